Background: an optimization exercise with open tools, aiming at a short achievable clock period and few clock cycles. Do not read the settings as production practice.
At most, simulation tests tie the RTL to the original design; equivalence was not proved.
Runs are listed by start time; runs that overlapped did not see each other's results, and the first one shown may already differ from the original design.
Not every run is shown, and edits may drop behaviour that the tests do not exercise.
The RTL of runs 4 to 7, 12 to 15, 18 to 22, 24 to 28, 31, 34 and 37 was laid out without a check of its function.

## flow/run.sh

```bash
#!/bin/bash
# synth_recipe.tcl (not shown) runs the flow's synth.tcl, then flattens the netlist and writes it again
# the make line also repeats each setting of config.mk as NAME=value (left out here)
make -C /OpenROAD-flow-scripts/flow DESIGN_CONFIG=/design/flow/config.mk WORK_HOME=/design/flow/orfs CLKGATE_MAP_FILE= SYNTH_SCRIPT=/design/flow/synth_recipe.tcl finish
```

## flow/config.mk

```make
export PLATFORM = sky130hd
export DESIGN_NAME = cpu
export DESIGN_NICKNAME = cpu
export VERILOG_FILES = /design/flow/design.v
export SDC_FILE = /design/flow/constraint.sdc
export NUM_CORES = 4
export LEC_CHECK = 0
export CAP_MARGIN = 20
export CORE_MARGIN = 2
export CORE_UTILIZATION = 40
export SLEW_MARGIN = 20
```

## flow/constraint.sdc

```tcl
create_clock -name core_clock -period 4.0 [get_ports {CLOCK}]
set_input_delay 0.8000 -clock core_clock [delete_from_list [all_inputs] [get_ports {CLOCK}]]
set_output_delay 0.8000 -clock core_clock [all_outputs]
set_load 0.01 [all_outputs]
```

## flow/design.v

```verilog
typedef logic [8-1:0] DEFAULT_TYPE;
typedef logic [9-1:0] EXTEND_DEFAULT_TYPE;
typedef struct packed{
  DEFAULT_TYPE a;
  DEFAULT_TYPE sp;
  DEFAULT_TYPE flag;
} REGISTER_PACK_TYPE;
typedef enum logic [2:0] {
  RESET_STAGE
  , FETCH_OPERATION
  , DECODE
  , FETCH_IMMEDIATE
  , EXECUTE
  , WRITE_REGISTER
  , WRITE_MEMORY
} STAGE_TYPE;
typedef enum logic [1:0] {
  IDL_FETCH_OPERATION
  , BGN_FETCH_OPERATION
  , END_FETCH_OPERATION
} STAGE_FETCH_OPERATION_TYPE;
typedef enum logic [3:0] {
  IDL_FETCH_IMMEDIATE
  , BGN_FETCH_IMMEDIATE
  , END_FETCH_IMMEDIATE
  , WAIT_IMMEDIATE
  , LOAD_IMMEDIATE
  , WAIT_SRC_ADDR
  , LOAD_SRC_ADDR
  , WAIT_SRC
  , LOAD_SRC
  , WAIT_DST_ADDR
  , LOAD_DST_ADDR
  , WAIT_DST
  , LOAD_DST
} STAGE_FETCH_IMMEDIATE_TYPE;
typedef enum logic [4:0] {ADD, CMP, MOV, HLT, JMP, NOP, PUSH, POP, JO, JNO, JC, JNC, JZ, JNZ, JBE, JA, JS, JNS, JP, JNP, JL, JGE, JLE, JG} OPECODE_TYPE;
typedef enum logic [3:0] {
  REG_A
  , REG_SP
  , ADDRESS_REG_A
  , ADDRESS_REG_SP_PUSH
  , ADDRESS_REG_SP_POP
  , ADDRESS_REG_SP
  , ADDRESS_IMM
  , IMM
  , UNUSED
} OPERAND_TYPE;
typedef enum logic [3:0] {MEMORY_STAY, MEMORY_READ, MEMORY_WRITE} MEMORY_FLAG_TYPE;
typedef enum logic [1:0] {
  IDL_WRITE_MEMORY
  , BGN_WRITE_MEMORY
  , END_WRITE_MEMORY
} STAGE_WRITE_MEMORY_TYPE;
typedef struct packed{
  OPECODE_TYPE ope;
  OPERAND_TYPE src;
  OPERAND_TYPE dst;
} INSTRUCTION_PACK_TYPE;
module cpu( 
  input logic CLOCK
  , input logic RESET
  , input  logic [8-1:0] read_bus
  , output logic [3:0]          ctrl_bus
  , output logic [8-1:0] addr_bus
  , output logic [8-1:0] write_bus
  , output logic [8-1:0] OUT
);
  STAGE_TYPE stage;
  STAGE_FETCH_OPERATION_TYPE stage_fetch_operation;
  STAGE_FETCH_IMMEDIATE_TYPE stage_fetch_immediate;
  STAGE_WRITE_MEMORY_TYPE    stage_write_memory;
  DEFAULT_TYPE ip;
  DEFAULT_TYPE ope;
  INSTRUCTION_PACK_TYPE instruction;
  decoder decoder0(.*);
  REGISTER_PACK_TYPE register;
  DEFAULT_TYPE imm;
  DEFAULT_TYPE mem_src, imm_src_addr;
  DEFAULT_TYPE mem_dst, imm_dst_addr;
  DEFAULT_TYPE addr_immediate;
  DEFAULT_TYPE next_ip_immediate;
  DEFAULT_TYPE src;
  decoder_src decoder_src0(.*);
  DEFAULT_TYPE original_dst;
  update_original_dst update_original_dst0(.*);
  DEFAULT_TYPE dst, dst_register_flag;;
  alu alu0(.*);
  update_register_value update_register_value0(.*);
  DEFAULT_TYPE jmp;
  jmp_addr_bus jmp_addr_bus0(.*);
  DEFAULT_TYPE addr_write;
  MEMORY_FLAG_TYPE ctrl_bus_write;
  update_memory_write update_memory_write0(.*,
    .addr(addr_write),
    .ctrl_bus(ctrl_bus_write)
  );
  update_memory_addr_bus update_memory_addr_bus0(.*);
  update_memory_flag update_memory_flag0(.*);
  update_stage update_stage0(.*);
  DEFAULT_TYPE next_ip_operation;
  update_stage_fetch_operation update_stage_fetch_operation0(.*, .next_ip(next_ip_operation));
  update_ip  update_ip0(.*);
  update_stage_fetch_immediate update_stage_fetch_immediate0(.*,
    .next_ip(next_ip_immediate),
    .addr(addr_immediate)
  );
  assign OUT = register.a;
  logic flag_carry, flag_zero, flag_sign, flag_overflow, flag_underflow;
  assign flag_carry     = register.flag[0];
  assign flag_zero      = register.flag[1];
  assign flag_sign      = register.flag[2];
  assign flag_overflow  = register.flag[3];
  assign flag_underflow = register.flag[4];
endmodule 
module decoder( 
  input    logic        CLOCK
  , input  logic        RESET
  , input  STAGE_TYPE   stage
  , input  DEFAULT_TYPE ope
  , output INSTRUCTION_PACK_TYPE instruction
);
  INSTRUCTION_PACK_TYPE next_instruction;
  always_comb begin
    case (stage)
      DECODE: casez (ope)
        8'b00_???_???: next_instruction.ope = MOV;
        8'b01_???_???: next_instruction.ope = ADD;
        8'b10_???_???: next_instruction.ope = CMP;
        8'b11_000_???: next_instruction.ope = PUSH;
        8'b11_001_???: next_instruction.ope = POP;
        8'b11_010_000: next_instruction.ope = JMP;
        8'b11_100_000: next_instruction.ope = JO;
        8'b11_100_001: next_instruction.ope = JNO;
        8'b11_100_010: next_instruction.ope = JC;
        8'b11_100_011: next_instruction.ope = JNC;
        8'b11_100_100: next_instruction.ope = JZ;
        8'b11_100_101: next_instruction.ope = JNZ;
        8'b11_100_110: next_instruction.ope = JBE;
        8'b11_100_111: next_instruction.ope = JA;
        8'b11_101_000: next_instruction.ope = JS;
        8'b11_101_001: next_instruction.ope = JNS;
        8'b11_101_010: next_instruction.ope = JP;
        8'b11_101_011: next_instruction.ope = JNP;
        8'b11_101_100: next_instruction.ope = JL;
        8'b11_101_101: next_instruction.ope = JGE;
        8'b11_101_110: next_instruction.ope = JLE;
        8'b11_101_111: next_instruction.ope = JG;
        8'b11_111_110: next_instruction.ope = NOP;
        8'b11_111_111: next_instruction.ope = HLT;
        default:              next_instruction.ope = HLT;
      endcase
      default:                next_instruction.ope = instruction.ope;
    endcase
  end
  always_comb begin
    case (stage)
      DECODE: casez (ope)
        8'b0?_000_???: next_instruction.dst = REG_A;
        8'b0?_001_???: next_instruction.dst = ADDRESS_REG_A;
        8'b0?_010_???: next_instruction.dst = ADDRESS_IMM;
        8'b0?_011_???: next_instruction.dst = IMM;
        8'b0?_100_???: next_instruction.dst = REG_SP;
        8'b0?_101_???: next_instruction.dst = ADDRESS_REG_SP;
        8'b0?_110_???: next_instruction.dst = ADDRESS_IMM;
        8'b0?_111_???: next_instruction.dst = IMM;
        8'b10_000_???: next_instruction.dst = REG_A;
        8'b10_001_???: next_instruction.dst = ADDRESS_REG_A;
        8'b10_010_???: next_instruction.dst = ADDRESS_IMM;
        8'b10_011_???: next_instruction.dst = IMM;
        8'b10_100_???: next_instruction.dst = REG_SP;
        8'b10_101_???: next_instruction.dst = ADDRESS_REG_SP;
        8'b10_110_???: next_instruction.dst = ADDRESS_IMM;
        8'b10_111_???: next_instruction.dst = IMM;
        8'b11_000_???: next_instruction.dst = ADDRESS_REG_SP;
        8'b11_001_000: next_instruction.dst = REG_A;
        8'b11_001_001: next_instruction.dst = ADDRESS_REG_A;
        8'b11_001_010: next_instruction.dst = ADDRESS_IMM;
        8'b11_001_011: next_instruction.dst = IMM;
        8'b11_001_100: next_instruction.dst = REG_SP;
        8'b11_001_101: next_instruction.dst = ADDRESS_REG_SP;
        8'b11_001_110: next_instruction.dst = ADDRESS_IMM;
        8'b11_001_111: next_instruction.dst = IMM;
        default:              next_instruction.dst = UNUSED;
        endcase
      default:                next_instruction.dst = instruction.dst;
    endcase
  end
  always_comb begin
    case (stage)
      DECODE: casez (ope)
        8'b0?_???_000: next_instruction.src = REG_A;
        8'b0?_???_001: next_instruction.src = ADDRESS_REG_A;
        8'b0?_???_010: next_instruction.src = ADDRESS_IMM;
        8'b0?_???_011: next_instruction.src = IMM;  
        8'b0?_???_100: next_instruction.src = REG_SP;
        8'b0?_???_101: next_instruction.src = ADDRESS_REG_SP;
        8'b0?_???_110: next_instruction.src = ADDRESS_IMM;
        8'b0?_???_111: next_instruction.src = IMM;
        8'b10_???_000: next_instruction.src = REG_A;
        8'b10_???_001: next_instruction.src = ADDRESS_REG_A;
        8'b10_???_010: next_instruction.src = ADDRESS_IMM;
        8'b10_???_011: next_instruction.src = IMM;  
        8'b10_???_100: next_instruction.src = REG_SP;
        8'b10_???_101: next_instruction.src = ADDRESS_REG_SP;
        8'b10_???_110: next_instruction.src = ADDRESS_IMM;
        8'b10_???_111: next_instruction.src = IMM;
        8'b11_000_000: next_instruction.src = REG_A;
        8'b11_000_001: next_instruction.src = ADDRESS_REG_A;
        8'b11_000_010: next_instruction.src = ADDRESS_IMM;
        8'b11_000_011: next_instruction.src = IMM;
        8'b11_000_100: next_instruction.src = REG_SP;
        8'b11_000_101: next_instruction.src = ADDRESS_REG_SP;
        8'b11_000_110: next_instruction.src = ADDRESS_IMM;
        8'b11_000_111: next_instruction.src = IMM;
        8'b11_001_???: next_instruction.src = ADDRESS_REG_SP;
        8'b11_01?_???: next_instruction.src = IMM;
        8'b11_10?_???: next_instruction.src = IMM;
        default:              next_instruction.src = UNUSED;
        endcase
      default:                next_instruction.src = instruction.src;
    endcase
  end
  always_ff @(posedge CLOCK) begin
    if (RESET) begin
      instruction.ope <= NOP;
      instruction.src <= UNUSED;
      instruction.dst <= UNUSED;
    end else begin
      instruction.ope <= next_instruction.ope;
      instruction.src <= next_instruction.src;
      instruction.dst <= next_instruction.dst;
    end
  end
endmodule 
module decoder_src( 
  input INSTRUCTION_PACK_TYPE instruction
  , input REGISTER_PACK_TYPE register
  , input DEFAULT_TYPE imm
  , input DEFAULT_TYPE mem_src
  , output DEFAULT_TYPE src
);
  always_comb begin
    case (instruction.src)
      REG_A:               src = register.a;
      REG_SP:              src = register.sp;
      ADDRESS_REG_A:       src = mem_src;
      ADDRESS_REG_SP:      src = mem_src;
      ADDRESS_IMM:         src = mem_src;
      IMM:                 src = imm;
      default:             src = 8'd0;
    endcase
  end
endmodule 
module update_original_dst( 
  input    logic        CLOCK
  , input  logic        RESET
  , input INSTRUCTION_PACK_TYPE instruction
  , input  REGISTER_PACK_TYPE register
  , input  DEFAULT_TYPE imm
  , input  DEFAULT_TYPE mem_dst
  , output DEFAULT_TYPE original_dst
);
  DEFAULT_TYPE next_original_dst;
  always_comb begin
    case (instruction.dst)
      REG_A:               next_original_dst = register.a;
      REG_SP:              next_original_dst = register.sp;
      ADDRESS_REG_A:       next_original_dst = mem_dst;
      ADDRESS_REG_SP:      next_original_dst = mem_dst;
      ADDRESS_IMM:         next_original_dst = mem_dst;
      default:             next_original_dst = 8'd0;
    endcase
  end
  always_ff @(posedge CLOCK) begin
    if (RESET) original_dst <= 8'b0;
    else original_dst <= next_original_dst;
  end
endmodule 
module alu( 
  input    logic        CLOCK
  , input  logic        RESET
  , input  STAGE_TYPE   stage
  , input  INSTRUCTION_PACK_TYPE instruction
  , input  DEFAULT_TYPE src
  , input  DEFAULT_TYPE original_dst
  , output DEFAULT_TYPE dst
  , output DEFAULT_TYPE dst_register_flag
);
  EXTEND_DEFAULT_TYPE u_ex_src1, u_ex_src2, u_ex_inv2;
  EXTEND_DEFAULT_TYPE s_ex_src1, s_ex_src2, s_ex_inv2;
  assign u_ex_src1 = {1'b0, original_dst};
  assign u_ex_src2 = {1'b0, src};
  assign u_ex_inv2 = {1'b0, 8'(~(src) + 8'b1)};
  assign s_ex_src1 = {original_dst[8-1], original_dst};
  assign s_ex_src2 = {src[8-1], src};
  assign s_ex_inv2 = ~(s_ex_src2) + 9'b1;
  EXTEND_DEFAULT_TYPE u_ex_dst;
  always_comb begin
    case (instruction.ope)
      ADD:     u_ex_dst = u_ex_src1 + u_ex_src2;
      CMP:     u_ex_dst = u_ex_src1 + u_ex_inv2;
      MOV:     u_ex_dst = u_ex_src2;
      PUSH:    u_ex_dst = u_ex_src2;
      POP:     u_ex_dst = u_ex_src2;
      HLT:     u_ex_dst = u_ex_src1;
      default: u_ex_dst = u_ex_src1;
    endcase
  end
  EXTEND_DEFAULT_TYPE s_ex_dst;
  always_comb begin
    case (instruction.ope)
      ADD:     s_ex_dst = s_ex_src1 + s_ex_src2;
      CMP:     s_ex_dst = s_ex_src1 + s_ex_inv2;
      MOV:     s_ex_dst = s_ex_src2;
      PUSH:    s_ex_dst = s_ex_src2;
      POP:     s_ex_dst = s_ex_src2;
      HLT:     s_ex_dst = s_ex_src1;
      default: s_ex_dst = s_ex_src1;
    endcase
  end
  logic carry, zero, sign, overflow, underflow;
  assign carry     = u_ex_dst[9-1];
  assign zero      = ~(|(u_ex_dst[8-1:0]));
  assign sign      = u_ex_dst[8-1];
  assign overflow  = ((s_ex_dst[9-1] == 1'b0) & (s_ex_dst[8-1] == 1'b1)) ? 1'b1 : 1'b0;
  assign underflow = ((s_ex_dst[9-1] == 1'b1) & (s_ex_dst[8-1] == 1'b0)) ? 1'b1 : 1'b0;
  DEFAULT_TYPE flag;
  assign flag = {1'b0, 1'b0, 1'b0, underflow, overflow, sign, zero, carry};
  DEFAULT_TYPE next_dst;
  always_comb begin
    case (stage)
      EXECUTE: case (instruction.ope)
        CMP:     next_dst = dst;
        default: next_dst = u_ex_dst[8-1:0];
      endcase
      default:   next_dst = dst;
    endcase
  end
  DEFAULT_TYPE next_flag;
  always_comb begin
    case (stage)
      EXECUTE: case (instruction.ope)
        ADD:     next_flag = flag;
        CMP:     next_flag = flag;
        default: next_flag = dst_register_flag;
      endcase
      default:   next_flag = dst_register_flag;
    endcase
  end
  always_ff @(posedge CLOCK) begin
    if (RESET) dst <= 8'd0;
    else dst <= next_dst;
    if (RESET) dst_register_flag <= 8'd0;
    else dst_register_flag <= next_flag;
  end
endmodule 
module jmp_addr_bus( 
  input INSTRUCTION_PACK_TYPE instruction
  , input DEFAULT_TYPE imm
  , input REGISTER_PACK_TYPE register
  , output DEFAULT_TYPE jmp
);
  logic cf, zf, sf, of;
  assign cf = register.flag[0];
  assign zf = register.flag[1];
  assign sf = register.flag[2];
  assign of = register.flag[3];
  always_comb begin
    case (instruction.ope)
      JMP:     jmp = imm;
      JO:      jmp = (of == 1'b1)                   ? imm : 8'd0;
      JNO:     jmp = (of == 1'b0)                   ? imm : 8'd0;
      JC:      jmp = (cf == 1'b1)                   ? imm : 8'd0;
      JNC:     jmp = (cf == 1'b0)                   ? imm : 8'd0;
      JZ:      jmp = (zf == 1'b1)                   ? imm : 8'd0;
      JNZ:     jmp = (zf == 1'b0)                   ? imm : 8'd0;
      JBE:     jmp = ((cf == 1'b1) | (zf == 1'b1))  ? imm : 8'd0;
      JA:      jmp = ((cf == 1'b0) & (zf == 1'b0))  ? imm : 8'd0;
      JS:      jmp = (sf == 1'b1)                   ? imm : 8'd0;
      JNS:     jmp = (sf == 1'b0)                   ? imm : 8'd0;
      JP:      jmp = imm;  
      JNP:     jmp = imm;  
      JL:      jmp = (sf != of)                     ? imm : 8'd0;
      JGE:     jmp = (sf == of)                     ? imm : 8'd0;
      JLE:     jmp = ((zf == 1'b1) | (sf != of))    ? imm : 8'd0;
      JG:      jmp = ((zf != 1'b1) & (sf == of))    ? imm : 8'd0;
      default: jmp = 8'd0;
    endcase
  end
endmodule 
module update_stage( 
  input    logic CLOCK
  , input  logic RESET
  , input STAGE_FETCH_OPERATION_TYPE stage_fetch_operation
  , input STAGE_FETCH_IMMEDIATE_TYPE stage_fetch_immediate
  , input STAGE_WRITE_MEMORY_TYPE    stage_write_memory
  , input INSTRUCTION_PACK_TYPE instruction
  , output STAGE_TYPE stage
);
  STAGE_TYPE next_stage;
  always_comb begin
    case (stage)
      RESET_STAGE: next_stage = FETCH_OPERATION;
      FETCH_OPERATION: case (stage_fetch_operation)
        END_FETCH_OPERATION: next_stage = DECODE;
        default:             next_stage = FETCH_OPERATION;
      endcase
      DECODE: next_stage = FETCH_IMMEDIATE;
      FETCH_IMMEDIATE: case (stage_fetch_immediate)
        END_FETCH_IMMEDIATE: next_stage = EXECUTE;
        default:             next_stage = FETCH_IMMEDIATE;
      endcase
      EXECUTE: next_stage = WRITE_REGISTER;
      WRITE_REGISTER: case (instruction.dst)
        ADDRESS_IMM:         next_stage = WRITE_MEMORY;
        ADDRESS_REG_SP:      next_stage = WRITE_MEMORY;
        default:             next_stage = FETCH_OPERATION;
      endcase
      WRITE_MEMORY: case (stage_write_memory)
        END_WRITE_MEMORY:    next_stage = FETCH_OPERATION;
        default:             next_stage = WRITE_MEMORY;
      endcase
      default: next_stage = FETCH_OPERATION;
    endcase
  end
  always_ff @(posedge CLOCK) begin
    if (RESET) stage <= RESET_STAGE;
    else stage <= next_stage;
  end
endmodule 
module update_register_value( 
  input    logic        CLOCK
  , input  logic        RESET
  , input  STAGE_TYPE   stage
  , input  INSTRUCTION_PACK_TYPE instruction
  , input  DEFAULT_TYPE dst
  , output REGISTER_PACK_TYPE register
  , input  DEFAULT_TYPE dst_register_flag
);
  REGISTER_PACK_TYPE next_register;
  always_comb begin
    if ((stage == WRITE_REGISTER) & (instruction.dst == REG_A )) next_register.a  = dst;
    else next_register.a = register.a;
  end
  always_comb begin
    if (stage == WRITE_REGISTER) begin
      if (instruction.dst == REG_SP)    next_register.sp = dst;
      else if (instruction.ope == PUSH) next_register.sp = register.sp-8'd1;
      else if (instruction.ope == POP)  next_register.sp = register.sp+8'd1;
      else next_register.sp = register.sp;
    end else next_register.sp = register.sp;
  end
  always_comb begin
    if (stage == WRITE_REGISTER) next_register.flag = dst_register_flag;
    else next_register.flag = register.flag;
  end
  always_ff @(posedge CLOCK) begin
    if (RESET) register.a <= 8'd0;
    else              register.a <= next_register.a;
    if (RESET) register.sp <= 8'd128;
    else              register.sp <= next_register.sp;
    if (RESET) register.flag <= 8'd128;
    else              register.flag <= next_register.flag;
  end
endmodule 
module update_ip( 
  input    logic        CLOCK
  , input  logic        RESET
  , input  STAGE_TYPE   stage
  , input INSTRUCTION_PACK_TYPE instruction
  , input  DEFAULT_TYPE next_ip_operation
  , input  DEFAULT_TYPE next_ip_immediate
  , input  DEFAULT_TYPE jmp
  , output DEFAULT_TYPE ip
);
  DEFAULT_TYPE next_ip;
  always_comb begin
    if (instruction.ope == HLT) next_ip = ip;
    else case (stage)
      FETCH_OPERATION: next_ip = next_ip_operation;
      FETCH_IMMEDIATE: next_ip = next_ip_immediate;
      EXECUTE:         next_ip = ip + jmp;
      default:         next_ip = ip;
    endcase
  end
  always_ff @(posedge CLOCK) begin
    if (RESET) ip <= 8'b0;
    else ip <= next_ip;
  end
endmodule 
module update_memory_addr_bus( 
  input    STAGE_TYPE   stage
  , input  DEFAULT_TYPE ip
  , input  DEFAULT_TYPE addr_immediate
  , input  DEFAULT_TYPE addr_write
  , output DEFAULT_TYPE addr_bus
);
  always_comb begin
    case (stage)
      FETCH_OPERATION: addr_bus = ip;
      FETCH_IMMEDIATE: addr_bus = addr_immediate;
      WRITE_MEMORY:    addr_bus = addr_write;
      default:         addr_bus = 8'd0;
    endcase
  end
endmodule 
module update_memory_write( 
  input    logic        CLOCK
  , input  logic        RESET
  , input  REGISTER_PACK_TYPE register
  , input  DEFAULT_TYPE imm_dst_addr
  , output DEFAULT_TYPE addr
  , input  STAGE_TYPE   stage
  , input INSTRUCTION_PACK_TYPE instruction
  , input  DEFAULT_TYPE dst
  , output DEFAULT_TYPE write_bus
  , output STAGE_WRITE_MEMORY_TYPE stage_write_memory
  , output MEMORY_FLAG_TYPE ctrl_bus
);
  STAGE_WRITE_MEMORY_TYPE next_stage_write_memory;
  always_comb begin
    case (stage)
      WRITE_MEMORY: begin
        case (stage_write_memory)
          BGN_WRITE_MEMORY: next_stage_write_memory = END_WRITE_MEMORY;
          END_WRITE_MEMORY: next_stage_write_memory = IDL_WRITE_MEMORY;
          IDL_WRITE_MEMORY: next_stage_write_memory = BGN_WRITE_MEMORY;
          default:          next_stage_write_memory = IDL_WRITE_MEMORY;
        endcase
      end
      default: next_stage_write_memory = IDL_WRITE_MEMORY;
    endcase
  end
  always_comb begin
    case (stage)
      WRITE_MEMORY: case(stage_write_memory)
        BGN_WRITE_MEMORY: ctrl_bus = MEMORY_WRITE;
        END_WRITE_MEMORY: ctrl_bus = MEMORY_WRITE;
        IDL_WRITE_MEMORY: ctrl_bus = MEMORY_STAY;
        default:          ctrl_bus = MEMORY_STAY;
      endcase
      default:            ctrl_bus = MEMORY_STAY;
    endcase
  end
  always_comb begin
    case (stage)
      WRITE_MEMORY: case (instruction.dst)
        ADDRESS_REG_A:  addr = register.a;
        ADDRESS_REG_SP: addr = register.sp;
        ADDRESS_IMM:    addr = imm_dst_addr;
        default:        addr = 8'd0;
      endcase
      default:          addr = 8'd0;
    endcase
  end
  DEFAULT_TYPE next_write_bus;
  always_comb begin
    case (stage)
      WRITE_MEMORY: case (instruction.dst)
        REG_A:          next_write_bus = write_bus;
        REG_SP:         next_write_bus = write_bus;
        ADDRESS_REG_A:  next_write_bus = dst;
        ADDRESS_REG_SP: next_write_bus = dst;
        ADDRESS_IMM:    next_write_bus = dst;
        default:        next_write_bus = write_bus;
      endcase
      default:         next_write_bus = write_bus;
    endcase
  end
  always_ff @(posedge CLOCK) begin
    if (RESET) begin
      stage_write_memory <= IDL_WRITE_MEMORY;
      write_bus <= 8'b0;
    end else begin
      stage_write_memory <= next_stage_write_memory;
      write_bus <= next_write_bus;
    end
  end
endmodule 
module update_memory_flag( 
  input    STAGE_TYPE       stage
  , input  MEMORY_FLAG_TYPE ctrl_bus_write
  , output MEMORY_FLAG_TYPE ctrl_bus
);
  always_comb begin
    case (stage)
      FETCH_OPERATION: ctrl_bus = MEMORY_READ;
      FETCH_IMMEDIATE: ctrl_bus = MEMORY_READ;
      WRITE_MEMORY:    ctrl_bus = ctrl_bus_write;
      default:         ctrl_bus = MEMORY_STAY;
    endcase
  end
endmodule 
module update_stage_fetch_operation( 
  input logic CLOCK
  , input logic RESET
  , input STAGE_TYPE stage
  , input  DEFAULT_TYPE read_bus
  , input  DEFAULT_TYPE ip
  , output STAGE_FETCH_OPERATION_TYPE stage_fetch_operation
  , output DEFAULT_TYPE next_ip
  , output DEFAULT_TYPE ope
);
  STAGE_FETCH_OPERATION_TYPE next_stage_fetch_operation;
  always_comb begin
    case (stage)
      FETCH_OPERATION: begin
        case (stage_fetch_operation)
          BGN_FETCH_OPERATION: next_stage_fetch_operation = END_FETCH_OPERATION;
          END_FETCH_OPERATION: next_stage_fetch_operation = IDL_FETCH_OPERATION;
          IDL_FETCH_OPERATION: next_stage_fetch_operation = BGN_FETCH_OPERATION;
          default:             next_stage_fetch_operation = IDL_FETCH_OPERATION;
        endcase
      end
      default: next_stage_fetch_operation = IDL_FETCH_OPERATION;
    endcase
  end
  DEFAULT_TYPE next_ope;
  always_comb begin
    case (stage)
      FETCH_OPERATION: begin
        case (stage_fetch_operation)
          BGN_FETCH_OPERATION: begin
            next_ope = read_bus;
            next_ip  = ip;
          end
          END_FETCH_OPERATION: begin
            next_ope = ope;
            next_ip  = ip + 8'd1;
          end
          default: begin
            next_ope = ope;
            next_ip  = ip;
          end
        endcase
      end
      default: begin
        next_ope = ope;
        next_ip  = ip;
      end
    endcase
  end
  always_ff @(posedge CLOCK) begin
    if (RESET) begin
      stage_fetch_operation <= IDL_FETCH_OPERATION;
      ope <= 8'b11111110;
    end else begin
      stage_fetch_operation <= next_stage_fetch_operation;
      ope <= next_ope;
    end
  end
endmodule 
module update_stage_fetch_immediate( 
  input logic CLOCK
  , input logic RESET
  , input STAGE_TYPE stage
  , input  DEFAULT_TYPE read_bus
  , input  DEFAULT_TYPE ip
  , input  REGISTER_PACK_TYPE register
  , input  INSTRUCTION_PACK_TYPE instruction
  , output STAGE_FETCH_IMMEDIATE_TYPE stage_fetch_immediate
  , output DEFAULT_TYPE next_ip
  , output DEFAULT_TYPE imm
  , output DEFAULT_TYPE mem_src
  , output DEFAULT_TYPE imm_src_addr
  , output DEFAULT_TYPE mem_dst
  , output DEFAULT_TYPE imm_dst_addr
  , output DEFAULT_TYPE addr
);
  STAGE_FETCH_IMMEDIATE_TYPE next_stage_fetch_immediate;
  always_comb begin
    case (stage)
      FETCH_IMMEDIATE: case (stage_fetch_immediate)
        BGN_FETCH_IMMEDIATE: begin
          if (instruction.src == IMM)            next_stage_fetch_immediate = WAIT_IMMEDIATE;
          else if     (instruction.src == ADDRESS_IMM)    next_stage_fetch_immediate = WAIT_SRC_ADDR;
          else if     (instruction.src == ADDRESS_REG_A)  next_stage_fetch_immediate = WAIT_SRC;
          else if     (instruction.src == ADDRESS_REG_SP) next_stage_fetch_immediate = WAIT_SRC;
          else if     (instruction.dst == ADDRESS_IMM)    next_stage_fetch_immediate = WAIT_DST_ADDR;
          else if     (instruction.dst == ADDRESS_REG_A)  next_stage_fetch_immediate = WAIT_DST;
          else if     (instruction.dst == ADDRESS_REG_SP) next_stage_fetch_immediate = WAIT_DST;
          else                                            next_stage_fetch_immediate = END_FETCH_IMMEDIATE;
        end
        LOAD_IMMEDIATE: begin
          if (instruction.dst == ADDRESS_IMM)    next_stage_fetch_immediate = WAIT_DST_ADDR;
          else if     (instruction.dst == ADDRESS_REG_A)  next_stage_fetch_immediate = WAIT_DST;
          else if     (instruction.dst == ADDRESS_REG_SP) next_stage_fetch_immediate = WAIT_DST;
          else                                            next_stage_fetch_immediate = END_FETCH_IMMEDIATE;
        end
        LOAD_SRC_ADDR: next_stage_fetch_immediate = WAIT_SRC;
        LOAD_SRC: begin
          if (instruction.dst == ADDRESS_IMM)    next_stage_fetch_immediate = WAIT_DST_ADDR;
          else if     (instruction.dst == ADDRESS_REG_A)  next_stage_fetch_immediate = WAIT_DST;
          else if     (instruction.dst == ADDRESS_REG_SP) next_stage_fetch_immediate = WAIT_DST;
          else                                            next_stage_fetch_immediate = END_FETCH_IMMEDIATE;
        end
        LOAD_DST_ADDR: next_stage_fetch_immediate = WAIT_DST;
        LOAD_DST: next_stage_fetch_immediate = END_FETCH_IMMEDIATE;
        WAIT_IMMEDIATE: next_stage_fetch_immediate = LOAD_IMMEDIATE;
        WAIT_SRC_ADDR:  next_stage_fetch_immediate = LOAD_SRC_ADDR;
        WAIT_SRC:       next_stage_fetch_immediate = LOAD_SRC;
        WAIT_DST_ADDR:  next_stage_fetch_immediate = LOAD_DST_ADDR;
        WAIT_DST:       next_stage_fetch_immediate = LOAD_DST;
        END_FETCH_IMMEDIATE: next_stage_fetch_immediate = IDL_FETCH_IMMEDIATE;
        IDL_FETCH_IMMEDIATE: next_stage_fetch_immediate = BGN_FETCH_IMMEDIATE;
        default:             next_stage_fetch_immediate = IDL_FETCH_IMMEDIATE;
      endcase
      default: next_stage_fetch_immediate = IDL_FETCH_IMMEDIATE;
    endcase
  end
  DEFAULT_TYPE next_imm;
  DEFAULT_TYPE next_mem_src;
  DEFAULT_TYPE next_mem_dst;
  DEFAULT_TYPE next_imm_src_addr;
  DEFAULT_TYPE next_imm_dst_addr;
  always_comb begin
    case (stage)
      FETCH_IMMEDIATE: case (stage_fetch_immediate)
        LOAD_IMMEDIATE: begin
          next_ip           = ip + 8'd1;
          next_imm          = read_bus;
          next_imm_src_addr = imm_src_addr;
          next_mem_src      = mem_src;
          next_imm_dst_addr = imm_dst_addr;
          next_mem_dst      = mem_dst;
        end
        LOAD_SRC_ADDR: begin
          next_ip           = ip + 8'd1;
          next_imm          = imm;
          next_imm_src_addr = read_bus;
          next_mem_src      = mem_src;
          next_imm_dst_addr = imm_dst_addr;
          next_mem_dst      = mem_dst;
        end
        LOAD_SRC: begin
          next_ip           = ip;
          next_imm          = imm;
          next_imm_src_addr = imm_src_addr;
          next_mem_src      = read_bus;
          next_imm_dst_addr = imm_dst_addr;
          next_mem_dst      = mem_dst;
        end
        LOAD_DST_ADDR: begin
          next_ip           = ip + 8'd1;
          next_imm          = imm;
          next_imm_src_addr = imm_src_addr;
          next_mem_src      = mem_src;
          next_imm_dst_addr = read_bus;
          next_mem_dst      = mem_dst;
        end
        LOAD_DST: begin
          next_ip           = ip;
          next_imm          = imm;
          next_imm_src_addr = imm_src_addr;
          next_mem_src      = mem_src;
          next_imm_dst_addr = imm_dst_addr;
          next_mem_dst      = read_bus;
        end
        default: begin
          next_ip           = ip;
          next_imm          = imm;
          next_imm_src_addr = imm_src_addr;
          next_mem_src      = mem_src;
          next_imm_dst_addr = imm_dst_addr;
          next_mem_dst      = mem_dst;
        end
      endcase
      default: begin
        next_ip           = ip;
        next_imm          = imm;
        next_imm_src_addr = imm_src_addr;
        next_mem_src      = mem_src;
        next_imm_dst_addr = imm_dst_addr;
        next_mem_dst      = mem_dst;
      end
    endcase
  end
  always_comb begin
    case (stage)
      FETCH_IMMEDIATE: begin
        case (stage_fetch_immediate)
          WAIT_IMMEDIATE, LOAD_IMMEDIATE:  addr = ip;
          WAIT_SRC_ADDR,  LOAD_SRC_ADDR:   addr = ip;
          WAIT_DST_ADDR,  LOAD_DST_ADDR:   addr = ip;
          WAIT_SRC, LOAD_SRC: case (instruction.src)
            ADDRESS_REG_A:       addr = register.a;
            ADDRESS_REG_SP:      addr = register.sp;
            ADDRESS_IMM:         addr = imm_src_addr;
            default:             addr = 8'd0;
          endcase
          WAIT_DST, LOAD_DST: case (instruction.dst)
            ADDRESS_REG_A:  addr = register.a;
            ADDRESS_REG_SP: addr = register.sp;
            ADDRESS_IMM:    addr = imm_dst_addr;
            default:        addr = 8'd0;
          endcase
          default:          addr = 8'd0;
        endcase
      end
      default:              addr = 8'd0;
    endcase
  end
  always_ff @(posedge CLOCK) begin
    if (RESET) begin
      stage_fetch_immediate <= IDL_FETCH_IMMEDIATE;
      imm          <= 8'd0;
      imm_src_addr <= 8'd0;
      mem_src      <= 8'd0;
      imm_dst_addr <= 8'd0;
      mem_dst      <= 8'd0;
    end else begin
      stage_fetch_immediate <= next_stage_fetch_immediate;
      imm          <= next_imm;
      imm_src_addr <= next_imm_src_addr;
      mem_src      <= next_mem_src;
      imm_dst_addr <= next_imm_dst_addr;
      mem_dst      <= next_mem_dst;
    end
  end
endmodule 
```

==> results of run 1 <==
-- flip-flops by register name, indices dropped and copies added, names as in the netlist, 3 cells and up --
name and flops:
update_ip0.ip 8, update_memory_write0.write_bus 8, update_original_dst0.original_dst 8, alu0.dst 8, update_stage_fetch_immediate0.mem_src 8, update_stage_fetch_immediate0.imm_dst_addr 8
update_stage0.stage 3, alu0.dst_register_flag 4, update_stage_fetch_immediate0.mem_dst 8, update_register_value0.register 20, update_stage_fetch_immediate0.stage_fetch_immediate 4, update_stage_fetch_immediate0.imm_src_addr 8
update_stage_fetch_operation0.ope 8, update_stage_fetch_immediate0.imm 8, decoder0.instruction 13
-- cells by family (layout without fill, tap and decap cells) --
| group | count (synthesis) | count (layout) | synth area share |
|---|---|---|---|
| AND/OR/NAND/NOR | 369 | 369 | 0.217 |
| AO/OA/AOI/OAI | 254 | 254 | 0.205 |
| flip-flops | 128 | 128 | 0.320 |
| buffers and inverters | 113 | 135 | 0.0603 |
| multiplexers | 81 | 81 | 0.103 |
| adder cells (fa/ha/maj) | 44 | 44 | 0.0716 |
| XOR/XNOR | 20 | 20 | 0.0219 |
| other | 1 | 2 | 0.000468 |
-- timing repair --
action	CTS	global route
buffers inserted	0	0
resized for setup	0	10
setup endpoints to repair	0	12
-- placed cells by master, fill, tap and decap left out, types with 26 or more instances in the layout --
master and n:
buf_4 30, clkdlybuf4s50_1 34, nand2_1 82, dfxtp_1 124, ha_1 41, nand3_1 26, nor2_1 146, inv_1 42
mux2i_1 69, a21oi_1 70, o21ai_0 48
-- synthesized netlist by cell type (all sizes together) (11+ instances only) --
| cell type | number |
|---|---|
| dfxtp | 128 |
| xnor2 | 15 |
| inv | 43 |
| a31oi | 12 |
| nand2 | 82 |
| mux2i | 69 |
| a22oi | 24 |
| buf | 22 |
| nor2b | 16 |
| o21ai | 51 |
| mux2 | 12 |
| a21oi | 71 |
| a211oi | 16 |
| o22ai | 11 |
| nand3 | 26 |
| nor3 | 19 |
| clkbuf | 48 |
| nand2b | 16 |
| nor2 | 148 |
| ha | 41 |
-- layout make-up --
type / instances / area [sq um]
clock buffer: 21 / 470
clock inverter: 7 / 87.6
fill: 1977 / 10400
inverter: 43 / 161
multi-input combinational: 770 / 4990
sequential: 128 / 2570
tap: 265 / 332
timing repair buffer: 64 / 566
-- stage by stage --
step / area, sq um / instances / utilization / hold slack, ns
floorplan: 8010 / 1011 / - / 0.427
global placement: 8590 / 1270 / 0.440 / 0.452
detailed placement: 8590 / 1270 / 0.440 / 0.463
CTS: 9150 / 1298 / 0.468 / 0.464
global route: 9170 / 1298 / 0.470 / 0.477
finish: 9170 / 1298 / 0.470 / 0.463
-- worst reg2reg max path, cell delays in order, from the launching register on --
cell	delay [ns]
dfxtp_1	0.50
buf_4	0.22
nand3b_1	0.11
a21oi_1	0.21
a221o_1	0.32
inv_1	0.13
ha_1	0.23
nor2_1	0.14
xor2_1	0.23
ha_1	0.29
nand2_1	0.12
a31oi_1	0.11
or4_1	0.40
o21ai_0	0.10
xnor2_1	0.14
a21oi_1	0.12
a31o_2	0.25
-- final timing paths --
check / start / end / slack, ns / cells past startpoint
worst max register to register: decoder0.instruction[4]$_SDFFE_PP0P_ / alu0.dst_register_flag[1]$_SDFFE_PP0P_ / 0.27 / 16
worst min register to register: alu0.dst_register_flag[2]$_SDFFE_PP0P_ / update_register_value0.register[2]$_SDFFE_PP0P_ / 0.46 / 2
worst max-delay path: decoder0.instruction[4]$_SDFFE_PP0P_ / addr_bus[7] / 0.22 / 8
worst min-delay path: alu0.dst_register_flag[2]$_SDFFE_PP0P_ / update_register_value0.register[2]$_SDFFE_PP0P_ / 0.46 / 2
-- metal layers --
layer / vias to the layer above / share of wire / global-route usage
met3: 43 / 0.051 / 0.0445
met1: 3411 / 0.49 / 0.327
met5: - / 0 / 0
li1: 3620 / - / -
met4: 0 / 0.021 / 0.0706
met2: 211 / 0.44 / 0.357
==> key figures, run 1 <==
Drt
  – Via count: ~7.3k
  – WL per Instance: 18.7 um
  – 1st-iter DRT viols: between 500 and 600
  – Drt pass-1 iters: 5
  – Routed wire length: roughly 24000 um
  – DRC: 0
  – Post-route ant nets: 0
  – Vias per inst: between 5 and 6

Die
  – Die span in x: 146 um
  – Die area: between 0.02 and 0.025 sq mm
  – Initial Util: 0.410
  – I/O pin count: 38
  – Row count: 51
  – Core area: between 0.015 and 0.02 sq mm
  – Chip height: roughly 150 um

Critical path
  – Worst EP arrival: around 3.0 ns
  – CP max stage delay: about 0.57 ns
  – Crit-path cells: buf_4, nand3b_1, a21oi_1, buf_4, and3_1, a22oi_1, o22ai_1, clkdlybuf4s50_1
  – Critical Path Slowest Stage Cell: clkdlybuf4s50_1
  – CP Max Fanout: 10
  – Worst Path Required: ~3.2 ns
  – WS Path Type: reg -> out
  – Delay-heaviest family, CP: buffers and inverters
  – Worst path buffer plus inverter count: 3
  – Critical path endpoint category: output pin
  – CP dominant cell by count: buf_4
  – Critical Path Source Type: flop

Clock network
  – CTS tree: yes
  – Number of H-tree levels: 4
  – Root Buffer: clkbuf_16
  – CTS Buf Count: 17
  – Clock transition at path regs: around 0.06 ns
  – Hold bufs inserted after CTS: 0
  – Latest clock arrival within the worst-skew pair: 0.43 ns
  – Clock buffer depth: 2
  – Clk sinks: around 130

Final layout
  – Diodes inserted: 0
  – Area growth syn-to-layout: 14.5%
  – Nets: about 1.1k
  – Share of cells above drive strength 1: 0.0862

Placement
  – DP HPWL: between 15000 and 20000 um
  – DP Worst Slack: 0.122 ns
  – IO buf count: 35
  – RD Place Congestion: between 0.8 and 0.9

Logic synthesis
  – Synth Register Bits: roughly 130
  – Post-synth ARST share: 0
  – Mapped Avg Cell Area: about 8 sq um
  – Area share of the largest cell type after synthesis: 0.320
  – Fraction of the yosys area taken by sequential cells: 0.320
  – Top area cells in the synthesized netlist: dfxtp_1, mux2i_1, nor2_1
  – Synth warn: 13
  – Count of cell types in the netlist: 66
  – Cells after Synth: roughly 1.0k
  – Prevailing post-synth register cell: dfxtp_1
  – Cell area after synthesis: 0.00801 sq mm
  – Largest area contributor in the netlist: dfxtp_1
  – Post-synth EDFFs: 0

Timing
  – Tcrit/Tclk final: 0.946
  – Worst Setup Slack, final: 0.216 ns
  – Max Freq: approximately 260 MHz
  – Max Slew Vio Count: 0
  – Final hold vios: 0
  – # setup viols final: 0
  – Relative slew slack: 0.349
  – RSZ-0062 raised after global routing: no
  – Max Clock Skew: a little over 0.008 ns
  – TNS Setup: 0 ns
  – Least-Margin Pin Slew: between 0.9 and 1 ns
  – Minimum clock period: between 3 and 4 ns

Outcome
  – Outcome: timing/DRC/antenna clean

Global route
  – Largest net degree at the start of global routing: slightly below 90
  – Total grt overflow: 0
  – Initial antenna violation count: 0
  – Gr usage total: 0.231
  – Vias in the first global route: just under 7k
  – First-pass GRT wire length: roughly 38000 um

Worst hold path
  – Worst Hold Class: reg -> reg

Run
  – Max-Cap Viols: 0
Testbench counts, summed over its fixed seeds: cycles 108,034.
Power of run 1 is not shown: the default activity estimate is doubtful for this run.
==> run 2: changes to the inputs <==
==> flow/design.v (replaced) <==
module cpu (
    input  logic       CLOCK
  , input  logic       RESET
  , input  logic [7:0] read_bus
  , output logic [3:0] ctrl_bus
  , output logic [7:0] addr_bus
  , output logic [7:0] write_bus
  , output logic [7:0] OUT
);
  logic [7:0] a, sp, last;
  logic       fc, fz, fs, fo, fu;
  logic [7:0] addr_q, wd_q;
  logic       wr_q;
  logic [7:0] fp;             
  logic [7:0] hd;             
  logic [7:0] q [0:3];        
  logic [2:0] qn;             
  logic       pv;             
  logic       rv;             
  logic       ph;             
  localparam logic [1:0] S_DEC = 2'd0, S_A1 = 2'd1, S_A2 = 2'd2, S_A3 = 2'd3;
  logic [1:0] st;
  logic       i_add, i_cmp, i_push, i_pop, i_dsta, i_dstsp, i_r1, i_r2, i_w, i_wimm;
  logic [7:0] i_x, i_y, i_r2addr, i_db;
  assign addr_bus  = addr_q;
  assign write_bus = wd_q;
  assign ctrl_bus  = {2'b00, wr_q, 1'b0};
  assign OUT       = a;
  logic [7:0] o;
  assign o = q[0];
  logic d_mac, d_mov, d_add, d_cmp, d_push, d_pop, d_jmp, d_jcc, d_nop, d_hlt;
  always_comb begin
    d_mac  = ~(o[7] & o[6]);
    d_mov  = o[7:6] == 2'b00;
    d_add  = o[7:6] == 2'b01;
    d_cmp  = o[7:6] == 2'b10;
    d_push = o[7:3] == 5'b11000;
    d_pop  = o[7:3] == 5'b11001;
    d_jmp  = o == 8'b11010000;
    d_jcc  = o[7:4] == 4'b1110;
    d_nop  = o == 8'b11111110;
    d_hlt  = o[7:6] == 2'b11 & ~(d_push | d_pop | d_jmp | d_jcc | d_nop);
  end
  logic [2:0] sm, dm;
  assign sm = o[2:0];
  assign dm = d_pop ? o[2:0] : o[5:3];
  logic has_sb, has_db, d_r1, d_r2, d_w, d_wimm, d_dsta, d_dstsp;
  always_comb begin
    has_sb  = (d_mac | d_push) & sm[1];
    has_db  = (d_mac | d_pop) & (dm[1:0] == 2'b10);
    d_r1    = ((d_mac | d_push) & (sm[1:0] == 2'b01 | sm[1:0] == 2'b10)) | d_pop;
    d_r2    = (d_add | d_cmp) & (dm[1:0] == 2'b01 | dm[1:0] == 2'b10);
    d_wimm  = (d_mac | d_pop) & (dm[1:0] == 2'b10);
    d_w     = d_wimm | ((d_mac | d_pop) & dm == 3'b101) | d_push;
    d_dsta  = (d_mac | d_pop) & dm == 3'b000;
    d_dstsp = (d_mac | d_pop) & dm == 3'b100;
  end
  logic [1:0] nb;
  logic [2:0] need;
  logic [1:0] cons_n;
  always_comb begin
    if (d_jmp | d_jcc) nb = 2'd1;
    else if (d_hlt | d_nop) nb = 2'd0;
    else nb = {1'b0, has_sb} + {1'b0, has_db};
    need   = {2'b00, ~ph} + {1'b0, nb};
    if (need == 3'd0) need = 3'd1;
    cons_n = d_hlt ? {1'b0, ~ph} : ({1'b0, ~ph} + nb);
  end
  logic [7:0] sb, db;
  always_comb begin
    sb = ph ? q[0] : q[1];
    case ({~ph, has_sb})
      2'b00:   db = q[0];
      2'b01,
      2'b10:   db = q[1];
      default: db = q[2];
    endcase
  end
  logic [7:0] dx, dy;
  always_comb begin
    if (dm[1:0] == 2'b00) dx = dm[2] ? sp : a;
    else dx = 8'd0;
    if (d_pop) dy = 8'd0;
    else if (sm[1:0] == 2'b00) dy = sm[2] ? sp : a;
    else dy = sb;
  end
  logic taken;
  always_comb begin
    logic base;
    case (o[3:1])
      3'd0: base = fo;
      3'd1: base = fc;
      3'd2: base = fz;
      3'd3: base = fc | fz;
      3'd4: base = fs;
      3'd5: base = 1'b0;
      3'd6: base = fs ^ fo;
      default: base = fz | (fs ^ fo);
    endcase
    taken = d_jmp | (d_jcc & ((o[3:1] == 3'd5) | (base ^ o[0])));
  end
  logic avail, go;
  assign avail = qn >= need;
  assign go    = (st == S_DEC) & avail;
  logic [7:0] hd_next_ip;    
  assign hd_next_ip = hd + {6'd0, cons_n};
  logic ex_dec, ex_a3, ex;
  assign ex_dec = go & (d_mac | d_push | d_pop) & ~d_r1 & ~d_r2;
  assign ex_a3  = st == S_A3;
  assign ex     = ex_dec | ex_a3;
  logic e_add, e_cmp, e_push, e_pop, e_dsta, e_dstsp, e_w, e_wimm;
  logic [7:0] e_x, e_y, e_db;
  always_comb begin
    if (ex_a3) begin
      e_add = i_add; e_cmp = i_cmp; e_push = i_push; e_pop = i_pop;
      e_dsta = i_dsta; e_dstsp = i_dstsp; e_w = i_w; e_wimm = i_wimm;
      e_x = i_r2 ? read_bus : i_x;
      e_y = (i_r1 & ~i_r2) ? read_bus : i_y;
      e_db = i_db;
    end else begin
      e_add = d_add; e_cmp = d_cmp; e_push = d_push; e_pop = d_pop;
      e_dsta = d_dsta; e_dstsp = d_dstsp; e_w = d_w; e_wimm = d_wimm;
      e_x = dx;
      e_y = dy;
      e_db = db;
    end
  end
  logic [7:0] yy, sum, res;
  logic       c8, s8;
  logic       n_c, n_z, n_s, n_o, n_u;
  always_comb begin
    yy = e_cmp ? ~e_y : e_y;
    {c8, sum} = {1'b0, e_x} + {1'b0, yy} + {8'd0, e_cmp};
    s8 = e_x[7] ^ yy[7] ^ c8;
    n_c = e_cmp ? (c8 & (e_y != 8'd0)) : c8;
    n_z = sum == 8'd0;
    n_s = sum[7];
    n_o = ~s8 & sum[7];
    n_u = s8 & ~sum[7];
    res = e_add ? sum : e_cmp ? last : e_y;
  end
  logic [7:0] sp_inc, sp_dec, sp_wr;
  assign sp_inc = sp + 8'd1;
  assign sp_dec = sp - 8'd1;
  assign sp_wr  = e_push ? sp_dec : e_pop ? sp_inc : sp;
  logic [7:0] e_waddr;
  assign e_waddr = e_wimm ? e_db : sp_wr;
  logic       rq, rq_w;
  logic [7:0] rq_addr;
  always_comb begin
    rq = 1'b0; rq_w = 1'b0; rq_addr = 8'd0;
    if (go & d_r1) begin
      rq = 1'b1;
      if (d_pop) rq_addr = sp;
      else if (sm[1:0] == 2'b10) rq_addr = sb;
      else rq_addr = sm[2] ? sp : a;
    end else if (go & d_r2) begin
      rq = 1'b1;
      if (dm[1:0] == 2'b10) rq_addr = db;
      else rq_addr = dm[2] ? sp : a;
    end else if (st == S_A1 & i_r1 & i_r2) begin
      rq = 1'b1;
      rq_addr = i_r2addr;
    end else if (ex & e_w) begin
      rq = 1'b1; rq_w = 1'b1;
      rq_addr = e_waddr;
    end
  end
  logic [2:0] consumed;
  assign consumed = go ? {1'b0, cons_n} : 3'd0;
  logic [7:0] hd_after;
  assign hd_after = hd + {5'd0, consumed};
  logic jflush, wdiff_hit, wflush, flush;
  logic [7:0] wdiff;
  assign jflush   = go & taken;
  assign wdiff    = e_waddr - hd_after;
  assign wdiff_hit = wdiff[7:3] == 5'd0;
  assign wflush   = ex & e_w & (e_waddr[7] | (e_waddr[6] & e_waddr[5])) & wdiff_hit;
  assign flush    = jflush | wflush;
  logic [7:0] new_fp;
  assign new_fp = jflush ? (hd_next_ip + sb) : hd_after;
  logic [2:0] qn_after;
  assign qn_after = flush ? 3'd0 : (qn - consumed + {2'b00, rv});
  logic pv_keep;
  assign pv_keep = pv & ~flush;
  logic fetch;
  assign fetch = ~rq & ({1'b0, qn_after} + {3'b000, pv_keep} < 4'd4);
  logic [7:0] fp_cur;
  assign fp_cur = flush ? new_fp : fp;
  logic [7:0] qs [0:3];
  always_comb begin
    for (int i = 0; i < 4; i++) begin
      logic [2:0] k;
      k = 3'(i) + consumed;
      if (k < qn) qs[i] = q[k[1:0]];
      else qs[i] = read_bus;
    end
  end
  always_ff @(posedge CLOCK) begin
    if (RESET) begin
      a <= 8'd0; sp <= 8'h80; last <= 8'd0;
      fc <= 1'b0; fz <= 1'b0; fs <= 1'b0; fo <= 1'b0; fu <= 1'b0;
      addr_q <= 8'd0; wd_q <= 8'd0; wr_q <= 1'b0;
      fp <= 8'd1; hd <= 8'd0; qn <= 3'd0; pv <= 1'b1; rv <= 1'b0; ph <= 1'b0;
      st <= S_DEC;
      for (int i = 0; i < 4; i++) q[i] <= 8'd0;
      i_add <= 1'b0; i_cmp <= 1'b0; i_push <= 1'b0; i_pop <= 1'b0;
      i_dsta <= 1'b0; i_dstsp <= 1'b0; i_r1 <= 1'b0; i_r2 <= 1'b0; i_w <= 1'b0; i_wimm <= 1'b0;
      i_x <= 8'd0; i_y <= 8'd0; i_r2addr <= 8'd0; i_db <= 8'd0;
    end else begin
      for (int i = 0; i < 4; i++) q[i] <= qs[i];
      qn <= qn_after;
      hd <= jflush ? new_fp : hd_after;
      rv <= pv_keep;
      if (rq) begin
        addr_q <= rq_addr;
        wr_q   <= rq_w;
        if (rq_w) wd_q <= res;
        pv     <= 1'b0;
        fp     <= fp_cur;
      end else if (fetch) begin
        addr_q <= fp_cur;
        wr_q   <= 1'b0;
        pv     <= 1'b1;
        fp     <= fp_cur + 8'd1;
      end else begin
        wr_q   <= 1'b0;
        pv     <= 1'b0;
        fp     <= fp_cur;
      end
      if (go) ph <= d_hlt;
      if (go & (d_jmp | d_jcc | d_nop | d_hlt)) last <= 8'd0;
      if (ex) begin
        last <= res;
        if (e_dsta) a <= res;
        if (e_dstsp) sp <= res;
        else sp <= sp_wr;
        if (e_add | e_cmp) begin
          fc <= n_c; fz <= n_z; fs <= n_s; fo <= n_o; fu <= n_u;
        end
      end
      case (st)
        S_DEC: if (go & (d_r1 | d_r2)) begin
          st <= S_A1;
          i_add <= d_add; i_cmp <= d_cmp; i_push <= d_push; i_pop <= d_pop;
          i_dsta <= d_dsta; i_dstsp <= d_dstsp; i_w <= d_w; i_wimm <= d_wimm;
          i_r1 <= d_r1; i_r2 <= d_r2;
          i_x <= dx; i_y <= dy; i_db <= db;
          i_r2addr <= (dm[1:0] == 2'b10) ? db : (dm[2] ? sp : a);
        end
        S_A1: st <= (i_r1 & i_r2) ? S_A2 : S_A3;
        S_A2: begin
          i_y <= read_bus;
          st <= S_A3;
        end
        default: st <= S_DEC;
      endcase
    end
  end
endmodule
--- a/flow/config.mk
+++ b/flow/config.mk
@@ -6,6 +6,8 @@
 export NUM_CORES = 4
 export LEC_CHECK = 0
+export ABC_CLOCK_PERIOD_IN_PS = 1500
 export CAP_MARGIN = 20
 export CORE_MARGIN = 2
 export CORE_UTILIZATION = 40
+export SETUP_SLACK_MARGIN = 2.0
 export SLEW_MARGIN = 20
==> run 2 against run 1 <==
Net effect:
- the layout now fails its checks (negative setup slack)
- fmax is 43% lower
- count of clock-buffer cells in the layout decreased by 2
- via count grew 74%
- sequential share of layout area down 11 points
- non-clock buffer count increased by 312
- critical path type is now reg -> reg
- critical endpoint is now fp[4]$_SDFF_PP0_
- highest routed layer unchanged
==> key figures, run 2 <==
Timing
  – Final hold vios: 0 (unchanged)
  – # setup viols final: 142 (+142)
  – Worst Setup Slack, final: -2.66 ns (-2.88 ns)
  – Max Clock Skew: 0.0195 ns (+0.0113 ns)
  – Tcrit/Tclk final: 1.67 (+0.720)
  – Max Slew Vio Count: 0 (unchanged)
  – Relative slew slack: 0.341 (-0.00783)
  – Minimum clock period: 6.66 ns (+2.88 ns)
  – Least-Margin Pin Slew: 0.989 ns (+0.0118 ns)
  – RSZ-0062 raised after global routing: yes
  – Max Freq: 150 MHz (-43%)

Die
  – Die span in x: 172 um (+18%)
  – Core area: 0.0279 sq mm (+43%)
  – Initial Util: 0.407 (-0.00347)
  – Row count: 61 (+20%)
  – Chip height: 172 um (+18%)
  – Die area: 0.0297 sq mm (+40%)
  – I/O pin count: 38 (unchanged)

Logic synthesis
  – Synth Register Bits: 143 (+12%)
  – Largest area contributor in the netlist: dfxtp_1
  – Fraction of the yosys area taken by sequential cells: 0.253 (-0.0673)
  – Commonest cells post-synth: nor2_1, a21oi_1, dfxtp_1, nand2_1, clkbuf_1
  – Post-synth EDFFs: 0 (unchanged)
  – Synth warn: 3 (-10)
  – Prevailing post-synth register cell: dfxtp_1
  – Area share of the largest cell type after synthesis: 0.253 (-0.0673)
  – Cells after Synth: 1474 (+46%)
  – Mapped Avg Cell Area: 7.69 sq um (-3.1%)
  – Count of cell types in the netlist: 96 (+45%)
  – Top area cells in the synthesized netlist: dfxtp_1, ha_1, nor2_1
  – Post-synth ARST share: 0 (unchanged)
  – Most common cell in the netlist: nor2_1
  – Cell area after synthesis: 0.0113 sq mm (+41%)

Worst hold path
  – Worst Hold Class: reg -> reg

Drt
  – Post-route ant nets: 0 (unchanged)
  – Vias per inst: 5.90 (+5.1%)
  – Drt pass-1 iters: 8 (+3)
  – Via count: 12.7k (+74%)
  – WL per Instance: 20.6 um (+10%)
  – Routed wire length: 44400 um (+83%)
  – 1st-iter DRT viols: 1072 (+89%)
  – DRC: 0 (unchanged)

Critical path
  – Critical Path Slowest Stage Cell: fa_2
  – CP Max Fanout: 5 (-5)
  – WS Path Type: reg -> reg
  – CP dominant cell by count: ha_4
  – CP max stage delay: 0.59 ns (+0.02 ns)
  – Worst Path Required: 4.37 ns (+1.17 ns)
  – Critical Path Source Type: flop
  – Worst EP arrival: 7.03 ns (+4.05 ns)
  – Critical path endpoint category: flop

Clock network
  – Hold bufs inserted after CTS: 0 (unchanged)
  – Clock buffer depth: 2 (unchanged)
  – Number of H-tree levels: 4 (unchanged)
  – Clock transition at path regs: 0.07 ns (about the same)
  – CTS tree: yes
  – Clk sinks: 143 (+12%)
  – CTS Buf Count: 17 (unchanged)
  – Root Buffer: clkbuf_16
  – Latest clock arrival within the worst-skew pair: 0.44 ns (about the same)

Placement
  – DP Worst Slack: -2.85 ns (-2.97 ns)
  – RD Place Congestion: 0.930 (+4.6%)
  – DP HPWL: 31600 um (+78%)
  – IO buf count: 34 (-2.9%)
  – Placed Cells: 2079 (+64%)
  – Dpl cell area: 0.0146 sq mm (+70%)

Final layout
  – Finished Layout Cells: 2155 (+66%)
  – Fin util: 0.595 (+0.125)
  – Most common cell after layout, fill and taps aside: buf_4
  – Area growth syn-to-layout: 46.2%
  – Cell area after layout: 0.0166 sq mm (+81%)
  – Diodes inserted: 0 (unchanged)
  – Most frequent cells in the layout: buf_4, nor2_1, dfxtp_1, a21oi_1, nand2_1
  – Top reg by flops: q
  – Nets: 1845 (+71%)
  – Max reg flops: 32 (+60%)
  – Fillers: 2387 (+21%)
  – Share of cells above drive strength 1: 0.354 (+0.268)

Global route
  – Total grt overflow: 0 (unchanged)
  – Vias in the first global route: 12.3k (+81%)
  – Gr usage total: 0.296 (+0.0651)
  – First-pass GRT wire length: 67900 um (+77%)
  – Initial antenna violation count: 0 (unchanged)
  – Largest net degree at the start of global routing: 79 (-11%)

Outcome
  – Outcome: complete, but fails checks
  – Violated Checks: negative setup slack

Run
  – Max-Cap Viols: 0 (unchanged)
-- run 2: changes by cell type in the layout (fill, tap and decap cells not counted), sizes merged, moves of 33 or more --
| cell | previous run | this run |
|---|---|---|
| a211oi | 16 | 66 |
| a21oi | 71 | 154 |
| a221oi | 3 | 36 |
| buf | 30 | 341 |
| nand2 | 82 | 121 |
| nor2 | 148 | 209 |
-- run 2: critical path, delay by kind of cell (launching register included) --
family / cells / cell delay, ns
AO/OA/AOI/OAI: 15 / 2.55
adder cells (fa/ha/maj): 8 / 2.18
buffers and inverters: 6 / 0.53
flip-flops: 1 / 0.34
multiplexers: 1 / 0.34
AND/OR/NAND/NOR: 6 / 0.68
-- run 2: logic make-up (layout without fill, tap and decap cells) --
group,Yosys count,in the layout,synth area share
other,1,3,0.000331
adders and majority gates,72,72,0.0834
and+or+nand+nor,500,501,0.205
AOI/OAI and AO/OA,447,448,0.271
buffers and inverters,172,471,0.0627
DFF,143,143,0.253
xor gates and xnor gates,38,38,0.0317
muxes,101,101,0.0930
-- run 2: area by class of cell --
type | instances | area [sq um] | share of cell area
multi-input cells | 1163 | 9030 | 0.545
repair buffers | 376 | 3350 | 0.202
flip-flops and latches | 143 | 2870 | 0.173
well taps | 378 | 473 | 0.0285
clock buffers | 19 | 453 | 0.0273
inverters | 63 | 244 | 0.0147
clock inverters | 13 | 149 | 0.00899
-- run 2: worst paths after layout --
path                              from                    to  slack (ns)  cells after the start
hold / removal    i_db[2]$_SDFFE_PP0P_  i_db[2]$_SDFFE_PP0P_        0.45                      2
setup reg to reg  q[0][4]$_SDFFE_PP0P_      fp[4]$_SDFF_PP0_       -2.66                     36
setup / recovery  q[0][4]$_SDFFE_PP0P_      fp[4]$_SDFF_PP0_       -2.66                     36
hold reg to reg   i_db[2]$_SDFFE_PP0P_  i_db[2]$_SDFFE_PP0P_        0.45                      2
-- run 2: metrics by stage --
stage | hold slack, ns | setup TNS [ns]
6_report | 0.453 | -137.48
5_1_grt | 0.483 | -164.34
4_1_cts | 0.454 | -117.73
2_1_floorplan | 0.428 | -129.65
3_5_place_dp | 0.445 | -149.89
3_3_place_gp | 0.435 | -138.32
-- run 2: timing repair --
| action | 4_1_cts | 5_1_grt |
|---|---|---|
| buffers inserted | 20 | 18 |
| setup endpoints to repair | 168 | 168 |
| cloned | 3 | 3 |
| pin swaps | 54 | 44 |
| resized for setup | 118 | 98 |
| hold endpoints to repair | 0 | 0 |
-- run 2: layer usage --
layer	up-vias	global-route usage	routed length, um
li1	5932	-	-
met1	6068	0.382	18700
met2	549	0.502	20900
met3	157	0.0350	2890
met4	0	0.123	1970
met5	-	0	0
Testbench counts for the RTL of run 2, summed over its fixed seeds: cycles 22,933.
Power of run 2 is not shown: the default activity estimate is doubtful for this run.
==> run 3: changes to the inputs <==
--- a/flow/config.mk
+++ b/flow/config.mk
@@ -6,8 +6,6 @@
 export NUM_CORES = 4
 export LEC_CHECK = 0
-export ABC_CLOCK_PERIOD_IN_PS = 1500
 export CAP_MARGIN = 20
 export CORE_MARGIN = 2
 export CORE_UTILIZATION = 40
-export SETUP_SLACK_MARGIN = 2.0
 export SLEW_MARGIN = 20
==> run 3 against run 2 <==
Net effect:
- the layout still fails its checks (negative setup slack)
- global-route usage up 0.18 points
- first-iteration DRC count up 27%
- area after synthesis unchanged
- fmax down 0.63%
- synthesized cell count unchanged
- core utilization up 1.3 points
- clock skew down 0.0050 ns
- sequential cell count unchanged
- die area unchanged
- via count up 1.5%
- routed wire length up 2.7%
- critical path type unchanged
- highest routed layer unchanged
==> key figures, run 3 <==
Logic synthesis
  – Simple-gate area share of the yosys netlist: 0.205 (unchanged)
  – Mapped Avg Cell Area: 7.69 sq um (unchanged)
  – Compound-Gate Fraction of Synth Area: 0.271 (unchanged)
  – Largest area contributor in the netlist: dfxtp_1
  – Count of cell types in the netlist: 96 (unchanged)
  – Largest family of logic cells by synthesized area: compound AO/OA/AOI/OAI gates
  – Area share of the largest cell type after synthesis: 0.253 (unchanged)
  – Multiplexer area fraction after synthesis: 0.0930 (unchanged)
  – Cells after Synth: 1474 (unchanged)
  – Synth warn: 3 (unchanged)
  – Adder-cell share of the synthesized area: 0.0834 (unchanged)
  – Fraction of the yosys area taken by sequential cells: 0.253 (unchanged)
  – Cell area after synthesis: 0.0113 sq mm (unchanged)
  – Post-synth ARST share: 0 (unchanged)
  – Commonest cells post-synth: nor2_1, a21oi_1, dfxtp_1, nand2_1, clkbuf_1
  – Post-synth EDFFs: 0 (unchanged)
  – Post-Synth XOR/XNOR Area: 0.0317 (unchanged)
  – Prevailing post-synth register cell: dfxtp_1
  – Synth Register Bits: 143 (unchanged)
  – Top area cells in the synthesized netlist: dfxtp_1, ha_1, nor2_1
  – Most common cell in the netlist: nor2_1

Placement
  – DP Worst Slack: -2.92 ns (-0.0690 ns)
  – RD Place Congestion: 0.921 (-1.0%)
  – Dpl cell area: 0.0146 sq mm (about the same)
  – DP HPWL: 32200 um (+2.0%)
  – IO buf count: 34 (unchanged)

Timing
  – Max Clock Skew: 0.0145 ns (-0.00498 ns)
  – Tcrit/Tclk final: 1.68 (+0.0105)
  – Least-Margin Pin Slew: 0.811 ns (-0.178 ns)
  – Final hold vios: 0 (unchanged)
  – TNS Setup: -143.22 ns (-5.74 ns)
  – Max Freq: 149 MHz (-0.63%)
  – Relative slew slack: 0.454 (+0.113)
  – Max Slew Vio Count: 0 (unchanged)
  – Minimum clock period: 6.71 ns (+0.0420 ns)
  – # setup viols final: 137 (-3.5%)
  – Worst Setup Slack, final: -2.71 ns (-0.0420 ns)
  – RSZ-0062 raised after global routing: yes

Drt
  – DRC: 0 (unchanged)
  – Vias per inst: 5.96 (+1.1%)
  – WL per Instance: 21.1 um (+2.3%)
  – 1st-iter DRT viols: 1361 (+27%)
  – Post-route ant nets: 0 (unchanged)
  – Routed wire length: 45600 um (+2.7%)
  – Via count: 12.9k (+1.5%)
  – Drt pass-1 iters: 5 (-3)

Critical path
  – Critical Path Slowest Stage Cell: fa_2
  – CP Max Fanout: 4 (-1)
  – CP max stage delay: 0.58 ns (about the same)
  – Worst path buffer plus inverter count: 6 (unchanged)
  – CP dominant cell by count: ha_4
  – Critical Path Source Type: flop
  – Worst EP arrival: 7.08 ns (+0.05 ns)
  – Worst Path Required: 4.37 ns (about the same)
  – Critical path endpoint category: flop
  – Delay-heaviest family, CP: compound AO/OA/AOI/OAI gates
  – WS Path Type: reg -> reg

Final layout
  – Nets: 1853 (+0.43%)
  – Share of cells above drive strength 1: 0.370 (+0.0158)
  – Cell area after layout: 0.0169 sq mm (+2.2%)
  – Fillers: 2352 (-1.5%)
  – Most common cell after layout, fill and taps aside: buf_4
  – Most frequent cells in the layout: buf_4, nor2_1, dfxtp_1, a21oi_1, nand2_1
  – Area growth syn-to-layout: 49.4%
  – Max reg flops: 32 (unchanged)
  – Multi-input logic area: 0.00917 sq mm (+1.5%)
  – Reg area: 0.00287 sq mm (about the same)
  – Top reg by flops: q
  – Diodes inserted: 0 (unchanged)

Clock network
  – Root Buffer: clkbuf_16
  – Hold bufs inserted after CTS: 0 (unchanged)
  – Clk sinks: 143 (unchanged)
  – Number of H-tree levels: 4 (unchanged)
  – CTS tree: yes
  – Latest clock arrival within the worst-skew pair: 0.44 ns (about the same)
  – Clock transition at path regs: 0.06 ns (about the same)
  – CTS Buf Count: 17 (unchanged)
  – Clock buffer depth: 2 (unchanged)

Die
  – Core area: 0.0279 sq mm (unchanged)
  – Initial Util: 0.407 (unchanged)
  – Chip height: 172 um (unchanged)
  – Die area: 0.0297 sq mm (unchanged)
  – Die span in x: 172 um (unchanged)
  – Row count: 61 (unchanged)
  – I/O pin count: 38 (unchanged)

Global route
  – First-pass GRT wire length: 67900 um (about the same)
  – Initial antenna violation count: 0 (unchanged)
  – Total grt overflow: 0 (unchanged)
  – Largest net degree at the start of global routing: 64 (-19%)
  – Gr usage total: 0.298 (+0.00175)
  – Vias in the first global route: 12.0k (-1.9%)

Run
  – Max-Cap Viols: 0 (unchanged)

Worst hold path
  – Worst Hold Class: reg -> reg

Outcome
  – Outcome: complete, but fails checks
  – Violated Checks: negative setup slack
[run 3: cell counts after synthesis]
No cell type changed its count.
[run 3: logic make-up after synthesis]
kind of cell | after synthesis
adders and majority gates | 72
AOI/OAI and AO/OA | 447
and+or+nand+nor | 500
DFF | 143
other | 1
muxes | 101
xor gates and xnor gates | 38
buffers and inverters | 172
[run 3: path summary, 6_finish.rpt]
check                            start                  end  slack (ns)  cells after the start
setup reg to reg  q[0][5]$_SDFFE_PP0P_     fp[4]$_SDFF_PP0_       -2.71                     36
hold reg to reg    i_x[1]$_SDFFE_PP0P_  i_x[1]$_SDFFE_PP0P_        0.46                      2
setup / recovery  q[0][5]$_SDFFE_PP0P_     fp[4]$_SDFF_PP0_       -2.71                     36
hold / removal     i_x[1]$_SDFFE_PP0P_  i_x[1]$_SDFFE_PP0P_        0.46                      2
[run 3: what timing repair did]
| action | 4_1_cts | 5_1_grt |
|---|---|---|
| gates resized for setup | 118 | 152 |
| setup endpoints to repair | 142 | 142 |
| gates cloned | 1 | 7 |
| pin swaps | 50 | 58 |
| setup buffers | 22 | 28 |
[run 3: cell type report]
class	count	share of cell area
clock buffers	20	0.0270
clock inverters	12	0.0107
inverters	63	0.0152
multi-input cells	1163	0.541
flip-flops and latches	143	0.169
well taps	378	0.0279
repair buffers	384	0.208
[run 3: per-layer routing]
metal / vias to the layer above / share of wire / track usage
met5: - / 0 / 0
met2: 640 / 0.47 / 0.507
li1: 5941 / - / -
met1: 6180 / 0.42 / 0.388
met4: 0 / 0.041 / 0.106
met3: 133 / 0.070 / 0.0366
[run 3: tightest hold or removal path: cells and delay by family, from the launching register on]
kind | cells | cell delay, ns
AO/OA/AOI/OAI | 1 | 0.04
flip-flops | 1 | 0.31
AND/OR/NAND/NOR | 1 | 0.06
[run 3: through the flow]
step | instances | hold WS, ns | utilization
after global routing | 2163 | 0.470 | 0.608
after global placement | 2078 | 0.437 | 0.523
final | 2163 | 0.458 | 0.608
after CTS | 2131 | 0.452 | 0.572
after detailed placement | 2078 | 0.443 | 0.523
after floorplan | 1476 | 0.428 | -
Power of run 3 is not shown: the default activity estimate is doubtful for this run.
==> run 4: changes to the inputs <==
--- a/flow/design.v
+++ b/flow/design.v
@@ -14,4 +14,6 @@
   logic [7:0] fp;             
   logic [7:0] hd;             
+  logic [7:0] hd1, hd2;       
+  logic [4:0] hdw1;           
   logic [7:0] q [0:3];        
   logic [2:0] qn;             
@@ -19,4 +21,5 @@
   logic       rv;             
   logic       ph;             
+  logic       whit;           
   localparam logic [1:0] S_DEC = 2'd0, S_A1 = 2'd1, S_A2 = 2'd2, S_A3 = 2'd3;
   logic [1:0] st;
@@ -27,10 +30,18 @@
   assign ctrl_bus  = {2'b00, wr_q, 1'b0};
   assign OUT       = a;
+  logic [7:0] vq [0:4];
+  always_comb begin
+    for (int i = 0; i < 5; i++) begin
+      if (i < 4 && 3'(i) < qn) vq[i] = q[i[1:0]];
+      else vq[i] = read_bus;
+    end
+  end
+  logic [2:0] avail;
+  assign avail = qn + {2'b00, rv};
   logic [7:0] o;
-  assign o = q[0];
-  logic d_mac, d_mov, d_add, d_cmp, d_push, d_pop, d_jmp, d_jcc, d_nop, d_hlt;
+  assign o = vq[0];
+  logic d_mac, d_add, d_cmp, d_push, d_pop, d_jmp, d_jcc, d_nop, d_hlt;
   always_comb begin
     d_mac  = ~(o[7] & o[6]);
-    d_mov  = o[7:6] == 2'b00;
     d_add  = o[7:6] == 2'b01;
     d_cmp  = o[7:6] == 2'b10;
@@ -51,5 +62,5 @@
     d_r1    = ((d_mac | d_push) & (sm[1:0] == 2'b01 | sm[1:0] == 2'b10)) | d_pop;
     d_r2    = (d_add | d_cmp) & (dm[1:0] == 2'b01 | dm[1:0] == 2'b10);
-    d_wimm  = (d_mac | d_pop) & (dm[1:0] == 2'b10);
+    d_wimm  = has_db;
     d_w     = d_wimm | ((d_mac | d_pop) & dm == 3'b101) | d_push;
     d_dsta  = (d_mac | d_pop) & dm == 3'b000;
@@ -69,10 +80,10 @@
   logic [7:0] sb, db;
   always_comb begin
-    sb = ph ? q[0] : q[1];
+    sb = ph ? vq[0] : vq[1];
     case ({~ph, has_sb})
-      2'b00:   db = q[0];
+      2'b00:   db = vq[0];
       2'b01,
-      2'b10:   db = q[1];
-      default: db = q[2];
+      2'b10:   db = vq[1];
+      default: db = vq[2];
     endcase
   end
@@ -81,28 +92,23 @@
     if (dm[1:0] == 2'b00) dx = dm[2] ? sp : a;
     else dx = 8'd0;
-    if (d_pop) dy = 8'd0;
-    else if (sm[1:0] == 2'b00) dy = sm[2] ? sp : a;
+    if (sm[1:0] == 2'b00) dy = sm[2] ? sp : a;
     else dy = sb;
   end
-  logic taken;
-  always_comb begin
-    logic base;
+  logic taken, cbase;
+  always_comb begin
     case (o[3:1])
-      3'd0: base = fo;
-      3'd1: base = fc;
-      3'd2: base = fz;
-      3'd3: base = fc | fz;
-      3'd4: base = fs;
-      3'd5: base = 1'b0;
-      3'd6: base = fs ^ fo;
-      default: base = fz | (fs ^ fo);
+      3'd0: cbase = fo;
+      3'd1: cbase = fc;
+      3'd2: cbase = fz;
+      3'd3: cbase = fc | fz;
+      3'd4: cbase = fs;
+      3'd5: cbase = 1'b0;
+      3'd6: cbase = fs ^ fo;
+      default: cbase = fz | (fs ^ fo);
     endcase
-    taken = d_jmp | (d_jcc & ((o[3:1] == 3'd5) | (base ^ o[0])));
-  end
-  logic avail, go;
-  assign avail = qn >= need;
-  assign go    = (st == S_DEC) & avail;
-  logic [7:0] hd_next_ip;    
-  assign hd_next_ip = hd + {6'd0, cons_n};
+    taken = d_jmp | (d_jcc & ((o[3:1] == 3'd5) | (cbase ^ o[0])));
+  end
+  logic go;
+  assign go = (st == S_DEC) & ~whit & (avail >= need);
   logic ex_dec, ex_a3, ex;
   assign ex_dec = go & (d_mac | d_push | d_pop) & ~d_r1 & ~d_r2;
@@ -110,12 +116,11 @@
   assign ex     = ex_dec | ex_a3;
   logic e_add, e_cmp, e_push, e_pop, e_dsta, e_dstsp, e_w, e_wimm;
-  logic [7:0] e_x, e_y, e_db;
-  always_comb begin
-    if (ex_a3) begin
+  logic [7:0] e_x, e_y;
+  always_comb begin
+    if (st == S_A3) begin
       e_add = i_add; e_cmp = i_cmp; e_push = i_push; e_pop = i_pop;
       e_dsta = i_dsta; e_dstsp = i_dstsp; e_w = i_w; e_wimm = i_wimm;
       e_x = i_r2 ? read_bus : i_x;
       e_y = (i_r1 & ~i_r2) ? read_bus : i_y;
-      e_db = i_db;
     end else begin
       e_add = d_add; e_cmp = d_cmp; e_push = d_push; e_pop = d_pop;
@@ -123,5 +128,4 @@
       e_x = dx;
       e_y = dy;
-      e_db = db;
     end
   end
@@ -140,10 +144,32 @@
     res = e_add ? sum : e_cmp ? last : e_y;
   end
-  logic [7:0] sp_inc, sp_dec, sp_wr;
+  logic [7:0] sp_inc, sp_dec;
   assign sp_inc = sp + 8'd1;
   assign sp_dec = sp - 8'd1;
-  assign sp_wr  = e_push ? sp_dec : e_pop ? sp_inc : sp;
+  function automatic logic near_hd(input logic [7:0] x, input logic [7:0] h, input logic [4:0] h1);
+    logic ram, nr;
+    ram = x[7] | (x[6] & x[5]);
+    nr = (x[7:3] == h[7:3]) | (x[7:3] == h1);
+    near_hd = ram & nr;
+  endfunction
   logic [7:0] e_waddr;
-  assign e_waddr = e_wimm ? e_db : sp_wr;
+  logic       e_whit;
+  always_comb begin
+    logic [7:0] wdb;
+    wdb = (st == S_A3) ? i_db : db;
+    if (e_wimm) begin
+      e_waddr = wdb;
+      e_whit  = near_hd(wdb, hd, hdw1);
+    end else if (e_push) begin
+      e_waddr = sp_dec;
+      e_whit  = near_hd(sp_dec, hd, hdw1);
+    end else if (e_pop) begin
+      e_waddr = sp_inc;
+      e_whit  = near_hd(sp_inc, hd, hdw1);
+    end else begin
+      e_waddr = sp;
+      e_whit  = near_hd(sp, hd, hdw1);
+    end
+  end
   logic       rq, rq_w;
   logic [7:0] rq_addr;
@@ -167,32 +193,33 @@
     end
   end
-  logic [2:0] consumed;
-  assign consumed = go ? {1'b0, cons_n} : 3'd0;
+  logic [1:0] consumed;
+  assign consumed = go ? cons_n : 2'd0;
+  logic jflush;
+  assign jflush = go & taken;
+  logic [7:0] target;
+  assign target = (ph ? hd1 : hd2) + sb;
   logic [7:0] hd_after;
-  assign hd_after = hd + {5'd0, consumed};
-  logic jflush, wdiff_hit, wflush, flush;
-  logic [7:0] wdiff;
-  assign jflush   = go & taken;
-  assign wdiff    = e_waddr - hd_after;
-  assign wdiff_hit = wdiff[7:3] == 5'd0;
-  assign wflush   = ex & e_w & (e_waddr[7] | (e_waddr[6] & e_waddr[5])) & wdiff_hit;
-  assign flush    = jflush | wflush;
-  logic [7:0] new_fp;
-  assign new_fp = jflush ? (hd_next_ip + sb) : hd_after;
-  logic [2:0] qn_after;
-  assign qn_after = flush ? 3'd0 : (qn - consumed + {2'b00, rv});
-  logic pv_keep;
-  assign pv_keep = pv & ~flush;
-  logic fetch;
-  assign fetch = ~rq & ({1'b0, qn_after} + {3'b000, pv_keep} < 4'd4);
-  logic [7:0] fp_cur;
-  assign fp_cur = flush ? new_fp : fp;
+  always_comb begin
+    case (consumed)
+      2'd0: hd_after = hd;
+      2'd1: hd_after = hd1;
+      2'd2: hd_after = hd2;
+      default: hd_after = hd + 8'd3;
+    endcase
+    if (jflush) hd_after = target;
+  end
+  logic flush;
+  assign flush = jflush | whit;
+  logic fetch_room;
+  assign fetch_room = ({1'b0, qn} + {3'b000, rv} + {3'b000, pv} < 4'd4) | (go & ~ph);
   logic [7:0] qs [0:3];
   always_comb begin
     for (int i = 0; i < 4; i++) begin
-      logic [2:0] k;
-      k = 3'(i) + consumed;
-      if (k < qn) qs[i] = q[k[1:0]];
-      else qs[i] = read_bus;
+      case (consumed)
+        2'd0: qs[i] = vq[i];
+        2'd1: qs[i] = vq[i + 1];
+        2'd2: qs[i] = vq[i + 2];
+        default: qs[i] = (i < 2) ? vq[i + 3] : read_bus;
+      endcase
     end
   end
@@ -202,5 +229,6 @@
       fc <= 1'b0; fz <= 1'b0; fs <= 1'b0; fo <= 1'b0; fu <= 1'b0;
       addr_q <= 8'd0; wd_q <= 8'd0; wr_q <= 1'b0;
-      fp <= 8'd1; hd <= 8'd0; qn <= 3'd0; pv <= 1'b1; rv <= 1'b0; ph <= 1'b0;
+      fp <= 8'd1; hd <= 8'd0; hd1 <= 8'd1; hd2 <= 8'd2; hdw1 <= 5'd1;
+      qn <= 3'd0; pv <= 1'b1; rv <= 1'b0; ph <= 1'b0; whit <= 1'b0;
       st <= S_DEC;
       for (int i = 0; i < 4; i++) q[i] <= 8'd0;
@@ -210,7 +238,11 @@
     end else begin
       for (int i = 0; i < 4; i++) q[i] <= qs[i];
-      qn <= qn_after;
-      hd <= jflush ? new_fp : hd_after;
-      rv <= pv_keep;
+      qn <= flush ? 3'd0 : (avail - {1'b0, consumed});
+      rv <= pv & ~flush;
+      hd <= hd_after;
+      hd1 <= hd_after + 8'd1;
+      hd2 <= hd_after + 8'd2;
+      hdw1 <= hd_after[7:3] + 5'd1;
+      whit <= rq_w & e_whit;
       if (rq) begin
         addr_q <= rq_addr;
@@ -218,14 +250,24 @@
         if (rq_w) wd_q <= res;
         pv     <= 1'b0;
-        fp     <= fp_cur;
-      end else if (fetch) begin
-        addr_q <= fp_cur;
+        if (whit) fp <= hd;
+        else if (jflush) fp <= target;
+      end else if (whit) begin
+        addr_q <= hd;
         wr_q   <= 1'b0;
         pv     <= 1'b1;
-        fp     <= fp_cur + 8'd1;
+        fp     <= hd1;
+      end else if (jflush) begin
+        addr_q <= target;
+        wr_q   <= 1'b0;
+        pv     <= 1'b1;
+        fp     <= target + 8'd1;
+      end else if (fetch_room) begin
+        addr_q <= fp;
+        wr_q   <= 1'b0;
+        pv     <= 1'b1;
+        fp     <= fp + 8'd1;
       end else begin
         wr_q   <= 1'b0;
         pv     <= 1'b0;
-        fp     <= fp_cur;
       end
       if (go) ph <= d_hlt;
@@ -235,5 +277,6 @@
         if (e_dsta) a <= res;
         if (e_dstsp) sp <= res;
-        else sp <= sp_wr;
+        else if (e_push) sp <= sp_dec;
+        else if (e_pop) sp <= sp_inc;
         if (e_add | e_cmp) begin
           fc <= n_c; fz <= n_z; fs <= n_s; fo <= n_o; fu <= n_u;
==> run 4 against run 3 <==
Net effect:
- still fails the layout checks on negative setup slack
- non-clock buffer count increased by 79
- clock skew increased by 0.0013 ns
- fmax up 24%
- worst setup slack improved by 1.3 ns
- first-iteration DRC count grew 8.2%
- count of clock-buffer cells in the layout is 3 lower
- global-route usage down 0.25 points
- routed wire length grew 14%
- highest routed layer is now met5
==> key figures, run 4 <==
Die
  – Die span in x: 180 um (+4.7%)
  – Chip height: 180 um (+4.7%)
  – Row count: 64 (+4.9%)
  – Die area: 0.0325 sq mm (+9.6%)
  – Initial Util: 0.407 (about the same)
  – Core area: 0.0306 sq mm (+9.8%)
  – I/O pin count: 38 (unchanged)

Drt
  – Via count: 14.1k (+9.7%)
  – Vias per inst: 5.95 (-0.15%)
  – 1st-iter DRT viols: 1473 (+8.2%)
  – WL per Instance: 21.8 um (+3.3%)
  – Post-route ant nets: 0 (unchanged)
  – DRC: 0 (unchanged)
  – Drt pass-1 iters: 8 (+3)
  – Routed wire length: 51800 um (+14%)

Global route
  – Vias in the first global route: 13.3k (+10%)
  – GR Util met1: 0.386 (-0.00166)
  – Largest net degree at the start of global routing: 58 (-9.4%)
  – Gr usage total: 0.296 (-0.00246)
  – First-pass GRT wire length: 76100 um (+12%)
  – Gr busiest metal: met2
  – Total grt overflow: 0 (unchanged)
  – Met3 Use GR: 0.0511 (+0.0145)
  – Initial antenna violation count: 1 (+1)
  – Met2 global-route usage: 0.500 (-0.00727)

Critical path
  – Setup crit start: qn[1]$_SDFF_PP0_
  – CP Depth: 27 (-25%)
  – Worst path buffer plus inverter count: 8 (+2)
  – Critical path endpoint category: flop
  – Worst Setup EP: fp[7]$_SDFFE_PP0P_
  – Delay-heaviest family, CP: compound AO/OA/AOI/OAI gates
  – R2R Path End: fp[7]$_SDFFE_PP0P_
  – Worst Path Required: 4.34 ns (-0.03 ns)
  – Critical Path Slowest Stage Cell: or3_1
  – Worst EP arrival: 5.75 ns (-1.33 ns)
  – Critical Path Source Type: flop
  – CP max stage delay: 0.38 ns (-0.20 ns)
  – WS Path Type: reg -> reg
  – RR Startpoint: qn[1]$_SDFF_PP0_
  – Worst-case reg-to-reg path depth: 27 (-25%)
  – CP Max Fanout: 6 (+2)
  – Worst R2R Setup Slack: -1.41 ns (+1.30 ns)

Clock network
  – Clk sinks: 164 (+15%)
  – Clock buffer depth: 2 (unchanged)
  – Hold bufs inserted after CTS: 0 (unchanged)
  – Root Buffer: clkbuf_16
  – Number of H-tree levels: 4 (unchanged)
  – CTS Buf Count: 17 (unchanged)
  – CTS tree: yes
  – Latest clock arrival within the worst-skew pair: 0.46 ns (+0.02 ns)
  – Clock transition at path regs: 0.07 ns (about the same)

Logic synthesis
  – Cell area after synthesis: 0.0124 sq mm (+9.8%)
  – Largest area contributor in the netlist: dfxtp_1
  – Most common cell in the netlist: nand2_1
  – Synth warn: 4 (+1)
  – Count of cell types in the netlist: 103 (+7.3%)
  – Post-synth ARST share: 0 (unchanged)
  – Synth Register Bits: 164 (+15%)
  – Prevailing post-synth register cell: dfxtp_1
  – Fraction of the yosys area taken by sequential cells: 0.264 (+0.0113)
  – Post-synth EDFFs: 0 (unchanged)
  – Commonest cells post-synth: nand2_1, nor2_1, dfxtp_1, a21oi_1, clkbuf_1
  – Area share of the largest cell type after synthesis: 0.264 (+0.0113)
  – Cells after Synth: 1603 (+8.8%)
  – Mapped Avg Cell Area: 7.76 sq um (+0.96%)
  – Top area cells in the synthesized netlist: dfxtp_1, nand2_1, mux2i_1

Final layout
  – Area growth syn-to-layout: 49.5% (about the same)
  – Nets: 2024 (+9.2%)
  – Most frequent cells in the layout: buf_4, dfxtp_1, nand2_1, nor2_1, a21oi_1
  – Most common cell after layout, fill and taps aside: buf_4
  – Max reg flops: 32 (unchanged)
  – Share of cells above drive strength 1: 0.396 (+0.0265)
  – Fillers: 2663 (+13%)
  – Top reg by flops: q
  – Reg area: 0.00329 sq mm (+15%)
  – Diodes inserted: 0 (unchanged)
  – Multi-input logic area: 0.00995 sq mm (+8.5%)

Placement
  – DP HPWL: 37100 um (+15%)
  – IO buf count: 34 (unchanged)
  – RD Place Congestion: 0.962 (+4.5%)
  – DP Worst Slack: -1.95 ns (+0.975 ns)

Timing
  – # setup viols final: 164 (+20%)
  – Relative slew slack: 0.390 (-0.0640)
  – Final hold vios: 0 (unchanged)
  – RSZ-0062 raised after global routing: yes
  – Tcrit/Tclk final: 1.35 (-0.324)
  – Max Freq: 185 MHz (+24%)
  – Minimum clock period: 5.41 ns (-1.30 ns)
  – Max Clock Skew: 0.0158 ns (+0.00133 ns)
  – Least-Margin Pin Slew: 0.915 ns (+0.105 ns)
  – Worst Setup Slack, final: -1.41 ns (+1.30 ns)
  – Max Slew Vio Count: 0 (unchanged)

Worst hold path
  – Worst Hold Class: reg -> reg

Outcome
  – Violated Checks: negative setup slack
  – Outcome: complete, but fails checks

Run
  – Max-Cap Viols: 0 (unchanged)
-- run 4: changes by cell type in the layout (fill, tap and decap cells not counted), moves of 18 or more --
| cell | delta |
|---|---|
| xor2_1 | +18 |
| dfxtp_1 | +24 |
| a211oi_1 | -22 |
| nor2_1 | -46 |
| nand2_1 | +53 |
| xnor2_1 | +32 |
| a21oi_1 | -24 |
| buf_4 | +80 |
-- run 4: cells by family (layout without fill, tap and decap cells) --
kind of cell    count (synthesis)  count (layout)  synth area share
flops                         164             164             0.264
xor+xnor                       83              83            0.0590
simple gates                  537             538             0.199
compound gates                472             473             0.259
mux                           127             127             0.113
fa+ha+maj                      46              46            0.0481
other cells                     1               3          0.000301
buf+inv                       173             547            0.0576
-- run 4: repair_timing --
action	in CTS	in global routing
resized for setup	92	217
endpoints found under the setup margin	164	164
pin swaps	21	72
setup buffers	21	46
cloned	4	7
-- run 4: worst min path at each step --
| stage | startpoint | end | depth (start not counted) |
|---|---|---|---|
| final | i_db[6]$_SDFFE_PP0P_ | i_db[6]$_SDFFE_PP0P_ | 2 |
| after detailed placement | i_x[5]$_SDFFE_PP0P_ | i_x[5]$_SDFFE_PP0P_ | 2 |
| after global routing | i_db[6]$_SDFFE_PP0P_ | i_db[6]$_SDFFE_PP0P_ | 2 |
| after CTS | i_x[5]$_SDFFE_PP0P_ | i_x[5]$_SDFFE_PP0P_ | 2 |
| after global placement | i_x[6]$_SDFFE_PP0P_ | i_x[6]$_SDFFE_PP0P_ | 2 |
| after floorplan | i_w$_SDFFE_PP0P_ | i_w$_SDFFE_PP0P_ | 2 |
-- run 4: final cells by class --
type | instances | share of cell area
clock buffers | 17 | 0.0229
clock inverters | 15 | 0.00855
inverters | 52 | 0.0109
multi-input cells | 1270 | 0.535
flip-flops and latches | 164 | 0.177
well taps | 396 | 0.0267
repair buffers | 463 | 0.219
-- run 4: tightest hold or removal path: stages (launching register included) --
cell	delay [ns]
dfxtp_1	0.31
nand2_1	0.05
a21oi_1	0.05
-- run 4: routing by layer --
layer	share of wire	vias up
met5	0.00025	-
met4	0.036	2
met3	0.070	145
met2	0.47	621
met1	0.42	6832
li1	-	6548
-- run 4: per-stage QoR --
step / util / setup TNS, ns / std cells / hold WS (ns) / instance area [sq um]
3_3_place_gp: 0.528 / -227.85 / 2277 / 0.441 / 16100
5_1_grt: 0.608 / -175.03 / 2377 / 0.469 / 18600
3_5_place_dp: 0.528 / -241.75 / 2277 / 0.447 / 16100
6_report: 0.608 / -154.54 / 2377 / 0.451 / 18600
2_1_floorplan: - / -118.94 / 1605 / 0.431 / 13300
4_1_cts: 0.566 / -117.75 / 2334 / 0.456 / 17300
Power of run 4 is left out: the tool's default activity adds up to more than one toggle a clock period on the data nets, which glitch-free logic cannot reach.
==> run 5: changes to the inputs <==
--- a/flow/config.mk
+++ b/flow/config.mk
@@ -6,6 +6,8 @@
 export NUM_CORES = 4
 export LEC_CHECK = 0
+export ABC_CLOCK_PERIOD_IN_PS = 2000
 export CAP_MARGIN = 20
 export CORE_MARGIN = 2
 export CORE_UTILIZATION = 40
+export SETUP_SLACK_MARGIN = 2.0
 export SLEW_MARGIN = 20
==> run 5 against run 4 <==
Net effect:
- still fails the layout checks on negative setup slack
- worst setup slack better by 0.090 ns
- via count is 2.2% lower
- first-iteration DRC count is 15% lower
- clock skew is 0.0011 ns lower
- synthesized cell count stayed put
- global-route usage hardly changed
- fmax is 1.7% higher
- sequential cell count stayed put
- final cell count is 1.1% lower
- sequential share of layout area is 0.90 points higher
- critical endpoint is now hd1[6]$_SDFF_PP0_
- highest routed layer unchanged
==> key figures, run 5 <==
Logic synthesis
  – Top area cells in the synthesized netlist: dfxtp_1, nand2_1, mux2i_1
  – Fraction of the yosys area taken by sequential cells: 0.264 (unchanged)
  – Area share of the largest cell type after synthesis: 0.264 (unchanged)
  – Post-synth EDFFs: 0 (unchanged)
  – Commonest cells post-synth: nand2_1, nor2_1, dfxtp_1, a21oi_1, clkbuf_1
  – Post-synth ARST share: 0 (unchanged)
  – Most common cell in the netlist: nand2_1
  – Prevailing post-synth register cell: dfxtp_1
  – Synth warn: 4 (unchanged)
  – Mapped Avg Cell Area: 7.76 sq um (unchanged)
  – Cell area after synthesis: 0.0124 sq mm (unchanged)
  – Largest area contributor in the netlist: dfxtp_1
  – Cells after Synth: 1603 (unchanged)
  – Synth Register Bits: 164 (unchanged)
  – Count of cell types in the netlist: 103 (unchanged)

Die
  – Die area: 0.0325 sq mm (unchanged)
  – I/O pin count: 38 (unchanged)
  – Die span in x: 180 um (unchanged)
  – Initial Util: 0.407 (unchanged)
  – Chip height: 180 um (unchanged)
  – Core area: 0.0306 sq mm (unchanged)
  – Row count: 64 (unchanged)

Critical path
  – CP Max Fanout: 6 (unchanged)
  – Critical path endpoint category: flop
  – RR Startpoint: qn[1]$_SDFF_PP0_
  – Worst-case reg-to-reg path depth: 25 (-7.4%)
  – Worst R2R Setup Slack: -1.32 ns (+0.09 ns)
  – Critical Path Source Type: flop
  – Worst Path Required: 4.34 ns (about the same)
  – Worst EP arrival: 5.66 ns (-0.09 ns)
  – R2R Path End: hd1[6]$_SDFF_PP0_
  – WS Path Type: reg -> reg

Clock network
  – Number of H-tree levels: 4 (unchanged)
  – Clock transition at path regs: 0.08 ns (about the same)
  – Clock buffer depth: 2 (unchanged)
  – Clk sinks: 164 (unchanged)
  – CTS tree: yes
  – CTS Buf Count: 17 (unchanged)
  – Root Buffer: clkbuf_16
  – Latest clock arrival within the worst-skew pair: 0.46 ns (about the same)
  – Hold bufs inserted after CTS: 0 (unchanged)

Final layout
  – Fin util: 0.578 (-0.0297)
  – Max reg flops: 32 (unchanged)
  – Fillers: 2771 (+4.1%)
  – Most frequent cells in the layout: buf_4, nand2_1, dfxtp_1, nor2_1, a21oi_1
  – Finished Layout Cells: 2350 (-1.1%)
  – Reg area: 0.00329 sq mm (about the same)
  – Top reg by flops: q
  – Multi-input logic area: 0.00945 sq mm (-5.0%)
  – Area growth syn-to-layout: 42.1%
  – Share of cells above drive strength 1: 0.350 (-0.0467)
  – Most common cell after layout, fill and taps aside: buf_4
  – Diodes inserted: 0 (unchanged)
  – Nets: 1997 (-1.3%)

Timing
  – RSZ-0062 raised after global routing: yes
  – Max Slew Vio Count: 0 (unchanged)
  – Relative slew slack: 0.409 (+0.0197)
  – Max Freq: 188 MHz (+1.7%)
  – # setup viols final: 164 (unchanged)
  – Worst Setup Slack, final: -1.32 ns (+0.0899 ns)
  – Least-Margin Pin Slew: 0.886 ns (-0.0296 ns)
  – Max Clock Skew: 0.0147 ns (-0.00113 ns)
  – TNS Setup: -130.52 ns (+24.02 ns)
  – Minimum clock period: 5.32 ns (-0.0899 ns)
  – Final hold vios: 0 (unchanged)
  – Hold_ws: 0.456 ns (+0.00426 ns)
  – Tcrit/Tclk final: 1.33 (-0.0225)

Global route
  – First-pass GRT wire length: 76100 um (about the same)
  – Vias in the first global route: 13.3k (-0.030%)
  – Gr usage total: 0.296 (about the same)
  – Total grt overflow: 0 (unchanged)
  – Initial antenna violation count: 1 (unchanged)
  – Largest net degree at the start of global routing: 58 (unchanged)

Drt
  – Routed wire length: 49700 um (-4.1%)
  – Via count: 13.8k (-2.2%)
  – 1st-iter DRT viols: 1249 (-15%)
  – Post-route ant nets: 0 (unchanged)
  – Vias per inst: 5.89 (-1.1%)
  – WL per Instance: 21.1 um (-3.0%)
  – Drt pass-1 iters: 6 (-2)
  – DRC: 0 (unchanged)

Placement
  – RD Place Congestion: 0.962 (unchanged)
  – Placed Cells: 2277 (unchanged)
  – DP HPWL: 37100 um (unchanged)
  – IO buf count: 34 (unchanged)

Outcome
  – Outcome: complete, but fails checks
  – Violated Checks: negative setup slack

Worst hold path
  – Worst Hold Class: reg -> reg
  – Beginning of the worst hold path: i_x[5]$_SDFFE_PP0P_
  – Endpoint with the worst hold slack: i_x[5]$_SDFFE_PP0P_
  – Hold Path Stages: 2 (unchanged)

Run
  – Max-Cap Viols: 0 (unchanged)
==> run 5: changes by cell type in the layout (fill, tap and decap cells not counted), sizes merged <==
cell	before	now
dlygate4sd2	6	15
o21ai	85	84
buf	426	404
nand2	192	191
clkdlybuf4s50	27	7
clkdlybuf4s15	0	2
dlymetal6s2s	0	8
clkbuf	21	19
==> run 5: cells by family (layout without fill, tap and decap cells) <==
kind of cell / Yosys count / count (layout) / share of synthesized area
compound gates: 472 / 472 / 0.259
other cells: 1 / 3 / 0.000301
xor+xnor: 83 / 83 / 0.0590
buf+inv: 173 / 522 / 0.0576
flops: 164 / 164 / 0.264
mux: 127 / 127 / 0.113
simple gates: 537 / 537 / 0.199
fa+ha+maj: 46 / 46 / 0.0481
==> run 5: layer usage <==
metal,part of all wire,track usage,up-vias
met3,0.074,0.0511,105
met2,0.47,0.500,595
li1,-,-,6493
met4,0.029,0.0832,2
met5,0.00028,0,-
met1,0.42,0.387,6645
==> run 5: worst max-delay path by stage <==
| stage | slack [ns] | start | cells past startpoint | endpoint |
|---|---|---|---|---|
| after floorplan | -1.52 | qn[1]$_SDFF_PP0_ | 27 | hd1[6]$_SDFF_PP0_ |
| after global placement | -1.82 | read_bus[5] | 25 | hd1[6]$_SDFF_PP0_ |
| after detailed placement | -1.95 | read_bus[5] | 26 | hd2[7]$_SDFF_PP0_ |
| after CTS | -1.29 | qn[1]$_SDFF_PP0_ | 25 | hd1[6]$_SDFF_PP0_ |
| after global routing | -1.52 | read_bus[5] | 28 | hd1[6]$_SDFF_PP0_ |
| final | -1.32 | qn[1]$_SDFF_PP0_ | 25 | hd1[6]$_SDFF_PP0_ |
==> run 5: final cells by class <==
class | count | area share
repair buffers | 438 | 0.207
well taps | 396 | 0.0280
clock inverters | 15 | 0.00899
multi-input cells | 1268 | 0.534
inverters | 52 | 0.0115
clock buffers | 17 | 0.0241
flip-flops and latches | 164 | 0.186
==> run 5: through the flow <==
step | worst slack, ns | cell area [sq um]
6_report | -1.32 | 17700
5_1_grt | -1.52 | 17700
3_3_place_gp | -1.82 | 16100
2_1_floorplan | -1.52 | 13300
4_1_cts | -1.29 | 17300
3_5_place_dp | -1.95 | 16100
==> run 5: timing repair <==
action                     4_1_cts  5_1_grt
gates resized for setup        107       61
gates cloned                     4        1
buffers inserted                21       15
pin swaps                       21       13
setup endpoints to repair      189      180
==> run 5: worst max-delay path: stages, from the launching register on <==
cell and delay, ns:
dfxtp_2 0.35, or3_1 0.38, buf_6 0.16, mux2_4 0.32, ha_4 0.20, nand4b_1 0.13, nor3_1 0.07, a221o_1 0.33
a21o_1 0.20, ha_4 0.17, ha_4 0.27, o21ai_2 0.05, ha_1 0.26, nand2b_4 0.15, a211oi_4 0.30, buf_6 0.16
nor4_2 0.04, mux2i_2 0.26, inv_2 0.09, a222oi_1 0.31, a21oi_1 0.09, mux2i_2 0.21, inv_1 0.12, ha_4 0.19
nand3_2 0.08, mux2_4 0.30
Power of run 5 is not shown: the default activity estimate is doubtful for this run.
--- run 6: outline of the changes from run 5 ---
flow/design.v: 303 -> 339 lines; modules unchanged: 0
  cpu: edited, 303 -> 339 lines, shown in part
==> module cpu, changes in run 6, first 15 of 495 lines <==
@@ -12,31 +12,53 @@
   logic [7:0] addr_q, wd_q;
   logic       wr_q;
-  logic [7:0] fp;             
-  logic [7:0] hd;             
-  logic [7:0] hd1, hd2;       
-  logic [4:0] hdw1;           
-  logic [7:0] q [0:3];        
-  logic [2:0] qn;             
-  logic       pv;             
-  logic       rv;             
-  logic       ph;             
-  logic       whit;           
-  localparam logic [1:0] S_DEC = 2'd0, S_A1 = 2'd1, S_A2 = 2'd2, S_A3 = 2'd3;
-  logic [1:0] st;
--- a/flow/config.mk
+++ b/flow/config.mk
@@ -6,8 +6,6 @@
 export NUM_CORES = 4
 export LEC_CHECK = 0
-export ABC_CLOCK_PERIOD_IN_PS = 2000
 export CAP_MARGIN = 20
 export CORE_MARGIN = 2
 export CORE_UTILIZATION = 40
-export SETUP_SLACK_MARGIN = 2.0
 export SLEW_MARGIN = 20
==> run 6 against run 5 <==
Net effect:
- worst setup slack improved by 0.96 ns
- final cell count fell by 2.0%
- core utilization fell by 6.6 points
- synthesized cell count rose by 4.6%
- highest routed layer is now met4
- largest cell class unchanged
- critical path type unchanged
- the layout still fails its checks (negative setup slack)
- sequential cell count rose by 25
- count of clock-buffer cells in the layout rose by 4
- first-iteration DRC count fell by 7.4%
- non-clock buffer count fell by 153
==> key figures, run 6 <==
Drt
  – Vias per inst: 5.76 (-2.2%)
  – Drt pass-1 iters: 5 (-1)
  – Routed wire length: 45900 um (-7.6%)
  – Top Layer Used: met4
  – DR WL met3: 2210 um (-40%)
  – 1st-iter DRT viols: 1157 (-7.4%)
  – DRC: 0 (unchanged)
  – Via count: 13.3k (-4.2%)
  – Post-route ant nets: 0 (unchanged)
  – WL per Instance: 19.9 um (-5.7%)
  – Routed met2 length: 22000 um (-6.0%)
  – M1 WL: 20400 um (-3.2%)

Critical path
  – Worst EP arrival: 4.74 ns (-0.92 ns)
  – Delay-heaviest family, CP: simple AND/OR/NAND/NOR gates
  – CP Depth: 19 (-24%)
  – Worst path buffer plus inverter count: 2 (-2)
  – Critical Path Source Type: flop
  – CP max stage delay: 0.55 ns (+0.17 ns)
  – Critical Path Slowest Stage Cell: mux4_2
  – CP dominant cell by count: a21oi_4
  – Worst Path Required: 4.38 ns (+0.04 ns)
  – WS Path Type: reg -> reg
  – Critical path endpoint category: flop
  – Worst-case reg-to-reg path depth: 19 (-24%)
  – Crit-path cells: mux4_2, mux2i_4, nand3_4, nor3_2, nand2b_4, ha_4, a21boi_4, ha_4, a21oi_4, a21oi_4, buf_4, buf_4, a21oi_4, nor2_4, and3_4, a222oi_1, o22ai_1, or4_1, a21oi_1
  – CP Max Fanout: 6 (unchanged)

Logic synthesis
  – Cell area after synthesis: 0.0135 sq mm (+8.3%)
  – Mapped Avg Cell Area: 8.03 sq um (+3.5%)
  – Prevailing post-synth register cell: dfxtp_1
  – Area share of the largest cell type after synthesis: 0.233 (-0.0305)
  – Largest area contributor in the netlist: dfxtp_1
  – Count of cell types in the netlist: 90 (-13%)
  – Post-synth ARST share: 0 (unchanged)
  – Commonest cells post-synth: nand2_1, nor2_1, a21oi_1, dfxtp_1, clkbuf_1
  – Synth warn: 2 (-2)
  – Cells after Synth: 1677 (+4.6%)
  – Top area cells in the synthesized netlist: dfxtp_1, edfxtp_1, mux2i_1
  – Synth Register Bits: 189 (+15%)
  – Fraction of the yosys area taken by sequential cells: 0.305 (+0.0408)
  – Post-synth EDFFs: 32 (+32)
  – Most common cell in the netlist: nand2_1

Timing
  – Least-Margin Pin Slew: 0.827 ns (-0.0585 ns)
  – Max Slew Vio Count: 0 (unchanged)
  – Max Freq: 230 MHz (+22%)
  – Minimum clock period: 4.36 ns (-0.962 ns)
  – Max Clock Skew: 0.0149 ns (+0.000202 ns)
  – TNS Setup: -5.32 ns (+125.20 ns)
  – Final hold vios: 0 (unchanged)
  – Relative slew slack: 0.447 (+0.0377)
  – RSZ-0062 raised after global routing: yes
  – Tcrit/Tclk final: 1.09 (-0.241)
  – Worst Setup Slack, final: -0.356 ns (+0.962 ns)
  – # setup viols final: 37 (-77%)

Die
  – I/O pin count: 38 (unchanged)
  – Row count: 67 (+4.7%)
  – Chip height: 187 um (+4.0%)
  – Die area: 0.0352 sq mm (+8.1%)
  – Initial Util: 0.404 (-0.00304)
  – Core area: 0.0334 sq mm (+9.1%)
  – Die span in x: 187 um (+4.0%)

Placement
  – DP HPWL: 33300 um (-10%)
  – Dpl cell area: 0.0156 sq mm (-3.3%)
  – IO buf count: 34 (unchanged)
  – RD Place Congestion: 0.894 (-7.1%)

Clock network
  – CTS Buf Count: 17 (unchanged)
  – Clock transition at path regs: 0.08 ns (about the same)
  – Latest clock arrival within the worst-skew pair: 0.46 ns (about the same)
  – Number of H-tree levels: 4 (unchanged)
  – Hold bufs inserted after CTS: 0 (unchanged)
  – CTS tree: yes
  – Clk sinks: 189 (+15%)
  – Root Buffer: clkbuf_16
  – Clock buffer depth: 2 (unchanged)

Worst hold path
  – Worst Hold Class: reg -> reg
  – Hold Path Stages: 2 (unchanged)

Global route
  – Initial antenna violation count: 0 (-1)
  – Total grt overflow: 0 (unchanged)
  – First-pass GRT wire length: 70400 um (-7.5%)
  – Gr usage total: 0.254 (-0.0416)
  – Vias in the first global route: 12.5k (-5.7%)
  – Largest net degree at the start of global routing: 104 (+79%)

Final layout
  – Max reg flops: 32 (unchanged)
  – Share of cells above drive strength 1: 0.251 (-0.0982)
  – Diodes inserted: 0 (unchanged)
  – Area growth syn-to-layout: 27.0%
  – Fin util: 0.513 (-0.0655)
  – Top reg by flops: buf_q
  – Reg area: 0.00411 sq mm (+25%)
  – Multi-input logic area: 0.00928 sq mm (-1.8%)
  – Nets: 1896 (-5.1%)
  – Most common cell after layout, fill and taps aside: buf_4
  – Cell area after layout: 0.0171 sq mm (-3.3%)
  – Most frequent cells in the layout: buf_4, nand2_1, nor2_1, dfxtp_1, a21oi_1
  – Fillers: 3211 (+16%)

Outcome
  – Outcome: complete, but fails checks
  – Violated Checks: negative setup slack

Run
  – Max-Cap Viols: 0 (unchanged)
run 6: changes by cell type after synthesis, sizes merged, moves of 11 or more:
| cell | delta |
|---|---|
| a221oi | -15 |
| clkbuf | +27 |
| a21oi | +31 |
| o22ai | -20 |
| and2 | +22 |
| edfxtp | +32 |
| xor2 | +11 |
| and3 | +14 |
| mux4 | +22 |
| a22oi | -13 |
| mux2 | -23 |
run 6: worst register-to-register path: stages, from the launching register on:
cell	delay, ns
dfxtp_4	0.40
mux4_2	0.55
mux2i_4	0.21
nand3_4	0.13
nor3_2	0.17
nand2b_4	0.18
ha_4	0.13
a21boi_4	0.20
ha_4	0.24
a21oi_4	0.13
a21oi_4	0.09
buf_4	0.14
buf_4	0.13
a21oi_4	0.17
nor2_4	0.05
and3_4	0.21
a222oi_1	0.34
o22ai_1	0.16
or4_1	0.54
a21oi_1	0.13
run 6: layer usage:
layer  global-route usage  vias up
met2                0.419      387
met3               0.0439       79
met5                    0        -
met4               0.0848        0
met1                0.337     6473
li1                     -     6315
run 6: repair_timing:
action	CTS	global route
pin swaps	22	46
resized for setup	48	108
gates cloned	2	1
setup buffers	13	23
setup endpoints to repair	58	66
run 6: layout make-up:
class                           count  share of cell area
Clock buffer                       21              0.0282
Clock inverter                     11             0.00461
Inverter                           51              0.0115
Multi-Input combinational cell   1297               0.543
Sequential cell                   189               0.240
Tap cell                          448              0.0328
Timing Repair Buffer              285               0.140
run 6: logic make-up after synthesis:
kind of cell,count (synthesis),synth area share
adder cells (fa/ha/maj),45,0.0429
AND/OR/NAND/NOR,571,0.195
buffers and inverters,194,0.0569
AO/OA/AOI/OAI,440,0.207
other,1,0.000278
XOR/XNOR,103,0.0670
flip-flops,189,0.305
multiplexers,134,0.126
run 6: final timing paths:
kind | from | end | slack, ns
max | flop | hdw1[4]$_SDFF_PP0_ | -0.36
min | last[7]$_SDFFE_PP0P_ | last[7]$_SDFFE_PP0P_ | 0.46
max reg2reg | flop | hdw1[4]$_SDFF_PP0_ | -0.36
min reg2reg | last[7]$_SDFFE_PP0P_ | last[7]$_SDFFE_PP0P_ | 0.46
run 6: per-stage QoR:
step | hold slack, ns | cells | setup slack (ns)
finish | 0.456 | 2302 | -0.356
global route | 0.476 | 2302 | -0.535
CTS | 0.455 | 2284 | -0.305
detailed placement | 0.444 | 2238 | -0.705
global placement | 0.438 | 2238 | -0.619
floorplan | 0.427 | 1679 | -0.365
Power of run 6 is not shown: the default activity estimate is doubtful for this run.
==> run 7: changes to the inputs <==
--- a/flow/config.mk
+++ b/flow/config.mk
@@ -6,6 +6,8 @@
 export NUM_CORES = 4
 export LEC_CHECK = 0
+export ABC_CLOCK_PERIOD_IN_PS = 2500
 export CAP_MARGIN = 20
 export CORE_MARGIN = 2
 export CORE_UTILIZATION = 40
+export SETUP_SLACK_MARGIN = 1.5
 export SLEW_MARGIN = 20
==> run 7 against run 6 <==
Net effect:
- still fails the layout checks on negative setup slack
- clock skew is 0.0034 ns lower
- fmax is 0.82% lower
- register-to-register slack worse by 0.04 ns
- area after synthesis stayed put
- routed wire length is 3.1% higher
- die area stayed put
- largest cell class unchanged
==> key figures, run 7 <==
Outcome
  – Outcome: complete, but fails checks
  – Violated Checks: negative setup slack

Logic synthesis
  – Most common cell in the netlist: nand2_1
  – Post-synth EDFFs: 32 (unchanged)
  – Commonest cells post-synth: nand2_1, nor2_1, a21oi_1, dfxtp_1, clkbuf_1
  – Cells after Synth: 1677 (unchanged)
  – Top area cells in the synthesized netlist: dfxtp_1, edfxtp_1, mux2i_1
  – Synth Register Bits: 189 (unchanged)
  – Synth warn: 2 (unchanged)
  – Mapped Avg Cell Area: 8.03 sq um (unchanged)
  – Area share of the largest cell type after synthesis: 0.233 (unchanged)
  – Cell area after synthesis: 0.0135 sq mm (unchanged)
  – Count of cell types in the netlist: 90 (unchanged)
  – Largest area contributor in the netlist: dfxtp_1
  – Post-synth ARST share: 0 (unchanged)
  – Fraction of the yosys area taken by sequential cells: 0.305 (unchanged)
  – Prevailing post-synth register cell: dfxtp_1

Global route
  – GR Util met1: 0.363 (+0.0254)
  – Met3 Use GR: 0.0328 (-0.0111)
  – Vias in the first global route: 12.9k (+3.2%)
  – Initial antenna violation count: 0 (unchanged)
  – Total grt overflow: 0 (unchanged)
  – Gr busiest metal: met2
  – First-pass GRT wire length: 73000 um (+3.7%)
  – Largest net degree at the start of global routing: 67 (-36%)
  – Met2 global-route usage: 0.432 (+0.0130)
  – Gr usage total: 0.262 (+0.00746)

Timing
  – Max Clock Skew: 0.0115 ns (-0.00344 ns)
  – TNS Setup: -11.15 ns (-5.83 ns)
  – Tcrit/Tclk final: 1.10 (+0.00895)
  – RSZ-0062 raised after global routing: yes
  – # setup viols final: 58 (+57%)
  – Relative slew slack: 0.384 (-0.0628)
  – Final hold vios: 0 (unchanged)
  – Least-Margin Pin Slew: 0.914 ns (+0.0865 ns)
  – Worst Setup Slack, final: -0.392 ns (-0.0358 ns)
  – Max Freq: 228 MHz (-0.82%)
  – Minimum clock period: 4.39 ns (+0.0358 ns)
  – Max Slew Vio Count: 0 (unchanged)

Die
  – Chip height: 187 um (unchanged)
  – Die area: 0.0352 sq mm (unchanged)
  – Die span in x: 187 um (unchanged)
  – I/O pin count: 38 (unchanged)
  – Core area: 0.0334 sq mm (unchanged)
  – Initial Util: 0.404 (unchanged)
  – Row count: 67 (unchanged)

Critical path
  – Critical Path Source Type: flop
  – Worst Path Required: 4.38 ns (about the same)
  – CP Max Fanout: 5 (-1)
  – WS Path Type: reg -> reg
  – Worst EP arrival: 4.77 ns (+0.03 ns)
  – Critical path endpoint category: flop

Final layout
  – Area growth syn-to-layout: 38.3%
  – Max reg flops: 32 (unchanged)
  – Nets: 1949 (+2.8%)
  – Most frequent cells in the layout: buf_4, nand2_1, nor2_1, dfxtp_1, a21oi_1
  – Top reg by flops: buf_q
  – Share of cells above drive strength 1: 0.335 (+0.0839)
  – Most common cell after layout, fill and taps aside: buf_4
  – Diodes inserted: 0 (unchanged)

Clock network
  – Clock buffer depth: 2 (unchanged)
  – CTS tree: yes
  – Clock transition at path regs: 0.08 ns (about the same)
  – Root Buffer: clkbuf_16
  – Number of H-tree levels: 4 (unchanged)
  – Clk sinks: 189 (unchanged)
  – CTS Buf Count: 17 (unchanged)
  – Latest clock arrival within the worst-skew pair: 0.46 ns (about the same)

Run
  – Max-Cap Viols: 0 (unchanged)

Drt
  – Routed wire length: 47300 um (+3.1%)
  – Post-route ant nets: 0 (unchanged)
  – DRC: 0 (unchanged)
  – WL per Instance: 20.1 um (+0.78%)
  – Vias per inst: 5.79 (+0.57%)
  – Via count: 13.6k (+2.8%)
  – Drt pass-1 iters: 6 (+1)
  – 1st-iter DRT viols: 1175 (+1.6%)

Placement
  – IO buf count: 34 (unchanged)
  – DP Worst Slack: -0.779 ns (-0.0739 ns)
  – DP HPWL: 33000 um (-0.98%)
  – RD Place Congestion: 0.875 (-2.1%)

Worst hold path
  – Worst Hold Class: reg -> reg
run 7: kinds of logic after synthesis:
| family | after synthesis | share of synthesized area |
|---|---|---|
| adders and majority gates | 45 | 0.0429 |
| DFF | 189 | 0.305 |
| AOI/OAI and AO/OA | 440 | 0.207 |
| other | 1 | 0.000278 |
| xor gates and xnor gates | 103 | 0.0670 |
| buffers and inverters | 194 | 0.0569 |
| muxes | 134 | 0.126 |
| and+or+nand+nor | 571 | 0.195 |
run 7: worst paths after layout:
path	from	endpoint	slack, ns	cells past startpoint
hold / removal	p_tgt[0]$_SDFFE_PP0P_	p_tgt[0]$_SDFFE_PP0P_	0.46	2
setup / recovery	flop	hdw1[4]$_SDFF_PP0_	-0.39	18
hold reg to reg	p_tgt[0]$_SDFFE_PP0P_	p_tgt[0]$_SDFFE_PP0P_	0.46	2
setup reg to reg	flop	hdw1[4]$_SDFF_PP0_	-0.39	18
run 7: through the flow:
stage                     cell area (sq um)   util  instances  hold WS, ns
after floorplan                       14000      -       1679        0.427
after global placement                15800  0.474       2228        0.437
after detailed placement              15800  0.474       2228        0.445
after CTS                             17800  0.535       2323        0.456
after global routing                  18600  0.558       2354        0.475
final                                 18600  0.558       2354        0.456
run 7: per-layer routing:
layer	part of all wire	vias to the layer above	routed length [um]
met3	0.055	68	2590
met1	0.44	6686	21000
met5	0	-	0
met2	0.48	470	22700
li1	-	6407	-
met4	0.020	0	946
run 7: repair_timing:
| item | CTS | global route |
|---|---|---|
| pin swaps | 59 | 51 |
| hold buffers | 0 | 0 |
| endpoints found under the setup margin | 116 | 119 |
| gates resized for setup | 223 | 118 |
| buffers inserted | 64 | 31 |
run 7: area by class of cell:
type,instances,area [sq um]
timing repair buffer,339,3040
clock buffer,17,425
fill,3034,14700
multi-input combinational,1296,10100
clock inverter,14,196
tap,448,561
sequential,189,4140
inverter,51,191
run 7: worst max-delay path, cell delays in order, from the launching register on:
cell and delay (ns):
dfxtp_2 0.36, buf_6 0.12, mux4_2 0.54, mux2_4 0.30, nor2_4 0.14, nand2_2 0.06, nand2_2 0.09, ha_4 0.13
a21boi_4 0.22, ha_4 0.24, a21oi_4 0.15, a21oi_4 0.10, mux2i_1 0.12, a211o_1 0.31, and3_4 0.22, a222oi_1 0.40
o22ai_2 0.14, or4_1 0.53, a21oi_1 0.13
Power of run 7 is not shown: the default activity estimate is doubtful for this run.
==> run 8: changes to the inputs <==
--- a/flow/design.v
+++ b/flow/design.v
@@ -14,8 +14,11 @@
   logic [7:0] fp;                   
   logic       fpx;
-  logic [7:0] hd, hd1, hd2;         
-  logic       hfix;                 
-  logic [4:0] hdw1;                 
-  logic [7:0] buf_q [0:3];          
+  logic [7:0] ra;                   
+  logic [4:0] hb, hbm1, hbp1, hbp2;  
+  logic [7:0] b_d [0:3];
+  logic [7:0] b_a [0:3];
+  logic [7:0] b_t [0:3];            
+  logic [2:0] b_n [0:3];            
+  logic [1:0] b_j [0:3];            
   logic [1:0] rp, wp;
   logic [3:0] qt;                   
@@ -37,7 +40,37 @@
   assign ctrl_bus  = {2'b00, wr_q, 1'b0};
   assign OUT       = a;
-  logic [7:0] vq [0:2];
-  always_comb begin
-    for (int i = 0; i < 3; i++) vq[i] = qt[i] ? buf_q[rp + 2'(i)] : read_bus;
+  function automatic logic [2:0] opnb(input logic [7:0] o);
+    logic mac, push, pop, jmp, jcc, hs, hd, n1, n2;
+    logic [2:0] dm;
+    mac  = ~(o[7] & o[6]);
+    push = o[7:3] == 5'b11000;
+    pop  = o[7:3] == 5'b11001;
+    jmp  = o == 8'b11010000;
+    jcc  = o[7:4] == 4'b1110;
+    dm   = pop ? o[2:0] : o[5:3];
+    hs   = (mac | push) & o[1];
+    hd   = (mac | pop) & (dm[1:0] == 2'b10);
+    n2   = hs & hd;
+    n1   = jmp | jcc | (hs ^ hd);
+    opnb = {n2, n1, ~n1 & ~n2};
+  endfunction
+  logic [2:0] rb_n;
+  logic [1:0] rb_j;
+  logic [7:0] rb_t;
+  assign rb_n = opnb(read_bus);
+  assign rb_j = {read_bus == 8'b11010000, read_bus[7:4] == 4'b1110};
+  assign rb_t = ra + read_bus + 8'd1;
+  logic [7:0] vq0, vq1, vq2, vt0, vt1, va0;
+  logic [2:0] vn0;
+  logic [1:0] vj0;
+  always_comb begin
+    vq0 = qt[0] ? b_d[rp] : read_bus;
+    vt0 = qt[0] ? b_t[rp] : rb_t;
+    vn0 = qt[0] ? b_n[rp] : rb_n;
+    vj0 = qt[0] ? b_j[rp] : rb_j;
+    va0 = qt[0] ? b_a[rp] : ra;
+    vq1 = qt[1] ? b_d[rp + 2'd1] : read_bus;
+    vt1 = qt[1] ? b_t[rp + 2'd1] : rb_t;
+    vq2 = qt[2] ? b_d[rp + 2'd2] : read_bus;
   end
   logic av1, av2, av3, av4;         
@@ -46,4 +79,7 @@
   assign av3 = qt[2] | (qt[1] & rv);
   assign av4 = qt[3] | (qt[2] & rv);
+  logic [7:0] fa, hd;
+  assign fa = fpx ? fp : fp + 8'd1;
+  assign hd = qt[0] ? b_a[rp] : rv ? ra : pv ? addr_q : fa;
   function automatic logic cond(input logic [3:0] cc, input logic c, input logic z,
                                 input logic s, input logic v);
@@ -62,5 +98,5 @@
   endfunction
   logic [7:0] o;
-  assign o = vq[0];
+  assign o = vq0;
   logic d_mac, d_add, d_cmp, d_push, d_pop, d_jmp, d_jcc, d_nop, d_hlt;
   always_comb begin
@@ -70,6 +106,6 @@
     d_push = o[7:3] == 5'b11000;
     d_pop  = o[7:3] == 5'b11001;
-    d_jmp  = o == 8'b11010000;
-    d_jcc  = o[7:4] == 4'b1110;
+    d_jmp  = vj0[1];
+    d_jcc  = vj0[0];
     d_nop  = o == 8'b11111110;
     d_hlt  = o[7:6] == 2'b11 & ~(d_push | d_pop | d_jmp | d_jcc | d_nop);
@@ -88,27 +124,23 @@
     d_dstsp = (d_mac | d_pop) & dm == 3'b100;
   end
-  logic nb0, nb1, nb2;
-  assign nb2 = has_sb & has_db;
-  assign nb1 = (d_jmp | d_jcc) | (has_sb ^ has_db);
-  assign nb0 = ~nb1 & ~nb2;
   logic bytes_ok;
   always_comb begin
-    if (ph) bytes_ok = nb2 ? av2 : av1;
-    else    bytes_ok = nb2 ? av3 : nb1 ? av2 : av1;
+    if (ph) bytes_ok = vn0[2] ? av2 : av1;
+    else    bytes_ok = vn0[2] ? av3 : vn0[1] ? av2 : av1;
   end
   logic [3:0] cons_h;
-  assign cons_h = ph ? {1'b0, nb2, nb1, nb0} : {nb2, nb1, nb0, 1'b0};
+  assign cons_h = ph ? {1'b0, vn0} : {vn0, 1'b0};
   logic [7:0] sb, db;
   always_comb begin
-    sb = ph ? vq[0] : vq[1];
+    sb = ph ? vq0 : vq1;
     case ({~ph, has_sb})
-      2'b00:   db = vq[0];
+      2'b00:   db = vq0;
       2'b01,
-      2'b10:   db = vq[1];
-      default: db = vq[2];
+      2'b10:   db = vq1;
+      default: db = vq2;
     endcase
   end
   logic [7:0] d_tgt;
-  assign d_tgt = (ph ? hd1 : hd2) + sb;
+  assign d_tgt = ph ? vt0 : vt1;
   logic d_stable;
   assign d_stable = ~(xv & (p_add | p_cmp));
@@ -145,5 +177,5 @@
     s8 = e_x[7] ^ yy[7] ^ c8;
     n_c = p_cmp ? (c8 & (e_y != 8'd0)) : c8;
-    n_z = sum == 8'd0;
+    n_z = ((e_x ^ yy) == {(e_x[6:0] | yy[6:0]), p_cmp});
     n_s = sum[7];
     n_o = ~s8 & sum[7];
@@ -154,26 +186,18 @@
   assign sp_inc = sp + 8'd1;
   assign sp_dec = sp - 8'd1;
-  function automatic logic near_hd(input logic [7:0] x, input logic [7:0] h, input logic [4:0] h1);
-    logic ram, nr;
-    ram = x[7] | (x[6] & x[5]);
-    nr = (x[7:3] == h[7:3]) | (x[7:3] == h1);
-    near_hd = ram & nr;
-  endfunction
+  logic x_whit;
+  always_comb begin
+    logic hit_db, hit_sp;
+    hit_db = (p_db[7] | (p_db[6] & p_db[5])) & ((p_db[7:3] == hb) | (p_db[7:3] == hbp1));
+    hit_sp = (sp[7] | (sp[6] & (sp[5] | sp[4:0] == 5'h1f)))
+           & ((sp[7:3] == hbm1) | (sp[7:3] == hb) | (sp[7:3] == hbp1) | (sp[7:3] == hbp2));
+    x_whit = p_wimm ? hit_db : hit_sp;
+  end
   logic [7:0] x_waddr;
-  logic       x_whit;
   always_comb begin
-    if (p_wimm) begin
-      x_waddr = p_db;
-      x_whit  = near_hd(p_db, hd, hdw1);
-    end else if (p_push) begin
-      x_waddr = sp_dec;
-      x_whit  = near_hd(sp_dec, hd, hdw1);
-    end else if (p_pop) begin
-      x_waddr = sp_inc;
-      x_whit  = near_hd(sp_inc, hd, hdw1);
-    end else begin
-      x_waddr = sp;
-      x_whit  = near_hd(sp, hd, hdw1);
-    end
+    if (p_wimm) x_waddr = p_db;
+    else if (p_push) x_waddr = sp_dec;
+    else if (p_pop) x_waddr = sp_inc;
+    else x_waddr = sp;
   end
   logic       x_rq, x_rqw;
@@ -211,7 +235,4 @@
     else rd_a = d_tgt;
   end
-  logic [7:0] hd3, hd4;
-  assign hd3 = hd + 8'd3;
-  assign hd4 = hd + 8'd4;
   logic room;
   always_comb begin
@@ -230,6 +251,4 @@
     if (redir) qt_n = 4'd0;
   end
-  logic [7:0] fa;                   
-  assign fa = fpx ? fp : fp + 8'd1;
   always_ff @(posedge CLOCK) begin
     if (RESET) begin
@@ -237,9 +256,11 @@
       fc <= 1'b0; fz <= 1'b0; fs <= 1'b0; fo <= 1'b0; fu <= 1'b0;
       addr_q <= 8'd0; wd_q <= 8'd0; wr_q <= 1'b0;
-      fp <= 8'd0; fpx <= 1'b0;
-      hd <= 8'd0; hd1 <= 8'd1; hd2 <= 8'd2; hdw1 <= 5'd1; hfix <= 1'b0;
+      fp <= 8'd0; fpx <= 1'b0; ra <= 8'd0;
+      hb <= 5'd0; hbm1 <= 5'h1f; hbp1 <= 5'd1; hbp2 <= 5'd2;
       rp <= 2'd0; wp <= 2'd0;
       qt <= 4'd0; pv <= 1'b1; rv <= 1'b0; ph <= 1'b0;
-      for (int i = 0; i < 4; i++) buf_q[i] <= 8'd0;
+      for (int i = 0; i < 4; i++) begin
+        b_d[i] <= 8'd0; b_a[i] <= 8'd0; b_t[i] <= 8'd0; b_n[i] <= 3'd0; b_j[i] <= 2'd0;
+      end
       xv <= 1'b0; xs <= X_EX;
       p_add <= 1'b0; p_cmp <= 1'b0; p_push <= 1'b0; p_pop <= 1'b0; p_alu <= 1'b0;
@@ -251,7 +272,10 @@
       i_y <= 8'd0;
     end else begin
-      if (rv) buf_q[wp] <= read_bus;
+      if (rv) begin
+        b_d[wp] <= read_bus; b_a[wp] <= ra; b_t[wp] <= rb_t; b_n[wp] <= rb_n; b_j[wp] <= rb_j;
+      end
       qt <= qt_n;
       rv <= pv & ~redir;
+      ra <= addr_q;
       if (redir) begin
         rp <= 2'd0; wp <= 2'd0;
@@ -265,15 +289,8 @@
         endcase
       end
-      case (1'b1)
-        ch[1]:   begin hd <= hd1; hd1 <= hd2; hd2 <= hd3; hdw1 <= hd1[7:3] + 5'd1; end
-        ch[2]:   begin hd <= hd2; hd1 <= hd3; hd2 <= hd4; hdw1 <= hd2[7:3] + 5'd1; end
-        ch[3]:   begin hd <= hd3; hd1 <= hd4; hd2 <= hd + 8'd5; hdw1 <= hd3[7:3] + 5'd1; end
-        default: begin hdw1 <= hd[7:3] + 5'd1; end
-      endcase
-      if (hfix) begin
-        hd1 <= hd + 8'd1; hd2 <= hd + 8'd2;
-      end
-      if (redir) hd <= rd_a;
-      hfix <= redir;
+      hb <= hd[7:3];
+      hbm1 <= hd[7:3] - 5'd1;
+      hbp1 <= hd[7:3] + 5'd1;
+      hbp2 <= hd[7:3] + 5'd2;
       if (x_rq) begin
         addr_q <= x_addr;
@@ -332,6 +349,4 @@
         p_r2s <= (dm[1:0] == 2'b10) ? 2'd2 : {1'b0, dm[2]};
         p_sb <= sb; p_db <= db; p_tgt <= d_tgt; p_cc <= o[3:0];
-      end else if (xjt) begin
-        xv <= 1'b0;
       end
     end
--- a/flow/config.mk
+++ b/flow/config.mk
@@ -6,8 +6,8 @@
 export NUM_CORES = 4
 export LEC_CHECK = 0
-export ABC_CLOCK_PERIOD_IN_PS = 2500
+export ABC_CLOCK_PERIOD_IN_PS = 1500
 export CAP_MARGIN = 20
 export CORE_MARGIN = 2
 export CORE_UTILIZATION = 40
-export SETUP_SLACK_MARGIN = 1.5
+export GPL_TIMING_DRIVEN = 1
 export SLEW_MARGIN = 20
==> run 8 against run 7 <==
Net effect:
- now clean on timing, DRC and antenna
- final cell count increased by 1.9%
- sequential share of layout area increased by 12 points
- largest cell class unchanged
- first-iteration DRC count increased by 12%
- non-clock buffer count decreased by 154
- critical path depth decreased by 6
- highest routed layer unchanged
- critical endpoint is now addr_q[6]$_SDFFE_PP0P_
==> key figures, run 8 <==
Logic synthesis
  – Largest area contributor in the netlist: edfxtp_1
  – Fraction of the yosys area taken by sequential cells: 0.397 (+0.0923)
  – Commonest cells post-synth: nor2_1, nand2_1, dfxtp_1, a21oi_1, edfxtp_1
  – Top area cells in the synthesized netlist: edfxtp_1, dfxtp_1, mux4_2
  – Prevailing post-synth register cell: dfxtp_1
  – Cell area after synthesis: 0.0165 sq mm (+22%)
  – Area share of the largest cell type after synthesis: 0.211 (-0.0221)
  – Post-synth EDFFs: 116 (+260%)
  – Post-synth ARST share: 0 (unchanged)
  – Synth warn: 1 (-1)
  – Most common cell in the netlist: nor2_1
  – Mapped Avg Cell Area: 9.36 sq um (+17%)
  – Synth Register Bits: 269 (+42%)
  – Count of cell types in the netlist: 91 (+1.1%)
  – Cells after Synth: 1762 (+5.1%)

Clock network
  – CTS Buf Count: 29 (+12)
  – Post-CTS setup buffer count: 0 (-100%)
  – Number of H-tree levels: 1 (-3)
  – Root Buffer: clkbuf_16
  – Clock buffer depth: 3 (+1)
  – Latest clock arrival within the worst-skew pair: 0.58 ns (+0.12 ns)
  – Clk sinks: 269 (+42%)
  – Clock transition at path regs: 0.06 ns (-0.02 ns)
  – CTS tree: yes

Timing
  – # setup viols final: 0 (-100%)
  – Max Slew Vio Count: 0 (unchanged)
  – Tcrit/Tclk final: 0.920 (-0.178)
  – Max Clock Skew: 0.0118 ns (+0.000341 ns)
  – TNS Setup: 0 ns (+11.15 ns)
  – Minimum clock period: 3.68 ns (-0.714 ns)
  – RSZ-0062 raised after global routing: no
  – Relative slew slack: 0.439 (+0.0543)
  – Max Freq: 272 MHz (+19%)
  – Least-Margin Pin Slew: 0.840 ns (-0.0738 ns)
  – Final hold vios: 0 (unchanged)
  – Worst Setup Slack, final: 0.322 ns (+0.714 ns)

Global route
  – Total grt overflow: 0 (unchanged)
  – Gr usage total: 0.234 (-0.0273)
  – Initial antenna violation count: 0 (unchanged)
  – Vias in the first global route: 13.1k (+1.5%)
  – First-pass GRT wire length: 79100 um (+8.4%)
  – Largest net degree at the start of global routing: 69 (+3.0%)

Final layout
  – Area growth syn-to-layout: 16.2%
  – Biggest registers after layout: b_a (32), b_d (32), b_t (32)
  – Share of cells above drive strength 1: 0.163 (-0.172)
  – Nets: 1904 (-2.3%)
  – Fillers: 3836 (+26%)
  – Most common cell after layout, fill and taps aside: nor2_1
  – Fin util: 0.470 (-0.0880)
  – Diodes inserted: 0 (unchanged)
  – Most frequent cells in the layout: nor2_1, nand2_1, dfxtp_1, buf_4, a21oi_1

Die
  – Row count: 74 (+10%)
  – I/O pin count: 38 (unchanged)
  – Chip height: 207 um (+10%)
  – Die span in x: 207 um (+10%)
  – Initial Util: 0.405 (+0.00105)
  – Die area: 0.0429 sq mm (+22%)
  – Core area: 0.0407 sq mm (+22%)

Drt
  – 1st-iter DRT viols: 1318 (+12%)
  – Drt pass-1 iters: 5 (-1)
  – WL per Instance: 21.5 um (+7.0%)
  – Post-route ant nets: 0 (unchanged)
  – DRC: 0 (unchanged)
  – Routed wire length: 51500 um (+9.0%)
  – Via count: 13.8k (+1.2%)
  – Vias per inst: 5.75 (-0.64%)

Critical path
  – Critical path endpoint category: flop
  – Worst Path Required: 4.47 ns (+0.09 ns)
  – Worst-case reg-to-reg path depth: 13 (-5)
  – Worst EP arrival: 4.14 ns (-0.63 ns)
  – Critical Path Source Type: input port
  – WS Path Type: in -> reg
  – CP Max Fanout: 12 (+7)

Placement
  – IO buf count: 34 (unchanged)
  – DP Worst Slack: -0.234 ns (+0.546 ns)
  – RD Place Congestion: 0.890 (+1.7%)
  – DP HPWL: 36900 um (+12%)

Worst hold path
  – Worst Hold Class: reg -> reg
  – Hold Path Stages: 2 (unchanged)

Outcome
  – Outcome: timing/DRC/antenna clean

Run
  – Max-Cap Viols: 0 (unchanged)
## run 8: cell types whose count changed after synthesis, sizes merged, moves of 14 or more
cell	before	now
a21oi	164	132
and2	36	58
edfxtp	32	116
mux4	24	52
nand2	193	169
nor2	177	204
nor2b	11	25
xnor2	66	28
xor2	37	57
## run 8: repair_timing
action | 4_1_cts | 5_1_grt
setup endpoints to repair | 0 | 7
hold buffers | 0 | 0
gates resized for setup | 0 | 1
## run 8: final cells by class
cell class | count | area [sq um] | area share
clock buffers | 38 | 810 | 0.0422
clock inverters | 15 | 259 | 0.0135
flip-flops and latches | 269 | 6550 | 0.342
multi-input cells | 1302 | 9170 | 0.478
inverters | 57 | 214 | 0.0112
well taps | 532 | 666 | 0.0347
repair buffers | 185 | 1500 | 0.0781
## run 8: cells by family (layout without fill, tap and decap cells)
family	after synthesis	after routing	synth area share
fa+ha+maj	50	50	0.0389
buf+inv	193	295	0.0474
simple gates	620	620	0.178
xor+xnor	85	85	0.0452
other cells	1	3	0.000227
flops	269	269	0.397
compound gates	390	390	0.157
mux	154	154	0.137
## run 8: per-stage QoR
stage               hold WS (ns)  cell area [sq um]  std cells
global placement           0.438              18100       2345
floorplan                  0.429              16500       1764
global route               0.487              19200       2398
detailed placement         0.449              18100       2345
CTS                        0.458              19200       2398
finish                     0.460              19200       2398
## run 8: critical path: stages
cell	delay (ns)
clkdlybuf4s50_1	0.55
buf_4	0.26
or4b_4	0.58
nor4_1	0.34
a211oi_1	0.14
a2111oi_4	0.38
o311ai_4	0.24
o211ai_4	0.34
buf_4	0.21
nor3_1	0.05
o21ai_0	0.17
nand2_1	0.07
## run 8: worst paths after layout
path	from	slack [ns]	endpoint
setup reg to reg	flop	0.35	p_db[7]$_SDFFE_PP0N_
hold reg to reg	p_tgt[2]$_SDFFE_PP0N_	0.46	p_tgt[2]$_SDFFE_PP0N_
hold / removal	p_tgt[2]$_SDFFE_PP0N_	0.46	p_tgt[2]$_SDFFE_PP0N_
setup / recovery	read_bus[2]	0.32	addr_q[6]$_SDFFE_PP0P_
## run 8: per-layer routing
metal  share of wire  wire [um]  track usage  up-vias
li1                -          -            -     6508
met1            0.46      23600        0.335     6745
met2            0.45      23200        0.370      465
met3           0.063       3230       0.0311       79
met4           0.028       1430       0.0702        0
met5               0          0            0        -
Testbench counts for the RTL of run 8, summed over its fixed seeds: cycles 22,212.
Power of run 8 is not shown: the default activity estimate is doubtful for this run.
==> run 9: changes to the inputs <==
--- a/flow/config.mk
+++ b/flow/config.mk
@@ -6,8 +6,6 @@
 export NUM_CORES = 4
 export LEC_CHECK = 0
-export ABC_CLOCK_PERIOD_IN_PS = 1500
 export CAP_MARGIN = 20
 export CORE_MARGIN = 2
 export CORE_UTILIZATION = 40
-export GPL_TIMING_DRIVEN = 1
 export SLEW_MARGIN = 20
==> run 9 against run 8 <==
Net effect:
- still clean
- first-iteration DRC count is the same
- worst setup slack is the same
- sequential share of layout area is the same
- hold slack is the same
- critical path depth is the same
- fmax is the same
- design area is the same
- core utilization is the same
- routed wire length is the same
- die area is the same
- sequential cell count is the same
- highest routed layer unchanged
==> key figures, run 9 <==
Outcome
  – Outcome: timing/DRC/antenna clean

Timing
  – Tcrit/Tclk final: 0.920 (unchanged)
  – # setup viols final: 0 (unchanged)
  – TNS Setup: 0 ns (unchanged)
  – Least-Margin Pin Slew: 0.840 ns (unchanged)
  – Max Slew Vio Count: 0 (unchanged)
  – RSZ-0062 raised after global routing: no
  – Max Freq: 272 MHz (unchanged)
  – Max Clock Skew: 0.0118 ns (unchanged)
  – Minimum clock period: 3.68 ns (unchanged)
  – Final hold vios: 0 (unchanged)
  – Hold_ws: 0.460 ns (unchanged)
  – Relative slew slack: 0.439 (unchanged)

Logic synthesis
  – Area share of the largest cell type after synthesis: 0.211 (unchanged)
  – Cell area after synthesis: 0.0165 sq mm (unchanged)
  – Post-Synth XOR/XNOR Area: 0.0452 (unchanged)
  – Largest family of logic cells by synthesized area: simple AND/OR/NAND/NOR gates
  – Post-synth EDFFs: 116 (unchanged)
  – Adder-cell share of the synthesized area: 0.0389 (unchanged)
  – Top area cells in the synthesized netlist: edfxtp_1, dfxtp_1, mux4_2
  – Synth Register Bits: 269 (unchanged)
  – Commonest cells post-synth: nor2_1, nand2_1, dfxtp_1, a21oi_1, edfxtp_1
  – Simple-gate area share of the yosys netlist: 0.178 (unchanged)
  – Cells after Synth: 1762 (unchanged)
  – Largest area contributor in the netlist: edfxtp_1
  – Multiplexer area fraction after synthesis: 0.137 (unchanged)
  – Most common cell in the netlist: nor2_1
  – Fraction of the yosys area taken by sequential cells: 0.397 (unchanged)
  – Count of cell types in the netlist: 91 (unchanged)
  – Post-synth ARST share: 0 (unchanged)
  – Mapped Avg Cell Area: 9.36 sq um (unchanged)
  – Synth warn: 1 (unchanged)
  – Prevailing post-synth register cell: dfxtp_1
  – Compound-Gate Fraction of Synth Area: 0.157 (unchanged)

Clock network
  – Number of H-tree levels: 1 (unchanged)
  – Clock transition at path regs: 0.06 ns (about the same)
  – Latest clock arrival within the worst-skew pair: 0.58 ns (about the same)
  – Root Buffer: clkbuf_16
  – Clock buffer depth: 3 (unchanged)
  – Clk sinks: 269 (unchanged)
  – CTS Buf Count: 29 (unchanged)
  – Hold bufs inserted after CTS: 0 (unchanged)
  – CTS tree: yes

Run
  – Max-Cap Viols: 0 (unchanged)

Die
  – Chip height: 207 um (unchanged)
  – Die area: 0.0429 sq mm (unchanged)
  – I/O pin count: 38 (unchanged)
  – Core area: 0.0407 sq mm (unchanged)
  – Die span in x: 207 um (unchanged)
  – Initial Util: 0.405 (unchanged)
  – Row count: 74 (unchanged)

Drt
  – Via count: 13.8k (unchanged)
  – DRC: 0 (unchanged)
  – 1st-iter DRT viols: 1318 (unchanged)
  – Vias per inst: 5.75 (unchanged)
  – WL per Instance: 21.5 um (unchanged)
  – Drt pass-1 iters: 5 (unchanged)
  – Post-route ant nets: 0 (unchanged)
  – Routed wire length: 51500 um (unchanged)

Critical path
  – Worst R2R Setup Slack: 0.35 ns (about the same)
  – Crit-path cells: clkdlybuf4s50_1, buf_4, or4b_4, nor4_1, a211oi_1, a2111oi_4, o311ai_4, o211ai_4, buf_4, nor3_1, o21ai_0, nand2_1
  – Worst Path Required: 4.47 ns (about the same)
  – Critical Path Slowest Stage Cell: or4b_4
  – Critical Path Source Type: input port
  – Worst path buffer plus inverter count: 3 (unchanged)
  – CP max stage delay: 0.58 ns (about the same)
  – Worst EP arrival: 4.14 ns (about the same)
  – WS Path Type: in -> reg
  – CP dominant cell by count: buf_4
  – Delay-heaviest family, CP: compound AO/OA/AOI/OAI gates
  – CP Max Fanout: 12 (unchanged)
  – Critical path endpoint category: flop

Worst hold path
  – Worst Hold Class: reg -> reg

Final layout
  – Fin util: 0.470 (unchanged)
  – Area growth syn-to-layout: 16.2% (unchanged)
  – Most common cell after layout, fill and taps aside: nor2_1
  – Share of cells above drive strength 1: 0.163 (unchanged)
  – Most frequent cells in the layout: nor2_1, nand2_1, dfxtp_1, buf_4, a21oi_1
  – Nets: 1904 (unchanged)
  – Biggest registers after layout: b_a (32), b_d (32), b_t (32)
  – Diodes inserted: 0 (unchanged)
  – Cell area after layout: 0.0192 sq mm (unchanged)

Global route
  – Largest net degree at the start of global routing: 69 (unchanged)
  – Total grt overflow: 0 (unchanged)
  – Initial antenna violation count: 0 (unchanged)
  – Vias in the first global route: 13.1k (unchanged)
  – First-pass GRT wire length: 79100 um (unchanged)
  – Gr usage total: 0.234 (unchanged)

Placement
  – DP HPWL: 36900 um (unchanged)
  – Dpl cell area: 0.0181 sq mm (unchanged)
  – IO buf count: 34 (unchanged)
  – RD Place Congestion: 0.890 (unchanged)
[run 9: cell counts after synthesis]
Identical to the previous run, type by type.
[run 9: cell type report]
cell class | instances | area (sq um)
clock buffers | 38 | 810
clock inverters | 15 | 259
fillers | 3836 | 21600
inverters | 57 | 214
multi-input cells | 1302 | 9170
flip-flops and latches | 269 | 6550
well taps | 532 | 666
repair buffers | 185 | 1500
[run 9: what timing repair did]
item                                    CTS  global route
buffers inserted                          0             0
endpoints found under the hold margin     0             0
resized for setup                         0             1
endpoints found under the setup margin    0             7
[run 9: metrics by stage]
| stage | cells | setup WS, ns |
|---|---|---|
| after floorplan | 1764 | 0.146 |
| after global placement | 2345 | -0.253 |
| after detailed placement | 2345 | -0.234 |
| after CTS | 2398 | 0.365 |
| after global routing | 2398 | 0.0202 |
| final | 2398 | 0.322 |
[run 9: worst paths after layout]
kind,start,end,cells past startpoint
max,read_bus[2],addr_q[6]$_SDFFE_PP0P_,12
min,p_tgt[2]$_SDFFE_PP0N_,p_tgt[2]$_SDFFE_PP0N_,2
max reg2reg,flop,p_db[7]$_SDFFE_PP0N_,13
min reg2reg,p_tgt[2]$_SDFFE_PP0N_,p_tgt[2]$_SDFFE_PP0N_,2
[run 9: logic make-up (layout without fill, tap and decap cells)]
| kind of cell | count (synthesis) | count (layout) |
|---|---|---|
| compound gates | 390 | 390 |
| xor+xnor | 85 | 85 |
| fa+ha+maj | 50 | 50 |
| buf+inv | 193 | 295 |
| flops | 269 | 269 |
| mux | 154 | 154 |
| other cells | 1 | 3 |
| simple gates | 620 | 620 |
[run 9: worst reg2reg max path, delay by kind of cell, from the launching register on]
kind	cells	cell delay (ns)
adders and majority gates	1	0.39
buffers and inverters	2	0.26
DFF	1	0.75
muxes	2	0.91
AOI/OAI and AO/OA	3	0.61
and+or+nand+nor	5	0.66
[run 9: layer usage]
layer	track usage	share of wire
met5	0	0
met2	0.370	0.45
met4	0.0702	0.028
met1	0.335	0.46
met3	0.0311	0.063
Power of run 9 is not shown: the default activity estimate is doubtful for this run.
==> run 10: changes to the inputs <==
--- a/flow/config.mk
+++ b/flow/config.mk
@@ -9,3 +9,4 @@
 export CORE_MARGIN = 2
 export CORE_UTILIZATION = 40
+export SETUP_SLACK_MARGIN = 1.5
 export SLEW_MARGIN = 20
==> run 10 against run 9 <==
Net effect:
- still clean on timing, DRC and antenna
- sequential cell count stayed put
- area after synthesis stayed put
- final cell count is 4.4% higher
- routed wire length is 6.7% higher
- register-to-register slack better by 0.56 ns
- sequential share of layout area is 3.7 points lower
- fmax is 19% higher
- via count is 5.3% higher
- core utilization is 6.1 points higher
- critical path type is now reg -> reg
==> key figures, run 10 <==
Logic synthesis
  – Prevailing post-synth register cell: dfxtp_1
  – Synth Register Bits: 269 (unchanged)
  – Post-synth EDFFs: 116 (unchanged)
  – Area share of the largest cell type after synthesis: 0.211 (unchanged)
  – Commonest cells post-synth: nor2_1, nand2_1, dfxtp_1, a21oi_1, edfxtp_1
  – Mapped Avg Cell Area: 9.36 sq um (unchanged)
  – Largest area contributor in the netlist: edfxtp_1
  – Top area cells in the synthesized netlist: edfxtp_1, dfxtp_1, mux4_2
  – Synth warn: 1 (unchanged)
  – Cells after Synth: 1762 (unchanged)
  – Count of cell types in the netlist: 91 (unchanged)
  – Post-synth ARST share: 0 (unchanged)
  – Fraction of the yosys area taken by sequential cells: 0.397 (unchanged)
  – Most common cell in the netlist: nor2_1
  – Cell area after synthesis: 0.0165 sq mm (unchanged)

Critical path
  – Critical path endpoint category: flop
  – CP Max Fanout: 5 (-7)
  – Worst Path Required: 4.44 ns (-0.03 ns)
  – R2R Path End: sp[7]$_SDFFE_PP1P_
  – Critical Path Source Type: flop
  – Worst R2R Setup Slack: 0.91 ns (+0.56 ns)
  – Worst path buffer plus inverter count: 2 (-1)
  – Delay-heaviest family, CP: compound AO/OA/AOI/OAI gates
  – Crit-path cells: mux2i_1, o21ai_1, nand2_1, o21ai_2, xor2_1, inv_1, ha_4, buf_4, a21oi_4, nand2b_4, nand4_1, a31oi_4, xor2_2, a21oi_2, a2111oi_2, a31oi_1
  – CP max stage delay: 0.39 ns (-0.19 ns)
  – WS Path Type: reg -> reg
  – Worst-case reg-to-reg path depth: 16 (+3)
  – RR Startpoint: p_ysp$_SDFFE_PP0N_
  – Critical Path Slowest Stage Cell: dfxtp_4
  – Worst EP arrival: 3.53 ns (-0.61 ns)

Drt
  – Post-route ant nets: 0 (unchanged)
  – Via count: 14.5k (+5.3%)
  – Vias per inst: 5.80 (+0.83%)
  – 1st-iter DRT viols: 1269 (-3.7%)
  – Routed wire length: 55000 um (+6.7%)
  – WL per Instance: 22.0 um (+2.2%)
  – Drt pass-1 iters: 5 (unchanged)
  – DRC: 0 (unchanged)

Timing
  – RSZ-0062 raised after global routing: yes
  – Minimum clock period: 3.09 ns (-0.592 ns)
  – Max Clock Skew: 0.0154 ns (+0.00361 ns)
  – Hold_ws: 0.455 ns (-0.00512 ns)
  – Tcrit/Tclk final: 0.772 (-0.148)
  – Worst Setup Slack, final: 0.913 ns (+0.592 ns)
  – Max Slew Vio Count: 0 (unchanged)
  – Least-Margin Pin Slew: 0.766 ns (-0.0734 ns)
  – Max Freq: 324 MHz (+19%)
  – Final hold vios: 0 (unchanged)
  – Relative slew slack: 0.484 (+0.0449)
  – # setup viols final: 0 (unchanged)

Worst hold path
  – Beginning of the worst hold path: p_tgt[0]$_SDFFE_PP0N_
  – Hold Path Stages: 2 (unchanged)
  – Endpoint with the worst hold slack: p_tgt[0]$_SDFFE_PP0N_
  – Worst Hold Class: reg -> reg

Global route
  – Initial antenna violation count: 0 (unchanged)
  – Total grt overflow: 0 (unchanged)
  – Gr usage total: 0.244 (+0.00966)
  – Largest net degree at the start of global routing: 64 (-7.2%)
  – First-pass GRT wire length: 82800 um (+4.6%)
  – Vias in the first global route: 13.6k (+4.2%)

Run
  – Max-Cap Viols: 0 (unchanged)

Die
  – Die span in x: 207 um (unchanged)
  – Die area: 0.0429 sq mm (unchanged)
  – I/O pin count: 38 (unchanged)
  – Initial Util: 0.405 (unchanged)
  – Chip height: 207 um (unchanged)
  – Core area: 0.0407 sq mm (unchanged)
  – Row count: 74 (unchanged)

Placement
  – RD Place Congestion: 0.893 (+0.35%)
  – IO buf count: 34 (unchanged)
  – DP Worst Slack: -0.0722 ns (+0.161 ns)
  – DP HPWL: 37400 um (+1.5%)

Clock network
  – Clock buffer depth: 3 (unchanged)
  – Number of H-tree levels: 1 (unchanged)
  – Clock transition at path regs: 0.06 ns (about the same)
  – Latest clock arrival within the worst-skew pair: 0.59 ns (about the same)
  – CTS Buf Count: 31 (+6.9%)
  – Root Buffer: clkbuf_16
  – CTS tree: yes
  – Clk sinks: 269 (unchanged)

Final layout
  – Biggest registers after layout: b_a (32), b_d (32), b_t (32)
  – Most common cell after layout, fill and taps aside: buf_4
  – Diodes inserted: 0 (unchanged)
  – Nets: 2009 (+5.5%)
  – Area growth syn-to-layout: 31.2%
  – Most frequent cells in the layout: buf_4, nor2_1, nand2_1, dfxtp_1, edfxtp_1
  – Share of cells above drive strength 1: 0.319 (+0.157)

Outcome
  – Outcome: timing/DRC/antenna clean
-- run 10: changes by cell type in the layout (fill, tap and decap cells not counted), moves of 12 or more --
cell | before | now
buf_6 | 0 | 41
a21oi_2 | 0 | 19
o21ai_2 | 1 | 14
nor2_1 | 202 | 189
a211oi_1 | 37 | 24
dfxtp_1 | 150 | 133
a21oi_1 | 132 | 107
o21ai_1 | 9 | 21
o21ai_0 | 73 | 45
nand2_1 | 167 | 147
ha_1 | 48 | 29
ha_4 | 0 | 17
buf_4 | 150 | 198
-- run 10: worst reg2reg max path, stage by stage, from the launching register on --
cell	delay, ns
dfxtp_4	0.39
mux2i_1	0.23
o21ai_1	0.10
nand2_1	0.09
o21ai_2	0.06
xor2_1	0.18
inv_1	0.10
ha_4	0.26
buf_4	0.14
a21oi_4	0.12
nand2b_4	0.14
nand4_1	0.14
a31oi_4	0.27
xor2_2	0.19
a21oi_2	0.09
a2111oi_2	0.37
a31oi_1	0.07
-- run 10: how the worst max path moves through the flow --
stage,start,to,slack [ns],cells past startpoint
after floorplan,read_bus[1],fp[5]$_SDFFE_PP0P_,0.61,14
after global placement,read_bus[1],sp[7]$_SDFFE_PP1P_,0.003,16
after detailed placement,read_bus[1],sp[7]$_SDFFE_PP1P_,-0.07,16
after CTS,p_ysp$_SDFFE_PP0N_,sp[6]$_SDFFE_PP0P_,0.86,15
after global routing,p_ysp$_SDFFE_PP0N_,sp[7]$_SDFFE_PP1P_,0.78,16
final,p_ysp$_SDFFE_PP0N_,sp[7]$_SDFFE_PP1P_,0.91,16
-- run 10: kinds of logic (layout without fill, tap and decap cells) --
kind of cell / after synthesis / count (layout) / share of synthesized area
XOR/XNOR: 85 / 85 / 0.0452
other: 1 / 3 / 0.000227
flip-flops: 269 / 269 / 0.397
AND/OR/NAND/NOR: 620 / 620 / 0.178
AO/OA/AOI/OAI: 390 / 390 / 0.157
adder cells (fa/ha/maj): 50 / 50 / 0.0389
multiplexers: 154 / 154 / 0.137
buffers and inverters: 193 / 401 / 0.0474
-- run 10: area by class of cell --
type                            count  area, sq um
Fill cell                        3591        19100
Multi-Input combinational cell   1302        10600
Sequential cell                   269         6590
Timing Repair Buffer              288         2560
Clock buffer                       42          837
Tap cell                          532          666
Inverter                           57          231
Clock inverter                     14          180
-- run 10: per-layer routing --
| metal | part of all wire | routed length, um | track usage |
|---|---|---|---|
| met2 | 0.47 | 26100 | 0.398 |
| met4 | 0.029 | 1620 | 0.0680 |
| met5 | 0 | 0 | 0 |
| met1 | 0.44 | 24000 | 0.342 |
| met3 | 0.060 | 3310 | 0.0293 |
-- run 10: stage by stage --
stage | TNS (ns) | utilization | instance area, sq um | cells
2_1_floorplan | 0 | - | 16900 | 1764
3_3_place_gp | 0 | 0.449 | 18300 | 2331
3_5_place_dp | -0.0983 | 0.450 | 18300 | 2331
4_1_cts | 0 | 0.502 | 20400 | 2453
5_1_grt | 0 | 0.531 | 21600 | 2504
6_report | 0 | 0.531 | 21600 | 2504
-- run 10: timing repair --
item                       in CTS  in global routing
pin swaps                      57                 71
cloned                          2                  3
gates resized for setup       176                162
setup buffers                  64                 48
hold buffers                    0                  0
setup endpoints to repair     224                112
Power of run 10 is not shown: the default activity estimate is doubtful for this run.
==> run 11: changes to the inputs <==
--- a/flow/config.mk
+++ b/flow/config.mk
@@ -9,4 +9,5 @@
 export CORE_MARGIN = 2
 export CORE_UTILIZATION = 40
-export SETUP_SLACK_MARGIN = 1.5
+export SETUP_SLACK_MARGIN = 2.5
 export SLEW_MARGIN = 20
+export TNS_END_PERCENT = 100
==> run 11 against run 10 <==
Net effect:
- core utilization rose by 6.1 points
- fmax fell by 0.97%
- global-route usage rose by 1.4 points
- highest routed layer unchanged
- die area did not move
- sequential cell count did not move
- still clean on timing, DRC and antenna
- final cell count rose by 3.8%
- first-iteration DRC count rose by 23%
- via count rose by 6.8%
- critical path type unchanged
- critical path depth rose by 1
- clock skew fell by 0.0063 ns
==> key figures, run 11 <==
Outcome
  – Outcome: timing/DRC/antenna clean

Timing
  – RSZ-0062 raised after global routing: yes
  – Minimum clock period: 3.12 ns (+0.0304 ns)
  – Worst Setup Slack, final: 0.883 ns (-0.0304 ns)
  – Least-Margin Pin Slew: 0.757 ns (-0.00908 ns)
  – Max Freq: 321 MHz (-0.97%)
  – Final hold vios: 0 (unchanged)
  – Relative slew slack: 0.495 (+0.0115)
  – Max Clock Skew: 0.00919 ns (-0.00625 ns)
  – Tcrit/Tclk final: 0.779 (+0.00759)
  – # setup viols final: 0 (unchanged)
  – Max Slew Vio Count: 0 (unchanged)

Clock network
  – Root Buffer: clkbuf_16
  – Clock transition at path regs: 0.07 ns (about the same)
  – Clk sinks: 269 (unchanged)
  – Clock buffer depth: 3 (unchanged)
  – CTS Buf Count: 30 (-3.2%)
  – Latest clock arrival within the worst-skew pair: 0.58 ns (about the same)
  – Hold bufs inserted after CTS: 0 (unchanged)
  – Number of H-tree levels: 1 (unchanged)
  – CTS tree: yes

Final layout
  – Fin util: 0.592 (+0.0612)
  – Share of cells above drive strength 1: 0.437 (+0.117)
  – Diodes inserted: 0 (unchanged)
  – Nets: 2103 (+4.7%)
  – Finished Layout Cells: 2598 (+3.8%)
  – Fillers: 3228 (-10%)
  – Biggest registers after layout: b_a (32), b_d (32), b_t (32)
  – Most frequent cells in the layout: buf_4, nor2_1, buf_6, nand2_1, edfxtp_1
  – Most common cell after layout, fill and taps aside: buf_4
  – Area growth syn-to-layout: 46.4%
  – Cell area after layout: 0.0241 sq mm (+12%)

Logic synthesis
  – Largest area contributor in the netlist: edfxtp_1
  – Post-synth ARST share: 0 (unchanged)
  – Count of cell types in the netlist: 91 (unchanged)
  – Area share of the largest cell type after synthesis: 0.211 (unchanged)
  – Prevailing post-synth register cell: dfxtp_1
  – Top area cells in the synthesized netlist: edfxtp_1, dfxtp_1, mux4_2
  – Mapped Avg Cell Area: 9.36 sq um (unchanged)
  – Synth Register Bits: 269 (unchanged)
  – Fraction of the yosys area taken by sequential cells: 0.397 (unchanged)
  – Post-synth EDFFs: 116 (unchanged)
  – Most common cell in the netlist: nor2_1
  – Cells after Synth: 1762 (unchanged)
  – Commonest cells post-synth: nor2_1, nand2_1, dfxtp_1, a21oi_1, edfxtp_1
  – Cell area after synthesis: 0.0165 sq mm (unchanged)
  – Synth warn: 1 (unchanged)

Global route
  – Gr usage total: 0.258 (+0.0139)
  – Vias in the first global route: 14.4k (+5.4%)
  – Total grt overflow: 0 (unchanged)
  – Initial antenna violation count: 0 (unchanged)
  – Largest net degree at the start of global routing: 59 (-7.8%)
  – First-pass GRT wire length: 87000 um (+5.1%)

Critical path
  – Worst Setup EP: fc$_SDFFE_PP0P_
  – R2R Path End: fc$_SDFFE_PP0P_
  – RR Startpoint: p_ysp$_SDFFE_PP0N_
  – Setup crit start: p_ysp$_SDFFE_PP0N_
  – Worst-case reg-to-reg path depth: 17 (+1)
  – Worst Path Required: 4.51 ns (+0.07 ns)
  – Worst R2R Setup Slack: 0.88 ns (-0.03 ns)
  – Delay-heaviest family, CP: compound AO/OA/AOI/OAI gates
  – CP max stage delay: 0.38 ns (about the same)
  – Critical Path Source Type: flop
  – Worst path buffer plus inverter count: 3 (+1)
  – Critical Path Slowest Stage Cell: dfxtp_4
  – CP Depth: 17 (+1)
  – CP Max Fanout: 6 (+1)
  – Critical path endpoint category: flop
  – Crit-path cells: buf_6, mux2i_2, o21ai_2, nand2_2, o21ai_4, xor2_2, inv_2, fa_2, nor2b_1, o21ai_1, a21boi_1, o21ai_2, buf_4, a21boi_4, o21ai_1, a211o_1, a21oi_1
  – Worst EP arrival: 3.62 ns (+0.09 ns)
  – WS Path Type: reg -> reg

Drt
  – Drt pass-1 iters: 6 (+1)
  – 1st-iter DRT viols: 1565 (+23%)
  – DRC: 0 (unchanged)
  – WL per Instance: 23.9 um (+8.8%)
  – Vias per inst: 5.97 (+2.9%)
  – Routed wire length: 62100 um (+13%)
  – Post-route ant nets: 0 (unchanged)
  – Via count: 15.5k (+6.8%)

Die
  – Core area: 0.0407 sq mm (unchanged)
  – Die span in x: 207 um (unchanged)
  – Die area: 0.0429 sq mm (unchanged)
  – Initial Util: 0.405 (unchanged)
  – Row count: 74 (unchanged)
  – I/O pin count: 38 (unchanged)
  – Chip height: 207 um (unchanged)

Run
  – Max-Cap Viols: 0 (unchanged)

Worst hold path
  – Worst Hold Class: reg -> reg
  – Hold Path Stages: 2 (unchanged)

Placement
  – IO buf count: 34 (unchanged)
  – Placed Cells: 2293 (-1.6%)
  – RD Place Congestion: 0.917 (+2.7%)
  – Dpl cell area: 0.0185 sq mm (+0.94%)
  – DP Worst Slack: -0.165 ns (-0.0928 ns)
  – DP HPWL: 37100 um (-0.97%)
==> run 11: worst min path at each step <==
stage	slack, ns	endpoint	from
after global routing	0.47	p_tgt[7]$_SDFFE_PP0N_	p_tgt[7]$_SDFFE_PP0N_
after global placement	0.44	p_tgt[6]$_SDFFE_PP0N_	p_tgt[6]$_SDFFE_PP0N_
after floorplan	0.43	p_tgt[6]$_SDFFE_PP0N_	p_tgt[6]$_SDFFE_PP0N_
final	0.46	p_tgt[7]$_SDFFE_PP0N_	p_tgt[7]$_SDFFE_PP0N_
after detailed placement	0.45	p_tgt[7]$_SDFFE_PP0N_	p_tgt[7]$_SDFFE_PP0N_
after CTS	0.46	p_tgt[7]$_SDFFE_PP0N_	p_tgt[7]$_SDFFE_PP0N_
==> run 11: layout make-up <==
| cell class | instances | area, sq um | area share |
|---|---|---|---|
| multi-input combinational | 1320 | 11700 | 0.486 |
| clock inverter | 16 | 200 | 0.00830 |
| tap | 532 | 666 | 0.0276 |
| clock buffer | 39 | 826 | 0.0342 |
| timing repair buffer | 365 | 3760 | 0.156 |
| inverter | 57 | 285 | 0.0118 |
| sequential | 269 | 6670 | 0.276 |
==> run 11: kinds of logic (layout without fill, tap and decap cells) <==
| kind of cell | count (synthesis) | count (layout) | synth area share |
|---|---|---|---|
| other cells | 1 | 3 | 0.000227 |
| flops | 269 | 269 | 0.397 |
| compound gates | 390 | 390 | 0.157 |
| fa+ha+maj | 50 | 50 | 0.0389 |
| buf+inv | 193 | 477 | 0.0474 |
| xor+xnor | 85 | 85 | 0.0452 |
| mux | 154 | 154 | 0.137 |
| simple gates | 620 | 638 | 0.178 |
==> run 11: routing by layer <==
layer	up-vias	wire length, um	track usage
met2	706	29800	0.432
li1	6962	-	-
met4	0	2920	0.0855
met5	-	0	0
met3	182	4480	0.0323
met1	7659	24900	0.345
==> run 11: repair_timing <==
action,CTS,global route
pin swaps,82,135
setup buffers,131,93
gates resized for setup,444,299
endpoints found under the setup margin,391,386
gates cloned,12,14
==> run 11: worst min-delay path, cell delays in order, from the launching register on <==
cell and delay [ns]:
dfxtp_1 0.31, nand2_1 0.05, a21oi_1 0.05
==> run 11: per-stage QoR <==
| step | hold slack (ns) | setup TNS [ns] |
|---|---|---|
| 6_report | 0.462 | 0 |
| 3_3_place_gp | 0.442 | -0.416 |
| 4_1_cts | 0.456 | 0 |
| 3_5_place_dp | 0.450 | -1.44 |
| 5_1_grt | 0.468 | 0 |
| 2_1_floorplan | 0.432 | 0 |
Power of run 11 is not shown: the default activity estimate is doubtful for this run.
==> run 12: changes to the inputs <==
--- a/flow/design.v
+++ b/flow/design.v
@@ -18,5 +18,4 @@
   logic [7:0] b_d [0:3];
   logic [7:0] b_a [0:3];
-  logic [7:0] b_t [0:3];            
   logic [2:0] b_n [0:3];            
   logic [1:0] b_j [0:3];            
@@ -33,6 +32,7 @@
   logic       p_ya, p_ysp, p_xa, p_xsp;
   logic [1:0] p_r1s, p_r2s;         
-  logic [7:0] p_sb, p_db, p_tgt;
+  logic [7:0] p_sb, p_db, p_oa;     
   logic [3:0] p_cc;
+  logic       p_off;               
   logic [7:0] i_y;
   assign addr_bus  = addr_q;
@@ -40,4 +40,49 @@
   assign ctrl_bus  = {2'b00, wr_q, 1'b0};
   assign OUT       = a;
+  function automatic logic [7:0] inc8(input logic [7:0] x);
+    logic [7:0] c;
+    c[0] = 1'b1;
+    c[1] = x[0];
+    c[2] = &x[1:0];
+    c[3] = &x[2:0];
+    c[4] = &x[3:0];
+    c[5] = &x[4:0];
+    c[6] = &x[5:0];
+    c[7] = &x[6:0];
+    inc8 = x ^ c;
+  endfunction
+  function automatic logic [7:0] dec8(input logic [7:0] x);
+    logic [7:0] b;
+    b[0] = 1'b1;
+    b[1] = ~x[0];
+    b[2] = ~|x[1:0];
+    b[3] = ~|x[2:0];
+    b[4] = ~|x[3:0];
+    b[5] = ~|x[4:0];
+    b[6] = ~|x[5:0];
+    b[7] = ~|x[6:0];
+    dec8 = x ^ b;
+  endfunction
+  function automatic logic [8:0] add8(input logic [7:0] x, input logic [7:0] y, input logic ci);
+    logic [7:0] g, p, t;
+    logic [8:0] c;
+    g = x & y; p = x | y; t = x ^ y;
+    c[0] = ci;
+    c[1] = g[0] | p[0] & ci;
+    c[2] = g[1] | p[1] & g[0] | p[1] & p[0] & ci;
+    c[3] = g[2] | p[2] & g[1] | p[2] & p[1] & g[0] | p[2] & p[1] & p[0] & ci;
+    c[4] = g[3] | p[3] & g[2] | p[3] & p[2] & g[1] | p[3] & p[2] & p[1] & g[0]
+         | p[3] & p[2] & p[1] & p[0] & ci;
+    for (int i = 5; i <= 8; i++) begin
+      logic gg, pp;
+      gg = g[i-1]; pp = p[i-1];
+      for (int j = i - 2; j >= 4; j--) begin
+        gg = gg | pp & g[j];
+        pp = pp & p[j];
+      end
+      c[i] = gg | pp & c[4];
+    end
+    add8 = {c[8], t ^ c[7:0]};
+  endfunction
   function automatic logic [2:0] opnb(input logic [7:0] o);
     logic mac, push, pop, jmp, jcc, hs, hd, n1, n2;
@@ -57,19 +102,16 @@
   logic [2:0] rb_n;
   logic [1:0] rb_j;
-  logic [7:0] rb_t;
   assign rb_n = opnb(read_bus);
   assign rb_j = {read_bus == 8'b11010000, read_bus[7:4] == 4'b1110};
-  assign rb_t = ra + read_bus + 8'd1;
-  logic [7:0] vq0, vq1, vq2, vt0, vt1, va0;
+  logic [7:0] vq0, vq1, vq2, va0, va1;
   logic [2:0] vn0;
   logic [1:0] vj0;
   always_comb begin
     vq0 = qt[0] ? b_d[rp] : read_bus;
-    vt0 = qt[0] ? b_t[rp] : rb_t;
     vn0 = qt[0] ? b_n[rp] : rb_n;
     vj0 = qt[0] ? b_j[rp] : rb_j;
     va0 = qt[0] ? b_a[rp] : ra;
     vq1 = qt[1] ? b_d[rp + 2'd1] : read_bus;
-    vt1 = qt[1] ? b_t[rp + 2'd1] : rb_t;
+    va1 = qt[1] ? b_a[rp + 2'd1] : ra;
     vq2 = qt[2] ? b_d[rp + 2'd2] : read_bus;
   end
@@ -80,5 +122,5 @@
   assign av4 = qt[3] | (qt[2] & rv);
   logic [7:0] fa, hd;
-  assign fa = fpx ? fp : fp + 8'd1;
+  assign fa = fpx ? fp : inc8(fp);
   assign hd = qt[0] ? b_a[rp] : rv ? ra : pv ? addr_q : fa;
   function automatic logic cond(input logic [3:0] cc, input logic c, input logic z,
@@ -141,11 +183,4 @@
     endcase
   end
-  logic [7:0] d_tgt;
-  assign d_tgt = ph ? vt0 : vt1;
-  logic d_stable;
-  assign d_stable = ~(xv & (p_add | p_cmp));
-  logic d_jres, d_jtaken;
-  assign d_jres   = d_jmp | (d_jcc & d_stable);
-  assign d_jtaken = d_jmp | (d_jcc & d_stable & cond(o[3:0], fc, fz, fs, fo));
   logic x_done;
   always_comb begin
@@ -174,5 +209,5 @@
   always_comb begin
     yy = p_cmp ? ~e_y : e_y;
-    {c8, sum} = {1'b0, e_x} + {1'b0, yy} + {8'd0, p_cmp};
+    {c8, sum} = add8(e_x, yy, p_cmp);
     s8 = e_x[7] ^ yy[7] ^ c8;
     n_c = p_cmp ? (c8 & (e_y != 8'd0)) : c8;
@@ -184,6 +219,6 @@
   end
   logic [7:0] sp_inc, sp_dec;
-  assign sp_inc = sp + 8'd1;
-  assign sp_dec = sp - 8'd1;
+  assign sp_inc = inc8(sp);
+  assign sp_dec = dec8(sp);
   logic x_whit;
   always_comb begin
@@ -218,20 +253,20 @@
     end
   end
+  logic [7:0] x_tgt;
+  assign x_tgt = add8(p_oa, p_sb, 1'b1);
   logic xjt, xwh, xfl;
-  assign xjt = xv & xs == X_EX & p_jcc & cond(p_cc, fc, fz, fs, fo);
+  assign xjt = xv & xs == X_EX & p_jcc & p_off & cond(p_cc, fc, fz, fs, fo);
   assign xwh = x_done & p_w & x_whit;
   assign xfl = xjt | xwh;
-  logic x_free, dload, dredir, redir;
+  logic x_free, dload, redir;
   assign x_free = ~xv | x_done;
   assign dload  = bytes_ok & x_free & ~xfl;
-  assign dredir = dload & d_jtaken;
-  assign redir  = xfl | dredir;
+  assign redir  = xfl;
   logic [3:0] ch;                   
   assign ch = dload ? cons_h : 4'b0001;
   logic [7:0] rd_a;
   always_comb begin
-    if (xjt) rd_a = p_tgt;
-    else if (xwh) rd_a = hd;
-    else rd_a = d_tgt;
+    if (xjt) rd_a = x_tgt;
+    else rd_a = hd;
   end
   logic room;
@@ -261,5 +296,5 @@
       qt <= 4'd0; pv <= 1'b1; rv <= 1'b0; ph <= 1'b0;
       for (int i = 0; i < 4; i++) begin
-        b_d[i] <= 8'd0; b_a[i] <= 8'd0; b_t[i] <= 8'd0; b_n[i] <= 3'd0; b_j[i] <= 2'd0;
+        b_d[i] <= 8'd0; b_a[i] <= 8'd0; b_n[i] <= 3'd0; b_j[i] <= 2'd0;
       end
       xv <= 1'b0; xs <= X_EX;
@@ -269,9 +304,9 @@
       p_ya <= 1'b0; p_ysp <= 1'b0; p_xa <= 1'b0; p_xsp <= 1'b0;
       p_r1s <= 2'd0; p_r2s <= 2'd0;
-      p_sb <= 8'd0; p_db <= 8'd0; p_tgt <= 8'd0; p_cc <= 4'd0;
+      p_sb <= 8'd0; p_db <= 8'd0; p_oa <= 8'd0; p_cc <= 4'd0; p_off <= 1'b0;
       i_y <= 8'd0;
     end else begin
       if (rv) begin
-        b_d[wp] <= read_bus; b_a[wp] <= ra; b_t[wp] <= rb_t; b_n[wp] <= rb_n; b_j[wp] <= rb_j;
+        b_d[wp] <= read_bus; b_a[wp] <= ra; b_n[wp] <= rb_n; b_j[wp] <= rb_j;
       end
       qt <= qt_n;
@@ -341,5 +376,6 @@
         p_alu <= d_mac | d_push | d_pop;
         p_z <= d_jmp | d_jcc | d_nop | d_hlt;
-        p_jcc <= d_jcc & ~d_jres;
+        p_jcc <= d_jcc | d_jmp;
+        p_oa <= ph ? va0 : va1;
         p_r1 <= d_r1; p_r2 <= d_r2; p_w <= d_w; p_wimm <= has_db;
         p_dsta <= d_dsta; p_dstsp <= d_dstsp;
@@ -348,5 +384,6 @@
         p_r1s <= d_pop ? 2'd1 : (sm[1:0] == 2'b10) ? 2'd2 : {1'b0, sm[2]};
         p_r2s <= (dm[1:0] == 2'b10) ? 2'd2 : {1'b0, dm[2]};
-        p_sb <= sb; p_db <= db; p_tgt <= d_tgt; p_cc <= o[3:0];
+        p_sb <= sb; p_db <= db; p_cc <= d_jmp ? 4'b1010 : o[3:0];
+        p_off <= sb != 8'd0;
       end
     end
--- a/flow/config.mk
+++ b/flow/config.mk
@@ -9,5 +9,4 @@
 export CORE_MARGIN = 2
 export CORE_UTILIZATION = 40
-export SETUP_SLACK_MARGIN = 2.5
+export SETUP_SLACK_MARGIN = 2.0
 export SLEW_MARGIN = 20
-export TNS_END_PERCENT = 100
==> run 12 against run 11 <==
Net effect:
- routed wire length down 18%
- sequential cell count shrank 31
- register-to-register slack better by 0.12 ns
- core utilization is 2.1 points lower
- hold slack got worse by 0.013 ns
- synthesized cell count is 7.1% lower
- fmax is 3.9% higher
==> key figures, run 12 <==
Critical path
  – Worst-case reg-to-reg path depth: 11 (-6)
  – CP max stage delay: 0.54 ns (+0.16 ns)
  – Crit-path cells: mux4_2, mux2_4, or4_4, nor2_4, a21o_1, inv_2, ha_4, a21oi_2, o21ai_1, a211oi_1, nor3_1
  – Critical Path Slowest Stage Cell: mux4_2
  – Critical Path Source Type: flop
  – Worst path buffer plus inverter count: 1 (-2)
  – Delay-heaviest family, CP: multiplexers
  – CP Max Fanout: 5 (-1)
  – WS Path Type: reg -> reg
  – R2R Path End: p_w$_SDFFE_PP0N_
  – Worst EP arrival: 3.40 ns (-0.22 ns)
  – Worst R2R Setup Slack: 1.00 ns (+0.12 ns)
  – CP Depth: 11 (-6)
  – Critical path endpoint category: flop
  – Worst Path Required: 4.40 ns (-0.11 ns)

Global route
  – Vias in the first global route: 13.3k (-7.2%)
  – First-pass GRT wire length: 77900 um (-10%)
  – Initial antenna violation count: 1 (+1)
  – Largest net degree at the start of global routing: 93 (+58%)
  – Gr usage total: 0.255 (-0.00310)
  – Total grt overflow: 0 (unchanged)

Drt
  – Post-route ant nets: 0 (unchanged)
  – Vias per inst: 5.88 (-1.5%)
  – Drt pass-1 iters: 5 (-1)
  – DRC: 0 (unchanged)
  – 1st-iter DRT viols: 1231 (-21%)
  – Via count: 13.6k (-12%)
  – WL per Instance: 21.9 um (-8.2%)
  – Routed wire length: 50900 um (-18%)

Die
  – Die span in x: 198 um (-4.4%)
  – Initial Util: 0.408 (+0.00377)
  – Die area: 0.0391 sq mm (-8.7%)
  – Chip height: 198 um (-4.4%)
  – Core area: 0.0368 sq mm (-9.7%)
  – Row count: 70 (-5.4%)
  – I/O pin count: 38 (unchanged)

Clock network
  – Clock buffer depth: 3 (unchanged)
  – CTS tree: yes
  – CTS Buf Count: 28 (-6.7%)
  – Hold bufs inserted after CTS: 0 (unchanged)
  – Clk sinks: 238 (-12%)
  – Clock transition at path regs: 0.06 ns (about the same)
  – Number of H-tree levels: 1 (unchanged)
  – Root Buffer: clkbuf_16
  – Latest clock arrival within the worst-skew pair: 0.56 ns (-0.02 ns)

Timing
  – Relative slew slack: 0.310 (-0.185)
  – RSZ-0062 raised after global routing: yes
  – Tcrit/Tclk final: 0.750 (-0.0295)
  – Hold_ws: 0.449 ns (-0.0127 ns)
  – Max Freq: 333 MHz (+3.9%)
  – Max Clock Skew: 0.0139 ns (+0.00468 ns)
  – TNS Setup: 0 ns (unchanged)
  – Minimum clock period: 3.00 ns (-0.118 ns)
  – Max Slew Vio Count: 0 (unchanged)
  – # setup viols final: 0 (unchanged)
  – Worst Setup Slack, final: 1.00 ns (+0.118 ns)
  – Least-Margin Pin Slew: 1.04 ns (+0.278 ns)
  – Final hold vios: 0 (unchanged)

Logic synthesis
  – Post-synth EDFFs: 84 (-28%)
  – Fraction of the yosys area taken by sequential cells: 0.373 (-0.0240)
  – Cell area after synthesis: 0.0150 sq mm (-8.9%)
  – Synth Register Bits: 238 (-12%)
  – Mapped Avg Cell Area: 9.18 sq um (-1.9%)
  – Commonest cells post-synth: nand2_1, dfxtp_1, nor2_1, a21oi_1, clkbuf_1
  – Largest area contributor in the netlist: dfxtp_1
  – Count of cell types in the netlist: 83 (-8.8%)
  – Prevailing post-synth register cell: dfxtp_1
  – Synth warn: 1 (unchanged)
  – Top area cells in the synthesized netlist: dfxtp_1, edfxtp_1, mux4_2
  – Most common cell in the netlist: nand2_1
  – Area share of the largest cell type after synthesis: 0.205 (-0.00610)
  – Post-synth ARST share: 0 (unchanged)
  – Cells after Synth: 1637 (-7.1%)

Outcome
  – Outcome: timing/DRC/antenna clean

Final layout
  – Nets: 1908 (-9.3%)
  – Share of cells above drive strength 1: 0.395 (-0.0416)
  – Area growth syn-to-layout: 39.9%
  – Most frequent cells in the layout: buf_4, nand2_1, nor2_1, dfxtp_1, a21oi_1
  – Biggest registers after layout: b_a (32), b_d (32), b_n (12)
  – Most common cell after layout, fill and taps aside: buf_4
  – Diodes inserted: 0 (unchanged)

Placement
  – IO buf count: 34 (unchanged)
  – DP HPWL: 33300 um (-10%)
  – DP Worst Slack: 0.130 ns (+0.295 ns)
  – RD Place Congestion: 0.887 (-3.3%)

Worst hold path
  – Worst Hold Class: reg -> reg
  – Endpoint with the worst hold slack: wd_q[3]$_SDFFE_PP0P_
  – Hold Path Stages: 2 (unchanged)
  – Beginning of the worst hold path: wd_q[3]$_SDFFE_PP0P_

Run
  – Max-Cap Viols: 0 (unchanged)
## run 12: cell count changes in the layout (fill, tap and decap cells not counted), moves of 12 or more
cell	delta
ha_1	+12
xnor2_1	+27
nor2_1	-43
buf_4	-30
mux2i_1	-15
o21ai_1	-12
edfxtp_1	-32
inv_1	+21
xor2_1	-30
buf_6	-62
nor2_2	-22
a21oi_1	+12
## run 12: worst register-to-register path, stage by stage (launching register included)
cell	delay [ns]
dfxtp_4	0.42
mux4_2	0.54
mux2_4	0.31
or4_4	0.54
nor2_4	0.13
a21o_1	0.16
inv_2	0.06
ha_4	0.16
a21oi_2	0.12
o21ai_1	0.09
a211oi_1	0.24
nor3_1	0.07
## run 12: kinds of logic after synthesis
family | count (synthesis) | synth area share
AOI/OAI and AO/OA | 380 | 0.168
xor gates and xnor gates | 75 | 0.0437
adders and majority gates | 65 | 0.0551
buffers and inverters | 202 | 0.0527
DFF | 238 | 0.373
muxes | 133 | 0.130
other | 1 | 0.000250
and+or+nand+nor | 543 | 0.177
## run 12: cell type report
type / count / area (sq um)
fillers: 3068 / 15800
multi-input cells: 1202 / 10800
flip-flops and latches: 238 / 5720
repair buffers: 284 / 2770
clock buffers: 36 / 761
well taps: 468 / 586
inverters: 79 / 318
clock inverters: 14 / 106
## run 12: routing by layer
metal	global-route usage	routed length, um	part of all wire	up-vias
li1	-	-	-	6309
met1	0.336	21800	0.43	6755
met2	0.427	24300	0.48	448
met3	0.0329	2730	0.054	134
met4	0.0944	2100	0.041	2
met5	0	12	0.00024	-
## run 12: worst max-delay path by stage
stage,start,endpoint,slack (ns)
global placement,read_bus[0],sp[5]$_SDFFE_PP0P_,0.22
finish,flop,p_w$_SDFFE_PP0N_,1.00
global route,xs[1]$_SDFFE_PP0P_,a[6]$_SDFFE_PP0P_,0.90
detailed placement,read_bus[0],sp[5]$_SDFFE_PP0P_,0.13
CTS,xs[1]$_SDFFE_PP0P_,sp[5]$_SDFFE_PP0P_,1.06
floorplan,read_bus[1],sp[5]$_SDFFE_PP0P_,0.94
## run 12: stage by stage
stage | utilization | instances | area [sq um]
final | 0.571 | 2321 | 21000
after global routing | 0.571 | 2321 | 21000
after CTS | 0.545 | 2278 | 20000
after detailed placement | 0.449 | 2079 | 16500
after global placement | 0.449 | 2079 | 16500
after floorplan | - | 1639 | 15800
## run 12: what timing repair did
item	4_1_cts	5_1_grt
gates resized for setup	435	146
endpoints found under the setup margin	307	218
pin swaps	111	81
cloned	4	2
buffers inserted	145	41
Power of run 12 is not shown: the default activity estimate is doubtful for this run.
==> run 13: changes to the inputs <==
--- a/flow/design.v
+++ b/flow/design.v
@@ -30,5 +30,7 @@
   logic       p_add, p_cmp, p_push, p_pop, p_alu, p_z, p_jcc;
   logic       p_r1, p_r2, p_w, p_wimm, p_dsta, p_dstsp;
-  logic       p_ya, p_ysp, p_xa, p_xsp;
+  logic       p_ya, p_ysp, p_yimm, p_xa, p_xsp;
+  logic       sx_a, sx_sp, sx_rb;   
+  logic [4:0] syp, syn;             
   logic [1:0] p_r1s, p_r2s;         
   logic [7:0] p_sb, p_db, p_oa;     
@@ -193,28 +195,24 @@
   logic x_alu;
   assign x_alu = x_done & p_alu;
-  logic [7:0] e_x, e_y;
+  logic [7:0] e_x, yy;
   always_comb begin
-    if (xs == X_A3 & p_r2) e_x = read_bus;
-    else if (p_xa) e_x = a;
-    else if (p_xsp) e_x = sp;
-    else e_x = 8'd0;
-    if (xs == X_A3 & p_r1) e_y = p_r2 ? i_y : read_bus;
-    else if (p_ya) e_y = a;
-    else if (p_ysp) e_y = sp;
-    else e_y = p_sb;
+    e_x = ({8{sx_a}} & a) | ({8{sx_sp}} & sp) | ({8{sx_rb}} & read_bus);
+    yy  = ({8{syp[0]}} & a) | ({8{syp[1]}} & sp) | ({8{syp[2]}} & p_sb)
+        | ({8{syp[3]}} & read_bus) | ({8{syp[4]}} & i_y)
+        | ({8{syn[0]}} & ~a) | ({8{syn[1]}} & ~sp) | ({8{syn[2]}} & ~p_sb)
+        | ({8{syn[3]}} & ~read_bus) | ({8{syn[4]}} & ~i_y);
   end
-  logic [7:0] yy, sum, res;
+  logic [7:0] sum, res;
   logic       c8, s8;
   logic       n_c, n_z, n_s, n_o, n_u;
   always_comb begin
-    yy = p_cmp ? ~e_y : e_y;
     {c8, sum} = add8(e_x, yy, p_cmp);
     s8 = e_x[7] ^ yy[7] ^ c8;
-    n_c = p_cmp ? (c8 & (e_y != 8'd0)) : c8;
+    n_c = p_cmp ? (c8 & (yy != 8'hff)) : c8;
     n_z = ((e_x ^ yy) == {(e_x[6:0] | yy[6:0]), p_cmp});
     n_s = sum[7];
     n_o = ~s8 & sum[7];
     n_u = s8 & ~sum[7];
-    res = p_add ? sum : p_cmp ? last : e_y;
+    res = p_add ? sum : p_cmp ? last : yy;
   end
   logic [7:0] sp_inc, sp_dec;
@@ -287,4 +285,5 @@
   end
   always_ff @(posedge CLOCK) begin
+    logic [4:0] ysel;
     if (RESET) begin
       a <= 8'd0; sp <= 8'h80; last <= 8'd0;
@@ -302,5 +301,7 @@
       p_z <= 1'b0; p_jcc <= 1'b0;
       p_r1 <= 1'b0; p_r2 <= 1'b0; p_w <= 1'b0; p_wimm <= 1'b0; p_dsta <= 1'b0; p_dstsp <= 1'b0;
-      p_ya <= 1'b0; p_ysp <= 1'b0; p_xa <= 1'b0; p_xsp <= 1'b0;
+      p_ya <= 1'b0; p_ysp <= 1'b0; p_yimm <= 1'b0; p_xa <= 1'b0; p_xsp <= 1'b0;
+      sx_a <= 1'b0; sx_sp <= 1'b0; sx_rb <= 1'b0;
+      syp <= 5'd0; syn <= 5'd0;
       p_r1s <= 2'd0; p_r2s <= 2'd0;
       p_sb <= 8'd0; p_db <= 8'd0; p_oa <= 8'd0; p_cc <= 4'd0; p_off <= 1'b0;
@@ -370,4 +371,10 @@
         default: xs <= X_EX;
       endcase
+      if ((xs == X_A1 & ~(p_r1 & p_r2)) | xs == X_A2) begin
+        sx_rb <= p_r2; sx_a <= ~p_r2 & p_xa; sx_sp <= ~p_r2 & p_xsp;
+        ysel = {p_r1 & p_r2, p_r1 & ~p_r2, ~p_r1 & p_yimm, ~p_r1 & p_ysp, ~p_r1 & p_ya};
+        syp <= ysel & {5{~p_cmp}};
+        syn <= ysel & {5{p_cmp}};
+      end
       if (dload) ph <= d_hlt;
       if (x_free) begin
@@ -380,6 +387,10 @@
         p_r1 <= d_r1; p_r2 <= d_r2; p_w <= d_w; p_wimm <= has_db;
         p_dsta <= d_dsta; p_dstsp <= d_dstsp;
-        p_ya <= sm == 3'b000; p_ysp <= sm == 3'b100;
+        p_ya <= sm == 3'b000; p_ysp <= sm == 3'b100; p_yimm <= sm[1:0] == 2'b11;
         p_xa <= dm == 3'b000; p_xsp <= dm == 3'b100;
+        sx_a <= dm == 3'b000; sx_sp <= dm == 3'b100; sx_rb <= 1'b0;
+        ysel = {2'b00, sm[1:0] == 2'b11, sm == 3'b100, sm == 3'b000};
+        syp <= ysel & {5{~d_cmp}};
+        syn <= ysel & {5{d_cmp}};
         p_r1s <= d_pop ? 2'd1 : (sm[1:0] == 2'b10) ? 2'd2 : {1'b0, sm[2]};
         p_r2s <= (dm[1:0] == 2'b10) ? 2'd2 : {1'b0, dm[2]};
==> run 13 against run 12 <==
Net effect:
- still clean
- design area rose by 4.2%
- critical path depth rose by 3
- final cell count rose by 4.8%
- area after synthesis rose by 5.5%
- non-clock buffer count rose by 6
- global-route usage fell by 0.078 points
- hold slack improved by 0.021 ns
- register-to-register slack improved by 0.08 ns
- worst setup slack improved by 0.065 ns
- sequential cell count rose by 14
- routed wire length rose by 6.2%
- synthesized cell count rose by 4.4%
- largest cell class unchanged
- highest routed layer is now met4
==> key figures, run 13 <==
Final layout
  – Diodes inserted: 0 (unchanged)
  – Area growth syn-to-layout: 38.1%
  – Most frequent cells in the layout: buf_4, nor2_1, dfxtp_1, nand2_1, edfxtp_1
  – Share of cells above drive strength 1: 0.404 (+0.00914)
  – Nets: 1970 (+3.2%)
  – Biggest registers after layout: b_a (32), b_d (32), b_n (12)
  – Cell area after layout: 0.0219 sq mm (+4.2%)
  – Fin util: 0.563 (-0.00870)
  – Most common cell after layout, fill and taps aside: buf_4

Worst hold path
  – Worst Hold Class: reg -> reg
  – Endpoint with the worst hold slack: p_dsta$_SDFFE_PP0N_
  – Hold Path Stages: 2 (unchanged)
  – Beginning of the worst hold path: p_dsta$_SDFFE_PP0N_

Clock network
  – CTS Buf Count: 29 (+3.6%)
  – Latest clock arrival within the worst-skew pair: 0.56 ns (about the same)
  – Clk sinks: 252 (+5.9%)
  – Root Buffer: clkbuf_16
  – Clock buffer depth: 3 (unchanged)
  – Clock transition at path regs: 0.06 ns (about the same)
  – Number of H-tree levels: 1 (unchanged)
  – CTS tree: yes

Placement
  – DP HPWL: 34700 um (+4.1%)
  – Dpl cell area: 0.0174 sq mm (+5.4%)
  – RD Place Congestion: 0.898 (+1.3%)
  – IO buf count: 34 (unchanged)

Timing
  – # setup viols final: 0 (unchanged)
  – Final hold vios: 0 (unchanged)
  – Max Clock Skew: 0.0151 ns (+0.00125 ns)
  – Tcrit/Tclk final: 0.734 (-0.0161)
  – RSZ-0062 raised after global routing: yes
  – Minimum clock period: 2.93 ns (-0.0645 ns)
  – Max Freq: 341 MHz (+2.2%)
  – Least-Margin Pin Slew: 0.764 ns (-0.271 ns)
  – Relative slew slack: 0.490 (+0.180)
  – Max Slew Vio Count: 0 (unchanged)
  – TNS Setup: 0 ns (unchanged)
  – Hold_ws: 0.470 ns (+0.0211 ns)

Critical path
  – R2R Path End: sp[4]$_SDFFE_PP0P_
  – Critical Path Slowest Stage Cell: fa_2
  – Worst R2R Setup Slack: 1.08 ns (+0.08 ns)
  – Crit-path cells: buf_4, mux2_2, a211oi_2, nand3_2, inv_2, ha_4, o31a_1, nand2_1, nor2_2, fa_2, nand2_2, o21ai_4, mux2_4, a21oi_2
  – Worst EP arrival: 3.42 ns (+0.02 ns)
  – RR Startpoint: i_y[3]$_SDFFE_PP0P_
  – Worst-case reg-to-reg path depth: 14 (+3)
  – CP Max Fanout: 4 (-1)
  – Critical Path Source Type: input port
  – Critical path endpoint category: flop
  – CP max stage delay: 0.45 ns (-0.09 ns)
  – Worst Path Required: 4.49 ns (+0.09 ns)
  – WS Path Type: in -> reg

Drt
  – DR WL met3: 3360 um (+23%)
  – WL per Instance: 22.2 um (+1.3%)
  – Vias per inst: 5.86 (-0.34%)
  – 1st-iter DRT viols: 1154 (-6.3%)
  – Post-route ant nets: 0 (unchanged)
  – Via count: 14.3k (+4.5%)
  – DRC: 0 (unchanged)
  – Routed met2 length: 25900 um (+6.7%)
  – M1 WL: 23000 um (+5.4%)
  – Top Layer Used: met4
  – Drt pass-1 iters: 6 (+1)
  – Routed wire length: 54100 um (+6.2%)

Global route
  – Initial antenna violation count: 0 (-1)
  – Largest net degree at the start of global routing: 52 (-44%)
  – First-pass GRT wire length: 81700 um (+4.9%)
  – Total grt overflow: 0 (unchanged)
  – Vias in the first global route: 13.7k (+2.7%)
  – Gr usage total: 0.254 (-0.000783)

Logic synthesis
  – Post-synth ARST share: 0 (unchanged)
  – Mapped Avg Cell Area: 9.28 sq um (+1.1%)
  – Area share of the largest cell type after synthesis: 0.212 (+0.00694)
  – Post-synth EDFFs: 84 (unchanged)
  – Most common cell in the netlist: dfxtp_1
  – Cells after Synth: 1709 (+4.4%)
  – Fraction of the yosys area taken by sequential cells: 0.371 (-0.00184)
  – Prevailing post-synth register cell: dfxtp_1
  – Commonest cells post-synth: dfxtp_1, nor2_1, nand2_1, a21oi_1, clkbuf_1
  – Largest area contributor in the netlist: dfxtp_1
  – Top area cells in the synthesized netlist: dfxtp_1, edfxtp_1, mux4_2
  – Count of cell types in the netlist: 97 (+17%)
  – Synth warn: 1 (unchanged)
  – Synth Register Bits: 252 (+5.9%)
  – Cell area after synthesis: 0.0159 sq mm (+5.5%)

Die
  – Row count: 72 (+2.9%)
  – Chip height: 203 um (+2.7%)
  – Core area: 0.0389 sq mm (+5.8%)
  – I/O pin count: 38 (unchanged)
  – Die area: 0.0412 sq mm (+5.4%)
  – Die span in x: 203 um (+2.7%)
  – Initial Util: 0.407 (-0.00106)

Outcome
  – Outcome: timing/DRC/antenna clean

Run
  – Max-Cap Viols: 0 (unchanged)
==> run 13: repair_timing <==
item,in CTS,in global routing
hold buffers,0,0
endpoints found under the setup margin,329,228
gates cloned,5,0
endpoints found under the hold margin,0,0
setup buffers,135,55
gates resized for setup,394,143
pin swaps,119,69
==> run 13: per-layer routing <==
metal | vias up | global-route usage
li1 | 6570 | -
met1 | 7058 | 0.339
met2 | 521 | 0.423
met3 | 109 | 0.0324
met4 | 0 | 0.0902
met5 | - | 0
==> run 13: worst max path at each step <==
stage / startpoint / endpoint / slack (ns) / cells after the start
floorplan: read_bus[0] / sp[4]$_SDFFE_PP0P_ / 0.83 / 14
global placement: read_bus[0] / sp[4]$_SDFFE_PP0P_ / 0.04 / 13
detailed placement: read_bus[0] / sp[4]$_SDFFE_PP0P_ / 0.02 / 13
CTS: i_y[3]$_SDFFE_PP0P_ / sp[4]$_SDFFE_PP0P_ / 1.18 / 14
global route: flop / p_db[6]$_SDFFE_PP0N_ / 0.98 / 13
finish: read_bus[2] / sp[4]$_SDFFE_PP0P_ / 1.07 / 14
==> run 13: worst max-delay path: cells and delay by family <==
kind                       cells  cell delay [ns]
AOI/OAI and AO/OA              4             0.61
buffers and inverters          2             0.25
adders and majority gates      2             0.61
muxes                          2             0.63
and+or+nand+nor                4             0.51
==> run 13: cell type report <==
type | instances | area [sq um]
fill | 3293 | 17000
tap | 518 | 648
multi-input combinational | 1237 | 11100
clock inverter | 9 | 174
timing repair buffer | 290 | 2770
sequential | 252 | 6000
clock buffer | 44 | 893
inverter | 83 | 343
==> run 13: stage by stage <==
stage	std cells	setup slack, ns
after CTS	2378	1.18
after global routing	2433	0.976
after global placement	2185	0.0394
final	2433	1.07
after floorplan	1711	0.832
after detailed placement	2185	0.0176
==> run 13: cells by family (layout without fill, tap and decap cells) <==
logic type                 Yosys count  in the layout  synth area share
adders and majority gates           67             67            0.0543
other                                1              3          0.000237
xor gates and xnor gates            66             66            0.0365
muxes                              159            159             0.140
AOI/OAI and AO/OA                  372            374             0.160
buffers and inverters              225            426            0.0575
and+or+nand+nor                    567            568             0.180
DFF                                252            252             0.371
Power of run 13 is not shown: the default activity estimate is doubtful for this run.
## Run 14: large edit since run 13, in outline
flow/design.v: 402 -> 432 lines; modules unchanged: 0
  cpu: edited, 402 -> 432 lines, not shown
==> run 14 against run 13 <==
Net effect:
- still clean on timing, DRC and antenna
- design area increased by 14%
- fmax increased by 0.92%
- global-route usage increased by 1.7 points
- routed wire length increased by 30%
- via count increased by 31%
- area after synthesis increased by 19%
==> key figures, run 14 <==
Clock network
  – Clock buffer depth: 3 (unchanged)
  – Number of H-tree levels: 2 (+1)
  – Latest clock arrival within the worst-skew pair: 0.59 ns (+0.03 ns)
  – CTS Buf Count: 41 (+41%)
  – CTS tree: yes
  – Clock transition at path regs: 0.06 ns (about the same)
  – Clk sinks: 357 (+42%)
  – Root Buffer: clkbuf_16

Placement
  – IO buf count: 34 (unchanged)
  – Dpl cell area: 0.0206 sq mm (+18%)
  – RD Place Congestion: 0.896 (-0.29%)
  – DP HPWL: 44000 um (+27%)

Logic synthesis
  – Cell area after synthesis: 0.0189 sq mm (+19%)
  – Synth Register Bits: 357 (+42%)
  – Commonest cells post-synth: nand2_1, dfxtp_1, a21oi_1, nor2_1, clkbuf_1
  – Adder-cell share of the synthesized area: 0.0442 (-0.0101)
  – Synth warn: 4 (+3)
  – Mapped Avg Cell Area: 7.96 sq um (-14%)
  – Area share of the largest cell type after synthesis: 0.378 (+0.166)
  – Cells after Synth: 2375 (+39%)
  – Most common cell in the netlist: nand2_1
  – Multiplexer area fraction after synthesis: 0.0478 (-0.0923)
  – Post-synth ARST share: 0 (unchanged)
  – Simple-gate area share of the yosys netlist: 0.195 (+0.0150)
  – Largest area contributor in the netlist: dfxtp_1
  – Largest family of logic cells by synthesized area: compound AO/OA/AOI/OAI gates
  – Fraction of the yosys area taken by sequential cells: 0.378 (+0.00666)
  – Top area cells in the synthesized netlist: dfxtp_1, nand2_1, a21oi_1
  – Prevailing post-synth register cell: dfxtp_1
  – Post-synth EDFFs: 0 (-100%)
  – Compound-Gate Fraction of Synth Area: 0.242 (+0.0816)
  – Count of cell types in the netlist: 97 (unchanged)
  – Post-Synth XOR/XNOR Area: 0.0324 (-0.00404)

Final layout
  – Most frequent cells in the layout: nand2_1, dfxtp_1, a21oi_1, nor2_1, buf_4
  – Share of cells above drive strength 1: 0.274 (-0.130)
  – Max reg flops: 108
  – Nets: 2565 (+30%)
  – Area growth syn-to-layout: 31.9%
  – Fillers: 4220 (+28%)
  – Top reg by flops: b_u
  – Cell area after layout: 0.0249 sq mm (+14%)
  – Most common cell after layout, fill and taps aside: nand2_1
  – Biggest registers after layout: b_u (108), b_a (32), b_d (32)
  – Diodes inserted: 0 (unchanged)

Timing
  – Max Freq: 344 MHz (+0.92%)
  – Final hold vios: 0 (unchanged)
  – Relative slew slack: 0.457 (-0.0323)
  – # setup viols final: 0 (unchanged)
  – Max Clock Skew: 0.0275 ns (+0.0123 ns)
  – Minimum clock period: 2.91 ns (-0.0267 ns)
  – Tcrit/Tclk final: 0.727 (-0.00668)
  – RSZ-0062 raised after global routing: yes
  – Least-Margin Pin Slew: 0.814 ns (+0.0501 ns)
  – Max Slew Vio Count: 0 (unchanged)

Drt
  – 1st-iter DRT viols: 1921 (+66%)
  – Via count: 18.7k (+31%)
  – DRC: 0 (unchanged)
  – Vias per inst: 5.97 (+1.9%)
  – Post-route ant nets: 0 (unchanged)
  – WL per Instance: 22.5 um (+1.4%)
  – Drt pass-1 iters: 19 (+13)
  – Routed wire length: 70500 um (+30%)

Critical path
  – Critical path endpoint category: flop
  – WS Path Type: reg -> reg
  – CP dominant cell by count: ha_4
  – Worst-case reg-to-reg path depth: 14 (unchanged)
  – Crit-path cells: ha_4, and3_4, ha_4, inv_2, ha_4, nand2b_4, a21o_4, nor3_4, a221oi_4, and3_4, nand2b_4, a222oi_1, buf_4, nor3b_1
  – Critical Path Source Type: flop
  – Worst Path Required: 4.46 ns (-0.03 ns)
  – Delay-heaviest family, CP: compound AO/OA/AOI/OAI gates
  – Worst R2R Setup Slack: 1.09 ns (about the same)
  – CP Max Fanout: 5 (+1)
  – CP max stage delay: 0.47 ns (+0.02 ns)
  – RR Startpoint: sp[0]$_SDFFE_PP0P_
  – Worst EP arrival: 3.37 ns (-0.05 ns)
  – Critical Path Slowest Stage Cell: a221oi_4
  – Worst path buffer plus inverter count: 2 (unchanged)
  – R2R Path End: s0[0]$_SDFF_PP0_

Die
  – Row count: 79 (+9.7%)
  – Initial Util: 0.405 (-0.00202)
  – Chip height: 221 um (+9.0%)
  – I/O pin count: 38 (unchanged)
  – Die span in x: 221 um (+9.0%)
  – Die area: 0.0490 sq mm (+19%)
  – Core area: 0.0467 sq mm (+20%)

Global route
  – First-pass GRT wire length: 105000 um (+28%)
  – Total grt overflow: 0 (unchanged)
  – Gr usage total: 0.271 (+0.0169)
  – Initial antenna violation count: 0 (unchanged)
  – Vias in the first global route: 17.7k (+29%)
  – Largest net degree at the start of global routing: 163 (+210%)

Worst hold path
  – Beginning of the worst hold path: b_u[3][13]$_SDFFE_PP0P_
  – Endpoint with the worst hold slack: b_u[3][13]$_SDFFE_PP0P_
  – Worst Hold Class: reg -> reg
  – Hold Path Stages: 2 (unchanged)

Outcome
  – Outcome: timing/DRC/antenna clean

Run
  – Max-Cap Viols: 0 (unchanged)
-- run 14: cell types whose count changed after synthesis, sizes merged, moves of 26 or more --
cell    before  now
and2        58   16
nor3        43   17
a222oi       8   46
a21oi      109  246
nand2      129  405
clkbuf     107  168
edfxtp      84    0
dfxtp      168  357
a22oi        4   86
nor2       148  233
mux4        45    0
-- run 14: metrics by stage --
stage	TNS (ns)	setup WS [ns]	utilization	hold WS [ns]	cells
floorplan	0	0.474	-	0.420	2377
global placement	0	0.00829	0.441	0.434	2903
detailed placement	-0.0601	-0.0135	0.441	0.444	2903
CTS	0	1.07	0.511	0.455	3078
global route	0	0.971	0.535	0.470	3127
finish	0	1.09	0.535	0.452	3127
-- run 14: cell families (layout without fill, tap and decap cells) --
kind of cell | count (synthesis) | after routing
AO/OA/AOI/OAI | 670 | 670
XOR/XNOR | 70 | 70
adder cells (fa/ha/maj) | 65 | 65
buffers and inverters | 286 | 427
flip-flops | 357 | 357
multiplexers | 88 | 88
other | 1 | 3
AND/OR/NAND/NOR | 838 | 840
-- run 14: how the worst max path moves through the flow --
| stage | startpoint | to | slack (ns) | cells after the start |
|---|---|---|---|---|
| after floorplan | read_bus[1] | s0[0]$_SDFF_PP0_ | 0.47 | 14 |
| after global placement | read_bus[6] | s1[0]$_SDFF_PP0_ | 0.008 | 13 |
| after detailed placement | read_bus[6] | s1[0]$_SDFF_PP0_ | -0.01 | 13 |
| after CTS | sp[0]$_SDFFE_PP0P_ | sp[4]$_SDFFE_PP0P_ | 1.07 | 16 |
| after global routing | sp[0]$_SDFFE_PP0P_ | sp[4]$_SDFFE_PP0P_ | 0.97 | 16 |
| final | sp[0]$_SDFFE_PP0P_ | s0[0]$_SDFF_PP0_ | 1.09 | 14 |
-- run 14: final cells by class --
| class | count | area (sq um) | area share |
|---|---|---|---|
| multi-input combinational | 1736 | 12500 | 0.503 |
| clock buffer | 62 | 1220 | 0.0491 |
| inverter | 80 | 320 | 0.0128 |
| tap | 607 | 759 | 0.0305 |
| sequential | 357 | 7280 | 0.292 |
| timing repair buffer | 274 | 2680 | 0.107 |
| clock inverter | 11 | 140 | 0.00562 |
-- run 14: worst reg2reg max path: stages, from the launching register on --
cell and delay [ns]:
dfxtp_4 0.38, ha_4 0.16, and3_4 0.15, ha_4 0.15, inv_2 0.05, ha_4 0.11, nand2b_4 0.11, a21o_4 0.15
nor3_4 0.06, a221oi_4 0.47, and3_4 0.35, nand2b_4 0.09, a222oi_1 0.33, buf_4 0.20, nor3b_1 0.05
-- run 14: repair_timing --
| action | in CTS | in global routing |
|---|---|---|
| resized for setup | 361 | 170 |
| hold endpoints to repair | 0 | 0 |
| cloned | 2 | 3 |
| setup buffers | 100 | 46 |
| pin swaps | 99 | 96 |
| endpoints found under the setup margin | 253 | 176 |
| hold buffers | 0 | 0 |
-- run 14: layer usage --
metal / part of all wire / vias up / wire length [um] / track usage
met5: 0 / - / 0 / 0
met4: 0.034 / 0 / 2430 / 0.0998
met2: 0.47 / 801 / 33100 / 0.449
met1: 0.42 / 9051 / 29500 / 0.355
li1: - / 8655 / - / -
met3: 0.077 / 171 / 5440 / 0.0436
Power of run 14 is not shown: the default activity estimate is doubtful for this run.
==> run 15: changes to the inputs <==
--- a/flow/design.v
+++ b/flow/design.v
@@ -90,6 +90,7 @@
   logic [3:0] p_cc;
   logic       p_off;                
-  logic       sx_a, sx_sp, sx_rb;   
-  logic [4:0] syp, syn;             
+  logic       sx_a, sx_sp, sx_rb, inv_rb;
+  logic [3:0] syp, syn;             
+  logic [3:0] rsel;                 
   logic [7:0] i_y;
   assign addr_bus  = addr_q;
@@ -223,9 +224,7 @@
   logic [7:0] e_x, yy;
   always_comb begin
-    e_x = ({8{sx_a}} & a) | ({8{sx_sp}} & sp) | ({8{sx_rb}} & read_bus);
-    yy  = ({8{syp[0]}} & a) | ({8{syp[1]}} & sp) | ({8{syp[2]}} & p_sb)
-        | ({8{syp[3]}} & read_bus) | ({8{syp[4]}} & i_y)
-        | ({8{syn[0]}} & ~a) | ({8{syn[1]}} & ~sp) | ({8{syn[2]}} & ~p_sb)
-        | ({8{syn[3]}} & ~read_bus) | ({8{syn[4]}} & ~i_y);
+    e_x = ({8{sx_a}} & a) | ({8{sx_sp}} & sp) | ({8{sx_rb}} & (read_bus ^ {8{inv_rb}}));
+    yy  = ({8{syp[0]}} & a) | ({8{syp[1]}} & sp) | ({8{syp[2]}} & p_sb) | ({8{syp[3]}} & i_y)
+        | ({8{syn[0]}} & ~a) | ({8{syn[1]}} & ~sp) | ({8{syn[2]}} & ~p_sb) | ({8{syn[3]}} & ~i_y);
   end
   logic [7:0] sum, res;
@@ -233,12 +232,15 @@
   logic       n_c, n_z, n_s, n_o, n_u;
   always_comb begin
+    logic sub_nz;
     {c8, sum} = add8(e_x, yy, p_cmp);
     s8 = e_x[7] ^ yy[7] ^ c8;
-    n_c = p_cmp ? (c8 & (yy != 8'hff)) : c8;
+    sub_nz = inv_rb ? (read_bus != 8'd0) : (yy != 8'hff);
+    n_c = p_cmp ? (c8 & sub_nz) : c8;
     n_z = ((e_x ^ yy) == {(e_x[6:0] | yy[6:0]), p_cmp});
     n_s = sum[7];
     n_o = ~s8 & sum[7];
     n_u = s8 & ~sum[7];
-    res = p_add ? sum : p_cmp ? last : yy;
+    res = ({8{rsel[0]}} & sum) | ({8{rsel[1]}} & last) | ({8{rsel[2]}} & yy)
+        | ({8{rsel[3]}} & read_bus);
   end
   logic [7:0] sp_inc, sp_dec;
@@ -313,5 +315,5 @@
   end
   always_ff @(posedge CLOCK) begin
-    logic [4:0] ysel;
+    logic [3:0] ysel;
     if (RESET) begin
       a <= 8'd0; sp <= 8'h80; last <= 8'd0;
@@ -331,6 +333,6 @@
       p_r1 <= 1'b0; p_r2 <= 1'b0; p_w <= 1'b0; p_wimm <= 1'b0; p_dsta <= 1'b0; p_dstsp <= 1'b0;
       p_ya <= 1'b0; p_ysp <= 1'b0; p_yimm <= 1'b0; p_xa <= 1'b0; p_xsp <= 1'b0;
-      sx_a <= 1'b0; sx_sp <= 1'b0; sx_rb <= 1'b0;
-      syp <= 5'd0; syn <= 5'd0;
+      sx_a <= 1'b0; sx_sp <= 1'b0; sx_rb <= 1'b0; inv_rb <= 1'b0;
+      syp <= 4'd0; syn <= 4'd0; rsel <= 4'd0;
       p_r1s <= 2'd0; p_r2s <= 2'd0;
       p_sb <= 8'd0; p_db <= 8'd0; p_oa <= 8'd0; p_cc <= 4'd0; p_off <= 1'b0;
@@ -401,8 +403,15 @@
       endcase
       if ((xs == X_A1 & ~(p_r1 & p_r2)) | xs == X_A2) begin
-        sx_rb <= p_r2; sx_a <= ~p_r2 & p_xa; sx_sp <= ~p_r2 & p_xsp;
-        ysel = {p_r1 & p_r2, p_r1 & ~p_r2, ~p_r1 & p_yimm, ~p_r1 & p_ysp, ~p_r1 & p_ya};
-        syp <= ysel & {5{~p_cmp}};
-        syn <= ysel & {5{p_cmp}};
+        sx_rb <= 1'b1; sx_a <= 1'b0; sx_sp <= 1'b0;
+        inv_rb <= p_cmp & ~p_r2;
+        if (p_r2) begin
+          ysel = {p_r1, ~p_r1 & p_yimm, ~p_r1 & p_ysp, ~p_r1 & p_ya};
+          syp <= ysel & {4{~p_cmp}};
+          syn <= ysel & {4{p_cmp}};
+        end else begin
+          syp <= {2'b00, p_xsp, p_xa};
+          syn <= 4'd0;
+        end
+        rsel <= {~p_add & ~p_cmp, 1'b0, p_cmp, p_add};
       end
       if (dload) ph <= vu0[U_HLT];
@@ -418,8 +427,9 @@
         p_ya <= vu0[U_YA]; p_ysp <= vu0[U_YSP]; p_yimm <= vu0[U_YIMM];
         p_xa <= vu0[U_XA]; p_xsp <= vu0[U_XSP];
-        sx_a <= vu0[U_XA]; sx_sp <= vu0[U_XSP]; sx_rb <= 1'b0;
-        ysel = {2'b00, vu0[U_YIMM], vu0[U_YSP], vu0[U_YA]};
-        syp <= ysel & {5{~vu0[U_CMP]}};
-        syn <= ysel & {5{vu0[U_CMP]}};
+        sx_a <= vu0[U_XA]; sx_sp <= vu0[U_XSP]; sx_rb <= 1'b0; inv_rb <= 1'b0;
+        ysel = {1'b0, vu0[U_YIMM], vu0[U_YSP], vu0[U_YA]};
+        syp <= ysel & {4{~vu0[U_CMP]}};
+        syn <= ysel & {4{vu0[U_CMP]}};
+        rsel <= {1'b0, ~vu0[U_ADD] & ~vu0[U_CMP], vu0[U_CMP], vu0[U_ADD]};
         p_r1s <= {vu0[U_R1S1], vu0[U_R1S0]};
         p_r2s <= {vu0[U_R2S1], vu0[U_R2S0]};
==> run 15 against run 14 <==
Net effect:
- register-to-register slack worse by 0.18 ns
- die area fell by 0.14%
- first-iteration DRC count grew 24%
- hold slack better by 0.00056 ns
- global-route usage is 1.5 points higher
- critical path depth is 1 higher
- area after synthesis fell by 0.15%
- design area is 3.6% higher
- worst setup slack worse by 0.18 ns
==> key figures, run 15 <==
Outcome
  – Outcome: timing/DRC/antenna clean

Logic synthesis
  – Commonest cells post-synth: nand2_1, dfxtp_1, a21oi_1, nor2_1, clkbuf_1
  – Area share of the largest cell type after synthesis: 0.382 (+0.00373)
  – Largest area contributor in the netlist: dfxtp_1
  – Synth warn: 4 (unchanged)
  – Post-synth EDFFs: 0 (unchanged)
  – Count of cell types in the netlist: 83 (-14%)
  – Cells after Synth: 2392 (+0.72%)
  – Cell area after synthesis: 0.0189 sq mm (-0.15%)
  – Prevailing post-synth register cell: dfxtp_1
  – Most common cell in the netlist: nand2_1
  – Synth Register Bits: 360 (+0.84%)
  – Post-synth ARST share: 0 (unchanged)
  – Fraction of the yosys area taken by sequential cells: 0.382 (+0.00373)
  – Top area cells in the synthesized netlist: dfxtp_1, nand2_1, a21oi_1
  – Mapped Avg Cell Area: 7.89 sq um (-0.86%)

Timing
  – Worst Setup Slack, final: 0.913 ns (-0.179 ns)
  – Max Freq: 324 MHz (-5.8%)
  – Relative slew slack: 0.286 (-0.171)
  – # setup viols final: 0 (unchanged)
  – Least-Margin Pin Slew: 1.07 ns (+0.253 ns)
  – TNS Setup: 0 ns (unchanged)
  – RSZ-0062 raised after global routing: yes
  – Minimum clock period: 3.09 ns (+0.179 ns)
  – Max Clock Skew: 0.0137 ns (-0.0137 ns)
  – Tcrit/Tclk final: 0.772 (+0.0448)
  – Max Slew Vio Count: 0 (unchanged)
  – Final hold vios: 0 (unchanged)

Drt
  – Top Layer Used: met4
  – WL per Instance: 23.4 um (+3.6%)
  – Post-route ant nets: 0 (unchanged)
  – 1st-iter DRT viols: 2381 (+24%)
  – Routed wire length: 74800 um (+6.2%)
  – Vias per inst: 6.08 (+1.8%)
  – Routed met2 length: 34000 um (+2.8%)
  – Drt pass-1 iters: 9 (-10)
  – DR WL met3: 7420 um (+36%)
  – DRC: 0 (unchanged)
  – M1 WL: 30300 um (+2.9%)
  – Via count: 19.5k (+4.3%)

Worst hold path
  – Worst Hold Class: reg -> reg
  – Endpoint with the worst hold slack: b_u[2][27]$_SDFFE_PP0P_
  – Beginning of the worst hold path: b_u[2][27]$_SDFFE_PP0P_
  – Hold Path Stages: 2 (unchanged)

Die
  – Initial Util: 0.406 (about the same)
  – Core area: 0.0466 sq mm (-0.21%)
  – Chip height: 221 um (about the same)
  – Die area: 0.0490 sq mm (-0.14%)
  – I/O pin count: 38 (unchanged)
  – Die span in x: 221 um (about the same)
  – Row count: 79 (unchanged)

Global route
  – Initial antenna violation count: 2 (+2)
  – Gr usage total: 0.286 (+0.0149)
  – First-pass GRT wire length: 110000 um (+4.6%)
  – Total grt overflow: 0 (unchanged)
  – Largest net degree at the start of global routing: 159 (-2.5%)
  – Vias in the first global route: 18.1k (+2.3%)

Clock network
  – CTS Buf Count: 41 (unchanged)
  – Clk sinks: 360 (+0.84%)
  – Root Buffer: clkbuf_16
  – Clock transition at path regs: 0.07 ns (about the same)
  – Hold bufs inserted after CTS: 0 (unchanged)
  – CTS tree: yes
  – Clock buffer depth: 3 (unchanged)
  – Number of H-tree levels: 2 (unchanged)
  – Latest clock arrival within the worst-skew pair: 0.58 ns (about the same)

Final layout
  – Finished Layout Cells: 3203 (+2.4%)
  – Most frequent cells in the layout: nand2_1, dfxtp_1, a21oi_1, nor2_1, buf_4
  – Top reg by flops: b_u
  – Max reg flops: 108 (unchanged)
  – Fillers: 4088 (-3.1%)
  – Area growth syn-to-layout: 36.8%
  – Nets: 2640 (+2.9%)
  – Share of cells above drive strength 1: 0.310 (+0.0364)
  – Biggest registers after layout: b_u (108), b_a (32), b_d (32)
  – Most common cell after layout, fill and taps aside: nand2_1
  – Fin util: 0.555 (+0.0205)

Placement
  – RD Place Congestion: 0.934 (+4.3%)
  – DP Worst Slack: -0.251 ns (-0.238 ns)
  – Placed Cells: 2934 (+1.1%)
  – IO buf count: 34 (unchanged)
  – DP HPWL: 45100 um (+2.6%)

Critical path
  – Critical path endpoint category: flop
  – RR Startpoint: sp[0]$_SDFFE_PP0P_
  – CP Max Fanout: 3 (-2)
  – Worst EP arrival: 3.53 ns (+0.16 ns)
  – Worst-case reg-to-reg path depth: 15 (+1)
  – Worst R2R Setup Slack: 0.91 ns (-0.18 ns)
  – R2R Path End: sp[4]$_SDFFE_PP0P_
  – WS Path Type: reg -> reg
  – Worst Path Required: 4.44 ns (-0.02 ns)
  – Critical Path Source Type: flop

Run
  – Max-Cap Viols: 0 (unchanged)
run 15: timing repair:
item                       in CTS  in global routing
setup endpoints to repair     270                210
pin swaps                     111                110
buffers inserted              105                 85
gates cloned                    5                  0
resized for setup             431                228
run 15: kinds of logic after synthesis:
kind of cell | synth area share
AND/OR/NAND/NOR | 0.200
AO/OA/AOI/OAI | 0.238
flip-flops | 0.382
buffers and inverters | 0.0629
XOR/XNOR | 0.0348
multiplexers | 0.0376
adder cells (fa/ha/maj) | 0.0443
other | 0.000199
run 15: stage by stage:
step	hold WS [ns]	instance area, sq um
finish	0.452	25800
global placement	0.441	20500
CTS	0.455	24200
floorplan	0.425	19600
detailed placement	0.447	20500
global route	0.471	25800
run 15: worst max-delay path by stage:
stage | startpoint | endpoint | slack [ns] | cells past startpoint
finish | sp[0]$_SDFFE_PP0P_ | sp[4]$_SDFFE_PP0P_ | 0.91 | 15
global route | i_y[0]$_SDFFE_PP0P_ | sp[5]$_SDFFE_PP0P_ | 0.75 | 16
CTS | inv_rb$_SDFFE_PP0P_ | sp[4]$_SDFFE_PP0P_ | 0.96 | 13
detailed placement | read_bus[0] | sp[4]$_SDFFE_PP0P_ | -0.25 | 16
global placement | read_bus[0] | sp[4]$_SDFFE_PP0P_ | -0.25 | 17
floorplan | read_bus[0] | sp[4]$_SDFFE_PP0P_ | 0.27 | 15
run 15: critical path: stages, from the launching register on:
cell	delay [ns]
dfxtp_4	0.38
mux2i_1	0.18
nand4_1	0.27
inv_2	0.19
ha_4	0.14
nand2b_4	0.12
a21oi_4	0.07
o21bai_4	0.18
a21oi_2	0.09
or2_4	0.24
fa_2	0.40
a222oi_1	0.21
a21boi_2	0.22
nor2_1	0.05
a21oi_1	0.13
a211oi_1	0.08
run 15: metal layers:
metal / vias up / GRT usage
li1: 8848 / -
met1: 9396 / 0.375
met2: 1018 / 0.452
met3: 217 / 0.0613
met4: 0 / 0.123
met5: - / 0
run 15: layout make-up:
class	count	area, sq um	area share
multi-input combinational	1739	12800	0.494
sequential	360	7340	0.284
timing repair buffer	332	3210	0.124
clock buffer	57	1220	0.0472
tap	607	759	0.0294
inverter	91	365	0.0141
clock inverter	16	180	0.00697
antenna	1	2.50	0.0000968
Power of run 15 is not shown: the default activity estimate is doubtful for this run.
==> run 16: changes to the inputs <==
--- a/flow/design.v
+++ b/flow/design.v
@@ -69,5 +69,5 @@
   logic       fpx;
   logic [7:0] ra;                   
-  logic [4:0] hb, hbm1, hbp1, hbp2;  
+  logic       sir;                  
   logic [7:0]      b_d [0:3];
   logic [7:0]      b_a [0:3];
@@ -90,7 +90,6 @@
   logic [3:0] p_cc;
   logic       p_off;                
-  logic       sx_a, sx_sp, sx_rb, inv_rb;
-  logic [3:0] syp, syn;             
-  logic [3:0] rsel;                 
+  logic       sx_a, sx_sp, sx_rb;   
+  logic [4:0] syp, syn;             
   logic [7:0] i_y;
   assign addr_bus  = addr_q;
@@ -224,7 +223,9 @@
   logic [7:0] e_x, yy;
   always_comb begin
-    e_x = ({8{sx_a}} & a) | ({8{sx_sp}} & sp) | ({8{sx_rb}} & (read_bus ^ {8{inv_rb}}));
-    yy  = ({8{syp[0]}} & a) | ({8{syp[1]}} & sp) | ({8{syp[2]}} & p_sb) | ({8{syp[3]}} & i_y)
-        | ({8{syn[0]}} & ~a) | ({8{syn[1]}} & ~sp) | ({8{syn[2]}} & ~p_sb) | ({8{syn[3]}} & ~i_y);
+    e_x = ({8{sx_a}} & a) | ({8{sx_sp}} & sp) | ({8{sx_rb}} & read_bus);
+    yy  = ({8{syp[0]}} & a) | ({8{syp[1]}} & sp) | ({8{syp[2]}} & p_sb)
+        | ({8{syp[3]}} & read_bus) | ({8{syp[4]}} & i_y)
+        | ({8{syn[0]}} & ~a) | ({8{syn[1]}} & ~sp) | ({8{syn[2]}} & ~p_sb)
+        | ({8{syn[3]}} & ~read_bus) | ({8{syn[4]}} & ~i_y);
   end
   logic [7:0] sum, res;
@@ -232,15 +233,12 @@
   logic       n_c, n_z, n_s, n_o, n_u;
   always_comb begin
-    logic sub_nz;
     {c8, sum} = add8(e_x, yy, p_cmp);
     s8 = e_x[7] ^ yy[7] ^ c8;
-    sub_nz = inv_rb ? (read_bus != 8'd0) : (yy != 8'hff);
-    n_c = p_cmp ? (c8 & sub_nz) : c8;
+    n_c = p_cmp ? (c8 & (yy != 8'hff)) : c8;
     n_z = ((e_x ^ yy) == {(e_x[6:0] | yy[6:0]), p_cmp});
     n_s = sum[7];
     n_o = ~s8 & sum[7];
     n_u = s8 & ~sum[7];
-    res = ({8{rsel[0]}} & sum) | ({8{rsel[1]}} & last) | ({8{rsel[2]}} & yy)
-        | ({8{rsel[3]}} & read_bus);
+    res = p_add ? sum : p_cmp ? last : yy;
   end
   logic [7:0] sp_inc, sp_dec;
@@ -248,11 +246,5 @@
   assign sp_dec = dec8(sp);
   logic x_whit;
-  always_comb begin
-    logic hit_db, hit_sp;
-    hit_db = (p_db[7] | (p_db[6] & p_db[5])) & ((p_db[7:3] == hb) | (p_db[7:3] == hbp1));
-    hit_sp = (sp[7] | (sp[6] & (sp[5] | sp[4:0] == 5'h1f)))
-           & ((sp[7:3] == hbm1) | (sp[7:3] == hb) | (sp[7:3] == hbp1) | (sp[7:3] == hbp2));
-    x_whit = p_wimm ? hit_db : hit_sp;
-  end
+  assign x_whit = sir;
   logic [7:0] x_waddr;
   always_comb begin
@@ -315,5 +307,5 @@
   end
   always_ff @(posedge CLOCK) begin
-    logic [3:0] ysel;
+    logic [4:0] ysel;
     if (RESET) begin
       a <= 8'd0; sp <= 8'h80; last <= 8'd0;
@@ -321,5 +313,5 @@
       addr_q <= 8'd0; wd_q <= 8'd0; wr_q <= 1'b0;
       fp <= 8'd0; fpx <= 1'b0; ra <= 8'd0;
-      hb <= 5'd0; hbm1 <= 5'h1f; hbp1 <= 5'd1; hbp2 <= 5'd2;
+      sir <= 1'b0;
       rp <= 4'b0001; wp <= 4'b0001;
       s0 <= 4'd0; s1 <= 4'd0; s2 <= 4'd0; s0r <= 1'b1; s1r <= 1'b1; s2r <= 1'b1;
@@ -333,6 +325,6 @@
       p_r1 <= 1'b0; p_r2 <= 1'b0; p_w <= 1'b0; p_wimm <= 1'b0; p_dsta <= 1'b0; p_dstsp <= 1'b0;
       p_ya <= 1'b0; p_ysp <= 1'b0; p_yimm <= 1'b0; p_xa <= 1'b0; p_xsp <= 1'b0;
-      sx_a <= 1'b0; sx_sp <= 1'b0; sx_rb <= 1'b0; inv_rb <= 1'b0;
-      syp <= 4'd0; syn <= 4'd0; rsel <= 4'd0;
+      sx_a <= 1'b0; sx_sp <= 1'b0; sx_rb <= 1'b0;
+      syp <= 5'd0; syn <= 5'd0;
       p_r1s <= 2'd0; p_r2s <= 2'd0;
       p_sb <= 8'd0; p_db <= 8'd0; p_oa <= 8'd0; p_cc <= 4'd0; p_off <= 1'b0;
@@ -356,8 +348,5 @@
       if (redir) wp <= 4'b0001;
       else if (rv) wp <= rot(wp, 1);
-      hb <= hd[7:3];
-      hbm1 <= hd[7:3] - 5'd1;
-      hbp1 <= hd[7:3] + 5'd1;
-      hbp2 <= hd[7:3] + 5'd2;
+      sir <= hd >= 8'h59;
       if (x_rq) begin
         addr_q <= x_addr;
@@ -403,15 +392,8 @@
       endcase
       if ((xs == X_A1 & ~(p_r1 & p_r2)) | xs == X_A2) begin
-        sx_rb <= 1'b1; sx_a <= 1'b0; sx_sp <= 1'b0;
-        inv_rb <= p_cmp & ~p_r2;
-        if (p_r2) begin
-          ysel = {p_r1, ~p_r1 & p_yimm, ~p_r1 & p_ysp, ~p_r1 & p_ya};
-          syp <= ysel & {4{~p_cmp}};
-          syn <= ysel & {4{p_cmp}};
-        end else begin
-          syp <= {2'b00, p_xsp, p_xa};
-          syn <= 4'd0;
-        end
-        rsel <= {~p_add & ~p_cmp, 1'b0, p_cmp, p_add};
+        sx_rb <= p_r2; sx_a <= ~p_r2 & p_xa; sx_sp <= ~p_r2 & p_xsp;
+        ysel = {p_r1 & p_r2, p_r1 & ~p_r2, ~p_r1 & p_yimm, ~p_r1 & p_ysp, ~p_r1 & p_ya};
+        syp <= ysel & {5{~p_cmp}};
+        syn <= ysel & {5{p_cmp}};
       end
       if (dload) ph <= vu0[U_HLT];
@@ -427,9 +409,8 @@
         p_ya <= vu0[U_YA]; p_ysp <= vu0[U_YSP]; p_yimm <= vu0[U_YIMM];
         p_xa <= vu0[U_XA]; p_xsp <= vu0[U_XSP];
-        sx_a <= vu0[U_XA]; sx_sp <= vu0[U_XSP]; sx_rb <= 1'b0; inv_rb <= 1'b0;
-        ysel = {1'b0, vu0[U_YIMM], vu0[U_YSP], vu0[U_YA]};
-        syp <= ysel & {4{~vu0[U_CMP]}};
-        syn <= ysel & {4{vu0[U_CMP]}};
-        rsel <= {1'b0, ~vu0[U_ADD] & ~vu0[U_CMP], vu0[U_CMP], vu0[U_ADD]};
+        sx_a <= vu0[U_XA]; sx_sp <= vu0[U_XSP]; sx_rb <= 1'b0;
+        ysel = {2'b00, vu0[U_YIMM], vu0[U_YSP], vu0[U_YA]};
+        syp <= ysel & {5{~vu0[U_CMP]}};
+        syn <= ysel & {5{vu0[U_CMP]}};
         p_r1s <= {vu0[U_R1S1], vu0[U_R1S0]};
         p_r2s <= {vu0[U_R2S1], vu0[U_R2S0]};
==> run 16 against run 15 <==
Net effect:
- sequential share of layout area is 0.76 points lower
- non-clock buffer count is 10 higher
- clock skew is 0.0010 ns higher
- first-iteration DRC count is 17% higher
- critical endpoint is now fc$_SDFFE_PP0P_
- largest cell class unchanged
==> key figures, run 16 <==
Global route
  – Largest net degree at the start of global routing: 190 (+19%)
  – Met2 global-route usage: 0.450 (-0.00223)
  – Vias in the first global route: 17.4k (-4.1%)
  – Initial antenna violation count: 0 (-2)
  – GR Util met1: 0.381 (+0.00536)
  – Gr busiest metal: met2
  – Total grt overflow: 0 (unchanged)
  – Gr usage total: 0.282 (-0.00406)
  – First-pass GRT wire length: 104000 um (-5.5%)
  – Met3 Use GR: 0.0515 (-0.00984)

Logic synthesis
  – Most common cell in the netlist: nand2_1
  – Largest family of logic cells by synthesized area: compound AO/OA/AOI/OAI gates
  – Prevailing post-synth register cell: dfxtp_1
  – Compound-Gate Fraction of Synth Area: 0.249 (+0.0111)
  – Synth warn: 4 (unchanged)
  – Count of cell types in the netlist: 93 (+12%)
  – Largest area contributor in the netlist: dfxtp_1
  – Post-synth ARST share: 0 (unchanged)
  – Top area cells in the synthesized netlist: dfxtp_1, nand2_1, a21oi_1
  – Area share of the largest cell type after synthesis: 0.378 (-0.00404)
  – Cells after Synth: 2293 (-4.1%)
  – Commonest cells post-synth: nand2_1, dfxtp_1, a21oi_1, nor2_1, clkbuf_1
  – Adder-cell share of the synthesized area: 0.0429 (-0.00136)
  – Fraction of the yosys area taken by sequential cells: 0.378 (-0.00404)
  – Multiplexer area fraction after synthesis: 0.0517 (+0.0141)
  – Cell area after synthesis: 0.0180 sq mm (-4.5%)
  – Mapped Avg Cell Area: 7.86 sq um (-0.42%)
  – Post-Synth XOR/XNOR Area: 0.0160 (-0.0188)
  – Post-synth EDFFs: 0 (unchanged)
  – Simple-gate area share of the yosys netlist: 0.201 (+0.000930)
  – Synth Register Bits: 340 (-5.6%)

Timing
  – Least-Margin Pin Slew: 1.08 ns (+0.0158 ns)
  – Max Freq: 346 MHz (+6.8%)
  – Tcrit/Tclk final: 0.723 (-0.0491)
  – Final hold vios: 0 (unchanged)
  – Hold_ws: 0.450 ns (-0.00171 ns)
  – RSZ-0062 raised after global routing: yes
  – Max Clock Skew: 0.0147 ns (+0.00102 ns)
  – Minimum clock period: 2.89 ns (-0.196 ns)
  – # setup viols final: 0 (unchanged)
  – TNS Setup: 0 ns (unchanged)
  – Max Slew Vio Count: 0 (unchanged)
  – Relative slew slack: 0.278 (-0.00794)

Drt
  – Post-route ant nets: 0 (unchanged)
  – DRC: 0 (unchanged)
  – Drt pass-1 iters: 8 (-1)
  – 1st-iter DRT viols: 2791 (+17%)
  – Routed wire length: 69800 um (-6.7%)
  – WL per Instance: 22.5 um (-3.5%)
  – Vias per inst: 6.06 (-0.30%)
  – Via count: 18.8k (-3.6%)

Final layout
  – Area growth syn-to-layout: 39.7%
  – Max reg flops: 108 (unchanged)
  – Nets: 2544 (-3.6%)
  – Top reg by flops: b_u
  – Most common cell after layout, fill and taps aside: nand2_1
  – Fillers: 3839 (-6.1%)
  – Biggest registers after layout: b_u (108), b_a (32), b_d (32)
  – Diodes inserted: 0 (-1)
  – Most frequent cells in the layout: nand2_1, dfxtp_1, nor2_1, a21oi_1, buf_4
  – Share of cells above drive strength 1: 0.341 (+0.0303)

Critical path
  – Worst R2R Setup Slack: 1.12 ns (+0.21 ns)
  – Worst Path Required: 4.42 ns (-0.02 ns)
  – Worst EP arrival: 3.31 ns (-0.22 ns)
  – RR Startpoint: syn[0]$_SDFFE_PP0P_
  – Critical Path Source Type: input port
  – R2R Path End: fc$_SDFFE_PP0P_
  – WS Path Type: in -> reg
  – Critical path endpoint category: flop
  – Worst-case reg-to-reg path depth: 19 (+4)
  – CP Max Fanout: 2 (-1)

Run
  – Max-Cap Viols: 0 (unchanged)

Clock network
  – Root Buffer: clkbuf_16
  – Number of H-tree levels: 2 (unchanged)
  – CTS tree: yes
  – Clk sinks: 340 (-5.6%)
  – Clock buffer depth: 3 (unchanged)
  – Clock transition at path regs: 0.06 ns (about the same)
  – Latest clock arrival within the worst-skew pair: 0.58 ns (about the same)
  – CTS Buf Count: 40 (-2.4%)

Worst hold path
  – Beginning of the worst hold path: b_u[1][22]$_SDFFE_PP0P_
  – Endpoint with the worst hold slack: b_u[1][22]$_SDFFE_PP0P_
  – Hold Path Stages: 2 (unchanged)
  – Worst Hold Class: reg -> reg

Die
  – Die span in x: 216 um (-2.3%)
  – Chip height: 216 um (-2.3%)
  – Initial Util: 0.407 (+0.00112)
  – Row count: 77 (-2.5%)
  – Core area: 0.0443 sq mm (-4.8%)
  – I/O pin count: 38 (unchanged)
  – Die area: 0.0468 sq mm (-4.5%)

Placement
  – IO buf count: 34 (unchanged)
  – DP HPWL: 41800 um (-7.4%)
  – RD Place Congestion: 0.901 (-3.6%)

Outcome
  – Outcome: timing/DRC/antenna clean
run 16: changes by cell type after synthesis, sizes merged, moves of 13 or more:
cell	previous run	this run
nor2	220	246
a31oi	21	5
inv	90	74
mux2i	63	77
clkbuf	165	179
nand3	57	38
xor2	41	19
nor4	20	2
dfxtp	360	340
nand2	412	381
xnor2	34	14
buf	42	29
run 16: timing repair:
item,in CTS,in global routing
buffers inserted,134,78
hold buffers,0,0
resized for setup,515,245
pin swaps,126,130
setup endpoints to repair,270,234
cloned,7,6
run 16: cells by family after synthesis:
family | Yosys count
AOI/OAI and AO/OA | 658
xor gates and xnor gates | 33
adders and majority gates | 60
buffers and inverters | 282
DFF | 340
muxes | 91
other | 1
and+or+nand+nor | 828
run 16: critical path, stage by stage:
cell      delay (ns)
buf_12          0.11
mux2_4          0.19
a211oi_2        0.03
nand4_1         0.13
inv_2           0.07
buf_4           0.13
buf_4           0.12
buf_4           0.12
buf_4           0.12
buf_4           0.12
buf_4           0.12
buf_4           0.12
buf_4           0.12
buf_4           0.12
buf_4           0.12
buf_4           0.12
buf_4           0.14
nor4_4          0.14
a41oi_2         0.17
o31ai_1         0.11
a21oi_1         0.09
run 16: metal layers:
layer / up-vias / wire length (um)
li1: 8522 / -
met1: 9096 / 29000
met4: 0 / 2770
met2: 948 / 31700
met3: 212 / 6300
met5: - / 0
run 16: cell type report:
class	count	area [sq um]	share of cell area
clock inverter	15	138	0.00546
timing repair buffer	342	3380	0.134
tap	592	741	0.0294
multi-input combinational	1676	12500	0.496
sequential	340	6970	0.277
clock buffer	58	1180	0.0468
inverter	74	294	0.0117
run 16: worst max-delay path by stage:
stage,cells after the start,end,startpoint
2_1_floorplan,13,s1r$_SDFF_PP1_,read_bus[5]
3_3_place_gp,17,sp[4]$_SDFFE_PP0P_,read_bus[0]
3_5_place_dp,17,sp[4]$_SDFFE_PP0P_,read_bus[0]
4_1_cts,13,s1[0]$_SDFF_PP0_,read_bus[5]
5_1_grt,19,fc$_SDFFE_PP0P_,syn[0]$_SDFFE_PP0P_
6_report,21,fc$_SDFFE_PP0P_,read_bus[0]
run 16: metrics by stage:
step	util	cell area (sq um)	setup slack [ns]	instances
6_report	0.568	25200	1.11	3097
3_5_place_dp	0.438	19400	-0.112	2799
2_1_floorplan	-	18600	0.725	2295
3_3_place_gp	0.438	19400	-0.117	2799
4_1_cts	0.529	23400	1.18	3013
5_1_grt	0.568	25200	1.01	3097
Testbench counts for the RTL of run 16, summed over its fixed seeds: cycles 22,767.
Power of run 16 is not shown: the default activity estimate is doubtful for this run.
==> run 17: changes to the inputs <==
--- a/flow/config.mk
+++ b/flow/config.mk
@@ -8,5 +8,6 @@
 export CAP_MARGIN = 20
 export CORE_MARGIN = 2
-export CORE_UTILIZATION = 40
+export CORE_UTILIZATION = 25
+export PLACE_DENSITY = 0.5
 export SETUP_SLACK_MARGIN = 2.0
 export SLEW_MARGIN = 20
==> run 17 against run 16 <==
Net effect:
- worst setup slack got worse by 0.063 ns
- count of clock-buffer cells in the layout rose by 1
- hold slack improved by 0.0028 ns
- routed wire length increased by 5.3%
- still clean on timing, DRC and antenna
- global-route usage is 9.4 points lower
- first-iteration DRC count down 26%
==> key figures, run 17 <==
Outcome
  – Outcome: timing/DRC/antenna clean

Final layout
  – Fin util: 0.351 (-0.217)
  – Share of cells above drive strength 1: 0.316 (-0.0249)
  – Top reg by flops: b_u
  – Biggest registers after layout: b_u (108), b_a (32), b_d (32)
  – Max reg flops: 108 (unchanged)
  – Most common cell after layout, fill and taps aside: nand2_1
  – Area growth syn-to-layout: 39.4%
  – Most frequent cells in the layout: nand2_1, dfxtp_1, nor2_1, a21oi_1, buf_4
  – Cell area after layout: 0.0251 sq mm (-0.25%)
  – Diodes inserted: 0 (unchanged)
  – Nets: 2497 (-1.8%)
  – Fillers: 7261 (+89%)

Global route
  – Vias in the first global route: 17.4k (-0.13%)
  – Initial antenna violation count: 1 (+1)
  – Largest net degree at the start of global routing: 121 (-36%)
  – Total grt overflow: 0 (unchanged)
  – Gr usage total: 0.187 (-0.0944)
  – First-pass GRT wire length: 108000 um (+4.2%)

Logic synthesis
  – Most common cell in the netlist: nand2_1
  – Post-synth EDFFs: 0 (unchanged)
  – Commonest cells post-synth: nand2_1, dfxtp_1, a21oi_1, nor2_1, clkbuf_1
  – Mapped Avg Cell Area: 7.86 sq um (unchanged)
  – Synth Register Bits: 340 (unchanged)
  – Cells after Synth: 2293 (unchanged)
  – Top area cells in the synthesized netlist: dfxtp_1, nand2_1, a21oi_1
  – Cell area after synthesis: 0.0180 sq mm (unchanged)
  – Count of cell types in the netlist: 93 (unchanged)
  – Area share of the largest cell type after synthesis: 0.378 (unchanged)
  – Largest area contributor in the netlist: dfxtp_1
  – Synth warn: 4 (unchanged)
  – Prevailing post-synth register cell: dfxtp_1
  – Fraction of the yosys area taken by sequential cells: 0.378 (unchanged)
  – Post-synth ARST share: 0 (unchanged)

Timing
  – Minimum clock period: 2.95 ns (+0.0626 ns)
  – Tcrit/Tclk final: 0.738 (+0.0157)
  – Least-Margin Pin Slew: 0.947 ns (-0.135 ns)
  – Final hold vios: 0 (unchanged)
  – Max Clock Skew: 0.0369 ns (+0.0221 ns)
  – # setup viols final: 0 (unchanged)
  – TNS Setup: 0 ns (unchanged)
  – Max Freq: 339 MHz (-2.1%)
  – Hold_ws: 0.453 ns (+0.00279 ns)
  – RSZ-0062 raised after global routing: yes
  – Max Slew Vio Count: 0 (unchanged)
  – Relative slew slack: 0.368 (+0.0893)

Die
  – Chip height: 273 um (+26%)
  – Die span in x: 273 um (+26%)
  – Initial Util: 0.252 (-0.155)
  – I/O pin count: 38 (unchanged)
  – Core area: 0.0715 sq mm (+61%)
  – Row count: 98 (+27%)
  – Die area: 0.0743 sq mm (+59%)

Drt
  – DRC: 0 (unchanged)
  – Routed wire length: 73500 um (+5.3%)
  – Post-route ant nets: 0 (unchanged)
  – Via count: 18.3k (-2.8%)
  – Drt pass-1 iters: 8 (unchanged)
  – WL per Instance: 21.6 um (-4.1%)
  – 1st-iter DRT viols: 2058 (-26%)
  – Vias per inst: 5.37 (-11%)

Clock network
  – Latest clock arrival within the worst-skew pair: 0.60 ns (+0.02 ns)
  – CTS tree: yes
  – CTS Buf Count: 40 (unchanged)
  – Number of H-tree levels: 2 (unchanged)
  – Clock buffer depth: 3 (unchanged)
  – Root Buffer: clkbuf_16
  – Clock transition at path regs: 0.06 ns (about the same)
  – Hold bufs inserted after CTS: 0 (unchanged)
  – Clk sinks: 340 (unchanged)

Worst hold path
  – Hold Path Stages: 2 (unchanged)
  – Worst Hold Class: reg -> reg
  – Beginning of the worst hold path: b_u[3][26]$_SDFFE_PP0P_
  – Endpoint with the worst hold slack: b_u[3][26]$_SDFFE_PP0P_

Placement
  – Dpl cell area: 0.0199 sq mm (+2.8%)
  – RD Place Congestion: 0.860 (-4.5%)
  – IO buf count: 34 (unchanged)
  – DP HPWL: 45900 um (+9.9%)

Critical path
  – R2R Path End: sp[6]$_SDFFE_PP0P_
  – Critical Path Source Type: input port
  – CP Max Fanout: 3 (+1)
  – RR Startpoint: syp[3]$_SDFFE_PP0P_
  – Worst Path Required: 4.48 ns (+0.06 ns)
  – Worst-case reg-to-reg path depth: 16 (-3)
  – Worst EP arrival: 3.43 ns (+0.12 ns)
  – WS Path Type: in -> reg
  – Critical path endpoint category: flop
  – Worst R2R Setup Slack: 1.11 ns (about the same)

Run
  – Max-Cap Viols: 0 (unchanged)
## run 17: what timing repair did
action	CTS	global route
resized for setup	438	242
endpoints found under the hold margin	0	0
gates cloned	4	5
setup buffers	107	55
pin swaps	106	112
setup endpoints to repair	306	201
## run 17: how the worst max path moves through the flow
stage | from | endpoint | slack (ns) | cells past startpoint
floorplan | read_bus[5] | s1r$_SDFF_PP1_ | 0.72 | 13
global placement | read_bus[0] | sp[4]$_SDFFE_PP0P_ | -0.12 | 18
detailed placement | read_bus[0] | last[4]$_SDFFE_PP0P_ | -0.12 | 17
CTS | read_bus[0] | sp[4]$_SDFFE_PP0P_ | 1.10 | 18
global route | read_bus[0] | sp[4]$_SDFFE_PP0P_ | 0.94 | 18
finish | read_bus[0] | wd_q[4]$_SDFFE_PP0P_ | 1.05 | 17
## run 17: worst max-delay path, stage by stage
cell and delay [ns]:
buf_6 0.09, buf_8 0.13, mux2_4 0.29, a211oi_2 0.20, nand4_1 0.16, buf_4 0.19, ha_4 0.16, inv_4 0.05
a21oi_4 0.06, o21bai_4 0.14, a21oi_2 0.09, nor2_2 0.10, fa_2 0.45, nand2_2 0.08, o21ai_2 0.07, buf_6 0.15
a211oi_2 0.20
## run 17: area by class of cell
| cell class | count | area (sq um) | area share |
|---|---|---|---|
| clock buffer | 59 | 1170 | 0.0467 |
| clock inverter | 8 | 116 | 0.00463 |
| inverter | 74 | 285 | 0.0114 |
| multi-input combinational | 1677 | 12400 | 0.494 |
| sequential | 340 | 6930 | 0.276 |
| tap | 950 | 1190 | 0.0473 |
| timing repair buffer | 294 | 3020 | 0.120 |
## run 17: cell families after synthesis
logic type / share of synthesized area
simple gates: 0.201
compound gates: 0.249
flops: 0.378
buf+inv: 0.0609
mux: 0.0517
fa+ha+maj: 0.0429
xor+xnor: 0.0160
other cells: 0.000208
## run 17: layer usage
layer / share of wire / track usage / wire length (um)
met5: 0 / 0 / 0
met4: 0.028 / 0.0596 / 2080
met2: 0.46 / 0.302 / 33600
met1: 0.45 / 0.257 / 32900
met3: 0.066 / 0.0266 / 4860
## run 17: per-stage QoR
step / setup WS [ns] / std cells
after global routing: 0.936 / 3402
after global placement: -0.119 / 3164
after floorplan: 0.725 / 2295
final: 1.05 / 3402
after detailed placement: -0.115 / 3164
after CTS: 1.10 / 3342
Power of run 17 is not shown: the default activity estimate is doubtful for this run.
==> run 18: changes to the inputs <==
--- a/flow/design.v
+++ b/flow/design.v
@@ -152,10 +152,10 @@
   logic [U_W_-1:0] vu0;
   always_comb begin
-    vq0 = {8{s0r}} & read_bus;
+    vq0 = 8'd0;
     vq1 = {8{s1r}} & read_bus;
     vq2 = {8{s2r}} & read_bus;
-    va0 = {8{s0r}} & ra;
+    va0 = 8'd0;
     va1 = {8{s1r}} & ra;
-    vu0 = {U_W_{s0r}} & rb_u;
+    vu0 = '0;
     for (int k = 0; k < 4; k++) begin
       vq0 = vq0 | ({8{s0[k]}} & b_d[k]);
@@ -192,6 +192,6 @@
   logic bytes_ok;
   always_comb begin
-    if (ph) bytes_ok = vu0[U_NB2] ? av2 : av1;
-    else    bytes_ok = vu0[U_NB2] ? av3 : vu0[U_NB1] ? av2 : av1;
+    if (ph) bytes_ok = qt[0] & (vu0[U_NB2] ? av2 : av1);
+    else    bytes_ok = qt[0] & (vu0[U_NB2] ? av3 : vu0[U_NB1] ? av2 : av1);
   end
   logic [3:0] cons_h;
@@ -280,7 +280,17 @@
   assign x_free = ~xv | x_done;
   assign dload  = bytes_ok & x_free & ~xfl;
-  assign redir  = xfl;
+  assign redir  = (xjt & ~jskip) | xwh;
+  logic out2, out3, out4, jskip;
+  assign out2 = qt[1] | (qt[0] & (rv | pv)) | (rv & pv);
+  assign out3 = qt[2] | (qt[1] & (rv | pv)) | (qt[0] & rv & pv);
+  assign out4 = qt[3] | (qt[2] & (rv | pv)) | (qt[1] & rv & pv);
+  assign jskip = (p_sb[7:2] == 6'd0)
+               & ((p_sb[1:0] == 2'd1 & out2) | (p_sb[1:0] == 2'd2 & out3) | (p_sb[1:0] == 2'd3 & out4));
   logic [3:0] ch;                   
-  assign ch = dload ? cons_h : 4'b0001;
+  always_comb begin
+    if (dload) ch = cons_h;
+    else if (xjt & jskip) ch = {p_sb[1:0] == 2'd3, p_sb[1:0] == 2'd2, p_sb[1:0] == 2'd1, 1'b0};
+    else ch = 4'b0001;
+  end
   logic [7:0] rd_a;
   assign rd_a = xjt ? x_tgt : hd;
--- a/flow/config.mk
+++ b/flow/config.mk
@@ -8,6 +8,5 @@
 export CAP_MARGIN = 20
 export CORE_MARGIN = 2
-export CORE_UTILIZATION = 25
-export PLACE_DENSITY = 0.5
+export CORE_UTILIZATION = 40
 export SETUP_SLACK_MARGIN = 2.0
 export SLEW_MARGIN = 20
==> run 18 against run 17 <==
Net effect:
- first-iteration DRC count is 13% lower
- core utilization is 21 points higher
- critical path depth is 2 lower
- die area is 39% lower
- critical endpoint is now sp[4]$_SDFFE_PP0P_
- highest routed layer unchanged
==> key figures, run 18 <==
Outcome
  – Outcome: timing/DRC/antenna clean

Timing
  – Max Slew Vio Count: 0 (unchanged)
  – Least-Margin Pin Slew: 0.938 ns (-0.00916 ns)
  – TNS Setup: 0 ns (unchanged)
  – Relative slew slack: 0.374 (+0.00611)
  – Max Freq: 344 MHz (+1.7%)
  – Minimum clock period: 2.90 ns (-0.0485 ns)
  – RSZ-0062 raised after global routing: yes
  – Max Clock Skew: 0.0175 ns (-0.0194 ns)
  – # setup viols final: 0 (unchanged)
  – Tcrit/Tclk final: 0.726 (-0.0121)
  – Final hold vios: 0 (unchanged)

Logic synthesis
  – Multiplexer area fraction after synthesis: 0.0524 (+0.000647)
  – Synth Register Bits: 339 (-0.29%)
  – Mapped Avg Cell Area: 7.86 sq um (about the same)
  – Synth warn: 4 (unchanged)
  – Top area cells in the synthesized netlist: dfxtp_1, nand2_1, a21oi_1
  – Largest family of logic cells by synthesized area: compound AO/OA/AOI/OAI gates
  – Prevailing post-synth register cell: dfxtp_1
  – Post-synth ARST share: 0 (unchanged)
  – Compound-Gate Fraction of Synth Area: 0.242 (-0.00783)
  – Count of cell types in the netlist: 84 (-9.7%)
  – Commonest cells post-synth: nand2_1, dfxtp_1, nor2_1, a21oi_1, clkbuf_1
  – Most common cell in the netlist: nand2_1
  – Cells after Synth: 2235 (-2.5%)
  – Cell area after synthesis: 0.0176 sq mm (-2.6%)
  – Simple-gate area share of the yosys netlist: 0.201 (-0.000481)
  – Area share of the largest cell type after synthesis: 0.386 (+0.00879)
  – Fraction of the yosys area taken by sequential cells: 0.386 (+0.00879)
  – Post-Synth XOR/XNOR Area: 0.0180 (+0.00192)
  – Largest area contributor in the netlist: dfxtp_1
  – Post-synth EDFFs: 0 (unchanged)
  – Adder-cell share of the synthesized area: 0.0426 (-0.000297)

Clock network
  – Latest clock arrival within the worst-skew pair: 0.55 ns (-0.05 ns)
  – Clk sinks: 339 (-0.29%)
  – CTS tree: yes
  – Clock transition at path regs: 0.06 ns (about the same)
  – CTS Buf Count: 38 (-5.0%)
  – Root Buffer: clkbuf_16
  – Number of H-tree levels: 2 (unchanged)
  – Clock buffer depth: 3 (unchanged)

Worst hold path
  – Beginning of the worst hold path: b_u[3][18]$_SDFFE_PP0P_
  – Worst Hold Class: reg -> reg

Die
  – Core area: 0.0432 sq mm (-40%)
  – Row count: 76 (-22%)
  – Initial Util: 0.407 (+0.155)
  – Die span in x: 214 um (-22%)
  – Die area: 0.0456 sq mm (-39%)
  – I/O pin count: 38 (unchanged)
  – Chip height: 214 um (-22%)

Placement
  – RD Place Congestion: 0.903 (+5.0%)
  – DP HPWL: 39300 um (-14%)
  – IO buf count: 34 (unchanged)

Global route
  – Gr usage total: 0.288 (+0.101)
  – Total grt overflow: 0 (unchanged)
  – Vias in the first global route: 17.4k (+0.017%)
  – First-pass GRT wire length: 102000 um (-6.0%)
  – Initial antenna violation count: 0 (-1)
  – Largest net degree at the start of global routing: 127 (+5.0%)

Drt
  – Routed wire length: 67300 um (-8.4%)
  – WL per Instance: 22.4 um (+3.7%)
  – 1st-iter DRT viols: 1783 (-13%)
  – Drt pass-1 iters: 8 (unchanged)
  – Post-route ant nets: 0 (unchanged)
  – DRC: 0 (unchanged)
  – Vias per inst: 5.99 (+12%)
  – Via count: 18.0k (-1.5%)

Final layout
  – Most common cell after layout, fill and taps aside: nand2_1
  – Diodes inserted: 0 (unchanged)
  – Area growth syn-to-layout: 37.9%
  – Most frequent cells in the layout: nand2_1, dfxtp_1, nor2_1, a21oi_1, buf_4
  – Max reg flops: 108 (unchanged)
  – Fillers: 3744 (-48%)
  – Share of cells above drive strength 1: 0.308 (-0.00727)
  – Top reg by flops: b_u
  – Nets: 2457 (-1.6%)
  – Biggest registers after layout: b_u (108), b_a (32), b_d (32)

Critical path
  – Worst Path Required: 4.46 ns (-0.02 ns)
  – WS Path Type: reg -> reg
  – Critical Path Source Type: flop
  – Critical path endpoint category: flop
  – RR Startpoint: p_sb[0]$_SDFFE_PP0N_
  – Worst EP arrival: 3.36 ns (-0.07 ns)
  – CP Max Fanout: 3 (unchanged)
  – Setup crit start: p_sb[0]$_SDFFE_PP0N_

Run
  – Max-Cap Viols: 0 (unchanged)
[run 18: changes by cell type after synthesis, sizes merged, moves of 7 or more]
cell,change
o221ai,-7
nand2,-17
a22oi,+19
a22o,+10
and3,-9
nand3,+10
a222oi,-19
o21ai,-25
clkbuf,-12
a221oi,+11
o2111ai,-7
a311oi,+11
[run 18: final timing paths]
check	endpoint	slack (ns)	cells after the start
worst max register to register	sp[4]$_SDFFE_PP0P_	1.10	15
worst max-delay path	sp[4]$_SDFFE_PP0P_	1.10	15
worst min register to register	b_u[3][18]$_SDFFE_PP0P_	0.45	2
worst min-delay path	b_u[3][18]$_SDFFE_PP0P_	0.45	2
[run 18: through the flow]
stage                     hold slack (ns)  utilization  cell area (sq um)  std cells  setup slack [ns]
after floorplan                     0.432            -              18500       2237             0.910
after global placement              0.441        0.437              18800       2712             0.164
after detailed placement            0.447        0.437              18800       2712             0.136
after CTS                           0.455        0.539              23300       2959              1.21
after global routing                0.471        0.561              24200       3004             0.902
final                               0.454        0.561              24200       3004              1.10
[run 18: cell type report]
| class | instances | area (sq um) | share of cell area |
|---|---|---|---|
| Multi-Input combinational cell | 1637 | 11800 | 0.486 |
| Sequential cell | 339 | 6950 | 0.287 |
| Timing Repair Buffer | 302 | 3130 | 0.129 |
| Clock buffer | 53 | 1120 | 0.0462 |
| Tap cell | 585 | 732 | 0.0302 |
| Inverter | 71 | 305 | 0.0126 |
| Clock inverter | 17 | 203 | 0.00837 |
[run 18: cell families after synthesis]
family	Yosys count
AOI/OAI and AO/OA	631
adders and majority gates	58
buffers and inverters	263
other	1
muxes	90
and+or+nand+nor	817
xor gates and xnor gates	36
DFF	339
[run 18: layer usage]
metal,vias up,global-route usage,wire length (um)
li1,8260,-,-
met1,8687,0.366,27300
met2,824,0.465,30600
met3,209,0.0542,5810
met4,0,0.153,3520
met5,-,0,0
[run 18: worst max-delay path: stages, from the launching register on]
cell and delay, ns:
dfxtp_4 0.39, mux2i_1 0.21, nand2_1 0.07, or3_4 0.40, ha_4 0.17, nor2_1 0.08, o21ai_1 0.09, o211ai_1 0.16
a21oi_1 0.11, nor2_1 0.15, fa_1 0.44, nand2_2 0.10, o21ai_4 0.07, nor2_1 0.09, a21oi_1 0.05, a211oi_1 0.22
[run 18: timing repair]
action,CTS,global route
buffers inserted,163,45
pin swaps,154,81
hold buffers,0,0
endpoints found under the setup margin,255,191
gates cloned,14,0
resized for setup,488,152
Power of run 18 is not shown: the default activity estimate is doubtful for this run.
==> run 19: changes to the inputs <==
--- a/flow/design.v
+++ b/flow/design.v
@@ -80,7 +80,6 @@
   logic            rv;              
   logic            ph;              
-  localparam logic [1:0] X_EX = 2'd0, X_A1 = 2'd1, X_A2 = 2'd2, X_A3 = 2'd3;
   logic       xv;
-  logic [1:0] xs;
+  logic       x_ex, x_a1, x_a2, x_a3, x_done, x_free;
   logic       p_add, p_cmp, p_push, p_pop, p_alu, p_z, p_jcc;
   logic       p_r1, p_r2, p_w, p_wimm, p_dsta, p_dstsp;
@@ -90,7 +89,10 @@
   logic [3:0] p_cc;
   logic       p_off;                
-  logic       sx_a, sx_sp, sx_rb;   
-  logic [4:0] syp, syn;             
-  logic [7:0] i_y;
+  logic       sx_a, sx_sp;          
+  logic [2:0] syp, syn;             
+  logic [7:0] opy;                  
+  logic       inv_rb;
+  logic [4:0] a_sel, sp_sel, l_sel, w_sel;
+  logic       a_hold, sp_hold, sp_dsel, sp_isel, l_hold, w_hold, f_e, f_m;
   assign addr_bus  = addr_q;
   assign write_bus = wd_q;
@@ -211,35 +213,35 @@
     endcase
   end
-  logic x_done;
+  logic [7:0] ex_x, ey, sum_e;
+  logic       c8_e, s8_e, ec, ez, es, eo, eu;
   always_comb begin
-    case (xs)
-      X_EX:    x_done = xv & ~p_r1 & ~p_r2;
-      X_A3:    x_done = 1'b1;
-      default: x_done = 1'b0;
-    endcase
-  end
-  logic x_alu;
-  assign x_alu = x_done & p_alu;
-  logic [7:0] e_x, yy;
-  always_comb begin
-    e_x = ({8{sx_a}} & a) | ({8{sx_sp}} & sp) | ({8{sx_rb}} & read_bus);
-    yy  = ({8{syp[0]}} & a) | ({8{syp[1]}} & sp) | ({8{syp[2]}} & p_sb)
-        | ({8{syp[3]}} & read_bus) | ({8{syp[4]}} & i_y)
-        | ({8{syn[0]}} & ~a) | ({8{syn[1]}} & ~sp) | ({8{syn[2]}} & ~p_sb)
-        | ({8{syn[3]}} & ~read_bus) | ({8{syn[4]}} & ~i_y);
-  end
-  logic [7:0] sum, res;
-  logic       c8, s8;
-  logic       n_c, n_z, n_s, n_o, n_u;
-  always_comb begin
-    {c8, sum} = add8(e_x, yy, p_cmp);
-    s8 = e_x[7] ^ yy[7] ^ c8;
-    n_c = p_cmp ? (c8 & (yy != 8'hff)) : c8;
-    n_z = ((e_x ^ yy) == {(e_x[6:0] | yy[6:0]), p_cmp});
-    n_s = sum[7];
-    n_o = ~s8 & sum[7];
-    n_u = s8 & ~sum[7];
-    res = p_add ? sum : p_cmp ? last : yy;
-  end
+    ex_x = ({8{sx_a}} & a) | ({8{sx_sp}} & sp);
+    ey   = ({8{syp[0]}} & a) | ({8{syp[1]}} & sp) | ({8{syp[2]}} & p_sb)
+         | ({8{syn[0]}} & ~a) | ({8{syn[1]}} & ~sp) | ({8{syn[2]}} & ~p_sb);
+    {c8_e, sum_e} = add8(ex_x, ey, p_cmp);
+    s8_e = ex_x[7] ^ ey[7] ^ c8_e;
+    ec = p_cmp ? (c8_e & (ey != 8'hff)) : c8_e;
+    ez = ((ex_x ^ ey) == {(ex_x[6:0] | ey[6:0]), p_cmp});
+    es = sum_e[7];
+    eo = ~s8_e & sum_e[7];
+    eu = s8_e & ~sum_e[7];
+  end
+  logic [7:0] mx, sum_m;
+  logic       c8_m, s8_m, mc, mz, ms, mo, mu;
+  always_comb begin
+    mx = read_bus ^ {8{inv_rb}};
+    {c8_m, sum_m} = add8(mx, opy, p_cmp);
+    s8_m = mx[7] ^ opy[7] ^ c8_m;
+    mc = p_cmp ? (c8_m & (inv_rb ? (read_bus != 8'd0) : (opy != 8'hff))) : c8_m;
+    mz = ((mx ^ opy) == {(mx[6:0] | opy[6:0]), p_cmp});
+    ms = sum_m[7];
+    mo = ~s8_m & sum_m[7];
+    mu = s8_m & ~sum_m[7];
+  end
+  function automatic logic [7:0] pick(input logic [4:0] sel, input logic [7:0] se,
+      input logic [7:0] sm, input logic [7:0] sl, input logic [7:0] sy, input logic [7:0] sr);
+    pick = ({8{sel[0]}} & se) | ({8{sel[1]}} & sm) | ({8{sel[2]}} & sl)
+         | ({8{sel[3]}} & sy) | ({8{sel[4]}} & sr);
+  endfunction
   logic [7:0] sp_inc, sp_dec;
   assign sp_inc = inc8(sp);
@@ -258,11 +260,11 @@
   always_comb begin
     x_rq = 1'b0; x_rqw = 1'b0; x_addr = x_waddr;
-    if (xv & xs == X_EX & p_r1) begin
+    if (x_ex & p_r1) begin
       x_rq = 1'b1;
       x_addr = p_r1s == 2'd0 ? a : p_r1s == 2'd1 ? sp : p_sb;
-    end else if (xv & xs == X_EX & p_r2) begin
+    end else if (x_ex & p_r2) begin
       x_rq = 1'b1;
       x_addr = p_r2s == 2'd0 ? a : p_r2s == 2'd1 ? sp : p_db;
-    end else if (xs == X_A1 & p_r1 & p_r2) begin
+    end else if (x_a1 & p_r1 & p_r2) begin
       x_rq = 1'b1;
       x_addr = p_r2s == 2'd0 ? a : p_r2s == 2'd1 ? sp : p_db;
@@ -274,9 +276,8 @@
   assign x_tgt = add8(p_oa, p_sb, 1'b1);
   logic xjt, xwh, xfl;
-  assign xjt = xv & xs == X_EX & p_jcc & p_off & cond(p_cc, fc, fz, fs, fo);
+  assign xjt = x_ex & p_jcc & p_off & cond(p_cc, fc, fz, fs, fo);
   assign xwh = x_done & p_w & x_whit;
   assign xfl = xjt | xwh;
-  logic x_free, dload, redir;
-  assign x_free = ~xv | x_done;
+  logic dload, redir;
   assign dload  = bytes_ok & x_free & ~xfl;
   assign redir  = (xjt & ~jskip) | xwh;
@@ -317,5 +318,4 @@
   end
   always_ff @(posedge CLOCK) begin
-    logic [4:0] ysel;
     if (RESET) begin
       a <= 8'd0; sp <= 8'h80; last <= 8'd0;
@@ -330,14 +330,16 @@
         b_d[i] <= 8'd0; b_a[i] <= 8'd0; b_u[i] <= '0;
       end
-      xv <= 1'b0; xs <= X_EX;
+      xv <= 1'b0; x_ex <= 1'b0; x_a1 <= 1'b0; x_a2 <= 1'b0; x_a3 <= 1'b0;
+      x_done <= 1'b0; x_free <= 1'b1;
       p_add <= 1'b0; p_cmp <= 1'b0; p_push <= 1'b0; p_pop <= 1'b0; p_alu <= 1'b0;
       p_z <= 1'b0; p_jcc <= 1'b0;
       p_r1 <= 1'b0; p_r2 <= 1'b0; p_w <= 1'b0; p_wimm <= 1'b0; p_dsta <= 1'b0; p_dstsp <= 1'b0;
       p_ya <= 1'b0; p_ysp <= 1'b0; p_yimm <= 1'b0; p_xa <= 1'b0; p_xsp <= 1'b0;
-      sx_a <= 1'b0; sx_sp <= 1'b0; sx_rb <= 1'b0;
-      syp <= 5'd0; syn <= 5'd0;
+      sx_a <= 1'b0; sx_sp <= 1'b0; syp <= 3'd0; syn <= 3'd0; opy <= 8'd0; inv_rb <= 1'b0;
+      a_sel <= 5'd0; sp_sel <= 5'd0; l_sel <= 5'd0; w_sel <= 5'd0;
+      a_hold <= 1'b1; sp_hold <= 1'b1; sp_dsel <= 1'b0; sp_isel <= 1'b0; l_hold <= 1'b1; w_hold <= 1'b1;
+      f_e <= 1'b0; f_m <= 1'b0;
       p_r1s <= 2'd0; p_r2s <= 2'd0;
       p_sb <= 8'd0; p_db <= 8'd0; p_oa <= 8'd0; p_cc <= 4'd0; p_off <= 1'b0;
-      i_y <= 8'd0;
     end else begin
       for (int k = 0; k < 4; k++) begin
@@ -362,5 +364,4 @@
         addr_q <= x_addr;
         wr_q   <= x_rqw;
-        if (x_rqw) wd_q <= res;
         pv     <= 1'b0;
         if (redir) begin fp <= rd_a; fpx <= 1'b1; end
@@ -381,29 +382,58 @@
         pv     <= 1'b0;
       end
-      if (x_alu) begin
-        last <= res;
-        if (p_dsta) a <= res;
-        if (p_dstsp) sp <= res;
-        else if (p_push) sp <= sp_dec;
-        else if (p_pop) sp <= sp_inc;
-        if (p_add | p_cmp) begin
-          fc <= n_c; fz <= n_z; fs <= n_s; fo <= n_o; fu <= n_u;
-        end
+      a    <= pick(a_sel, sum_e, sum_m, last, ey, read_bus) | ({8{a_hold}} & a);
+      sp   <= pick(sp_sel, sum_e, sum_m, last, ey, read_bus) | ({8{sp_hold}} & sp)
+            | ({8{sp_dsel}} & sp_dec) | ({8{sp_isel}} & sp_inc);
+      last <= pick(l_sel, sum_e, sum_m, last, ey, read_bus) | ({8{l_hold}} & last);
+      wd_q <= pick(w_sel, sum_e, sum_m, last, ey, read_bus) | ({8{w_hold}} & wd_q);
+      if (f_e) begin fc <= ec; fz <= ez; fs <= es; fo <= eo; fu <= eu; end
+      if (f_m) begin fc <= mc; fz <= mz; fs <= ms; fo <= mo; fu <= mu; end
+      if (x_free) begin
+        x_ex <= dload;
+        x_a1 <= 1'b0; x_a2 <= 1'b0; x_a3 <= 1'b0;
+        x_done <= dload & ~vu0[U_R1] & ~vu0[U_R2];
+        x_free <= ~dload | (~vu0[U_R1] & ~vu0[U_R2]);
+      end else begin
+        x_ex <= 1'b0;
+        x_a1 <= x_ex;
+        x_a2 <= x_a1 & p_r1 & p_r2;
+        x_a3 <= (x_a1 & ~(p_r1 & p_r2)) | x_a2;
+        x_done <= (x_a1 & ~(p_r1 & p_r2)) | x_a2;
+        x_free <= (x_a1 & ~(p_r1 & p_r2)) | x_a2;
       end
-      if (xv & xs == X_EX & p_z) last <= 8'd0;
-      case (xs)
-        X_EX: if (xv & (p_r1 | p_r2)) xs <= X_A1;
-        X_A1: xs <= (p_r1 & p_r2) ? X_A2 : X_A3;
-        X_A2: begin
-          i_y <= read_bus;
-          xs <= X_A3;
-        end
-        default: xs <= X_EX;
-      endcase
-      if ((xs == X_A1 & ~(p_r1 & p_r2)) | xs == X_A2) begin
-        sx_rb <= p_r2; sx_a <= ~p_r2 & p_xa; sx_sp <= ~p_r2 & p_xsp;
-        ysel = {p_r1 & p_r2, p_r1 & ~p_r2, ~p_r1 & p_yimm, ~p_r1 & p_ysp, ~p_r1 & p_ya};
-        syp <= ysel & {5{~p_cmp}};
-        syn <= ysel & {5{p_cmp}};
+      if (x_a2) begin
+        opy <= read_bus ^ {8{p_cmp}}; inv_rb <= 1'b0;
+      end else if (x_a1 & ~p_r2) begin
+        opy <= ({8{p_xa}} & a) | ({8{p_xsp}} & sp); inv_rb <= p_cmp;
+      end else if (x_a1 & ~p_r1) begin
+        opy <= (({8{p_ya}} & a) | ({8{p_ysp}} & sp) | ({8{p_yimm}} & p_sb)) ^ {8{p_cmp}};
+        inv_rb <= 1'b0;
+      end
+      begin
+        logic nx_ex, nx_a3, nx_z, cm, c_add, c_cmp, c_dsta, c_dstsp, c_push, c_pop, c_w;
+        logic [4:0] roh;
+        nx_ex = x_free & dload & vu0[U_ALU] & ~vu0[U_R1] & ~vu0[U_R2];
+        nx_z  = x_free & dload & vu0[U_Z];
+        nx_a3 = (x_a1 & ~(p_r1 & p_r2)) | x_a2;
+        c_add   = nx_ex ? vu0[U_ADD]   : p_add;
+        c_cmp   = nx_ex ? vu0[U_CMP]   : p_cmp;
+        c_dsta  = nx_ex ? vu0[U_DSTA]  : p_dsta;
+        c_dstsp = nx_ex ? vu0[U_DSTSP] : p_dstsp;
+        c_push  = nx_ex ? vu0[U_PUSH]  : p_push;
+        c_pop   = nx_ex ? vu0[U_POP]   : p_pop;
+        c_w     = nx_ex ? vu0[U_W]     : p_w;
+        cm = nx_ex | nx_a3;
+        if (nx_ex) roh = {1'b0, ~c_add & ~c_cmp, c_cmp, 1'b0, c_add};
+        else       roh = {~c_add & ~c_cmp, 1'b0, c_cmp, c_add, 1'b0};
+        roh = roh & {5{cm}};
+        a_sel <= roh & {5{c_dsta}};       a_hold <= ~(cm & c_dsta);
+        sp_sel <= roh & {5{c_dstsp}};
+        sp_dsel <= cm & c_push;
+        sp_isel <= cm & c_pop & ~c_dstsp;
+        sp_hold <= ~(cm & (c_dstsp | c_push | c_pop));
+        l_sel <= roh;                     l_hold <= ~cm & ~nx_z;
+        w_sel <= roh & {5{c_w}};          w_hold <= ~(cm & c_w);
+        f_e <= nx_ex & (c_add | c_cmp);
+        f_m <= nx_a3 & (c_add | c_cmp);
       end
       if (dload) ph <= vu0[U_HLT];
@@ -419,8 +449,7 @@
         p_ya <= vu0[U_YA]; p_ysp <= vu0[U_YSP]; p_yimm <= vu0[U_YIMM];
         p_xa <= vu0[U_XA]; p_xsp <= vu0[U_XSP];
-        sx_a <= vu0[U_XA]; sx_sp <= vu0[U_XSP]; sx_rb <= 1'b0;
-        ysel = {2'b00, vu0[U_YIMM], vu0[U_YSP], vu0[U_YA]};
-        syp <= ysel & {5{~vu0[U_CMP]}};
-        syn <= ysel & {5{vu0[U_CMP]}};
+        sx_a <= vu0[U_XA]; sx_sp <= vu0[U_XSP];
+        syp <= {vu0[U_YIMM], vu0[U_YSP], vu0[U_YA]} & {3{~vu0[U_CMP]}};
+        syn <= {vu0[U_YIMM], vu0[U_YSP], vu0[U_YA]} & {3{vu0[U_CMP]}};
         p_r1s <= {vu0[U_R1S1], vu0[U_R1S0]};
         p_r2s <= {vu0[U_R2S1], vu0[U_R2S0]};
==> run 19 against run 18 <==
Net effect:
- hold slack got worse by 0.00071 ns
- register-to-register slack improved by 0.06 ns
- die area is 9.0% higher
- sequential cell count is 22 higher
- area after synthesis up 9.2%
- synthesized cell count rose by 8.1%
==> key figures, run 19 <==
Outcome
  – Outcome: timing/DRC/antenna clean

Logic synthesis
  – Cell area after synthesis: 0.0192 sq mm (+9.2%)
  – Mapped Avg Cell Area: 7.94 sq um (+1.0%)
  – Synth warn: 4 (unchanged)
  – Synth Register Bits: 361 (+6.5%)
  – Post-synth EDFFs: 0 (unchanged)
  – Post-synth ARST share: 0 (unchanged)
  – Cells after Synth: 2416 (+8.1%)
  – Area share of the largest cell type after synthesis: 0.377 (-0.00955)
  – Fraction of the yosys area taken by sequential cells: 0.377 (-0.00955)
  – Most common cell in the netlist: nand2_1
  – Top area cells in the synthesized netlist: dfxtp_1, nand2_1, a21oi_1
  – Largest area contributor in the netlist: dfxtp_1
  – Prevailing post-synth register cell: dfxtp_1
  – Commonest cells post-synth: nand2_1, dfxtp_1, a21oi_1, nor2_1, clkbuf_1
  – Count of cell types in the netlist: 78 (-7.1%)

Drt
  – Drt pass-1 iters: 10 (+2)
  – WL per Instance: 23.4 um (+4.4%)
  – 1st-iter DRT viols: 2537 (+42%)
  – Routed wire length: 73600 um (+9.4%)
  – DRC: 0 (unchanged)
  – Vias per inst: 6.15 (+2.7%)
  – Post-route ant nets: 0 (unchanged)
  – Via count: 19.3k (+7.6%)

Die
  – I/O pin count: 38 (unchanged)
  – Die area: 0.0497 sq mm (+9.0%)
  – Chip height: 223 um (+4.4%)
  – Row count: 80 (+5.3%)
  – Die span in x: 223 um (+4.4%)
  – Initial Util: 0.403 (-0.00348)
  – Core area: 0.0475 sq mm (+10%)

Final layout
  – Diodes inserted: 0 (unchanged)
  – Most frequent cells in the layout: nand2_1, dfxtp_1, a21oi_1, nor2_1, buf_4
  – Biggest registers after layout: b_u (108), b_a (32), b_d (32)
  – Max reg flops: 108 (unchanged)
  – Fin util: 0.526 (-0.0354)
  – Nets: 2586 (+5.3%)
  – Finished Layout Cells: 3148 (+4.8%)
  – Area growth syn-to-layout: 30.3%
  – Share of cells above drive strength 1: 0.265 (-0.0435)
  – Fillers: 4295 (+15%)
  – Most common cell after layout, fill and taps aside: nand2_1
  – Top reg by flops: b_u

Timing
  – Max Clock Skew: 0.0347 ns (+0.0172 ns)
  – Final hold vios: 0 (unchanged)
  – Max Freq: 351 MHz (+2.0%)
  – Tcrit/Tclk final: 0.712 (-0.0142)
  – Max Slew Vio Count: 0 (unchanged)
  – Relative slew slack: 0.354 (-0.0201)
  – Least-Margin Pin Slew: 0.969 ns (+0.0314 ns)
  – # setup viols final: 0 (unchanged)
  – RSZ-0062 raised after global routing: yes
  – TNS Setup: 0 ns (unchanged)
  – Minimum clock period: 2.85 ns (-0.0569 ns)

Critical path
  – Crit-path cells: and3b_1, or4_4, or3_4, nand3_4, nand2b_4, or3_4, buf_4, mux2i_4, or2_1
  – Critical Path Slowest Stage Cell: or4_4
  – Critical path endpoint category: flop
  – Delay-heaviest family, CP: simple AND/OR/NAND/NOR gates
  – Worst path buffer plus inverter count: 1 (+1)
  – CP Max Fanout: 7 (+4)
  – Worst Path Required: 4.45 ns (about the same)
  – WS Path Type: reg -> reg
  – Critical Path Source Type: flop
  – CP max stage delay: 0.47 ns (+0.03 ns)
  – Worst EP arrival: 3.29 ns (-0.07 ns)
  – CP dominant cell by count: or3_4

Clock network
  – Clock transition at path regs: 0.06 ns (about the same)
  – Root Buffer: clkbuf_16
  – CTS tree: yes
  – Number of H-tree levels: 2 (unchanged)
  – CTS Buf Count: 42 (+11%)
  – Clk sinks: 361 (+6.5%)
  – Latest clock arrival within the worst-skew pair: 0.59 ns (+0.04 ns)
  – Clock buffer depth: 3 (unchanged)
  – Hold bufs inserted after CTS: 0 (unchanged)

Global route
  – First-pass GRT wire length: 111000 um (+9.0%)
  – Vias in the first global route: 18.3k (+5.2%)
  – Largest net degree at the start of global routing: 126 (-0.79%)
  – Total grt overflow: 0 (unchanged)
  – Gr usage total: 0.286 (-0.00198)
  – Initial antenna violation count: 0 (unchanged)

Placement
  – Placed Cells: 2910 (+7.3%)
  – DP HPWL: 47300 um (+20%)
  – IO buf count: 34 (unchanged)
  – RD Place Congestion: 0.930 (+3.0%)

Worst hold path
  – Worst Hold Class: reg -> reg

Run
  – Max-Cap Viols: 0 (unchanged)
run 19: cell count changes in the layout (fill, tap and decap cells not counted), moves of 16 or more:
cell	delta
mux2i_1	-20
a31oi_1	+16
nor2_1	-29
a21oi_2	-20
nand2_1	+47
a222oi_1	+30
xnor2_1	+23
inv_1	+22
dfxtp_1	+36
run 19: final timing paths:
check	start	end	slack, ns	cells after the start
hold reg to reg	b_u[3][27]$_SDFFE_PP0P_	b_u[3][27]$_SDFFE_PP0P_	0.45	2
setup reg to reg	p_cc[2]$_SDFFE_PP0P_	w_hold$_SDFF_PP1_	1.15	9
setup / recovery	p_cc[2]$_SDFFE_PP0P_	w_hold$_SDFF_PP1_	1.15	9
hold / removal	b_u[3][27]$_SDFFE_PP0P_	b_u[3][27]$_SDFFE_PP0P_	0.45	2
run 19: cell families (layout without fill, tap and decap cells):
| kind of cell | count (synthesis) | count (layout) | synth area share |
|---|---|---|---|
| buffers and inverters | 301 | 415 | 0.0613 |
| AO/OA/AOI/OAI | 696 | 697 | 0.249 |
| other | 1 | 3 | 0.000196 |
| multiplexers | 72 | 72 | 0.0382 |
| AND/OR/NAND/NOR | 837 | 837 | 0.191 |
| adder cells (fa/ha/maj) | 74 | 74 | 0.0502 |
| flip-flops | 361 | 361 | 0.377 |
| XOR/XNOR | 74 | 74 | 0.0338 |
run 19: tightest hold or removal path, stage by stage (launching register included):
cell and delay [ns]:
dfxtp_1 0.31, nand2_1 0.05, a21oi_1 0.05
run 19: timing repair:
item | 4_1_cts | 5_1_grt
pin swaps | 117 | 97
resized for setup | 414 | 145
cloned | 1 | 1
setup buffers | 105 | 56
endpoints found under the setup margin | 244 | 248
hold endpoints to repair | 0 | 0
run 19: layout make-up:
| class | instances | area, sq um | share of cell area |
|---|---|---|---|
| multi-input cells | 1757 | 12800 | 0.511 |
| flip-flops and latches | 361 | 7370 | 0.295 |
| repair buffers | 251 | 2320 | 0.0928 |
| clock buffers | 63 | 1270 | 0.0509 |
| well taps | 615 | 769 | 0.0308 |
| inverters | 89 | 353 | 0.0141 |
| clock inverters | 12 | 148 | 0.00591 |
run 19: metal layers:
metal | track usage | wire (um) | vias to the layer above
li1 | - | - | 8789
met1 | 0.398 | 31200 | 9322
met2 | 0.446 | 32900 | 1036
met3 | 0.0519 | 6960 | 201
met4 | 0.0985 | 2580 | 0
met5 | 0 | 0 | -
run 19: through the flow:
stage / hold WS, ns / instance area [sq um] / worst slack, ns
finish: 0.453 / 25000 / 1.15
floorplan: 0.426 / 20100 / 1.01
CTS: 0.455 / 24000 / 1.24
detailed placement: 0.447 / 20500 / 0.253
global route: 0.470 / 25000 / 1.10
global placement: 0.441 / 20500 / 0.253
Power of run 19 is not shown: the default activity estimate is doubtful for this run.
==> run 20: changes to the inputs <==
--- a/flow/design.v
+++ b/flow/design.v
@@ -92,5 +92,6 @@
   logic [2:0] syp, syn;             
   logic [7:0] opy;                  
-  logic       inv_rb;
+  logic       inv_rb;               
+  logic       m_cin;
   logic [4:0] a_sel, sp_sel, l_sel, w_sel;
   logic       a_hold, sp_hold, sp_dsel, sp_isel, l_hold, w_hold, f_e, f_m;
@@ -230,12 +231,20 @@
   logic       c8_m, s8_m, mc, mz, ms, mo, mu;
   always_comb begin
-    mx = read_bus ^ {8{inv_rb}};
-    {c8_m, sum_m} = add8(mx, opy, p_cmp);
+    mx = read_bus;
+    {c8_m, sum_m} = add8(mx, opy, m_cin);
     s8_m = mx[7] ^ opy[7] ^ c8_m;
-    mc = p_cmp ? (c8_m & (inv_rb ? (read_bus != 8'd0) : (opy != 8'hff))) : c8_m;
-    mz = ((mx ^ opy) == {(mx[6:0] | opy[6:0]), p_cmp});
-    ms = sum_m[7];
-    mo = ~s8_m & sum_m[7];
-    mu = s8_m & ~sum_m[7];
+    if (inv_rb) begin
+      mc = ~c8_m & (read_bus != 8'd0);
+      mz = ~(mx ^ opy) == {(mx[6:0] & opy[6:0]), 1'b0};
+      ms = ~sum_m[7];
+      mo = s8_m & ~sum_m[7];
+      mu = ~s8_m & sum_m[7];
+    end else begin
+      mc = p_cmp ? (c8_m & (opy != 8'hff)) : c8_m;
+      mz = ((mx ^ opy) == {(mx[6:0] | opy[6:0]), m_cin});
+      ms = sum_m[7];
+      mo = ~s8_m & sum_m[7];
+      mu = s8_m & ~sum_m[7];
+    end
   end
   function automatic logic [7:0] pick(input logic [4:0] sel, input logic [7:0] se,
@@ -336,5 +345,5 @@
       p_r1 <= 1'b0; p_r2 <= 1'b0; p_w <= 1'b0; p_wimm <= 1'b0; p_dsta <= 1'b0; p_dstsp <= 1'b0;
       p_ya <= 1'b0; p_ysp <= 1'b0; p_yimm <= 1'b0; p_xa <= 1'b0; p_xsp <= 1'b0;
-      sx_a <= 1'b0; sx_sp <= 1'b0; syp <= 3'd0; syn <= 3'd0; opy <= 8'd0; inv_rb <= 1'b0;
+      sx_a <= 1'b0; sx_sp <= 1'b0; syp <= 3'd0; syn <= 3'd0; opy <= 8'd0; inv_rb <= 1'b0; m_cin <= 1'b0;
       a_sel <= 5'd0; sp_sel <= 5'd0; l_sel <= 5'd0; w_sel <= 5'd0;
       a_hold <= 1'b1; sp_hold <= 1'b1; sp_dsel <= 1'b0; sp_isel <= 1'b0; l_hold <= 1'b1; w_hold <= 1'b1;
@@ -403,10 +412,10 @@
       end
       if (x_a2) begin
-        opy <= read_bus ^ {8{p_cmp}}; inv_rb <= 1'b0;
+        opy <= read_bus ^ {8{p_cmp}}; inv_rb <= 1'b0; m_cin <= p_cmp;
       end else if (x_a1 & ~p_r2) begin
-        opy <= ({8{p_xa}} & a) | ({8{p_xsp}} & sp); inv_rb <= p_cmp;
+        opy <= (({8{p_xa}} & a) | ({8{p_xsp}} & sp)) ^ {8{p_cmp}}; inv_rb <= p_cmp; m_cin <= 1'b0;
       end else if (x_a1 & ~p_r1) begin
         opy <= (({8{p_ya}} & a) | ({8{p_ysp}} & sp) | ({8{p_yimm}} & p_sb)) ^ {8{p_cmp}};
-        inv_rb <= 1'b0;
+        inv_rb <= 1'b0; m_cin <= p_cmp;
       end
       begin
==> run 20 against run 19 <==
Net effect:
- still clean
- core utilization down 0.62 points
- fmax fell by 2.1%
- critical path depth up 6
- via count fell by 0.54%
- design area is 1.2% lower
- critical path type unchanged
- highest routed layer unchanged
==> key figures, run 20 <==
Critical path
  – R2R Path End: last[4]$_SDFF_PP0_
  – Worst-case reg-to-reg path depth: 15 (+6)
  – Worst path buffer plus inverter count: 3 (+2)
  – CP Max Fanout: 4 (-3)
  – Critical path endpoint category: flop
  – Worst R2R Setup Slack: 1.09 ns (-0.06 ns)
  – CP max stage delay: 0.52 ns (+0.05 ns)
  – Critical Path Source Type: flop
  – RR Startpoint: p_sb[0]$_SDFFE_PP0P_
  – Critical Path Slowest Stage Cell: fa_2
  – Delay-heaviest family, CP: compound AO/OA/AOI/OAI gates
  – Worst Path Required: 4.43 ns (-0.02 ns)
  – Worst EP arrival: 3.34 ns (+0.05 ns)
  – WS Path Type: reg -> reg
  – Crit-path cells: buf_6, mux2i_2, nand3_2, inv_2, ha_4, nand2b_4, a21oi_4, nor2_4, o21ba_4, nor2_4, nor2_2, fa_2, inv_2, a222oi_1, a31oi_1

Clock network
  – Clock transition at path regs: 0.06 ns (about the same)
  – Hold bufs inserted after CTS: 0 (unchanged)
  – Latest clock arrival within the worst-skew pair: 0.58 ns (about the same)
  – CTS tree: yes
  – Clk sinks: 362 (+0.28%)
  – Number of H-tree levels: 2 (unchanged)
  – CTS Buf Count: 40 (-4.8%)
  – Root Buffer: clkbuf_16
  – Clock buffer depth: 3 (unchanged)

Logic synthesis
  – Synth Register Bits: 362 (+0.28%)
  – Post-synth EDFFs: 0 (unchanged)
  – Largest area contributor in the netlist: dfxtp_1
  – Count of cell types in the netlist: 79 (+1.3%)
  – Commonest cells post-synth: nand2_1, dfxtp_1, a21oi_1, nor2_1, clkbuf_1
  – Cells after Synth: 2411 (-0.21%)
  – Fraction of the yosys area taken by sequential cells: 0.377 (about the same)
  – Area share of the largest cell type after synthesis: 0.377 (about the same)
  – Cell area after synthesis: 0.0192 sq mm (+0.22%)
  – Most common cell in the netlist: nand2_1
  – Post-synth ARST share: 0 (unchanged)
  – Prevailing post-synth register cell: dfxtp_1
  – Top area cells in the synthesized netlist: dfxtp_1, nand2_1, a21oi_1
  – Mapped Avg Cell Area: 7.97 sq um (+0.42%)
  – Synth warn: 4 (unchanged)

Worst hold path
  – Hold Path Stages: 2 (unchanged)
  – Beginning of the worst hold path: b_u[3][17]$_SDFFE_PP0P_
  – Endpoint with the worst hold slack: b_u[3][17]$_SDFFE_PP0P_
  – Worst Hold Class: reg -> reg

Final layout
  – Share of cells above drive strength 1: 0.257 (-0.00814)
  – Biggest registers after layout: b_u (108), b_a (32), b_d (32)
  – Top reg by flops: b_u
  – Most common cell after layout, fill and taps aside: nand2_1
  – Nets: 2572 (-0.54%)
  – Multi-input logic area: 0.0125 sq mm (-1.7%)
  – Most frequent cells in the layout: nand2_1, dfxtp_1, a21oi_1, nor2_1, buf_4
  – Area growth syn-to-layout: 28.5%
  – Reg area: 0.00739 sq mm (+0.31%)
  – Max reg flops: 108 (unchanged)
  – Fillers: 4338 (+1.0%)
  – Cell area after layout: 0.0247 sq mm (-1.2%)
  – Diodes inserted: 0 (unchanged)

Drt
  – Drt pass-1 iters: 8 (-2)
  – Post-route ant nets: 0 (unchanged)
  – Routed wire length: 73500 um (-0.16%)
  – Vias per inst: 6.15 (+0.13%)
  – Via count: 19.2k (-0.54%)
  – DRC: 0 (unchanged)
  – 1st-iter DRT viols: 2762 (+8.9%)
  – WL per Instance: 23.5 um (+0.51%)

Placement
  – IO buf count: 34 (unchanged)
  – RD Place Congestion: 0.966 (+3.9%)
  – DP HPWL: 47700 um (+0.86%)
  – DP Worst Slack: 0.568 ns (+0.315 ns)
  – Dpl cell area: 0.0206 sq mm (+0.41%)

Timing
  – # setup viols final: 0 (unchanged)
  – Final hold vios: 0 (unchanged)
  – RSZ-0062 raised after global routing: yes
  – TNS Setup: 0 ns (unchanged)
  – Tcrit/Tclk final: 0.728 (+0.0156)
  – Hold_ws: 0.451 ns (-0.00270 ns)
  – Max Slew Vio Count: 0 (unchanged)
  – Relative slew slack: 0.249 (-0.104)
  – Worst Setup Slack, final: 1.09 ns (-0.0623 ns)
  – Least-Margin Pin Slew: 1.12 ns (+0.155 ns)
  – Max Freq: 344 MHz (-2.1%)
  – Max Clock Skew: 0.0264 ns (-0.00827 ns)
  – Minimum clock period: 2.91 ns (+0.0624 ns)

Die
  – Chip height: 223 um (+0.11%)
  – Initial Util: 0.404 (+0.000868)
  – I/O pin count: 38 (unchanged)
  – Die span in x: 223 um (+0.11%)
  – Row count: 80 (unchanged)
  – Core area: 0.0475 sq mm (unchanged)
  – Die area: 0.0498 sq mm (+0.21%)

Global route
  – First-pass GRT wire length: 110000 um (-0.49%)
  – Gr usage total: 0.284 (-0.00252)
  – Total grt overflow: 0 (unchanged)
  – Vias in the first global route: 18.5k (+1.2%)
  – Largest net degree at the start of global routing: 72 (-43%)
  – Initial antenna violation count: 0 (unchanged)

Outcome
  – Outcome: timing/DRC/antenna clean

Run
  – Max-Cap Viols: 0 (unchanged)
## run 20: cells by family (layout without fill, tap and decap cells)
logic type / count (synthesis) / after routing / synth area share
xor+xnor: 60 / 60 / 0.0273
other cells: 1 / 3 / 0.000195
compound gates: 717 / 717 / 0.258
buf+inv: 310 / 409 / 0.0625
simple gates: 807 / 807 / 0.180
fa+ha+maj: 79 / 79 / 0.0557
mux: 75 / 75 / 0.0398
flops: 362 / 362 / 0.377
## run 20: per-stage QoR
stage,util,cells
after floorplan,-,2413
after global placement,0.433,2912
after CTS,0.498,3078
after global routing,0.519,3127
final,0.519,3127
after detailed placement,0.433,2913
## run 20: cell type report
cell class	instances	area share
Clock buffer	56	0.0454
Clock inverter	15	0.00851
Inverter	100	0.0160
Tap cell	615	0.0312
Timing Repair Buffer	238	0.0919
Sequential cell	362	0.299
Multi-Input combinational cell	1741	0.508
## run 20: worst register-to-register path: stages, from the launching register on
cell	delay (ns)
dfxtp_2	0.32
buf_6	0.11
mux2i_2	0.15
nand3_2	0.12
inv_2	0.08
ha_4	0.17
nand2b_4	0.14
a21oi_4	0.17
nor2_4	0.05
o21ba_4	0.21
nor2_4	0.13
nor2_2	0.06
fa_2	0.52
inv_2	0.06
a222oi_1	0.34
a31oi_1	0.12
## run 20: worst max path at each step
| stage | start | end | cells past startpoint |
|---|---|---|---|
| detailed placement | read_bus[5] | b_u[0][2]$_SDFFE_PP0P_ | 11 |
| global placement | read_bus[5] | b_u[1][2]$_SDFFE_PP0P_ | 11 |
| floorplan | p_sb[0]$_SDFFE_PP0P_ | last[4]$_SDFF_PP0_ | 15 |
| CTS | p_sb[0]$_SDFFE_PP0P_ | a[4]$_SDFF_PP0_ | 15 |
| global route | p_sb[0]$_SDFFE_PP0P_ | a[4]$_SDFF_PP0_ | 15 |
| finish | p_sb[0]$_SDFFE_PP0P_ | last[4]$_SDFF_PP0_ | 15 |
## run 20: layer usage
layer / wire length (um) / GRT usage / up-vias
met1: 30600 / 0.375 / 9231
met3: 6470 / 0.0456 / 229
met2: 33000 / 0.456 / 1039
met4: 3480 / 0.130 / 0
met5: 0 / 0 / -
li1: - / - / 8744
## run 20: what timing repair did
item	4_1_cts	5_1_grt
pin swaps	79	87
setup buffers	93	48
endpoints found under the setup margin	249	241
resized for setup	349	176
cloned	1	1
Power of run 20 is not shown: the default activity estimate is doubtful for this run.
==> run 21: changes to the inputs <==
--- a/flow/design.v
+++ b/flow/design.v
@@ -125,21 +125,18 @@
   endfunction
   function automatic logic [8:0] add8(input logic [7:0] x, input logic [7:0] y, input logic ci);
-    logic [7:0] g, p, t;
+    logic [8:0] g, p;
+    logic [7:0] t;
     logic [8:0] c;
-    g = x & y; p = x | y; t = x ^ y;
-    c[0] = ci;
-    c[1] = g[0] | p[0] & ci;
-    c[2] = g[1] | p[1] & g[0] | p[1] & p[0] & ci;
-    c[3] = g[2] | p[2] & g[1] | p[2] & p[1] & g[0] | p[2] & p[1] & p[0] & ci;
-    c[4] = g[3] | p[3] & g[2] | p[3] & p[2] & g[1] | p[3] & p[2] & p[1] & g[0]
-         | p[3] & p[2] & p[1] & p[0] & ci;
-    for (int i = 5; i <= 8; i++) begin
-      logic gg, pp;
-      gg = g[i-1]; pp = p[i-1];
-      for (int j = i - 2; j >= 4; j--) begin
-        gg = gg | pp & g[j];
-        pp = pp & p[j];
+    g = {x & y, ci}; p = {x | y, 1'b0}; t = x ^ y;
+    for (int i = 0; i <= 8; i++) begin
+      logic acc;
+      acc = 1'b0;
+      for (int j = 0; j <= i; j++) begin
+        logic term;
+        term = g[j];
+        for (int k = j + 1; k <= i; k++) term = term & p[k];
+        acc = acc | term;
       end
-      c[i] = gg | pp & c[4];
+      c[i] = acc;
     end
     add8 = {c[8], t ^ c[7:0]};
--- a/flow/config.mk
+++ b/flow/config.mk
@@ -9,4 +9,4 @@
 export CORE_MARGIN = 2
 export CORE_UTILIZATION = 40
-export SETUP_SLACK_MARGIN = 2.0
+export SETUP_SLACK_MARGIN = 2.5
 export SLEW_MARGIN = 20
==> run 21 against run 20 <==
Net effect:
- routed wire length up 16%
- die area up 0.75%
- synthesized cell count up 2.0%
- via count up 7.7%
- register-to-register slack better by 0.16 ns
- sequential cell count unchanged
- design area up 10%
- largest cell class unchanged
==> key figures, run 21 <==
Final layout
  – Area growth syn-to-layout: 40.8%
  – Nets: 2735 (+6.3%)
  – Most common cell after layout, fill and taps aside: nand2_1
  – Most frequent cells in the layout: nand2_1, dfxtp_1, a21oi_1, buf_4, nor2_1
  – Top reg by flops: b_u
  – Share of cells above drive strength 1: 0.340 (+0.0830)
  – Max reg flops: 108 (unchanged)
  – Biggest registers after layout: b_u (108), b_a (32), b_d (32)

Die
  – Chip height: 224 um (+0.38%)
  – I/O pin count: 38 (unchanged)
  – Core area: 0.0477 sq mm (+0.42%)
  – Die span in x: 224 um (+0.38%)
  – Die area: 0.0502 sq mm (+0.75%)
  – Initial Util: 0.406 (+0.00140)
  – Row count: 80 (unchanged)

Timing
  – Max Slew Vio Count: 0 (unchanged)
  – Least-Margin Pin Slew: 0.841 ns (-0.283 ns)
  – Minimum clock period: 2.75 ns (-0.159 ns)
  – Relative slew slack: 0.438 (+0.189)
  – RSZ-0062 raised after global routing: yes
  – Max Clock Skew: 0.0179 ns (-0.00849 ns)
  – Tcrit/Tclk final: 0.688 (-0.0398)
  – Hold_ws: 0.456 ns (+0.00527 ns)
  – TNS Setup: 0 ns (unchanged)
  – # setup viols final: 0 (unchanged)
  – Final hold vios: 0 (unchanged)
  – Max Freq: 364 MHz (+5.8%)

Clock network
  – Latest clock arrival within the worst-skew pair: 0.58 ns (about the same)
  – Number of H-tree levels: 2 (unchanged)
  – CTS Buf Count: 40 (unchanged)
  – CTS tree: yes
  – Root Buffer: clkbuf_16
  – Clk sinks: 362 (unchanged)
  – Clock buffer depth: 3 (unchanged)
  – Clock transition at path regs: 0.06 ns (about the same)

Logic synthesis
  – Prevailing post-synth register cell: dfxtp_1
  – Post-synth ARST share: 0 (unchanged)
  – Commonest cells post-synth: nand2_1, dfxtp_1, a21oi_1, nor2_1, clkbuf_1
  – Most common cell in the netlist: nand2_1
  – Cell area after synthesis: 0.0194 sq mm (+0.77%)
  – Fraction of the yosys area taken by sequential cells: 0.374 (-0.00287)
  – Cells after Synth: 2459 (+2.0%)
  – Synth Register Bits: 362 (unchanged)
  – Area share of the largest cell type after synthesis: 0.374 (-0.00287)
  – Synth warn: 4 (unchanged)
  – Count of cell types in the netlist: 80 (+1.3%)
  – Largest area contributor in the netlist: dfxtp_1
  – Top area cells in the synthesized netlist: dfxtp_1, nand2_1, a21oi_1
  – Post-synth EDFFs: 0 (unchanged)
  – Mapped Avg Cell Area: 7.88 sq um (-1.2%)

Global route
  – First-pass GRT wire length: 119000 um (+7.5%)
  – Total grt overflow: 0 (unchanged)
  – Largest net degree at the start of global routing: 111 (+54%)
  – Initial antenna violation count: 2 (+2)
  – Gr usage total: 0.308 (+0.0241)
  – Vias in the first global route: 19.3k (+4.6%)

Drt
  – 1st-iter DRT viols: 2944 (+6.6%)
  – Post-route ant nets: 0 (unchanged)
  – Routed met2 length: 37800 um (+15%)
  – WL per Instance: 25.9 um (+10%)
  – Via count: 20.7k (+7.7%)
  – Top Layer Used: met5
  – DRC: 0 (unchanged)
  – Vias per inst: 6.30 (+2.3%)
  – Routed wire length: 85300 um (+16%)
  – Drt pass-1 iters: 9 (+1)
  – DR WL met3: 9190 um (+42%)
  – M1 WL: 32800 um (+7.4%)

Placement
  – DP HPWL: 49000 um (+2.8%)
  – RD Place Congestion: 0.969 (+0.25%)
  – IO buf count: 34 (unchanged)

Critical path
  – Worst EP arrival: 3.26 ns (-0.08 ns)
  – Worst-case reg-to-reg path depth: 12 (-3)
  – Worst Path Required: 4.51 ns (+0.08 ns)
  – WS Path Type: reg -> reg
  – Critical path endpoint category: flop
  – Critical Path Source Type: flop
  – CP Max Fanout: 4 (unchanged)

Run
  – Max-Cap Viols: 0 (unchanged)

Worst hold path
  – Worst Hold Class: reg -> reg
  – Hold Path Stages: 2 (unchanged)

Outcome
  – Outcome: timing/DRC/antenna clean
==> run 21: through the flow <==
stage          instances  worst slack (ns)  utilization  area [sq um]
6_report            3291              1.25        0.571         27300
5_1_grt             3290              1.18        0.571         27300
4_1_cts             3206              1.32        0.539         25700
3_5_place_dp        2956             0.485        0.443         21100
3_3_place_gp        2956             0.564        0.443         21100
2_1_floorplan       2461              1.34            -         21000
==> run 21: kinds of logic (layout without fill, tap and decap cells) <==
logic type	count (synthesis)	after routing	synth area share
fa+ha+maj	72	72	0.0473
xor+xnor	70	70	0.0317
compound gates	721	721	0.255
flops	362	362	0.374
other cells	1	4	0.000194
buf+inv	307	513	0.0627
simple gates	851	859	0.189
mux	75	75	0.0401
==> run 21: layout make-up <==
class	instances	area (sq um)
clock buffer	54	1120
tap	615	769
multi-input combinational	1800	13500
antenna	1	2.50
inverter	89	384
timing repair buffer	360	3880
sequential	362	7420
fill	3998	20500
clock inverter	10	156
==> run 21: repair_timing <==
action                     CTS  global route
gates cloned                10            22
setup endpoints to repair  377           358
setup buffers              176            62
gates resized for setup    593           149
pin swaps                  174           106
hold buffers                 0             0
==> run 21: worst paths after layout <==
kind | slack (ns) | to | from
hold reg to reg | 0.46 | b_u[3][11]$_SDFFE_PP0P_ | b_u[3][11]$_SDFFE_PP0P_
setup / recovery | 1.25 | fo$_SDFFE_PP0P_ | a[0]$_SDFF_PP0_
hold / removal | 0.46 | b_u[3][11]$_SDFFE_PP0P_ | b_u[3][11]$_SDFFE_PP0P_
setup reg to reg | 1.25 | fo$_SDFFE_PP0P_ | a[0]$_SDFF_PP0_
==> run 21: metal layers <==
metal	GRT usage	vias to the layer above
li1	-	9138
met1	0.405	9925
met2	0.494	1293
met3	0.0539	363
met4	0.137	2
met5	0	-
==> run 21: critical path, stage by stage (launching register included) <==
cell and delay (ns):
dfxtp_4 0.37, mux2i_2 0.16, nand3_2 0.14, inv_2 0.07, ha_4 0.16, nand2b_4 0.14
a21oi_4 0.16, o21bai_4 0.08, a221oi_4 0.30, a221oi_4 0.14, or4b_1 0.49, a311o_1 0.32
a21oi_1 0.13
Power of run 21 is not shown: the default activity estimate is doubtful for this run.
==> run 22: changes to the inputs <==
--- a/flow/config.mk
+++ b/flow/config.mk
@@ -9,4 +9,4 @@
 export CORE_MARGIN = 2
 export CORE_UTILIZATION = 40
-export SETUP_SLACK_MARGIN = 2.5
+export SETUP_SLACK_MARGIN = 2.0
 export SLEW_MARGIN = 20
==> run 22 against run 21 <==
Net effect:
- routed wire length down 12%
- fmax down 1.5%
- die area did not move
- critical endpoint unchanged
- via count decreased by 5.2%
- non-clock buffer count decreased by 119
- synthesized cell count unchanged
- area after synthesis unchanged
- first-iteration DRC count decreased by 11%
- sequential share of layout area rose by 2.3 points
- design area decreased by 8.3%
- highest routed layer is now met4
- count of clock-buffer cells in the layout grew 6
==> key figures, run 22 <==
Final layout
  – Fillers: 4310 (+7.8%)
  – Multi-input logic area: 0.0127 sq mm (-6.1%)
  – Top reg by flops: b_u
  – Area growth syn-to-layout: 29.2%
  – Most frequent cells in the layout: nand2_1, dfxtp_1, a21oi_1, nor2_1, buf_4
  – Nets: 2611 (-4.5%)
  – Cell area after layout: 0.0250 sq mm (-8.3%)
  – Max reg flops: 108 (unchanged)
  – Reg area: 0.00738 sq mm (-0.52%)
  – Share of cells above drive strength 1: 0.256 (-0.0842)
  – Biggest registers after layout: b_u (108), b_a (32), b_d (32)
  – Most common cell after layout, fill and taps aside: nand2_1
  – Diodes inserted: 0 (-1)

Logic synthesis
  – Cell area after synthesis: 0.0194 sq mm (unchanged)
  – Multiplexer area fraction after synthesis: 0.0401 (unchanged)
  – Mapped Avg Cell Area: 7.88 sq um (unchanged)
  – Post-synth EDFFs: 0 (unchanged)
  – Prevailing post-synth register cell: dfxtp_1
  – Largest family of logic cells by synthesized area: compound AO/OA/AOI/OAI gates
  – Area share of the largest cell type after synthesis: 0.374 (unchanged)
  – Adder-cell share of the synthesized area: 0.0473 (unchanged)
  – Compound-Gate Fraction of Synth Area: 0.255 (unchanged)
  – Commonest cells post-synth: nand2_1, dfxtp_1, a21oi_1, nor2_1, clkbuf_1
  – Count of cell types in the netlist: 80 (unchanged)
  – Largest area contributor in the netlist: dfxtp_1
  – Most common cell in the netlist: nand2_1
  – Post-Synth XOR/XNOR Area: 0.0317 (unchanged)
  – Simple-gate area share of the yosys netlist: 0.189 (unchanged)
  – Synth Register Bits: 362 (unchanged)
  – Fraction of the yosys area taken by sequential cells: 0.374 (unchanged)
  – Top area cells in the synthesized netlist: dfxtp_1, nand2_1, a21oi_1
  – Synth warn: 4 (unchanged)
  – Cells after Synth: 2459 (unchanged)
  – Post-synth ARST share: 0 (unchanged)

Die
  – Core area: 0.0477 sq mm (unchanged)
  – Die span in x: 224 um (unchanged)
  – Die area: 0.0502 sq mm (unchanged)
  – Row count: 80 (unchanged)
  – I/O pin count: 38 (unchanged)
  – Chip height: 224 um (unchanged)
  – Initial Util: 0.406 (unchanged)

Placement
  – DP Worst Slack: 0.479 ns (-0.00632 ns)
  – DP HPWL: 47600 um (-3.0%)
  – RD Place Congestion: 0.930 (-4.0%)
  – Dpl cell area: 0.0206 sq mm (-2.4%)
  – IO buf count: 34 (unchanged)

Clock network
  – CTS tree: yes
  – Root Buffer: clkbuf_16
  – Latest clock arrival within the worst-skew pair: 0.59 ns (about the same)
  – CTS Buf Count: 41 (+2.5%)
  – Number of H-tree levels: 2 (unchanged)
  – Clk sinks: 362 (unchanged)
  – Clock buffer depth: 3 (unchanged)
  – Clock transition at path regs: 0.07 ns (about the same)

Critical path
  – WS Path Type: reg -> reg
  – Worst-case reg-to-reg path depth: 12 (unchanged)
  – Critical path endpoint category: flop
  – Worst R2R Setup Slack: 1.21 ns (-0.04 ns)
  – Worst EP arrival: 3.31 ns (+0.05 ns)
  – Critical Path Source Type: flop
  – CP Max Fanout: 4 (unchanged)
  – Worst Path Required: 4.52 ns (about the same)

Timing
  – Max Freq: 358 MHz (-1.5%)
  – Least-Margin Pin Slew: 1.04 ns (+0.203 ns)
  – # setup viols final: 0 (unchanged)
  – Max Slew Vio Count: 0 (unchanged)
  – Minimum clock period: 2.79 ns (+0.0408 ns)
  – Tcrit/Tclk final: 0.698 (+0.0102)
  – TNS Setup: 0 ns (unchanged)
  – Worst Setup Slack, final: 1.21 ns (-0.0408 ns)
  – Hold_ws: 0.453 ns (-0.00285 ns)
  – Final hold vios: 0 (unchanged)
  – Relative slew slack: 0.303 (-0.135)
  – RSZ-0062 raised after global routing: yes
  – Max Clock Skew: 0.0360 ns (+0.0181 ns)

Outcome
  – Outcome: timing/DRC/antenna clean

Drt
  – Drt pass-1 iters: 9 (unchanged)
  – 1st-iter DRT viols: 2611 (-11%)
  – DRC: 0 (unchanged)
  – Via count: 19.7k (-5.2%)
  – WL per Instance: 23.6 um (-8.9%)
  – Vias per inst: 6.19 (-1.7%)
  – Post-route ant nets: 0 (unchanged)
  – Routed wire length: 74900 um (-12%)

Global route
  – Vias in the first global route: 18.7k (-3.2%)
  – Total grt overflow: 0 (unchanged)
  – First-pass GRT wire length: 113000 um (-4.3%)
  – Initial antenna violation count: 0 (-2)
  – Largest net degree at the start of global routing: 140 (+26%)
  – Gr usage total: 0.291 (-0.0167)

Worst hold path
  – Worst Hold Class: reg -> reg
  – Hold Path Stages: 2 (unchanged)

Run
  – Max-Cap Viols: 0 (unchanged)
[run 22: cell counts after synthesis]
No cell type changed its count.
[run 22: through the flow]
step	util	instances
2_1_floorplan	-	2461
3_3_place_gp	0.432	2951
3_5_place_dp	0.432	2951
4_1_cts	0.511	3142
5_1_grt	0.524	3174
6_report	0.524	3174
[run 22: final timing paths]
check                       endpoint                    start
min reg2reg  b_u[1][17]$_SDFFE_PP0P_  b_u[1][17]$_SDFFE_PP0P_
max                  fo$_SDFFE_PP0P_          a[0]$_SDFF_PP0_
max reg2reg          fo$_SDFFE_PP0P_          a[0]$_SDFF_PP0_
min          b_u[1][17]$_SDFFE_PP0P_  b_u[1][17]$_SDFFE_PP0P_
[run 22: routing by layer]
metal / part of all wire / vias up / GRT usage / wire length, um
met5: 0 / - / 0 / 0
met4: 0.043 / 0 / 0.128 / 3190
met3: 0.094 / 258 / 0.0505 / 7020
met2: 0.45 / 1074 / 0.460 / 33800
met1: 0.41 / 9439 / 0.390 / 30900
li1: - / 8881 / - / -
[run 22: worst max-delay path, stage by stage (launching register included)]
cell,delay [ns]
dfxtp_4,0.38
mux2i_2,0.15
nand3_2,0.15
inv_2,0.08
ha_4,0.17
nand2b_4,0.14
a21oi_4,0.17
o21bai_4,0.09
a221oi_4,0.31
a221oi_4,0.13
or4b_1,0.49
a311o_1,0.34
a21oi_2,0.11
[run 22: layout make-up]
cell class	instances	area share
clock inverters	13	0.00740
repair buffers	241	0.0959
clock buffers	60	0.0484
multi-input cells	1794	0.508
flip-flops and latches	362	0.295
well taps	615	0.0307
inverters	89	0.0148
[run 22: logic make-up (layout without fill, tap and decap cells)]
family          count (synthesis)  count (layout)
buf+inv                       307             403
compound gates                721             721
flops                         362             362
fa+ha+maj                      72              72
xor+xnor                       70              70
other cells                     1               3
mux                            75              75
simple gates                  851             853
[run 22: repair_timing]
item / CTS / global route
pin swaps: 67 / 66
cloned: 6 / 0
setup buffers: 112 / 32
resized for setup: 416 / 120
hold buffers: 0 / 0
setup endpoints to repair: 335 / 188
Power of run 22 is not shown: the default activity estimate is doubtful for this run.
==> run 23: changes to the inputs <==
--- a/flow/design.v
+++ b/flow/design.v
@@ -80,6 +80,7 @@
   logic            rv;              
   logic            ph;              
+  localparam logic [1:0] X_EX = 2'd0, X_A1 = 2'd1, X_A2 = 2'd2, X_A3 = 2'd3;
   logic       xv;
-  logic       x_ex, x_a1, x_a2, x_a3, x_done, x_free;
+  logic [1:0] xs;
   logic       p_add, p_cmp, p_push, p_pop, p_alu, p_z, p_jcc;
   logic       p_r1, p_r2, p_w, p_wimm, p_dsta, p_dstsp;
@@ -92,6 +93,5 @@
   logic [2:0] syp, syn;             
   logic [7:0] opy;                  
-  logic       inv_rb;               
-  logic       m_cin;
+  logic       inv_rb;
   logic [4:0] a_sel, sp_sel, l_sel, w_sel;
   logic       a_hold, sp_hold, sp_dsel, sp_isel, l_hold, w_hold, f_e, f_m;
@@ -125,18 +125,21 @@
   endfunction
   function automatic logic [8:0] add8(input logic [7:0] x, input logic [7:0] y, input logic ci);
-    logic [8:0] g, p;
-    logic [7:0] t;
+    logic [7:0] g, p, t;
     logic [8:0] c;
-    g = {x & y, ci}; p = {x | y, 1'b0}; t = x ^ y;
-    for (int i = 0; i <= 8; i++) begin
-      logic acc;
-      acc = 1'b0;
-      for (int j = 0; j <= i; j++) begin
-        logic term;
-        term = g[j];
-        for (int k = j + 1; k <= i; k++) term = term & p[k];
-        acc = acc | term;
+    g = x & y; p = x | y; t = x ^ y;
+    c[0] = ci;
+    c[1] = g[0] | p[0] & ci;
+    c[2] = g[1] | p[1] & g[0] | p[1] & p[0] & ci;
+    c[3] = g[2] | p[2] & g[1] | p[2] & p[1] & g[0] | p[2] & p[1] & p[0] & ci;
+    c[4] = g[3] | p[3] & g[2] | p[3] & p[2] & g[1] | p[3] & p[2] & p[1] & g[0]
+         | p[3] & p[2] & p[1] & p[0] & ci;
+    for (int i = 5; i <= 8; i++) begin
+      logic gg, pp;
+      gg = g[i-1]; pp = p[i-1];
+      for (int j = i - 2; j >= 4; j--) begin
+        gg = gg | pp & g[j];
+        pp = pp & p[j];
       end
-      c[i] = acc;
+      c[i] = gg | pp & c[4];
     end
     add8 = {c[8], t ^ c[7:0]};
@@ -211,4 +214,12 @@
     endcase
   end
+  logic x_done;
+  always_comb begin
+    case (xs)
+      X_EX:    x_done = xv & ~p_r1 & ~p_r2;
+      X_A3:    x_done = 1'b1;
+      default: x_done = 1'b0;
+    endcase
+  end
   logic [7:0] ex_x, ey, sum_e;
   logic       c8_e, s8_e, ec, ez, es, eo, eu;
@@ -228,20 +239,12 @@
   logic       c8_m, s8_m, mc, mz, ms, mo, mu;
   always_comb begin
-    mx = read_bus;
-    {c8_m, sum_m} = add8(mx, opy, m_cin);
+    mx = read_bus ^ {8{inv_rb}};
+    {c8_m, sum_m} = add8(mx, opy, p_cmp);
     s8_m = mx[7] ^ opy[7] ^ c8_m;
-    if (inv_rb) begin
-      mc = ~c8_m & (read_bus != 8'd0);
-      mz = ~(mx ^ opy) == {(mx[6:0] & opy[6:0]), 1'b0};
-      ms = ~sum_m[7];
-      mo = s8_m & ~sum_m[7];
-      mu = ~s8_m & sum_m[7];
-    end else begin
-      mc = p_cmp ? (c8_m & (opy != 8'hff)) : c8_m;
-      mz = ((mx ^ opy) == {(mx[6:0] | opy[6:0]), m_cin});
-      ms = sum_m[7];
-      mo = ~s8_m & sum_m[7];
-      mu = s8_m & ~sum_m[7];
-    end
+    mc = p_cmp ? (c8_m & (inv_rb ? (read_bus != 8'd0) : (opy != 8'hff))) : c8_m;
+    mz = ((mx ^ opy) == {(mx[6:0] | opy[6:0]), p_cmp});
+    ms = sum_m[7];
+    mo = ~s8_m & sum_m[7];
+    mu = s8_m & ~sum_m[7];
   end
   function automatic logic [7:0] pick(input logic [4:0] sel, input logic [7:0] se,
@@ -266,11 +269,11 @@
   always_comb begin
     x_rq = 1'b0; x_rqw = 1'b0; x_addr = x_waddr;
-    if (x_ex & p_r1) begin
+    if (xv & xs == X_EX & p_r1) begin
       x_rq = 1'b1;
       x_addr = p_r1s == 2'd0 ? a : p_r1s == 2'd1 ? sp : p_sb;
-    end else if (x_ex & p_r2) begin
+    end else if (xv & xs == X_EX & p_r2) begin
       x_rq = 1'b1;
       x_addr = p_r2s == 2'd0 ? a : p_r2s == 2'd1 ? sp : p_db;
-    end else if (x_a1 & p_r1 & p_r2) begin
+    end else if (xs == X_A1 & p_r1 & p_r2) begin
       x_rq = 1'b1;
       x_addr = p_r2s == 2'd0 ? a : p_r2s == 2'd1 ? sp : p_db;
@@ -282,8 +285,9 @@
   assign x_tgt = add8(p_oa, p_sb, 1'b1);
   logic xjt, xwh, xfl;
-  assign xjt = x_ex & p_jcc & p_off & cond(p_cc, fc, fz, fs, fo);
+  assign xjt = xv & xs == X_EX & p_jcc & p_off & cond(p_cc, fc, fz, fs, fo);
   assign xwh = x_done & p_w & x_whit;
   assign xfl = xjt | xwh;
-  logic dload, redir;
+  logic x_free, dload, redir;
+  assign x_free = ~xv | x_done;
   assign dload  = bytes_ok & x_free & ~xfl;
   assign redir  = (xjt & ~jskip) | xwh;
@@ -336,11 +340,10 @@
         b_d[i] <= 8'd0; b_a[i] <= 8'd0; b_u[i] <= '0;
       end
-      xv <= 1'b0; x_ex <= 1'b0; x_a1 <= 1'b0; x_a2 <= 1'b0; x_a3 <= 1'b0;
-      x_done <= 1'b0; x_free <= 1'b1;
+      xv <= 1'b0; xs <= X_EX;
       p_add <= 1'b0; p_cmp <= 1'b0; p_push <= 1'b0; p_pop <= 1'b0; p_alu <= 1'b0;
       p_z <= 1'b0; p_jcc <= 1'b0;
       p_r1 <= 1'b0; p_r2 <= 1'b0; p_w <= 1'b0; p_wimm <= 1'b0; p_dsta <= 1'b0; p_dstsp <= 1'b0;
       p_ya <= 1'b0; p_ysp <= 1'b0; p_yimm <= 1'b0; p_xa <= 1'b0; p_xsp <= 1'b0;
-      sx_a <= 1'b0; sx_sp <= 1'b0; syp <= 3'd0; syn <= 3'd0; opy <= 8'd0; inv_rb <= 1'b0; m_cin <= 1'b0;
+      sx_a <= 1'b0; sx_sp <= 1'b0; syp <= 3'd0; syn <= 3'd0; opy <= 8'd0; inv_rb <= 1'b0;
       a_sel <= 5'd0; sp_sel <= 5'd0; l_sel <= 5'd0; w_sel <= 5'd0;
       a_hold <= 1'b1; sp_hold <= 1'b1; sp_dsel <= 1'b0; sp_isel <= 1'b0; l_hold <= 1'b1; w_hold <= 1'b1;
@@ -395,24 +398,17 @@
       if (f_e) begin fc <= ec; fz <= ez; fs <= es; fo <= eo; fu <= eu; end
       if (f_m) begin fc <= mc; fz <= mz; fs <= ms; fo <= mo; fu <= mu; end
-      if (x_free) begin
-        x_ex <= dload;
-        x_a1 <= 1'b0; x_a2 <= 1'b0; x_a3 <= 1'b0;
-        x_done <= dload & ~vu0[U_R1] & ~vu0[U_R2];
-        x_free <= ~dload | (~vu0[U_R1] & ~vu0[U_R2]);
-      end else begin
-        x_ex <= 1'b0;
-        x_a1 <= x_ex;
-        x_a2 <= x_a1 & p_r1 & p_r2;
-        x_a3 <= (x_a1 & ~(p_r1 & p_r2)) | x_a2;
-        x_done <= (x_a1 & ~(p_r1 & p_r2)) | x_a2;
-        x_free <= (x_a1 & ~(p_r1 & p_r2)) | x_a2;
-      end
-      if (x_a2) begin
-        opy <= read_bus ^ {8{p_cmp}}; inv_rb <= 1'b0; m_cin <= p_cmp;
-      end else if (x_a1 & ~p_r2) begin
-        opy <= (({8{p_xa}} & a) | ({8{p_xsp}} & sp)) ^ {8{p_cmp}}; inv_rb <= p_cmp; m_cin <= 1'b0;
-      end else if (x_a1 & ~p_r1) begin
+      case (xs)
+        X_EX: if (xv & (p_r1 | p_r2)) xs <= X_A1;
+        X_A1: xs <= (p_r1 & p_r2) ? X_A2 : X_A3;
+        X_A2: xs <= X_A3;
+        default: xs <= X_EX;
+      endcase
+      if (xs == X_A2) begin
+        opy <= read_bus ^ {8{p_cmp}}; inv_rb <= 1'b0;
+      end else if (xs == X_A1 & ~p_r2) begin
+        opy <= ({8{p_xa}} & a) | ({8{p_xsp}} & sp); inv_rb <= p_cmp;
+      end else if (xs == X_A1 & ~p_r1) begin
         opy <= (({8{p_ya}} & a) | ({8{p_ysp}} & sp) | ({8{p_yimm}} & p_sb)) ^ {8{p_cmp}};
-        inv_rb <= 1'b0; m_cin <= p_cmp;
+        inv_rb <= 1'b0;
       end
       begin
@@ -421,5 +417,5 @@
         nx_ex = x_free & dload & vu0[U_ALU] & ~vu0[U_R1] & ~vu0[U_R2];
         nx_z  = x_free & dload & vu0[U_Z];
-        nx_a3 = (x_a1 & ~(p_r1 & p_r2)) | x_a2;
+        nx_a3 = (xs == X_A1 & ~(p_r1 & p_r2)) | (xs == X_A2);
         c_add   = nx_ex ? vu0[U_ADD]   : p_add;
         c_cmp   = nx_ex ? vu0[U_CMP]   : p_cmp;
==> run 23 against run 22 <==
Net effect:
- final cell count up 1.3%
- clock skew grew 0.0064 ns
- critical path depth shrank 2
- global-route usage grew 0.23 points
- critical endpoint is now a_sel[2]$_SDFF_PP0_
- sequential share of layout area down 1.5 points
- highest routed layer unchanged
- worst setup slack improved by 0.020 ns
- count of clock-buffer cells in the layout decreased by 2
- sequential cell count decreased by 3
- synthesized cell count is essentially flat
==> key figures, run 23 <==
Clock network
  – Latest clock arrival within the worst-skew pair: 0.59 ns (about the same)
  – CTS Buf Count: 40 (-2.4%)
  – Number of H-tree levels: 2 (unchanged)
  – Clock transition at path regs: 0.06 ns (about the same)
  – Root Buffer: clkbuf_16
  – CTS tree: yes
  – Clock buffer depth: 3 (unchanged)
  – Hold bufs inserted after CTS: 0 (unchanged)
  – Clk sinks: 359 (-0.83%)

Critical path
  – Worst path buffer plus inverter count: 1 (unchanged)
  – Setup crit start: xs[1]$_SDFFE_PP0P_
  – WS Path Type: reg -> reg
  – Critical Path Slowest Stage Cell: or4b_4
  – Worst EP arrival: 3.29 ns (-0.02 ns)
  – Critical path endpoint category: flop
  – Crit-path cells: inv_4, ha_4, or4b_4, nand3_4, o2111ai_4, a21o_4, or3_4, a21o_4, or2_4, nor2_1
  – RR Startpoint: xs[1]$_SDFFE_PP0P_
  – Critical Path Source Type: flop
  – CP Max Fanout: 8 (+4)
  – Worst Path Required: 4.52 ns (about the same)
  – CP dominant cell by count: a21o_4
  – Delay-heaviest family, CP: simple AND/OR/NAND/NOR gates
  – CP max stage delay: 0.50 ns (about the same)

Logic synthesis
  – Synth Register Bits: 359 (-0.83%)
  – Count of cell types in the netlist: 76 (-5.0%)
  – Cells after Synth: 2457 (-0.081%)
  – Fraction of the yosys area taken by sequential cells: 0.373 (-0.00108)
  – Post-synth ARST share: 0 (unchanged)
  – Largest area contributor in the netlist: dfxtp_1
  – Most common cell in the netlist: nand2_1
  – Synth warn: 4 (unchanged)
  – Post-synth EDFFs: 0 (unchanged)
  – Cell area after synthesis: 0.0193 sq mm (-0.54%)
  – Mapped Avg Cell Area: 7.84 sq um (-0.46%)
  – Commonest cells post-synth: nand2_1, dfxtp_1, a21oi_1, nor2_1, clkbuf_1
  – Prevailing post-synth register cell: dfxtp_1
  – Area share of the largest cell type after synthesis: 0.373 (-0.00108)
  – Top area cells in the synthesized netlist: dfxtp_1, nand2_1, a21oi_1

Placement
  – IO buf count: 34 (unchanged)
  – Placed Cells: 2950 (-0.034%)
  – RD Place Congestion: 0.981 (+5.5%)
  – DP HPWL: 47800 um (+0.57%)

Global route
  – First-pass GRT wire length: 114000 um (+0.62%)
  – Largest net degree at the start of global routing: 109 (-22%)
  – Initial antenna violation count: 0 (unchanged)
  – Gr usage total: 0.294 (+0.00231)
  – Total grt overflow: 0 (unchanged)
  – Vias in the first global route: 18.8k (+0.32%)

Drt
  – Routed wire length: 77100 um (+3.0%)
  – Vias per inst: 6.25 (+0.89%)
  – 1st-iter DRT viols: 2755 (+5.5%)
  – Via count: 20.1k (+2.2%)
  – Drt pass-1 iters: 7 (-2)
  – WL per Instance: 24.0 um (+1.6%)
  – DRC: 0 (unchanged)
  – Post-route ant nets: 0 (unchanged)

Worst hold path
  – Beginning of the worst hold path: b_u[1][17]$_SDFFE_PP0P_
  – Worst Hold Class: reg -> reg

Die
  – Row count: 80 (unchanged)
  – Core area: 0.0476 sq mm (-0.21%)
  – I/O pin count: 38 (unchanged)
  – Initial Util: 0.404 (-0.00135)
  – Die area: 0.0499 sq mm (-0.53%)
  – Die span in x: 223 um (-0.27%)
  – Chip height: 223 um (-0.27%)

Timing
  – Relative slew slack: 0.350 (+0.0473)
  – TNS Setup: 0 ns (unchanged)
  – Hold_ws: 0.454 ns (+0.000952 ns)
  – RSZ-0062 raised after global routing: yes
  – Minimum clock period: 2.77 ns (-0.0203 ns)
  – Final hold vios: 0 (unchanged)
  – Max Clock Skew: 0.0424 ns (+0.00641 ns)
  – # setup viols final: 0 (unchanged)
  – Max Slew Vio Count: 0 (unchanged)
  – Max Freq: 361 MHz (+0.73%)
  – Tcrit/Tclk final: 0.693 (-0.00508)
  – Least-Margin Pin Slew: 0.973 ns (-0.0707 ns)

Final layout
  – Diodes inserted: 0 (unchanged)
  – Biggest registers after layout: b_u (108), b_a (32), b_d (32)
  – Most common cell after layout, fill and taps aside: nand2_1
  – Most frequent cells in the layout: nand2_1, dfxtp_1, a21oi_1, nor2_1, buf_4
  – Share of cells above drive strength 1: 0.307 (+0.0512)
  – Top reg by flops: b_u
  – Fillers: 4180 (-3.0%)
  – Area growth syn-to-layout: 35.8%
  – Finished Layout Cells: 3216 (+1.3%)
  – Max reg flops: 108 (unchanged)
  – Nets: 2660 (+1.9%)

Outcome
  – Outcome: timing/DRC/antenna clean

Run
  – Max-Cap Viols: 0 (unchanged)
==> run 23: cell types whose count changed in the layout (fill, tap and decap cells not counted), sizes merged, moves of 11 or more <==
cell	change
nand2	-41
nor3	+18
a22o	-14
and2	+13
a211oi	+11
buf	+45
a21oi	-27
nor2	+28
==> run 23: area by class of cell <==
class / count / area (sq um) / area share
sequential: 359 / 7320 / 0.280
multi-input combinational: 1797 / 13600 / 0.518
clock buffer: 58 / 1190 / 0.0455
clock inverter: 15 / 250 / 0.00956
timing repair buffer: 281 / 2690 / 0.103
tap: 615 / 769 / 0.0294
inverter: 91 / 389 / 0.0149
==> run 23: per-layer routing <==
layer	global-route usage	up-vias	part of all wire
met5	0	-	0
met1	0.397	9839	0.41
met2	0.468	1048	0.46
li1	-	8997	-
met3	0.0519	206	0.097
met4	0.110	0	0.035
==> run 23: per-stage QoR <==
step,utilization,instance area (sq um),worst slack [ns]
floorplan,-,20500,1.01
global placement,0.435,20700,0.290
detailed placement,0.435,20700,0.328
CTS,0.522,24900,1.24
global route,0.549,26200,1.13
finish,0.549,26200,1.23
==> run 23: logic make-up (layout without fill, tap and decap cells) <==
| family | count (synthesis) | count (layout) | synth area share |
|---|---|---|---|
| xor+xnor | 70 | 70 | 0.0318 |
| mux | 62 | 62 | 0.0328 |
| other cells | 1 | 3 | 0.000195 |
| flops | 359 | 359 | 0.373 |
| simple gates | 876 | 878 | 0.198 |
| compound gates | 704 | 704 | 0.249 |
| fa+ha+maj | 80 | 80 | 0.0539 |
| buf+inv | 305 | 445 | 0.0607 |
==> run 23: worst min-delay path, stage by stage, from the launching register on <==
cell and delay (ns):
dfxtp_1 0.31, nand2_1 0.05, a21oi_1 0.05
==> run 23: final timing paths <==
kind              slack (ns)                      end  cells after the start
hold reg to reg         0.45  b_u[1][17]$_SDFFE_PP0P_                      2
setup reg to reg        1.23      a_sel[2]$_SDFF_PP0_                     10
setup / recovery        1.23      a_sel[2]$_SDFF_PP0_                     10
hold / removal          0.45  b_u[1][17]$_SDFFE_PP0P_                      2
==> run 23: timing repair <==
action | CTS | global route
resized for setup | 502 | 209
buffers inserted | 136 | 49
setup endpoints to repair | 368 | 230
gates cloned | 2 | 6
pin swaps | 132 | 95
Testbench counts for the RTL of run 23, summed over its fixed seeds: cycles 23,184.
Power of run 23 is not shown: the default activity estimate is doubtful for this run.
==> run 24: changes to the inputs <==
==> flow/design.v: back to that of run 21 <==
--- a/flow/config.mk
+++ b/flow/config.mk
@@ -9,4 +9,4 @@
 export CORE_MARGIN = 2
 export CORE_UTILIZATION = 40
-export SETUP_SLACK_MARGIN = 2.0
+export SETUP_SLACK_MARGIN = 3.0
 export SLEW_MARGIN = 20
==> run 24 against run 23 <==
Net effect:
- still clean on timing, DRC and antenna
- via count grew 9.8%
- synthesized cell count is essentially flat
- non-clock buffer count grew 154
- first-iteration DRC count up 23%
- largest cell class unchanged
==> key figures, run 24 <==
Outcome
  – Outcome: timing/DRC/antenna clean

Drt
  – Routed met2 length: 39500 um (+12%)
  – DR WL met3: 10600 um (+42%)
  – Vias per inst: 6.48 (+3.7%)
  – Routed wire length: 90900 um (+18%)
  – Top Layer Used: met4
  – Via count: 22.1k (+9.8%)
  – DRC: 0 (unchanged)
  – Post-route ant nets: 0 (unchanged)
  – 1st-iter DRT viols: 3381 (+23%)
  – M1 WL: 33900 um (+6.7%)
  – Drt pass-1 iters: 12 (+5)
  – WL per Instance: 26.7 um (+11%)

Final layout
  – Nets: 2840 (+6.8%)
  – Most frequent cells in the layout: nand2_1, dfxtp_1, buf_4, buf_6, nor2_1
  – Area growth syn-to-layout: 55.4%
  – Max reg flops: 108 (unchanged)
  – Multi-input logic area: 0.0149 sq mm (+9.9%)
  – Fin util: 0.630 (+0.0811)
  – Reg area: 0.00745 sq mm (+1.8%)
  – Fillers: 3607 (-14%)
  – Biggest registers after layout: b_u (108), b_a (32), b_d (32)
  – Top reg by flops: b_u
  – Most common cell after layout, fill and taps aside: nand2_1
  – Share of cells above drive strength 1: 0.453 (+0.146)
  – Diodes inserted: 0 (unchanged)
  – Cell area after layout: 0.0301 sq mm (+15%)

Critical path
  – Worst Path Required: 4.50 ns (-0.02 ns)
  – Crit-path cells: mux2i_1, nand3_2, inv_2, ha_4, nand2b_4, a21oi_4, o21bai_4, a221oi_4, a221oi_4, or4b_1, a311o_1, a21oi_1
  – Delay-heaviest family, CP: compound AO/OA/AOI/OAI gates
  – Critical path endpoint category: flop
  – Worst EP arrival: 3.29 ns (about the same)
  – Worst R2R Setup Slack: 1.21 ns (-0.02 ns)
  – Worst path buffer plus inverter count: 1 (unchanged)
  – CP dominant cell by count: a221oi_4
  – CP max stage delay: 0.49 ns (about the same)
  – Critical Path Slowest Stage Cell: or4b_1
  – CP Max Fanout: 4 (-4)
  – Critical Path Source Type: flop
  – WS Path Type: reg -> reg

Global route
  – First-pass GRT wire length: 128000 um (+12%)
  – Gr usage total: 0.333 (+0.0398)
  – Vias in the first global route: 20.4k (+8.6%)
  – Largest net degree at the start of global routing: 73 (-33%)
  – Initial antenna violation count: 0 (unchanged)
  – Total grt overflow: 0 (unchanged)

Timing
  – Final hold vios: 0 (unchanged)
  – RSZ-0062 raised after global routing: yes
  – TNS Setup: 0 ns (unchanged)
  – Max Freq: 358 MHz (-0.68%)
  – # setup viols final: 0 (unchanged)
  – Relative slew slack: 0.412 (+0.0620)
  – Max Slew Vio Count: 0 (unchanged)
  – Tcrit/Tclk final: 0.698 (+0.00476)
  – Worst Setup Slack, final: 1.21 ns (-0.0191 ns)
  – Minimum clock period: 2.79 ns (+0.0191 ns)
  – Max Clock Skew: 0.0179 ns (-0.0245 ns)
  – Least-Margin Pin Slew: 0.879 ns (-0.0940 ns)

Clock network
  – Clk sinks: 362 (+0.84%)
  – Root Buffer: clkbuf_16
  – Latest clock arrival within the worst-skew pair: 0.58 ns (about the same)
  – Clock transition at path regs: 0.06 ns (about the same)
  – Clock buffer depth: 3 (unchanged)
  – Number of H-tree levels: 2 (unchanged)
  – CTS Buf Count: 43 (+7.5%)
  – Hold bufs inserted after CTS: 0 (unchanged)
  – CTS tree: yes

Logic synthesis
  – Post-synth EDFFs: 0 (unchanged)
  – Area share of the largest cell type after synthesis: 0.374 (+0.00108)
  – Commonest cells post-synth: nand2_1, dfxtp_1, a21oi_1, nor2_1, clkbuf_1
  – Post-synth ARST share: 0 (unchanged)
  – Count of cell types in the netlist: 80 (+5.3%)
  – Synth warn: 4 (unchanged)
  – Synth Register Bits: 362 (+0.84%)
  – Largest area contributor in the netlist: dfxtp_1
  – Cells after Synth: 2459 (+0.081%)
  – Most common cell in the netlist: nand2_1
  – Fraction of the yosys area taken by sequential cells: 0.374 (+0.00108)
  – Cell area after synthesis: 0.0194 sq mm (+0.55%)
  – Top area cells in the synthesized netlist: dfxtp_1, nand2_1, a21oi_1
  – Mapped Avg Cell Area: 7.88 sq um (+0.46%)
  – Prevailing post-synth register cell: dfxtp_1

Run
  – Max-Cap Viols: 0 (unchanged)

Placement
  – DP HPWL: 48200 um (+0.75%)
  – Dpl cell area: 0.0212 sq mm (+2.3%)
  – DP Worst Slack: 0.457 ns (+0.128 ns)
  – RD Place Congestion: 0.959 (-2.3%)
  – IO buf count: 34 (unchanged)

Die
  – Die area: 0.0502 sq mm (+0.53%)
  – Row count: 80 (unchanged)
  – Chip height: 224 um (+0.27%)
  – Initial Util: 0.406 (+0.00135)
  – I/O pin count: 38 (unchanged)
  – Core area: 0.0477 sq mm (+0.21%)
  – Die span in x: 224 um (+0.27%)

Worst hold path
  – Worst Hold Class: reg -> reg
==> run 24: worst min-delay path, delay by kind of cell (launching register included) <==
family | cells | cell delay [ns]
AO/OA/AOI/OAI | 1 | 0.04
AND/OR/NAND/NOR | 1 | 0.06
flip-flops | 1 | 0.32
==> run 24: worst paths after layout <==
check	end	start	cells after the start
max	fo$_SDFFE_PP0P_	a[0]$_SDFF_PP0_	12
min	b_u[3][7]$_SDFFE_PP0P_	b_u[3][7]$_SDFFE_PP0P_	2
max reg2reg	fo$_SDFFE_PP0P_	a[0]$_SDFF_PP0_	12
min reg2reg	b_u[3][7]$_SDFFE_PP0P_	b_u[3][7]$_SDFFE_PP0P_	2
==> run 24: area by class of cell <==
class | count | area share
multi-input combinational | 1827 | 0.495
sequential | 362 | 0.248
timing repair buffer | 435 | 0.169
clock buffer | 62 | 0.0429
tap | 615 | 0.0256
inverter | 89 | 0.0131
clock inverter | 16 | 0.00657
==> run 24: cells by family (layout without fill, tap and decap cells) <==
group | count (synthesis) | in the layout | synth area share
AND/OR/NAND/NOR | 851 | 886 | 0.189
AO/OA/AOI/OAI | 721 | 721 | 0.255
flip-flops | 362 | 362 | 0.374
buffers and inverters | 307 | 602 | 0.0627
multiplexers | 75 | 75 | 0.0401
adder cells (fa/ha/maj) | 72 | 72 | 0.0473
XOR/XNOR | 70 | 70 | 0.0317
other | 1 | 3 | 0.000194
==> run 24: per-layer routing <==
layer  track usage  up-vias
met5             0        -
met4         0.192        0
li1              -     9417
met1         0.428    10600
met3        0.0649      462
met2         0.523     1557
==> run 24: per-stage QoR <==
stage,std cells,hold slack [ns]
2_1_floorplan,2461,0.419
3_5_place_dp,2937,0.445
3_3_place_gp,2937,0.440
5_1_grt,3406,0.470
4_1_cts,3305,0.456
6_report,3406,0.457
==> run 24: what timing repair did <==
action / in CTS / in global routing
endpoints found under the setup margin: 387 / 387
buffers inserted: 241 / 92
hold endpoints to repair: 0 / 0
pin swaps: 230 / 243
resized for setup: 735 / 376
cloned: 49 / 9
Power of run 24 is not shown: the default activity estimate is doubtful for this run.
==> run 25: changes to the inputs <==
--- a/flow/design.v
+++ b/flow/design.v
@@ -124,5 +124,5 @@
     dec8 = x ^ b;
   endfunction
-  function automatic logic [8:0] add8(input logic [7:0] x, input logic [7:0] y, input logic ci);
+  function automatic logic [9:0] add8(input logic [7:0] x, input logic [7:0] y, input logic ci);
     logic [8:0] g, p;
     logic [7:0] t;
@@ -140,5 +140,5 @@
       c[i] = acc;
     end
-    add8 = {c[8], t ^ c[7:0]};
+    add8 = {c[8], c[7], t ^ c[7:0]};
   endfunction
   function automatic logic [3:0] rot(input logic [3:0] x, input int n);
@@ -212,36 +212,29 @@
   end
   logic [7:0] ex_x, ey, sum_e;
-  logic       c8_e, s8_e, ec, ez, es, eo, eu;
+  logic       c8_e, c7_e, t7_e, ec, ez, es, eo, eu;
   always_comb begin
     ex_x = ({8{sx_a}} & a) | ({8{sx_sp}} & sp);
     ey   = ({8{syp[0]}} & a) | ({8{syp[1]}} & sp) | ({8{syp[2]}} & p_sb)
          | ({8{syn[0]}} & ~a) | ({8{syn[1]}} & ~sp) | ({8{syn[2]}} & ~p_sb);
-    {c8_e, sum_e} = add8(ex_x, ey, p_cmp);
-    s8_e = ex_x[7] ^ ey[7] ^ c8_e;
+    {c8_e, c7_e, sum_e} = add8(ex_x, ey, p_cmp);
+    t7_e = ex_x[7] ^ ey[7];
     ec = p_cmp ? (c8_e & (ey != 8'hff)) : c8_e;
     ez = ((ex_x ^ ey) == {(ex_x[6:0] | ey[6:0]), p_cmp});
-    es = sum_e[7];
-    eo = ~s8_e & sum_e[7];
-    eu = s8_e & ~sum_e[7];
+    es = t7_e ^ c7_e;
+    eo = t7_e ? (c8_e & ~c7_e) : (~c8_e & c7_e);
+    eu = t7_e ? (~c8_e & c7_e) : (c8_e & ~c7_e);
   end
   logic [7:0] mx, sum_m;
-  logic       c8_m, s8_m, mc, mz, ms, mo, mu;
+  logic       c8_m, c7_m, t7_m, mc, mz, ms, mo, mu;
   always_comb begin
     mx = read_bus;
-    {c8_m, sum_m} = add8(mx, opy, m_cin);
-    s8_m = mx[7] ^ opy[7] ^ c8_m;
-    if (inv_rb) begin
-      mc = ~c8_m & (read_bus != 8'd0);
-      mz = ~(mx ^ opy) == {(mx[6:0] & opy[6:0]), 1'b0};
-      ms = ~sum_m[7];
-      mo = s8_m & ~sum_m[7];
-      mu = ~s8_m & sum_m[7];
-    end else begin
-      mc = p_cmp ? (c8_m & (opy != 8'hff)) : c8_m;
-      mz = ((mx ^ opy) == {(mx[6:0] | opy[6:0]), m_cin});
-      ms = sum_m[7];
-      mo = ~s8_m & sum_m[7];
-      mu = s8_m & ~sum_m[7];
-    end
+    {c8_m, c7_m, sum_m} = add8(mx, opy, m_cin);
+    t7_m = mx[7] ^ opy[7] ^ inv_rb;
+    mc = (c8_m ^ inv_rb) & (inv_rb ? (read_bus != 8'd0) : (~p_cmp | (opy != 8'hff)));
+    mz = inv_rb ? (~(mx ^ opy) == {(mx[6:0] & opy[6:0]), 1'b0})
+                : ((mx ^ opy) == {(mx[6:0] | opy[6:0]), m_cin});
+    ms = t7_m ^ c7_m;
+    mo = t7_m ? (c8_m & ~c7_m) : (~c8_m & c7_m);
+    mu = t7_m ? (~c8_m & c7_m) : (c8_m & ~c7_m);
   end
   function automatic logic [7:0] pick(input logic [4:0] sel, input logic [7:0] se,
@@ -280,5 +273,7 @@
   end
   logic [7:0] x_tgt;
-  assign x_tgt = add8(p_oa, p_sb, 1'b1);
+  logic [9:0] x_tgt_c;
+  assign x_tgt_c = add8(p_oa, p_sb, 1'b1);
+  assign x_tgt = x_tgt_c[7:0];
   logic xjt, xwh, xfl;
   assign xjt = x_ex & p_jcc & p_off & cond(p_cc, fc, fz, fs, fo);
--- a/flow/config.mk
+++ b/flow/config.mk
@@ -9,4 +9,4 @@
 export CORE_MARGIN = 2
 export CORE_UTILIZATION = 40
-export SETUP_SLACK_MARGIN = 3.0
+export SETUP_SLACK_MARGIN = 2.5
 export SLEW_MARGIN = 20
==> run 25 against run 24 <==
Net effect:
- worst setup slack got worse by 0.13 ns
- clock skew grew 0.015 ns
- first-iteration DRC count grew 13%
- via count up 5.8%
- core utilization up 3.2 points
- routed wire length increased by 20%
- count of clock-buffer cells in the layout down 6
- hold slack better by 0.0061 ns
- design area rose by 5.4%
- die area grew 0.24%
==> key figures, run 25 <==
Critical path
  – Critical path endpoint category: flop
  – Worst Path Required: 4.48 ns (-0.02 ns)
  – Worst path buffer plus inverter count: 2 (+1)
  – Critical Path Source Type: flop
  – Critical Path Slowest Stage Cell: a221o_2
  – CP Max Fanout: 4 (unchanged)
  – WS Path Type: reg -> reg
  – Worst EP arrival: 3.40 ns (+0.11 ns)
  – Delay-heaviest family, CP: compound AO/OA/AOI/OAI gates
  – CP max stage delay: 0.48 ns (about the same)
  – Crit-path cells: mux2i_1, nand3_2, inv_2, ha_4, nand2b_4, a21oi_2, o21ba_4, o41a_1, a221o_2, buf_6, o21ai_2, a31oi_1, o41ai_1

Logic synthesis
  – Post-synth EDFFs: 0 (unchanged)
  – Cells after Synth: 2442 (-0.69%)
  – Most common cell in the netlist: nand2_1
  – Area share of the largest cell type after synthesis: 0.373 (-0.000892)
  – Fraction of the yosys area taken by sequential cells: 0.373 (-0.000892)
  – Synth warn: 4 (unchanged)
  – Count of cell types in the netlist: 87 (+8.8%)
  – Prevailing post-synth register cell: dfxtp_1
  – Post-synth ARST share: 0 (unchanged)
  – Commonest cells post-synth: nand2_1, dfxtp_1, a21oi_1, nor2_1, clkbuf_1
  – Top area cells in the synthesized netlist: dfxtp_1, nand2_1, a21oi_1
  – Mapped Avg Cell Area: 7.95 sq um (+0.94%)
  – Synth Register Bits: 362 (unchanged)
  – Largest area contributor in the netlist: dfxtp_1
  – Cell area after synthesis: 0.0194 sq mm (+0.24%)

Drt
  – Vias per inst: 6.84 (+5.6%)
  – Post-route ant nets: 0 (unchanged)
  – Via count: 23.3k (+5.8%)
  – DRC: 0 (unchanged)
  – Drt pass-1 iters: 8 (-4)
  – 1st-iter DRT viols: 3810 (+13%)
  – WL per Instance: 32.0 um (+20%)
  – Routed wire length: 109000 um (+20%)

Placement
  – Placed Cells: 2935 (-0.068%)
  – IO buf count: 34 (unchanged)
  – RD Place Congestion: 0.938 (-2.1%)
  – DP HPWL: 49700 um (+3.2%)
  – DP Worst Slack: 0.481 ns (+0.0244 ns)

Clock network
  – Root Buffer: clkbuf_16
  – Clock transition at path regs: 0.06 ns (about the same)
  – Number of H-tree levels: 2 (unchanged)
  – Clk sinks: 362 (unchanged)
  – CTS tree: yes
  – CTS Buf Count: 41 (-4.7%)
  – Latest clock arrival within the worst-skew pair: 0.61 ns (+0.03 ns)
  – Clock buffer depth: 3 (unchanged)
  – Hold bufs inserted after CTS: 0 (unchanged)

Timing
  – Worst Setup Slack, final: 1.08 ns (-0.125 ns)
  – Final hold vios: 0 (unchanged)
  – TNS Setup: 0 ns (unchanged)
  – Hold_ws: 0.463 ns (+0.00609 ns)
  – Max Clock Skew: 0.0326 ns (+0.0148 ns)
  – Minimum clock period: 2.92 ns (+0.126 ns)
  – Relative slew slack: 0.419 (+0.00630)
  – Max Freq: 343 MHz (-4.3%)
  – RSZ-0062 raised after global routing: yes
  – Tcrit/Tclk final: 0.729 (+0.0314)
  – Least-Margin Pin Slew: 0.871 ns (-0.00856 ns)
  – Max Slew Vio Count: 0 (unchanged)
  – # setup viols final: 0 (unchanged)

Die
  – I/O pin count: 38 (unchanged)
  – Row count: 80 (unchanged)
  – Die span in x: 224 um (+0.12%)
  – Initial Util: 0.406 (about the same)
  – Die area: 0.0503 sq mm (+0.24%)
  – Chip height: 224 um (+0.12%)
  – Core area: 0.0478 sq mm (+0.21%)

Final layout
  – Fillers: 3293 (-8.7%)
  – Reg area: 0.00743 sq mm (-0.25%)
  – Nets: 2850 (+0.35%)
  – Share of cells above drive strength 1: 0.514 (+0.0612)
  – Max reg flops: 108 (unchanged)
  – Area growth syn-to-layout: 63.3%
  – Top reg by flops: b_u
  – Multi-input logic area: 0.0159 sq mm (+6.6%)
  – Most common cell after layout, fill and taps aside: dfxtp_1
  – Biggest registers after layout: b_u (108), b_a (32), b_d (32)
  – Most frequent cells in the layout: dfxtp_1, nand2_1, buf_4, a21oi_2, nor2_1
  – Finished Layout Cells: 3413 (+0.21%)

Global route
  – Largest net degree at the start of global routing: 119 (+63%)
  – First-pass GRT wire length: 143000 um (+12%)
  – Gr busiest metal: met2
  – Met2 global-route usage: 0.585 (+0.0620)
  – Total grt overflow: 0 (unchanged)
  – Vias in the first global route: 21.4k (+5.0%)
  – Initial antenna violation count: 1 (+1)
  – Gr usage total: 0.383 (+0.0500)
  – Met3 Use GR: 0.118 (+0.0530)
  – GR Util met1: 0.470 (+0.0424)

Worst hold path
  – Worst Hold Class: reg -> reg

Outcome
  – Outcome: timing/DRC/antenna clean

Run
  – Max-Cap Viols: 0 (unchanged)
==> run 25: timing repair <==
item	in CTS	in global routing
cloned	57	4
endpoints found under the setup margin	376	371
setup buffers	234	110
resized for setup	925	475
pin swaps	302	256
==> run 25: final cells by class <==
| type | count | area share |
|---|---|---|
| Antenna cell | 1 | 0.0000789 |
| Clock buffer | 56 | 0.0371 |
| Clock inverter | 16 | 0.00923 |
| Inverter | 99 | 0.0129 |
| Multi-Input combinational cell | 1792 | 0.501 |
| Sequential cell | 362 | 0.234 |
| Tap cell | 615 | 0.0243 |
| Timing Repair Buffer | 471 | 0.181 |
| Timing Repair inverter | 1 | 0.000237 |
==> run 25: worst register-to-register path, delay by kind of cell, from the launching register on <==
family	cells	cell delay, ns
DFF	1	0.38
adders and majority gates	1	0.13
muxes	1	0.21
AOI/OAI and AO/OA	7	1.54
buffers and inverters	2	0.27
and+or+nand+nor	2	0.27
==> run 25: layer usage <==
layer  part of all wire  routed length, um
met1               0.34              37300
met2               0.43              46500
met3               0.14              15200
met4              0.094              10300
met5             0.0011                115
==> run 25: per-stage QoR <==
step                       util  area, sq um
after floorplan               -        21200
after global placement    0.443        21200
after detailed placement  0.443        21200
after CTS                 0.602        28800
after global routing      0.663        31700
final                     0.663        31700
==> run 25: cells by family after synthesis <==
kind of cell / after synthesis / share of synthesized area
adder cells (fa/ha/maj): 72 / 0.0472
XOR/XNOR: 70 / 0.0316
AO/OA/AOI/OAI: 714 / 0.259
flip-flops: 362 / 0.373
AND/OR/NAND/NOR: 840 / 0.186
other: 1 / 0.000193
multiplexers: 69 / 0.0377
buffers and inverters: 314 / 0.0644
==> run 25: final timing paths <==
check                              start                endpoint  slack [ns]  cells past startpoint
setup / recovery         a[0]$_SDFF_PP0_         fo$_SDFFE_PP0P_        1.08                     13
hold reg to reg   b_u[0][6]$_SDFFE_PP0P_  b_u[0][6]$_SDFFE_PP0P_        0.46                      2
hold / removal    b_u[0][6]$_SDFFE_PP0P_  b_u[0][6]$_SDFFE_PP0P_        0.46                      2
setup reg to reg         a[0]$_SDFF_PP0_         fo$_SDFFE_PP0P_        1.08                     13
Power of run 25 is not shown: the default activity estimate is doubtful for this run.
==> run 26: changes to the inputs <==
--- a/flow/design.v
+++ b/flow/design.v
@@ -12,5 +12,5 @@
                  U_R1 = 12, U_R2 = 13, U_W = 14, U_WIMM = 15, U_DSTA = 16, U_DSTSP = 17,
                  U_YA = 18, U_YSP = 19, U_YIMM = 20, U_XA = 21, U_XSP = 22, U_R1S0 = 23,
-                 U_R1S1 = 24, U_R2S0 = 25, U_R2S1 = 26, U_HSB = 27, U_W_ = 28;
+                 U_R1S1 = 24, U_R2S0 = 25, U_R2S1 = 26, U_HSB = 27, U_NZ = 28, U_W_ = 29;
   function automatic logic [U_W_-1:0] pdec(input logic [7:0] o);
     logic mac, add, cmp, push, pop, jmp, jcc, nop, hlt, hs, hd;
@@ -60,4 +60,5 @@
     if (pop) u[U_R1S0] = 1'b1;
     u[U_HSB]   = hs;
+    u[U_NZ]    = o != 8'd0;         
     pdec = u;
   endfunction
@@ -72,4 +73,6 @@
   logic [7:0]      b_d [0:3];
   logic [7:0]      b_a [0:3];
+  logic [7:0]      b_t [0:3];       
+  logic            f_done;          
   logic [U_W_-1:0] b_u [0:3];
   logic [3:0]      rp, wp;          
@@ -124,5 +127,5 @@
     dec8 = x ^ b;
   endfunction
-  function automatic logic [9:0] add8(input logic [7:0] x, input logic [7:0] y, input logic ci);
+  function automatic logic [8:0] add8(input logic [7:0] x, input logic [7:0] y, input logic ci);
     logic [8:0] g, p;
     logic [7:0] t;
@@ -140,5 +143,5 @@
       c[i] = acc;
     end
-    add8 = {c[8], c[7], t ^ c[7:0]};
+    add8 = {c[8], t ^ c[7:0]};
   endfunction
   function automatic logic [3:0] rot(input logic [3:0] x, input int n);
@@ -149,5 +152,10 @@
   logic [U_W_-1:0] rb_u;
   assign rb_u = pdec(read_bus);
-  logic [7:0]      vq0, vq1, vq2, va0, va1;
+  logic [8:0] rb_tc;
+  logic [7:0] rb_t;
+  assign rb_tc = add8(ra, read_bus, 1'b1);
+  assign rb_t = rb_tc[7:0];
+  logic [7:0]      vq0, vq1, vq2, va0, va1, vt0, vt1;
+  logic            vz1;             
   logic [U_W_-1:0] vu0;
   always_comb begin
@@ -157,4 +165,7 @@
     va0 = 8'd0;
     va1 = {8{s1r}} & ra;
+    vt0 = 8'd0;
+    vt1 = 8'd0;
+    vz1 = 1'b0;
     vu0 = '0;
     for (int k = 0; k < 4; k++) begin
@@ -164,4 +175,7 @@
       va0 = va0 | ({8{s0[k]}} & b_a[k]);
       va1 = va1 | ({8{s1[k]}} & b_a[k]);
+      vt0 = vt0 | ({8{s0[k]}} & b_t[k]);
+      vt1 = vt1 | ({8{s1[k]}} & b_t[k]);
+      vz1 = vz1 | (s1[k] & b_u[k][U_NZ]);
       vu0 = vu0 | ({U_W_{s0[k]}} & b_u[k]);
     end
@@ -212,29 +226,36 @@
   end
   logic [7:0] ex_x, ey, sum_e;
-  logic       c8_e, c7_e, t7_e, ec, ez, es, eo, eu;
+  logic       c8_e, s8_e, ec, ez, es, eo, eu;
   always_comb begin
     ex_x = ({8{sx_a}} & a) | ({8{sx_sp}} & sp);
     ey   = ({8{syp[0]}} & a) | ({8{syp[1]}} & sp) | ({8{syp[2]}} & p_sb)
          | ({8{syn[0]}} & ~a) | ({8{syn[1]}} & ~sp) | ({8{syn[2]}} & ~p_sb);
-    {c8_e, c7_e, sum_e} = add8(ex_x, ey, p_cmp);
-    t7_e = ex_x[7] ^ ey[7];
+    {c8_e, sum_e} = add8(ex_x, ey, p_cmp);
+    s8_e = ex_x[7] ^ ey[7] ^ c8_e;
     ec = p_cmp ? (c8_e & (ey != 8'hff)) : c8_e;
     ez = ((ex_x ^ ey) == {(ex_x[6:0] | ey[6:0]), p_cmp});
-    es = t7_e ^ c7_e;
-    eo = t7_e ? (c8_e & ~c7_e) : (~c8_e & c7_e);
-    eu = t7_e ? (~c8_e & c7_e) : (c8_e & ~c7_e);
+    es = sum_e[7];
+    eo = ~s8_e & sum_e[7];
+    eu = s8_e & ~sum_e[7];
   end
   logic [7:0] mx, sum_m;
-  logic       c8_m, c7_m, t7_m, mc, mz, ms, mo, mu;
+  logic       c8_m, s8_m, mc, mz, ms, mo, mu;
   always_comb begin
     mx = read_bus;
-    {c8_m, c7_m, sum_m} = add8(mx, opy, m_cin);
-    t7_m = mx[7] ^ opy[7] ^ inv_rb;
-    mc = (c8_m ^ inv_rb) & (inv_rb ? (read_bus != 8'd0) : (~p_cmp | (opy != 8'hff)));
-    mz = inv_rb ? (~(mx ^ opy) == {(mx[6:0] & opy[6:0]), 1'b0})
-                : ((mx ^ opy) == {(mx[6:0] | opy[6:0]), m_cin});
-    ms = t7_m ^ c7_m;
-    mo = t7_m ? (c8_m & ~c7_m) : (~c8_m & c7_m);
-    mu = t7_m ? (~c8_m & c7_m) : (c8_m & ~c7_m);
+    {c8_m, sum_m} = add8(mx, opy, m_cin);
+    s8_m = mx[7] ^ opy[7] ^ c8_m;
+    if (inv_rb) begin
+      mc = ~c8_m & (read_bus != 8'd0);
+      mz = ~(mx ^ opy) == {(mx[6:0] & opy[6:0]), 1'b0};
+      ms = ~sum_m[7];
+      mo = s8_m & ~sum_m[7];
+      mu = ~s8_m & sum_m[7];
+    end else begin
+      mc = p_cmp ? (c8_m & (opy != 8'hff)) : c8_m;
+      mz = ((mx ^ opy) == {(mx[6:0] | opy[6:0]), m_cin});
+      ms = sum_m[7];
+      mo = ~s8_m & sum_m[7];
+      mu = s8_m & ~sum_m[7];
+    end
   end
   function automatic logic [7:0] pick(input logic [4:0] sel, input logic [7:0] se,
@@ -273,11 +294,17 @@
   end
   logic [7:0] x_tgt;
-  logic [9:0] x_tgt_c;
-  assign x_tgt_c = add8(p_oa, p_sb, 1'b1);
-  assign x_tgt = x_tgt_c[7:0];
+  assign x_tgt = add8(p_oa, p_sb, 1'b1);
   logic xjt, xwh, xfl;
   assign xjt = x_ex & p_jcc & p_off & cond(p_cc, fc, fz, fs, fo);
   assign xwh = x_done & p_w & x_whit;
   assign xfl = xjt | xwh;
+  logic h_stable, h_offb, h_taken, h_nz, fold;
+  logic [7:0] h_tgt;
+  assign h_stable = ~(xv & (p_add | p_cmp));
+  assign h_offb   = ph ? qt[0] : qt[1];
+  assign h_taken  = vu0[U_JMP] | (vu0[U_JCC] & h_stable & cond(vq0[3:0], fc, fz, fs, fo));
+  assign h_nz     = ph ? vu0[U_NZ] : vz1;
+  assign h_tgt    = ph ? vt0 : vt1;
+  assign fold     = qt[0] & h_offb & h_taken & h_nz & ~f_done & ~xfl;
   logic dload, redir;
   assign dload  = bytes_ok & x_free & ~xfl;
@@ -296,5 +323,7 @@
   end
   logic [7:0] rd_a;
-  assign rd_a = xjt ? x_tgt : hd;
+  assign rd_a = xjt ? x_tgt : xwh ? hd : h_tgt;
+  logic fetch_redir;
+  assign fetch_redir = redir | fold;
   logic room;
   always_comb begin
@@ -313,7 +342,10 @@
     rp_n = ({4{ch[0]}} & rp) | ({4{ch[1]}} & rot(rp, 1))
          | ({4{ch[2]}} & rot(rp, 2)) | ({4{ch[3]}} & rot(rp, 3));
-    if (redir) begin
+    if (redir | (fold & dload)) begin
       qt_n = 4'd0;
       rp_n = 4'b0001;
+    end else if (fold) begin
+      qt_n = ph ? 4'b0001 : 4'b0011;
+      rp_n = rp;
     end
   end
@@ -325,9 +357,9 @@
       fp <= 8'd0; fpx <= 1'b0; ra <= 8'd0;
       sir <= 1'b0;
-      rp <= 4'b0001; wp <= 4'b0001;
+      rp <= 4'b0001; wp <= 4'b0001; f_done <= 1'b0;
       s0 <= 4'd0; s1 <= 4'd0; s2 <= 4'd0; s0r <= 1'b1; s1r <= 1'b1; s2r <= 1'b1;
       qt <= 4'd0; pv <= 1'b1; rv <= 1'b0; ph <= 1'b0;
       for (int i = 0; i < 4; i++) begin
-        b_d[i] <= 8'd0; b_a[i] <= 8'd0; b_u[i] <= '0;
+        b_d[i] <= 8'd0; b_a[i] <= 8'd0; b_u[i] <= '0; b_t[i] <= 8'd0;
       end
       xv <= 1'b0; x_ex <= 1'b0; x_a1 <= 1'b0; x_a2 <= 1'b0; x_a3 <= 1'b0;
@@ -346,5 +378,5 @@
       for (int k = 0; k < 4; k++) begin
         if (rv & wp[k]) begin
-          b_d[k] <= read_bus; b_a[k] <= ra; b_u[k] <= rb_u;
+          b_d[k] <= read_bus; b_a[k] <= ra; b_u[k] <= rb_u; b_t[k] <= rb_t;
         end
       end
@@ -357,8 +389,10 @@
       s1r <= ~qt_n[1];
       s2r <= ~qt_n[2];
-      rv <= pv & ~redir;
+      rv <= pv & ~fetch_redir;
       ra <= addr_q;
-      if (redir) wp <= 4'b0001;
+      if (redir | (fold & dload)) wp <= 4'b0001;
+      else if (fold) wp <= ph ? rot(rp, 1) : rot(rp, 2);
       else if (rv) wp <= rot(wp, 1);
+      f_done <= ~redir & ~dload & (fold | f_done);
       sir <= hd >= 8'h59;
       if (x_rq) begin
@@ -366,6 +400,6 @@
         wr_q   <= x_rqw;
         pv     <= 1'b0;
-        if (redir) begin fp <= rd_a; fpx <= 1'b1; end
-      end else if (redir) begin
+        if (fetch_redir) begin fp <= rd_a; fpx <= 1'b1; end
+      end else if (fetch_redir) begin
         addr_q <= rd_a;
         wr_q   <= 1'b0;
@@ -444,5 +478,5 @@
         p_alu <= vu0[U_ALU];
         p_z <= vu0[U_Z];
-        p_jcc <= vu0[U_JCC] | vu0[U_JMP];
+        p_jcc <= (vu0[U_JCC] | vu0[U_JMP]) & ~f_done & ~fold;
         p_oa <= ph ? va0 : va1;
         p_r1 <= vu0[U_R1]; p_r2 <= vu0[U_R2]; p_w <= vu0[U_W]; p_wimm <= vu0[U_WIMM];
==> run 26 against run 25 <==
Net effect:
- first-iteration DRC count is 9.2% lower
- final cell count up 11%
- die area up 11%
- critical endpoint is now addr_q[4]$_SDFFE_PP0P_
- largest cell class unchanged
==> key figures, run 26 <==
Timing
  – Max Slew Vio Count: 0 (unchanged)
  – Hold_ws: 0.447 ns (-0.0165 ns)
  – RSZ-0062 raised after global routing: yes
  – Max Clock Skew: 0.0226 ns (-0.0101 ns)
  – Minimum clock period: 2.92 ns (+0.00225 ns)
  – # setup viols final: 0 (unchanged)
  – Final hold vios: 0 (unchanged)
  – TNS Setup: 0 ns (unchanged)
  – Least-Margin Pin Slew: 0.800 ns (-0.0708 ns)
  – Relative slew slack: 0.464 (+0.0451)
  – Tcrit/Tclk final: 0.730 (about the same)
  – Max Freq: 343 MHz (about the same)

Global route
  – Gr usage total: 0.328 (-0.0552)
  – Total grt overflow: 0 (unchanged)
  – First-pass GRT wire length: 140000 um (-2.2%)
  – Largest net degree at the start of global routing: 69 (-42%)
  – Initial antenna violation count: 1 (unchanged)
  – Vias in the first global route: 22.0k (+3.1%)

Die
  – Core area: 0.0536 sq mm (+12%)
  – Die span in x: 236 um (+5.3%)
  – Die area: 0.0558 sq mm (+11%)
  – Initial Util: 0.403 (-0.00309)
  – Row count: 85 (+6.3%)
  – Chip height: 236 um (+5.3%)
  – I/O pin count: 38 (unchanged)

Final layout
  – Area growth syn-to-layout: 53.0%
  – Finished Layout Cells: 3775 (+11%)
  – Most common cell after layout, fill and taps aside: nand2_1
  – Fillers: 4128 (+25%)
  – Max reg flops: 112 (+3.7%)
  – Share of cells above drive strength 1: 0.419 (-0.0949)
  – Top reg by flops: b_u
  – Most frequent cells in the layout: nand2_1, dfxtp_1, buf_4, nor2_1, a21oi_1
  – Nets: 3143 (+10%)

Clock network
  – Latest clock arrival within the worst-skew pair: 0.61 ns (about the same)
  – Clock transition at path regs: 0.06 ns (about the same)
  – CTS tree: yes
  – Number of H-tree levels: 2 (unchanged)
  – Hold bufs inserted after CTS: 0 (unchanged)
  – Clk sinks: 400 (+10%)
  – Root Buffer: clkbuf_16
  – CTS Buf Count: 46 (+12%)
  – Clock buffer depth: 3 (unchanged)

Logic synthesis
  – Top area cells in the synthesized netlist: dfxtp_1, nand2_1, a21oi_1
  – Commonest cells post-synth: nand2_1, dfxtp_1, a21oi_1, nor2_1, clkbuf_1
  – Synth Register Bits: 400 (+10%)
  – Simple-gate area share of the yosys netlist: 0.183 (-0.00332)
  – Cell area after synthesis: 0.0216 sq mm (+11%)
  – Multiplexer area fraction after synthesis: 0.0404 (+0.00270)
  – Post-synth EDFFs: 0 (unchanged)
  – Area share of the largest cell type after synthesis: 0.371 (-0.00228)
  – Largest area contributor in the netlist: dfxtp_1
  – Fraction of the yosys area taken by sequential cells: 0.371 (-0.00228)
  – Compound-Gate Fraction of Synth Area: 0.259 (about the same)
  – Post-synth ARST share: 0 (unchanged)
  – Mapped Avg Cell Area: 7.83 sq um (-1.5%)
  – Count of cell types in the netlist: 78 (-10%)
  – Synth warn: 5 (+1)
  – Cells after Synth: 2756 (+13%)
  – Largest family of logic cells by synthesized area: compound AO/OA/AOI/OAI gates
  – Most common cell in the netlist: nand2_1
  – Adder-cell share of the synthesized area: 0.0511 (+0.00395)
  – Prevailing post-synth register cell: dfxtp_1
  – Post-Synth XOR/XNOR Area: 0.0321 (+0.000478)

Drt
  – Via count: 24.5k (+5.2%)
  – Post-route ant nets: 0 (unchanged)
  – 1st-iter DRT viols: 3459 (-9.2%)
  – DRC: 0 (unchanged)
  – Vias per inst: 6.50 (-4.9%)
  – WL per Instance: 28.0 um (-13%)
  – Routed wire length: 106000 um (-3.4%)
  – Drt pass-1 iters: 8 (unchanged)

Placement
  – IO buf count: 34 (unchanged)
  – Placed Cells: 3318 (+13%)
  – DP HPWL: 58200 um (+17%)
  – RD Place Congestion: 0.919 (-2.1%)

Critical path
  – Critical path endpoint category: flop
  – Worst EP arrival: 3.39 ns (about the same)
  – Worst Path Required: 4.47 ns (about the same)
  – Critical Path Source Type: flop
  – WS Path Type: reg -> reg
  – CP Max Fanout: 6 (+2)

Worst hold path
  – Worst Hold Class: reg -> reg

Run
  – Max-Cap Viols: 0 (unchanged)

Outcome
  – Outcome: timing/DRC/antenna clean
-- run 26: cell type report --
type	instances	area (sq um)	area share
flip-flops and latches	400	8190	0.248
well taps	696	871	0.0264
inverters	106	429	0.0130
repair buffers	470	5510	0.167
clock buffers	60	1290	0.0392
multi-input cells	2022	16500	0.501
diodes	2	5.00	0.000152
clock inverters	19	169	0.00512
-- run 26: final timing paths --
| path | from | end | slack [ns] | depth (start not counted) |
|---|---|---|---|---|
| max | qt[1]$_SDFF_PP0_ | addr_q[4]$_SDFFE_PP0P_ | 1.08 | 10 |
| min | xv$_SDFFE_PP0P_ | xv$_SDFFE_PP0P_ | 0.45 | 1 |
| max reg2reg | qt[1]$_SDFF_PP0_ | addr_q[4]$_SDFFE_PP0P_ | 1.08 | 10 |
| min reg2reg | xv$_SDFFE_PP0P_ | xv$_SDFFE_PP0P_ | 0.45 | 1 |
-- run 26: metal layers --
layer / global-route usage / vias to the layer above / routed length, um / share of wire
met1: 0.432 / 11800 / 39700 / 0.38
met3: 0.0763 / 549 / 12700 / 0.12
li1: - / 10400 / - / -
met2: 0.505 / 1760 / 45300 / 0.43
met5: 0 / - / 7 / 0.000066
met4: 0.161 / 2 / 7900 / 0.075
-- run 26: stage by stage --
step | instance area (sq um) | worst slack, ns | util
after floorplan | 23500 | 1.15 | -
after global placement | 23700 | 0.441 | 0.442
after detailed placement | 23700 | 0.371 | 0.442
after CTS | 29400 | 1.22 | 0.548
after global routing | 33000 | 1.03 | 0.616
final | 33000 | 1.08 | 0.616
-- run 26: repair_timing --
| action | 4_1_cts | 5_1_grt |
|---|---|---|
| pin swaps | 226 | 238 |
| resized for setup | 701 | 421 |
| setup buffers | 186 | 145 |
| hold endpoints to repair | 0 | 0 |
| setup endpoints to repair | 421 | 339 |
| gates cloned | 17 | 28 |
-- run 26: logic make-up (layout without fill, tap and decap cells) --
kind of cell	after synthesis	in the layout
other	1	5
adders and majority gates	87	87
muxes	83	83
and+or+nand+nor	928	942
buffers and inverters	350	655
xor gates and xnor gates	79	79
DFF	400	400
AOI/OAI and AO/OA	828	828
-- run 26: critical path, cell delays in order (launching register included) --
cell and delay [ns]:
dfxtp_1 0.50, inv_1 0.20, a21oi_2 0.39, a21oi_1 0.22, nor4_1 0.27, o31a_1 0.34
mux2i_4 0.14, buf_4 0.16, and2_4 0.18, a211oi_2 0.25, o32ai_1 0.12
Power of run 26 is not shown: the default activity estimate is doubtful for this run.
==> run 27: changes to the inputs <==
--- a/flow/design.v
+++ b/flow/design.v
@@ -166,6 +166,6 @@
     va1 = {8{s1r}} & ra;
     vt0 = 8'd0;
-    vt1 = 8'd0;
-    vz1 = 1'b0;
+    vt1 = {8{s1r}} & rb_t;
+    vz1 = s1r & rb_u[U_NZ];
     vu0 = '0;
     for (int k = 0; k < 4; k++) begin
@@ -302,9 +302,9 @@
   logic [7:0] h_tgt;
   assign h_stable = ~(xv & (p_add | p_cmp));
-  assign h_offb   = ph ? qt[0] : qt[1];
+  assign h_offb   = ph ? qt[0] : av2;
   assign h_taken  = vu0[U_JMP] | (vu0[U_JCC] & h_stable & cond(vq0[3:0], fc, fz, fs, fo));
   assign h_nz     = ph ? vu0[U_NZ] : vz1;
   assign h_tgt    = ph ? vt0 : vt1;
-  assign fold     = qt[0] & h_offb & h_taken & h_nz & ~f_done & ~xfl;
+  assign fold     = qt[0] & h_offb & h_taken & ~f_done & ~xfl;
   logic dload, redir;
   assign dload  = bytes_ok & x_free & ~xfl;
@@ -326,4 +326,31 @@
   logic fetch_redir;
   assign fetch_redir = redir | fold;
+  logic [7:0] addr_n, fp_n, vt1b;
+  always_comb begin
+    logic s_x, s_xt, s_hd, s_ht0, s_htr, s_htb, s_fa, s_hold;
+    logic f_xt, f_hd, f_ht0, f_htr, f_htb, f_fa, f_hold;
+    vt1b = 8'd0;
+    for (int k = 0; k < 4; k++) vt1b = vt1b | ({8{s1[k]}} & b_t[k]);
+    s_x    = x_rq;
+    s_xt   = ~x_rq & fetch_redir & xjt;
+    s_hd   = ~x_rq & fetch_redir & ~xjt & xwh;
+    s_ht0  = ~x_rq & fetch_redir & ~xjt & ~xwh & ph;
+    s_htr  = ~x_rq & fetch_redir & ~xjt & ~xwh & ~ph & s1r;
+    s_htb  = ~x_rq & fetch_redir & ~xjt & ~xwh & ~ph & ~s1r;
+    s_fa   = ~x_rq & ~fetch_redir & room;
+    s_hold = ~x_rq & ~fetch_redir & ~room;
+    addr_n = ({8{s_x}} & x_addr) | ({8{s_xt}} & x_tgt) | ({8{s_hd}} & hd)
+           | ({8{s_ht0}} & vt0) | ({8{s_htr}} & rb_t) | ({8{s_htb}} & vt1b)
+           | ({8{s_fa}} & fa) | ({8{s_hold}} & addr_q);
+    f_xt   = fetch_redir & xjt;
+    f_hd   = fetch_redir & ~xjt & xwh;
+    f_ht0  = fetch_redir & ~xjt & ~xwh & ph;
+    f_htr  = fetch_redir & ~xjt & ~xwh & ~ph & s1r;
+    f_htb  = fetch_redir & ~xjt & ~xwh & ~ph & ~s1r;
+    f_fa   = ~fetch_redir & ~x_rq & room;
+    f_hold = ~fetch_redir & (x_rq | ~room);
+    fp_n   = ({8{f_xt}} & x_tgt) | ({8{f_hd}} & hd) | ({8{f_ht0}} & vt0) | ({8{f_htr}} & rb_t)
+           | ({8{f_htb}} & vt1b) | ({8{f_fa}} & fa) | ({8{f_hold}} & fp);
+  end
   logic room;
   always_comb begin
@@ -396,25 +423,10 @@
       f_done <= ~redir & ~dload & (fold | f_done);
       sir <= hd >= 8'h59;
-      if (x_rq) begin
-        addr_q <= x_addr;
-        wr_q   <= x_rqw;
-        pv     <= 1'b0;
-        if (fetch_redir) begin fp <= rd_a; fpx <= 1'b1; end
-      end else if (fetch_redir) begin
-        addr_q <= rd_a;
-        wr_q   <= 1'b0;
-        pv     <= 1'b1;
-        fp     <= rd_a;
-        fpx    <= 1'b0;
-      end else if (room) begin
-        addr_q <= fa;
-        wr_q   <= 1'b0;
-        pv     <= 1'b1;
-        fp     <= fa;
-        fpx    <= 1'b0;
-      end else begin
-        wr_q   <= 1'b0;
-        pv     <= 1'b0;
-      end
+      addr_q <= addr_n;
+      fp     <= fp_n;
+      wr_q   <= x_rq & x_rqw;
+      pv     <= ~x_rq & (fetch_redir | room);
+      if (fetch_redir) fpx <= x_rq;
+      else if (~x_rq & room) fpx <= 1'b0;
       a    <= pick(a_sel, sum_e, sum_m, last, ey, read_bus) | ({8{a_hold}} & a);
       sp   <= pick(sp_sel, sum_e, sum_m, last, ey, read_bus) | ({8{sp_hold}} & sp)
--- a/flow/config.mk
+++ b/flow/config.mk
@@ -9,4 +9,4 @@
 export CORE_MARGIN = 2
 export CORE_UTILIZATION = 40
-export SETUP_SLACK_MARGIN = 2.5
+export SETUP_SLACK_MARGIN = 2.0
 export SLEW_MARGIN = 20
==> run 27 against run 26 <==
Net effect:
- critical endpoint is now a_hold$_SDFF_PP1_
- routed wire length fell by 16%
- hold slack got worse by 0.00057 ns
- global-route usage fell by 2.6 points
- worst setup slack better by 0.0036 ns
- design area decreased by 15%
- count of clock-buffer cells in the layout stayed put
- non-clock buffer count fell by 211
- synthesized cell count is 1.1% lower
==> key figures, run 27 <==
Outcome
  – Outcome: timing/DRC/antenna clean

Critical path
  – Critical path endpoint category: flop
  – Worst Path Required: 4.46 ns (about the same)
  – Worst R2R Setup Slack: 1.09 ns (about the same)
  – Worst-case reg-to-reg path depth: 11 (+1)
  – WS Path Type: reg -> reg
  – Critical Path Slowest Stage Cell: or4b_4
  – RR Startpoint: s0[0]$_SDFF_PP0_
  – R2R Path End: a_hold$_SDFF_PP1_
  – Crit-path cells: buf_6, a22o_1, a221oi_4, buf_12, mux2i_2, a21oi_2, o21ai_4, or4b_4, mux2i_4, buf_12, nand2b_1
  – CP dominant cell by count: buf_12
  – CP max stage delay: 0.64 ns (+0.14 ns)
  – Worst EP arrival: 3.38 ns (about the same)
  – CP Max Fanout: 6 (unchanged)
  – Critical Path Source Type: flop

Clock network
  – Clk sinks: 396 (-1.0%)
  – Clock transition at path regs: 0.07 ns (about the same)
  – Hold bufs inserted after CTS: 0 (unchanged)
  – Latest clock arrival within the worst-skew pair: 0.58 ns (-0.03 ns)
  – CTS tree: yes
  – Clock buffer depth: 3 (unchanged)
  – Root Buffer: clkbuf_16
  – Number of H-tree levels: 2 (unchanged)
  – CTS Buf Count: 44 (-4.3%)

Drt
  – DRC: 0 (unchanged)
  – 1st-iter DRT viols: 2963 (-14%)
  – Via count: 22.2k (-9.6%)
  – Drt pass-1 iters: 9 (+1)
  – Vias per inst: 6.29 (-3.3%)
  – Post-route ant nets: 0 (unchanged)
  – Routed wire length: 88200 um (-16%)
  – WL per Instance: 25.0 um (-11%)

Die
  – Die area: 0.0556 sq mm (-0.38%)
  – Row count: 84 (-1.2%)
  – Chip height: 236 um (-0.19%)
  – Core area: 0.0529 sq mm (-1.4%)
  – Die span in x: 236 um (-0.19%)
  – I/O pin count: 38 (unchanged)
  – Initial Util: 0.407 (+0.00402)

Logic synthesis
  – Top area cells in the synthesized netlist: dfxtp_1, nand2_1, a21oi_1
  – Area share of the largest cell type after synthesis: 0.369 (-0.00228)
  – Count of cell types in the netlist: 83 (+6.4%)
  – Fraction of the yosys area taken by sequential cells: 0.369 (-0.00228)
  – Most common cell in the netlist: nand2_1
  – Commonest cells post-synth: nand2_1, dfxtp_1, a21oi_1, nor2_1, clkbuf_1
  – Mapped Avg Cell Area: 7.89 sq um (+0.74%)
  – Largest area contributor in the netlist: dfxtp_1
  – Cells after Synth: 2725 (-1.1%)
  – Prevailing post-synth register cell: dfxtp_1
  – Synth warn: 5 (unchanged)
  – Cell area after synthesis: 0.0215 sq mm (-0.39%)
  – Post-synth EDFFs: 0 (unchanged)
  – Post-synth ARST share: 0 (unchanged)
  – Synth Register Bits: 396 (-1.0%)

Timing
  – Minimum clock period: 2.91 ns (-0.00365 ns)
  – RSZ-0062 raised after global routing: yes
  – Max Clock Skew: 0.0170 ns (-0.00550 ns)
  – Least-Margin Pin Slew: 1.12 ns (+0.319 ns)
  – # setup viols final: 0 (unchanged)
  – Relative slew slack: 0.246 (-0.217)
  – Max Freq: 343 MHz (+0.13%)
  – Max Slew Vio Count: 0 (unchanged)
  – Final hold vios: 0 (unchanged)
  – Tcrit/Tclk final: 0.729 (-0.000912)
  – Worst Setup Slack, final: 1.09 ns (+0.00365 ns)
  – TNS Setup: 0 ns (unchanged)

Global route
  – Largest net degree at the start of global routing: 107 (+55%)
  – Gr usage total: 0.303 (-0.0256)
  – Total grt overflow: 0 (unchanged)
  – Vias in the first global route: 20.9k (-5.3%)
  – Initial antenna violation count: 1 (unchanged)
  – First-pass GRT wire length: 131000 um (-6.7%)

Final layout
  – Max reg flops: 108 (-3.6%)
  – Fillers: 4749 (+15%)
  – Most common cell after layout, fill and taps aside: nand2_1
  – Share of cells above drive strength 1: 0.264 (-0.155)
  – Top reg by flops: b_u
  – Nets: 2904 (-7.6%)
  – Most frequent cells in the layout: nand2_1, dfxtp_1, a21oi_1, nor2_1, buf_4
  – Area growth syn-to-layout: 30.5%

Placement
  – RD Place Congestion: 0.956 (+4.1%)
  – DP Worst Slack: 0.388 ns (+0.0177 ns)
  – DP HPWL: 57500 um (-1.2%)
  – IO buf count: 34 (unchanged)

Worst hold path
  – Worst Hold Class: reg -> reg
  – Beginning of the worst hold path: xv$_SDFFE_PP0P_
  – Hold Path Stages: 2 (+1)
  – Endpoint with the worst hold slack: xv$_SDFFE_PP0P_

Run
  – Max-Cap Viols: 0 (unchanged)
-- run 27: cell count changes in the layout (fill, tap and decap cells not counted), sizes merged, moves of 15 or more --
| cell | delta |
|---|---|
| buf | -208 |
| clkdlybuf4s15 | +16 |
| nor2 | +23 |
| nand2 | -20 |
| o21ai | -15 |
| clkbuf | -18 |
| a22oi | -27 |
| nand3 | -25 |
| a22o | +21 |
| a221oi | +15 |
-- run 27: worst max-delay path by stage --
stage	start	end	slack (ns)
after global placement	read_bus[0]	last[5]$_SDFF_PP0_	0.44
after detailed placement	read_bus[0]	addr_q[7]$_SDFF_PP0_	0.39
final	s0[0]$_SDFF_PP0_	a_hold$_SDFF_PP1_	1.09
after global routing	s0[0]$_SDFF_PP0_	sp_isel$_SDFF_PP0_	1.03
after floorplan	s0[2]$_SDFF_PP0_	s1[3]$_SDFF_PP0_	1.21
after CTS	s0[0]$_SDFF_PP0_	s1[3]$_SDFF_PP0_	1.12
-- run 27: through the flow --
step / cell area, sq um / util / cells / hold WS, ns
final: 28100 / 0.531 / 3527 / 0.446
after global routing: 28100 / 0.531 / 3526 / 0.465
after CTS: 27100 / 0.512 / 3490 / 0.443
after detailed placement: 23000 / 0.435 / 3295 / 0.432
after global placement: 23000 / 0.435 / 3295 / 0.428
after floorplan: 22400 / - / 2727 / 0.416
-- run 27: cells by family (layout without fill, tap and decap cells) --
group	count (synthesis)	in the layout	synth area share
xor+xnor	78	78	0.0318
buf+inv	336	442	0.0608
flops	396	396	0.369
other cells	1	4	0.000174
mux	83	83	0.0400
compound gates	830	830	0.266
fa+ha+maj	87	87	0.0513
simple gates	914	919	0.181
-- run 27: worst max-delay path: cells and delay by family (launching register included) --
family / cells / cell delay (ns)
AO/OA/AOI/OAI: 4 / 0.82
multiplexers: 2 / 0.31
flip-flops: 1 / 0.40
buffers and inverters: 3 / 0.46
AND/OR/NAND/NOR: 2 / 0.77
-- run 27: metal layers --
metal	vias to the layer above	part of all wire	track usage	wire, um
met5	-	0.00015	0	13
li1	9937	-	-	-
met1	10700	0.41	0.402	35800
met4	2	0.050	0.142	4450
met3	275	0.099	0.0614	8700
met2	1241	0.44	0.470	39200
-- run 27: area by class of cell --
class                      count  area, sq um  area share
sequential                   396         8100       0.289
inverter                     106          439      0.0157
antenna                        1         2.50   0.0000892
clock buffer                  60         1290      0.0461
multi-input combinational   2000        14500       0.518
tap                          688          861      0.0307
clock inverter                17          256     0.00914
timing repair buffer         259         2580      0.0920
-- run 27: what timing repair did --
| item | in CTS | in global routing |
|---|---|---|
| setup endpoints to repair | 317 | 252 |
| pin swaps | 112 | 103 |
| gates resized for setup | 493 | 144 |
| buffers inserted | 111 | 34 |
| gates cloned | 7 | 2 |
| endpoints found under the hold margin | 0 | 0 |
Power of run 27 is not shown: the default activity estimate is doubtful for this run.
==> run 28: changes to the inputs <==
--- a/flow/config.mk
+++ b/flow/config.mk
@@ -9,4 +9,4 @@
 export CORE_MARGIN = 2
 export CORE_UTILIZATION = 40
-export SETUP_SLACK_MARGIN = 2.0
+export SETUP_SLACK_MARGIN = 2.5
 export SLEW_MARGIN = 20
==> run 28 against run 27 <==
Net effect:
- routed wire length rose by 9.9%
- sequential cell count did not move
- area after synthesis did not move
- critical path depth did not move
- non-clock buffer count rose by 90
- die area did not move
- clock skew fell by 0.0020 ns
- core utilization rose by 4.6 points
- global-route usage rose by 2.0 points
- first-iteration DRC count rose by 7.6%
- critical path type unchanged
- critical endpoint is now s1[3]$_SDFF_PP0_
==> key figures, run 28 <==
Clock network
  – Clk sinks: 396 (unchanged)
  – CTS Buf Count: 46 (+4.5%)
  – Clock transition at path regs: 0.06 ns (about the same)
  – CTS tree: yes
  – Number of H-tree levels: 2 (unchanged)
  – Clock buffer depth: 3 (unchanged)
  – Latest clock arrival within the worst-skew pair: 0.60 ns (+0.02 ns)
  – Root Buffer: clkbuf_16

Global route
  – Vias in the first global route: 21.6k (+3.5%)
  – Gr usage total: 0.323 (+0.0201)
  – Initial antenna violation count: 0 (-1)
  – Total grt overflow: 0 (unchanged)
  – First-pass GRT wire length: 138000 um (+5.5%)
  – Largest net degree at the start of global routing: 76 (-29%)

Drt
  – Drt pass-1 iters: 9 (unchanged)
  – Routed wire length: 96900 um (+9.9%)
  – DRC: 0 (unchanged)
  – Via count: 23.1k (+4.2%)
  – WL per Instance: 26.7 um (+6.9%)
  – Post-route ant nets: 0 (unchanged)
  – Vias per inst: 6.37 (+1.3%)
  – 1st-iter DRT viols: 3188 (+7.6%)

Final layout
  – Most frequent cells in the layout: nand2_1, dfxtp_1, nor2_1, buf_4, a21oi_2
  – Cell area after layout: 0.0305 sq mm (+8.6%)
  – Fin util: 0.576 (+0.0455)
  – Share of cells above drive strength 1: 0.368 (+0.104)
  – Max reg flops: 108 (unchanged)
  – Fillers: 4510 (-5.0%)
  – Area growth syn-to-layout: 41.7%
  – Top reg by flops: b_u
  – Most common cell after layout, fill and taps aside: nand2_1
  – Nets: 2999 (+3.3%)
  – Diodes inserted: 0 (-1)

Timing
  – TNS Setup: 0 ns (unchanged)
  – Tcrit/Tclk final: 0.753 (+0.0244)
  – RSZ-0062 raised after global routing: yes
  – Max Clock Skew: 0.0151 ns (-0.00198 ns)
  – # setup viols final: 0 (unchanged)
  – Final hold vios: 0 (unchanged)
  – Max Freq: 332 MHz (-3.2%)
  – Hold_ws: 0.441 ns (-0.00478 ns)
  – Relative slew slack: 0.217 (-0.0295)
  – Minimum clock period: 3.01 ns (+0.0975 ns)
  – Least-Margin Pin Slew: 1.17 ns (+0.0561 ns)
  – Max Slew Vio Count: 0 (unchanged)

Critical path
  – Worst EP arrival: 3.55 ns (+0.17 ns)
  – Critical path endpoint category: flop
  – Worst path buffer plus inverter count: 2 (-1)
  – CP Max Fanout: 4 (-2)
  – Delay-heaviest family, CP: compound AO/OA/AOI/OAI gates
  – WS Path Type: reg -> reg
  – Worst R2R Setup Slack: 0.99 ns (-0.10 ns)
  – Worst Path Required: 4.53 ns (+0.07 ns)
  – CP max stage delay: 0.38 ns (-0.26 ns)
  – Critical Path Slowest Stage Cell: dfxtp_4
  – Critical Path Source Type: flop
  – Crit-path cells: a22o_4, or2_4, a22o_1, a221oi_4, mux2i_4, buf_6, o221ai_4, nand2b_4, o32a_1, inv_2, and4b_1

Die
  – Initial Util: 0.407 (unchanged)
  – Core area: 0.0529 sq mm (unchanged)
  – Chip height: 236 um (unchanged)
  – Die span in x: 236 um (unchanged)
  – I/O pin count: 38 (unchanged)
  – Row count: 84 (unchanged)
  – Die area: 0.0556 sq mm (unchanged)

Logic synthesis
  – Largest area contributor in the netlist: dfxtp_1
  – Synth warn: 5 (unchanged)
  – Top area cells in the synthesized netlist: dfxtp_1, nand2_1, a21oi_1
  – Synth Register Bits: 396 (unchanged)
  – Fraction of the yosys area taken by sequential cells: 0.369 (unchanged)
  – Count of cell types in the netlist: 83 (unchanged)
  – Post-synth EDFFs: 0 (unchanged)
  – Post-synth ARST share: 0 (unchanged)
  – Area share of the largest cell type after synthesis: 0.369 (unchanged)
  – Cells after Synth: 2725 (unchanged)
  – Mapped Avg Cell Area: 7.89 sq um (unchanged)
  – Cell area after synthesis: 0.0215 sq mm (unchanged)
  – Commonest cells post-synth: nand2_1, dfxtp_1, a21oi_1, nor2_1, clkbuf_1
  – Prevailing post-synth register cell: dfxtp_1
  – Most common cell in the netlist: nand2_1

Placement
  – RD Place Congestion: 0.969 (+1.4%)
  – Dpl cell area: 0.0237 sq mm (+2.8%)
  – IO buf count: 34 (unchanged)
  – DP HPWL: 58200 um (+1.2%)

Outcome
  – Outcome: timing/DRC/antenna clean

Worst hold path
  – Worst Hold Class: reg -> reg

Run
  – Max-Cap Viols: 0 (unchanged)
-- run 28: per-layer routing --
layer,GRT usage,up-vias,share of wire
li1,-,10100,-
met1,0.417,11200,0.39
met2,0.501,1426,0.44
met3,0.0781,343,0.11
met4,0.163,2,0.060
met5,0,-,0.00036
-- run 28: cell type report --
type | count | area, sq um | area share
flip-flops and latches | 396 | 8120 | 0.266
well taps | 688 | 861 | 0.0283
clock buffers | 65 | 1340 | 0.0439
inverters | 106 | 454 | 0.0149
repair buffers | 349 | 3750 | 0.123
clock inverters | 19 | 221 | 0.00727
multi-input cells | 2003 | 15700 | 0.516
-- run 28: what timing repair did --
item	in CTS	in global routing
gates cloned	11	8
pin swaps	190	149
gates resized for setup	652	246
endpoints found under the setup margin	412	302
hold buffers	0	0
setup buffers	172	60
-- run 28: kinds of logic after synthesis --
family                     Yosys count  share of synthesized area
DFF                                396                      0.369
AOI/OAI and AO/OA                  830                      0.266
adders and majority gates           87                     0.0513
buffers and inverters              336                     0.0608
muxes                               83                     0.0400
xor gates and xnor gates            78                     0.0318
other                                1                   0.000174
and+or+nand+nor                    914                      0.181
-- run 28: final timing paths --
path / end / cells past startpoint / from
setup / recovery: s1[3]$_SDFF_PP0_ / 11 / s0[0]$_SDFF_PP0_
hold / removal: p_jcc$_SDFFE_PP0P_ / 2 / p_jcc$_SDFFE_PP0P_
setup reg to reg: s1[3]$_SDFF_PP0_ / 11 / s0[0]$_SDFF_PP0_
hold reg to reg: p_jcc$_SDFFE_PP0P_ / 2 / p_jcc$_SDFFE_PP0P_
-- run 28: metrics by stage --
| step | setup WS (ns) | std cells |
|---|---|---|
| after global routing | 0.922 | 3626 |
| after global placement | 0.429 | 3291 |
| final | 0.988 | 3626 |
| after floorplan | 1.21 | 2727 |
| after CTS | 1.04 | 3558 |
| after detailed placement | 0.376 | 3291 |
-- run 28: tightest hold or removal path, cell delays in order (launching register included) --
cell and delay (ns):
dfxtp_1 0.31, nand2_1 0.05, nand2_1 0.04
Power of run 28 is not shown: the default activity estimate is doubtful for this run.
==> run 29: changes to the inputs <==
--- a/flow/design.v
+++ b/flow/design.v
@@ -12,5 +12,5 @@
                  U_R1 = 12, U_R2 = 13, U_W = 14, U_WIMM = 15, U_DSTA = 16, U_DSTSP = 17,
                  U_YA = 18, U_YSP = 19, U_YIMM = 20, U_XA = 21, U_XSP = 22, U_R1S0 = 23,
-                 U_R1S1 = 24, U_R2S0 = 25, U_R2S1 = 26, U_HSB = 27, U_NZ = 28, U_W_ = 29;
+                 U_R1S1 = 24, U_R2S0 = 25, U_R2S1 = 26, U_HSB = 27, U_W_ = 28;
   function automatic logic [U_W_-1:0] pdec(input logic [7:0] o);
     logic mac, add, cmp, push, pop, jmp, jcc, nop, hlt, hs, hd;
@@ -60,5 +60,4 @@
     if (pop) u[U_R1S0] = 1'b1;
     u[U_HSB]   = hs;
-    u[U_NZ]    = o != 8'd0;         
     pdec = u;
   endfunction
@@ -73,6 +72,4 @@
   logic [7:0]      b_d [0:3];
   logic [7:0]      b_a [0:3];
-  logic [7:0]      b_t [0:3];       
-  logic            f_done;          
   logic [U_W_-1:0] b_u [0:3];
   logic [3:0]      rp, wp;          
@@ -152,10 +149,5 @@
   logic [U_W_-1:0] rb_u;
   assign rb_u = pdec(read_bus);
-  logic [8:0] rb_tc;
-  logic [7:0] rb_t;
-  assign rb_tc = add8(ra, read_bus, 1'b1);
-  assign rb_t = rb_tc[7:0];
-  logic [7:0]      vq0, vq1, vq2, va0, va1, vt0, vt1;
-  logic            vz1;             
+  logic [7:0]      vq0, vq1, vq2, va0, va1;
   logic [U_W_-1:0] vu0;
   always_comb begin
@@ -165,7 +157,4 @@
     va0 = 8'd0;
     va1 = {8{s1r}} & ra;
-    vt0 = 8'd0;
-    vt1 = {8{s1r}} & rb_t;
-    vz1 = s1r & rb_u[U_NZ];
     vu0 = '0;
     for (int k = 0; k < 4; k++) begin
@@ -175,7 +164,4 @@
       va0 = va0 | ({8{s0[k]}} & b_a[k]);
       va1 = va1 | ({8{s1[k]}} & b_a[k]);
-      vt0 = vt0 | ({8{s0[k]}} & b_t[k]);
-      vt1 = vt1 | ({8{s1[k]}} & b_t[k]);
-      vz1 = vz1 | (s1[k] & b_u[k][U_NZ]);
       vu0 = vu0 | ({U_W_{s0[k]}} & b_u[k]);
     end
@@ -299,12 +285,4 @@
   assign xwh = x_done & p_w & x_whit;
   assign xfl = xjt | xwh;
-  logic h_stable, h_offb, h_taken, h_nz, fold;
-  logic [7:0] h_tgt;
-  assign h_stable = ~(xv & (p_add | p_cmp));
-  assign h_offb   = ph ? qt[0] : av2;
-  assign h_taken  = vu0[U_JMP] | (vu0[U_JCC] & h_stable & cond(vq0[3:0], fc, fz, fs, fo));
-  assign h_nz     = ph ? vu0[U_NZ] : vz1;
-  assign h_tgt    = ph ? vt0 : vt1;
-  assign fold     = qt[0] & h_offb & h_taken & ~f_done & ~xfl;
   logic dload, redir;
   assign dload  = bytes_ok & x_free & ~xfl;
@@ -323,34 +301,5 @@
   end
   logic [7:0] rd_a;
-  assign rd_a = xjt ? x_tgt : xwh ? hd : h_tgt;
-  logic fetch_redir;
-  assign fetch_redir = redir | fold;
-  logic [7:0] addr_n, fp_n, vt1b;
-  always_comb begin
-    logic s_x, s_xt, s_hd, s_ht0, s_htr, s_htb, s_fa, s_hold;
-    logic f_xt, f_hd, f_ht0, f_htr, f_htb, f_fa, f_hold;
-    vt1b = 8'd0;
-    for (int k = 0; k < 4; k++) vt1b = vt1b | ({8{s1[k]}} & b_t[k]);
-    s_x    = x_rq;
-    s_xt   = ~x_rq & fetch_redir & xjt;
-    s_hd   = ~x_rq & fetch_redir & ~xjt & xwh;
-    s_ht0  = ~x_rq & fetch_redir & ~xjt & ~xwh & ph;
-    s_htr  = ~x_rq & fetch_redir & ~xjt & ~xwh & ~ph & s1r;
-    s_htb  = ~x_rq & fetch_redir & ~xjt & ~xwh & ~ph & ~s1r;
-    s_fa   = ~x_rq & ~fetch_redir & room;
-    s_hold = ~x_rq & ~fetch_redir & ~room;
-    addr_n = ({8{s_x}} & x_addr) | ({8{s_xt}} & x_tgt) | ({8{s_hd}} & hd)
-           | ({8{s_ht0}} & vt0) | ({8{s_htr}} & rb_t) | ({8{s_htb}} & vt1b)
-           | ({8{s_fa}} & fa) | ({8{s_hold}} & addr_q);
-    f_xt   = fetch_redir & xjt;
-    f_hd   = fetch_redir & ~xjt & xwh;
-    f_ht0  = fetch_redir & ~xjt & ~xwh & ph;
-    f_htr  = fetch_redir & ~xjt & ~xwh & ~ph & s1r;
-    f_htb  = fetch_redir & ~xjt & ~xwh & ~ph & ~s1r;
-    f_fa   = ~fetch_redir & ~x_rq & room;
-    f_hold = ~fetch_redir & (x_rq | ~room);
-    fp_n   = ({8{f_xt}} & x_tgt) | ({8{f_hd}} & hd) | ({8{f_ht0}} & vt0) | ({8{f_htr}} & rb_t)
-           | ({8{f_htb}} & vt1b) | ({8{f_fa}} & fa) | ({8{f_hold}} & fp);
-  end
+  assign rd_a = xjt ? x_tgt : hd;
   logic room;
   always_comb begin
@@ -369,10 +318,7 @@
     rp_n = ({4{ch[0]}} & rp) | ({4{ch[1]}} & rot(rp, 1))
          | ({4{ch[2]}} & rot(rp, 2)) | ({4{ch[3]}} & rot(rp, 3));
-    if (redir | (fold & dload)) begin
+    if (redir) begin
       qt_n = 4'd0;
       rp_n = 4'b0001;
-    end else if (fold) begin
-      qt_n = ph ? 4'b0001 : 4'b0011;
-      rp_n = rp;
     end
   end
@@ -384,9 +330,9 @@
       fp <= 8'd0; fpx <= 1'b0; ra <= 8'd0;
       sir <= 1'b0;
-      rp <= 4'b0001; wp <= 4'b0001; f_done <= 1'b0;
+      rp <= 4'b0001; wp <= 4'b0001;
       s0 <= 4'd0; s1 <= 4'd0; s2 <= 4'd0; s0r <= 1'b1; s1r <= 1'b1; s2r <= 1'b1;
       qt <= 4'd0; pv <= 1'b1; rv <= 1'b0; ph <= 1'b0;
       for (int i = 0; i < 4; i++) begin
-        b_d[i] <= 8'd0; b_a[i] <= 8'd0; b_u[i] <= '0; b_t[i] <= 8'd0;
+        b_d[i] <= 8'd0; b_a[i] <= 8'd0; b_u[i] <= '0;
       end
       xv <= 1'b0; x_ex <= 1'b0; x_a1 <= 1'b0; x_a2 <= 1'b0; x_a3 <= 1'b0;
@@ -405,5 +351,5 @@
       for (int k = 0; k < 4; k++) begin
         if (rv & wp[k]) begin
-          b_d[k] <= read_bus; b_a[k] <= ra; b_u[k] <= rb_u; b_t[k] <= rb_t;
+          b_d[k] <= read_bus; b_a[k] <= ra; b_u[k] <= rb_u;
         end
       end
@@ -416,24 +362,37 @@
       s1r <= ~qt_n[1];
       s2r <= ~qt_n[2];
-      rv <= pv & ~fetch_redir;
+      rv <= pv & ~redir;
       ra <= addr_q;
-      if (redir | (fold & dload)) wp <= 4'b0001;
-      else if (fold) wp <= ph ? rot(rp, 1) : rot(rp, 2);
+      if (redir) wp <= 4'b0001;
       else if (rv) wp <= rot(wp, 1);
-      f_done <= ~redir & ~dload & (fold | f_done);
       sir <= hd >= 8'h59;
-      addr_q <= addr_n;
-      fp     <= fp_n;
-      wr_q   <= x_rq & x_rqw;
-      pv     <= ~x_rq & (fetch_redir | room);
-      if (fetch_redir) fpx <= x_rq;
-      else if (~x_rq & room) fpx <= 1'b0;
-      a    <= pick(a_sel, sum_e, sum_m, last, ey, read_bus) | ({8{a_hold}} & a);
-      sp   <= pick(sp_sel, sum_e, sum_m, last, ey, read_bus) | ({8{sp_hold}} & sp)
-            | ({8{sp_dsel}} & sp_dec) | ({8{sp_isel}} & sp_inc);
-      last <= pick(l_sel, sum_e, sum_m, last, ey, read_bus) | ({8{l_hold}} & last);
-      wd_q <= pick(w_sel, sum_e, sum_m, last, ey, read_bus) | ({8{w_hold}} & wd_q);
-      if (f_e) begin fc <= ec; fz <= ez; fs <= es; fo <= eo; fu <= eu; end
-      if (f_m) begin fc <= mc; fz <= mz; fs <= ms; fo <= mo; fu <= mu; end
+      if (x_rq) begin
+        addr_q <= x_addr;
+        wr_q   <= x_rqw;
+        pv     <= 1'b0;
+        if (redir) begin fp <= rd_a; fpx <= 1'b1; end
+      end else if (redir) begin
+        addr_q <= rd_a;
+        wr_q   <= 1'b0;
+        pv     <= 1'b1;
+        fp     <= rd_a;
+        fpx    <= 1'b0;
+      end else if (room) begin
+        addr_q <= fa;
+        wr_q   <= 1'b0;
+        pv     <= 1'b1;
+        fp     <= fa;
+        fpx    <= 1'b0;
+      end else begin
+        wr_q   <= 1'b0;
+        pv     <= 1'b0;
+      end
+      a    <= pick(a_sel & {5{xv}}, sum_e, sum_m, last, ey, read_bus) | ({8{a_hold | ~xv}} & a);
+      sp   <= pick(sp_sel & {5{xv}}, sum_e, sum_m, last, ey, read_bus) | ({8{sp_hold | ~xv}} & sp)
+            | ({8{sp_dsel & xv}} & sp_dec) | ({8{sp_isel & xv}} & sp_inc);
+      last <= pick(l_sel & {5{xv}}, sum_e, sum_m, last, ey, read_bus) | ({8{l_hold | ~xv}} & last);
+      wd_q <= pick(w_sel & {5{xv}}, sum_e, sum_m, last, ey, read_bus) | ({8{w_hold | ~xv}} & wd_q);
+      if (f_e & xv) begin fc <= ec; fz <= ez; fs <= es; fo <= eo; fu <= eu; end
+      if (f_m & xv) begin fc <= mc; fz <= mz; fs <= ms; fo <= mo; fu <= mu; end
       if (x_free) begin
         x_ex <= dload;
@@ -460,6 +419,6 @@
         logic nx_ex, nx_a3, nx_z, cm, c_add, c_cmp, c_dsta, c_dstsp, c_push, c_pop, c_w;
         logic [4:0] roh;
-        nx_ex = x_free & dload & vu0[U_ALU] & ~vu0[U_R1] & ~vu0[U_R2];
-        nx_z  = x_free & dload & vu0[U_Z];
+        nx_ex = x_free & ~xfl & vu0[U_ALU] & ~vu0[U_R1] & ~vu0[U_R2];
+        nx_z  = x_free & ~xfl & vu0[U_Z];
         nx_a3 = (x_a1 & ~(p_r1 & p_r2)) | x_a2;
         c_add   = nx_ex ? vu0[U_ADD]   : p_add;
@@ -490,5 +449,5 @@
         p_alu <= vu0[U_ALU];
         p_z <= vu0[U_Z];
-        p_jcc <= (vu0[U_JCC] | vu0[U_JMP]) & ~f_done & ~fold;
+        p_jcc <= vu0[U_JCC] | vu0[U_JMP];
         p_oa <= ph ? va0 : va1;
         p_r1 <= vu0[U_R1]; p_r2 <= vu0[U_R2]; p_w <= vu0[U_W]; p_wimm <= vu0[U_WIMM];
--- a/flow/config.mk
+++ b/flow/config.mk
@@ -9,4 +9,4 @@
 export CORE_MARGIN = 2
 export CORE_UTILIZATION = 40
-export SETUP_SLACK_MARGIN = 2.5
+export SETUP_SLACK_MARGIN = 2.0
 export SLEW_MARGIN = 20
==> run 29 against run 28 <==
Net effect:
- still clean on timing, DRC and antenna
- area after synthesis shrank 9.3%
- clock skew grew 0.0037 ns
- first-iteration DRC count shrank 18%
- hold slack gained 0.013 ns
- core utilization shrank 3.9 points
- non-clock buffer count shrank 69
- global-route usage shrank 2.5 points
- die area shrank 9.2%
- fmax grew 12%
- critical path type unchanged
- critical endpoint is now a[7]$_SDFF_PP0_
- largest cell class unchanged
- highest routed layer is now met4
==> key figures, run 29 <==
Outcome
  – Outcome: timing/DRC/antenna clean

Logic synthesis
  – Prevailing post-synth register cell: dfxtp_1
  – Fraction of the yosys area taken by sequential cells: 0.373 (+0.00407)
  – Mapped Avg Cell Area: 7.85 sq um (-0.46%)
  – Cells after Synth: 2482 (-8.9%)
  – Synth Register Bits: 363 (-8.3%)
  – Post-synth EDFFs: 0 (unchanged)
  – Commonest cells post-synth: nand2_1, dfxtp_1, a21oi_1, nor2_1, clkbuf_1
  – Largest area contributor in the netlist: dfxtp_1
  – Synth warn: 4 (-1)
  – Top area cells in the synthesized netlist: dfxtp_1, nand2_1, a21oi_1
  – Most common cell in the netlist: nand2_1
  – Count of cell types in the netlist: 77 (-7.2%)
  – Area share of the largest cell type after synthesis: 0.373 (+0.00407)
  – Post-synth ARST share: 0 (unchanged)
  – Cell area after synthesis: 0.0195 sq mm (-9.3%)

Final layout
  – Area growth syn-to-layout: 32.1%
  – Max reg flops: 108 (unchanged)
  – Top reg by flops: b_u
  – Nets: 2676 (-11%)
  – Fillers: 4241 (-6.0%)
  – Biggest registers after layout: b_u (108), b_a (32), b_d (32)
  – Share of cells above drive strength 1: 0.288 (-0.0805)
  – Multi-input logic area: 0.0131 sq mm (-16%)
  – Fin util: 0.537 (-0.0390)
  – Most common cell after layout, fill and taps aside: nand2_1
  – Most frequent cells in the layout: nand2_1, dfxtp_1, a21oi_1, nor2_1, buf_4
  – Diodes inserted: 0 (unchanged)
  – Reg area: 0.00744 sq mm (-8.3%)

Timing
  – # setup viols final: 0 (unchanged)
  – Tcrit/Tclk final: 0.674 (-0.0790)
  – Minimum clock period: 2.70 ns (-0.316 ns)
  – Least-Margin Pin Slew: 1.02 ns (-0.160 ns)
  – Max Freq: 371 MHz (+12%)
  – RSZ-0062 raised after global routing: yes
  – Max Clock Skew: 0.0188 ns (+0.00375 ns)
  – Final hold vios: 0 (unchanged)
  – Max Slew Vio Count: 0 (unchanged)
  – TNS Setup: 0 ns (unchanged)
  – Relative slew slack: 0.322 (+0.105)

Clock network
  – Latest clock arrival within the worst-skew pair: 0.59 ns (about the same)
  – Hold bufs inserted after CTS: 0 (unchanged)
  – CTS tree: yes
  – CTS Buf Count: 42 (-8.7%)
  – Number of H-tree levels: 2 (unchanged)
  – Clk sinks: 363 (-8.3%)
  – Clock transition at path regs: 0.06 ns (about the same)
  – Clock buffer depth: 3 (unchanged)
  – Root Buffer: clkbuf_16

Global route
  – Gr usage total: 0.298 (-0.0250)
  – Vias in the first global route: 18.7k (-13%)
  – First-pass GRT wire length: 116000 um (-16%)
  – Total grt overflow: 0 (unchanged)
  – Initial antenna violation count: 0 (unchanged)
  – Largest net degree at the start of global routing: 189 (+150%)

Drt
  – DRC: 0 (unchanged)
  – Drt pass-1 iters: 10 (+1)
  – Via count: 20.2k (-12%)
  – Vias per inst: 6.25 (-1.9%)
  – WL per Instance: 24.4 um (-8.7%)
  – Post-route ant nets: 0 (unchanged)
  – Routed wire length: 79000 um (-18%)
  – 1st-iter DRT viols: 2625 (-18%)

Placement
  – IO buf count: 34 (unchanged)
  – RD Place Congestion: 0.937 (-3.3%)
  – DP HPWL: 50200 um (-14%)

Critical path
  – Critical Path Source Type: flop
  – R2R Path End: a[7]$_SDFF_PP0_
  – Setup crit start: sp[0]$_SDFF_PP0_
  – Worst EP arrival: 3.13 ns (-0.42 ns)
  – Worst Path Required: 4.43 ns (-0.10 ns)
  – Worst Setup EP: a[7]$_SDFF_PP0_
  – Worst R2R Setup Slack: 1.30 ns (+0.32 ns)
  – RR Startpoint: sp[0]$_SDFF_PP0_
  – CP Max Fanout: 5 (+1)
  – Worst-case reg-to-reg path depth: 13 (+2)
  – Critical path endpoint category: flop
  – WS Path Type: reg -> reg

Die
  – Core area: 0.0479 sq mm (-9.3%)
  – Die span in x: 225 um (-4.7%)
  – I/O pin count: 38 (unchanged)
  – Row count: 80 (-4.8%)
  – Die area: 0.0505 sq mm (-9.2%)
  – Chip height: 225 um (-4.7%)
  – Initial Util: 0.407 (about the same)

Worst hold path
  – Worst Hold Class: reg -> reg
  – Beginning of the worst hold path: b_u[1][7]$_SDFFE_PP0P_

Run
  – Max-Cap Viols: 0 (unchanged)
[run 29: timing repair]
action	in CTS	in global routing
buffers inserted	115	66
gates resized for setup	435	199
endpoints found under the setup margin	257	179
gates cloned	1	1
pin swaps	95	112
[run 29: critical path: stages, from the launching register on]
cell      delay, ns
dfxtp_4        0.41
mux2i_4        0.26
nand3_4        0.13
inv_4          0.09
ha_4           0.13
nand2b_4       0.12
a21oi_4        0.06
o21bai_4       0.14
a221oi_2       0.07
buf_4          0.15
a221o_1        0.39
xor2_4         0.21
a221oi_2       0.30
nor3_1         0.07
[run 29: how the worst min path moves through the flow]
stage / to / slack, ns / depth (start not counted)
floorplan: p_db[6]$_SDFFE_PP0P_ / 0.43 / 2
global placement: b_u[1][7]$_SDFFE_PP0P_ / 0.44 / 2
detailed placement: b_u[1][7]$_SDFFE_PP0P_ / 0.45 / 2
CTS: b_u[1][7]$_SDFFE_PP0P_ / 0.45 / 2
global route: b_u[2][26]$_SDFFE_PP0P_ / 0.47 / 2
finish: b_u[1][7]$_SDFFE_PP0P_ / 0.45 / 2
[run 29: layer usage]
layer  global-route usage  routed length [um]  part of all wire
met4                0.142                4140             0.052
met5                    0                   0                 0
met3               0.0575                7980              0.10
met2                0.455               34400              0.44
met1                0.404               32500              0.41
[run 29: layout make-up]
class,instances,area share
clock buffers,60,0.0474
well taps,615,0.0299
clock inverters,14,0.00670
multi-input cells,1816,0.510
repair buffers,280,0.100
flip-flops and latches,363,0.289
inverters,91,0.0164
[run 29: cell families after synthesis]
logic type | Yosys count | share of synthesized area
XOR/XNOR | 66 | 0.0297
buffers and inverters | 306 | 0.0612
other | 1 | 0.000192
multiplexers | 73 | 0.0395
AO/OA/AOI/OAI | 738 | 0.259
AND/OR/NAND/NOR | 863 | 0.191
flip-flops | 363 | 0.373
adder cells (fa/ha/maj) | 72 | 0.0470
[run 29: through the flow]
step                std cells  worst slack, ns  area, sq um  hold slack (ns)
CTS                      3172             1.32        24500            0.454
floorplan                2484             1.49        20500            0.425
detailed placement       2982            0.490        20900            0.446
global placement         2982            0.497        20900            0.441
finish                   3239             1.30        25800            0.454
global route             3239             1.21        25800            0.466
Testbench counts for the RTL of run 29, summed over its fixed seeds: cycles 23,184.
Power of run 29 is not shown: the default activity estimate is doubtful for this run.
==> run 30: changes to the inputs <==
--- a/flow/config.mk
+++ b/flow/config.mk
@@ -9,4 +9,4 @@
 export CORE_MARGIN = 2
 export CORE_UTILIZATION = 40
-export SETUP_SLACK_MARGIN = 2.0
+export SETUP_SLACK_MARGIN = 2.5
 export SLEW_MARGIN = 20
==> run 30 against run 29 <==
Net effect:
- area after synthesis unchanged
- routed wire length increased by 14%
- global-route usage increased by 2.4 points
- final cell count rose by 3.6%
- critical path type unchanged
- critical endpoint is now sp[6]$_SDFF_PP0_
- largest cell class unchanged
- highest routed layer is now met5
==> key figures, run 30 <==
Critical path
  – Delay-heaviest family, CP: compound AO/OA/AOI/OAI gates
  – Critical path endpoint category: flop
  – CP max stage delay: 0.37 ns (-0.04 ns)
  – Setup crit start: sp[0]$_SDFF_PP0_
  – Critical Path Slowest Stage Cell: dfxtp_4
  – RR Startpoint: sp[0]$_SDFF_PP0_
  – WS Path Type: reg -> reg
  – Worst Path Required: 4.45 ns (+0.02 ns)
  – CP Max Fanout: 4 (-1)
  – CP dominant cell by count: a21oi_4
  – R2R Path End: sp[6]$_SDFF_PP0_
  – Crit-path cells: mux2i_2, nand3_2, inv_2, ha_4, nand2b_4, a21oi_4, o21bai_4, a221oi_4, buf_4, buf_6, a21oi_4, xnor2_4, a221oi_2, o22ai_1
  – CP Depth: 14 (+1)
  – Worst R2R Setup Slack: 1.39 ns (+0.09 ns)
  – Worst-case reg-to-reg path depth: 14 (+1)
  – Worst path buffer plus inverter count: 3 (+1)
  – Worst EP arrival: 3.05 ns (-0.08 ns)
  – Critical Path Source Type: flop
  – Worst Setup EP: sp[6]$_SDFF_PP0_

Global route
  – GR Util met1: 0.410 (+0.00621)
  – Gr busiest metal: met2
  – Vias in the first global route: 20.0k (+7.1%)
  – Initial antenna violation count: 1 (+1)
  – First-pass GRT wire length: 124000 um (+7.5%)
  – Met2 global-route usage: 0.510 (+0.0555)
  – Gr usage total: 0.322 (+0.0243)
  – Total grt overflow: 0 (unchanged)
  – Met3 Use GR: 0.0844 (+0.0269)
  – Largest net degree at the start of global routing: 93 (-51%)

Logic synthesis
  – Cells after Synth: 2482 (unchanged)
  – Fraction of the yosys area taken by sequential cells: 0.373 (unchanged)
  – Cell area after synthesis: 0.0195 sq mm (unchanged)
  – Most common cell in the netlist: nand2_1
  – Commonest cells post-synth: nand2_1, dfxtp_1, a21oi_1, nor2_1, clkbuf_1
  – Area share of the largest cell type after synthesis: 0.373 (unchanged)
  – Post-synth EDFFs: 0 (unchanged)
  – Post-synth ARST share: 0 (unchanged)
  – Synth warn: 4 (unchanged)
  – Mapped Avg Cell Area: 7.85 sq um (unchanged)
  – Synth Register Bits: 363 (unchanged)
  – Count of cell types in the netlist: 77 (unchanged)
  – Top area cells in the synthesized netlist: dfxtp_1, nand2_1, a21oi_1
  – Largest area contributor in the netlist: dfxtp_1
  – Prevailing post-synth register cell: dfxtp_1

Clock network
  – CTS tree: yes
  – Number of H-tree levels: 2 (unchanged)
  – Latest clock arrival within the worst-skew pair: 0.58 ns (about the same)
  – Clk sinks: 363 (unchanged)
  – Clock buffer depth: 3 (unchanged)
  – Root Buffer: clkbuf_16
  – Clock transition at path regs: 0.06 ns (about the same)
  – CTS Buf Count: 41 (-2.4%)
  – Hold bufs inserted after CTS: 0 (unchanged)

Die
  – Core area: 0.0479 sq mm (unchanged)
  – I/O pin count: 38 (unchanged)
  – Die span in x: 225 um (unchanged)
  – Die area: 0.0505 sq mm (unchanged)
  – Initial Util: 0.407 (unchanged)
  – Chip height: 225 um (unchanged)
  – Row count: 80 (unchanged)

Timing
  – TNS Setup: 0 ns (unchanged)
  – Max Freq: 383 MHz (+3.4%)
  – RSZ-0062 raised after global routing: yes
  – # setup viols final: 0 (unchanged)
  – Max Slew Vio Count: 0 (unchanged)
  – Max Clock Skew: 0.0125 ns (-0.00632 ns)
  – Minimum clock period: 2.61 ns (-0.0879 ns)
  – Final hold vios: 0 (unchanged)
  – Tcrit/Tclk final: 0.652 (-0.0220)
  – Relative slew slack: 0.489 (+0.167)
  – Least-Margin Pin Slew: 0.766 ns (-0.249 ns)

Drt
  – Drt pass-1 iters: 14 (+4)
  – DRC: 0 (unchanged)
  – Vias per inst: 6.44 (+3.0%)
  – Via count: 21.6k (+6.7%)
  – 1st-iter DRT viols: 3040 (+16%)
  – Post-route ant nets: 0 (unchanged)
  – Routed wire length: 90000 um (+14%)
  – WL per Instance: 26.8 um (+10%)

Final layout
  – Share of cells above drive strength 1: 0.386 (+0.0980)
  – Fin util: 0.598 (+0.0606)
  – Biggest registers after layout: b_u (108), b_a (32), b_d (32)
  – Nets: 2790 (+4.3%)
  – Most common cell after layout, fill and taps aside: nand2_1
  – Area growth syn-to-layout: 47.0%
  – Max reg flops: 108 (unchanged)
  – Most frequent cells in the layout: nand2_1, dfxtp_1, buf_4, a21oi_1, nor2_1
  – Top reg by flops: b_u

Worst hold path
  – Worst Hold Class: reg -> reg

Placement
  – DP HPWL: 50400 um (+0.41%)
  – RD Place Congestion: 0.933 (-0.38%)
  – IO buf count: 34 (unchanged)

Outcome
  – Outcome: timing/DRC/antenna clean

Run
  – Max-Cap Viols: 0 (unchanged)
## run 30: final cells by class
class	instances	area, sq um
fill	3828	19300
sequential	363	7460
multi-input combinational	1820	14400
inverter	91	420
clock buffer	54	1180
timing repair buffer	391	4240
tap	615	769
antenna	1	2.50
clock inverter	19	236
## run 30: repair_timing
action / CTS / global route
pin swaps: 192 / 183
setup buffers: 197 / 92
setup endpoints to repair: 378 / 291
hold endpoints to repair: 0 / 0
gates cloned: 8 / 15
gates resized for setup: 675 / 299
## run 30: worst min-delay path by stage
stage / start / to / slack, ns / cells after the start
5_1_grt: b_u[3][19]$_SDFFE_PP0P_ / b_u[3][19]$_SDFFE_PP0P_ / 0.47 / 2
6_report: b_u[3][16]$_SDFFE_PP0P_ / b_u[3][16]$_SDFFE_PP0P_ / 0.45 / 2
2_1_floorplan: p_db[6]$_SDFFE_PP0P_ / p_db[6]$_SDFFE_PP0P_ / 0.42 / 2
3_3_place_gp: b_u[2][16]$_SDFFE_PP0P_ / b_u[2][16]$_SDFFE_PP0P_ / 0.44 / 2
3_5_place_dp: b_u[3][19]$_SDFFE_PP0P_ / b_u[3][19]$_SDFFE_PP0P_ / 0.45 / 2
4_1_cts: b_u[3][19]$_SDFFE_PP0P_ / b_u[3][19]$_SDFFE_PP0P_ / 0.45 / 2
## run 30: cells by family after synthesis
logic type | count (synthesis) | share of synthesized area
DFF | 363 | 0.373
buffers and inverters | 306 | 0.0612
adders and majority gates | 72 | 0.0470
xor gates and xnor gates | 66 | 0.0297
and+or+nand+nor | 863 | 0.191
other | 1 | 0.000192
AOI/OAI and AO/OA | 738 | 0.259
muxes | 73 | 0.0395
## run 30: through the flow
stage          setup slack (ns)  hold WS (ns)  std cells  area [sq um]
4_1_cts                    1.52         0.454       3246         26400
3_5_place_dp              0.408         0.446       2968         21100
6_report                   1.39         0.453       3354         28700
3_3_place_gp              0.462         0.440       2968         21100
5_1_grt                    1.28         0.473       3353         28700
2_1_floorplan              1.50         0.425       2484         20900
## run 30: metal layers
metal	routed length, um	share of wire
met2	39100	0.43
met5	13	0.00014
met1	33500	0.37
met3	11000	0.12
met4	6340	0.071
## run 30: worst min-delay path: stages (launching register included)
cell and delay (ns):
dfxtp_1 0.31, nand2_1 0.05, a21oi_1 0.05
Power of run 30 is not shown: the default activity estimate is doubtful for this run.
==> run 31: changes to the inputs <==
--- a/flow/design.v
+++ b/flow/design.v
@@ -12,5 +12,5 @@
                  U_R1 = 12, U_R2 = 13, U_W = 14, U_WIMM = 15, U_DSTA = 16, U_DSTSP = 17,
                  U_YA = 18, U_YSP = 19, U_YIMM = 20, U_XA = 21, U_XSP = 22, U_R1S0 = 23,
-                 U_R1S1 = 24, U_R2S0 = 25, U_R2S1 = 26, U_HSB = 27, U_W_ = 28;
+                 U_R1S1 = 24, U_R2S0 = 25, U_R2S1 = 26, U_HSB = 27, U_NZ = 28, U_W_ = 29;
   function automatic logic [U_W_-1:0] pdec(input logic [7:0] o);
     logic mac, add, cmp, push, pop, jmp, jcc, nop, hlt, hs, hd;
@@ -60,4 +60,5 @@
     if (pop) u[U_R1S0] = 1'b1;
     u[U_HSB]   = hs;
+    u[U_NZ]    = o != 8'd0;         
     pdec = u;
   endfunction
@@ -72,4 +73,6 @@
   logic [7:0]      b_d [0:3];
   logic [7:0]      b_a [0:3];
+  logic [7:0]      b_t [0:3];       
+  logic            f_done;          
   logic [U_W_-1:0] b_u [0:3];
   logic [3:0]      rp, wp;          
@@ -149,5 +152,10 @@
   logic [U_W_-1:0] rb_u;
   assign rb_u = pdec(read_bus);
-  logic [7:0]      vq0, vq1, vq2, va0, va1;
+  logic [8:0] rb_tc;
+  logic [7:0] rb_t;
+  assign rb_tc = add8(ra, read_bus, 1'b1);
+  assign rb_t = rb_tc[7:0];
+  logic [7:0]      vq0, vq1, vq2, va0, va1, vt0, vt1;
+  logic            vz1;             
   logic [U_W_-1:0] vu0;
   always_comb begin
@@ -157,4 +165,7 @@
     va0 = 8'd0;
     va1 = {8{s1r}} & ra;
+    vt0 = 8'd0;
+    vt1 = {8{s1r}} & rb_t;
+    vz1 = s1r & rb_u[U_NZ];
     vu0 = '0;
     for (int k = 0; k < 4; k++) begin
@@ -164,4 +175,7 @@
       va0 = va0 | ({8{s0[k]}} & b_a[k]);
       va1 = va1 | ({8{s1[k]}} & b_a[k]);
+      vt0 = vt0 | ({8{s0[k]}} & b_t[k]);
+      vt1 = vt1 | ({8{s1[k]}} & b_t[k]);
+      vz1 = vz1 | (s1[k] & b_u[k][U_NZ]);
       vu0 = vu0 | ({U_W_{s0[k]}} & b_u[k]);
     end
@@ -285,4 +299,12 @@
   assign xwh = x_done & p_w & x_whit;
   assign xfl = xjt | xwh;
+  logic h_stable, h_offb, h_taken, h_nz, fold;
+  logic [7:0] h_tgt;
+  assign h_stable = ~(xv & (p_add | p_cmp));
+  assign h_offb   = ph ? qt[0] : av2;
+  assign h_taken  = vu0[U_JMP] | (vu0[U_JCC] & h_stable & cond(vq0[3:0], fc, fz, fs, fo));
+  assign h_nz     = ph ? vu0[U_NZ] : vz1;
+  assign h_tgt    = ph ? vt0 : vt1;
+  assign fold     = qt[0] & h_offb & h_taken & ~f_done & ~xfl;
   logic dload, redir;
   assign dload  = bytes_ok & x_free & ~xfl;
@@ -301,5 +323,34 @@
   end
   logic [7:0] rd_a;
-  assign rd_a = xjt ? x_tgt : hd;
+  assign rd_a = xjt ? x_tgt : xwh ? hd : h_tgt;
+  logic fetch_redir;
+  assign fetch_redir = redir | fold;
+  logic [7:0] addr_n, fp_n, vt1b;
+  always_comb begin
+    logic s_x, s_xt, s_hd, s_ht0, s_htr, s_htb, s_fa, s_hold;
+    logic f_xt, f_hd, f_ht0, f_htr, f_htb, f_fa, f_hold;
+    vt1b = 8'd0;
+    for (int k = 0; k < 4; k++) vt1b = vt1b | ({8{s1[k]}} & b_t[k]);
+    s_x    = x_rq;
+    s_xt   = ~x_rq & fetch_redir & xjt;
+    s_hd   = ~x_rq & fetch_redir & ~xjt & xwh;
+    s_ht0  = ~x_rq & fetch_redir & ~xjt & ~xwh & ph;
+    s_htr  = ~x_rq & fetch_redir & ~xjt & ~xwh & ~ph & s1r;
+    s_htb  = ~x_rq & fetch_redir & ~xjt & ~xwh & ~ph & ~s1r;
+    s_fa   = ~x_rq & ~fetch_redir & room;
+    s_hold = ~x_rq & ~fetch_redir & ~room;
+    addr_n = ({8{s_x}} & x_addr) | ({8{s_xt}} & x_tgt) | ({8{s_hd}} & hd)
+           | ({8{s_ht0}} & vt0) | ({8{s_htr}} & rb_t) | ({8{s_htb}} & vt1b)
+           | ({8{s_fa}} & fa) | ({8{s_hold}} & addr_q);
+    f_xt   = fetch_redir & xjt;
+    f_hd   = fetch_redir & ~xjt & xwh;
+    f_ht0  = fetch_redir & ~xjt & ~xwh & ph;
+    f_htr  = fetch_redir & ~xjt & ~xwh & ~ph & s1r;
+    f_htb  = fetch_redir & ~xjt & ~xwh & ~ph & ~s1r;
+    f_fa   = ~fetch_redir & ~x_rq & room;
+    f_hold = ~fetch_redir & (x_rq | ~room);
+    fp_n   = ({8{f_xt}} & x_tgt) | ({8{f_hd}} & hd) | ({8{f_ht0}} & vt0) | ({8{f_htr}} & rb_t)
+           | ({8{f_htb}} & vt1b) | ({8{f_fa}} & fa) | ({8{f_hold}} & fp);
+  end
   logic room;
   always_comb begin
@@ -318,7 +369,10 @@
     rp_n = ({4{ch[0]}} & rp) | ({4{ch[1]}} & rot(rp, 1))
          | ({4{ch[2]}} & rot(rp, 2)) | ({4{ch[3]}} & rot(rp, 3));
-    if (redir) begin
+    if (redir | (fold & dload)) begin
       qt_n = 4'd0;
       rp_n = 4'b0001;
+    end else if (fold) begin
+      qt_n = ph ? 4'b0001 : 4'b0011;
+      rp_n = rp;
     end
   end
@@ -330,9 +384,9 @@
       fp <= 8'd0; fpx <= 1'b0; ra <= 8'd0;
       sir <= 1'b0;
-      rp <= 4'b0001; wp <= 4'b0001;
+      rp <= 4'b0001; wp <= 4'b0001; f_done <= 1'b0;
       s0 <= 4'd0; s1 <= 4'd0; s2 <= 4'd0; s0r <= 1'b1; s1r <= 1'b1; s2r <= 1'b1;
       qt <= 4'd0; pv <= 1'b1; rv <= 1'b0; ph <= 1'b0;
       for (int i = 0; i < 4; i++) begin
-        b_d[i] <= 8'd0; b_a[i] <= 8'd0; b_u[i] <= '0;
+        b_d[i] <= 8'd0; b_a[i] <= 8'd0; b_u[i] <= '0; b_t[i] <= 8'd0;
       end
       xv <= 1'b0; x_ex <= 1'b0; x_a1 <= 1'b0; x_a2 <= 1'b0; x_a3 <= 1'b0;
@@ -351,5 +405,5 @@
       for (int k = 0; k < 4; k++) begin
         if (rv & wp[k]) begin
-          b_d[k] <= read_bus; b_a[k] <= ra; b_u[k] <= rb_u;
+          b_d[k] <= read_bus; b_a[k] <= ra; b_u[k] <= rb_u; b_t[k] <= rb_t;
         end
       end
@@ -362,30 +416,17 @@
       s1r <= ~qt_n[1];
       s2r <= ~qt_n[2];
-      rv <= pv & ~redir;
+      rv <= pv & ~fetch_redir;
       ra <= addr_q;
-      if (redir) wp <= 4'b0001;
+      if (redir | (fold & dload)) wp <= 4'b0001;
+      else if (fold) wp <= ph ? rot(rp, 1) : rot(rp, 2);
       else if (rv) wp <= rot(wp, 1);
+      f_done <= ~redir & ~dload & (fold | f_done);
       sir <= hd >= 8'h59;
-      if (x_rq) begin
-        addr_q <= x_addr;
-        wr_q   <= x_rqw;
-        pv     <= 1'b0;
-        if (redir) begin fp <= rd_a; fpx <= 1'b1; end
-      end else if (redir) begin
-        addr_q <= rd_a;
-        wr_q   <= 1'b0;
-        pv     <= 1'b1;
-        fp     <= rd_a;
-        fpx    <= 1'b0;
-      end else if (room) begin
-        addr_q <= fa;
-        wr_q   <= 1'b0;
-        pv     <= 1'b1;
-        fp     <= fa;
-        fpx    <= 1'b0;
-      end else begin
-        wr_q   <= 1'b0;
-        pv     <= 1'b0;
-      end
+      addr_q <= addr_n;
+      fp     <= fp_n;
+      wr_q   <= x_rq & x_rqw;
+      pv     <= ~x_rq & (fetch_redir | room);
+      if (fetch_redir) fpx <= x_rq;
+      else if (~x_rq & room) fpx <= 1'b0;
       a    <= pick(a_sel & {5{xv}}, sum_e, sum_m, last, ey, read_bus) | ({8{a_hold | ~xv}} & a);
       sp   <= pick(sp_sel & {5{xv}}, sum_e, sum_m, last, ey, read_bus) | ({8{sp_hold | ~xv}} & sp)
@@ -449,5 +490,5 @@
         p_alu <= vu0[U_ALU];
         p_z <= vu0[U_Z];
-        p_jcc <= vu0[U_JCC] | vu0[U_JMP];
+        p_jcc <= (vu0[U_JCC] | vu0[U_JMP]) & ~f_done & ~fold;
         p_oa <= ph ? va0 : va1;
         p_r1 <= vu0[U_R1]; p_r2 <= vu0[U_R2]; p_w <= vu0[U_W]; p_wimm <= vu0[U_WIMM];
==> run 31 against run 30 <==
Net effect:
- register-to-register slack worse by 0.41 ns
- still clean on timing, DRC and antenna
- synthesized cell count increased by 12%
- critical path type unchanged
- fmax down 13%
- hold slack is essentially flat
==> key figures, run 31 <==
Final layout
  – Most common cell after layout, fill and taps aside: nand2_1
  – Top reg by flops: b_u
  – Fillers: 4429 (+16%)
  – Nets: 3152 (+13%)
  – Share of cells above drive strength 1: 0.374 (-0.0112)
  – Most frequent cells in the layout: nand2_1, dfxtp_1, a21oi_1, buf_4, nor2_1
  – Max reg flops: 108 (unchanged)
  – Area growth syn-to-layout: 47.2% (about the same)

Worst hold path
  – Worst Hold Class: reg -> reg
  – Endpoint with the worst hold slack: b_u[2][10]$_SDFFE_PP0P_
  – Hold Path Stages: 2 (unchanged)
  – Beginning of the worst hold path: b_u[2][10]$_SDFFE_PP0P_

Logic synthesis
  – Largest area contributor in the netlist: dfxtp_1
  – Post-synth ARST share: 0 (unchanged)
  – Count of cell types in the netlist: 89 (+16%)
  – Prevailing post-synth register cell: dfxtp_1
  – Post-synth EDFFs: 0 (unchanged)
  – Fraction of the yosys area taken by sequential cells: 0.363 (-0.00971)
  – Mapped Avg Cell Area: 7.85 sq um (about the same)
  – Area share of the largest cell type after synthesis: 0.363 (-0.00971)
  – Synth warn: 5 (+1)
  – Commonest cells post-synth: nand2_1, dfxtp_1, a21oi_1, nor2_1, clkbuf_1
  – Cells after Synth: 2781 (+12%)
  – Cell area after synthesis: 0.0218 sq mm (+12%)
  – Top area cells in the synthesized netlist: dfxtp_1, nand2_1, a21oi_1
  – Most common cell in the netlist: nand2_1
  – Synth Register Bits: 396 (+9.1%)

Placement
  – IO buf count: 34 (unchanged)
  – DP HPWL: 61300 um (+22%)
  – RD Place Congestion: 0.965 (+3.4%)

Global route
  – First-pass GRT wire length: 144000 um (+16%)
  – Largest net degree at the start of global routing: 105 (+13%)
  – Total grt overflow: 0 (unchanged)
  – Initial antenna violation count: 2 (+1)
  – Vias in the first global route: 22.7k (+13%)
  – Gr usage total: 0.336 (+0.0136)

Clock network
  – CTS Buf Count: 45 (+9.8%)
  – Root Buffer: clkbuf_16
  – Number of H-tree levels: 2 (unchanged)
  – Clock transition at path regs: 0.06 ns (about the same)
  – Latest clock arrival within the worst-skew pair: 0.61 ns (+0.03 ns)
  – Clk sinks: 396 (+9.1%)
  – Clock buffer depth: 3 (unchanged)
  – CTS tree: yes

Drt
  – Vias per inst: 6.43 (about the same)
  – Drt pass-1 iters: 12 (-2)
  – M1 WL: 38800 um (+16%)
  – DRC: 0 (unchanged)
  – Routed met2 length: 43400 um (+11%)
  – Via count: 24.4k (+13%)
  – Routed wire length: 103000 um (+15%)
  – 1st-iter DRT viols: 3841 (+26%)
  – Top Layer Used: met5
  – WL per Instance: 27.2 um (+1.4%)
  – DR WL met3: 13400 um (+22%)
  – Post-route ant nets: 0 (unchanged)

Critical path
  – Setup crit start: s0[0]$_SDFF_PP0_
  – Worst Path Required: 4.49 ns (+0.04 ns)
  – Worst EP arrival: 3.51 ns (+0.46 ns)
  – R2R Path End: s0[3]$_SDFF_PP0_
  – Worst R2R Setup Slack: 0.99 ns (-0.41 ns)
  – Critical Path Source Type: flop
  – Crit-path cells: buf_8, a22o_1, a221oi_2, buf_4, mux2_4, a211o_4, a21o_1, o21ai_4, o22ai_2, o41ai_4, buf_6, nor2_1
  – CP max stage delay: 0.40 ns (+0.03 ns)
  – Worst-case reg-to-reg path depth: 12 (-2)
  – Critical path endpoint category: flop
  – CP Max Fanout: 6 (+2)
  – RR Startpoint: s0[0]$_SDFF_PP0_
  – WS Path Type: reg -> reg
  – Critical Path Slowest Stage Cell: dfxtp_4

Timing
  – Least-Margin Pin Slew: 1.11 ns (+0.343 ns)
  – Tcrit/Tclk final: 0.753 (+0.101)
  – Max Clock Skew: 0.0351 ns (+0.0226 ns)
  – Relative slew slack: 0.261 (-0.228)
  – Final hold vios: 0 (unchanged)
  – Max Freq: 332 MHz (-13%)
  – TNS Setup: 0 ns (unchanged)
  – Minimum clock period: 3.01 ns (+0.405 ns)
  – RSZ-0062 raised after global routing: yes
  – # setup viols final: 0 (unchanged)
  – Max Slew Vio Count: 0 (unchanged)

Outcome
  – Outcome: timing/DRC/antenna clean

Run
  – Max-Cap Viols: 0 (unchanged)

Die
  – Die area: 0.0565 sq mm (+12%)
  – I/O pin count: 38 (unchanged)
  – Die span in x: 238 um (+5.7%)
  – Initial Util: 0.405 (-0.00163)
  – Core area: 0.0539 sq mm (+12%)
  – Row count: 85 (+6.3%)
  – Chip height: 238 um (+5.7%)
==> run 31: timing repair <==
item                       in CTS  in global routing
setup endpoints to repair     413                344
pin swaps                     226                179
gates resized for setup       833                242
cloned                         10                 17
hold buffers                    0                  0
buffers inserted              239                 83
==> run 31: worst max-delay path by stage <==
stage,to,depth (start not counted)
finish,s0[3]$_SDFF_PP0_,12
CTS,s0[1]$_SDFF_PP0_,12
detailed placement,fs$_SDFFE_PP0P_,11
floorplan,fs$_SDFFE_PP0P_,12
global placement,fs$_SDFFE_PP0P_,11
global route,addr_q[4]$_SDFF_PP0_,13
==> run 31: through the flow <==
stage,instances,util,setup slack (ns),cell area [sq um],hold slack (ns)
3_5_place_dp,3355,0.439,0.337,23700,0.448
5_1_grt,3787,0.596,0.905,32100,0.481
3_3_place_gp,3355,0.439,0.348,23700,0.442
2_1_floorplan,2783,-,1.27,23300,0.420
4_1_cts,3686,0.558,1.08,30100,0.456
6_report,3787,0.596,0.986,32100,0.453
==> run 31: kinds of logic (layout without fill, tap and decap cells) <==
kind of cell | Yosys count | count (layout) | share of synthesized area
xor gates and xnor gates | 72 | 72 | 0.0289
muxes | 85 | 85 | 0.0409
other | 1 | 4 | 0.000172
adders and majority gates | 87 | 87 | 0.0505
and+or+nand+nor | 939 | 947 | 0.186
DFF | 396 | 396 | 0.363
AOI/OAI and AO/OA | 856 | 857 | 0.269
buffers and inverters | 345 | 643 | 0.0613
==> run 31: routing by layer <==
| metal | GRT usage | vias to the layer above |
|---|---|---|
| met1 | 0.445 | 11600 |
| met4 | 0.183 | 2 |
| met2 | 0.501 | 1742 |
| li1 | - | 10600 |
| met3 | 0.0822 | 441 |
| met5 | 0 | - |
==> run 31: cell type report <==
class                   instances  area, sq um  share of cell area
diodes                          1         2.50           0.0000779
well taps                     696          871              0.0271
clock inverters                19          248             0.00771
repair buffers                457         4970               0.155
multi-input cells            2051        16100               0.502
flip-flops and latches        396         8150               0.254
inverters                     104          447              0.0139
clock buffers                  63         1320              0.0410
==> run 31: critical path: cells and delay by family (launching register included) <==
kind	cells	cell delay, ns
and+or+nand+nor	1	0.05
muxes	1	0.31
DFF	1	0.40
AOI/OAI and AO/OA	7	1.57
buffers and inverters	3	0.56
Power of run 31 is not shown: the default activity estimate is doubtful for this run.
==> run 32: changes to the inputs <==
==> flow/design.v: back to that of run 29 <==
--- a/flow/config.mk
+++ b/flow/config.mk
@@ -8,5 +8,5 @@
 export CAP_MARGIN = 20
 export CORE_MARGIN = 2
-export CORE_UTILIZATION = 40
+export CORE_UTILIZATION = 55
 export SETUP_SLACK_MARGIN = 2.5
 export SLEW_MARGIN = 20
==> run 32 against run 31 <==
Net effect:
- routed wire length up 2.4%
- non-clock buffer count down 27
- worst setup slack improved by 0.38 ns
- critical path depth fell by 3
- global-route usage up 13 points
- sequential cell count is 33 lower
- design area fell by 7.1%
- first-iteration DRC count grew 26%
- area after synthesis decreased by 11%
- hold slack improved by 0.0083 ns
==> key figures, run 32 <==
Outcome
  – Outcome: timing/DRC/antenna clean

Critical path
  – WS Path Type: reg -> reg
  – Worst EP arrival: 3.15 ns (-0.36 ns)
  – CP Max Fanout: 7 (+1)
  – Worst Path Required: 4.52 ns (+0.03 ns)
  – Critical Path Source Type: flop
  – Critical path endpoint category: flop

Logic synthesis
  – Most common cell in the netlist: nand2_1
  – Count of cell types in the netlist: 77 (-13%)
  – Cells after Synth: 2482 (-11%)
  – Prevailing post-synth register cell: dfxtp_1
  – Mapped Avg Cell Area: 7.85 sq um (about the same)
  – Synth warn: 4 (-1)
  – Top area cells in the synthesized netlist: dfxtp_1, nand2_1, a21oi_1
  – Cell area after synthesis: 0.0195 sq mm (-11%)
  – Post-synth ARST share: 0 (unchanged)
  – Area share of the largest cell type after synthesis: 0.373 (+0.00971)
  – Synth Register Bits: 363 (-8.3%)
  – Post-synth EDFFs: 0 (unchanged)
  – Largest area contributor in the netlist: dfxtp_1
  – Commonest cells post-synth: nand2_1, dfxtp_1, a21oi_1, nor2_1, clkbuf_1
  – Fraction of the yosys area taken by sequential cells: 0.373 (+0.00971)

Timing
  – Relative slew slack: 0.375 (+0.114)
  – # setup viols final: 0 (unchanged)
  – Minimum clock period: 2.64 ns (-0.378 ns)
  – Max Clock Skew: 0.0422 ns (+0.00710 ns)
  – TNS Setup: 0 ns (unchanged)
  – Tcrit/Tclk final: 0.659 (-0.0946)
  – RSZ-0062 raised after global routing: yes
  – Max Freq: 379 MHz (+14%)
  – Max Slew Vio Count: 0 (unchanged)
  – Final hold vios: 0 (unchanged)
  – Least-Margin Pin Slew: 0.937 ns (-0.172 ns)

Die
  – Core area: 0.0347 sq mm (-36%)
  – Row count: 68 (-20%)
  – Die span in x: 192 um (-19%)
  – Chip height: 192 um (-19%)
  – I/O pin count: 38 (unchanged)
  – Die area: 0.0370 sq mm (-35%)
  – Initial Util: 0.562 (+0.157)

Final layout
  – Nets: 2825 (-10%)
  – Most frequent cells in the layout: nand2_1, dfxtp_1, buf_4, nor2_1, buf_6
  – Max reg flops: 108 (unchanged)
  – Biggest registers after layout: b_u (108), b_a (32), b_d (32)
  – Most common cell after layout, fill and taps aside: nand2_1
  – Reg area: 0.00745 sq mm (-8.7%)
  – Multi-input logic area: 0.0150 sq mm (-6.8%)
  – Area growth syn-to-layout: 53.1%
  – Top reg by flops: b_u
  – Share of cells above drive strength 1: 0.435 (+0.0606)
  – Fillers: 1623 (-63%)

Run
  – Max-Cap Viols: 0 (unchanged)

Global route
  – Largest net degree at the start of global routing: 86 (-18%)
  – Total grt overflow: 0 (unchanged)
  – First-pass GRT wire length: 129000 um (-11%)
  – Initial antenna violation count: 2 (unchanged)
  – Vias in the first global route: 20.9k (-7.9%)
  – Gr usage total: 0.467 (+0.131)

Clock network
  – CTS Buf Count: 41 (-8.9%)
  – Number of H-tree levels: 2 (unchanged)
  – Clk sinks: 363 (-8.3%)
  – Clock transition at path regs: 0.07 ns (about the same)
  – Latest clock arrival within the worst-skew pair: 0.63 ns (+0.02 ns)
  – CTS tree: yes
  – Clock buffer depth: 3 (unchanged)
  – Root Buffer: clkbuf_16

Drt
  – 1st-iter DRT viols: 4858 (+26%)
  – WL per Instance: 32.7 um (+20%)
  – Routed wire length: 106000 um (+2.4%)
  – Post-route ant nets: 0 (unchanged)
  – Via count: 24.0k (-1.3%)
  – Vias per inst: 7.44 (+16%)
  – DRC: 0 (unchanged)
  – Drt pass-1 iters: 20 (+8)

Placement
  – RD Place Congestion: 0.973 (+0.76%)
  – DP HPWL: 48600 um (-21%)
  – IO buf count: 34 (unchanged)

Worst hold path
  – Worst Hold Class: reg -> reg
-- run 32: cell types whose count changed in the layout (fill, tap and decap cells not counted), moves of 30 or more --
| cell | before | now |
|---|---|---|
| nand2_1 | 420 | 308 |
| nand2_4 | 11 | 59 |
| a22oi_1 | 102 | 63 |
| nor2_1 | 210 | 180 |
| a21oi_2 | 41 | 107 |
| a21oi_1 | 230 | 135 |
-- run 32: cell families after synthesis --
logic type               Yosys count  synth area share
AO/OA/AOI/OAI                    738             0.259
XOR/XNOR                          66            0.0297
adder cells (fa/ha/maj)           72            0.0470
buffers and inverters            306            0.0612
flip-flops                       363             0.373
multiplexers                      73            0.0395
other                              1          0.000192
AND/OR/NAND/NOR                  863             0.191
-- run 32: layout make-up --
| cell class | instances | area share |
|---|---|---|
| inverter | 91 | 0.0142 |
| timing repair buffer | 430 | 0.167 |
| clock buffer | 60 | 0.0415 |
| tap | 455 | 0.0191 |
| sequential | 363 | 0.250 |
| multi-input combinational | 1816 | 0.504 |
| antenna | 1 | 0.0000839 |
| clock inverter | 12 | 0.00499 |
-- run 32: through the flow --
| stage | std cells | cell area, sq um | setup slack, ns | hold WS [ns] | util |
|---|---|---|---|---|---|
| 5_1_grt | 3227 | 29800 | 1.30 | 0.479 | 0.859 |
| 4_1_cts | 3116 | 27000 | 1.48 | 0.452 | 0.777 |
| 3_5_place_dp | 2807 | 20900 | 0.562 | 0.447 | 0.602 |
| 2_1_floorplan | 2484 | 20900 | 1.50 | 0.425 | - |
| 6_report | 3228 | 29800 | 1.36 | 0.461 | 0.860 |
| 3_3_place_gp | 2807 | 20900 | 0.590 | 0.441 | 0.602 |
-- run 32: worst paths after layout --
check                           slack (ns)                    start                       to  cells past startpoint
worst max-delay path                  1.36         s0[0]$_SDFF_PP0_         s0[0]$_SDFF_PP0_                      9
worst max register to register        1.36         s0[0]$_SDFF_PP0_         s0[0]$_SDFF_PP0_                      9
worst min register to register        0.46  b_u[3][11]$_SDFFE_PP0P_  b_u[3][11]$_SDFFE_PP0P_                      2
worst min-delay path                  0.46  b_u[3][11]$_SDFFE_PP0P_  b_u[3][11]$_SDFFE_PP0P_                      2
-- run 32: timing repair --
| item | CTS | global route |
|---|---|---|
| endpoints found under the setup margin | 377 | 332 |
| cloned | 17 | 12 |
| setup buffers | 220 | 99 |
| pin swaps | 238 | 294 |
| resized for setup | 731 | 447 |
| hold buffers | 0 | 0 |
-- run 32: routing by layer --
metal | share of wire | GRT usage
met5 | 0.0021 | 0
met3 | 0.17 | 0.158
met4 | 0.11 | 0.300
met2 | 0.40 | 0.698
met1 | 0.32 | 0.574
-- run 32: worst max-delay path, stage by stage (launching register included) --
cell and delay, ns:
dfxtp_4 0.44, buf_12 0.17, a22oi_2 0.26, and2_4 0.24, o211ai_1 0.17, a21o_1 0.23
mux2_4 0.34, a222oi_1 0.35, and2_4 0.26, nor2b_2 0.07
Testbench counts for the RTL of run 32, summed over its fixed seeds: cycles 23,184.
Power of run 32 is not shown: the default activity estimate is doubtful for this run.
==> run 33: changes to the inputs <==
--- a/flow/config.mk
+++ b/flow/config.mk
@@ -8,5 +8,5 @@
 export CAP_MARGIN = 20
 export CORE_MARGIN = 2
-export CORE_UTILIZATION = 55
+export CORE_UTILIZATION = 30
 export SETUP_SLACK_MARGIN = 2.5
 export SLEW_MARGIN = 20
==> run 33 against run 32 <==
Net effect:
- critical path depth decreased by 1
- fmax fell by 11%
- global-route usage shrank 19 points
- core utilization decreased by 38 points
- count of clock-buffer cells in the layout shrank 4
- sequential cell count stayed put
- register-to-register slack lost 0.34 ns
- clock skew shrank 0.013 ns
==> key figures, run 33 <==
Outcome
  – Outcome: timing/DRC/antenna clean

Logic synthesis
  – Post-Synth XOR/XNOR Area: 0.0297 (unchanged)
  – Prevailing post-synth register cell: dfxtp_1
  – Adder-cell share of the synthesized area: 0.0470 (unchanged)
  – Compound-Gate Fraction of Synth Area: 0.259 (unchanged)
  – Cells after Synth: 2482 (unchanged)
  – Most common cell in the netlist: nand2_1
  – Largest area contributor in the netlist: dfxtp_1
  – Count of cell types in the netlist: 77 (unchanged)
  – Post-synth EDFFs: 0 (unchanged)
  – Multiplexer area fraction after synthesis: 0.0395 (unchanged)
  – Fraction of the yosys area taken by sequential cells: 0.373 (unchanged)
  – Mapped Avg Cell Area: 7.85 sq um (unchanged)
  – Simple-gate area share of the yosys netlist: 0.191 (unchanged)
  – Synth Register Bits: 363 (unchanged)
  – Area share of the largest cell type after synthesis: 0.373 (unchanged)
  – Top area cells in the synthesized netlist: dfxtp_1, nand2_1, a21oi_1
  – Largest family of logic cells by synthesized area: compound AO/OA/AOI/OAI gates
  – Cell area after synthesis: 0.0195 sq mm (unchanged)
  – Commonest cells post-synth: nand2_1, dfxtp_1, a21oi_1, nor2_1, clkbuf_1
  – Post-synth ARST share: 0 (unchanged)
  – Synth warn: 4 (unchanged)

Timing
  – Max Slew Vio Count: 0 (unchanged)
  – Relative slew slack: 0.326 (-0.0488)
  – Final hold vios: 0 (unchanged)
  – TNS Setup: 0 ns (unchanged)
  – Hold_ws: 0.459 ns (-0.00252 ns)
  – Tcrit/Tclk final: 0.744 (+0.0849)
  – Minimum clock period: 2.97 ns (+0.340 ns)
  – Max Freq: 336 MHz (-11%)
  – Max Clock Skew: 0.0295 ns (-0.0128 ns)
  – # setup viols final: 0 (unchanged)
  – Least-Margin Pin Slew: 1.01 ns (+0.0744 ns)
  – Worst Setup Slack, final: 1.03 ns (-0.340 ns)
  – RSZ-0062 raised after global routing: yes

Clock network
  – Clk sinks: 363 (unchanged)
  – Clock transition at path regs: 0.07 ns (about the same)
  – CTS Buf Count: 39 (-4.9%)
  – Latest clock arrival within the worst-skew pair: 0.59 ns (-0.04 ns)
  – Root Buffer: clkbuf_16
  – Clock buffer depth: 3 (unchanged)
  – Hold bufs inserted after CTS: 0 (unchanged)
  – CTS tree: yes
  – Number of H-tree levels: 2 (unchanged)

Drt
  – Drt pass-1 iters: 10 (-50%)
  – 1st-iter DRT viols: 3519 (-28%)
  – Routed wire length: 103000 um (-2.2%)
  – Via count: 22.7k (-5.4%)
  – WL per Instance: 28.4 um (-13%)
  – Post-route ant nets: 0 (unchanged)
  – DRC: 0 (unchanged)
  – Vias per inst: 6.26 (-16%)

Placement
  – Dpl cell area: 0.0214 sq mm (+2.5%)
  – IO buf count: 34 (unchanged)
  – RD Place Congestion: 0.932 (-4.2%)
  – DP HPWL: 51900 um (+6.7%)
  – DP Worst Slack: 0.523 ns (-0.0382 ns)

Final layout
  – Nets: 2829 (+0.14%)
  – Top reg by flops: b_u
  – Most frequent cells in the layout: dfxtp_1, nand2_1, nor2_1, buf_6, buf_4
  – Most common cell after layout, fill and taps aside: dfxtp_1
  – Biggest registers after layout: b_u (108), b_a (32), b_d (32)
  – Fillers: 5440 (+240%)
  – Cell area after layout: 0.0311 sq mm (+4.2%)
  – Max reg flops: 108 (unchanged)
  – Multi-input logic area: 0.0152 sq mm (+0.92%)
  – Reg area: 0.00746 sq mm (+0.22%)
  – Area growth syn-to-layout: 59.4%
  – Share of cells above drive strength 1: 0.456 (+0.0212)

Critical path
  – Worst EP arrival: 3.44 ns (+0.29 ns)
  – WS Path Type: reg -> reg
  – Worst Path Required: 4.47 ns (-0.05 ns)
  – Critical Path Source Type: flop
  – Critical path endpoint category: flop
  – CP Max Fanout: 7 (unchanged)

Global route
  – Vias in the first global route: 21.3k (+2.1%)
  – Initial antenna violation count: 0 (-2)
  – Gr usage total: 0.277 (-0.190)
  – Total grt overflow: 0 (unchanged)
  – Largest net degree at the start of global routing: 91 (+5.8%)
  – First-pass GRT wire length: 140000 um (+8.3%)

Worst hold path
  – Worst Hold Class: reg -> reg

Die
  – Initial Util: 0.303 (-0.259)
  – Core area: 0.0643 sq mm (+85%)
  – Row count: 93 (+37%)
  – I/O pin count: 38 (unchanged)
  – Chip height: 259 um (+35%)
  – Die area: 0.0670 sq mm (+81%)
  – Die span in x: 259 um (+35%)

Run
  – Max-Cap Viols: 0 (unchanged)
==> run 33: cell counts after synthesis <==
Identical to the previous run, type by type.
==> run 33: final cells by class <==
class                   count  share of cell area
repair buffers            433               0.179
clock buffers              56              0.0380
multi-input cells        1819               0.488
well taps                 855              0.0344
diodes                      1           0.0000805
inverters                  91              0.0132
flip-flops and latches    363               0.240
clock inverters            15             0.00765
==> run 33: kinds of logic after synthesis <==
| kind of cell | Yosys count |
|---|---|
| flops | 363 |
| compound gates | 738 |
| xor+xnor | 66 |
| fa+ha+maj | 72 |
| simple gates | 863 |
| other cells | 1 |
| buf+inv | 306 |
| mux | 73 |
==> run 33: metrics by stage <==
step,std cells,utilization
floorplan,2484,-
global placement,3216,0.333
detailed placement,3216,0.333
CTS,3537,0.438
global route,3632,0.483
finish,3633,0.483
==> run 33: critical path: stages (launching register included) <==
cell and delay (ns):
dfxtp_4 0.41, a22oi_1 0.56, nand2_2 0.32, a21o_2 0.33, a21o_1 0.17, mux2_4 0.32
a222oi_1 0.37, and2_4 0.28, nor2b_1 0.09
==> run 33: timing repair <==
item / CTS / global route
gates resized for setup: 789 / 502
setup endpoints to repair: 387 / 377
pin swaps: 188 / 265
buffers inserted: 198 / 93
cloned: 52 / 2
==> run 33: path summary, 6_finish.rpt <==
kind | start | to | slack (ns) | cells after the start
worst max-delay path | s0[0]$_SDFF_PP0_ | s0[0]$_SDFF_PP0_ | 1.03 | 8
worst min-delay path | b_u[1][17]$_SDFFE_PP0P_ | b_u[1][17]$_SDFFE_PP0P_ | 0.46 | 2
worst max register to register | s0[0]$_SDFF_PP0_ | s0[0]$_SDFF_PP0_ | 1.03 | 8
worst min register to register | b_u[1][17]$_SDFFE_PP0P_ | b_u[1][17]$_SDFFE_PP0P_ | 0.46 | 2
==> run 33: per-layer routing <==
| metal | wire length (um) | vias to the layer above | global-route usage |
|---|---|---|---|
| li1 | - | 9449 | - |
| met1 | 36400 | 10900 | 0.331 |
| met2 | 45400 | 1777 | 0.434 |
| met3 | 12400 | 615 | 0.0705 |
| met4 | 8970 | 0 | 0.195 |
| met5 | 0 | - | 0 |
Power of run 33 is not shown: the default activity estimate is doubtful for this run.
==> run 34: changes to the inputs <==
--- a/flow/design.v
+++ b/flow/design.v
@@ -124,5 +124,5 @@
     dec8 = x ^ b;
   endfunction
-  function automatic logic [8:0] add8(input logic [7:0] x, input logic [7:0] y, input logic ci);
+  function automatic logic [9:0] add8(input logic [7:0] x, input logic [7:0] y, input logic ci);
     logic [8:0] g, p;
     logic [7:0] t;
@@ -140,5 +140,5 @@
       c[i] = acc;
     end
-    add8 = {c[8], t ^ c[7:0]};
+    add8 = {c[8], c[7], t ^ c[7:0]};
   endfunction
   function automatic logic [3:0] rot(input logic [3:0] x, input int n);
@@ -212,36 +212,29 @@
   end
   logic [7:0] ex_x, ey, sum_e;
-  logic       c8_e, s8_e, ec, ez, es, eo, eu;
+  logic       c8_e, c7_e, t7_e, ec, ez, es, eo, eu;
   always_comb begin
     ex_x = ({8{sx_a}} & a) | ({8{sx_sp}} & sp);
     ey   = ({8{syp[0]}} & a) | ({8{syp[1]}} & sp) | ({8{syp[2]}} & p_sb)
          | ({8{syn[0]}} & ~a) | ({8{syn[1]}} & ~sp) | ({8{syn[2]}} & ~p_sb);
-    {c8_e, sum_e} = add8(ex_x, ey, p_cmp);
-    s8_e = ex_x[7] ^ ey[7] ^ c8_e;
+    {c8_e, c7_e, sum_e} = add8(ex_x, ey, p_cmp);
+    t7_e = ex_x[7] ^ ey[7];
     ec = p_cmp ? (c8_e & (ey != 8'hff)) : c8_e;
     ez = ((ex_x ^ ey) == {(ex_x[6:0] | ey[6:0]), p_cmp});
-    es = sum_e[7];
-    eo = ~s8_e & sum_e[7];
-    eu = s8_e & ~sum_e[7];
+    es = t7_e ^ c7_e;
+    eo = t7_e ? (c8_e & ~c7_e) : (~c8_e & c7_e);
+    eu = t7_e ? (~c8_e & c7_e) : (c8_e & ~c7_e);
   end
   logic [7:0] mx, sum_m;
-  logic       c8_m, s8_m, mc, mz, ms, mo, mu;
+  logic       c8_m, c7_m, t7_m, mc, mz, ms, mo, mu;
   always_comb begin
     mx = read_bus;
-    {c8_m, sum_m} = add8(mx, opy, m_cin);
-    s8_m = mx[7] ^ opy[7] ^ c8_m;
-    if (inv_rb) begin
-      mc = ~c8_m & (read_bus != 8'd0);
-      mz = ~(mx ^ opy) == {(mx[6:0] & opy[6:0]), 1'b0};
-      ms = ~sum_m[7];
-      mo = s8_m & ~sum_m[7];
-      mu = ~s8_m & sum_m[7];
-    end else begin
-      mc = p_cmp ? (c8_m & (opy != 8'hff)) : c8_m;
-      mz = ((mx ^ opy) == {(mx[6:0] | opy[6:0]), m_cin});
-      ms = sum_m[7];
-      mo = ~s8_m & sum_m[7];
-      mu = s8_m & ~sum_m[7];
-    end
+    {c8_m, c7_m, sum_m} = add8(mx, opy, m_cin);
+    t7_m = mx[7] ^ opy[7] ^ inv_rb;
+    mc = (c8_m ^ inv_rb) & (inv_rb ? (read_bus != 8'd0) : (~p_cmp | (opy != 8'hff)));
+    mz = inv_rb ? (~(mx ^ opy) == {(mx[6:0] & opy[6:0]), 1'b0})
+                : ((mx ^ opy) == {(mx[6:0] | opy[6:0]), m_cin});
+    ms = t7_m ^ c7_m;
+    mo = t7_m ? (c8_m & ~c7_m) : (~c8_m & c7_m);
+    mu = t7_m ? (~c8_m & c7_m) : (c8_m & ~c7_m);
   end
   function automatic logic [7:0] pick(input logic [4:0] sel, input logic [7:0] se,
@@ -280,5 +273,7 @@
   end
   logic [7:0] x_tgt;
-  assign x_tgt = add8(p_oa, p_sb, 1'b1);
+  logic [9:0] x_tgt_c;
+  assign x_tgt_c = add8(p_oa, p_sb, 1'b1);
+  assign x_tgt = x_tgt_c[7:0];
   logic xjt, xwh, xfl;
   assign xjt = x_ex & p_jcc & p_off & cond(p_cc, fc, fz, fs, fo);
--- a/flow/config.mk
+++ b/flow/config.mk
@@ -8,5 +8,5 @@
 export CAP_MARGIN = 20
 export CORE_MARGIN = 2
-export CORE_UTILIZATION = 30
+export CORE_UTILIZATION = 40
 export SETUP_SLACK_MARGIN = 2.5
 export SLEW_MARGIN = 20
==> run 34 against run 33 <==
Net effect:
- core utilization grew 9.9 points
- sequential share of layout area up 2.7 points
- routed wire length down 22%
- first-iteration DRC count down 28%
- non-clock buffer count down 124
- count of clock-buffer cells in the layout increased by 8
- critical path type unchanged
==> key figures, run 34 <==
Outcome
  – Outcome: timing/DRC/antenna clean

Logic synthesis
  – Post-synth ARST share: 0 (unchanged)
  – Count of cell types in the netlist: 78 (+1.3%)
  – Largest area contributor in the netlist: dfxtp_1
  – Post-synth EDFFs: 0 (unchanged)
  – Top area cells in the synthesized netlist: dfxtp_1, nand2_1, a21oi_1
  – Prevailing post-synth register cell: dfxtp_1
  – Cells after Synth: 2450 (-1.3%)
  – Synth warn: 4 (unchanged)
  – Cell area after synthesis: 0.0194 sq mm (-0.42%)
  – Most common cell in the netlist: nand2_1
  – Fraction of the yosys area taken by sequential cells: 0.374 (+0.00156)
  – Synth Register Bits: 363 (unchanged)
  – Commonest cells post-synth: nand2_1, dfxtp_1, a21oi_1, nor2_1, clkbuf_1
  – Area share of the largest cell type after synthesis: 0.374 (+0.00156)
  – Mapped Avg Cell Area: 7.92 sq um (+0.88%)

Timing
  – Relative slew slack: 0.468 (+0.142)
  – Max Clock Skew: 0.0203 ns (-0.00919 ns)
  – Tcrit/Tclk final: 0.683 (-0.0608)
  – Minimum clock period: 2.73 ns (-0.243 ns)
  – # setup viols final: 0 (unchanged)
  – RSZ-0062 raised after global routing: yes
  – Final hold vios: 0 (unchanged)
  – TNS Setup: 0 ns (unchanged)
  – Least-Margin Pin Slew: 0.797 ns (-0.214 ns)
  – Max Slew Vio Count: 0 (unchanged)
  – Max Freq: 366 MHz (+8.9%)

Clock network
  – Clock buffer depth: 3 (unchanged)
  – Clock transition at path regs: 0.06 ns (about the same)
  – CTS tree: yes
  – Clk sinks: 363 (unchanged)
  – Latest clock arrival within the worst-skew pair: 0.58 ns (about the same)
  – Hold bufs inserted after CTS: 0 (unchanged)
  – Number of H-tree levels: 2 (unchanged)
  – CTS Buf Count: 41 (+5.1%)
  – Root Buffer: clkbuf_16

Global route
  – Largest net degree at the start of global routing: 80 (-12%)
  – Gr usage total: 0.307 (+0.0299)
  – First-pass GRT wire length: 119000 um (-15%)
  – Total grt overflow: 0 (unchanged)
  – Initial antenna violation count: 0 (unchanged)
  – Vias in the first global route: 19.3k (-9.6%)

Drt
  – WL per Instance: 24.9 um (-12%)
  – DRC: 0 (unchanged)
  – Drt pass-1 iters: 10 (unchanged)
  – Post-route ant nets: 0 (unchanged)
  – Via count: 20.2k (-11%)
  – Vias per inst: 6.24 (-0.27%)
  – 1st-iter DRT viols: 2531 (-28%)
  – Routed wire length: 80600 um (-22%)

Run
  – Max-Cap Viols: 0 (unchanged)

Die
  – Die span in x: 224 um (-13%)
  – Core area: 0.0478 sq mm (-26%)
  – Die area: 0.0503 sq mm (-25%)
  – Row count: 80 (-14%)
  – Chip height: 224 um (-13%)
  – Initial Util: 0.406 (+0.103)
  – I/O pin count: 38 (unchanged)

Final layout
  – Share of cells above drive strength 1: 0.379 (-0.0773)
  – Area growth syn-to-layout: 43.5%
  – Top reg by flops: b_u
  – Most common cell after layout, fill and taps aside: nand2_1
  – Most frequent cells in the layout: nand2_1, dfxtp_1, nor2_1, a21oi_1, buf_4
  – Biggest registers after layout: b_u (108), b_a (32), b_d (32)
  – Nets: 2676 (-5.4%)
  – Diodes inserted: 0 (-1)
  – Max reg flops: 108 (unchanged)

Placement
  – DP HPWL: 49100 um (-5.4%)
  – RD Place Congestion: 0.967 (+3.7%)
  – IO buf count: 34 (unchanged)

Critical path
  – RR Startpoint: a[0]$_SDFF_PP0_
  – R2R Path End: sp[7]$_SDFF_PP1_
  – Critical path endpoint category: flop
  – Worst-case reg-to-reg path depth: 11 (+3)
  – Worst path buffer plus inverter count: 1 (+1)
  – Critical Path Slowest Stage Cell: dfxtp_4
  – WS Path Type: reg -> reg
  – Worst EP arrival: 3.19 ns (-0.25 ns)
  – Delay-heaviest family, CP: compound AO/OA/AOI/OAI gates
  – Worst R2R Setup Slack: 1.27 ns (+0.24 ns)
  – Setup crit start: a[0]$_SDFF_PP0_
  – Crit-path cells: mux2i_2, nand3_2, ha_1, inv_1, a21oi_4, o21bai_4, a21oi_4, a221oi_4, xnor2_2, a221o_1, a221o_1
  – CP max stage delay: 0.39 ns (-0.17 ns)
  – CP Depth: 11 (+3)
  – Worst Path Required: 4.46 ns (about the same)
  – Critical Path Source Type: flop
  – CP Max Fanout: 4 (-3)

Worst hold path
  – Beginning of the worst hold path: b_u[1][16]$_SDFFE_PP0P_
  – Worst Hold Class: reg -> reg
  – Hold Path Stages: 2 (unchanged)
  – Endpoint with the worst hold slack: b_u[1][16]$_SDFFE_PP0P_
[run 34: cell types whose count changed after synthesis, moves of 11 or more]
cell	previous run	this run
clkbuf_1	169	184
inv_1	87	104
nand2_1	409	394
nand3_1	63	51
nor2_1	234	219
nor2b_1	30	19
[run 34: logic make-up after synthesis]
group | synth area share
compound gates | 0.266
xor+xnor | 0.0302
fa+ha+maj | 0.0472
buf+inv | 0.0637
flops | 0.374
mux | 0.0376
other cells | 0.000193
simple gates | 0.181
[run 34: area by class of cell]
type,count,area (sq um)
fill,4139,20000
multi-input combinational,1774,14100
sequential,363,7430
timing repair buffer,309,3570
clock buffer,64,1320
tap,615,769
inverter,105,495
clock inverter,11,143
[run 34: worst max path at each step]
stage                  endpoint  slack, ns
2_1_floorplan  sp[7]$_SDFF_PP1_       1.14
3_3_place_gp   sp[7]$_SDFF_PP1_       0.45
3_5_place_dp   sp[7]$_SDFF_PP1_       0.41
4_1_cts        sp[7]$_SDFF_PP1_       1.30
5_1_grt        sp[7]$_SDFF_PP1_       1.20
6_report       sp[7]$_SDFF_PP1_       1.27
[run 34: worst min-delay path, stage by stage (launching register included)]
cell	delay (ns)
dfxtp_1	0.31
nand2_1	0.05
a21oi_1	0.05
[run 34: timing repair]
item / CTS / global route
endpoints found under the hold margin: 0 / 0
setup buffers: 161 / 46
gates cloned: 8 / 4
gates resized for setup: 673 / 221
pin swaps: 196 / 126
endpoints found under the setup margin: 380 / 268
[run 34: metrics by stage]
| step | hold WS (ns) | util | setup slack (ns) | cells | area, sq um |
|---|---|---|---|---|---|
| after detailed placement | 0.444 | 0.446 | 0.407 | 2947 | 21400 |
| after global routing | 0.476 | 0.582 | 1.20 | 3241 | 27900 |
| after CTS | 0.455 | 0.552 | 1.30 | 3191 | 26400 |
| after global placement | 0.441 | 0.446 | 0.450 | 2947 | 21400 |
| after floorplan | 0.425 | - | 1.14 | 2452 | 21400 |
| final | 0.454 | 0.582 | 1.27 | 3241 | 27900 |
[run 34: per-layer routing]
metal  share of wire  track usage  vias to the layer above  wire length (um)
met3           0.085       0.0541                      262              6820
met2            0.45        0.485                     1059             36400
met4           0.048        0.136                        0              3860
met1            0.42        0.411                     9863             33500
met5               0            0                        -                 0
li1                -            -                     9050                 -
Power of run 34 is not shown: the default activity estimate is doubtful for this run.
==> run 35: changes to the inputs <==
==> flow/design.v: back to that of run 29 <==
--- a/flow/config.mk
+++ b/flow/config.mk
@@ -9,4 +9,5 @@
 export CORE_MARGIN = 2
 export CORE_UTILIZATION = 40
+export GPL_TIMING_DRIVEN = 1
 export SETUP_SLACK_MARGIN = 2.5
 export SLEW_MARGIN = 20
==> run 35 against run 34 <==
Net effect:
- area after synthesis increased by 0.42%
- register-to-register slack improved by 0.12 ns
- first-iteration DRC count increased by 20%
- final cell count increased by 3.5%
- critical endpoint is now sp[6]$_SDFF_PP0_
- count of clock-buffer cells in the layout decreased by 10
==> key figures, run 35 <==
Outcome
  – Outcome: timing/DRC/antenna clean

Global route
  – First-pass GRT wire length: 124000 um (+4.8%)
  – Vias in the first global route: 20.0k (+4.0%)
  – Initial antenna violation count: 1 (+1)
  – Total grt overflow: 0 (unchanged)
  – Gr usage total: 0.322 (+0.0153)
  – Largest net degree at the start of global routing: 93 (+16%)

Worst hold path
  – Worst Hold Class: reg -> reg
  – Beginning of the worst hold path: b_u[3][16]$_SDFFE_PP0P_
  – Hold Path Stages: 2 (unchanged)
  – Endpoint with the worst hold slack: b_u[3][16]$_SDFFE_PP0P_

Logic synthesis
  – Commonest cells post-synth: nand2_1, dfxtp_1, a21oi_1, nor2_1, clkbuf_1
  – Synth warn: 4 (unchanged)
  – Post-synth EDFFs: 0 (unchanged)
  – Largest area contributor in the netlist: dfxtp_1
  – Count of cell types in the netlist: 77 (-1.3%)
  – Most common cell in the netlist: nand2_1
  – Post-synth ARST share: 0 (unchanged)
  – Cells after Synth: 2482 (+1.3%)
  – Top area cells in the synthesized netlist: dfxtp_1, nand2_1, a21oi_1
  – Synth Register Bits: 363 (unchanged)
  – Mapped Avg Cell Area: 7.85 sq um (-0.88%)
  – Cell area after synthesis: 0.0195 sq mm (+0.42%)
  – Prevailing post-synth register cell: dfxtp_1
  – Fraction of the yosys area taken by sequential cells: 0.373 (-0.00156)
  – Area share of the largest cell type after synthesis: 0.373 (-0.00156)

Final layout
  – Most frequent cells in the layout: nand2_1, dfxtp_1, buf_4, a21oi_1, nor2_1
  – Share of cells above drive strength 1: 0.386 (+0.00678)
  – Cell area after layout: 0.0287 sq mm (+2.9%)
  – Biggest registers after layout: b_u (108), b_a (32), b_d (32)
  – Top reg by flops: b_u
  – Area growth syn-to-layout: 47.0%
  – Nets: 2790 (+4.3%)
  – Most common cell after layout, fill and taps aside: nand2_1
  – Max reg flops: 108 (unchanged)

Clock network
  – Clock transition at path regs: 0.06 ns (about the same)
  – Clk sinks: 363 (unchanged)
  – Number of H-tree levels: 2 (unchanged)
  – Latest clock arrival within the worst-skew pair: 0.58 ns (about the same)
  – Root Buffer: clkbuf_16
  – CTS tree: yes
  – CTS Buf Count: 41 (unchanged)
  – Clock buffer depth: 3 (unchanged)

Placement
  – IO buf count: 34 (unchanged)
  – RD Place Congestion: 0.933 (-3.4%)
  – DP HPWL: 50400 um (+2.6%)
  – Dpl cell area: 0.0211 sq mm (-1.3%)

Drt
  – DRC: 0 (unchanged)
  – Via count: 21.6k (+6.7%)
  – Vias per inst: 6.44 (+3.1%)
  – Post-route ant nets: 0 (unchanged)
  – 1st-iter DRT viols: 3040 (+20%)
  – WL per Instance: 26.8 um (+7.9%)
  – Routed wire length: 90000 um (+12%)
  – Drt pass-1 iters: 14 (+4)

Die
  – Chip height: 225 um (+0.21%)
  – Row count: 80 (unchanged)
  – Initial Util: 0.407 (+0.000849)
  – Die span in x: 225 um (+0.21%)
  – Core area: 0.0479 sq mm (+0.21%)
  – Die area: 0.0505 sq mm (+0.41%)
  – I/O pin count: 38 (unchanged)

Critical path
  – Worst R2R Setup Slack: 1.39 ns (+0.12 ns)
  – Worst EP arrival: 3.05 ns (-0.14 ns)
  – Worst-case reg-to-reg path depth: 14 (+3)
  – Critical path endpoint category: flop
  – RR Startpoint: sp[0]$_SDFF_PP0_
  – Critical Path Source Type: flop
  – CP Max Fanout: 4 (unchanged)
  – R2R Path End: sp[6]$_SDFF_PP0_
  – WS Path Type: reg -> reg
  – Worst Path Required: 4.45 ns (about the same)

Timing
  – TNS Setup: 0 ns (unchanged)
  – Tcrit/Tclk final: 0.652 (-0.0308)
  – Least-Margin Pin Slew: 0.766 ns (-0.0315 ns)
  – RSZ-0062 raised after global routing: yes
  – Max Clock Skew: 0.0125 ns (-0.00779 ns)
  – Max Freq: 383 MHz (+4.7%)
  – # setup viols final: 0 (unchanged)
  – Final hold vios: 0 (unchanged)
  – Relative slew slack: 0.489 (+0.0210)
  – Max Slew Vio Count: 0 (unchanged)
  – Minimum clock period: 2.61 ns (-0.123 ns)

Run
  – Max-Cap Viols: 0 (unchanged)
[run 35: cell count changes after synthesis, moves of 9 or more]
| cell | change |
|---|---|
| buf_1 | +10 |
| nor2_1 | +15 |
| clkbuf_1 | -15 |
| inv_1 | -17 |
| nand3_1 | +12 |
| a31oi_1 | +9 |
| nor2b_1 | +11 |
| nand2_1 | +15 |
[run 35: how the worst max path moves through the flow]
stage | start | end | slack (ns) | depth (start not counted)
6_report | sp[0]$_SDFF_PP0_ | sp[6]$_SDFF_PP0_ | 1.39 | 14
5_1_grt | sp[0]$_SDFF_PP0_ | sp[6]$_SDFF_PP0_ | 1.28 | 14
4_1_cts | a[0]$_SDFF_PP0_ | wd_q[7]$_SDFF_PP0_ | 1.52 | 12
3_5_place_dp | read_bus[0] | wd_q[4]$_SDFF_PP0_ | 0.41 | 11
3_3_place_gp | read_bus[0] | a[4]$_SDFF_PP0_ | 0.46 | 11
2_1_floorplan | read_bus[0] | sp[7]$_SDFF_PP1_ | 1.50 | 11
[run 35: cells by family (layout without fill, tap and decap cells)]
| group | after synthesis | count (layout) | share of synthesized area |
|---|---|---|---|
| mux | 73 | 73 | 0.0395 |
| simple gates | 863 | 868 | 0.191 |
| compound gates | 738 | 738 | 0.259 |
| other cells | 1 | 4 | 0.000192 |
| buf+inv | 306 | 555 | 0.0612 |
| fa+ha+maj | 72 | 72 | 0.0470 |
| xor+xnor | 66 | 66 | 0.0297 |
| flops | 363 | 363 | 0.373 |
[run 35: per-layer routing]
layer | vias to the layer above | part of all wire | routed length [um] | global-route usage
met3 | 490 | 0.12 | 11000 | 0.0844
met4 | 2 | 0.071 | 6340 | 0.148
met1 | 10300 | 0.37 | 33500 | 0.410
met5 | - | 0.00014 | 13 | 0
met2 | 1513 | 0.43 | 39100 | 0.510
li1 | 9316 | - | - | -
[run 35: layout make-up]
| type | instances | area (sq um) |
|---|---|---|
| clock inverter | 19 | 236 |
| fill | 3828 | 19300 |
| sequential | 363 | 7460 |
| inverter | 91 | 420 |
| clock buffer | 54 | 1180 |
| multi-input combinational | 1820 | 14400 |
| tap | 615 | 769 |
| timing repair buffer | 391 | 4240 |
| antenna | 1 | 2.50 |
[run 35: metrics by stage]
step,std cells,hold slack [ns],setup slack (ns),utilization
floorplan,2484,0.425,1.50,-
global placement,2968,0.440,0.462,0.440
detailed placement,2968,0.446,0.408,0.440
CTS,3246,0.454,1.52,0.550
global route,3353,0.473,1.28,0.598
finish,3354,0.453,1.39,0.598
[run 35: critical path: stages (launching register included)]
cell and delay (ns):
dfxtp_4 0.37, mux2i_2 0.15, nand3_2 0.12, inv_2 0.07, ha_4 0.16, nand2b_4 0.14, a21oi_4 0.17, o21bai_4 0.09
a221oi_4 0.27, buf_4 0.20, buf_6 0.12, a21oi_4 0.07, xnor2_4 0.16, a221oi_2 0.27, o22ai_1 0.10
[run 35: what timing repair did]
| action | 4_1_cts | 5_1_grt |
|---|---|---|
| gates resized for setup | 675 | 299 |
| gates cloned | 8 | 15 |
| setup endpoints to repair | 378 | 291 |
| setup buffers | 197 | 92 |
| hold buffers | 0 | 0 |
| pin swaps | 192 | 183 |
Testbench counts for the RTL of run 35, summed over its fixed seeds: cycles 23,184.
Power of run 35 is not shown: the default activity estimate is doubtful for this run.
==> run 36: changes to the inputs <==
--- a/flow/config.mk
+++ b/flow/config.mk
@@ -8,6 +8,6 @@
 export CAP_MARGIN = 20
 export CORE_MARGIN = 2
-export CORE_UTILIZATION = 40
-export GPL_TIMING_DRIVEN = 1
+export CORE_UTILIZATION = 45
 export SETUP_SLACK_MARGIN = 2.5
 export SLEW_MARGIN = 20
+export TNS_END_PERCENT = 100
==> run 36 against run 35 <==
Net effect:
- register-to-register slack about the same
- global-route usage rose by 9.1 points
- hold slack improved by 0.010 ns
- sequential share of layout area shrank 2.3 points
- still clean
- die area shrank 11%
- clock skew is 0.020 ns higher
- worst setup slack got worse by 0.010 ns
- area after synthesis unchanged
- count of clock-buffer cells in the layout up 12
- core utilization rose by 14 points
- routed wire length up 17%
- highest routed layer unchanged
==> key figures, run 36 <==
Outcome
  – Outcome: timing/DRC/antenna clean

Critical path
  – Crit-path cells: mux2i_1, nand3_2, inv_2, ha_4, nand2b_4, a21oi_4, o21bai_4, a221oi_4, a221o_2, xor2_4, a221oi_2, nor3_1
  – Delay-heaviest family, CP: compound AO/OA/AOI/OAI gates
  – Critical path endpoint category: flop
  – CP Depth: 12 (-2)
  – Worst-case reg-to-reg path depth: 12 (-2)
  – Critical Path Slowest Stage Cell: a221o_2
  – CP Max Fanout: 5 (+1)
  – CP max stage delay: 0.46 ns (+0.09 ns)
  – Critical Path Source Type: flop
  – Worst Path Required: 4.45 ns (about the same)
  – Worst EP arrival: 3.06 ns (about the same)
  – WS Path Type: reg -> reg
  – Worst path buffer plus inverter count: 1 (-2)

Logic synthesis
  – Mapped Avg Cell Area: 7.85 sq um (unchanged)
  – Cells after Synth: 2482 (unchanged)
  – Top area cells in the synthesized netlist: dfxtp_1, nand2_1, a21oi_1
  – Post-synth ARST share: 0 (unchanged)
  – Synth Register Bits: 363 (unchanged)
  – Most common cell in the netlist: nand2_1
  – Count of cell types in the netlist: 77 (unchanged)
  – Commonest cells post-synth: nand2_1, dfxtp_1, a21oi_1, nor2_1, clkbuf_1
  – Area share of the largest cell type after synthesis: 0.373 (unchanged)
  – Fraction of the yosys area taken by sequential cells: 0.373 (unchanged)
  – Prevailing post-synth register cell: dfxtp_1
  – Largest area contributor in the netlist: dfxtp_1
  – Cell area after synthesis: 0.0195 sq mm (unchanged)
  – Post-synth EDFFs: 0 (unchanged)
  – Synth warn: 4 (unchanged)

Timing
  – Final hold vios: 0 (unchanged)
  – Least-Margin Pin Slew: 0.961 ns (+0.195 ns)
  – Relative slew slack: 0.359 (-0.130)
  – Tcrit/Tclk final: 0.655 (+0.00259)
  – Max Freq: 382 MHz (-0.40%)
  – Max Slew Vio Count: 0 (unchanged)
  – Max Clock Skew: 0.0320 ns (+0.0195 ns)
  – RSZ-0062 raised after global routing: yes
  – TNS Setup: 0 ns (unchanged)
  – Minimum clock period: 2.62 ns (+0.0104 ns)
  – # setup viols final: 0 (unchanged)

Drt
  – Vias per inst: 6.80 (+5.7%)
  – WL per Instance: 30.8 um (+15%)
  – DRC: 0 (unchanged)
  – Post-route ant nets: 0 (unchanged)
  – Drt pass-1 iters: 10 (-4)
  – Via count: 23.2k (+7.3%)
  – 1st-iter DRT viols: 3922 (+29%)
  – Routed wire length: 105000 um (+17%)

Placement
  – RD Place Congestion: 0.943 (+1.0%)
  – IO buf count: 34 (unchanged)
  – DP HPWL: 49900 um (-0.95%)
  – Dpl cell area: 0.0211 sq mm (about the same)

Clock network
  – Clock transition at path regs: 0.06 ns (about the same)
  – Clk sinks: 363 (unchanged)
  – Number of H-tree levels: 2 (unchanged)
  – Root Buffer: clkbuf_16
  – CTS tree: yes
  – Clock buffer depth: 3 (unchanged)
  – Hold bufs inserted after CTS: 0 (unchanged)
  – CTS Buf Count: 43 (+4.9%)
  – Latest clock arrival within the worst-skew pair: 0.60 ns (+0.02 ns)

Run
  – Max-Cap Viols: 0 (unchanged)

Final layout
  – Top reg by flops: b_u
  – Area growth syn-to-layout: 61.4%
  – Most frequent cells in the layout: dfxtp_1, nand2_1, buf_4, a21oi_2, nor2_1
  – Share of cells above drive strength 1: 0.492 (+0.106)
  – Biggest registers after layout: b_u (108), b_a (32), b_d (32)
  – Fin util: 0.734 (+0.136)
  – Cell area after layout: 0.0315 sq mm (+9.8%)
  – Nets: 2868 (+2.8%)
  – Most common cell after layout, fill and taps aside: dfxtp_1
  – Max reg flops: 108 (unchanged)

Worst hold path
  – Worst Hold Class: reg -> reg
  – Hold Path Stages: 2 (unchanged)

Global route
  – Largest net degree at the start of global routing: 144 (+55%)
  – First-pass GRT wire length: 138000 um (+11%)
  – Total grt overflow: 0 (unchanged)
  – Gr usage total: 0.413 (+0.0910)
  – Vias in the first global route: 21.2k (+6.1%)
  – Initial antenna violation count: 1 (unchanged)

Die
  – Initial Util: 0.455 (+0.0480)
  – I/O pin count: 38 (unchanged)
  – Row count: 76 (-5.0%)
  – Core area: 0.0429 sq mm (-11%)
  – Die span in x: 212 um (-5.6%)
  – Chip height: 212 um (-5.6%)
  – Die area: 0.0450 sq mm (-11%)
-- run 36: layout make-up --
cell class / instances / area (sq um)
clock inverter: 10 / 106
sequential: 363 / 7450
fill: 2747 / 11400
timing repair buffer: 466 / 5890
multi-input combinational: 1821 / 15600
tap: 585 / 732
clock buffer: 66 / 1260
inverter: 91 / 415
antenna: 1 / 2.50
-- run 36: cells by family after synthesis --
logic type / share of synthesized area
adders and majority gates: 0.0470
AOI/OAI and AO/OA: 0.259
DFF: 0.373
and+or+nand+nor: 0.191
muxes: 0.0395
xor gates and xnor gates: 0.0297
buffers and inverters: 0.0612
other: 0.000192
-- run 36: worst paths after layout --
kind                      startpoint            endpoint  slack [ns]
setup / recovery    sp[0]$_SDFF_PP0_  wd_q[7]$_SDFF_PP0_        1.38
hold / removal    wd_q[3]$_SDFF_PP0_  wd_q[3]$_SDFF_PP0_        0.46
setup reg to reg    sp[0]$_SDFF_PP0_  wd_q[7]$_SDFF_PP0_        1.38
hold reg to reg   wd_q[3]$_SDFF_PP0_  wd_q[3]$_SDFF_PP0_        0.46
-- run 36: tightest hold or removal path: stages (launching register included) --
cell	delay, ns
dfxtp_2	0.32
nand2_1	0.05
a21oi_1	0.05
-- run 36: layer usage --
layer / routed length, um / part of all wire / global-route usage / vias up
met5: 40 / 0.00038 / 0 / -
met4: 9790 / 0.093 / 0.288 / 2
met3: 14400 / 0.14 / 0.133 / 703
met2: 44100 / 0.42 / 0.620 / 1844
met1: 36500 / 0.35 / 0.501 / 11100
li1: - / - / - / 9507
-- run 36: timing repair --
action                     in CTS  in global routing
hold endpoints to repair        0                  0
gates cloned                   51                  8
buffers inserted              223                102
resized for setup             860                532
setup endpoints to repair     378                375
pin swaps                     313                244
-- run 36: through the flow --
stage | std cells | hold WS, ns | setup WS, ns
after floorplan | 2484 | 0.425 | 1.50
after global placement | 2942 | 0.439 | 0.550
after detailed placement | 2942 | 0.444 | 0.547
after CTS | 3292 | 0.453 | 1.41
after global routing | 3402 | 0.479 | 1.25
final | 3403 | 0.463 | 1.38
Power of run 36 is not shown: the default activity estimate is doubtful for this run.
==> run 37: changes to the inputs <==
--- a/flow/design.v
+++ b/flow/design.v
@@ -91,4 +91,6 @@
   logic       sx_a, sx_sp;          
   logic [2:0] syp, syn;             
+  logic [7:0] p_sbx;                
+  logic       y_imm;                
   logic [7:0] opy;                  
   logic       inv_rb;               
@@ -211,17 +213,25 @@
     endcase
   end
-  logic [7:0] ex_x, ey, sum_e;
-  logic       c8_e, s8_e, ec, ez, es, eo, eu;
+  logic [7:0] ex_x, ey_r, ey, sum_r, sum_i, sum_e;
+  logic       c8_r, s8_r, c8_i, s8_i, ec, ez, es, eo, eu;
   always_comb begin
+    logic rc, rz, rs, ro, ru, ic, iz, is_, io, iu;
     ex_x = ({8{sx_a}} & a) | ({8{sx_sp}} & sp);
-    ey   = ({8{syp[0]}} & a) | ({8{syp[1]}} & sp) | ({8{syp[2]}} & p_sb)
-         | ({8{syn[0]}} & ~a) | ({8{syn[1]}} & ~sp) | ({8{syn[2]}} & ~p_sb);
-    {c8_e, sum_e} = add8(ex_x, ey, p_cmp);
-    s8_e = ex_x[7] ^ ey[7] ^ c8_e;
-    ec = p_cmp ? (c8_e & (ey != 8'hff)) : c8_e;
-    ez = ((ex_x ^ ey) == {(ex_x[6:0] | ey[6:0]), p_cmp});
-    es = sum_e[7];
-    eo = ~s8_e & sum_e[7];
-    eu = s8_e & ~sum_e[7];
+    ey_r = ({8{syp[0]}} & a) | ({8{syp[1]}} & sp) | ({8{syn[0]}} & ~a) | ({8{syn[1]}} & ~sp);
+    ey   = y_imm ? p_sbx : ey_r;
+    {c8_r, sum_r} = add8(ex_x, ey_r, p_cmp);
+    {c8_i, sum_i} = add8(ex_x, p_sbx, p_cmp);
+    s8_r = ex_x[7] ^ ey_r[7] ^ c8_r;
+    s8_i = ex_x[7] ^ p_sbx[7] ^ c8_i;
+    rc = p_cmp ? (c8_r & (ey_r != 8'hff)) : c8_r;
+    ic = p_cmp ? (c8_i & (p_sbx != 8'hff)) : c8_i;
+    rz = ((ex_x ^ ey_r) == {(ex_x[6:0] | ey_r[6:0]), p_cmp});
+    iz = ((ex_x ^ p_sbx) == {(ex_x[6:0] | p_sbx[6:0]), p_cmp});
+    rs = sum_r[7]; is_ = sum_i[7];
+    ro = ~s8_r & sum_r[7]; io = ~s8_i & sum_i[7];
+    ru = s8_r & ~sum_r[7]; iu = s8_i & ~sum_i[7];
+    sum_e = y_imm ? sum_i : sum_r;
+    ec = y_imm ? ic : rc; ez = y_imm ? iz : rz; es = y_imm ? is_ : rs;
+    eo = y_imm ? io : ro; eu = y_imm ? iu : ru;
   end
   logic [7:0] mx, sum_m;
@@ -342,5 +352,5 @@
       p_r1 <= 1'b0; p_r2 <= 1'b0; p_w <= 1'b0; p_wimm <= 1'b0; p_dsta <= 1'b0; p_dstsp <= 1'b0;
       p_ya <= 1'b0; p_ysp <= 1'b0; p_yimm <= 1'b0; p_xa <= 1'b0; p_xsp <= 1'b0;
-      sx_a <= 1'b0; sx_sp <= 1'b0; syp <= 3'd0; syn <= 3'd0; opy <= 8'd0; inv_rb <= 1'b0; m_cin <= 1'b0;
+      sx_a <= 1'b0; sx_sp <= 1'b0; syp <= 3'd0; syn <= 3'd0; p_sbx <= 8'd0; y_imm <= 1'b0; opy <= 8'd0; inv_rb <= 1'b0; m_cin <= 1'b0;
       a_sel <= 5'd0; sp_sel <= 5'd0; l_sel <= 5'd0; w_sel <= 5'd0;
       a_hold <= 1'b1; sp_hold <= 1'b1; sp_dsel <= 1'b0; sp_isel <= 1'b0; l_hold <= 1'b1; w_hold <= 1'b1;
@@ -458,4 +468,6 @@
         syp <= {vu0[U_YIMM], vu0[U_YSP], vu0[U_YA]} & {3{~vu0[U_CMP]}};
         syn <= {vu0[U_YIMM], vu0[U_YSP], vu0[U_YA]} & {3{vu0[U_CMP]}};
+        p_sbx <= sb ^ {8{vu0[U_CMP]}};
+        y_imm <= vu0[U_YIMM];
         p_r1s <= {vu0[U_R1S1], vu0[U_R1S0]};
         p_r2s <= {vu0[U_R2S1], vu0[U_R2S0]};
--- a/flow/config.mk
+++ b/flow/config.mk
@@ -8,6 +8,5 @@
 export CAP_MARGIN = 20
 export CORE_MARGIN = 2
-export CORE_UTILIZATION = 45
+export CORE_UTILIZATION = 40
 export SETUP_SLACK_MARGIN = 2.5
 export SLEW_MARGIN = 20
-export TNS_END_PERCENT = 100
==> run 37 against run 36 <==
Net effect:
- still clean on timing, DRC and antenna
- critical path depth is 1 higher
- global-route usage is 11 points lower
- final cell count is 2.5% higher
- via count is 6.2% lower
- non-clock buffer count is 115 lower
- highest routed layer is now met4
==> key figures, run 37 <==
Final layout
  – Biggest registers after layout: b_u (108), b_a (32), b_d (32)
  – Top reg by flops: b_u
  – Share of cells above drive strength 1: 0.363 (-0.129)
  – Cell area after layout: 0.0292 sq mm (-7.2%)
  – Area growth syn-to-layout: 42.6%
  – Most frequent cells in the layout: nand2_1, dfxtp_1, nor2_1, a21oi_1, buf_4
  – Nets: 2891 (+0.80%)
  – Fillers: 4182 (+52%)
  – Max reg flops: 108 (unchanged)
  – Reg area: 0.00758 sq mm (+1.7%)
  – Most common cell after layout, fill and taps aside: nand2_1
  – Diodes inserted: 0 (-1)
  – Multi-input logic area: 0.0151 sq mm (-2.9%)

Logic synthesis
  – Prevailing post-synth register cell: dfxtp_1
  – Cell area after synthesis: 0.0205 sq mm (+5.0%)
  – Area share of the largest cell type after synthesis: 0.361 (-0.0118)
  – Synth Register Bits: 369 (+1.7%)
  – Most common cell in the netlist: nand2_1
  – Synth warn: 4 (unchanged)
  – Mapped Avg Cell Area: 7.84 sq um (-0.13%)
  – Cells after Synth: 2609 (+5.1%)
  – Top area cells in the synthesized netlist: dfxtp_1, nand2_1, a21oi_1
  – Post-synth EDFFs: 0 (unchanged)
  – Largest area contributor in the netlist: dfxtp_1
  – Post-synth ARST share: 0 (unchanged)
  – Fraction of the yosys area taken by sequential cells: 0.361 (-0.0118)
  – Count of cell types in the netlist: 81 (+5.2%)
  – Commonest cells post-synth: nand2_1, dfxtp_1, a21oi_1, nor2_1, clkbuf_1

Placement
  – IO buf count: 34 (unchanged)
  – RD Place Congestion: 0.954 (+1.1%)
  – DP HPWL: 51900 um (+4.0%)
  – Dpl cell area: 0.0220 sq mm (+4.3%)

Global route
  – Total grt overflow: 0 (unchanged)
  – First-pass GRT wire length: 126000 um (-8.3%)
  – Gr usage total: 0.307 (-0.106)
  – Largest net degree at the start of global routing: 125 (-13%)
  – Initial antenna violation count: 0 (-1)
  – Vias in the first global route: 20.6k (-2.9%)

Timing
  – Max Clock Skew: 0.0247 ns (-0.00730 ns)
  – Least-Margin Pin Slew: 0.911 ns (-0.0498 ns)
  – Max Freq: 378 MHz (-1.1%)
  – Max Slew Vio Count: 0 (unchanged)
  – Hold_ws: 0.454 ns (-0.00931 ns)
  – Relative slew slack: 0.388 (+0.0288)
  – Tcrit/Tclk final: 0.662 (+0.00700)
  – RSZ-0062 raised after global routing: yes
  – # setup viols final: 0 (unchanged)
  – Minimum clock period: 2.65 ns (+0.0280 ns)
  – TNS Setup: 0 ns (unchanged)
  – Final hold vios: 0 (unchanged)

Critical path
  – WS Path Type: reg -> reg
  – Worst Path Required: 4.47 ns (+0.02 ns)
  – CP Max Fanout: 4 (-1)
  – Worst R2R Setup Slack: 1.35 ns (-0.03 ns)
  – Setup crit start: a[0]$_SDFF_PP0_
  – Critical Path Source Type: flop
  – Worst-case reg-to-reg path depth: 13 (+1)
  – Critical path endpoint category: flop
  – Worst EP arrival: 3.12 ns (+0.06 ns)
  – RR Startpoint: a[0]$_SDFF_PP0_

Drt
  – DRC: 0 (unchanged)
  – 1st-iter DRT viols: 2852 (-27%)
  – Vias per inst: 6.23 (-8.5%)
  – Drt pass-1 iters: 9 (-1)
  – Via count: 21.7k (-6.2%)
  – Post-route ant nets: 0 (unchanged)
  – Routed wire length: 86300 um (-18%)
  – WL per Instance: 24.7 um (-20%)

Clock network
  – Latest clock arrival within the worst-skew pair: 0.58 ns (-0.02 ns)
  – Number of H-tree levels: 2 (unchanged)
  – Clock buffer depth: 3 (unchanged)
  – Root Buffer: clkbuf_16
  – Clk sinks: 369 (+1.7%)
  – CTS tree: yes
  – Clock transition at path regs: 0.06 ns (about the same)
  – CTS Buf Count: 42 (-2.3%)

Die
  – I/O pin count: 38 (unchanged)
  – Die span in x: 230 um (+8.5%)
  – Chip height: 230 um (+8.5%)
  – Die area: 0.0530 sq mm (+18%)
  – Row count: 82 (+7.9%)
  – Core area: 0.0504 sq mm (+17%)
  – Initial Util: 0.406 (-0.0483)

Run
  – Max-Cap Viols: 0 (unchanged)

Worst hold path
  – Hold Path Stages: 2 (unchanged)
  – Worst Hold Class: reg -> reg
  – Beginning of the worst hold path: b_u[0][26]$_SDFFE_PP0P_

Outcome
  – Outcome: timing/DRC/antenna clean
run 37: cell types whose count changed after synthesis, sizes merged, moves of 12 or more:
cell	previous run	this run
nor2	234	253
o21ai	60	72
ha	70	86
inv	88	111
clkbuf	171	184
a221oi	41	54
a211oi	53	35
xnor2	33	49
run 37: cell type report:
class / count / area share
Clock buffer: 58 / 0.0419
Clock inverter: 11 / 0.00382
Inverter: 112 / 0.0164
Multi-Input combinational cell: 1916 / 0.519
Sequential cell: 369 / 0.260
Tap cell: 672 / 0.0288
Timing Repair Buffer: 351 / 0.131
run 37: final timing paths:
kind,endpoint
setup / recovery,fs$_SDFFE_PP0P_
hold / removal,b_u[0][26]$_SDFFE_PP0P_
setup reg to reg,fs$_SDFFE_PP0P_
hold reg to reg,b_u[0][26]$_SDFFE_PP0P_
run 37: critical path, stage by stage (launching register included):
cell and delay, ns:
dfxtp_4 0.38, mux2i_2 0.22, nand2_2 0.14, inv_2 0.09, ha_4 0.12, nand2b_4 0.13, a21oi_4 0.07, o21bai_4 0.17
a21oi_4 0.10, a221o_2 0.42, xor2_2 0.18, mux2i_2 0.09, buf_4 0.17, a221oi_2 0.26
run 37: what timing repair did:
action | CTS | global route
setup endpoints to repair | 381 | 362
gates cloned | 6 | 4
pin swaps | 204 | 157
hold buffers | 0 | 0
buffers inserted | 193 | 75
resized for setup | 713 | 282
run 37: kinds of logic (layout without fill, tap and decap cells):
| family | count (synthesis) | count (layout) | synth area share |
|---|---|---|---|
| buffers and inverters | 331 | 532 | 0.0626 |
| other | 1 | 3 | 0.000183 |
| AND/OR/NAND/NOR | 896 | 901 | 0.190 |
| flip-flops | 369 | 369 | 0.361 |
| multiplexers | 80 | 80 | 0.0411 |
| AO/OA/AOI/OAI | 759 | 759 | 0.253 |
| adder cells (fa/ha/maj) | 89 | 89 | 0.0555 |
| XOR/XNOR | 84 | 84 | 0.0360 |
run 37: routing by layer:
metal  vias up  track usage  part of all wire
met2      1233        0.491              0.46
li1       9666            -                 -
met4         0        0.140             0.052
met1     10500        0.402              0.40
met3       294       0.0562             0.095
met5         -            0                 0
run 37: metrics by stage:
stage | setup WS (ns) | std cells | util
global placement | 0.291 | 3142 | 0.436
floorplan | 1.11 | 2611 | -
finish | 1.35 | 3489 | 0.579
CTS | 1.36 | 3410 | 0.542
global route | 1.26 | 3489 | 0.579
detailed placement | 0.257 | 3142 | 0.436
Power of run 37 is not shown: the default activity estimate is doubtful for this run.
==> run 38: changes to the inputs <==
==> flow/design.v: back to that of run 29 <==
--- a/flow/config.mk
+++ b/flow/config.mk
@@ -9,4 +9,4 @@
 export CORE_MARGIN = 2
 export CORE_UTILIZATION = 40
-export SETUP_SLACK_MARGIN = 2.5
+export SETUP_SLACK_MARGIN = 2.75
 export SLEW_MARGIN = 20
==> run 38 against run 37 <==
Net effect:
- synthesized cell count decreased by 4.9%
- fmax decreased by 0.44%
- count of clock-buffer cells in the layout increased by 1
- design area is 3.1% higher
- critical path depth shrank 1
- worst setup slack got worse by 0.012 ns
- largest cell class unchanged
==> key figures, run 38 <==
Timing
  – Max Clock Skew: 0.0223 ns (-0.00249 ns)
  – TNS Setup: 0 ns (unchanged)
  – Max Slew Vio Count: 0 (unchanged)
  – Tcrit/Tclk final: 0.665 (+0.00290)
  – RSZ-0062 raised after global routing: yes
  – Least-Margin Pin Slew: 0.869 ns (-0.0422 ns)
  – Minimum clock period: 2.66 ns (+0.0116 ns)
  – Max Freq: 376 MHz (-0.44%)
  – Final hold vios: 0 (unchanged)
  – Relative slew slack: 0.419 (+0.0312)
  – # setup viols final: 0 (unchanged)

Logic synthesis
  – Post-synth EDFFs: 0 (unchanged)
  – Largest area contributor in the netlist: dfxtp_1
  – Synth Register Bits: 363 (-1.6%)
  – Cells after Synth: 2482 (-4.9%)
  – Top area cells in the synthesized netlist: dfxtp_1, nand2_1, a21oi_1
  – Fraction of the yosys area taken by sequential cells: 0.373 (+0.0118)
  – Synth warn: 4 (unchanged)
  – Commonest cells post-synth: nand2_1, dfxtp_1, a21oi_1, nor2_1, clkbuf_1
  – Area share of the largest cell type after synthesis: 0.373 (+0.0118)
  – Cell area after synthesis: 0.0195 sq mm (-4.7%)
  – Most common cell in the netlist: nand2_1
  – Count of cell types in the netlist: 77 (-4.9%)
  – Post-synth ARST share: 0 (unchanged)
  – Prevailing post-synth register cell: dfxtp_1
  – Mapped Avg Cell Area: 7.85 sq um (+0.13%)

Critical path
  – Worst R2R Setup Slack: 1.34 ns (about the same)
  – Worst path buffer plus inverter count: 3 (+1)
  – CP Max Fanout: 4 (unchanged)
  – CP Depth: 12 (-1)
  – WS Path Type: reg -> reg
  – Setup crit start: a[0]$_SDFF_PP0_
  – Worst EP arrival: 3.12 ns (about the same)
  – RR Startpoint: a[0]$_SDFF_PP0_
  – CP max stage delay: 0.39 ns (-0.03 ns)
  – Critical path endpoint category: flop
  – Critical Path Slowest Stage Cell: dfxtp_4
  – Crit-path cells: mux2i_2, nand3_2, inv_2, buf_4, buf_6, fa_2, xnor2_4, a222oi_1, nand2_1, a221o_1, a22oi_1, nor2_1
  – Delay-heaviest family, CP: compound AO/OA/AOI/OAI gates
  – Worst-case reg-to-reg path depth: 12 (-1)
  – R2R Path End: sp[1]$_SDFF_PP0_
  – Critical Path Source Type: flop
  – Worst Path Required: 4.46 ns (about the same)
  – Worst Setup EP: sp[1]$_SDFF_PP0_

Drt
  – Vias per inst: 6.60 (+5.9%)
  – DR WL met3: 11800 um (+45%)
  – WL per Instance: 28.5 um (+15%)
  – 1st-iter DRT viols: 3502 (+23%)
  – Drt pass-1 iters: 15 (+6)
  – M1 WL: 35300 um (+3.3%)
  – DRC: 0 (unchanged)
  – Routed wire length: 96500 um (+12%)
  – Routed met2 length: 41300 um (+5.0%)
  – Top Layer Used: met4
  – Via count: 22.4k (+3.0%)
  – Post-route ant nets: 0 (unchanged)

Placement
  – DP HPWL: 50900 um (-1.9%)
  – IO buf count: 34 (unchanged)
  – RD Place Congestion: 0.977 (+2.5%)
  – Dpl cell area: 0.0213 sq mm (-2.9%)

Clock network
  – Root Buffer: clkbuf_16
  – Clock buffer depth: 3 (unchanged)
  – Clk sinks: 363 (-1.6%)
  – Latest clock arrival within the worst-skew pair: 0.60 ns (+0.02 ns)
  – Hold bufs inserted after CTS: 0 (unchanged)
  – CTS Buf Count: 42 (unchanged)
  – Number of H-tree levels: 2 (unchanged)
  – CTS tree: yes
  – Clock transition at path regs: 0.07 ns (about the same)

Final layout
  – Max reg flops: 108 (unchanged)
  – Share of cells above drive strength 1: 0.450 (+0.0867)
  – Area growth syn-to-layout: 54.3%
  – Cell area after layout: 0.0301 sq mm (+3.1%)
  – Top reg by flops: b_u
  – Most common cell after layout, fill and taps aside: nand2_1
  – Nets: 2823 (-2.4%)
  – Biggest registers after layout: b_u (108), b_a (32), b_d (32)
  – Most frequent cells in the layout: nand2_1, dfxtp_1, nor2_1, buf_4, a21oi_2

Global route
  – Vias in the first global route: 21.1k (+2.4%)
  – Initial antenna violation count: 2 (+2)
  – Gr usage total: 0.359 (+0.0517)
  – First-pass GRT wire length: 136000 um (+7.8%)
  – Total grt overflow: 0 (unchanged)
  – Largest net degree at the start of global routing: 112 (-10%)

Outcome
  – Outcome: timing/DRC/antenna clean

Die
  – Core area: 0.0479 sq mm (-4.8%)
  – I/O pin count: 38 (unchanged)
  – Row count: 80 (-2.4%)
  – Die span in x: 225 um (-2.4%)
  – Chip height: 225 um (-2.4%)
  – Initial Util: 0.407 (about the same)
  – Die area: 0.0505 sq mm (-4.7%)

Run
  – Max-Cap Viols: 0 (unchanged)

Worst hold path
  – Worst Hold Class: reg -> reg
==> run 38: routing by layer <==
layer | vias up | track usage
met5 | - | 0
met1 | 10700 | 0.450
li1 | 9406 | -
met4 | 0 | 0.229
met2 | 1681 | 0.555
met3 | 539 | 0.0843
==> run 38: metrics by stage <==
stage | hold WS [ns] | utilization | std cells | worst slack (ns)
floorplan | 0.425 | - | 2484 | 1.50
global placement | 0.439 | 0.445 | 2970 | 0.561
detailed placement | 0.447 | 0.445 | 2970 | 0.532
CTS | 0.454 | 0.588 | 3303 | 1.45
global route | 0.473 | 0.627 | 3388 | 1.26
finish | 0.450 | 0.627 | 3391 | 1.34
==> run 38: worst min path at each step <==
stage,cells past startpoint,endpoint,slack (ns),from
after detailed placement,2,b_u[3][17]$_SDFFE_PP0P_,0.45,b_u[3][17]$_SDFFE_PP0P_
final,2,b_u[3][7]$_SDFFE_PP0P_,0.45,b_u[3][7]$_SDFFE_PP0P_
after global placement,2,b_u[2][17]$_SDFFE_PP0P_,0.44,b_u[2][17]$_SDFFE_PP0P_
after floorplan,2,p_db[6]$_SDFFE_PP0P_,0.42,p_db[6]$_SDFFE_PP0P_
after global routing,2,b_u[0][6]$_SDFFE_PP0P_,0.47,b_u[0][6]$_SDFFE_PP0P_
after CTS,2,b_u[2][26]$_SDFFE_PP0P_,0.45,b_u[2][26]$_SDFFE_PP0P_
==> run 38: tightest hold or removal path, delay by kind of cell (launching register included) <==
family	cells	cell delay [ns]
AND/OR/NAND/NOR	1	0.05
flip-flops	1	0.31
AO/OA/AOI/OAI	1	0.04
==> run 38: timing repair <==
item | 4_1_cts | 5_1_grt
cloned | 41 | 0
pin swaps | 284 | 234
setup buffers | 217 | 84
gates resized for setup | 819 | 302
setup endpoints to repair | 380 | 380
==> run 38: cell families after synthesis <==
group | count (synthesis) | synth area share
fa+ha+maj | 72 | 0.0470
xor+xnor | 66 | 0.0297
flops | 363 | 0.373
other cells | 1 | 0.000192
simple gates | 863 | 0.191
compound gates | 738 | 0.259
buf+inv | 306 | 0.0612
mux | 73 | 0.0395
==> run 38: area by class of cell <==
| cell class | instances | area (sq um) |
|---|---|---|
| inverter | 91 | 408 |
| multi-input combinational | 1818 | 14800 |
| clock buffer | 59 | 1210 |
| tap | 615 | 769 |
| antenna | 4 | 10.0 |
| clock inverter | 16 | 220 |
| sequential | 363 | 7490 |
| fill | 3653 | 17900 |
| timing repair buffer | 425 | 5190 |
Testbench counts for the RTL of run 38, summed over its fixed seeds: cycles 23,184.
Power of run 38 is not shown: the default activity estimate is doubtful for this run.
==> run 39: changes to the inputs <==
--- a/flow/config.mk
+++ b/flow/config.mk
@@ -9,4 +9,4 @@
 export CORE_MARGIN = 2
 export CORE_UTILIZATION = 40
-export SETUP_SLACK_MARGIN = 2.75
+export SETUP_SLACK_MARGIN = 2.25
 export SLEW_MARGIN = 20
==> run 39 against run 38 <==
Net effect:
- still clean
- register-to-register slack improved by 0.09 ns
- sequential share of layout area rose by 2.5 points
- design area fell by 9.4%
- fmax rose by 3.6%
- area after synthesis did not move
- critical endpoint is now wd_q[7]$_SDFF_PP0_
- highest routed layer unchanged
==> key figures, run 39 <==
Logic synthesis
  – Post-synth ARST share: 0 (unchanged)
  – Top area cells in the synthesized netlist: dfxtp_1, nand2_1, a21oi_1
  – Area share of the largest cell type after synthesis: 0.373 (unchanged)
  – Most common cell in the netlist: nand2_1
  – Mapped Avg Cell Area: 7.85 sq um (unchanged)
  – Count of cell types in the netlist: 77 (unchanged)
  – Cells after Synth: 2482 (unchanged)
  – Fraction of the yosys area taken by sequential cells: 0.373 (unchanged)
  – Prevailing post-synth register cell: dfxtp_1
  – Post-synth EDFFs: 0 (unchanged)
  – Synth Register Bits: 363 (unchanged)
  – Cell area after synthesis: 0.0195 sq mm (unchanged)
  – Synth warn: 4 (unchanged)
  – Largest area contributor in the netlist: dfxtp_1
  – Commonest cells post-synth: nand2_1, dfxtp_1, a21oi_1, nor2_1, clkbuf_1

Clock network
  – CTS Buf Count: 42 (unchanged)
  – Clk sinks: 363 (unchanged)
  – Number of H-tree levels: 2 (unchanged)
  – Hold bufs inserted after CTS: 0 (unchanged)
  – Clock transition at path regs: 0.06 ns (about the same)
  – CTS tree: yes
  – Root Buffer: clkbuf_16
  – Clock buffer depth: 3 (unchanged)
  – Latest clock arrival within the worst-skew pair: 0.58 ns (-0.02 ns)

Drt
  – DRC: 0 (unchanged)
  – 1st-iter DRT viols: 2979 (-15%)
  – Vias per inst: 6.27 (-5.0%)
  – WL per Instance: 24.9 um (-12%)
  – Via count: 20.7k (-7.7%)
  – Routed wire length: 82100 um (-15%)
  – Drt pass-1 iters: 7 (-8)
  – Post-route ant nets: 0 (unchanged)

Final layout
  – Top reg by flops: b_u
  – Max reg flops: 108 (unchanged)
  – Fillers: 4161 (+14%)
  – Most common cell after layout, fill and taps aside: nand2_1
  – Area growth syn-to-layout: 39.8%
  – Diodes inserted: 0 (-4)
  – Nets: 2731 (-3.3%)
  – Share of cells above drive strength 1: 0.346 (-0.104)
  – Most frequent cells in the layout: nand2_1, dfxtp_1, a21oi_1, nor2_1, buf_4
  – Biggest registers after layout: b_u (108), b_a (32), b_d (32)

Critical path
  – Critical Path Source Type: flop
  – Worst Path Required: 4.44 ns (-0.02 ns)
  – Critical path endpoint category: flop
  – WS Path Type: reg -> reg
  – Worst EP arrival: 3.00 ns (-0.12 ns)
  – CP Max Fanout: 5 (+1)

Timing
  – Least-Margin Pin Slew: 1.09 ns (+0.222 ns)
  – RSZ-0062 raised after global routing: yes
  – Minimum clock period: 2.57 ns (-0.0916 ns)
  – Max Freq: 390 MHz (+3.6%)
  – Final hold vios: 0 (unchanged)
  – TNS Setup: 0 ns (unchanged)
  – Max Clock Skew: 0.0155 ns (-0.00679 ns)
  – Tcrit/Tclk final: 0.642 (-0.0229)
  – # setup viols final: 0 (unchanged)
  – Relative slew slack: 0.271 (-0.148)
  – Max Slew Vio Count: 0 (unchanged)

Placement
  – IO buf count: 34 (unchanged)
  – DP HPWL: 51500 um (+1.2%)
  – RD Place Congestion: 0.943 (-3.5%)

Die
  – Chip height: 225 um (unchanged)
  – Die span in x: 225 um (unchanged)
  – Core area: 0.0479 sq mm (unchanged)
  – Initial Util: 0.407 (unchanged)
  – Row count: 80 (unchanged)
  – I/O pin count: 38 (unchanged)
  – Die area: 0.0505 sq mm (unchanged)

Global route
  – Vias in the first global route: 19.5k (-7.6%)
  – Total grt overflow: 0 (unchanged)
  – Initial antenna violation count: 0 (-2)
  – First-pass GRT wire length: 121000 um (-11%)
  – Largest net degree at the start of global routing: 187 (+67%)
  – Gr usage total: 0.312 (-0.0464)

Run
  – Max-Cap Viols: 0 (unchanged)

Worst hold path
  – Worst Hold Class: reg -> reg

Outcome
  – Outcome: timing/DRC/antenna clean
==> run 39: final cells by class <==
| class | count | area (sq um) | share of cell area |
|---|---|---|---|
| multi-input combinational | 1817 | 13800 | 0.505 |
| sequential | 363 | 7460 | 0.274 |
| timing repair buffer | 334 | 3440 | 0.126 |
| clock buffer | 61 | 1210 | 0.0445 |
| tap | 615 | 769 | 0.0282 |
| inverter | 91 | 407 | 0.0149 |
| clock inverter | 14 | 203 | 0.00744 |
==> run 39: path summary, 6_finish.rpt <==
check / end / start / depth (start not counted) / slack, ns
max: wd_q[7]$_SDFF_PP0_ / a[0]$_SDFF_PP0_ / 12 / 1.43
min: b_u[3][19]$_SDFFE_PP0P_ / b_u[3][19]$_SDFFE_PP0P_ / 2 / 0.45
max reg2reg: wd_q[7]$_SDFF_PP0_ / a[0]$_SDFF_PP0_ / 12 / 1.43
min reg2reg: b_u[3][19]$_SDFFE_PP0P_ / b_u[3][19]$_SDFFE_PP0P_ / 2 / 0.45
==> run 39: what timing repair did <==
| action | CTS | global route |
|---|---|---|
| setup buffers | 170 | 62 |
| pin swaps | 150 | 127 |
| endpoints found under the setup margin | 355 | 282 |
| gates cloned | 4 | 2 |
| hold endpoints to repair | 0 | 0 |
| gates resized for setup | 616 | 210 |
==> run 39: cells by family after synthesis <==
| logic type | count (synthesis) | share of synthesized area |
|---|---|---|
| AND/OR/NAND/NOR | 863 | 0.191 |
| AO/OA/AOI/OAI | 738 | 0.259 |
| flip-flops | 363 | 0.373 |
| buffers and inverters | 306 | 0.0612 |
| multiplexers | 73 | 0.0395 |
| adder cells (fa/ha/maj) | 72 | 0.0470 |
| XOR/XNOR | 66 | 0.0297 |
| other | 1 | 0.000192 |
==> run 39: worst max-delay path, cell delays in order, from the launching register on <==
cell	delay (ns)
dfxtp_4	0.40
mux2i_1	0.23
nand3_2	0.16
inv_2	0.11
ha_4	0.13
nand2b_4	0.13
a21oi_4	0.06
o21bai_4	0.16
a221oi_4	0.10
a221o_2	0.43
xor2_4	0.20
a221oi_2	0.25
nor3_1	0.07
==> run 39: layer usage <==
metal | track usage | share of wire
met1 | 0.424 | 0.41
met5 | 0 | 0
met2 | 0.491 | 0.45
met4 | 0.137 | 0.044
met3 | 0.0495 | 0.091
==> run 39: per-stage QoR <==
step | cell area, sq um | hold slack, ns | util | worst slack, ns | std cells
6_report | 27300 | 0.451 | 0.568 | 1.43 | 3295
2_1_floorplan | 20600 | 0.425 | - | 1.49 | 2484
5_1_grt | 27300 | 0.470 | 0.568 | 1.35 | 3295
3_3_place_gp | 21100 | 0.440 | 0.439 | 0.584 | 2982
3_5_place_dp | 21100 | 0.446 | 0.439 | 0.546 | 2982
4_1_cts | 25900 | 0.454 | 0.539 | 1.42 | 3231
Power of run 39 is not shown: the default activity estimate is doubtful for this run.

## static timing again, ports no longer ideal
No port has a modelled driver above. Below, the same layouts with a new extraction and two added sets of constraints.
Step 1 assumes that a clkbuf_16 drives the clock port and a buf_2 every other input.
Step 2 moves the port delays by t, midway between the first and last clock arrival at a register: inputs arrive t later, outputs are due t later. That takes back most of the time a late clock gives input paths.
Slacks: no drivers / after step 1 / after step 2; pairs: no drivers / after step 1.
run	t, ns	setup slack, ns	hold WS [ns]	latest minus earliest clock arrival (ns)	worst slew at a driven data input, ns
run 1	0.473	0.216 / 0.167 / 0.272	0.463 / 0.463 / 0.463	0.009 / 0.009	0.03
run 2	0.486	-2.664 / -2.664 / -2.664	0.453 / 0.453 / 0.453	0.019 / 0.020	0.04
run 3	0.485	-2.706 / -2.706 / -2.706	0.458 / 0.458 / 0.458	0.015 / 0.015	0.04
run 4	0.502	-1.409 / -1.409 / -1.818	0.451 / 0.451 / 0.451	0.017 / 0.017	0.03
run 5	0.503	-1.319 / -1.319 / -1.778	0.456 / 0.456 / 0.456	0.016 / 0.016	0.03
run 6	0.502	-0.356 / -0.356 / -0.750	0.456 / 0.456 / 0.456	0.015 / 0.015	0.04
run 7	0.510	-0.392 / -0.392 / -0.712	0.456 / 0.456 / 0.456	0.011 / 0.011	0.05
run 8	0.627	0.322 / 0.353 / -0.273	0.460 / 0.460 / 0.460	0.012 / 0.013	0.06
run 9	0.627	0.322 / 0.353 / -0.273	0.460 / 0.460 / 0.460	0.012 / 0.013	0.06
run 10	0.637	0.913 / 0.913 / 0.345	0.455 / 0.455 / 0.455	0.017 / 0.017	0.04
run 11	0.625	0.883 / 0.883 / 0.295	0.462 / 0.462 / 0.462	0.011 / 0.011	0.07
run 12	0.611	1.001 / 1.001 / 0.629	0.449 / 0.449 / 0.449	0.014 / 0.014	0.05
run 13	0.611	1.065 / 1.078 / 0.479	0.470 / 0.470 / 0.470	0.015 / 0.015	0.06
run 14	0.633	1.092 / 1.092 / 0.517	0.452 / 0.452 / 0.452	0.029 / 0.028	0.08
run 15	0.629	0.913 / 0.913 / 0.344	0.452 / 0.452 / 0.452	0.014 / 0.015	0.04
run 16	0.633	1.109 / 1.117 / 0.487	0.450 / 0.450 / 0.450	0.015 / 0.015	0.06
run 17	0.641	1.047 / 1.079 / 0.437	0.453 / 0.453 / 0.453	0.037 / 0.037	0.08
run 18	0.601	1.095 / 1.095 / 0.586	0.454 / 0.454 / 0.454	0.017 / 0.017	0.06
run 19	0.631	1.152 / 1.152 / 0.755	0.453 / 0.453 / 0.453	0.037 / 0.037	0.04
run 20	0.631	1.090 / 1.090 / 0.934	0.451 / 0.451 / 0.451	0.027 / 0.027	0.06
run 21	0.629	1.249 / 1.249 / 1.062	0.456 / 0.456 / 0.456	0.020 / 0.020	0.06
run 22	0.632	1.208 / 1.208 / 0.902	0.453 / 0.453 / 0.453	0.036 / 0.036	0.03
run 23	0.625	1.228 / 1.228 / 0.862	0.454 / 0.454 / 0.454	0.043 / 0.043	0.08
run 24	0.633	1.209 / 1.209 / 1.084	0.457 / 0.457 / 0.457	0.019 / 0.019	0.19
run 25	0.662	1.084 / 1.084 / 0.955	0.463 / 0.463 / 0.463	0.033 / 0.032	0.08
run 26	0.655	1.082 / 1.082 / 0.902	0.447 / 0.447 / 0.447	0.023 / 0.023	0.15
run 27	0.636	1.085 / 1.085 / 0.906	0.446 / 0.446 / 0.446	0.018 / 0.018	0.05
run 28	0.646	0.988 / 0.988 / 0.967	0.441 / 0.441 / 0.441	0.019 / 0.018	0.19
run 29	0.635	1.304 / 1.304 / 1.075	0.454 / 0.454 / 0.454	0.019 / 0.019	0.05
run 30	0.628	1.392 / 1.392 / 1.084	0.453 / 0.453 / 0.453	0.013 / 0.014	0.11
run 31	0.652	0.986 / 0.986 / 0.921	0.453 / 0.453 / 0.453	0.036 / 0.036	0.06
run 32	0.661	1.365 / 1.365 / 1.088	0.461 / 0.461 / 0.461	0.049 / 0.049	0.09
run 33	0.639	1.025 / 1.025 / 1.025	0.459 / 0.459 / 0.459	0.030 / 0.029	0.06
run 34	0.629	1.268 / 1.268 / 0.972	0.454 / 0.454 / 0.454	0.021 / 0.021	0.07
run 35	0.628	1.392 / 1.392 / 1.084	0.453 / 0.453 / 0.453	0.013 / 0.014	0.11
run 36	0.644	1.381 / 1.381 / 1.134	0.463 / 0.463 / 0.463	0.033 / 0.032	0.06
run 37	0.627	1.353 / 1.353 / 0.927	0.454 / 0.454 / 0.454	0.027 / 0.027	0.06
run 38	0.645	1.342 / 1.342 / 1.150	0.450 / 0.450 / 0.450	0.028 / 0.028	0.15
run 39	0.629	1.433 / 1.433 / 1.040	0.451 / 0.451 / 0.451	0.016 / 0.015	0.06
Met with ideal ports but missed after step 2: setup timing in run 8 and run 9. The setup slack of run 16, which loses most, moves by +0.008 ns with the drivers and by -0.622 ns with both steps.
